This design comes from an exercise in tuning for small area, a short achievable clock period and few clock cycles on the open sky130 flow, not from production work.
Where RTL was checked, it was by simulation tests only, not by an equivalence proof against the original.
Runs are listed by start time; runs that overlapped did not see each other's results, and the first one shown may already differ from the original design.
Some runs may be left out. An edit can pass the tests and still lose a function that they never use.
For runs 6, 7, 9 to 12, 14, 15, 17, 19, 20, 26, 27, 29, 33 to 35 and 45, only the layout was checked, not whether the RTL still works.

$ cat config.mk
export PLATFORM = sky130hd
export DESIGN_NAME = chip
export DESIGN_NICKNAME = chip
export VERILOG_FILES = /design/flow/design.v
export SDC_FILE = /design/flow/constraint.sdc
export NUM_CORES = 4
export LEC_CHECK = 0
export CAP_MARGIN = 20
export CORE_MARGIN = 2
export CORE_UTILIZATION = 40
export SLEW_MARGIN = 20
$ cat constraint.sdc
create_clock -name core_clock -period 10.0 [get_ports {clk}]
set_input_delay 2.0000 -clock core_clock [delete_from_list [all_inputs] [get_ports {clk}]]
set_output_delay 2.0000 -clock core_clock [all_outputs]
set_load 0.01 [all_outputs]
$ cat design.v
module calculator (
    input wire clk,
    input wire rst,
    input wire signed [7:0] BplusX,
    input wire signed [7:0] BminX,
    input wire signed [7:0] BplusY,
    input wire signed [7:0] BminY,
    input wire signed [7:0] BplusZ,
    input wire signed [7:0] BminZ,
    output reg signed [15:0] omegaPsi,
    output reg signed [15:0] omegaTheta
);
    function automatic [8:0] abs9(input signed [8:0] v);
        abs9 = v[8] ? -v : v;
    endfunction
    function automatic [3:0] msb10(input [9:0] v);
        integer j;
        begin
            msb10 = 0;
            for (j = 0; j < 10; j = j + 1) begin
                if (v[j]) msb10 = j;
            end
        end
    endfunction
    reg signed  [8:0] dx, dy, dz;
    reg signed  [8:0] dx_t, dy_t, dz_t;
    reg         [9:0] sum_mag;
    reg         [9:0] sum_t;
    reg         [3:0] sh;
    reg         [3:0] sh_t;
    always_ff @(posedge clk) begin
        if (rst) begin
            dx <= 0; dy <= 0; dz <= 0;
            sum_mag <= 0; sh <= 0;
            omegaPsi <= 0; omegaTheta <= 0;
        end else begin
            dx_t  = BplusX - BminX;
            dy_t  = BplusY - BminY;
            dz_t  = BplusZ - BminZ;
            sum_t = abs9(dx_t) + abs9(dy_t) + abs9(dz_t);
            sh_t  = (sum_t == 0) ? 0 : msb10(sum_t);
            dx      <= dx_t;
            dy      <= dy_t;
            dz      <= dz_t;
            sum_mag <= sum_t;
            sh      <= sh_t;
            if (sum_t == 0) begin
                omegaPsi   <= 0;
                omegaTheta <= 0;
            end else begin
                omegaPsi   <= ($signed(dy_t)  <<< 8) >>> sh_t;
                omegaTheta <= ($signed(-dz_t) <<< 8) >>> sh_t;
            end
        end
    end
endmodule
module tmr (
    input  wire clk,
    input  wire rst,
    input  wire signed [7:0] BplusX,
    input  wire signed [7:0] BminX,
    input  wire signed [7:0] BplusY,
    input  wire signed [7:0] BminY,
    input  wire signed [7:0] BplusZ,
    input  wire signed [7:0] BminZ,
    output wire signed [15:0] omegaPsi,
    output wire signed [15:0] omegaTheta,
    output wire tmr_mismatch,
    output wire tmr_uncorrectable
);
    wire signed [15:0] psi0, psi1, psi2;
    wire signed [15:0] th0,  th1,  th2;
    calculator u_calc0 (
        .clk(clk), .rst(rst),
        .BplusX(BplusX), .BminX(BminX),
        .BplusY(BplusY), .BminY(BminY),
        .BplusZ(BplusZ), .BminZ(BminZ),
        .omegaPsi(psi0),
        .omegaTheta(th0)
    );
    calculator u_calc1 (
        .clk(clk), .rst(rst),
        .BplusX(BplusX), .BminX(BminX),
        .BplusY(BplusY), .BminY(BminY),
        .BplusZ(BplusZ), .BminZ(BminZ),
        .omegaPsi(psi1),
        .omegaTheta(th1)
    );
    calculator u_calc2 (
        .clk(clk), .rst(rst),
        .BplusX(BplusX), .BminX(BminX),
        .BplusY(BplusY), .BminY(BminY),
        .BplusZ(BplusZ), .BminZ(BminZ),
        .omegaPsi(psi2),
        .omegaTheta(th2)
    );
    assign omegaPsi   = (psi0 & psi1) | (psi0 & psi2) | (psi1 & psi2);
    assign omegaTheta = (th0  & th1 ) | (th0  & th2 ) | (th1  & th2 );
    wire diff_psi01 = (psi0 != psi1);
    wire diff_psi02 = (psi0 != psi2);
    wire diff_psi12 = (psi1 != psi2);
    wire diff_th01  = (th0 != th1);
    wire diff_th02  = (th0 != th2);
    wire diff_th12  = (th1 != th2);
    assign tmr_mismatch =
        (diff_psi01 | diff_psi02 | diff_psi12) |
        (diff_th01  | diff_th02  | diff_th12);
    wire uncor_psi = diff_psi01 & diff_psi02 & diff_psi12;
    wire uncor_th  = diff_th01  & diff_th02  & diff_th12;
    assign tmr_uncorrectable = uncor_psi | uncor_th;
endmodule
module crc8_stream #(
    parameter POLY = 8'h07
)(
    input wire clk,
    input wire rst_n,
    input wire start,
    input wire valid,
    input wire [7:0] byte_in,
    output reg [7:0] crc_out
);
    integer i;
    reg [7:0] temp;
    always @(posedge clk) begin
        if (!rst_n) begin
            crc_out <= 8'h00;
        end
        else if (start) begin
            crc_out <= 8'h00;
        end
        else if (valid) begin
            temp = crc_out ^ byte_in;
            for (i = 0; i < 8; i = i + 1) begin
                if (temp[7])
                    temp = (temp << 1) ^ POLY;
                else
                    temp = (temp << 1);
            end
            crc_out <= temp;
        end
    end
endmodule
module crc_controller #(
    parameter int N = 6
)(
    input wire clk,
    input wire rst_n,
    input wire start,
    input wire [8*N-1:0] bytes_flat,
    output reg done,
    output wire [7:0] crc_out
);
    logic crc_start, crc_valid;
    logic [7:0] crc_byte;
    logic [$clog2(N):0] idx;
    logic busy;
    crc8_stream u_crc (
        .clk (clk),
        .rst_n (rst_n),
        .start (crc_start),
        .valid (crc_valid),
        .byte_in (crc_byte),
        .crc_out (crc_out)
    );
    function automatic [7:0] get_byte(input int k);
        get_byte = bytes_flat[8*k +: 8];
    endfunction
    always_ff @(posedge clk) begin
        if (!rst_n) begin
            crc_start <= 1'b0;
            crc_valid <= 1'b0;
            crc_byte <= 8'd0;
            idx <= '0;
            busy <= 1'b0;
            done <= 1'b0;
        end else begin
            crc_start <= 1'b0;
            crc_valid <= 1'b0;
            done <= 1'b0;
            if (start && !busy) begin
                busy <= 1'b1;
                idx <= '0;
                crc_start <= 1'b1;
            end
            else if (busy) begin
                crc_valid <= 1'b1;
                crc_byte <= get_byte(idx);
                if (idx == N-1) begin
                    busy <= 1'b0;
                    done <= 1'b1;
                end
                idx <= idx + 1'b1;
            end
        end
    end
endmodule
module chip #(
    parameter int IN_BYTES  = 7,
    parameter int OUT_BYTES = 6
)(
    input wire clk,
    input wire rst_n,
    input wire in_valid,
    output wire in_ready,
    input  wire [7:0] in_data,
    output reg out_valid,
    input wire out_ready,
    output reg [7:0] out_data
);
    reg [7:0] in_buf [0:IN_BYTES-1];
    reg [$clog2(IN_BYTES):0] in_idx;
    wire signed [7:0] BplusX = $signed(in_buf[0]);
    wire signed [7:0] BminX  = $signed(in_buf[1]);
    wire signed [7:0] BplusY = $signed(in_buf[2]);
    wire signed [7:0] BminY  = $signed(in_buf[3]);
    wire signed [7:0] BplusZ = $signed(in_buf[4]);
    wire signed [7:0] BminZ  = $signed(in_buf[5]);
    wire [7:0] crc_in = in_buf[6];
    wire [8*6-1:0] sensor_flat =
        { in_buf[5], in_buf[4], in_buf[3], in_buf[2], in_buf[1], in_buf[0] };
    wire signed [15:0] omegaPsi;
    wire signed [15:0] omegaTheta;
    wire tmr_mismatch;
    wire tmr_uncorrectable;
    wire rst = ~rst_n;
    wire fire = out_valid && out_ready;
    tmr u_tmr (
        .clk(clk),
        .rst(rst),
        .BplusX(BplusX),
        .BminX(BminX),
        .BplusY(BplusY),
        .BminY(BminY),
        .BplusZ(BplusZ),
        .BminZ(BminZ),
        .omegaPsi(omegaPsi),
        .omegaTheta(omegaTheta),
        .tmr_mismatch(tmr_mismatch),
        .tmr_uncorrectable(tmr_uncorrectable)
    );
    reg crc1_start;
    wire crc1_done;
    wire [7:0] crc1_out;
    crc_controller #(.N(6)) u_crc1 (
        .clk(clk),
        .rst_n(rst_n),
        .start(crc1_start),
        .bytes_flat(sensor_flat),
        .done(crc1_done),
        .crc_out(crc1_out)
    );
    reg crc2_start;
    wire crc2_done;
    wire [7:0] crc2_out;
    wire [7:0] psi_hi = omegaPsi[15:8];
    wire [7:0] psi_lo = omegaPsi[7:0];
    wire [7:0] th_hi  = omegaTheta[15:8];
    wire [7:0] th_lo  = omegaTheta[7:0];
    wire [8*4-1:0] out_flat = { th_lo, th_hi, psi_lo, psi_hi };
    crc_controller #(.N(4)) u_crc2 (
        .clk(clk),
        .rst_n(rst_n),
        .start(crc2_start),
        .bytes_flat(out_flat),
        .done(crc2_done),
        .crc_out(crc2_out)
    );
    reg [7:0] out_buf [0:OUT_BYTES-1];
    reg [$clog2(OUT_BYTES):0] out_idx;
    reg crc_ok;
    reg error_crc;
    wire error_voter = tmr_mismatch;
    wire error_uncorrectable = tmr_uncorrectable;
    wire [7:0] flags_byte = {
        4'b0000,
        error_uncorrectable,
        error_voter,
        error_crc,
        crc_ok
    };
    typedef enum logic [3:0] {
        S_RECV       = 4'd0,
        S_CRC1       = 4'd1,
        S_CRC1_WAIT  = 4'd2,
        S_CHECK      = 4'd3,
        S_TMR_WAIT   = 4'd4,
        S_CRC2_PREP  = 4'd5,
        S_CRC2_START = 4'd6,
        S_CRC2_WAIT  = 4'd9,
        S_CRC2       = 4'd7,
        S_CRC2_LATCH = 4'd10,
        S_SEND       = 4'd8
    } state_t;
    state_t state;
    assign in_ready = (state == S_RECV);
    reg [3:0] wait_cnt;
    integer k;
    always_ff @(posedge clk) begin
    if (!rst_n) begin
        state <= S_RECV;
        in_idx <= 0;
        crc1_start <= 0;
        crc2_start <= 0;
        crc_ok <= 0;
        error_crc <= 0;
        out_valid <= 0;
        out_data <= 8'h00;
        out_idx <= 0;
        wait_cnt <= 0;
        for (k = 0; k < IN_BYTES; k = k + 1)  in_buf[k]  <= 8'h00;
        for (k = 0; k < OUT_BYTES; k = k + 1) out_buf[k] <= 8'h00;
    end else begin
        crc1_start <= 0;
        crc2_start <= 0;
        if (state != S_SEND) begin
            out_valid <= 0;
            out_idx <= 0;
        end
        case (state)
                S_RECV: begin  
                    crc_ok    <= 0;
                    error_crc <= 0;
                    if (in_valid && in_ready) begin
                        in_buf[in_idx] <= in_data;
                        if (in_idx == IN_BYTES-1) begin
                            in_idx <= 0;
                            crc1_start <= 1;
                            state <= S_CRC1;
                        end else begin
                            in_idx <= in_idx + 1;
                        end
                    end
                end
                S_CRC1: begin
                    if (crc1_done) begin
                        state <= S_CRC1_WAIT;
                    end
                end
                S_CRC1_WAIT: begin
                    state <= S_CHECK;
                end
                S_CHECK: begin
                    if (crc1_out == crc_in) begin
                        crc_ok <= 1;
                        error_crc <= 0;
                        wait_cnt <= 0;
                        state <= S_TMR_WAIT;
                    end else begin
                        crc_ok    <= 0;
                        error_crc <= 1;
                        out_buf[0] <= 8'h00;
                        out_buf[1] <= 8'h00;
                        out_buf[2] <= 8'h00;
                        out_buf[3] <= 8'h00;
                        out_buf[4] <= 8'h00;
                        out_buf[5] <= {
                            4'b0000,
                            error_uncorrectable,
                            error_voter,
                            1'b1,   
                            1'b0    
                        };
                        state      <= S_SEND;
                    end
                end
                S_TMR_WAIT: begin
                    if (wait_cnt == 4) begin
                        state <= S_CRC2_PREP;
                    end else begin
                        wait_cnt <= wait_cnt + 1;
                    end
                end
                S_CRC2_PREP: begin
                    state <= S_CRC2_START;
                end
                S_CRC2_START: begin
                    crc2_start <= 1;
                    state <= S_CRC2_WAIT;
                end
                S_CRC2_WAIT: begin
                    state <= S_CRC2;
                end
                S_CRC2: begin
                    if (crc2_done) begin
                        state <= S_CRC2_LATCH;
                    end
                end
                S_CRC2_LATCH: begin
                    out_buf[0] <= psi_hi;
                    out_buf[1] <= psi_lo;
                    out_buf[2] <= th_hi;
                    out_buf[3] <= th_lo;
                    out_buf[4] <= crc2_out;
                    out_buf[5] <= flags_byte;
                    state <= S_SEND;
                end
                S_SEND: begin
                    out_valid <= 1;
                    if (fire) begin
                        if (out_idx == OUT_BYTES-1) begin
                            out_valid <= 0;
                            out_idx <= 0;
                            state <= S_RECV;
                        end else begin
                            out_idx <= out_idx + 1;
                            out_data <= out_buf[out_idx + 1];
                        end
                    end else begin
                        out_data <= out_buf[out_idx];
                    end
                end
                default: begin
                    state <= S_RECV;
                end
            endcase
        end
    end
endmodule
$ cat run.sh
#!/bin/bash
# synth_recipe.tcl (not shown) runs the flow's synth.tcl, then flattens the netlist and writes it again
# the make line also repeats each setting of config.mk as NAME=value (left out here)
make -C /OpenROAD-flow-scripts/flow DESIGN_CONFIG=/design/flow/config.mk WORK_HOME=/design/flow/orfs CLKGATE_MAP_FILE= SYNTH_SCRIPT=/design/flow/synth_recipe.tcl finish
==> results of run 1 <==
## registers in the layout, summed over array words and instances (netlist names), 3 cells and up
name                      cells
in_buf                       56
out_buf                      42
u_tmr.u_calc2.omegaPsi       16
u_tmr.u_calc2.omegaTheta     16
out_data                      8
u_crc1.crc_byte               8
u_crc1.u_crc.crc_out          8
u_crc2.crc_byte               8
u_crc2.u_crc.crc_out          8
in_idx                        4
out_idx                       4
state                         4
u_crc1.idx                    4
wait_cnt                      4
u_crc2.idx                    3
## area by class of cell
type	instances	area, um2
inverters	77	289
well taps	396	495
fillers	2932	16900
clock inverters	12	135
flip-flops and latches	206	4600
multi-input cells	997	7190
repair buffers	28	280
clock buffers	28	594
## worst paths after layout
| path | from | end | slack [ps] |
|---|---|---|---|
| worst min register to register | out_data[0] | out_data[0] | 470 |
| worst max register to register | in_buf[3][0] | u_tmr.u_calc2.omegaPsi[1] | 3210 |
| worst min-delay path | out_data[0] | out_data[0] | 470 |
| worst max-delay path | in_buf[3][0] | u_tmr.u_calc2.omegaPsi[1] | 3210 |
## tightest hold or removal path: cells and delay by family (launching register included)
family	cells	cell delay, ps
DFF	1	310
AOI/OAI and AO/OA	1	60
and+or+nand+nor	1	50
## stage by stage
stage	instances	area, um2	setup slack, ps	hold WS, ps	util [%]
2_1_floorplan	1351	12400	4440	437	-
3_3_place_gp	1703	12800	3280	454	42.1
3_5_place_dp	1703	12800	3270	459	42.1
4_1_cts	1743	13600	3290	469	44.4
5_1_grt	1744	13600	2690	490	44.6
6_report	1744	13600	3210	467	44.6
## synthesized netlist by cell type, types with 8 or more instances
cell	n	area (um2)
dfxtp_1	158	3160
nor2_1	120	450
nor2b_1	99	619
nand2_1	93	349
inv_1	75	282
a22oi_1	66	495
xor2_1	56	490
a21oi_1	53	265
clkbuf_1	50	188
xnor2_1	49	429
edfxtp_1	48	1440
o21ai_0	47	235
and2_1	43	269
ha_1	42	526
mux2i_1	36	360
nand2b_1	18	113
nor3_1	18	90.1
mux4_2	16	360
nand3_1	16	80.1
mux2_2	15	169
o21a_1	15	113
o22ai_1	15	93.8
fa_1	13	260
a211oi_1	12	90.1
a21boi_0	12	90.1
buf_1	12	45.0
nor3b_1	12	90.1
a221oi_1	11	96.3
o211ai_1	11	82.6
a21o_1	9	67.6
nand4_1	8	50.1
## kinds of logic after synthesis
logic type,Yosys count,synth area share [%]
AOI/OAI and AO/OA,302,17.2
and+or+nand+nor,464,19.2
muxes,69,7.49
adders and majority gates,55,6.36
xor gates and xnor gates,107,7.70
buffers and inverters,148,4.74
DFF,206,37.3
## routing by layer
| metal | share of wire (%) | up-vias |
|---|---|---|
| li1 | - | 4715 |
| met4 | 2.3 | 0 |
| met1 | 45 | 4587 |
| met2 | 49 | 234 |
| met3 | 3.9 | 47 |
| met5 | 0 | - |
==> flow_summary.toml, run 1 <==
[run]
drv_cap = 0

[cts]
clock_path_buffers = 3
clk_latency_ps = 500
cts-resized-gates = 0
cts_sinks = 206
tritoncts = "built"
postCtsHoldBufs = 0
cts.clk_slew.worst_paths_ps = 60
cts_buffers = 23
root_buffer = "clkbuf_16"
htreeDepth = 1
post-cts-setup-buffers = 0

[route]
drt_first_iter_violations = 799
vias_per_cell = 5.49
via_count = 9583
drt_first_pass_iters = 5
drtAntennaViolNets = 0
post-route-drc-count = 0
routed_wl_um = 30600
drt-wirelength-per-cell_um = 17.5

[global_route]
grt_use_met3_pct = 2.05
grt-ovfl-total = 0
antenna_found_initial = 0
grt_usage_pct = 18.6
busiest_layer = "met2"
grt_pass1_wl_um = 49900
met2_usage_pct = 31.5
met1_usage_pct = 25.3
grt_max_degree = 68
grt_pass1_vias = 9218

[synthesis]
yosysSeqAreaShare_pct = 37.3
syn_area_mm2 = 0.0124
synth.net_count = 1418
synth-seq-cells = 206
ys_async_sr_fraction_pct = 0
synth_edf_count = 48
ys.flop_type = "dfxtp_1"
syn_avg_cell_area_um2 = 9.15
synthCells = 1351
synth_warnings = 6
ys_types = 84

[worst_setup_path]
cp_max_fo = 21
cp_num_buf_inv = 2
max_stage_delay_ps = 850
ff2ff_path_depth = 23
worstPathArrival_ps = 7170
crit_type = "reg2reg"
crit_chain = "ha_1 > fa_1 > nor2b_1 > o21ai_0 > a21boi_0 > o21a_1 > o21ai_0 > a31oi_1 > mux2i_1 > fa_1 > inv_1 > ha_1 > inv_1 > fa_1 > nand2b_1 > a21oi_1 > xor2_1 > o21ba_2 > o311ai_4 > mux2i_1 > mux2i_1 > nor2b_1 > o21a_1"
worst_setup_path_end_kind = "flip-flop"
crit_slowest_cell = "o311ai_4"
crit_path_start_kind = "flip-flop"
crit_cells = 23
cp_top_family = "compound AO/OA/AOI/OAI gates"
crit_required_ps = 10390

[floorplan]
dieArea_mm2 = 0.0323
core_mm2 = 0.0305
rows = 64
start_util_pct = 40.5
die_w_um = 180
die_h_um = 180
boundaryPins = 22

[sta]
final-setup-viol-count = 0
max_freq_ghz = 0.147
finalCritPeriodShare_pct = 67.9
drv_slew = 0
final_hold_viol_count = 0
rsz0062_at_grt = "no"
worst_pin_slew_ps = 1060
fin_tns_setup_ps = 0
fin_crit_ps = 6790
fin_skew_ps = 7.28
maxSlewHeadroom_pct = 29.4

[outcome]
status = "complete, no violations"

[place]
routabilityCongestion = 0.901
hpwl_um = 22700
portBuffers = 21

[final_layout]
nNetsFinal = 1400
mostFrequentLayoutCell = "dfxtp_1"
n_antenna_cell = 0
layout_common_cells = "dfxtp_1 (158), nor2_1 (120), nor2b_1 (99)"
syn_to_final_growth_pct = 9.98
drive_gt1_share_pct = 7.12

[min_path]
hold_depth = 2
hold_class = "reg2reg"
Testbench counts, summed over its fixed seeds: cycles 14,592.
Power of run 1 is not shown: the default activity estimate is doubtful for this run.
==> run 2: changes to the inputs <==
==> design.v (replaced) <==
module chip #(
    parameter int IN_BYTES  = 7,
    parameter int OUT_BYTES = 6
)(
    input wire clk,
    input wire rst_n,
    input wire in_valid,
    output reg in_ready,
    input  wire [7:0] in_data,
    output reg out_valid,
    input wire out_ready,
    output reg [7:0] out_data
);
    function automatic [7:0] crc8_upd(input [7:0] c, input [7:0] b);
        reg [7:0] t;
        integer i;
        begin
            t = c ^ b;
            for (i = 0; i < 8; i = i + 1)
                t = t[7] ? ((t << 1) ^ 8'h07) : (t << 1);
            crc8_upd = t;
        end
    endfunction
    function automatic [3:0] msb10(input [9:0] v);
        integer j;
        begin
            msb10 = 0;
            for (j = 0; j < 10; j = j + 1)
                if (v[j]) msb10 = j[3:0];
        end
    endfunction
    reg [2:0] icnt;      
    reg [7:0] P;         
    reg       sg;        
    reg       dv;        
    reg [9:0] S;         
    reg [7:0] Y;         
    reg [7:0] Z;         
    reg [7:0] crc_i;     
    reg       pok;       
    reg       full;      
    localparam [2:0] O_IDLE = 3'd0, O_LOAD = 3'd1, O_B0 = 3'd2, O_B1 = 3'd3,
                     O_B2 = 3'd4, O_B3 = 3'd5, O_B4 = 3'd6, O_B5 = 3'd7;
    reg [2:0] ost;       
    reg [3:0] sh;
    reg       ok;
    reg [7:0] crc_o;     
    wire accept = in_valid & in_ready;
    wire fire   = out_valid & out_ready;
    wire       zpair = (icnt == 3'd5);
    wire [8:0] tsum  = {P[7], P} + {~in_data[7], ~in_data} + {8'd0, ~zpair};
    wire [8:0] dnew  = tsum ^ {9{zpair}};
    wire [9:0] s_base = (icnt == 3'd2) ? 10'd0 : S;
    wire [9:0] s_new  = s_base + {2'b00, P ^ {8{sg}}} + {9'd0, sg};
    wire commit = full && (ost == O_IDLE || (ost == O_B5 && out_ready));
    wire       use_z = (ost == O_B1) || (ost == O_B2);           
    wire       hi    = (ost == O_LOAD) || (ost == O_B1);         
    wire [7:0] v     = use_z ? Z : Y;
    wire [24:0] wsrc = {{9{v[7]}}, v, 8'h00};
    wire [4:0]  wsh  = {1'b0, sh} + (hi ? 5'd8 : 5'd0);
    wire [24:0] wres = wsrc >> wsh;
    wire [7:0]  vbyte = ok ? wres[7:0] : 8'h00;
    reg [2:0] icnt_n;
    reg       full_n;
    reg [2:0] ost_n;
    always @* begin
        icnt_n = icnt;
        if (accept) icnt_n = (icnt == 3'd6) ? 3'd0 : icnt + 3'd1;
        full_n = (full & ~commit) | (accept & (icnt == 3'd6));
        ost_n = ost;
        if (commit) ost_n = O_LOAD;
        else if (ost == O_LOAD) ost_n = O_B0;
        else if (fire) ost_n = (ost == O_B5) ? O_IDLE : ost + 3'd1;
    end
    reg ready_n;
    always @* begin
        case (icnt_n)
            3'd1:    ready_n = ~full_n;
            3'd3:    ready_n = ~(ost_n == O_LOAD || ost_n == O_B0);
            3'd5:    ready_n = ~(ost_n == O_LOAD || ost_n == O_B0 || ost_n == O_B1 || ost_n == O_B2);
            default: ready_n = 1'b1;
        endcase
    end
    always @(posedge clk) begin
        if (!rst_n) begin
            icnt      <= 3'd0;
            dv        <= 1'b0;
            full      <= 1'b0;
            ost       <= O_IDLE;
            out_valid <= 1'b0;
            in_ready  <= 1'b1;
        end else begin
            icnt     <= icnt_n;
            full     <= full_n;
            ost      <= ost_n;
            in_ready <= ready_n;
            dv       <= accept & icnt[0];
            if (ost == O_LOAD) out_valid <= 1'b1;
            else if (fire && ost == O_B5) out_valid <= 1'b0;
        end
        if (accept) begin
            if (icnt != 3'd6) crc_i <= crc8_upd((icnt == 3'd0) ? 8'h00 : crc_i, in_data);
            else              pok   <= (crc_i == in_data);
            if (icnt[0]) begin
                P  <= dnew[7:0];
                sg <= dnew[8];
            end else begin
                P  <= in_data;
            end
            if (icnt == 3'd3) Y <= dnew[7:0];
            if (icnt == 3'd5) Z <= dnew[7:0];
        end
        if (dv) S <= s_new;
        if (commit) begin
            sh <= msb10(S);
            ok <= pok;
        end
        if (ost == O_LOAD) out_data <= vbyte;
        else if (fire) begin
            case (ost)
                O_B0, O_B1, O_B2: out_data <= vbyte;
                O_B3:             out_data <= crc8_upd(crc_o, out_data);
                O_B4:             out_data <= ok ? 8'h01 : 8'h02;
                default:          ;
            endcase
            if (ost == O_B0)                    crc_o <= crc8_upd(8'h00, out_data);
            else if (ost == O_B1 || ost == O_B2) crc_o <= crc8_upd(crc_o, out_data);
        end
    end
endmodule
==> run 2 against run 1 <==
Worst setup slack improved by 2000 ps. Worst hold slack got worse by 30 ps. Cell count fell by 58%. Synthesized area fell by 57%. Wire length fell by 63%. Design area fell by 56%. Via count fell by 60%. Critical endpoint is now sg. Largest cell class unchanged. Highest routed layer unchanged.
==> flow_summary.toml, run 2 <==
[cts]
clock_path_buffers = 2
root_buffer = "clkbuf_16"
post-cts-setup-buffers = 0
cts.clk_slew.worst_paths_ps = 60
cts_sinks = 75
htreeDepth = 3
postCtsHoldBufs = 0
cts-resized-gates = 0
cts_buffers = 9
clk_latency_ps = 340
tritoncts = "built"

[sta]
fin_skew_ps = 8.30
fin_tns_setup_ps = 0
final_hold_viol_count = 0
final-setup-viol-count = 0
rsz0062_at_grt = "no"
max_freq_ghz = 0.211
drv_slew = 0
finalCritPeriodShare_pct = 47.4
maxSlewHeadroom_pct = 38.9
fin_crit_ps = 4740
finalWorstSetupSlack_ps = 5260
worst_pin_slew_ps = 915

[worst_setup_path]
crit_required_ps = 10060
worstPathArrival_ps = 4800
crit_path_start_kind = "primary input"
crit_chain = "clkdlybuf4s50_1 > inv_1 > ha_1 > a21o_1 > fa_1 > a21o_1 > a21oi_1 > o21ai_0 > a2111oi_0 > a21oi_1 > xor2_1"
max_stage_delay_ps = 560
cp_max_fo = 4
startpoint = "in_data[0]"
crit_type = "in2reg"
worst_setup_path_end_kind = "flip-flop"
crit_slowest_cell = "clkdlybuf4s50_1"
r2r_start = "icnt[0]"

[route]
post-route-drc-count = 0
drt_first_pass_iters = 5
vias_per_cell = 5.28
routed_wl_um = 11300
via_count = 3857
drt-wirelength-per-cell_um = 15.4
drt_first_iter_violations = 278
drtAntennaViolNets = 0

[place]
routabilityCongestion = 0.888
dpl.cell_count = 715
hpwl_um = 8490
portBuffers = 21
pre_cts_slack_ps = 4960
placed_area_mm2 = 0.00566

[floorplan]
die_w_um = 119
rows = 42
dieArea_mm2 = 0.0142
die_h_um = 119
boundaryPins = 22
core_mm2 = 0.0131
start_util_pct = 40.4

[synthesis]
synth_common_cells = "xnor2_1 (68), edfxtp_1 (65), nand2_1 (47), xor2_1 (35), nor2_1 (34)"
syn_avg_cell_area_um2 = 9.92
yosys.area.top_type = "edfxtp_1"
yosysSeqAreaShare_pct = 40.7
netlist.area_leader.share_pct = 36.9
synth.net_count = 571
ys.flop_type = "edfxtp_1"
ys_async_sr_fraction_pct = 0
synth_area_leaders = "edfxtp_1 (37%), xnor2_1 (11%), xor2_1 (5.8%)"
synthCells = 533
synth_edf_count = 65
synth_warnings = 1
ys_types = 61
synth_most_common_cell = "xnor2_1"
syn_area_mm2 = 0.00529
synth-seq-cells = 75

[global_route]
grt_pass1_wl_um = 18500
met1_usage_pct = 20.4
grt-ovfl-total = 0
met2_usage_pct = 27.9
busiest_layer = "met2"
antenna_found_initial = 0
grt_use_met3_pct = 2.59
grt_usage_pct = 16.4
grt_max_degree = 28
grt_pass1_vias = 3796

[final_layout]
design_area_mm2 = 0.00597
syn_to_final_growth_pct = 13.0
mostFrequentLayoutCell = "xnor2_1"
largest_register_ffs = 10
nNetsFinal = 588
drive_gt1_share_pct = 6.49
layout_common_cells = "xnor2_1 (68), edfxtp_1 (65), nand2_1 (47)"
stdcell_count = 731
n_antenna_cell = 0
largest-register = "S"
nFillCells = 1203

[min_path]
hold_class = "reg2reg"
hold_start = "pok"

[outcome]
status = "complete, no violations"

[run]
drv_cap = 0
[run 2: cell count changes after synthesis, sizes merged, moves of 28 or more]
| cell | before | now |
|---|---|---|
| nor2b | 99 | 12 |
| nand2 | 95 | 47 |
| inv | 75 | 31 |
| a22oi | 66 | 2 |
| and2 | 43 | 9 |
| nor2 | 121 | 34 |
| clkbuf | 50 | 11 |
| a21oi | 53 | 25 |
| dfxtp | 158 | 10 |
[run 2: layout make-up]
class	count	area [um2]	area share, %
timing repair buffer	23	225	3.77
inverter	32	120	2.01
clock inverter	5	51.3	0.859
multi-input combinational	409	2950	49.4
tap	176	220	3.69
sequential	75	2150	36.0
clock buffer	11	253	4.23
[run 2: final timing paths]
check | depth (start not counted) | to | slack, ps
worst max-delay path | 11 | sg | 5260
worst min-delay path | 0 | ok | 440
worst max register to register | 10 | sg | 6680
worst min register to register | 0 | ok | 440
[run 2: worst max-delay path: cells and delay by family]
kind                       cells  cell delay [ps]
xor gates and xnor gates       1              160
buffers and inverters          2              620
AOI/OAI and AO/OA              6             1300
adders and majority gates      2              730
[run 2: routing by layer]
metal / part of all wire [%] / wire length, um
met2: 49 / 5500
met1: 46 / 5160
met3: 2.9 / 326
met5: 0 / 0
met4: 2.5 / 281
[run 2: cells by family (layout without fill, tap and decap cells)]
group | Yosys count | count (layout) | synth area share, %
flip-flops | 75 | 75 | 40.7
adder cells (fa/ha/maj) | 26 | 26 | 6.44
AO/OA/AOI/OAI | 100 | 100 | 12.1
multiplexers | 29 | 29 | 6.18
AND/OR/NAND/NOR | 151 | 151 | 13.8
buffers and inverters | 49 | 71 | 3.76
XOR/XNOR | 103 | 103 | 17.1
[run 2: stage by stage]
| step | util [%] | hold slack, ps |
|---|---|---|
| after CTS | 45.6 | 445 |
| final | 45.6 | 436 |
| after global placement | 43.2 | 413 |
| after floorplan | - | 400 |
| after detailed placement | 43.2 | 430 |
| after global routing | 45.6 | 451 |
Testbench counts for the RTL of run 2, summed over its fixed seeds: cycles 2,752.
Power of run 2 is not shown: the default activity estimate is doubtful for this run.
==> run 3: changes to the inputs <==
--- a/design.v
+++ b/design.v
@@ -32,2 +32,4 @@
     reg [2:0] icnt;      
+    reg [7:0] din;       
+    reg       acc_r;     
     reg [7:0] P;         
@@ -35,2 +37,3 @@
     reg       dv;        
+    reg       dfirst;    
     reg [9:0] S;         
@@ -44,2 +47,3 @@
     reg [2:0] ost;       
+    reg       lat;       
     reg [3:0] sh;
@@ -49,8 +53,12 @@
     wire fire   = out_valid & out_ready;
-    wire       zpair = (icnt == 3'd5);
-    wire [8:0] tsum  = {P[7], P} + {~in_data[7], ~in_data} + {8'd0, ~zpair};
+    wire [2:0] k = (icnt == 3'd0) ? 3'd6 : icnt - 3'd1;
+    wire       zpair = (k == 3'd5);
+    wire [8:0] tsum  = {P[7], P} + {~din[7], ~din} + {8'd0, ~zpair};
     wire [8:0] dnew  = tsum ^ {9{zpair}};
-    wire [9:0] s_base = (icnt == 3'd2) ? 10'd0 : S;
+    wire [9:0] s_base = dfirst ? 10'd0 : S;
     wire [9:0] s_new  = s_base + {2'b00, P ^ {8{sg}}} + {9'd0, sg};
-    wire commit = full && (ost == O_IDLE || (ost == O_B5 && out_ready));
+    wire [7:0] crc_i_new = crc8_upd((k == 3'd0) ? 8'h00 : crc_i, din);
+    wire       proc6     = acc_r && (k == 3'd6);
+    wire latch_ok = full && !lat && (ost == O_IDLE || ost == O_B5);
+    wire go       = (lat || latch_ok) && (ost == O_IDLE || (ost == O_B5 && out_ready));
     wire       use_z = (ost == O_B1) || (ost == O_B2);           
@@ -62,4 +70,6 @@
     wire [7:0]  vbyte = ok ? wres[7:0] : 8'h00;
+    wire [7:0]  crc_o_new = crc8_upd((ost == O_B0) ? 8'h00 : crc_o, out_data);
     reg [2:0] icnt_n;
     reg       full_n;
+    reg       lat_n;
     reg [2:0] ost_n;
@@ -68,5 +78,6 @@
         if (accept) icnt_n = (icnt == 3'd6) ? 3'd0 : icnt + 3'd1;
-        full_n = (full & ~commit) | (accept & (icnt == 3'd6));
-        ost_n = ost;
-        if (commit) ost_n = O_LOAD;
+        full_n = (full & ~latch_ok) | proc6;
+        lat_n  = (lat | latch_ok) & ~go;
+        ost_n  = ost;
+        if (go) ost_n = O_LOAD;
         else if (ost == O_LOAD) ost_n = O_B0;
@@ -77,5 +88,6 @@
         case (icnt_n)
-            3'd1:    ready_n = ~full_n;
-            3'd3:    ready_n = ~(ost_n == O_LOAD || ost_n == O_B0);
-            3'd5:    ready_n = ~(ost_n == O_LOAD || ost_n == O_B0 || ost_n == O_B1 || ost_n == O_B2);
+            3'd1:    ready_n = ~full_n | (~lat_n & (ost_n == O_IDLE || ost_n == O_B5));
+            3'd4:    ready_n = ~full_n & ~lat_n & ~(ost_n == O_LOAD || ost_n == O_B0);
+            3'd6:    ready_n = ~full_n & ~lat_n & ~(ost_n == O_LOAD || ost_n == O_B0 ||
+                                                    ost_n == O_B1 || ost_n == O_B2);
             default: ready_n = 1'b1;
@@ -84,6 +96,9 @@
     always @(posedge clk) begin
+        din <= in_data;
         if (!rst_n) begin
             icnt      <= 3'd0;
+            acc_r     <= 1'b0;
             dv        <= 1'b0;
             full      <= 1'b0;
+            lat       <= 1'b0;
             ost       <= O_IDLE;
@@ -93,6 +108,8 @@
             icnt     <= icnt_n;
+            acc_r    <= accept;
             full     <= full_n;
+            lat      <= lat_n;
             ost      <= ost_n;
             in_ready <= ready_n;
-            dv       <= accept & icnt[0];
+            dv       <= acc_r & k[0];
             if (ost == O_LOAD) out_valid <= 1'b1;
@@ -100,16 +117,17 @@
         end
-        if (accept) begin
-            if (icnt != 3'd6) crc_i <= crc8_upd((icnt == 3'd0) ? 8'h00 : crc_i, in_data);
-            else              pok   <= (crc_i == in_data);
-            if (icnt[0]) begin
-                P  <= dnew[7:0];
-                sg <= dnew[8];
+        if (acc_r) begin
+            crc_i <= crc_i_new;
+            if (k == 3'd6) pok <= (crc_i_new == 8'h00);
+            if (k[0]) begin
+                P      <= dnew[7:0];
+                sg     <= dnew[8];
+                dfirst <= (k == 3'd1);
             end else begin
-                P  <= in_data;
+                P      <= din;
             end
-            if (icnt == 3'd3) Y <= dnew[7:0];
-            if (icnt == 3'd5) Z <= dnew[7:0];
+            if (k == 3'd4) Y <= P;
+            if (k == 3'd6) Z <= P;
         end
         if (dv) S <= s_new;
-        if (commit) begin
+        if (latch_ok) begin
             sh <= msb10(S);
@@ -121,3 +139,3 @@
                 O_B0, O_B1, O_B2: out_data <= vbyte;
-                O_B3:             out_data <= crc8_upd(crc_o, out_data);
+                O_B3:             out_data <= crc_o_new;
                 O_B4:             out_data <= ok ? 8'h01 : 8'h02;
@@ -125,4 +143,3 @@
             endcase
-            if (ost == O_B0)                    crc_o <= crc8_upd(8'h00, out_data);
-            else if (ost == O_B1 || ost == O_B2) crc_o <= crc8_upd(crc_o, out_data);
+            if (ost == O_B0 || ost == O_B1 || ost == O_B2) crc_o <= crc_o_new;
         end
==> run 3 against run 2 <==
Highest routed layer unchanged. Design area rose by 8.0%. Clock skew about the same. Register-to-register slack lost 390 ps. Still clean. Clock-buffer cell count grew 1. Critical endpoint is now in_ready. Critical path type unchanged. First-iteration DRC count is 13% higher. Critical path depth decreased by 4. Via count up 9.1%. Synthesized area rose by 9.2%. Flip-flop and latch count rose by 11.
==> flow_summary.toml, run 3 <==
[route]
vias_per_cell = 5.46
drt_first_iter_violations = 313
drt-wirelength-per-cell_um = 16.1
via_count = 4208
drtAntennaViolNets = 0
post-route-drc-count = 0
drt_first_pass_iters = 6
routed_wl_um = 12400

[synthesis]
syn_avg_cell_area_um2 = 10.1
synth-seq-cells = 86
synth_warnings = 1
synth_area_leaders = "edfxtp_1 (34%), xnor2_1 (8.3%), dfxtp_1 (6.9%)"
synthCells = 569
yosys.area.top_type = "edfxtp_1"
ys_types = 72
synth.net_count = 612
synth_edf_count = 66
yosysSeqAreaShare_pct = 41.3
ys_async_sr_fraction_pct = 0
synth_most_common_cell = "edfxtp_1"
ys.flop_type = "edfxtp_1"
syn_area_mm2 = 0.00577
netlist.area_leader.share_pct = 34.3
synth_common_cells = "edfxtp_1 (66), xnor2_1 (55), nand2_1 (49), nor2_1 (45), a21oi_1 (32)"

[global_route]
grt_pass1_wl_um = 20400
grt_usage_pct = 17.4
grt-ovfl-total = 0
grt_max_degree = 20
grt_pass1_vias = 4208
antenna_found_initial = 0

[final_layout]
n_antenna_cell = 0
nFillCells = 1334
layout_common_cells = "edfxtp_1 (66), xnor2_1 (55), nand2_1 (49)"
multi_input_area_mm2 = 0.00320
drive_gt1_share_pct = 6.27
largest_register_ffs = 10
mostFrequentLayoutCell = "edfxtp_1"
design_area_mm2 = 0.00645
largest-register = "S"
regArea_mm2 = 0.00238
stdcell_count = 770
syn_to_final_growth_pct = 11.8
fin_util_pct = 46.1
nNetsFinal = 628

[cts]
htreeDepth = 3
clk_latency_ps = 340
postCtsHoldBufs = 0
post-cts-setup-buffers = 0
cts-resized-gates = 0
tritoncts = "built"
cts_sinks = 86
clock_path_buffers = 2
root_buffer = "clkbuf_16"
cts.clk_slew.worst_paths_ps = 60
cts_buffers = 9

[worst_setup_path]
crit_path_start_kind = "primary input"
worst_setup_path_end_kind = "flip-flop"
r2r-end = "sg"
crit_type = "in2reg"
cp-endpoint = "in_ready"
ff2ff_path_depth = 12
r2r_start = "icnt[0]"
cp_max_fo = 8
startpoint = "out_ready"
regToRegSetupSlack_ps = 6290
worstPathArrival_ps = 4050
crit_required_ps = 10220

[sta]
fin_skew_ps = 8.20
fin_crit_ps = 3830
final-setup-viol-count = 0
max_freq_ghz = 0.261
drv_slew = 0
final_hold_viol_count = 0
worst_pin_slew_ps = 942
rsz0062_at_grt = "no"
maxSlewHeadroom_pct = 37.1
finalCritPeriodShare_pct = 38.3
fin_tns_setup_ps = 0

[run]
drv_cap = 0

[place]
hpwl_um = 9290
placed_area_mm2 = 0.00614
dpl.cell_count = 753
portBuffers = 21
routabilityCongestion = 0.880

[floorplan]
start_util_pct = 41.3
rows = 43
boundaryPins = 22
die_w_um = 124
die_h_um = 124
core_mm2 = 0.0140
dieArea_mm2 = 0.0154

[min_path]
hold_class = "reg2reg"

[outcome]
status = "complete, no violations"
-- run 3: layout make-up --
type                    count  area share, %
well taps                 180           3.49
inverters                  29           1.69
clock inverters             4           1.12
multi-input cells         436           49.7
clock buffers              12           3.66
repair buffers             23           3.45
flip-flops and latches     86           36.9
-- run 3: worst max-delay path: stages --
cell and delay, ps:
clkdlybuf4s50_1 620, nand2_1 160, a211oi_1 610, nor3b_1 250
o21ai_0 110, a41oi_1 220, a31oi_1 60
-- run 3: logic make-up (layout without fill, tap and decap cells) --
kind of cell / after synthesis / after routing / share of synthesized area (%)
muxes: 21 / 21 / 5.53
DFF: 86 / 86 / 41.3
AOI/OAI and AO/OA: 132 / 132 / 15.6
adders and majority gates: 31 / 31 / 6.98
and+or+nand+nor: 167 / 167 / 14.1
xor gates and xnor gates: 85 / 85 / 13.4
buffers and inverters: 47 / 68 / 3.23
-- run 3: how the worst min path moves through the flow --
stage | start | end | cells past startpoint
2_1_floorplan | pok | ok | 0
3_3_place_gp | pok | ok | 0
3_5_place_dp | pok | ok | 0
4_1_cts | pok | ok | 0
5_1_grt | pok | ok | 0
6_report | pok | ok | 0
-- run 3: stage by stage --
step / setup WS, ps / hold WS, ps
2_1_floorplan: 6520 / 400
3_3_place_gp: 5920 / 413
3_5_place_dp: 5850 / 435
4_1_cts: 6200 / 446
5_1_grt: 6020 / 452
6_report: 6170 / 433
-- run 3: metal layers --
layer / part of all wire (%) / wire, um / up-vias / track usage [%]
li1: - / - / 2088 / -
met1: 45 / 5580 / 2020 / 21.4
met2: 49 / 6120 / 80 / 29.8
met3: 3.3 / 416 / 20 / 3.34
met4: 2.4 / 294 / 0 / 7.02
met5: 0 / 0 / - / 0
Testbench counts for the RTL of run 3, summed over its fixed seeds: cycles 2,760.
Power of run 3 is not shown: the default activity estimate is doubtful for this run.
==> run 4: changes to the inputs <==
==> flow/run.sh (new file) <==
#!/bin/bash
# Standard ORFS layout (standard.sh, unchanged synthesis, floorplan,
# power grid, placement, CTS and routing) with a tighter setup target for
# the timing repair steps, so that the resizer also shortens paths that
# already meet the 10 ns clock. Constraints (constraint.sdc) are unchanged.
set -euo pipefail
bash standard.sh SETUP_SLACK_MARGIN=7.0 finish > standard_make.log 2>&1
==> standard.sh (new file) <==
#!/bin/bash
# synth_recipe.tcl (not shown) runs the flow's synth.tcl, then flattens the netlist and writes it again
# the make line also repeats each setting of config.mk as NAME=value (left out here)
make -C /OpenROAD-flow-scripts/flow DESIGN_CONFIG=/design/flow/config.mk WORK_HOME=/design/flow/orfs CLKGATE_MAP_FILE= SYNTH_SCRIPT=/design/flow/synth_recipe.tcl "${@:-finish}"
removed: run.sh
==> run 4 against run 3 <==
Still clean. Global-route usage is 0.19 points lower. Cell count is 2.7% higher. Synthesized cell count stayed put. Clock skew is 2.6 ps lower. Critical path depth is 1 lower. Die area stayed put. Critical path type unchanged.
==> flow_summary.toml, run 4 <==
[route]
drt-wirelength-per-cell_um = 16.0
drt_first_iter_violations = 271
vias_per_cell = 5.40
drtAntennaViolNets = 0
drt_first_pass_iters = 5
post-route-drc-count = 0
via_count = 4275
routed_wl_um = 12600

[run]
drv_cap = 0

[worst_setup_path]
worst_setup_path_end_kind = "flip-flop"
worstPathArrival_ps = 3180
cp_max_fo = 7
crit_chain = "dlygate4sd2_1 > nand2_2 > o21ai_0 > o21ai_1 > a41oi_2 > a31oi_1"
max_stage_delay_ps = 350
crit_type = "in2reg"
regToRegSetupSlack_ps = 7050
crit_required_ps = 10220
crit_slowest_cell = "o21ai_0"
crit_path_start_kind = "primary input"

[cts]
cts_sinks = 86
clock_path_buffers = 2
tritoncts = "built"
htreeDepth = 3
cts.clk_slew.worst_paths_ps = 60
postCtsHoldBufs = 0
root_buffer = "clkbuf_16"
cts_buffers = 9
clk_latency_ps = 350

[synthesis]
yosys.area.top_type = "edfxtp_1"
synth_common_cells = "edfxtp_1 (66), xnor2_1 (55), nand2_1 (49), nor2_1 (45), a21oi_1 (32)"
syn_area_mm2 = 0.00577
synth-seq-cells = 86
ys_async_sr_fraction_pct = 0
synth_edf_count = 66
syn_avg_cell_area_um2 = 10.1
synth.net_count = 612
ys_types = 72
ys.flop_type = "edfxtp_1"
yosysSeqAreaShare_pct = 41.3
synth_most_common_cell = "edfxtp_1"
synthCells = 569
synth_warnings = 1
synth_area_leaders = "edfxtp_1 (34%), xnor2_1 (8.3%), dfxtp_1 (6.9%)"
netlist.area_leader.share_pct = 34.3

[floorplan]
die_w_um = 124
rows = 43
core_mm2 = 0.0140
start_util_pct = 41.3
die_h_um = 124
boundaryPins = 22
dieArea_mm2 = 0.0154

[global_route]
grt_pass1_vias = 4064
grt_usage_pct = 17.2
grt_pass1_wl_um = 20200
grt_max_degree = 20
antenna_found_initial = 0
grt-ovfl-total = 0

[final_layout]
mostFrequentLayoutCell = "edfxtp_1"
nNetsFinal = 650
largest-register = "S"
layout_common_cells = "edfxtp_1 (66), xnor2_1 (53), nand2_1 (47)"
n_antenna_cell = 0
largest_register_ffs = 10
drive_gt1_share_pct = 15.4
syn_to_final_growth_pct = 16.3

[sta]
final_hold_viol_count = 0
maxSlewHeadroom_pct = 41.1
fin_crit_ps = 2960
worst_pin_slew_ps = 882
final-setup-viol-count = 0
rsz0062_at_grt = "yes"
max_freq_ghz = 0.338
fin_tns_setup_ps = 0
fin_skew_ps = 5.61
finalCritPeriodShare_pct = 29.6
drv_slew = 0

[outcome]
status = "complete, no violations"

[place]
portBuffers = 21
routabilityCongestion = 0.918
hpwl_um = 9130

[min_path]
hold_class = "reg2reg"
-- run 4: layer usage --
layer / vias up / wire, um / track usage (%)
met5: - / 0 / 0
met4: 0 / 315 / 7.51
met2: 85 / 6270 / 28.9
li1: 2137 / - / -
met1: 2034 / 5630 / 21.4
met3: 19 / 415 / 3.34
-- run 4: worst max-delay path: cells and delay by family --
kind                   cells  cell delay, ps
and+or+nand+nor            1             120
buffers and inverters      1             260
AOI/OAI and AO/OA          4             800
-- run 4: worst paths after layout --
check,startpoint,endpoint,depth (start not counted)
setup / recovery,in_valid,in_ready,6
hold reg to reg,pok,ok,0
hold / removal,pok,ok,0
setup reg to reg,icnt[1],sg,12
-- run 4: logic make-up (layout without fill, tap and decap cells) --
kind of cell | count (synthesis) | in the layout | share of synthesized area, %
compound gates | 132 | 132 | 15.6
mux | 21 | 21 | 5.53
flops | 86 | 86 | 41.3
simple gates | 167 | 167 | 14.1
xor+xnor | 85 | 85 | 13.4
buf+inv | 47 | 89 | 3.23
fa+ha+maj | 31 | 31 | 6.98
-- run 4: what timing repair did --
action / 4_1_cts / 5_1_grt
resized for setup: 43 / 28
endpoints found under the hold margin: 0 / 0
buffers inserted: 13 / 10
pin swaps: 3 / 12
setup endpoints to repair: 38 / 19
-- run 4: metrics by stage --
| step | area (um2) | instances | hold slack, ps | utilization, % | setup WS [ps] |
|---|---|---|---|---|---|
| floorplan | 5820 | 569 | 400 | - | 6950 |
| global placement | 6180 | 753 | 409 | 44.2 | 6250 |
| detailed placement | 6180 | 753 | 414 | 44.2 | 6170 |
| finish | 6710 | 791 | 430 | 48.0 | 7040 |
| global route | 6710 | 791 | 432 | 48.0 | 6920 |
| CTS | 6610 | 781 | 430 | 47.3 | 6960 |
-- run 4: final cells by class --
class	count	area (um2)
inverters	29	119
well taps	180	225
clock buffers	13	240
clock inverters	2	33.8
repair buffers	45	350
fillers	1285	7280
flip-flops and latches	86	2400
multi-input cells	436	3350
Power of run 4 is not shown: the default activity estimate is doubtful for this run.
==> run 5: changes to the inputs <==
--- a/flow/run.sh
+++ b/flow/run.sh
@@ -6,2 +6,2 @@
 set -euo pipefail
-bash standard.sh SETUP_SLACK_MARGIN=7.0 finish > standard_make.log 2>&1
+bash standard.sh SETUP_SLACK_MARGIN=6.5 finish > standard_make.log 2>&1
==> run 5 against run 4 <==
Synthesized area unchanged. Die area unchanged. Non-clock buffer count down 16. Wire length down 0.17%. Clock skew up 2.5 ps. Cell count down 1.8%. Worst setup slack worse by 400 ps. Register-to-register slack worse by 410 ps. Synthesized cell count unchanged. Flip-flop and latch count unchanged. Clock-buffer cell count down 1. Sequential share of layout area up 0.74 points. Critical endpoint is now sg.
==> flow_summary.toml, run 5 <==
[worst_setup_path]
startpoint = "icnt[0]"
cp_max_fo = 6
crit_slowest_cell = "or3b_2"
crit_path_start_kind = "flip-flop"
r2r_start = "icnt[0]"
max_stage_delay_ps = 530
worst_setup_path_end_kind = "flip-flop"
crit_required_ps = 10080
ff2ff_path_depth = 12
r2r-end = "sg"
regToRegSetupSlack_ps = 6640
cp-endpoint = "sg"
crit_type = "reg2reg"
worstPathArrival_ps = 3440
crit_chain = "clkinvlp_4 > ha_1 > or3b_2 > a21o_4 > a21o_1 > fa_1 > a21o_1 > a21oi_2 > o21bai_1 > a21oi_2 > o221ai_1 > xnor2_1"

[sta]
rsz0062_at_grt = "no"
final-setup-viol-count = 0
maxSlewHeadroom_pct = 36.5
finalWorstSetupSlack_ps = 6640
fin_crit_ps = 3360
max_freq_ghz = 0.298
fin_skew_ps = 8.15
finalCritPeriodShare_pct = 33.6
worst_pin_slew_ps = 952
fin_tns_setup_ps = 0
drv_slew = 0
final_hold_viol_count = 0
worst_hold_slack_ps = 435

[synthesis]
synth_compound_area_share_pct = 15.6
syn_avg_cell_area_um2 = 10.1
ys_async_sr_fraction_pct = 0
synthCells = 569
synth_most_common_cell = "edfxtp_1"
synthSimpleGateAreaFrac_pct = 14.1
synthMuxAreaShare_pct = 5.53
yosys.area.top_type = "edfxtp_1"
synth_xor_xnor_area_share_pct = 13.4
syn_area_mm2 = 0.00577
synth.net_count = 612
synth_top_family_by_area = "compound AO/OA/AOI/OAI gates"
synth_edf_count = 66
synth-seq-cells = 86
synth_common_cells = "edfxtp_1 (66), xnor2_1 (55), nand2_1 (49), nor2_1 (45), a21oi_1 (32)"
netlist.area_leader.share_pct = 34.3
ys_types = 72
synth_adder_area_share_pct = 6.98
yosysSeqAreaShare_pct = 41.3
ys.flop_type = "edfxtp_1"
synth_area_leaders = "edfxtp_1 (34%), xnor2_1 (8.3%), dfxtp_1 (6.9%)"
synth_warnings = 1

[floorplan]
die_h_um = 124
rows = 43
die_w_um = 124
dieArea_mm2 = 0.0154
core_mm2 = 0.0140
start_util_pct = 41.3
boundaryPins = 22

[cts]
htreeDepth = 3
cts_sinks = 86
clk_latency_ps = 340
root_buffer = "clkbuf_16"
tritoncts = "built"
cts.clk_slew.worst_paths_ps = 60
clock_path_buffers = 2
cts_buffers = 9

[global_route]
grt_usage_pct = 17.4
grt-ovfl-total = 0
antenna_found_initial = 0
grt_pass1_wl_um = 20500
grt_max_degree = 20
grt_pass1_vias = 4206

[route]
via_count = 4254
drt-wirelength-per-cell_um = 16.2
drt_first_pass_iters = 5
post-route-drc-count = 0
drt_first_iter_violations = 268
vias_per_cell = 5.47
routed_wl_um = 12600
drtAntennaViolNets = 0

[final_layout]
drive_gt1_share_pct = 8.56
nFillCells = 1329
largest-register = "S"
mostFrequentLayoutCell = "edfxtp_1"
layout_common_cells = "edfxtp_1 (66), xnor2_1 (55), nand2_1 (49)"
nNetsFinal = 634
design_area_mm2 = 0.00655
syn_to_final_growth_pct = 13.5
largest_register_ffs = 10

[place]
hpwl_um = 9290
placed_area_mm2 = 0.00614
pre_cts_slack_ps = 5850
routabilityCongestion = 0.880
portBuffers = 21

[min_path]
hold_class = "reg2reg"

[outcome]
status = "complete, no violations"

[run]
drv_cap = 0
-- run 5: cell counts after synthesis --
No cell type changed its count.
-- run 5: what timing repair did --
action                                  CTS  global route
endpoints found under the setup margin   13            22
hold buffers                              0             0
pin swaps                                 0             2
buffers inserted                          1             6
gates resized for setup                   5             8
-- run 5: cell type report --
class                      instances  area (um2)  share of cell area (%)
clock buffer                      12         236                    3.61
inverter                          29         113                    1.72
tap                              180         225                    3.44
clock inverter                     4        72.6                    1.11
sequential                        86        2390                    36.4
multi-input combinational        436        3240                    49.5
timing repair buffer              29         273                    4.16
antenna                            1        2.50                  0.0382
-- run 5: layer usage --
layer	up-vias	GRT usage (%)	part of all wire, %
li1	2099	-	-
met1	2041	21.5	45
met2	94	29.8	50
met3	20	3.34	3.2
met4	0	7.02	2.3
met5	-	0	0
-- run 5: kinds of logic after synthesis --
family | after synthesis
DFF | 86
muxes | 21
xor gates and xnor gates | 85
adders and majority gates | 31
AOI/OAI and AO/OA | 132
and+or+nand+nor | 167
buffers and inverters | 47
-- run 5: worst min path at each step --
stage | cells after the start | from | end | slack, ps
CTS | 0 | pok | ok | 450
finish | 0 | pok | ok | 430
detailed placement | 0 | pok | ok | 440
floorplan | 0 | pok | ok | 400
global route | 0 | pok | ok | 450
global placement | 0 | pok | ok | 410
-- run 5: critical path, delay by kind of cell (launching register included) --
family                     cells  cell delay [ps]
and+or+nand+nor                1              530
AOI/OAI and AO/OA              7             1240
adders and majority gates      2              660
xor gates and xnor gates       1              140
DFF                            1              380
buffers and inverters          1              140
-- run 5: stage by stage --
stage | cells | util (%)
floorplan | 569 | -
global placement | 753 | 43.9
detailed placement | 753 | 43.9
CTS | 770 | 46.2
global route | 776 | 46.8
finish | 777 | 46.8
Power of run 5 is not shown: the default activity estimate is doubtful for this run.
==> run 6: changes to the inputs <==
--- a/design.v
+++ b/design.v
@@ -53,4 +53,9 @@
     wire fire   = out_valid & out_ready;
-    wire [2:0] k = (icnt == 3'd0) ? 3'd6 : icnt - 3'd1;
-    wire       zpair = (k == 3'd5);
+    wire k0   = (icnt == 3'd1);
+    wire k1   = (icnt == 3'd2);
+    wire k4   = (icnt == 3'd5);
+    wire k5   = (icnt == 3'd6);
+    wire k6   = (icnt == 3'd0);
+    wire kodd = (icnt == 3'd2) || (icnt == 3'd4) || (icnt == 3'd6);
+    wire       zpair = k5;
     wire [8:0] tsum  = {P[7], P} + {~din[7], ~din} + {8'd0, ~zpair};
@@ -59,4 +64,4 @@
     wire [9:0] s_new  = s_base + {2'b00, P ^ {8{sg}}} + {9'd0, sg};
-    wire [7:0] crc_i_new = crc8_upd((k == 3'd0) ? 8'h00 : crc_i, din);
-    wire       proc6     = acc_r && (k == 3'd6);
+    wire [7:0] crc_i_new = crc8_upd(k0 ? 8'h00 : crc_i, din);
+    wire       proc6     = acc_r && k6;
     wire latch_ok = full && !lat && (ost == O_IDLE || ost == O_B5);
@@ -66,6 +71,6 @@
     wire [7:0] v     = use_z ? Z : Y;
-    wire [24:0] wsrc = {{9{v[7]}}, v, 8'h00};
-    wire [4:0]  wsh  = {1'b0, sh} + (hi ? 5'd8 : 5'd0);
-    wire [24:0] wres = wsrc >> wsh;
-    wire [7:0]  vbyte = ok ? wres[7:0] : 8'h00;
+    wire [16:0] lsrc = {v[7], v, 8'h00};
+    wire [16:0] lres = lsrc >> sh;
+    wire        hbit = (sh[3] | (sh[2:0] == 3'd7)) ? v[7] : v[sh[2:0]];
+    wire [7:0]  vbyte = ~ok ? 8'h00 : hi ? {{7{v[7]}}, hbit} : lres[7:0];
     wire [7:0]  crc_o_new = crc8_upd((ost == O_B0) ? 8'h00 : crc_o, out_data);
@@ -113,3 +118,3 @@
             in_ready <= ready_n;
-            dv       <= acc_r & k[0];
+            dv       <= acc_r & kodd;
             if (ost == O_LOAD) out_valid <= 1'b1;
@@ -119,7 +124,7 @@
             crc_i <= crc_i_new;
-            if (k == 3'd6) pok <= (crc_i_new == 8'h00);
-            if (k[0]) begin
+            if (k6) pok <= (crc_i_new == 8'h00);
+            if (kodd) begin
                 P      <= dnew[7:0];
                 sg     <= dnew[8];
-                dfirst <= (k == 3'd1);
+                dfirst <= k1;
             end else begin
@@ -127,4 +132,4 @@
             end
-            if (k == 3'd4) Y <= P;
-            if (k == 3'd6) Z <= P;
+            if (k4) Y <= P;
+            if (k6) Z <= P;
         end
==> flow/run.sh (replaced) <==
#!/bin/bash
# Standard ORFS layout (standard.sh: unchanged synthesis, floorplan,
# power grid, placement, CTS and routing) with a tighter setup target for the
# timing repair steps, so that the resizer also shortens paths that already
# meet the 10 ns clock. The constraints (constraint.sdc) are not changed.
# make's full output goes to standard_make.log; each ORFS step keeps its own
# log under orfs/logs/.
set -euo pipefail
bash standard.sh SETUP_SLACK_MARGIN=7.0 finish > standard_make.log 2>&1
--- a/config.mk
+++ b/config.mk
@@ -9,3 +9,4 @@
 export CORE_MARGIN = 2
-export CORE_UTILIZATION = 40
+export CORE_UTILIZATION = 65
+export CTS_BUF_LIST = sky130_fd_sc_hd__clkbuf_4 sky130_fd_sc_hd__clkbuf_8
 export SLEW_MARGIN = 20
==> run 6 against run 5 <==
Clock skew increased by 1.4 ps. Clock-buffer cell count decreased by 3. Synthesized cell count decreased by 9.1%. Register-to-register slack improved by 430 ps. Via count decreased by 9.4%. Die area decreased by 41%. Still clean on timing, DRC and antenna. Wire length decreased by 14%. Synthesized area decreased by 5.6%. Critical endpoint is now in_ready. Critical path depth decreased by 5. Non-clock buffer count increased by 4. Highest routed layer unchanged. Worst setup slack improved by 370 ps.
==> flow_summary.toml, run 6 <==
[worst_setup_path]
max_stage_delay_ps = 310
crit_path_start_kind = "primary input"
worst_setup_path_end_kind = "flip-flop"
worstPathArrival_ps = 3310
crit_type = "in2reg"
crit_slowest_cell = "a2111oi_2"
crit_required_ps = 10320
cp_max_fo = 8
crit_chain = "buf_8 > and4b_1 > a211oi_4 > and3_4 > o21ai_2 > a2111oi_2 > a211o_1"

[synthesis]
ys.flop_type = "edfxtp_1"
ys_async_sr_fraction_pct = 0
synth_warnings = 1
synth-seq-cells = 86
synth_edf_count = 66
syn_area_mm2 = 0.00545
synth.net_count = 554
synth_area_leaders = "edfxtp_1 (36%), xnor2_1 (9.0%), dfxtp_1 (7.3%)"
ys_types = 64
synth_common_cells = "edfxtp_1 (66), xnor2_1 (56), nor2_1 (38), nand2_1 (37), o21ai_0 (27)"
yosysSeqAreaShare_pct = 43.7
syn_avg_cell_area_um2 = 10.5
synth_most_common_cell = "edfxtp_1"
netlist.area_leader.share_pct = 36.4
synthCells = 517
yosys.area.top_type = "edfxtp_1"

[cts]
cts_buffers = 9
root_buffer = "clkbuf_8"
htreeDepth = 3
tritoncts = "built"
cts.clk_slew.worst_paths_ps = 100
cts_sinks = 86
postCtsHoldBufs = 0
clk_latency_ps = 370
clock_path_buffers = 2

[outcome]
status = "complete, no violations"

[floorplan]
die_h_um = 95.6
boundaryPins = 22
core_mm2 = 0.00818
rows = 33
die_w_um = 95.6
dieArea_mm2 = 0.00913
start_util_pct = 66.7

[place]
pre_cts_slack_ps = 5980
routabilityCongestion = 0.844
portBuffers = 21
hpwl_um = 8030

[final_layout]
regArea_mm2 = 0.00239
drive_gt1_share_pct = 14.1
nNetsFinal = 580
n_antenna_cell = 0
largest_register_ffs = 10
syn_to_final_growth_pct = 10.8
nFillCells = 590
multi_input_area_mm2 = 0.00299
largest-register = "S"
mostFrequentLayoutCell = "edfxtp_1"
layout_common_cells = "edfxtp_1 (66), xnor2_1 (56), nor2_1 (38)"

[sta]
max_freq_ghz = 0.334
final-setup-viol-count = 0
maxSlewHeadroom_pct = 30.1
fin_crit_ps = 2990
drv_slew = 0
worst_pin_slew_ps = 1050
finalWorstSetupSlack_ps = 7010
fin_tns_setup_ps = 0
rsz0062_at_grt = "yes"
fin_skew_ps = 9.56
final_hold_viol_count = 0
finalCritPeriodShare_pct = 29.9

[global_route]
grt_pass1_vias = 3774
antenna_found_initial = 0
grt-ovfl-total = 0
grt_max_degree = 21
grt_pass1_wl_um = 17900
grt_usage_pct = 25.8

[route]
via_count = 3854
drt-wirelength-per-cell_um = 16.7
drt_first_iter_violations = 139
drt_first_pass_iters = 4
drtAntennaViolNets = 0
post-route-drc-count = 0
routed_wl_um = 10900
vias_per_cell = 5.90

[run]
drv_cap = 0

[min_path]
hold_class = "reg2reg"
-- run 6: final timing paths --
path | from | end | slack (ps) | cells past startpoint
setup / recovery | out_ready | in_ready | 7010 | 7
hold / removal | pok | ok | 430 | 0
setup reg to reg | icnt[0] | sg | 7070 | 9
hold reg to reg | pok | ok | 430 | 0
-- run 6: kinds of logic (layout without fill, tap and decap cells) --
| group | Yosys count | after routing | share of synthesized area, % |
|---|---|---|---|
| and+or+nand+nor | 157 | 157 | 14.9 |
| adders and majority gates | 25 | 25 | 6.02 |
| muxes | 23 | 23 | 6.25 |
| buffers and inverters | 40 | 71 | 2.82 |
| DFF | 86 | 86 | 43.7 |
| xor gates and xnor gates | 80 | 80 | 13.1 |
| AOI/OAI and AO/OA | 106 | 106 | 13.2 |
-- run 6: per-stage QoR --
| step | std cells | instance area (um2) | hold slack [ps] | utilization [%] |
|---|---|---|---|---|
| 2_1_floorplan | 517 | 5450 | 400 | - |
| 3_3_place_gp | 625 | 5730 | 404 | 70.1 |
| 3_5_place_dp | 625 | 5730 | 415 | 70.1 |
| 4_1_cts | 652 | 5980 | 439 | 73.2 |
| 5_1_grt | 653 | 6040 | 444 | 73.9 |
| 6_report | 653 | 6040 | 435 | 73.9 |
-- run 6: cell type report --
class	count	share of cell area, %
Sequential cell	86	39.6
Tap cell	105	2.18
Timing Repair Buffer	33	4.31
Clock inverter	7	1.06
Inverter	22	1.37
Clock buffer	9	2.05
Multi-Input combinational cell	391	49.4
-- run 6: metal layers --
metal  vias up  wire (um)  share of wire, %  track usage [%]
met5         -          0                 0                0
met2        79       5690                52             45.9
li1       1917          -                 -                -
met4         0        206               1.9             8.21
met3        17        367               3.4             4.51
met1      1841       4630                42             31.9
-- run 6: what timing repair did --
action | 4_1_cts | 5_1_grt
buffers inserted | 11 | 1
endpoints found under the setup margin | 28 | 15
resized for setup | 50 | 21
gates cloned | 0 | 0
pin swaps | 5 | 10
-- run 6: critical path, delay by kind of cell --
kind            cells  cell delay [ps]
compound gates      4              750
buf+inv             1              110
simple gates        2              450
Power of run 6 is not shown: the default activity estimate is doubtful for this run.
==> run 7: changes to the inputs <==
--- a/config.mk
+++ b/config.mk
@@ -9,4 +9,3 @@
 export CORE_MARGIN = 2
-export CORE_UTILIZATION = 65
-export CTS_BUF_LIST = sky130_fd_sc_hd__clkbuf_4 sky130_fd_sc_hd__clkbuf_8
+export CORE_UTILIZATION = 40
 export SLEW_MARGIN = 20
==> run 7 against run 6 <==
Critical path type unchanged. Global-route usage is 9.8 points lower. Maximum frequency is 2.8% lower. Die area is 60% higher. Still clean. Utilization down 27 points.
==> flow_summary.toml, run 7 <==
[outcome]
status = "complete, no violations"

[worst_setup_path]
crit_path_start_kind = "primary input"
cp_num_buf_inv = 1
crit_required_ps = 10290
worstPathArrival_ps = 3360
cp_max_fo = 7
crit_type = "in2reg"
worst_setup_path_end_kind = "flip-flop"
cp_top_family = "compound AO/OA/AOI/OAI gates"
crit_chain = "buf_8 > and4b_2 > a211oi_4 > and3_1 > o21ai_1 > a2111oi_2 > a211o_1"
max_stage_delay_ps = 360
crit_slowest_cell = "a2111oi_2"

[place]
dpl.cell_count = 696
routabilityCongestion = 0.843
hpwl_um = 8050
portBuffers = 21

[sta]
fin_skew_ps = 7.29
fin_crit_ps = 3080
max_freq_ghz = 0.325
finalCritPeriodShare_pct = 30.8
maxSlewHeadroom_pct = 36.9
worst_pin_slew_ps = 945
rsz0062_at_grt = "yes"
final-setup-viol-count = 0
final_hold_viol_count = 0
fin_tns_setup_ps = 0
drv_slew = 0

[global_route]
grt-ovfl-total = 0
grt_max_degree = 21
grt_pass1_wl_um = 18500
grt_usage_pct = 16.1
antenna_found_initial = 0
grt_pass1_vias = 3836

[cts]
htreeDepth = 3
tritoncts = "built"
clock_path_buffers = 2
clk_latency_ps = 350
cts_buffers = 9
cts_sinks = 86
root_buffer = "clkbuf_16"
cts.clk_slew.worst_paths_ps = 60
postCtsHoldBufs = 0

[run]
drv_cap = 0

[final_layout]
stdcell_count = 724
nNetsFinal = 580
mostFrequentLayoutCell = "edfxtp_1"
layout_common_cells = "edfxtp_1 (66), xnor2_1 (56), nor2_1 (38)"
largest-register = "S"
syn_to_final_growth_pct = 14.4
nFillCells = 1229
fin_util_pct = 46.9
largest_register_ffs = 10
drive_gt1_share_pct = 12.8
n_antenna_cell = 0

[synthesis]
synth_warnings = 1
syn_area_mm2 = 0.00545
ys.flop_type = "edfxtp_1"
syn_avg_cell_area_um2 = 10.5
yosys.area.top_type = "edfxtp_1"
yosysSeqAreaShare_pct = 43.7
synth-seq-cells = 86
synth_area_leaders = "edfxtp_1 (36%), xnor2_1 (9.0%), dfxtp_1 (7.3%)"
synthCells = 517
synth_most_common_cell = "edfxtp_1"
synth_edf_count = 66
ys_async_sr_fraction_pct = 0
synth_common_cells = "edfxtp_1 (66), xnor2_1 (56), nor2_1 (38), nand2_1 (37), o21ai_0 (27)"
synth.net_count = 554
netlist.area_leader.share_pct = 36.4
ys_types = 64

[floorplan]
start_util_pct = 41.0
rows = 42
boundaryPins = 22
die_w_um = 121
die_h_um = 121
dieArea_mm2 = 0.0146
core_mm2 = 0.0133

[route]
drt_first_pass_iters = 5
drtAntennaViolNets = 0
drt_first_iter_violations = 198
vias_per_cell = 5.29
drt-wirelength-per-cell_um = 15.1
routed_wl_um = 11000
post-route-drc-count = 0
via_count = 3828

[min_path]
hold_class = "reg2reg"
run 7: cell type report:
cell class	count	area [um2]	area share (%)
multi-input cells	391	2990	47.9
flip-flops and latches	86	2390	38.3
repair buffers	33	264	4.24
clock buffers	9	225	3.61
well taps	176	220	3.53
inverters	22	82.6	1.32
clock inverters	7	65.1	1.04
run 7: timing repair:
item	4_1_cts	5_1_grt
buffers inserted	9	3
setup endpoints to repair	28	27
endpoints found under the hold margin	0	0
gates resized for setup	35	22
pin swaps	1	6
run 7: worst paths after layout:
| path | startpoint | endpoint | slack (ps) | depth (start not counted) |
|---|---|---|---|---|
| worst max register to register | P[0] | sg | 7130 | 9 |
| worst min register to register | pok | ok | 420 | 0 |
| worst max-delay path | out_ready | in_ready | 6920 | 7 |
| worst min-delay path | pok | ok | 420 | 0 |
run 7: cell families (layout without fill, tap and decap cells):
logic type	after synthesis	count (layout)	share of synthesized area (%)
buffers and inverters	40	71	2.82
AOI/OAI and AO/OA	106	106	13.2
DFF	86	86	43.7
xor gates and xnor gates	80	80	13.1
muxes	23	23	6.25
and+or+nand+nor	157	157	14.9
adders and majority gates	25	25	6.02
run 7: layer usage:
| layer | GRT usage, % | wire length, um | up-vias |
|---|---|---|---|
| met2 | 28.4 | 5570 | 48 |
| met1 | 19.8 | 5050 | 1842 |
| li1 | - | - | 1928 |
| met4 | 5.89 | 144 | 0 |
| met3 | 2.41 | 207 | 10 |
| met5 | 0 | 0 | - |
run 7: per-stage QoR:
stage / hold slack [ps] / cell area (um2) / setup slack (ps)
detailed placement: 412 / 5820 / 5990
global placement: 407 / 5820 / 6070
global route: 442 / 6230 / 6800
finish: 424 / 6230 / 6920
CTS: 429 / 6200 / 6740
floorplan: 400 / 5450 / 6790
Power of run 7 is not shown: the default activity estimate is doubtful for this run.
==> run 8: changes to the inputs <==
--- a/design.v
+++ b/design.v
@@ -82,3 +82,3 @@
         icnt_n = icnt;
-        if (accept) icnt_n = (icnt == 3'd6) ? 3'd0 : icnt + 3'd1;
+        if (accept) icnt_n = icnt_inc;
         full_n = (full & ~latch_ok) | proc6;
@@ -90,12 +90,22 @@
     end
-    reg ready_n;
-    always @* begin
-        case (icnt_n)
-            3'd1:    ready_n = ~full_n | (~lat_n & (ost_n == O_IDLE || ost_n == O_B5));
-            3'd4:    ready_n = ~full_n & ~lat_n & ~(ost_n == O_LOAD || ost_n == O_B0);
-            3'd6:    ready_n = ~full_n & ~lat_n & ~(ost_n == O_LOAD || ost_n == O_B0 ||
-                                                    ost_n == O_B1 || ost_n == O_B2);
-            default: ready_n = 1'b1;
-        endcase
-    end
+    wire [2:0] icnt_inc = (icnt == 3'd6) ? 3'd0 : icnt + 3'd1;
+    wire is1 = accept ? (icnt == 3'd0) : (icnt == 3'd1);
+    wire is4 = accept ? (icnt == 3'd3) : (icnt == 3'd4);
+    wire is6 = accept ? (icnt == 3'd5) : (icnt == 3'd6);
+    wire       go0 = (lat || latch_ok) && (ost == O_IDLE);
+    wire       go1 = (lat || latch_ok) && (ost == O_IDLE || ost == O_B5);
+    wire       lat_n0 = (lat | latch_ok) & ~go0;
+    wire       lat_n1 = (lat | latch_ok) & ~go1;
+    wire [2:0] ost_step = (ost == O_B5) ? O_IDLE : ost + 3'd1;
+    wire [2:0] ost_n0 = go0 ? O_LOAD : (ost == O_LOAD) ? O_B0 : ost;
+    wire [2:0] ost_n1 = go1 ? O_LOAD : (ost == O_LOAD) ? O_B0 : out_valid ? ost_step : ost;
+    function automatic [2:0] conds(input fl, input lt, input [2:0] os);
+        conds[0] = ~fl | (~lt & (os == O_IDLE || os == O_B5));
+        conds[1] = ~fl & ~lt & ~(os == O_LOAD || os == O_B0);
+        conds[2] = ~fl & ~lt & ~(os == O_LOAD || os == O_B0 || os == O_B1 || os == O_B2);
+    endfunction
+    wire [2:0] c0 = conds(full_n, lat_n0, ost_n0);
+    wire [2:0] c1 = conds(full_n, lat_n1, ost_n1);
+    wire [2:0] c  = out_ready ? c1 : c0;
+    wire ready_n = ~((is1 & ~c[0]) | (is4 & ~c[1]) | (is6 & ~c[2]));
     always @(posedge clk) begin
--- a/config.mk
+++ b/config.mk
@@ -9,3 +9,4 @@
 export CORE_MARGIN = 2
-export CORE_UTILIZATION = 40
+export CORE_UTILIZATION = 75
+export CTS_BUF_LIST = sky130_fd_sc_hd__clkbuf_4 sky130_fd_sc_hd__clkbuf_8
 export SLEW_MARGIN = 20
==> run 8 against run 7 <==
Still clean. Flip-flop and latch count is the same. Worst setup slack gained 78 ps. Die area shrank 45%. Non-clock buffer count shrank 2. Critical path depth is the same. Maximum frequency grew 2.6%. Clock-buffer cell count grew 1. Critical endpoint unchanged.
==> flow_summary.toml, run 8 <==
[outcome]
status = "complete, no violations"

[route]
via_count = 4160
vias_per_cell = 6.30
drt_first_pass_iters = 5
routed_wl_um = 11600
post-route-drc-count = 0
drt-wirelength-per-cell_um = 17.6
drt_first_iter_violations = 345
drtAntennaViolNets = 0

[synthesis]
ys_types = 63
synth.net_count = 572
syn_avg_cell_area_um2 = 10.2
ys_async_sr_fraction_pct = 0
synth_edf_count = 66
syn_area_mm2 = 0.00548
synth_most_common_cell = "edfxtp_1"
synth_area_leaders = "edfxtp_1 (36%), xnor2_1 (8.0%), dfxtp_1 (7.3%)"
synthCells = 535
yosysSeqAreaShare_pct = 43.5
synth_warnings = 1
ys.flop_type = "edfxtp_1"
netlist.area_leader.share_pct = 36.2
synth_common_cells = "edfxtp_1 (66), xnor2_1 (50), nor2_1 (40), a21oi_1 (39), nand2_1 (31)"
yosys.area.top_type = "edfxtp_1"
synth-seq-cells = 86

[place]
routabilityCongestion = 0.895
dpl.cell_count = 635
pre_cts_slack_ps = 6200
portBuffers = 21
hpwl_um = 8250

[worst_setup_path]
crit_required_ps = 10240
max_stage_delay_ps = 320
cp_max_fo = 4
crit_path_start_kind = "primary input"
cp_num_buf_inv = 1
crit_type = "in2reg"
worst_setup_path_end_kind = "flip-flop"
cp_top_family = "compound AO/OA/AOI/OAI gates"
crit_slowest_cell = "a221oi_1"
crit_chain = "dlygate4sd2_1 > nand4b_1 > o21ai_0 > a22o_1 > nor2_1 > a221oi_1 > a41oi_2"
worstPathArrival_ps = 3240

[final_layout]
drive_gt1_share_pct = 12.1
mostFrequentLayoutCell = "edfxtp_1"
stdcell_count = 660
nNetsFinal = 593
largest-register = "S"
layout_common_cells = "edfxtp_1 (66), xnor2_1 (50), nor2_1 (39), a21oi_1 (39)"
largest_register_ffs = 10
regArea_mm2 = 0.00239
syn_to_final_growth_pct = 9.00
multi_input_area_mm2 = 0.00293
nFillCells = 436
n_antenna_cell = 0

[sta]
worst_pin_slew_ps = 879
fin_skew_ps = 11.8
finalCritPeriodShare_pct = 30.0
finalWorstSetupSlack_ps = 7000
maxSlewHeadroom_pct = 40.9
final_hold_viol_count = 0
rsz0062_at_grt = "yes"
worst_hold_slack_ps = 447
drv_slew = 0
final-setup-viol-count = 0
max_freq_ghz = 0.333
fin_crit_ps = 3000
fin_tns_setup_ps = 0

[cts]
root_buffer = "clkbuf_8"
postCtsHoldBufs = 0
cts.clk_slew.worst_paths_ps = 90
cts_sinks = 86
clock_path_buffers = 2
htreeDepth = 3
cts_buffers = 9
tritoncts = "built"
clk_latency_ps = 370

[floorplan]
rows = 31
die_w_um = 89.5
boundaryPins = 22
core_mm2 = 0.00718
die_h_um = 89.5
start_util_pct = 76.3
dieArea_mm2 = 0.00800

[global_route]
grt-ovfl-total = 0
grt_usage_pct = 30.5
grt_pass1_wl_um = 18300
grt_max_degree = 21
grt_pass1_vias = 3818
antenna_found_initial = 0

[run]
drv_cap = 0

[min_path]
hold_class = "reg2reg"
run 8: area by class of cell:
class                           count  share of cell area [%]
Inverter                           28                    1.76
Tap cell                           99                    2.07
Clock buffer                       10                    2.31
Clock inverter                      6                   0.775
Sequential cell                    86                    40.0
Multi-Input combinational cell    400                    49.1
Timing Repair Buffer               31                    3.90
run 8: worst reg2reg max path: stages, from the launching register on:
cell and delay, ps:
edfxtp_1 490, ha_1 380, a21o_1 180, fa_1 410
a21o_1 180, a21o_1 200, a21o_1 180, a21oi_1 330
xnor2_1 160, o21ai_0 80
run 8: path summary, 6_finish.rpt:
kind / slack [ps] / start / endpoint / depth (start not counted)
setup / recovery: 7000 / in_valid / in_ready / 7
hold / removal: 450 / pok / ok / 0
setup reg to reg: 7160 / P[0] / P[6] / 9
hold reg to reg: 450 / pok / ok / 0
run 8: per-stage QoR:
step | area [um2] | util, %
floorplan | 5480 | -
global placement | 5730 | 79.8
detailed placement | 5730 | 79.8
CTS | 5970 | 83.2
global route | 5970 | 83.2
finish | 5970 | 83.2
run 8: cells by family (layout without fill, tap and decap cells):
| kind of cell | Yosys count | after routing | share of synthesized area (%) |
|---|---|---|---|
| simple gates | 150 | 150 | 14.0 |
| fa+ha+maj | 25 | 25 | 5.98 |
| buf+inv | 49 | 75 | 3.68 |
| mux | 21 | 21 | 5.85 |
| xor+xnor | 79 | 79 | 12.6 |
| flops | 86 | 86 | 43.5 |
| compound gates | 125 | 125 | 14.3 |
run 8: per-layer routing:
layer | global-route usage (%) | share of wire [%] | wire length [um] | vias to the layer above
met5 | 0 | 0 | 0 | -
met3 | 7.02 | 5.9 | 682 | 30
li1 | - | - | - | 1969
met2 | 51.1 | 50 | 5760 | 162
met4 | 10.3 | 2.2 | 261 | 0
met1 | 39.3 | 42 | 4920 | 1999
run 8: what timing repair did:
action                     4_1_cts  5_1_grt
buffers inserted                 9        0
setup endpoints to repair       29        6
cloned                           0        0
pin swaps                        2        2
gates resized for setup         43       11
Testbench counts for the RTL of run 8, summed over its fixed seeds: cycles 2,760.
Power of run 8 is not shown: the default activity estimate is doubtful for this run.
==> run 9: changes to the inputs <==
--- a/design.v
+++ b/design.v
@@ -52,3 +52,4 @@
     wire accept = in_valid & in_ready;
-    wire fire   = out_valid & out_ready;
+    wire ovalid = ost[2] | ost[1];           
+    wire fire   = ovalid & out_ready;
     wire k0   = (icnt == 3'd1);
@@ -75,3 +76,3 @@
     wire [7:0]  vbyte = ~ok ? 8'h00 : hi ? {{7{v[7]}}, hbit} : lres[7:0];
-    wire [7:0]  crc_o_new = crc8_upd((ost == O_B0) ? 8'h00 : crc_o, out_data);
+    wire [7:0]  crc_o_new = crc8_upd((ost == O_LOAD) ? 8'h00 : crc_o, vbyte);
     reg [2:0] icnt_n;
@@ -100,3 +101,3 @@
     wire [2:0] ost_n0 = go0 ? O_LOAD : (ost == O_LOAD) ? O_B0 : ost;
-    wire [2:0] ost_n1 = go1 ? O_LOAD : (ost == O_LOAD) ? O_B0 : out_valid ? ost_step : ost;
+    wire [2:0] ost_n1 = go1 ? O_LOAD : (ost == O_LOAD) ? O_B0 : ovalid ? ost_step : ost;
     function automatic [2:0] conds(input fl, input lt, input [2:0] os);
@@ -150,7 +151,9 @@
         end
-        if (ost == O_LOAD) out_data <= vbyte;
-        else if (fire) begin
+        if (ost == O_LOAD) begin
+            out_data <= vbyte;
+            crc_o    <= crc_o_new;
+        end else if (fire) begin
             case (ost)
                 O_B0, O_B1, O_B2: out_data <= vbyte;
-                O_B3:             out_data <= crc_o_new;
+                O_B3:             out_data <= crc_o;
                 O_B4:             out_data <= ok ? 8'h01 : 8'h02;
--- a/flow/run.sh
+++ b/flow/run.sh
@@ -8,2 +8,2 @@
 set -euo pipefail
-bash standard.sh SETUP_SLACK_MARGIN=7.0 finish > standard_make.log 2>&1
+bash standard.sh SETUP_SLACK_MARGIN=7.2 finish > standard_make.log 2>&1
--- a/config.mk
+++ b/config.mk
@@ -9,3 +9,3 @@
 export CORE_MARGIN = 2
-export CORE_UTILIZATION = 75
+export CORE_UTILIZATION = 65
 export CTS_BUF_LIST = sky130_fd_sc_hd__clkbuf_4 sky130_fd_sc_hd__clkbuf_8
==> run 9 against run 8 <==
Still clean on timing, DRC and antenna. Clock skew fell by 1.7 ps. Global-route usage fell by 4.4 points. Flip-flop and latch count did not move. Critical path type unchanged. Largest cell class unchanged.
==> flow_summary.toml, run 9 <==
[synthesis]
ys_types = 64
synth_area_leaders = "edfxtp_1 (36%), xnor2_1 (7.4%), dfxtp_1 (7.3%)"
synth_edf_count = 66
ys.flop_type = "edfxtp_1"
syn_area_mm2 = 0.00547
syn_avg_cell_area_um2 = 10.1
synth-seq-cells = 86
synth_warnings = 1
synth_common_cells = "edfxtp_1 (66), nand2_1 (53), xnor2_1 (46), nor2_1 (43), o21ai_0 (33)"
netlist.area_leader.share_pct = 36.2
synthCells = 542
yosysSeqAreaShare_pct = 43.6
yosys.area.top_type = "edfxtp_1"
ys_async_sr_fraction_pct = 0
synth_most_common_cell = "edfxtp_1"
synth.net_count = 579

[worst_setup_path]
worstPathArrival_ps = 3220
worst_setup_path_end_kind = "flip-flop"
crit_type = "in2reg"
crit_path_start_kind = "primary input"
max_stage_delay_ps = 150
crit_required_ps = 10230
cp_max_fo = 4
crit_chain = "buf_6 > and2_4 > o21ai_2 > nand2_1 > buf_4 > a21oi_2 > nor2_1 > nor3_1 > o32ai_1 > a21oi_1 > o21ai_1"
crit_slowest_cell = "a21oi_1"

[final_layout]
mostFrequentLayoutCell = "edfxtp_1"
nFillCells = 520
multi_input_area_mm2 = 0.00315
syn_to_final_growth_pct = 18.9
regArea_mm2 = 0.00240
drive_gt1_share_pct = 22.4
n_antenna_cell = 0
nNetsFinal = 625
layout_common_cells = "edfxtp_1 (66), nand2_1 (51), nor2_1 (41), xnor2_1 (41), o21ai_0 (29)"
largest-register = "S"
largest_register_ffs = 10

[place]
hpwl_um = 7990
portBuffers = 21
routabilityCongestion = 0.881

[global_route]
antenna_found_initial = 0
grt-ovfl-total = 0
grt_pass1_vias = 3935
grt_max_degree = 18
grt_usage_pct = 26.1
grt_pass1_wl_um = 18500

[sta]
fin_skew_ps = 10.1
drv_slew = 0
fin_tns_setup_ps = 0
rsz0062_at_grt = "yes"
final_hold_viol_count = 0
max_freq_ghz = 0.335
maxSlewHeadroom_pct = 46.6
fin_crit_ps = 2990
finalCritPeriodShare_pct = 29.9
worst_pin_slew_ps = 799
final-setup-viol-count = 0

[floorplan]
die_w_um = 95.7
dieArea_mm2 = 0.00916
core_mm2 = 0.00818
die_h_um = 95.7
start_util_pct = 66.9
boundaryPins = 22
rows = 33

[route]
via_count = 4193
drt_first_pass_iters = 5
drt-wirelength-per-cell_um = 17.1
post-route-drc-count = 0
drtAntennaViolNets = 0
routed_wl_um = 11900
vias_per_cell = 6.01
drt_first_iter_violations = 237

[cts]
cts_buffers = 9
clock_path_buffers = 2
postCtsHoldBufs = 0
htreeDepth = 3
tritoncts = "built"
cts_sinks = 86
clk_latency_ps = 370
cts.clk_slew.worst_paths_ps = 90
root_buffer = "clkbuf_8"

[run]
drv_cap = 0

[min_path]
hold_class = "reg2reg"

[outcome]
status = "complete, no violations"
run 9: changes by cell type after synthesis, sizes merged, moves of 3 or more:
cell and change:
a31oi +8, nand2 +22, nor3b -4, nand3b -3
o21ai +4, and3 -5, a21boi +3, a21oi -5
nor3 -4
run 9: routing by layer:
layer	track usage [%]	wire [um]	vias up
met5	0	0	-
met4	10.0	237	0
met3	3.52	522	24
met2	44.2	5940	129
met1	34.2	5200	2021
li1	-	-	2019
run 9: worst max-delay path, delay by kind of cell:
kind | cells | cell delay [ps]
AOI/OAI and AO/OA | 5 | 570
and+or+nand+nor | 4 | 400
buffers and inverters | 2 | 240
run 9: area by class of cell:
class	count	share of cell area, %
inverter	28	1.73
tap	105	2.02
timing repair buffer	56	7.29
clock buffer	9	1.90
multi-input combinational	407	48.5
clock inverter	7	1.62
sequential	86	36.9
run 9: logic make-up after synthesis:
group / after synthesis / synth area share, %
AOI/OAI and AO/OA: 126 / 14.8
xor gates and xnor gates: 75 / 12.3
adders and majority gates: 25 / 5.99
buffers and inverters: 49 / 3.64
DFF: 86 / 43.6
muxes: 22 / 6.04
and+or+nand+nor: 159 / 13.7
run 9: metrics by stage:
stage,worst slack (ps),utilization [%],cell area [um2],hold slack [ps],instances
6_report,7010,79.6,6500,420,698
5_1_grt,6950,79.6,6500,432,698
4_1_cts,7040,76.5,6250,427,684
3_5_place_dp,6140,70.9,5790,405,648
3_3_place_gp,6210,70.9,5790,410,648
2_1_floorplan,6780,-,5550,400,542
run 9: repair_timing:
action / 4_1_cts / 5_1_grt
setup endpoints to repair: 50 / 40
gates resized for setup: 79 / 30
buffers inserted: 20 / 14
pin swaps: 23 / 25
run 9: path summary, 6_finish.rpt:
path	endpoint	start	slack, ps	depth (start not counted)
worst min register to register	ok	pok	420	0
worst max register to register	crc_o[4]	ost[1]	7090	11
worst min-delay path	ok	pok	420	0
worst max-delay path	in_ready	in_valid	7010	11
Power of run 9 is not shown: the default activity estimate is doubtful for this run.
==> run 10: changes to the inputs <==
--- a/flow/run.sh
+++ b/flow/run.sh
@@ -8,2 +8,2 @@
 set -euo pipefail
-bash standard.sh SETUP_SLACK_MARGIN=7.2 finish > standard_make.log 2>&1
+bash standard.sh SETUP_SLACK_MARGIN=7.0 finish > standard_make.log 2>&1
==> run 10 against run 9 <==
Still clean on timing, DRC and antenna. First-iteration DRC count up 40%. Utilization down 3.0 points. Die area unchanged. Non-clock buffer count down 12. Synthesized cell count unchanged. Maximum frequency down 3.9%. Register-to-register slack worse by 70 ps. Flip-flop and latch count unchanged. Via count down 1.5%. Largest cell class unchanged.
==> flow_summary.toml, run 10 <==
[outcome]
status = "complete, no violations"

[place]
placed_area_mm2 = 0.00575
dpl.cell_count = 648
hpwl_um = 8160
routabilityCongestion = 0.928
portBuffers = 21

[worst_setup_path]
crit_slowest_cell = "a211oi_1"
worstPathArrival_ps = 3390
crit_required_ps = 10280
r2r_start = "ost[0]"
max_stage_delay_ps = 290
crit_path_start_kind = "primary input"
crit_chain = "buf_8 > nand4b_1 > o21ai_2 > nand2_2 > buf_4 > buf_4 > nand2_1 > a211oi_1 > a21oi_1 > o32ai_1 > a21oi_1 > o21ai_1"
cp_max_fo = 4
crit_type = "in2reg"
startpoint = "in_valid"
worst_setup_path_end_kind = "flip-flop"

[route]
drt_first_pass_iters = 5
vias_per_cell = 6.02
drtAntennaViolNets = 0
post-route-drc-count = 0
via_count = 4129
drt-wirelength-per-cell_um = 16.8
drt_first_iter_violations = 332
routed_wl_um = 11500

[synthesis]
synth_common_cells = "edfxtp_1 (66), nand2_1 (53), xnor2_1 (46), nor2_1 (43), o21ai_0 (33)"
synthCells = 542
synth-seq-cells = 86
synth_warnings = 1
ys.flop_type = "edfxtp_1"
syn_avg_cell_area_um2 = 10.1
synth_area_leaders = "edfxtp_1 (36%), xnor2_1 (7.4%), dfxtp_1 (7.3%)"
syn_area_mm2 = 0.00547
synth.net_count = 579
yosysSeqAreaShare_pct = 43.6
ys_async_sr_fraction_pct = 0
ys_types = 64
synth_most_common_cell = "edfxtp_1"
yosys.area.top_type = "edfxtp_1"
synth_edf_count = 66
netlist.area_leader.share_pct = 36.2

[cts]
cts_sinks = 86
cts_buffers = 9
postCtsHoldBufs = 0
clock_path_buffers = 2
cts.clk_slew.worst_paths_ps = 90
tritoncts = "built"
clk_latency_ps = 360
root_buffer = "clkbuf_8"
htreeDepth = 3

[floorplan]
die_w_um = 95.7
die_h_um = 95.7
start_util_pct = 66.9
rows = 33
dieArea_mm2 = 0.00916
core_mm2 = 0.00818
boundaryPins = 22

[final_layout]
syn_to_final_growth_pct = 14.5
mostFrequentLayoutCell = "edfxtp_1"
largest_register_ffs = 10
nNetsFinal = 613
stdcell_count = 686
drive_gt1_share_pct = 17.6
n_antenna_cell = 0
design_area_mm2 = 0.00626
largest-register = "S"
layout_common_cells = "edfxtp_1 (66), nand2_1 (51), nor2_1 (42)"

[sta]
fin_tns_setup_ps = 0
fin_skew_ps = 11.0
drv_slew = 0
maxSlewHeadroom_pct = 46.7
rsz0062_at_grt = "yes"
fin_crit_ps = 3110
finalCritPeriodShare_pct = 31.1
final-setup-viol-count = 0
worst_pin_slew_ps = 798
max_freq_ghz = 0.322
final_hold_viol_count = 0

[global_route]
grt_pass1_wl_um = 18700
grt_max_degree = 18
antenna_found_initial = 0
grt_pass1_vias = 3915
grt-ovfl-total = 0
grt_usage_pct = 26.3

[run]
drv_cap = 0

[min_path]
hold_start = "pok"
hold_class = "reg2reg"
run 10: changes by cell type in the layout (fill, tap and decap cells not counted), sizes merged:
cell | before | now
clkdlybuf4s15 | 0 | 2
inv | 29 | 28
bufinv | 2 | 0
clkinv | 2 | 3
buf | 47 | 24
clkinvlp | 2 | 4
clkbuf | 9 | 17
dlymetal6s2s | 0 | 1
run 10: cells by family (layout without fill, tap and decap cells):
kind of cell    Yosys count  after routing  share of synthesized area (%)
simple gates            159            159                           13.7
buf+inv                  49             88                           3.64
xor+xnor                 75             75                           12.3
mux                      22             22                           6.04
fa+ha+maj                25             25                           5.99
compound gates          126            126                           14.8
flops                    86             86                           43.6
run 10: path summary, 6_finish.rpt:
| kind | endpoint | slack, ps | cells after the start |
|---|---|---|---|
| worst min register to register | ok | 430 | 0 |
| worst max register to register | crc_o[5] | 7020 | 12 |
| worst max-delay path | in_ready | 6890 | 12 |
| worst min-delay path | ok | 430 | 0 |
run 10: stage by stage:
step	worst slack [ps]	hold WS (ps)	util, %
2_1_floorplan	6780	400	-
3_3_place_gp	6210	407	70.3
3_5_place_dp	6120	420	70.3
4_1_cts	6960	441	74.3
5_1_grt	6850	455	76.6
6_report	6890	433	76.6
run 10: layer usage:
metal	up-vias	track usage (%)	wire, um
met2	153	43.0	5580
met4	0	7.74	231
met1	1961	36.3	5130
met5	-	0	0
li1	1988	-	-
met3	27	4.46	601
run 10: cell type report:
class | count | area, um2
Sequential cell | 86 | 2390
Clock buffer | 9 | 124
Clock inverter | 7 | 48.8
Tap cell | 105 | 131
Inverter | 28 | 110
Timing Repair Buffer | 44 | 390
Multi-Input combinational cell | 407 | 3060
Fill cell | 563 | 1910
run 10: critical path: cells and delay by family:
family	cells	cell delay [ps]
simple gates	3	270
compound gates	6	820
buf+inv	3	300
run 10: repair_timing:
item,CTS,global route
setup endpoints to repair,45,35
buffers inserted,8,14
resized for setup,44,33
pin swaps,12,11
Power of run 10 is not shown: the default activity estimate is doubtful for this run.
==> run 11: changes to the inputs <==
--- a/design.v
+++ b/design.v
@@ -77,2 +77,3 @@
     wire [7:0]  crc_o_new = crc8_upd((ost == O_LOAD) ? 8'h00 : crc_o, vbyte);
+    wire [2:0] icnt_inc = (icnt == 3'd6) ? 3'd0 : icnt + 3'd1;
     reg [2:0] icnt_n;
@@ -91,6 +92,6 @@
     end
-    wire [2:0] icnt_inc = (icnt == 3'd6) ? 3'd0 : icnt + 3'd1;
-    wire is1 = accept ? (icnt == 3'd0) : (icnt == 3'd1);
-    wire is4 = accept ? (icnt == 3'd3) : (icnt == 3'd4);
-    wire is6 = accept ? (icnt == 3'd5) : (icnt == 3'd6);
+    wire on_byte  = (icnt == 3'd1) || (icnt == 3'd4) || (icnt == 3'd6);    
+    wire pre_byte = (icnt == 3'd0) || (icnt == 3'd3) || (icnt == 3'd5);    
+    wire t1 = (icnt == 3'd0) || (icnt == 3'd1);
+    wire t4 = (icnt == 3'd3) || (icnt == 3'd4);
     wire       go0 = (lat || latch_ok) && (ost == O_IDLE);
@@ -102,11 +103,11 @@
     wire [2:0] ost_n1 = go1 ? O_LOAD : (ost == O_LOAD) ? O_B0 : ovalid ? ost_step : ost;
-    function automatic [2:0] conds(input fl, input lt, input [2:0] os);
-        conds[0] = ~fl | (~lt & (os == O_IDLE || os == O_B5));
-        conds[1] = ~fl & ~lt & ~(os == O_LOAD || os == O_B0);
-        conds[2] = ~fl & ~lt & ~(os == O_LOAD || os == O_B0 || os == O_B1 || os == O_B2);
+    function automatic cond(input ty1, input ty4, input fl, input lt, input [2:0] os);
+        if (ty1)      cond = ~fl | (~lt & (os == O_IDLE || os == O_B5));
+        else if (ty4) cond = ~fl & ~lt & ~(os == O_LOAD || os == O_B0);
+        else          cond = ~fl & ~lt & ~(os == O_LOAD || os == O_B0 || os == O_B1 || os == O_B2);
     endfunction
-    wire [2:0] c0 = conds(full_n, lat_n0, ost_n0);
-    wire [2:0] c1 = conds(full_n, lat_n1, ost_n1);
-    wire [2:0] c  = out_ready ? c1 : c0;
-    wire ready_n = ~((is1 & ~c[0]) | (is4 & ~c[1]) | (is6 & ~c[2]));
+    wire c0 = cond(t1, t4, full_n, lat_n0, ost_n0);
+    wire c1 = cond(t1, t4, full_n, lat_n1, ost_n1);
+    wire c  = out_ready ? c1 : c0;
+    wire ready_n = c | ~(on_byte | pre_byte) | (on_byte & accept) | (pre_byte & ~accept);
     always @(posedge clk) begin
==> run 11 against run 10 <==
Largest cell class unchanged. Cell count grew 2.5%. Synthesized area rose by 1.1%. Non-clock buffer count fell by 2. Still clean. Utilization is 1.6 points higher. Via count rose by 4.1%. Maximum frequency increased by 3.0%.
==> flow_summary.toml, run 11 <==
[global_route]
antenna_found_initial = 0
grt_usage_pct = 27.6
grt_pass1_vias = 4014
grt_pass1_wl_um = 19600
grt_max_degree = 26
grt-ovfl-total = 0

[route]
post-route-drc-count = 0
drt_first_pass_iters = 5
drt_first_iter_violations = 263
via_count = 4299
drtAntennaViolNets = 0
vias_per_cell = 6.12
routed_wl_um = 12400
drt-wirelength-per-cell_um = 17.7

[sta]
maxSlewHeadroom_pct = 43.8
worst_pin_slew_ps = 843
drv_slew = 0
max_freq_ghz = 0.331
fin_tns_setup_ps = 0
final-setup-viol-count = 0
worst_hold_slack_ps = 438
fin_crit_ps = 3020
final_hold_viol_count = 0
finalCritPeriodShare_pct = 30.2
rsz0062_at_grt = "yes"
fin_skew_ps = 14.3

[place]
portBuffers = 21
hpwl_um = 8530
routabilityCongestion = 0.930
dpl.cell_count = 666

[synthesis]
netlist.area_leader.share_pct = 35.8
synth_most_common_cell = "edfxtp_1"
synth_common_cells = "edfxtp_1 (66), nand2_1 (55), nor2_1 (42), xnor2_1 (37), o21ai_0 (36)"
synthCells = 565
yosysSeqAreaShare_pct = 43.1
syn_area_mm2 = 0.00553
synth_area_leaders = "edfxtp_1 (36%), dfxtp_1 (7.2%), xnor2_1 (5.9%)"
ys_types = 59
ys_async_sr_fraction_pct = 0
syn_avg_cell_area_um2 = 9.79
yosys.area.top_type = "edfxtp_1"
synth.net_count = 602
synth-seq-cells = 86
synth_edf_count = 66
ys.flop_type = "edfxtp_1"
synth_warnings = 1

[worst_setup_path]
cp_max_fo = 6
crit_path_start_kind = "flip-flop"
worstPathArrival_ps = 3130
crit_type = "reg2reg"
crit_required_ps = 10110
worst_setup_path_end_kind = "flip-flop"

[floorplan]
start_util_pct = 67.3
die_h_um = 96.2
die_w_um = 96.2
core_mm2 = 0.00822
boundaryPins = 22
dieArea_mm2 = 0.00926
rows = 33

[cts]
clock_path_buffers = 2
clk_latency_ps = 360
cts.clk_slew.worst_paths_ps = 90
postCtsHoldBufs = 0
tritoncts = "built"
cts_buffers = 9
htreeDepth = 3
cts_sinks = 86
root_buffer = "clkbuf_8"

[run]
drv_cap = 0

[final_layout]
nNetsFinal = 630
n_antenna_cell = 0
syn_to_final_growth_pct = 16.1
drive_gt1_share_pct = 16.1
largest_register_ffs = 10
mostFrequentLayoutCell = "edfxtp_1"
fin_util_pct = 78.2
largest-register = "S"
stdcell_count = 703
layout_common_cells = "edfxtp_1 (66), nand2_1 (55), nor2_1 (41)"

[outcome]
status = "complete, no violations"

[min_path]
hold_class = "reg2reg"
run 11: cell count changes in the layout (fill, tap and decap cells not counted), moves of 5 or more:
cell     change
o21ai_0      +5
mux2i_1      +5
xnor2_2      -5
a31oi_1      -6
xnor2_1      -5
run 11: path summary, 6_finish.rpt:
kind           from  endpoint  slack [ps]  cells after the start
min reg2reg     pok        ok         440                      0
min             pok        ok         440                      0
max          ost[1]  crc_o[3]        6980                     11
max reg2reg  ost[1]  crc_o[3]        6980                     11
run 11: cell families (layout without fill, tap and decap cells):
| family | Yosys count | count (layout) | synth area share, % |
|---|---|---|---|
| buffers and inverters | 57 | 90 | 4.05 |
| flip-flops | 86 | 86 | 43.1 |
| AND/OR/NAND/NOR | 175 | 175 | 15.2 |
| adder cells (fa/ha/maj) | 25 | 25 | 5.93 |
| AO/OA/AOI/OAI | 132 | 132 | 15.3 |
| XOR/XNOR | 66 | 66 | 10.8 |
| multiplexers | 24 | 24 | 5.59 |
run 11: through the flow:
stage               area, um2  worst slack, ps
floorplan                5560             6950
global placement         5800             6250
detailed placement       5800             6180
CTS                      6190             6860
global route             6420             6870
finish                   6420             6980
run 11: metal layers:
layer  up-vias  GRT usage, %  wire [um]
li1       2067             -          -
met1      2078          36.9       5370
met2       141          47.1       6300
met3        13          3.76        620
met4         0          7.62        147
met5         -             0          0
run 11: layout make-up:
class / count / area, um2
Multi-Input combinational cell: 422 / 3140
Fill cell: 552 / 1790
Sequential cell: 86 / 2400
Timing Repair Buffer: 42 / 388
Tap cell: 105 / 131
Inverter: 32 / 123
Clock inverter: 7 / 120
Clock buffer: 9 / 124
run 11: repair_timing:
item / in CTS / in global routing
resized for setup: 38 / 33
buffers inserted: 8 / 12
setup endpoints to repair: 47 / 23
pin swaps: 5 / 6
gates cloned: 0 / 1
run 11: worst max-delay path, cell delays in order (launching register included):
cell and delay [ps]:
dfxtp_4 410, inv_4 60, ha_4 170, mux2i_4 230
buf_12 160, mux4_2 330, mux4_2 510, a21oi_4 160
nor2_2 60, xor2_2 260, xnor2_2 170, xnor3_1 250
Power of run 11 is not shown: the default activity estimate is doubtful for this run.
==> run 12: changes to the inputs <==
--- a/design.v
+++ b/design.v
@@ -76,3 +76,3 @@
     wire [7:0]  vbyte = ~ok ? 8'h00 : hi ? {{7{v[7]}}, hbit} : lres[7:0];
-    wire [7:0]  crc_o_new = crc8_upd((ost == O_LOAD) ? 8'h00 : crc_o, vbyte);
+    wire [7:0]  crc_o_new = crc8_upd((ost == O_B0) ? 8'h00 : crc_o, out_data);
     wire [2:0] icnt_inc = (icnt == 3'd6) ? 3'd0 : icnt + 3'd1;
@@ -152,9 +152,7 @@
         end
-        if (ost == O_LOAD) begin
-            out_data <= vbyte;
-            crc_o    <= crc_o_new;
-        end else if (fire) begin
+        if (ost == O_LOAD) out_data <= vbyte;
+        else if (fire) begin
             case (ost)
                 O_B0, O_B1, O_B2: out_data <= vbyte;
-                O_B3:             out_data <= crc_o;
+                O_B3:             out_data <= crc_o_new;
                 O_B4:             out_data <= ok ? 8'h01 : 8'h02;
==> run 12 against run 11 <==
Still clean on timing, DRC and antenna. Non-clock buffer count shrank 9. Synthesized area grew 0.41%. Global-route usage shrank 1.0 points. Utilization shrank 3.7 points. Register-to-register slack gained 180 ps. Synthesized cell count shrank 2.3%. Wire length shrank 6.9%. Cell count shrank 2.6%. Die area grew 0.38%. Clock-buffer cell count is the same. Design area shrank 4.3%. Worst setup slack lost 5.9 ps. Critical path type is now in2reg. Critical endpoint is now in_ready.
==> flow_summary.toml, run 12 <==
[place]
hpwl_um = 8310
dpl.cell_count = 657
routabilityCongestion = 0.937
portBuffers = 21

[cts]
cts.clk_slew.worst_paths_ps = 90
clk_latency_ps = 360
cts_buffers = 9
postCtsHoldBufs = 0
cts_sinks = 86
root_buffer = "clkbuf_8"
clock_path_buffers = 2
htreeDepth = 3
tritoncts = "built"

[floorplan]
dieArea_mm2 = 0.00930
start_util_pct = 67.2
core_mm2 = 0.00826
rows = 33
die_w_um = 96.4
boundaryPins = 22
die_h_um = 96.4

[final_layout]
largest_register_ffs = 10
regArea_mm2 = 0.00239
n_antenna_cell = 0
nFillCells = 595
multi_input_area_mm2 = 0.00308
largest-register = "S"
mostFrequentLayoutCell = "edfxtp_1"
stdcell_count = 685
nNetsFinal = 612
drive_gt1_share_pct = 12.2
layout_common_cells = "edfxtp_1 (66), xnor2_1 (57), nor2_1 (38)"
syn_to_final_growth_pct = 10.7

[route]
drt_first_iter_violations = 240
routed_wl_um = 11600
post-route-drc-count = 0
vias_per_cell = 6.15
drt-wirelength-per-cell_um = 16.9
drtAntennaViolNets = 0
via_count = 4211
drt_first_pass_iters = 5

[sta]
max_freq_ghz = 0.331
maxSlewHeadroom_pct = 41.4
drv_slew = 0
worst_hold_slack_ps = 435
fin_tns_setup_ps = 0
final_hold_viol_count = 0
worst_pin_slew_ps = 877
final-setup-viol-count = 0
fin_skew_ps = 9.85
fin_crit_ps = 3030
rsz0062_at_grt = "yes"
finalCritPeriodShare_pct = 30.3

[global_route]
grt_pass1_vias = 3955
antenna_found_initial = 0
grt_pass1_wl_um = 18900
grt_max_degree = 21
grt-ovfl-total = 0
grt_usage_pct = 26.5

[worst_setup_path]
worstPathArrival_ps = 3260
crit_path_start_kind = "primary input"
ff2ff_path_depth = 9
cp_max_fo = 10
crit_type = "in2reg"
crit_required_ps = 10240
worst_setup_path_end_kind = "flip-flop"

[outcome]
status = "complete, no violations"

[synthesis]
synth.net_count = 589
synth_top_family_by_area = "simple AND/OR/NAND/NOR gates"
syn_area_mm2 = 0.00555
ys.flop_type = "edfxtp_1"
synth_compound_area_share_pct = 13.2
yosys.area.top_type = "edfxtp_1"
synthCells = 552
synth_xor_xnor_area_share_pct = 13.9
synthMuxAreaShare_pct = 4.75
ys_types = 62
syn_avg_cell_area_um2 = 10.1
synth_area_leaders = "edfxtp_1 (36%), xnor2_1 (9.0%), dfxtp_1 (7.2%)"
synth-seq-cells = 86
synth_adder_area_share_pct = 5.90
netlist.area_leader.share_pct = 35.7
synth_edf_count = 66
synth_most_common_cell = "edfxtp_1"
ys_async_sr_fraction_pct = 0
synth_common_cells = "edfxtp_1 (66), xnor2_1 (57), o21ai_0 (39), nor2_1 (38), nand2_1 (37)"
synth_warnings = 1
yosysSeqAreaShare_pct = 42.9
synthSimpleGateAreaFrac_pct = 16.3

[run]
drv_cap = 0

[min_path]
hold_class = "reg2reg"
hold_depth = 0
==> run 12: what timing repair did <==
item,in CTS,in global routing
pin swaps,5,0
buffers inserted,9,3
endpoints found under the setup margin,31,10
gates resized for setup,54,9
gates cloned,0,0
==> run 12: metrics by stage <==
stage	setup slack, ps	instance area (um2)	util, %
2_1_floorplan	6850	5600	-
3_3_place_gp	6290	5840	70.7
3_5_place_dp	6230	5840	70.7
4_1_cts	6950	6120	74.1
5_1_grt	6950	6150	74.5
6_report	6970	6150	74.5
==> run 12: cell families after synthesis <==
group | after synthesis
AO/OA/AOI/OAI | 119
XOR/XNOR | 88
adder cells (fa/ha/maj) | 25
buffers and inverters | 43
flip-flops | 86
multiplexers | 17
AND/OR/NAND/NOR | 174
==> run 12: final timing paths <==
kind,startpoint,endpoint,slack (ps)
setup / recovery,out_ready,in_ready,6970
hold reg to reg,pok,ok,430
hold / removal,pok,ok,430
setup reg to reg,P[0],sg,7160
==> run 12: final cells by class <==
cell class                 count  area share, %
clock buffer                   9           2.01
clock inverter                 7           1.32
inverter                      22           1.34
multi-input combinational    423           50.1
sequential                    86           38.9
tap                          105           2.14
timing repair buffer          33           4.17
==> run 12: critical path, cell delays in order <==
cell and delay [ps]:
clkdlybuf4s15_2 280, o311ai_4 270, a211o_1 150, o21ai_1 70, or4b_4 500
==> run 12: routing by layer <==
| layer | global-route usage [%] | share of wire (%) | vias to the layer above |
|---|---|---|---|
| li1 | - | - | 2042 |
| met1 | 35.9 | 43 | 2010 |
| met2 | 45.5 | 50 | 145 |
| met3 | 4.03 | 5.4 | 14 |
| met4 | 5.99 | 1.4 | 0 |
| met5 | 0 | 0 | - |
Power of run 12 is not shown: the default activity estimate is doubtful for this run.
==> run 13: changes to the inputs <==
--- a/design.v
+++ b/design.v
@@ -52,4 +52,3 @@
     wire accept = in_valid & in_ready;
-    wire ovalid = ost[2] | ost[1];           
-    wire fire   = ovalid & out_ready;
+    wire fire   = out_valid & out_ready;
     wire k0   = (icnt == 3'd1);
@@ -77,3 +76,2 @@
     wire [7:0]  crc_o_new = crc8_upd((ost == O_B0) ? 8'h00 : crc_o, out_data);
-    wire [2:0] icnt_inc = (icnt == 3'd6) ? 3'd0 : icnt + 3'd1;
     reg [2:0] icnt_n;
@@ -92,6 +90,6 @@
     end
-    wire on_byte  = (icnt == 3'd1) || (icnt == 3'd4) || (icnt == 3'd6);    
-    wire pre_byte = (icnt == 3'd0) || (icnt == 3'd3) || (icnt == 3'd5);    
-    wire t1 = (icnt == 3'd0) || (icnt == 3'd1);
-    wire t4 = (icnt == 3'd3) || (icnt == 3'd4);
+    wire [2:0] icnt_inc = (icnt == 3'd6) ? 3'd0 : icnt + 3'd1;
+    wire is1 = accept ? (icnt == 3'd0) : (icnt == 3'd1);
+    wire is4 = accept ? (icnt == 3'd3) : (icnt == 3'd4);
+    wire is6 = accept ? (icnt == 3'd5) : (icnt == 3'd6);
     wire       go0 = (lat || latch_ok) && (ost == O_IDLE);
@@ -102,12 +100,12 @@
     wire [2:0] ost_n0 = go0 ? O_LOAD : (ost == O_LOAD) ? O_B0 : ost;
-    wire [2:0] ost_n1 = go1 ? O_LOAD : (ost == O_LOAD) ? O_B0 : ovalid ? ost_step : ost;
-    function automatic cond(input ty1, input ty4, input fl, input lt, input [2:0] os);
-        if (ty1)      cond = ~fl | (~lt & (os == O_IDLE || os == O_B5));
-        else if (ty4) cond = ~fl & ~lt & ~(os == O_LOAD || os == O_B0);
-        else          cond = ~fl & ~lt & ~(os == O_LOAD || os == O_B0 || os == O_B1 || os == O_B2);
+    wire [2:0] ost_n1 = go1 ? O_LOAD : (ost == O_LOAD) ? O_B0 : out_valid ? ost_step : ost;
+    function automatic [2:0] conds(input fl, input lt, input [2:0] os);
+        conds[0] = ~fl | (~lt & (os == O_IDLE || os == O_B5));
+        conds[1] = ~fl & ~lt & ~(os == O_LOAD || os == O_B0);
+        conds[2] = ~fl & ~lt & ~(os == O_LOAD || os == O_B0 || os == O_B1 || os == O_B2);
     endfunction
-    wire c0 = cond(t1, t4, full_n, lat_n0, ost_n0);
-    wire c1 = cond(t1, t4, full_n, lat_n1, ost_n1);
-    wire c  = out_ready ? c1 : c0;
-    wire ready_n = c | ~(on_byte | pre_byte) | (on_byte & accept) | (pre_byte & ~accept);
+    wire [2:0] c0 = conds(full_n, lat_n0, ost_n0);
+    wire [2:0] c1 = conds(full_n, lat_n1, ost_n1);
+    wire [2:0] c  = out_ready ? c1 : c0;
+    wire ready_n = ~((is1 & ~c[0]) | (is4 & ~c[1]) | (is6 & ~c[2]));
     always @(posedge clk) begin
==> run 13 against run 12 <==
Still clean. Worst setup slack better by 45 ps. Die area down 1.3%. Synthesized area down 1.4%. Critical path depth up 2. Worst hold slack worse by 4.7 ps. Critical endpoint unchanged. Highest routed layer unchanged.
==> flow_summary.toml, run 13 <==
[outcome]
status = "complete, no violations"

[synthesis]
synth.net_count = 572
synth_common_cells = "edfxtp_1 (66), xnor2_1 (50), nor2_1 (40), a21oi_1 (39), nand2_1 (31)"
synthSimpleGateAreaFrac_pct = 14.0
netlist.area_leader.share_pct = 36.2
yosysSeqAreaShare_pct = 43.5
ys_types = 63
ys.flop_type = "edfxtp_1"
synth_top_family_by_area = "compound AO/OA/AOI/OAI gates"
syn_avg_cell_area_um2 = 10.2
synth_most_common_cell = "edfxtp_1"
syn_area_mm2 = 0.00548
synth_warnings = 1
synth-seq-cells = 86
yosys.area.top_type = "edfxtp_1"
synthMuxAreaShare_pct = 5.85
synthCells = 535
synth_compound_area_share_pct = 14.3
ys_async_sr_fraction_pct = 0
synth_xor_xnor_area_share_pct = 12.6
synth_adder_area_share_pct = 5.98
synth_edf_count = 66
synth_area_leaders = "edfxtp_1 (36%), xnor2_1 (8.0%), dfxtp_1 (7.3%)"

[floorplan]
die_w_um = 95.8
start_util_pct = 67.0
dieArea_mm2 = 0.00918
die_h_um = 95.8
rows = 33
core_mm2 = 0.00818
boundaryPins = 22

[sta]
fin_skew_ps = 12.0
worst_pin_slew_ps = 882
finalCritPeriodShare_pct = 29.8
fin_crit_ps = 2980
maxSlewHeadroom_pct = 40.8
fin_tns_setup_ps = 0
rsz0062_at_grt = "yes"
worst_hold_slack_ps = 430
drv_slew = 0
final-setup-viol-count = 0
max_freq_ghz = 0.336
final_hold_viol_count = 0

[final_layout]
fin_util_pct = 73.4
nNetsFinal = 594
n_antenna_cell = 0
drive_gt1_share_pct = 12.3
mostFrequentLayoutCell = "edfxtp_1"
largest_register_ffs = 10
largest-register = "S"
layout_common_cells = "edfxtp_1 (66), xnor2_1 (50), nor2_1 (39), a21oi_1 (39)"
syn_to_final_growth_pct = 9.48

[cts]
clk_latency_ps = 360
clock_path_buffers = 2
tritoncts = "built"
cts_buffers = 9
root_buffer = "clkbuf_8"
cts_sinks = 86
cts.clk_slew.worst_paths_ps = 70
htreeDepth = 3

[worst_setup_path]
crit_path_start_kind = "primary input"
worstPathArrival_ps = 3190
crit_type = "in2reg"
cp_max_fo = 4
ff2ff_path_depth = 9
worst_setup_path_end_kind = "flip-flop"
crit_required_ps = 10210

[place]
routabilityCongestion = 0.835
hpwl_um = 8130
portBuffers = 21

[global_route]
grt_usage_pct = 25.8
antenna_found_initial = 0
grt-ovfl-total = 0
grt_max_degree = 21
grt_pass1_vias = 3854
grt_pass1_wl_um = 18200

[route]
dr_wl_met3_um = 683
drt-wirelength-per-cell_um = 16.5
drt_first_iter_violations = 245
met1_length_um = 5090
vias_per_cell = 5.98
wl_met2_um = 5070
routed_wl_um = 11000
highest_layer = "met4"
post-route-drc-count = 0
via_count = 3989
drtAntennaViolNets = 0
drt_first_pass_iters = 4

[run]
drv_cap = 0

[min_path]
hold_depth = 0
hold_class = "reg2reg"
==> run 13: final timing paths <==
path / startpoint / to / slack [ps]
worst min-delay path: pok / ok / 430
worst max register to register: P[0] / P[6] / 7150
worst min register to register: pok / ok / 430
worst max-delay path: in_valid / in_ready / 7020
==> run 13: stage by stage <==
step	worst slack (ps)	instance area (um2)	instances
after floorplan	7030	5480	535
after global placement	6270	5740	641
after detailed placement	6190	5740	641
after CTS	7000	6000	666
after global routing	6960	6000	667
final	7020	6000	667
==> run 13: critical path, stage by stage <==
cell,delay [ps]
clkdlybuf4s15_2,200
and2_4,170
o21ai_2,190
nand2_2,100
o311ai_2,290
a31o_2,140
a41oi_1,100
==> run 13: cell type report <==
cell class | instances | area, um2
multi-input cells | 400 | 2930
fillers | 581 | 2180
flip-flops and latches | 86 | 2390
inverters | 28 | 105
well taps | 105 | 131
clock buffers | 13 | 166
clock inverters | 3 | 18.8
repair buffers | 32 | 251
==> run 13: repair_timing <==
item                                    CTS  global route
gates cloned                              0             0
endpoints found under the setup margin   30             7
pin swaps                                 4             0
setup buffers                             9             1
hold buffers                              0             0
gates resized for setup                  45            10
hold endpoints to repair                  0             0
==> run 13: layer usage <==
metal | global-route usage [%] | vias to the layer above
li1 | - | 1974
met1 | 36.3 | 1863
met2 | 40.6 | 134
met3 | 4.93 | 18
met5 | 0 | -
met4 | 7.98 | 0
==> run 13: kinds of logic (layout without fill, tap and decap cells) <==
family,Yosys count,in the layout
simple gates,150,150
fa+ha+maj,25,25
compound gates,125,125
mux,21,21
xor+xnor,79,79
flops,86,86
buf+inv,49,76
Testbench counts for the RTL of run 13, summed over its fixed seeds: cycles 2,760.
Power of run 13 is not shown: the default activity estimate is doubtful for this run.
==> run 14: changes to the inputs <==
--- a/design.v
+++ b/design.v
@@ -52,3 +52,4 @@
     wire accept = in_valid & in_ready;
-    wire fire   = out_valid & out_ready;
+    wire ovalid = ost[2] | ost[1];           
+    wire fire   = ovalid & out_ready;
     wire k0   = (icnt == 3'd1);
@@ -76,2 +77,3 @@
     wire [7:0]  crc_o_new = crc8_upd((ost == O_B0) ? 8'h00 : crc_o, out_data);
+    wire [2:0] icnt_inc = (icnt == 3'd6) ? 3'd0 : icnt + 3'd1;
     reg [2:0] icnt_n;
@@ -90,6 +92,6 @@
     end
-    wire [2:0] icnt_inc = (icnt == 3'd6) ? 3'd0 : icnt + 3'd1;
-    wire is1 = accept ? (icnt == 3'd0) : (icnt == 3'd1);
-    wire is4 = accept ? (icnt == 3'd3) : (icnt == 3'd4);
-    wire is6 = accept ? (icnt == 3'd5) : (icnt == 3'd6);
+    wire on_byte  = (icnt == 3'd1) || (icnt == 3'd4) || (icnt == 3'd6);    
+    wire pre_byte = (icnt == 3'd0) || (icnt == 3'd3) || (icnt == 3'd5);    
+    wire t1 = (icnt == 3'd0) || (icnt == 3'd1);
+    wire t4 = (icnt == 3'd3) || (icnt == 3'd4);
     wire       go0 = (lat || latch_ok) && (ost == O_IDLE);
@@ -100,12 +102,12 @@
     wire [2:0] ost_n0 = go0 ? O_LOAD : (ost == O_LOAD) ? O_B0 : ost;
-    wire [2:0] ost_n1 = go1 ? O_LOAD : (ost == O_LOAD) ? O_B0 : out_valid ? ost_step : ost;
-    function automatic [2:0] conds(input fl, input lt, input [2:0] os);
-        conds[0] = ~fl | (~lt & (os == O_IDLE || os == O_B5));
-        conds[1] = ~fl & ~lt & ~(os == O_LOAD || os == O_B0);
-        conds[2] = ~fl & ~lt & ~(os == O_LOAD || os == O_B0 || os == O_B1 || os == O_B2);
+    wire [2:0] ost_n1 = go1 ? O_LOAD : (ost == O_LOAD) ? O_B0 : ovalid ? ost_step : ost;
+    function automatic cond(input ty1, input ty4, input fl, input lt, input [2:0] os);
+        if (ty1)      cond = ~fl | (~lt & (os == O_IDLE || os == O_B5));
+        else if (ty4) cond = ~fl & ~lt & ~(os == O_LOAD || os == O_B0);
+        else          cond = ~fl & ~lt & ~(os == O_LOAD || os == O_B0 || os == O_B1 || os == O_B2);
     endfunction
-    wire [2:0] c0 = conds(full_n, lat_n0, ost_n0);
-    wire [2:0] c1 = conds(full_n, lat_n1, ost_n1);
-    wire [2:0] c  = out_ready ? c1 : c0;
-    wire ready_n = ~((is1 & ~c[0]) | (is4 & ~c[1]) | (is6 & ~c[2]));
+    wire c0 = cond(t1, t4, full_n, lat_n0, ost_n0);
+    wire c1 = cond(t1, t4, full_n, lat_n1, ost_n1);
+    wire c  = out_ready ? c1 : c0;
+    wire ready_n = c | ~(on_byte | pre_byte) | (on_byte & accept) | (pre_byte & ~accept);
     always @(posedge clk) begin
--- a/config.mk
+++ b/config.mk
@@ -9,4 +9,6 @@
 export CORE_MARGIN = 2
-export CORE_UTILIZATION = 65
-export CTS_BUF_LIST = sky130_fd_sc_hd__clkbuf_4 sky130_fd_sc_hd__clkbuf_8
+export CORE_UTILIZATION = 75
+export CTS_BUF_LIST = sky130_fd_sc_hd__clkbuf_8
+export CTS_CLUSTER_DIAMETER = 100
+export CTS_CLUSTER_SIZE = 40
 export SLEW_MARGIN = 20
==> run 14 against run 13 <==
Still clean. Die area decreased by 12%. Maximum frequency decreased by 0.21%. Worst setup slack got worse by 6.3 ps. Via count increased by 10%. Sequential share of layout area decreased by 1.2 points. Global-route usage increased by 5.4 points. Synthesized cell count increased by 3.2%. First-iteration DRC count increased by 73%. Clock skew decreased by 4.7 ps. Clock-buffer cell count decreased by 3.
==> flow_summary.toml, run 14 <==
[outcome]
status = "complete, no violations"

[route]
drt-wirelength-per-cell_um = 18.4
vias_per_cell = 6.44
post-route-drc-count = 0
via_count = 4389
drtAntennaViolNets = 0
drt_first_iter_violations = 423
routed_wl_um = 12500
drt_first_pass_iters = 7

[floorplan]
die_w_um = 90.0
core_mm2 = 0.00721
die_h_um = 90.0
dieArea_mm2 = 0.00811
rows = 31
boundaryPins = 22
start_util_pct = 77.0

[worst_setup_path]
cp_max_fo = 4
worstPathArrival_ps = 990
worst_setup_path_end_kind = "output port"
cp_top_family = "flip-flops"
crit_chain = "clkdlybuf4s15_2"
crit_slowest_cell = "dfxtp_2"
crit_required_ps = 8000
max_stage_delay_ps = 380
crit_type = "reg2out"
cp_num_buf_inv = 1
crit_path_start_kind = "flip-flop"

[cts]
cts_sinks = 86
clock_path_buffers = 2
clk_latency_ps = 370
tritoncts = "built"
root_buffer = "clkbuf_8"
cts.clk_slew.worst_paths_ps = 80
cts_buffers = 9
postCtsHoldBufs = 0
htreeDepth = 3

[global_route]
grt-ovfl-total = 0
antenna_found_initial = 0
grt_pass1_wl_um = 20200
grt_usage_pct = 31.2
grt_pass1_vias = 4212
grt_max_degree = 21

[run]
drv_cap = 0

[sta]
fin_tns_setup_ps = 0
max_freq_ghz = 0.335
fin_crit_ps = 2990
final_hold_viol_count = 0
maxSlewHeadroom_pct = 43.8
worst_pin_slew_ps = 842
fin_skew_ps = 7.31
final-setup-viol-count = 0
rsz0062_at_grt = "yes"
finalCritPeriodShare_pct = 29.9
drv_slew = 0

[final_layout]
nNetsFinal = 614
fin_util_pct = 85.6
drive_gt1_share_pct = 12.9
syn_to_final_growth_pct = 11.2
layout_common_cells = "edfxtp_1 (66), xnor2_1 (57), nor2_1 (37)"
largest_register_ffs = 10
largest-register = "S"
mostFrequentLayoutCell = "edfxtp_1"
n_antenna_cell = 0

[synthesis]
synth.net_count = 589
yosysSeqAreaShare_pct = 42.9
synthCells = 552
synth_edf_count = 66
synth_warnings = 1
syn_avg_cell_area_um2 = 10.1
netlist.area_leader.share_pct = 35.7
syn_area_mm2 = 0.00555
synth-seq-cells = 86
synth_area_leaders = "edfxtp_1 (36%), xnor2_1 (9.0%), dfxtp_1 (7.2%)"
ys_types = 62
yosys.area.top_type = "edfxtp_1"
ys_async_sr_fraction_pct = 0
synth_most_common_cell = "edfxtp_1"
synth_common_cells = "edfxtp_1 (66), xnor2_1 (57), o21ai_0 (39), nor2_1 (38), nand2_1 (37)"
ys.flop_type = "edfxtp_1"

[place]
routabilityCongestion = 0.921
portBuffers = 21
hpwl_um = 8620

[min_path]
hold_class = "reg2reg"
-- run 14: changes by cell type after synthesis, sizes merged, moves of 6 or more --
cell | before | now
a21oi | 39 | 28
nor2b | 12 | 19
nor4 | 1 | 8
o21ai | 32 | 39
xnor2 | 50 | 57
inv | 27 | 21
nand2 | 31 | 37
nand3 | 6 | 12
-- run 14: final cells by class --
type                       count  area (um2)
clock buffer                  10         138
multi-input combinational    423        3100
timing repair buffer          35         275
inverter                      22        82.6
fill                         391        1040
sequential                    86        2390
clock inverter                 6        70.1
tap                           99         124
-- run 14: layer usage --
metal	vias to the layer above	part of all wire (%)	track usage [%]
met4	0	3.1	11.3
met1	2090	41	39.9
met2	211	49	54.8
met5	-	0	0
li1	2043	-	-
met3	45	6.7	3.94
-- run 14: cell families (layout without fill, tap and decap cells) --
| kind of cell | after synthesis | after routing | synth area share [%] |
|---|---|---|---|
| simple gates | 174 | 174 | 16.3 |
| fa+ha+maj | 25 | 25 | 5.90 |
| mux | 17 | 17 | 4.75 |
| buf+inv | 43 | 73 | 3.02 |
| compound gates | 119 | 119 | 13.2 |
| flops | 86 | 86 | 42.9 |
| xor+xnor | 88 | 88 | 13.9 |
-- run 14: timing repair --
item | CTS | global route
cloned | 0 | 0
buffers inserted | 10 | 4
resized for setup | 53 | 14
endpoints found under the setup margin | 31 | 7
pin swaps | 5 | 6
-- run 14: path summary, 6_finish.rpt --
kind / end / start / cells after the start / slack (ps)
setup / recovery: in_ready / in_ready / 1 / 7010
hold / removal: ok / pok / 0 / 430
setup reg to reg: out_data[7] / ost[0] / 7 / 7080
hold reg to reg: ok / pok / 0 / 430
-- run 14: through the flow --
step,cells,hold WS (ps),setup slack (ps),cell area (um2)
final,681,429,7010,6180
after global routing,681,439,6980,6180
after CTS,677,426,6960,6120
after detailed placement,651,406,6210,5830
after global placement,651,406,6290,5830
after floorplan,552,400,6850,5600
Power of run 14 is not shown: the default activity estimate is doubtful for this run.
==> run 15: changes to the inputs <==
--- a/design.v
+++ b/design.v
@@ -44,5 +44,5 @@
     reg       full;      
-    localparam [2:0] O_IDLE = 3'd0, O_LOAD = 3'd1, O_B0 = 3'd2, O_B1 = 3'd3,
-                     O_B2 = 3'd4, O_B3 = 3'd5, O_B4 = 3'd6, O_B5 = 3'd7;
-    reg [2:0] ost;       
+    localparam [2:0] O_LOAD = 3'd0, O_B0 = 3'd1, O_B1 = 3'd2, O_B2 = 3'd3,
+                     O_B3 = 3'd4, O_B4 = 3'd5, O_B5 = 3'd6, O_IDLE = 3'd7;
+    reg [2:0] ost;
     reg       lat;       
@@ -52,3 +52,3 @@
     wire accept = in_valid & in_ready;
-    wire ovalid = ost[2] | ost[1];           
+    wire ovalid = (ost != O_LOAD) && (ost != O_IDLE);    
     wire fire   = ovalid & out_ready;
@@ -67,6 +67,7 @@
     wire       proc6     = acc_r && k6;
-    wire latch_ok = full && !lat && (ost == O_IDLE || ost == O_B5);
+    wire ost_end  = ost[2] & ost[1];                        
+    wire latch_ok = full && !lat && ost_end;
     wire go       = (lat || latch_ok) && (ost == O_IDLE || (ost == O_B5 && out_ready));
-    wire       use_z = (ost == O_B1) || (ost == O_B2);           
-    wire       hi    = (ost == O_LOAD) || (ost == O_B1);         
+    wire       use_z = ~ost[2] & ost[1];                    
+    wire       hi    = ~ost[2] & ~ost[0];                   
     wire [7:0] v     = use_z ? Z : Y;
@@ -78,16 +79,6 @@
     wire [2:0] icnt_inc = (icnt == 3'd6) ? 3'd0 : icnt + 3'd1;
-    reg [2:0] icnt_n;
-    reg       full_n;
-    reg       lat_n;
-    reg [2:0] ost_n;
-    always @* begin
-        icnt_n = icnt;
-        if (accept) icnt_n = icnt_inc;
-        full_n = (full & ~latch_ok) | proc6;
-        lat_n  = (lat | latch_ok) & ~go;
-        ost_n  = ost;
-        if (go) ost_n = O_LOAD;
-        else if (ost == O_LOAD) ost_n = O_B0;
-        else if (fire) ost_n = (ost == O_B5) ? O_IDLE : ost + 3'd1;
-    end
+    wire [2:0] icnt_n   = accept ? icnt_inc : icnt;
+    wire       full_n   = (full & ~latch_ok) | proc6;
+    wire       lat_n    = (lat | latch_ok) & ~go;
+    wire [2:0] ost_n    = go ? O_LOAD : (ost == O_LOAD || fire) ? ost + 3'd1 : ost;
     wire on_byte  = (icnt == 3'd1) || (icnt == 3'd4) || (icnt == 3'd6);    
@@ -96,13 +87,12 @@
     wire t4 = (icnt == 3'd3) || (icnt == 3'd4);
-    wire       go0 = (lat || latch_ok) && (ost == O_IDLE);
-    wire       go1 = (lat || latch_ok) && (ost == O_IDLE || ost == O_B5);
+    wire       go0    = (lat || latch_ok) && (ost == O_IDLE);
+    wire       go1    = (lat || latch_ok) && ost_end;
     wire       lat_n0 = (lat | latch_ok) & ~go0;
     wire       lat_n1 = (lat | latch_ok) & ~go1;
-    wire [2:0] ost_step = (ost == O_B5) ? O_IDLE : ost + 3'd1;
     wire [2:0] ost_n0 = go0 ? O_LOAD : (ost == O_LOAD) ? O_B0 : ost;
-    wire [2:0] ost_n1 = go1 ? O_LOAD : (ost == O_LOAD) ? O_B0 : ovalid ? ost_step : ost;
+    wire [2:0] ost_n1 = go1 ? O_LOAD : (ost == O_LOAD || ovalid) ? ost + 3'd1 : ost;
     function automatic cond(input ty1, input ty4, input fl, input lt, input [2:0] os);
-        if (ty1)      cond = ~fl | (~lt & (os == O_IDLE || os == O_B5));
-        else if (ty4) cond = ~fl & ~lt & ~(os == O_LOAD || os == O_B0);
-        else          cond = ~fl & ~lt & ~(os == O_LOAD || os == O_B0 || os == O_B1 || os == O_B2);
+        if (ty1)      cond = ~fl | (~lt & os[2] & os[1]);    
+        else if (ty4) cond = ~lt & (os[2] | os[1]);           
+        else          cond = ~lt & os[2];                     
     endfunction
--- a/config.mk
+++ b/config.mk
@@ -9,6 +9,4 @@
 export CORE_MARGIN = 2
-export CORE_UTILIZATION = 75
-export CTS_BUF_LIST = sky130_fd_sc_hd__clkbuf_8
-export CTS_CLUSTER_DIAMETER = 100
-export CTS_CLUSTER_SIZE = 40
+export CORE_UTILIZATION = 65
+export CTS_BUF_LIST = sky130_fd_sc_hd__clkbuf_4 sky130_fd_sc_hd__clkbuf_8
 export SLEW_MARGIN = 20
==> run 15 against run 14 <==
Synthesized area fell by 0.68%. Design area fell by 2.7%. Die area rose by 14%. Cell count fell by 2.6%. Register-to-register slack got worse by 70 ps. Utilization fell by 12 points. Sequential share of layout area rose by 1.1 points. Worst hold slack got worse by 2.0 ps. Wire length fell by 12%. Global-route usage fell by 5.4 points. Clock skew fell by 0.76 ps. Critical path type is now reg2reg. Largest cell class unchanged.
==> flow_summary.toml, run 15 <==
[global_route]
antenna_found_initial = 0
grt-ovfl-total = 0
grt_pass1_vias = 3854
grt_max_degree = 27
grt_usage_pct = 25.8
grt_pass1_wl_um = 18200

[sta]
fin_tns_setup_ps = 0
worst_pin_slew_ps = 922
fin_crit_ps = 2990
final-setup-viol-count = 0
max_freq_ghz = 0.334
finalCritPeriodShare_pct = 29.9
drv_slew = 0
maxSlewHeadroom_pct = 38.4
rsz0062_at_grt = "yes"
worst_hold_slack_ps = 427
final_hold_viol_count = 0
fin_skew_ps = 6.55

[synthesis]
synth_edf_count = 66
synth_area_leaders = "edfxtp_1 (36%), dfxtp_1 (7.3%), xnor2_1 (6.8%)"
synth_common_cells = "edfxtp_1 (66), xnor2_1 (43), nand2_1 (36), nor2_1 (36), xor2_1 (32)"
ys.flop_type = "edfxtp_1"
netlist.area_leader.share_pct = 35.9
syn_area_mm2 = 0.00552
synth.net_count = 565
synth_most_common_cell = "edfxtp_1"
yosysSeqAreaShare_pct = 43.2
synth_warnings = 1
synthCells = 528
yosys.area.top_type = "edfxtp_1"
ys_types = 73
ys_async_sr_fraction_pct = 0
synth-seq-cells = 86
syn_avg_cell_area_um2 = 10.4

[worst_setup_path]
crit_type = "reg2reg"
crit_path_frequent_cell = "a21o_1"
cp_num_buf_inv = 1
cp_max_fo = 6
cp_top_family = "compound AO/OA/AOI/OAI gates"
regToRegSetupSlack_ps = 7010
r2r_start = "P[0]"
max_stage_delay_ps = 500
ff2ff_path_depth = 10
worst_setup_path_end_kind = "flip-flop"
crit_path_start_kind = "flip-flop"
crit_slowest_cell = "edfxtp_1"
worstPathArrival_ps = 3110
r2r-end = "P[6]"
crit_chain = "ha_1 > a21oi_2 > inv_1 > fa_1 > a21o_1 > a21o_1 > a21o_1 > a21oi_1 > xnor2_1 > mux2_2"
crit_required_ps = 10120

[place]
hpwl_um = 8180
routabilityCongestion = 0.965
dpl.cell_count = 636
portBuffers = 21

[floorplan]
die_h_um = 96.1
boundaryPins = 22
dieArea_mm2 = 0.00924
core_mm2 = 0.00822
die_w_um = 96.1
start_util_pct = 67.1
rows = 33

[final_layout]
largest-register = "S"
n_antenna_cell = 0
nFillCells = 625
mostFrequentLayoutCell = "edfxtp_1"
layout_common_cells = "edfxtp_1 (66), xnor2_1 (43), nor2_1 (36)"
drive_gt1_share_pct = 13.8
syn_to_final_growth_pct = 8.92
nNetsFinal = 590
largest_register_ffs = 10
stdcell_count = 663

[min_path]
hold_start = "pok"
hold_depth = 0
holdPathEnd = "ok"
hold_class = "reg2reg"

[cts]
clk_latency_ps = 360
tritoncts = "built"
cts.clk_slew.worst_paths_ps = 90
cts_sinks = 86
cts_buffers = 9
root_buffer = "clkbuf_8"
htreeDepth = 3
clock_path_buffers = 2

[route]
routed_wl_um = 11100
drt_first_iter_violations = 359
vias_per_cell = 6.03
drt-wirelength-per-cell_um = 16.7
drt_first_pass_iters = 5
via_count = 3997
drtAntennaViolNets = 0
post-route-drc-count = 0

[run]
drv_cap = 0

[outcome]
status = "complete, no violations"
-- run 15: final cells by class --
type / count / area [um2] / area share [%]
multi-input cells: 394 / 2940 / 49.0
well taps: 105 / 131 / 2.19
clock inverters: 7 / 55.1 / 0.916
flip-flops and latches: 86 / 2390 / 39.8
inverters: 29 / 110 / 1.83
repair buffers: 33 / 255 / 4.25
clock buffers: 9 / 124 / 2.06
-- run 15: worst max-delay path by stage --
stage | startpoint | to | slack [ps] | cells past startpoint
global route | P[0] | P[6] | 6830 | 10
global placement | out_ready | out_data[3] | 6370 | 4
CTS | icnt[2] | P[6] | 6920 | 10
detailed placement | out_ready | out_data[3] | 6320 | 4
finish | P[0] | P[6] | 7010 | 10
floorplan | out_ready | out_data[0] | 7060 | 3
-- run 15: cell families after synthesis --
kind of cell             after synthesis  synth area share, %
AND/OR/NAND/NOR                      156                 14.8
AO/OA/AOI/OAI                        112                 13.4
flip-flops                            86                 43.2
XOR/XNOR                              78                 12.9
buffers and inverters                 48                 3.83
adder cells (fa/ha/maj)               25                 5.94
multiplexers                          23                 5.94
-- run 15: timing repair --
action,4_1_cts,5_1_grt
resized for setup,39,8
pin swaps,2,0
hold buffers,0,0
setup endpoints to repair,33,10
buffers inserted,10,1
-- run 15: worst register-to-register path: stages (launching register included) --
cell	delay [ps]
edfxtp_1	500
ha_1	370
a21oi_2	200
inv_1	80
fa_1	400
a21o_1	170
a21o_1	190
a21o_1	170
a21oi_1	300
xnor2_1	110
mux2_2	260
-- run 15: through the flow --
step                      util (%)  cell area (um2)  worst slack, ps
after floorplan                  -             5530             7060
after global placement        70.3             5770             6370
after detailed placement      70.3             5770             6320
after CTS                     73.1             6010             6920
after global routing          73.1             6010             6830
final                         73.1             6010             7010
-- run 15: metal layers --
layer  wire (um)  track usage (%)  vias up
met1        4920             34.1     1919
met2        5510             43.4      102
met4         162             7.86        0
met3         489             4.39       14
li1            -                -     1962
met5           0                0        -
Power of run 15 is not shown: the default activity estimate is doubtful for this run.
==> run 16: changes to the inputs <==
--- a/design.v
+++ b/design.v
@@ -77,3 +77,3 @@
     wire [7:0]  vbyte = ~ok ? 8'h00 : hi ? {{7{v[7]}}, hbit} : lres[7:0];
-    wire [7:0]  crc_o_new = crc8_upd((ost == O_B0) ? 8'h00 : crc_o, out_data);
+    wire [7:0]  crc_o_new = crc8_upd((ost == O_LOAD) ? 8'h00 : crc_o, vbyte);
     wire [2:0] icnt_inc = (icnt == 3'd6) ? 3'd0 : icnt + 3'd1;
@@ -142,7 +142,9 @@
         end
-        if (ost == O_LOAD) out_data <= vbyte;
-        else if (fire) begin
+        if (ost == O_LOAD) begin
+            out_data <= vbyte;
+            crc_o    <= crc_o_new;
+        end else if (fire) begin
             case (ost)
                 O_B0, O_B1, O_B2: out_data <= vbyte;
-                O_B3:             out_data <= crc_o_new;
+                O_B3:             out_data <= crc_o;
                 O_B4:             out_data <= ok ? 8'h01 : 8'h02;
==> run 16 against run 15 <==
Still clean. Global-route usage decreased by 0.079 points. Register-to-register slack improved by 180 ps. Worst hold slack got worse by 2.1 ps. First-iteration DRC count decreased by 40%. Synthesized cell count unchanged. Worst setup slack improved by 31 ps. Clock-buffer cell count unchanged. Flip-flop and latch count unchanged. Maximum frequency increased by 1.0%. Design area decreased by 1.2%. Non-clock buffer count decreased by 6. Critical endpoint is now out_data[3].
==> flow_summary.toml, run 16 <==
[cts]
clk_latency_ps = 360
htreeDepth = 3
tritoncts = "built"
cts_sinks = 86
clock_path_buffers = 2
postCtsHoldBufs = 0
cts.clk_slew.worst_paths_ps = 90
cts_buffers = 9
root_buffer = "clkbuf_8"

[final_layout]
design_area_mm2 = 0.00594
largest_register_ffs = 10
syn_to_final_growth_pct = 10.5
drive_gt1_share_pct = 9.49
largest-register = "S"
mostFrequentLayoutCell = "edfxtp_1"
n_antenna_cell = 0
nNetsFinal = 580
layout_common_cells = "edfxtp_1 (66), nand2_1 (62), xnor2_1 (47)"
stdcell_count = 653

[min_path]
hold_start = "pok"
holdPathEnd = "ok"
hold_class = "reg2reg"
hold_depth = 0

[worst_setup_path]
crit_required_ps = 8000
r2r_start = "P[0]"
r2r-end = "sg"
crit_chain = "clkdlybuf4s15_1"
cp_num_buf_inv = 1
ff2ff_path_depth = 10
crit_slowest_cell = "edfxtp_1"
worstPathArrival_ps = 960
crit_path_start_kind = "flip-flop"
max_stage_delay_ps = 370
cp_max_fo = 1
regToRegSetupSlack_ps = 7190
crit_type = "reg2out"
worst_setup_path_end_kind = "output port"
cp_top_family = "flip-flops"

[synthesis]
yosysSeqAreaShare_pct = 44.3
ys.flop_type = "edfxtp_1"
syn_area_mm2 = 0.00537
yosys.area.top_type = "edfxtp_1"
synth_most_common_cell = "edfxtp_1"
ys_types = 64
synth_area_leaders = "edfxtp_1 (37%), xnor2_1 (7.8%), dfxtp_1 (7.5%)"
synth.net_count = 565
synth_edf_count = 66
synth_warnings = 1
netlist.area_leader.share_pct = 36.9
synth_common_cells = "edfxtp_1 (66), nand2_1 (62), xnor2_1 (48), o21ai_0 (35), nor2_1 (33)"
syn_avg_cell_area_um2 = 10.2
synthCells = 528
synth-seq-cells = 86
ys_async_sr_fraction_pct = 0

[sta]
drv_slew = 0
final-setup-viol-count = 0
fin_skew_ps = 13.5
fin_crit_ps = 2960
final_hold_viol_count = 0
worst_pin_slew_ps = 864
maxSlewHeadroom_pct = 42.2
max_freq_ghz = 0.338
fin_tns_setup_ps = 0
rsz0062_at_grt = "yes"
finalCritPeriodShare_pct = 29.6

[floorplan]
rows = 33
start_util_pct = 66.4
boundaryPins = 22
dieArea_mm2 = 0.00901
die_w_um = 94.9
core_mm2 = 0.00809
die_h_um = 94.9

[route]
drt_first_pass_iters = 5
drtAntennaViolNets = 0
post-route-drc-count = 0
vias_per_cell = 5.85
drt-wirelength-per-cell_um = 16.3
drt_first_iter_violations = 217
via_count = 3820
routed_wl_um = 10700

[global_route]
grt-ovfl-total = 0
grt_max_degree = 20
grt_pass1_vias = 3724
grt_usage_pct = 25.7
antenna_found_initial = 0
grt_pass1_wl_um = 17900

[place]
routabilityCongestion = 0.905
hpwl_um = 7730
portBuffers = 21
dpl.cell_count = 631
placed_area_mm2 = 0.00561

[outcome]
status = "complete, no violations"

[run]
drv_cap = 0
==> run 16: per-stage QoR <==
stage / setup WS, ps / hold slack (ps) / util [%]
after floorplan: 7070 / 400 / -
after global placement: 6450 / 408 / 69.4
after detailed placement: 6420 / 405 / 69.4
after CTS: 6960 / 426 / 73.3
after global routing: 6960 / 451 / 73.3
final: 7040 / 425 / 73.3
==> run 16: how the worst max path moves through the flow <==
| stage | from | slack, ps | cells past startpoint | to |
|---|---|---|---|---|
| after floorplan | out_ready | 7070 | 3 | out_data[0] |
| after global placement | out_ready | 6450 | 4 | out_data[2] |
| after detailed placement | out_ready | 6420 | 4 | out_data[1] |
| after CTS | in_ready | 6960 | 1 | in_ready |
| after global routing | icnt[2] | 6960 | 8 | pok |
| final | out_data[3] | 7040 | 1 | out_data[3] |
==> run 16: cell type report <==
type | instances | area [um2]
fill | 620 | 2160
multi-input combinational | 393 | 2820
sequential | 86 | 2390
clock inverter | 7 | 128
clock buffer | 9 | 124
tap | 105 | 131
timing repair buffer | 27 | 249
inverter | 26 | 97.6
==> run 16: repair_timing <==
action / 4_1_cts / 5_1_grt
cloned: 0 / 0
setup buffers: 6 / 0
gates resized for setup: 29 / 11
setup endpoints to repair: 34 / 12
pin swaps: 3 / 1
==> run 16: routing by layer <==
layer  vias to the layer above  global-route usage, %  routed length, um
li1                       1894                      -                  -
met1                      1817                   33.7               4750
met2                        92                   44.0               5310
met3                        17                   3.43                446
met4                         0                   8.45                163
met5                         -                      0                  0
==> run 16: logic make-up after synthesis <==
family	share of synthesized area (%)
AO/OA/AOI/OAI	12.8
buffers and inverters	4.03
XOR/XNOR	12.5
adder cells (fa/ha/maj)	6.10
multiplexers	6.66
flip-flops	44.3
AND/OR/NAND/NOR	13.5
Testbench counts for the RTL of run 16, summed over its fixed seeds: cycles 2,760.
Power of run 16 is not shown: the default activity estimate is doubtful for this run.
==> run 17: changes to the inputs <==
--- a/design.v
+++ b/design.v
@@ -77,3 +77,3 @@
     wire [7:0]  vbyte = ~ok ? 8'h00 : hi ? {{7{v[7]}}, hbit} : lres[7:0];
-    wire [7:0]  crc_o_new = crc8_upd((ost == O_LOAD) ? 8'h00 : crc_o, vbyte);
+    wire [7:0]  crc_o_new = crc8_upd((ost == O_B0) ? 8'h00 : crc_o, out_data);
     wire [2:0] icnt_inc = (icnt == 3'd6) ? 3'd0 : icnt + 3'd1;
@@ -142,9 +142,7 @@
         end
-        if (ost == O_LOAD) begin
-            out_data <= vbyte;
-            crc_o    <= crc_o_new;
-        end else if (fire) begin
+        if (ost == O_LOAD) out_data <= vbyte;
+        else if (fire) begin
             case (ost)
                 O_B0, O_B1, O_B2: out_data <= vbyte;
-                O_B3:             out_data <= crc_o;
+                O_B3:             out_data <= crc_o_new;
                 O_B4:             out_data <= ok ? 8'h01 : 8'h02;
--- a/flow/run.sh
+++ b/flow/run.sh
@@ -8,2 +8,2 @@
 set -euo pipefail
-bash standard.sh SETUP_SLACK_MARGIN=7.0 finish > standard_make.log 2>&1
+bash standard.sh SETUP_SLACK_MARGIN=6.8 finish > standard_make.log 2>&1
==> run 17 against run 16 <==
Still clean. Via count grew 5.2%. Design area up 1.7%. Wire length is 4.8% higher. Non-clock buffer count increased by 2. Worst hold slack better by 1.8 ps. Clock skew decreased by 2.3 ps. Synthesized cell count is the same. Sequential share of layout area shrank 0.75 points. Critical endpoint unchanged. Largest cell class unchanged. Highest routed layer unchanged.
==> flow_summary.toml, run 17 <==
[outcome]
status = "complete, no violations"

[sta]
drv_slew = 0
maxSlewHeadroom_pct = 36.5
worst_pin_slew_ps = 951
fin_tns_setup_ps = 0
max_freq_ghz = 0.321
finalCritPeriodShare_pct = 31.2
fin_crit_ps = 3120
final_hold_viol_count = 0
fin_skew_ps = 11.2
final-setup-viol-count = 0
rsz0062_at_grt = "no"

[final_layout]
n_antenna_cell = 0
stdcell_count = 659
drive_gt1_share_pct = 11.6
mostFrequentLayoutCell = "edfxtp_1"
syn_to_final_growth_pct = 9.51
nNetsFinal = 586
largest_register_ffs = 10
largest-register = "S"
layout_common_cells = "edfxtp_1 (66), xnor2_1 (43), nor2_1 (36), nand2_1 (36), xor2_1 (32)"
nFillCells = 609

[worst_setup_path]
crit_chain = "dlygate4sd2_1"
crit_slowest_cell = "edfxtp_1"
max_stage_delay_ps = 450
cp_max_fo = 3
r2r_start = "P[0]"
regToRegSetupSlack_ps = 7000
ff2ff_path_depth = 10
r2r-end = "P[6]"
cp_num_buf_inv = 1
crit_path_start_kind = "flip-flop"
crit_required_ps = 8000
worstPathArrival_ps = 1120
cp_top_family = "flip-flops"
worst_setup_path_end_kind = "output port"
crit_type = "reg2out"

[min_path]
hold_class = "reg2reg"
holdPathEnd = "ok"
hold_start = "pok"
hold_depth = 0

[synthesis]
synth_common_cells = "edfxtp_1 (66), xnor2_1 (43), nand2_1 (36), nor2_1 (36), xor2_1 (32)"
syn_area_mm2 = 0.00552
syn_avg_cell_area_um2 = 10.4
synth.net_count = 565
synthCells = 528
synth-seq-cells = 86
synth_edf_count = 66
ys_types = 73
yosysSeqAreaShare_pct = 43.2
synth_area_leaders = "edfxtp_1 (36%), dfxtp_1 (7.3%), xnor2_1 (6.8%)"
ys_async_sr_fraction_pct = 0
netlist.area_leader.share_pct = 35.9
yosys.area.top_type = "edfxtp_1"
ys.flop_type = "edfxtp_1"
synth_warnings = 1
synth_most_common_cell = "edfxtp_1"

[cts]
tritoncts = "built"
cts.clk_slew.worst_paths_ps = 80
cts_buffers = 9
postCtsHoldBufs = 0
clock_path_buffers = 2
root_buffer = "clkbuf_8"
clk_latency_ps = 360
cts_sinks = 86
htreeDepth = 3

[route]
drt_first_pass_iters = 5
post-route-drc-count = 0
drt-wirelength-per-cell_um = 17.0
vias_per_cell = 6.10
drtAntennaViolNets = 0
routed_wl_um = 11200
drt_first_iter_violations = 326
via_count = 4019

[floorplan]
die_h_um = 96.1
boundaryPins = 22
start_util_pct = 67.1
die_w_um = 96.1
dieArea_mm2 = 0.00924
core_mm2 = 0.00822
rows = 33

[global_route]
grt_max_degree = 27
grt_pass1_wl_um = 18500
grt-ovfl-total = 0
grt_usage_pct = 26.3
antenna_found_initial = 0
grt_pass1_vias = 3906

[place]
portBuffers = 21
dpl.cell_count = 635
routabilityCongestion = 0.962
hpwl_um = 8240

[run]
drv_cap = 0
-- run 17: cell count changes in the layout (fill, tap and decap cells not counted), moves of 9 or more --
cell and delta:
nand2_1 -26, o21ai_0 -13, mux2i_1 -12, nor3_1 +12
dlygate4sd2_1 +9, o22ai_1 +9
-- run 17: logic make-up (layout without fill, tap and decap cells) --
logic type	after synthesis	in the layout	share of synthesized area, %
fa+ha+maj	25	25	5.94
simple gates	156	156	14.8
compound gates	112	112	13.4
mux	23	23	5.94
buf+inv	48	74	3.83
flops	86	86	43.2
xor+xnor	78	78	12.9
-- run 17: per-layer routing --
metal  GRT usage (%)  vias to the layer above  wire length, um
met5               0                        -                0
met4            8.33                        0              146
met3            3.37                       15              482
met2            45.4                      126             5640
met1            34.4                     1934             4900
li1                -                     1944                -
-- run 17: layout make-up --
type	count	area [um2]	share of cell area, %
inverter	29	113	1.86
clock buffer	10	138	2.28
tap	105	131	2.18
multi-input combinational	394	2940	48.7
timing repair buffer	29	260	4.31
sequential	86	2390	39.5
clock inverter	6	68.8	1.14
-- run 17: what timing repair did --
| item | in CTS | in global routing |
|---|---|---|
| pin swaps | 1 | 1 |
| setup buffers | 6 | 2 |
| setup endpoints to repair | 20 | 20 |
| cloned | 0 | 0 |
| gates resized for setup | 14 | 5 |
-- run 17: metrics by stage --
step	instance area (um2)	hold WS (ps)	setup WS [ps]	util, %
final	6040	427	6880	73.5
after detailed placement	5760	408	6060	70.1
after global routing	6040	449	6810	73.5
after global placement	5760	410	6140	70.1
after CTS	6010	429	6810	73.1
after floorplan	5520	400	6870	-
-- run 17: how the worst max path moves through the flow --
stage	startpoint	end	slack, ps	depth (start not counted)
floorplan	out_ready	out_data[0]	6870	3
global placement	out_ready	out_data[3]	6140	4
detailed placement	out_ready	out_data[3]	6060	4
finish	out_data[3]	out_data[3]	6880	1
CTS	ost[1]	out_data[2]	6810	8
global route	in_valid	in_ready	6810	6
Power of run 17 is not shown: the default activity estimate is doubtful for this run.
==> run 18: changes to the inputs <==
--- a/design.v
+++ b/design.v
@@ -77,3 +77,3 @@
     wire [7:0]  vbyte = ~ok ? 8'h00 : hi ? {{7{v[7]}}, hbit} : lres[7:0];
-    wire [7:0]  crc_o_new = crc8_upd((ost == O_B0) ? 8'h00 : crc_o, out_data);
+    wire [7:0]  crc_o_new = crc8_upd((ost == O_LOAD) ? 8'h00 : crc_o, vbyte);
     wire [2:0] icnt_inc = (icnt == 3'd6) ? 3'd0 : icnt + 3'd1;
@@ -142,7 +142,9 @@
         end
-        if (ost == O_LOAD) out_data <= vbyte;
-        else if (fire) begin
+        if (ost == O_LOAD) begin
+            out_data <= vbyte;
+            crc_o    <= crc_o_new;
+        end else if (fire) begin
             case (ost)
                 O_B0, O_B1, O_B2: out_data <= vbyte;
-                O_B3:             out_data <= crc_o_new;
+                O_B3:             out_data <= crc_o;
                 O_B4:             out_data <= ok ? 8'h01 : 8'h02;
--- a/flow/run.sh
+++ b/flow/run.sh
@@ -8,2 +8,2 @@
 set -euo pipefail
-bash standard.sh SETUP_SLACK_MARGIN=6.8 finish > standard_make.log 2>&1
+bash standard.sh SETUP_SLACK_MARGIN=7.2  finish > standard_make.log 2>&1
==> run 18 against run 17 <==
Largest cell class unchanged. Critical endpoint unchanged. Design area is 1.0% lower. Critical path depth unchanged. Highest routed layer unchanged. Via count decreased by 4.2%. First-iteration DRC count is 38% lower. Critical path type unchanged. Register-to-register slack better by 320 ps. Cell count fell by 0.15%.
==> flow_summary.toml, run 18 <==
[outcome]
status = "complete, no violations"

[global_route]
grt_pass1_vias = 3666
grt_max_degree = 20
grt-ovfl-total = 0
grt_usage_pct = 25.1
grt_pass1_wl_um = 17500
antenna_found_initial = 0

[run]
drv_cap = 0

[place]
portBuffers = 21
hpwl_um = 7700
routabilityCongestion = 0.916

[worst_setup_path]
regToRegSetupSlack_ps = 7320
crit_slowest_cell = "edfxtp_1"
worstPathArrival_ps = 890
crit_required_ps = 8000
crit_path_start_kind = "flip-flop"
cp_top_family = "flip-flops"
r2r_start = "ost[2]"
cp_num_buf_inv = 1
cp_max_fo = 1
crit_chain = "buf_2"
crit_type = "reg2out"
startpoint = "out_data[3]"
worst_setup_path_end_kind = "output port"
max_stage_delay_ps = 380

[floorplan]
dieArea_mm2 = 0.00901
boundaryPins = 22
die_w_um = 94.9
die_h_um = 94.9
start_util_pct = 66.4
core_mm2 = 0.00809
rows = 33

[sta]
final-setup-viol-count = 0
maxSlewHeadroom_pct = 43.6
fin_crit_ps = 2890
fin_skew_ps = 8.91
finalCritPeriodShare_pct = 28.9
final_hold_viol_count = 0
fin_tns_setup_ps = 0
worst_pin_slew_ps = 845
max_freq_ghz = 0.347
rsz0062_at_grt = "yes"
drv_slew = 0

[cts]
clock_path_buffers = 2
tritoncts = "built"
postCtsHoldBufs = 0
clk_latency_ps = 360
root_buffer = "clkbuf_8"
htreeDepth = 3
cts_buffers = 9
cts.clk_slew.worst_paths_ps = 100
cts_sinks = 86

[route]
via_count = 3849
drtAntennaViolNets = 0
drt_first_iter_violations = 201
drt-wirelength-per-cell_um = 16.0
post-route-drc-count = 0
vias_per_cell = 5.85
routed_wl_um = 10500
drt_first_pass_iters = 5

[final_layout]
syn_to_final_growth_pct = 11.2
layout_common_cells = "edfxtp_1 (66), nand2_1 (62), xnor2_1 (43)"
mostFrequentLayoutCell = "edfxtp_1"
nFillCells = 617
largest-register = "S"
nNetsFinal = 585
n_antenna_cell = 0
largest_register_ffs = 10
drive_gt1_share_pct = 13.2

[synthesis]
ys_types = 64
syn_avg_cell_area_um2 = 10.2
syn_area_mm2 = 0.00537
synthCells = 528
synthSimpleGateAreaFrac_pct = 13.5
ys.flop_type = "edfxtp_1"
yosysSeqAreaShare_pct = 44.3
netlist.area_leader.share_pct = 36.9
synth_area_leaders = "edfxtp_1 (37%), xnor2_1 (7.8%), dfxtp_1 (7.5%)"
synth-seq-cells = 86
synth_xor_xnor_area_share_pct = 12.5
yosys.area.top_type = "edfxtp_1"
synth_most_common_cell = "edfxtp_1"
ys_async_sr_fraction_pct = 0
synth_adder_area_share_pct = 6.10
synth_edf_count = 66
synth_common_cells = "edfxtp_1 (66), nand2_1 (62), xnor2_1 (48), o21ai_0 (35), nor2_1 (33)"
synth_compound_area_share_pct = 12.8
synth.net_count = 565
synth_warnings = 1
synthMuxAreaShare_pct = 6.66
synth_top_family_by_area = "simple AND/OR/NAND/NOR gates"

[min_path]
hold_start = "pok"
hold_class = "reg2reg"
run 18: cell types whose count changed after synthesis, sizes merged, moves of 4 or more:
cell and delta:
nand2 +26, a21oi -5, o21ai +14, nor3 -12
and2 +4, nand2b -5, mux2i +12, clkbuf +5
xor2 -5, nor2 -4, a31oi -4, xnor2 +4
o22ai -8
run 18: metal layers:
layer	vias up	share of wire, %	track usage [%]
met5	-	0	0
met3	17	4.8	4.95
li1	1911	-	-
met1	1818	44	33.6
met4	0	1.6	7.73
met2	103	50	41.3
run 18: cell type report:
type	count	area (um2)	area share, %
multi-input combinational	393	2870	48.1
sequential	86	2390	40.1
timing repair buffer	32	264	4.42
tap	105	131	2.20
clock buffer	9	124	2.07
inverter	26	110	1.84
clock inverter	7	78.8	1.32
run 18: repair_timing:
item | CTS | global route
pin swaps | 2 | 1
setup buffers | 5 | 6
gates resized for setup | 60 | 10
endpoints found under the hold margin | 0 | 0
gates cloned | 0 | 0
endpoints found under the setup margin | 46 | 32
run 18: cells by family (layout without fill, tap and decap cells):
group                    after synthesis  in the layout
AND/OR/NAND/NOR                      154            154
AO/OA/AOI/OAI                        109            109
flip-flops                            86             86
XOR/XNOR                              76             76
buffers and inverters                 49             74
multiplexers                          29             29
adder cells (fa/ha/maj)               25             25
run 18: worst paths after layout:
check,end,cells after the start
setup / recovery,out_data[3],1
hold / removal,ok,0
setup reg to reg,crc_o[3],8
hold reg to reg,ok,0
run 18: per-stage QoR:
| step | cell area, um2 | setup WS [ps] | utilization (%) | hold WS [ps] | instances |
|---|---|---|---|---|---|
| floorplan | 5420 | 7110 | - | 400 | 528 |
| finish | 5980 | 7110 | 73.9 | 432 | 658 |
| global placement | 5640 | 6340 | 69.7 | 409 | 631 |
| global route | 5980 | 7070 | 73.9 | 461 | 658 |
| detailed placement | 5640 | 6280 | 69.7 | 413 | 631 |
| CTS | 5890 | 7090 | 72.8 | 434 | 652 |
Testbench counts for the RTL of run 18, summed over its fixed seeds: cycles 2,760.
Power of run 18 is not shown: the default activity estimate is doubtful for this run.
==> run 19: changes to the inputs <==
--- a/design.v
+++ b/design.v
@@ -61,6 +61,9 @@
     wire       zpair = k5;
-    wire [8:0] tsum  = {P[7], P} + {~din[7], ~din} + {8'd0, ~zpair};
-    wire [8:0] dnew  = tsum ^ {9{zpair}};
     wire [9:0] s_base = dfirst ? 10'd0 : S;
-    wire [9:0] s_new  = s_base + {2'b00, P ^ {8{sg}}} + {9'd0, sg};
+    wire [9:0] add_a  = dv ? s_base : {{2{P[7]}}, P};
+    wire [9:0] add_b  = dv ? {2'b00, P ^ {8{sg}}} : {{2{~din[7]}}, ~din};
+    wire       add_c  = dv ? sg : ~zpair;
+    wire [9:0] asum   = add_a + add_b + {9'd0, add_c};
+    wire [8:0] dnew   = asum[8:0] ^ {9{zpair}};
+    wire [9:0] s_new  = asum;
     wire [7:0] crc_i_new = crc8_upd(k0 ? 8'h00 : crc_i, din);
--- a/flow/run.sh
+++ b/flow/run.sh
@@ -8,2 +8,2 @@
 set -euo pipefail
-bash standard.sh SETUP_SLACK_MARGIN=7.2  finish > standard_make.log 2>&1
+bash standard.sh SETUP_SLACK_MARGIN=7.0 "BUFFER_PORTS_ARGS=-buffer_cell sky130_fd_sc_hd__buf_1" finish > standard_make.log 2>&1
==> run 19 against run 18 <==
Still clean. Design area rose by 2.4%. Global-route usage rose by 3.8 points. Flip-flop and latch count did not move. Clock-buffer cell count did not move. Critical path type is now reg2reg. Highest routed layer unchanged.
==> flow_summary.toml, run 19 <==
[synthesis]
synthSimpleGateAreaFrac_pct = 13.9
ys_types = 62
synth_common_cells = "edfxtp_1 (66), nand2_1 (50), nor2_1 (37), xnor2_1 (33), xor2_1 (33)"
ys.flop_type = "edfxtp_1"
syn_area_mm2 = 0.00541
synth_adder_area_share_pct = 4.44
synth_top_family_by_area = "compound AO/OA/AOI/OAI gates"
yosys.area.top_type = "edfxtp_1"
syn_avg_cell_area_um2 = 10.2
synth_compound_area_share_pct = 14.0
synthCells = 532
yosysSeqAreaShare_pct = 44.1
synthMuxAreaShare_pct = 7.54
synth_xor_xnor_area_share_pct = 11.9
synth.net_count = 562
synth-seq-cells = 86
synth_area_leaders = "edfxtp_1 (37%), dfxtp_1 (7.4%), xnor2_1 (5.3%)"
synth_most_common_cell = "edfxtp_1"
synth_warnings = 1
netlist.area_leader.share_pct = 36.7
synth_edf_count = 66
ys_async_sr_fraction_pct = 0

[cts]
htreeDepth = 3
postCtsHoldBufs = 0
cts.clk_slew.worst_paths_ps = 80
clk_latency_ps = 350
cts_sinks = 86
clock_path_buffers = 2
tritoncts = "built"
root_buffer = "clkbuf_8"
cts_buffers = 9

[floorplan]
die_w_um = 95.2
core_mm2 = 0.00813
dieArea_mm2 = 0.00906
rows = 33
boundaryPins = 22
start_util_pct = 66.5
die_h_um = 95.2

[global_route]
grt_pass1_wl_um = 19700
grt_pass1_vias = 3962
antenna_found_initial = 0
grt-ovfl-total = 0
grt_usage_pct = 28.8
grt_max_degree = 30

[final_layout]
syn_to_final_growth_pct = 13.2
layout_common_cells = "edfxtp_1 (66), nand2_1 (50), nor2_1 (37)"
nNetsFinal = 599
largest_register_ffs = 10
largest-register = "S"
drive_gt1_share_pct = 19.0
stdcell_count = 679
n_antenna_cell = 0
nFillCells = 559
mostFrequentLayoutCell = "edfxtp_1"

[sta]
finalCritPeriodShare_pct = 29.6
max_freq_ghz = 0.338
worst_hold_slack_ps = 438
rsz0062_at_grt = "yes"
fin_crit_ps = 2960
final_hold_viol_count = 0
drv_slew = 0
maxSlewHeadroom_pct = 47.8
fin_skew_ps = 5.86
worst_pin_slew_ps = 783
fin_tns_setup_ps = 0
final-setup-viol-count = 0

[route]
drtAntennaViolNets = 0
vias_per_cell = 6.08
drt_first_iter_violations = 320
via_count = 4130
routed_wl_um = 12600
drt_first_pass_iters = 5
post-route-drc-count = 0
drt-wirelength-per-cell_um = 18.5

[min_path]
hold_depth = 0
hold_class = "reg2reg"

[place]
routabilityCongestion = 0.838
hpwl_um = 8590
portBuffers = 21
dpl.cell_count = 632

[worst_setup_path]
ff2ff_path_depth = 14
crit_type = "reg2reg"
crit_required_ps = 10110
worst_setup_path_end_kind = "flip-flop"
worstPathArrival_ps = 3070
cp_max_fo = 3
crit_path_start_kind = "flip-flop"

[outcome]
status = "complete, no violations"

[run]
drv_cap = 0
run 19: cell count changes after synthesis, moves of 6 or more:
cell,previous run,this run
nand2_1,62,50
o22a_1,0,7
xor2_1,27,33
xnor2_1,48,33
nor3_1,4,14
ha_1,23,16
nor2b_1,15,9
run 19: timing repair:
item	4_1_cts	5_1_grt
buffers inserted	21	10
setup endpoints to repair	30	23
resized for setup	18	25
pin swaps	10	17
run 19: worst max-delay path, stage by stage, from the launching register on:
cell and delay, ps:
edfxtp_1 500, xnor2_2 190, mux2i_2 190, fa_2 260
inv_2 40, fa_2 360, inv_2 60, a21oi_2 50
o21bai_2 190, a21oi_2 90, o21bai_2 200, xor2_2 200
xnor2_1 150, a21oi_1 90, o22a_1 160
run 19: area by class of cell:
class	count	area (um2)	share of cell area, %
multi-input combinational	391	2970	48.5
tap	105	131	2.15
clock inverter	7	41.3	0.675
clock buffer	9	124	2.02
sequential	86	2400	39.2
timing repair buffer	54	349	5.71
inverter	27	101	1.66
run 19: kinds of logic (layout without fill, tap and decap cells):
family,after synthesis,count (layout)
simple gates,156,156
compound gates,117,117
flops,86,86
xor+xnor,70,70
buf+inv,55,97
mux,30,30
fa+ha+maj,18,18
run 19: final timing paths:
check        start    to  slack, ps
max             sg  P[6]       7040
min reg2reg    pok    ok        440
max reg2reg     sg  P[6]       7040
min            pok    ok        440
run 19: routing by layer:
layer | track usage (%) | vias up | wire, um
met4 | 10.1 | 0 | 338
li1 | - | 1967 | -
met5 | 0 | - | 0
met3 | 5.61 | 30 | 561
met2 | 48.3 | 127 | 6340
met1 | 37.4 | 2006 | 5360
run 19: through the flow:
| step | cell area [um2] | utilization, % | worst slack [ps] |
|---|---|---|---|
| 2_1_floorplan | 5440 | - | 7010 |
| 3_3_place_gp | 5530 | 67.9 | 6470 |
| 3_5_place_dp | 5530 | 67.9 | 6280 |
| 4_1_cts | 5920 | 72.8 | 6920 |
| 5_1_grt | 6120 | 75.2 | 6840 |
| 6_report | 6120 | 75.2 | 7040 |
Power of run 19 is not shown: the default activity estimate is doubtful for this run.
==> run 20: changes to the inputs <==
--- a/flow/run.sh
+++ b/flow/run.sh
@@ -8,2 +8,2 @@
 set -euo pipefail
-bash standard.sh SETUP_SLACK_MARGIN=7.0 "BUFFER_PORTS_ARGS=-buffer_cell sky130_fd_sc_hd__buf_1" finish > standard_make.log 2>&1
+bash standard.sh SETUP_SLACK_MARGIN=7.2 "BUFFER_PORTS_ARGS=-buffer_cell sky130_fd_sc_hd__buf_1" finish > standard_make.log 2>&1
==> run 20 against run 19 <==
Critical path type unchanged. Largest cell class unchanged. Cell count is 2.2% higher. Highest routed layer unchanged. Critical endpoint unchanged. Flip-flop and latch count unchanged. Clock skew is 8.4 ps higher.
==> flow_summary.toml, run 20 <==
[cts]
cts_buffers = 9
cts.clk_slew.worst_paths_ps = 80
tritoncts = "built"
cts_sinks = 86
clock_path_buffers = 2
htreeDepth = 3
root_buffer = "clkbuf_8"
clk_latency_ps = 360

[route]
routed_wl_um = 13300
via_count = 4292
post-route-drc-count = 0
drtAntennaViolNets = 0
drt-wirelength-per-cell_um = 19.2
drt_first_iter_violations = 311
vias_per_cell = 6.18
drt_first_pass_iters = 7

[global_route]
antenna_found_initial = 0
grt-ovfl-total = 0
grt_max_degree = 29
grt_usage_pct = 30.0
grt_pass1_wl_um = 20600
grt_pass1_vias = 4167

[floorplan]
rows = 33
die_h_um = 95.2
start_util_pct = 66.5
core_mm2 = 0.00813
dieArea_mm2 = 0.00906
die_w_um = 95.2
boundaryPins = 22

[final_layout]
largest-register = "S"
syn_to_final_growth_pct = 19.8
mostFrequentLayoutCell = "edfxtp_1"
layout_common_cells = "edfxtp_1 (66), nand2_1 (49), buf_4 (42)"
largest_register_ffs = 10
nNetsFinal = 614
drive_gt1_share_pct = 27.5
n_antenna_cell = 0

[synthesis]
synth_warnings = 1
ys.flop_type = "edfxtp_1"
synthCells = 532
synth_most_common_cell = "edfxtp_1"
yosysSeqAreaShare_pct = 44.1
synth_common_cells = "edfxtp_1 (66), nand2_1 (50), nor2_1 (37), xnor2_1 (33), xor2_1 (33)"
ys_types = 62
synth-seq-cells = 86
synth_edf_count = 66
syn_area_mm2 = 0.00541
ys_async_sr_fraction_pct = 0
synth.net_count = 562
synth_area_leaders = "edfxtp_1 (37%), dfxtp_1 (7.4%), xnor2_1 (5.3%)"
syn_avg_cell_area_um2 = 10.2
netlist.area_leader.share_pct = 36.7
yosys.area.top_type = "edfxtp_1"

[worst_setup_path]
startpoint = "sg"
crit_required_ps = 10110
worst_setup_path_end_kind = "flip-flop"
crit_path_start_kind = "flip-flop"
cp_max_fo = 4
crit_type = "reg2reg"
r2r_start = "sg"
worstPathArrival_ps = 3110

[min_path]
hold_class = "reg2reg"
hold_start = "pok"

[outcome]
status = "complete, no violations"

[place]
pre_cts_slack_ps = 6390
hpwl_um = 8480
routabilityCongestion = 0.842
portBuffers = 21

[sta]
fin_skew_ps = 14.2
drv_slew = 0
final-setup-viol-count = 0
rsz0062_at_grt = "yes"
finalWorstSetupSlack_ps = 7000
final_hold_viol_count = 0
worst_pin_slew_ps = 838
max_freq_ghz = 0.334
fin_tns_setup_ps = 0
finalCritPeriodShare_pct = 30.0
fin_crit_ps = 3000
maxSlewHeadroom_pct = 44.1

[run]
drv_cap = 0
run 20: cells by family after synthesis:
kind of cell / Yosys count / synth area share, %
mux: 30 / 7.54
simple gates: 156 / 13.9
compound gates: 117 / 14.0
xor+xnor: 70 / 11.9
flops: 86 / 44.1
fa+ha+maj: 18 / 4.44
buf+inv: 55 / 4.17
run 20: critical path, stage by stage (launching register included):
cell	delay, ps
edfxtp_1	500
xnor2_1	180
mux2i_2	210
fa_2	260
inv_2	40
fa_2	340
inv_2	60
a21oi_2	50
o21bai_2	160
a21oi_1	90
o21bai_1	200
xor2_1	280
xnor2_1	150
a21oi_1	80
o22a_1	160
run 20: cell type report:
cell class	count	area, um2
Clock buffer	10	131
Clock inverter	6	92.6
Fill cell	495	1660
Inverter	27	101
Multi-Input combinational cell	392	3150
Sequential cell	86	2400
Tap cell	105	131
Timing Repair Buffer	68	467
run 20: layer usage:
metal  track usage [%]  share of wire (%)  vias to the layer above
met5                 0                  0                        -
met4              11.2                2.8                        0
met3              4.98                6.0                       44
met2              51.4                 52                      202
met1              38.2                 40                     2051
li1                  -                  -                     1995
run 20: final timing paths:
kind / slack (ps) / to / cells after the start
worst max-delay path: 7000 / P[6] / 14
worst min-delay path: 440 / ok / 0
worst max register to register: 7000 / P[6] / 14
worst min register to register: 440 / ok / 0
run 20: per-stage QoR:
stage,area (um2),util [%],hold WS [ps],instances
6_report,6480,79.6,441,694
5_1_grt,6480,79.6,443,694
4_1_cts,6110,75.1,440,675
3_5_place_dp,5580,68.6,420,631
3_3_place_gp,5580,68.6,403,631
2_1_floorplan,5530,-,400,532
run 20: timing repair:
| action | CTS | global route |
|---|---|---|
| setup endpoints to repair | 46 | 29 |
| resized for setup | 28 | 48 |
| pin swaps | 27 | 24 |
| cloned | 1 | 0 |
| hold buffers | 0 | 0 |
| setup buffers | 27 | 19 |
Power of run 20 is not shown: the default activity estimate is doubtful for this run.
==> run 21: changes to the inputs <==
--- a/design.v
+++ b/design.v
@@ -61,9 +61,6 @@
     wire       zpair = k5;
+    wire [8:0] tsum  = {P[7], P} + {~din[7], ~din} + {8'd0, ~zpair};
+    wire [8:0] dnew  = tsum ^ {9{zpair}};
     wire [9:0] s_base = dfirst ? 10'd0 : S;
-    wire [9:0] add_a  = dv ? s_base : {{2{P[7]}}, P};
-    wire [9:0] add_b  = dv ? {2'b00, P ^ {8{sg}}} : {{2{~din[7]}}, ~din};
-    wire       add_c  = dv ? sg : ~zpair;
-    wire [9:0] asum   = add_a + add_b + {9'd0, add_c};
-    wire [8:0] dnew   = asum[8:0] ^ {9{zpair}};
-    wire [9:0] s_new  = asum;
+    wire [9:0] s_new  = s_base + {2'b00, P ^ {8{sg}}} + {9'd0, sg};
     wire [7:0] crc_i_new = crc8_upd(k0 ? 8'h00 : crc_i, din);
--- a/flow/run.sh
+++ b/flow/run.sh
@@ -8,2 +8,2 @@
 set -euo pipefail
-bash standard.sh SETUP_SLACK_MARGIN=7.2 "BUFFER_PORTS_ARGS=-buffer_cell sky130_fd_sc_hd__buf_1" finish > standard_make.log 2>&1
+bash standard.sh SETUP_SLACK_MARGIN=7.0 "BUFFER_PORTS_ARGS=-buffer_cell sky130_fd_sc_hd__buf_1" finish > standard_make.log 2>&1
==> run 21 against run 20 <==
Sequential share of layout area up 4.3 points. First-iteration DRC count down 31%. Worst setup slack better by 76 ps. Critical path type is now reg2out. Worst hold slack better by 8.4 ps. Still clean.
==> flow_summary.toml, run 21 <==
[synthesis]
ys.flop_type = "edfxtp_1"
yosysSeqAreaShare_pct = 44.3
synth.net_count = 565
ys_types = 64
synthCells = 528
yosys.area.top_type = "edfxtp_1"
synth_area_leaders = "edfxtp_1 (37%), xnor2_1 (7.8%), dfxtp_1 (7.5%)"
syn_area_mm2 = 0.00537
synth-seq-cells = 86
netlist.area_leader.share_pct = 36.9
synth_common_cells = "edfxtp_1 (66), nand2_1 (62), xnor2_1 (48), o21ai_0 (35), nor2_1 (33)"
synth_warnings = 1
syn_avg_cell_area_um2 = 10.2
ys_async_sr_fraction_pct = 0
synth_edf_count = 66
synth_most_common_cell = "edfxtp_1"

[place]
routabilityCongestion = 0.850
placed_area_mm2 = 0.00548
hpwl_um = 7710
portBuffers = 21

[worst_setup_path]
cp_max_fo = 4
worst_setup_path_end_kind = "output port"
crit_type = "reg2out"
max_stage_delay_ps = 390
crit_required_ps = 8000
crit_chain = "buf_1"
cp_top_family = "flip-flops"
ff2ff_path_depth = 8
crit_path_start_kind = "flip-flop"
r2r_start = "ost[2]"
r2r-end = "crc_o[1]"
crit_slowest_cell = "dfxtp_1"
regToRegSetupSlack_ps = 7170
cp_num_buf_inv = 1
worstPathArrival_ps = 920

[floorplan]
start_util_pct = 66.4
core_mm2 = 0.00809
die_h_um = 94.9
rows = 33
boundaryPins = 22
die_w_um = 94.9
dieArea_mm2 = 0.00901

[sta]
fin_crit_ps = 2920
final_hold_viol_count = 0
rsz0062_at_grt = "yes"
fin_tns_setup_ps = 0
finalCritPeriodShare_pct = 29.2
drv_slew = 0
final-setup-viol-count = 0
fin_skew_ps = 9.33
worst_pin_slew_ps = 884
maxSlewHeadroom_pct = 41.0
max_freq_ghz = 0.342

[final_layout]
mostFrequentLayoutCell = "edfxtp_1"
largest-register = "S"
layout_common_cells = "edfxtp_1 (66), nand2_1 (62), xnor2_1 (46)"
n_antenna_cell = 0
syn_to_final_growth_pct = 7.22
nFillCells = 625
design_area_mm2 = 0.00576
nNetsFinal = 577
fin_util_pct = 71.2
largest_register_ffs = 10
drive_gt1_share_pct = 7.71

[cts]
clock_path_buffers = 2
cts.clk_slew.worst_paths_ps = 90
cts_sinks = 86
htreeDepth = 3
clk_latency_ps = 370
cts_buffers = 9
tritoncts = "built"
root_buffer = "clkbuf_8"

[route]
drtAntennaViolNets = 0
via_count = 3766
vias_per_cell = 5.79
drt-wirelength-per-cell_um = 16.6
post-route-drc-count = 0
drt_first_pass_iters = 5
drt_first_iter_violations = 214
routed_wl_um = 10800

[global_route]
grt_usage_pct = 26.1
grt_pass1_wl_um = 18000
grt_max_degree = 20
grt-ovfl-total = 0
antenna_found_initial = 0
grt_pass1_vias = 3730

[min_path]
hold_start = "pok"
hold_depth = 0
hold_class = "reg2reg"
holdPathEnd = "ok"

[outcome]
status = "complete, no violations"

[run]
drv_cap = 0
-- run 21: cell count changes after synthesis, sizes merged, moves of 4 or more --
cell and delta:
a21o +4, a21oi -4, clkbuf -5, ha +7
nand2 +12, nor2 -4, nor2b +5, nor3 -10
o22a -7, xnor2 +13, xor2 -7
-- run 21: kinds of logic after synthesis --
| group | Yosys count | share of synthesized area, % |
|---|---|---|
| multiplexers | 29 | 6.66 |
| flip-flops | 86 | 44.3 |
| AND/OR/NAND/NOR | 154 | 13.5 |
| AO/OA/AOI/OAI | 109 | 12.8 |
| buffers and inverters | 49 | 4.03 |
| adder cells (fa/ha/maj) | 25 | 6.10 |
| XOR/XNOR | 76 | 12.5 |
-- run 21: metrics by stage --
stage,hold WS (ps),worst slack [ps],cells
finish,449,7080,650
global route,480,6980,650
CTS,445,7010,650
detailed placement,423,6760,631
global placement,407,6840,631
floorplan,400,7070,528
-- run 21: routing by layer --
layer | track usage [%] | routed length (um)
met5 | 0 | 0
met4 | 8.94 | 147
met3 | 4.31 | 433
met2 | 44.9 | 5430
met1 | 33.5 | 4770
-- run 21: worst max-delay path by stage --
stage / start / to / slack, ps / depth (start not counted)
global placement: out_ready / out_data[1] / 6840 / 4
global route: icnt[1] / pok / 6980 / 8
detailed placement: icnt[1] / sg / 6760 / 10
floorplan: out_ready / out_data[0] / 7070 / 3
finish: in_ready / in_ready / 7080 / 1
CTS: icnt[1] / pok / 7010 / 8
-- run 21: what timing repair did --
item / CTS / global route
endpoints found under the setup margin: 7 / 8
endpoints found under the hold margin: 0 / 0
resized for setup: 1 / 4
setup buffers: 3 / 0
pin swaps: 1 / 0
hold buffers: 0 / 0
-- run 21: layout make-up --
class,instances,area [um2],area share [%]
clock buffers,9,124,2.15
clock inverters,7,97.6,1.69
inverters,26,97.6,1.69
multi-input cells,393,2810,48.8
flip-flops and latches,86,2380,41.4
well taps,105,131,2.28
repair buffers,24,114,1.98
Testbench counts for the RTL of run 21, summed over its fixed seeds: cycles 2,760.
Power of run 21 is not shown: the default activity estimate is doubtful for this run.
==> run 22: changes to the inputs <==
--- a/flow/run.sh
+++ b/flow/run.sh
@@ -8,2 +8,2 @@
 set -euo pipefail
-bash standard.sh SETUP_SLACK_MARGIN=7.0 "BUFFER_PORTS_ARGS=-buffer_cell sky130_fd_sc_hd__buf_1" finish > standard_make.log 2>&1
+bash standard.sh SETUP_SLACK_MARGIN=7.0 "BUFFER_PORTS_ARGS=-buffer_cell sky130_fd_sc_hd__buf_1" "CTS_ARGS=-sink_clustering_enable -repair_clock_nets -dont_use_dummy_load -buf_list {sky130_fd_sc_hd__clkbuf_16}" finish > standard_make.log 2>&1
--- a/config.mk
+++ b/config.mk
@@ -10,3 +10,3 @@
 export CORE_UTILIZATION = 65
-export CTS_BUF_LIST = sky130_fd_sc_hd__clkbuf_4 sky130_fd_sc_hd__clkbuf_8
+export CTS_BUF_LIST = sky130_fd_sc_hd__clkbuf_16
 export SLEW_MARGIN = 20
==> run 22 against run 21 <==
Synthesized area stayed put. Register-to-register slack better by 30 ps. Critical path depth stayed put. Critical path type unchanged. Synthesized cell count stayed put. Worst hold slack worse by 8.4 ps. First-iteration DRC count is 8.4% higher. Worst setup slack better by 43 ps.
==> flow_summary.toml, run 22 <==
[outcome]
status = "complete, no violations"

[final_layout]
stdcell_count = 642
syn_to_final_growth_pct = 7.15
n_antenna_cell = 0
largest_register_ffs = 10
nFillCells = 626
multi_input_area_mm2 = 0.00281
nNetsFinal = 576
layout_common_cells = "edfxtp_1 (66), nand2_1 (62), xnor2_1 (46)"
regArea_mm2 = 0.00238
drive_gt1_share_pct = 6.33
largest-register = "S"
fin_util_pct = 71.1
mostFrequentLayoutCell = "edfxtp_1"

[sta]
worst_pin_slew_ps = 867
final-setup-viol-count = 0
fin_crit_ps = 2880
drv_slew = 0
max_freq_ghz = 0.348
maxSlewHeadroom_pct = 42.1
final_hold_viol_count = 0
rsz0062_at_grt = "yes"
fin_tns_setup_ps = 0
fin_skew_ps = 15.8
finalCritPeriodShare_pct = 28.8

[synthesis]
synth_warnings = 1
synthCells = 528
syn_avg_cell_area_um2 = 10.2
ys_async_sr_fraction_pct = 0
synth_common_cells = "edfxtp_1 (66), nand2_1 (62), xnor2_1 (48), o21ai_0 (35), nor2_1 (33)"
synth_area_leaders = "edfxtp_1 (37%), xnor2_1 (7.8%), dfxtp_1 (7.5%)"
synth_edf_count = 66
synth.net_count = 565
ys.flop_type = "edfxtp_1"
ys_types = 64
synth_most_common_cell = "edfxtp_1"
yosys.area.top_type = "edfxtp_1"
synth-seq-cells = 86
syn_area_mm2 = 0.00537
netlist.area_leader.share_pct = 36.9
yosysSeqAreaShare_pct = 44.3

[worst_setup_path]
crit_type = "reg2out"
crit_chain = "buf_1"
cp_num_buf_inv = 1
crit_path_start_kind = "flip-flop"
cp_max_fo = 4
max_stage_delay_ps = 370
r2r_start = "P[0]"
r2r-end = "sg"
crit_slowest_cell = "dfxtp_1"
crit_required_ps = 8000
worst_setup_path_end_kind = "output port"
worstPathArrival_ps = 880
regToRegSetupSlack_ps = 7200
cp_top_family = "flip-flops"
ff2ff_path_depth = 10

[route]
vias_per_cell = 5.87
drt_first_pass_iters = 5
drtAntennaViolNets = 0
post-route-drc-count = 0
drt-wirelength-per-cell_um = 16.5
via_count = 3768
drt_first_iter_violations = 232
routed_wl_um = 10600

[global_route]
grt_usage_pct = 25.6
grt-ovfl-total = 0
grt_max_degree = 20
grt_pass1_vias = 3664
grt_pass1_wl_um = 17500
antenna_found_initial = 0

[cts]
cts.clk_slew.worst_paths_ps = 60
htreeDepth = 3
tritoncts = "built"
clock_path_buffers = 2
cts_buffers = 9
clk_latency_ps = 340
postCtsHoldBufs = 0
root_buffer = "clkbuf_16"
cts_sinks = 86

[floorplan]
rows = 33
start_util_pct = 66.4
dieArea_mm2 = 0.00901
core_mm2 = 0.00809
boundaryPins = 22
die_w_um = 94.9
die_h_um = 94.9

[min_path]
hold_start = "pok"
holdPathEnd = "ok"
hold_class = "reg2reg"
hold_depth = 0

[place]
routabilityCongestion = 0.850
portBuffers = 21
hpwl_um = 7710
dpl.cell_count = 631

[run]
drv_cap = 0
## run 22: changes by cell type in the layout (fill, tap and decap cells not counted), sizes merged
| cell | change |
|---|---|
| bufinv | -2 |
| buf | -1 |
| inv | -1 |
| clkinvlp | -2 |
| clkinv | -2 |
## run 22: final cells by class
| class | instances | share of cell area (%) |
|---|---|---|
| clock buffers | 9 | 3.91 |
| inverters | 26 | 1.70 |
| multi-input cells | 393 | 48.8 |
| flip-flops and latches | 86 | 41.4 |
| well taps | 105 | 2.28 |
| repair buffers | 23 | 1.85 |
## run 22: cells by family (layout without fill, tap and decap cells)
kind of cell	count (synthesis)	in the layout	synth area share [%]
compound gates	109	109	12.8
xor+xnor	76	76	12.5
fa+ha+maj	25	25	6.10
buf+inv	49	58	4.03
flops	86	86	44.3
mux	29	29	6.66
simple gates	154	154	13.5
## run 22: timing repair
item / 4_1_cts / 5_1_grt
endpoints found under the hold margin: 0 / 0
setup endpoints to repair: 6 / 8
pin swaps: 1 / 0
gates cloned: 0 / 0
resized for setup: 1 / 4
buffers inserted: 2 / 0
## run 22: worst max path at each step
stage / to / slack (ps) / cells after the start / start
final: in_ready / 7120 / 1 / in_ready
after global routing: pok / 6980 / 8 / icnt[1]
after CTS: pok / 7010 / 8 / icnt[1]
after detailed placement: sg / 6760 / 10 / icnt[1]
after global placement: out_data[1] / 6840 / 4 / out_ready
after floorplan: out_data[0] / 7070 / 3 / out_ready
## run 22: per-layer routing
metal  track usage (%)  routed length, um  up-vias
met4              9.06                166        0
met3              4.79                493       20
met1              33.0               4740     1772
met5                 0                  0        -
met2              43.1               5200      101
li1                  -                  -     1875
## run 22: through the flow
stage | cell area [um2] | setup WS (ps) | hold slack, ps
3_5_place_dp | 5480 | 6760 | 423
3_3_place_gp | 5480 | 6840 | 407
5_1_grt | 5760 | 6980 | 466
4_1_cts | 5740 | 7010 | 435
2_1_floorplan | 5390 | 7070 | 400
6_report | 5760 | 7120 | 441
Power of run 22 is not shown: the default activity estimate is doubtful for this run.
==> run 23: changes to the inputs <==
--- a/flow/run.sh
+++ b/flow/run.sh
@@ -8,2 +8,2 @@
 set -euo pipefail
-bash standard.sh SETUP_SLACK_MARGIN=7.0 "BUFFER_PORTS_ARGS=-buffer_cell sky130_fd_sc_hd__buf_1" "CTS_ARGS=-sink_clustering_enable -repair_clock_nets -dont_use_dummy_load -buf_list {sky130_fd_sc_hd__clkbuf_16}" finish > standard_make.log 2>&1
+bash standard.sh SETUP_SLACK_MARGIN=7.0 "BUFFER_PORTS_ARGS=-buffer_cell sky130_fd_sc_hd__buf_1" "CTS_ARGS=-sink_clustering_enable -repair_clock_nets -dont_use_dummy_load -buf_list {sky130_fd_sc_hd__clkbuf_4 sky130_fd_sc_hd__clkbuf_8}" finish > standard_make.log 2>&1
--- a/config.mk
+++ b/config.mk
@@ -10,3 +10,3 @@
 export CORE_UTILIZATION = 65
-export CTS_BUF_LIST = sky130_fd_sc_hd__clkbuf_16
+export CTS_BUF_LIST = sky130_fd_sc_hd__clkbuf_4 sky130_fd_sc_hd__clkbuf_8
 export SLEW_MARGIN = 20
==> run 23 against run 22 <==
Still clean on timing, DRC and antenna. Flip-flop and latch count stayed put. Synthesized cell count stayed put. First-iteration DRC count is 14% lower. Global-route usage is 0.12 points lower. Clock-buffer cell count stayed put. Non-clock buffer count is 2 higher. Clock skew is 5.7 ps higher. Wire length is 1.2% lower. Cell count is 0.31% higher. Highest routed layer unchanged.
==> flow_summary.toml, run 23 <==
[synthesis]
synth_common_cells = "edfxtp_1 (66), nand2_1 (62), xnor2_1 (48), o21ai_0 (35), nor2_1 (33)"
syn_avg_cell_area_um2 = 10.2
synth_edf_count = 66
netlist.area_leader.share_pct = 36.9
synthCells = 528
synth-seq-cells = 86
ys.flop_type = "edfxtp_1"
ys_async_sr_fraction_pct = 0
synth_warnings = 1
yosys.area.top_type = "edfxtp_1"
synth_area_leaders = "edfxtp_1 (37%), xnor2_1 (7.8%), dfxtp_1 (7.5%)"
synth.net_count = 565
synth_most_common_cell = "edfxtp_1"
ys_types = 64
yosysSeqAreaShare_pct = 44.3
syn_area_mm2 = 0.00537

[worst_setup_path]
cp_max_fo = 4
cp_num_buf_inv = 1
worst_setup_path_end_kind = "output port"
crit_path_start_kind = "flip-flop"
crit_slowest_cell = "dfxtp_1"
cp_top_family = "flip-flops"
crit_required_ps = 8000
crit_chain = "buf_1"
crit_type = "reg2out"
worstPathArrival_ps = 910
max_stage_delay_ps = 390

[cts]
cts_sinks = 86
clk_latency_ps = 360
clock_path_buffers = 2
tritoncts = "built"
postCtsHoldBufs = 0
cts_buffers = 9
htreeDepth = 3
root_buffer = "clkbuf_8"
cts.clk_slew.worst_paths_ps = 80

[sta]
fin_skew_ps = 21.4
worst_pin_slew_ps = 864
final-setup-viol-count = 0
rsz0062_at_grt = "no"
fin_tns_setup_ps = 0
final_hold_viol_count = 0
max_freq_ghz = 0.344
drv_slew = 0
fin_crit_ps = 2910
maxSlewHeadroom_pct = 42.2
finalCritPeriodShare_pct = 29.1

[route]
via_count = 3761
routed_wl_um = 10500
drt_first_iter_violations = 200
drtAntennaViolNets = 0
vias_per_cell = 5.84
drt_first_pass_iters = 5
drt-wirelength-per-cell_um = 16.3
post-route-drc-count = 0

[final_layout]
largest-register = "S"
n_antenna_cell = 0
layout_common_cells = "edfxtp_1 (66), nand2_1 (62), xnor2_1 (45)"
mostFrequentLayoutCell = "edfxtp_1"
drive_gt1_share_pct = 6.86
syn_to_final_growth_pct = 5.68
nNetsFinal = 578
largest_register_ffs = 10

[global_route]
grt-ovfl-total = 0
grt_usage_pct = 25.5
met2_usage_pct = 43.1
grt_pass1_vias = 3671
grt_use_met3_pct = 4.07
grt_pass1_wl_um = 17500
antenna_found_initial = 0
busiest_layer = "met2"
grt_max_degree = 20
met1_usage_pct = 33.0

[floorplan]
core_mm2 = 0.00809
start_util_pct = 66.4
die_h_um = 94.9
boundaryPins = 22
dieArea_mm2 = 0.00901
rows = 33
die_w_um = 94.9

[min_path]
hold_class = "reg2reg"

[place]
routabilityCongestion = 0.850
hpwl_um = 7710
portBuffers = 21

[outcome]
status = "complete, no violations"

[run]
drv_cap = 0
run 23: stage by stage:
step                hold WS [ps]  util [%]  std cells  setup slack, ps  cell area (um2)
detailed placement           423      67.7        631             6760             5480
floorplan                    400         -        528             7070             5390
CTS                          440      69.8        644             7010             5650
finish                       448      70.2        644             7090             5680
global route                 474      70.2        644             7020             5680
global placement             407      67.7        631             6840             5480
run 23: cell type report:
type,instances,area (um2)
Clock buffer,9,124
Tap cell,105,131
Sequential cell,86,2380
Fill cell,636,2410
Timing Repair Buffer,25,121
Multi-Input combinational cell,393,2820
Inverter,26,97.6
run 23: layer usage:
| layer | share of wire (%) | vias up | wire length (um) |
|---|---|---|---|
| li1 | - | 1878 | - |
| met1 | 44 | 1755 | 4610 |
| met2 | 50 | 117 | 5270 |
| met3 | 4.3 | 11 | 447 |
| met4 | 1.4 | 0 | 146 |
| met5 | 0 | - | 0 |
run 23: worst paths after layout:
path / start / to / slack [ps] / cells after the start
max: in_ready / in_ready / 7090 / 1
min: pok / ok / 450 / 0
max reg2reg: ost[2] / crc_o[1] / 7210 / 8
min reg2reg: pok / ok / 450 / 0
run 23: kinds of logic after synthesis:
logic type / count (synthesis) / share of synthesized area, %
DFF: 86 / 44.3
muxes: 29 / 6.66
and+or+nand+nor: 154 / 13.5
adders and majority gates: 25 / 6.10
AOI/OAI and AO/OA: 109 / 12.8
buffers and inverters: 49 / 4.03
xor gates and xnor gates: 76 / 12.5
run 23: repair_timing:
action / 4_1_cts / 5_1_grt
pin swaps: 1 / 0
resized for setup: 1 / 5
endpoints found under the setup margin: 6 / 8
buffers inserted: 4 / 0
Power of run 23 is not shown: the default activity estimate is doubtful for this run.
==> run 24: changes to the inputs <==
--- a/flow/run.sh
+++ b/flow/run.sh
@@ -8,2 +8,2 @@
 set -euo pipefail
-bash standard.sh SETUP_SLACK_MARGIN=7.0 "BUFFER_PORTS_ARGS=-buffer_cell sky130_fd_sc_hd__buf_1" "CTS_ARGS=-sink_clustering_enable -repair_clock_nets -dont_use_dummy_load -buf_list {sky130_fd_sc_hd__clkbuf_4 sky130_fd_sc_hd__clkbuf_8}" finish > standard_make.log 2>&1
+bash standard.sh SETUP_SLACK_MARGIN=7.2 "BUFFER_PORTS_ARGS=-buffer_cell sky130_fd_sc_hd__buf_1" "CTS_ARGS=-sink_clustering_enable -repair_clock_nets -dont_use_dummy_load -buf_list {sky130_fd_sc_hd__clkbuf_4 sky130_fd_sc_hd__clkbuf_8}" finish > standard_make.log 2>&1
==> run 24 against run 23 <==
Largest cell class unchanged. Worst setup slack better by 54 ps. First-iteration DRC count increased by 24%. Highest routed layer unchanged. Worst hold slack worse by 19 ps. Still clean on timing, DRC and antenna.
==> flow_summary.toml, run 24 <==
[synthesis]
synth_common_cells = "edfxtp_1 (66), nand2_1 (62), xnor2_1 (48), o21ai_0 (35), nor2_1 (33)"
netlist.area_leader.share_pct = 36.9
synth_warnings = 1
syn_area_mm2 = 0.00537
synth_edf_count = 66
yosys.area.top_type = "edfxtp_1"
syn_avg_cell_area_um2 = 10.2
synthCells = 528
synth_area_leaders = "edfxtp_1 (37%), xnor2_1 (7.8%), dfxtp_1 (7.5%)"
synth.net_count = 565
synth_most_common_cell = "edfxtp_1"
synth-seq-cells = 86
yosysSeqAreaShare_pct = 44.3
ys.flop_type = "edfxtp_1"
ys_async_sr_fraction_pct = 0
ys_types = 64

[sta]
rsz0062_at_grt = "yes"
drv_slew = 0
fin_crit_ps = 2850
final_hold_viol_count = 0
final-setup-viol-count = 0
finalWorstSetupSlack_ps = 7150
finalCritPeriodShare_pct = 28.5
max_freq_ghz = 0.350
fin_tns_setup_ps = 0
fin_skew_ps = 17.0
worst_pin_slew_ps = 830
maxSlewHeadroom_pct = 44.6

[final_layout]
n_antenna_cell = 0
layout_common_cells = "edfxtp_1 (66), nand2_1 (62), xnor2_1 (43)"
mostFrequentLayoutCell = "edfxtp_1"
syn_to_final_growth_pct = 8.50
nFillCells = 622
nNetsFinal = 586
drive_gt1_share_pct = 11.9
largest-register = "S"
largest_register_ffs = 10
fin_util_pct = 72.0

[route]
drt_first_iter_violations = 248
vias_per_cell = 5.87
via_count = 3826
post-route-drc-count = 0
drtAntennaViolNets = 0
drt-wirelength-per-cell_um = 15.8
drt_first_pass_iters = 5
routed_wl_um = 10300

[cts]
clk_latency_ps = 360
cts.clk_slew.worst_paths_ps = 70
htreeDepth = 3
cts_buffers = 9
clock_path_buffers = 2
root_buffer = "clkbuf_8"
tritoncts = "built"
cts_sinks = 86
postCtsHoldBufs = 0

[global_route]
grt-ovfl-total = 0
grt_use_met3_pct = 3.75
grt_usage_pct = 25.0
grt_pass1_wl_um = 17400
grt_pass1_vias = 3646
met2_usage_pct = 41.4
met1_usage_pct = 33.2
grt_max_degree = 20
antenna_found_initial = 0
busiest_layer = "met2"

[worst_setup_path]
cp_max_fo = 1
crit_required_ps = 8000
cp_top_family = "flip-flops"
crit_chain = "clkbuf_2"
regToRegSetupSlack_ps = 7330
crit_type = "reg2out"
crit_slowest_cell = "edfxtp_1"
max_stage_delay_ps = 370
cp_num_buf_inv = 1
worstPathArrival_ps = 850
crit_path_start_kind = "flip-flop"
worst_setup_path_end_kind = "output port"

[floorplan]
rows = 33
dieArea_mm2 = 0.00901
start_util_pct = 66.4
core_mm2 = 0.00809
boundaryPins = 22
die_h_um = 94.9
die_w_um = 94.9

[outcome]
status = "complete, no violations"

[place]
pre_cts_slack_ps = 6640
routabilityCongestion = 0.882
hpwl_um = 7530
portBuffers = 21

[run]
drv_cap = 0

[min_path]
hold_class = "reg2reg"
[run 24: cell types whose count changed in the layout (fill, tap and decap cells not counted), moves of 2 or more]
cell / previous run / this run
xnor2_1: 45 / 43
buf_1: 21 / 10
dfxtp_1: 18 / 14
buf_4: 3 / 12
buf_6: 0 / 2
clkbuf_2: 0 / 8
xnor2_2: 3 / 5
dfxtp_2: 2 / 5
[run 24: worst paths after layout]
path / end / depth (start not counted) / startpoint
worst min-delay path: ok / 0 / pok
worst max-delay path: out_data[2] / 1 / out_data[2]
worst max register to register: crc_o[4] / 7 / ost[2]
worst min register to register: ok / 0 / pok
[run 24: worst register-to-register path, stage by stage, from the launching register on]
cell      delay [ps]
dfxtp_4          460
nand2b_4         280
mux4_1           640
o32a_1           200
a21oi_1          130
o21ai_0          210
xnor2_1          370
xor2_1           120
[run 24: logic make-up after synthesis]
family	count (synthesis)	share of synthesized area, %
compound gates	109	12.8
xor+xnor	76	12.5
fa+ha+maj	25	6.10
buf+inv	49	4.03
flops	86	44.3
mux	29	6.66
simple gates	154	13.5
[run 24: layout make-up]
cell class                      count  area [um2]  area share (%)
Sequential cell                    86        2390            41.0
Clock buffer                        9         124            2.12
Timing Repair Buffer               33         210            3.61
Inverter                           26         110            1.89
Multi-Input combinational cell    393        2860            49.1
Tap cell                          105         131            2.25
[run 24: per-stage QoR]
stage               hold slack (ps)  instance area [um2]  cells
global placement                409                 5510    631
global route                    454                 5830    652
floorplan                       400                 5420    528
finish                          428                 5830    652
CTS                             430                 5730    645
detailed placement              406                 5510    631
[run 24: timing repair]
| action | in CTS | in global routing |
|---|---|---|
| pin swaps | 1 | 2 |
| buffers inserted | 5 | 7 |
| hold endpoints to repair | 0 | 0 |
| resized for setup | 13 | 17 |
| setup endpoints to repair | 38 | 32 |
[run 24: routing by layer]
metal / vias to the layer above / part of all wire (%)
met1: 1799 / 45
met3: 21 / 4.5
met2: 108 / 48
met5: - / 0
met4: 0 / 2.3
li1: 1898 / -
Power of run 24 is not shown: the default activity estimate is doubtful for this run.
==> run 25: changes to the inputs <==
--- a/flow/run.sh
+++ b/flow/run.sh
@@ -8,2 +8,2 @@
 set -euo pipefail
-bash standard.sh SETUP_SLACK_MARGIN=7.2 "BUFFER_PORTS_ARGS=-buffer_cell sky130_fd_sc_hd__buf_1" "CTS_ARGS=-sink_clustering_enable -repair_clock_nets -dont_use_dummy_load -buf_list {sky130_fd_sc_hd__clkbuf_4 sky130_fd_sc_hd__clkbuf_8}" finish > standard_make.log 2>&1
+bash standard.sh SETUP_SLACK_MARGIN=7.0 "BUFFER_PORTS_ARGS=-buffer_cell sky130_fd_sc_hd__buf_1" "CTS_ARGS=-sink_clustering_enable -repair_clock_nets -dont_use_dummy_load -buf_list {sky130_fd_sc_hd__clkbuf_4 sky130_fd_sc_hd__clkbuf_8}" finish > standard_make.log 2>&1
--- a/config.mk
+++ b/config.mk
@@ -9,3 +9,3 @@
 export CORE_MARGIN = 2
-export CORE_UTILIZATION = 65
+export CORE_UTILIZATION = 80
 export CTS_BUF_LIST = sky130_fd_sc_hd__clkbuf_4 sky130_fd_sc_hd__clkbuf_8
==> run 25 against run 24 <==
Still clean on timing, DRC and antenna. Die area decreased by 18%. Utilization rose by 16 points. Synthesized cell count did not move. Largest cell class unchanged.
==> flow_summary.toml, run 25 <==
[outcome]
status = "complete, no violations"

[sta]
final-setup-viol-count = 0
fin_crit_ps = 2910
fin_skew_ps = 15.4
final_hold_viol_count = 0
finalCritPeriodShare_pct = 29.1
maxSlewHeadroom_pct = 41.0
fin_tns_setup_ps = 0
worst_pin_slew_ps = 882
drv_slew = 0
rsz0062_at_grt = "no"
max_freq_ghz = 0.344

[route]
drt-wirelength-per-cell_um = 18.3
drt_first_iter_violations = 369
via_count = 3974
drtAntennaViolNets = 0
post-route-drc-count = 0
vias_per_cell = 6.45
routed_wl_um = 11300
drt_first_pass_iters = 7

[final_layout]
syn_to_final_growth_pct = 4.68
n_antenna_cell = 0
mostFrequentLayoutCell = "edfxtp_1"
largest-register = "S"
largest_register_ffs = 10
drive_gt1_share_pct = 6.31
layout_common_cells = "edfxtp_1 (66), nand2_1 (62), xnor2_1 (47)"
nNetsFinal = 578

[cts]
cts_buffers = 9
clock_path_buffers = 2
tritoncts = "built"
cts_sinks = 86
cts.clk_slew.worst_paths_ps = 70
htreeDepth = 3
clk_latency_ps = 350
root_buffer = "clkbuf_8"

[synthesis]
synth_edf_count = 66
syn_avg_cell_area_um2 = 10.2
syn_area_mm2 = 0.00537
synth_warnings = 1
synth.net_count = 565
netlist.area_leader.share_pct = 36.9
yosys.area.top_type = "edfxtp_1"
synth-seq-cells = 86
synthCells = 528
ys.flop_type = "edfxtp_1"
synth_most_common_cell = "edfxtp_1"
yosysSeqAreaShare_pct = 44.3
synth_area_leaders = "edfxtp_1 (37%), xnor2_1 (7.8%), dfxtp_1 (7.5%)"
ys_types = 64
synth_common_cells = "edfxtp_1 (66), nand2_1 (62), xnor2_1 (48), o21ai_0 (35), nor2_1 (33)"
ys_async_sr_fraction_pct = 0

[worst_setup_path]
crit_type = "reg2out"
worst_setup_path_end_kind = "output port"
cp_top_family = "flip-flops"
crit_path_start_kind = "flip-flop"
crit_chain = "buf_1"
crit_required_ps = 8000
max_stage_delay_ps = 390
cp_num_buf_inv = 1
ff2ff_path_depth = 8
crit_cells = 1
worstPathArrival_ps = 910
crit_slowest_cell = "dfxtp_1"
cp_max_fo = 4

[global_route]
grt_max_degree = 20
grt-ovfl-total = 0
grt_pass1_wl_um = 18500
antenna_found_initial = 0
grt_usage_pct = 32.1
grt_pass1_vias = 3870

[floorplan]
core_mm2 = 0.00642
die_h_um = 86.0
die_w_um = 86.0
dieArea_mm2 = 0.00739
boundaryPins = 22
rows = 29
start_util_pct = 83.7

[min_path]
hold_depth = 0
hold_class = "reg2reg"

[place]
hpwl_um = 8080
portBuffers = 21
routabilityCongestion = 0.848

[run]
drv_cap = 0
run 25: layout make-up:
class	count	area, um2
timing repair buffer	25	121
inverter	26	97.6
clock buffer	9	124
tap	77	96.3
multi-input combinational	393	2800
fill	332	798
sequential	86	2380
run 25: path summary, 6_finish.rpt:
kind	from	end	slack, ps
max	in_ready	in_ready	7090
min	pok	ok	440
max reg2reg	ost[2]	crc_o[0]	7120
min reg2reg	pok	ok	440
run 25: metal layers:
metal	vias up	track usage, %	wire, um
li1	1884	-	-
met1	1854	41.5	4620
met2	202	55.3	5770
met3	34	5.58	666
met4	0	10.1	206
met5	-	0	0
run 25: timing repair:
| action | in CTS | in global routing |
|---|---|---|
| pin swaps | 1 | 0 |
| cloned | 0 | 0 |
| hold buffers | 0 | 0 |
| hold endpoints to repair | 0 | 0 |
| endpoints found under the setup margin | 9 | 5 |
| gates resized for setup | 1 | 3 |
| buffers inserted | 4 | 0 |
run 25: cell families after synthesis:
group	count (synthesis)	share of synthesized area, %
mux	29	6.66
flops	86	44.3
compound gates	109	12.8
fa+ha+maj	25	6.10
xor+xnor	76	12.5
simple gates	154	13.5
buf+inv	49	4.03
run 25: per-stage QoR:
stage	utilization (%)	instances	setup slack, ps	instance area (um2)	hold WS [ps]
after floorplan	-	528	7070	5390	400
final	87.6	616	7090	5620	442
after CTS	87.4	616	7080	5620	443
after global placement	84.8	603	6850	5450	405
after global routing	87.6	616	7020	5620	445
after detailed placement	84.8	603	6780	5450	425
Power of run 25 is not shown: the default activity estimate is doubtful for this run.
==> run 26: changes to the inputs <==
--- a/design.v
+++ b/design.v
@@ -23,8 +23,8 @@
     endfunction
-    function automatic [3:0] msb10(input [9:0] v);
+    function automatic [3:0] lshift10(input [9:0] v);
         integer j;
         begin
-            msb10 = 0;
+            lshift10 = 4'd9;
             for (j = 0; j < 10; j = j + 1)
-                if (v[j]) msb10 = j[3:0];
+                if (v[j]) lshift10 = 4'd9 - j[3:0];
         end
@@ -48,3 +48,3 @@
     reg       lat;       
-    reg [3:0] sh;
+    reg [3:0] m;         
     reg       ok;
@@ -73,6 +73,4 @@
     wire [7:0] v     = use_z ? Z : Y;
-    wire [16:0] lsrc = {v[7], v, 8'h00};
-    wire [16:0] lres = lsrc >> sh;
-    wire        hbit = (sh[3] | (sh[2:0] == 3'd7)) ? v[7] : v[sh[2:0]];
-    wire [7:0]  vbyte = ~ok ? 8'h00 : hi ? {{7{v[7]}}, hbit} : lres[7:0];
+    wire [17:0] lres = {8'd0, v[7], v[7], v} << m;
+    wire [7:0]  vbyte = ~ok ? 8'h00 : hi ? {{7{v[7]}}, lres[9]} : lres[8:1];
     wire [7:0]  crc_o_new = crc8_upd((ost == O_LOAD) ? 8'h00 : crc_o, vbyte);
@@ -139,3 +137,3 @@
         if (latch_ok) begin
-            sh <= msb10(S);
+            m  <= lshift10(S);
             ok <= pok;
--- a/config.mk
+++ b/config.mk
@@ -9,3 +9,3 @@
 export CORE_MARGIN = 2
-export CORE_UTILIZATION = 80
+export CORE_UTILIZATION = 65
 export CTS_BUF_LIST = sky130_fd_sc_hd__clkbuf_4 sky130_fd_sc_hd__clkbuf_8
==> run 26 against run 25 <==
Maximum frequency shrank 0.37%. Wire length is 6.7% lower. Worst hold slack got worse by 27 ps. Still clean. Critical endpoint is now out_data[0]. Critical path depth up 3. Utilization shrank 18 points. Non-clock buffer count increased by 1. Critical path type is now in2reg. Largest cell class unchanged. Highest routed layer unchanged. Clock skew increased by 12 ps. Clock-buffer cell count unchanged. Register-to-register slack better by 30 ps. Via count decreased by 6.3%.
==> flow_summary.toml, run 26 <==
[place]
hpwl_um = 7850
routabilityCongestion = 0.853
portBuffers = 21
pre_cts_slack_ps = 6640

[synthesis]
synthMuxAreaShare_pct = 6.20
synth_edf_count = 66
synth-seq-cells = 86
ys_types = 61
synth_xor_xnor_area_share_pct = 14.3
synth_warnings = 1
synth_top_family_by_area = "XOR/XNOR gates"
yosysSeqAreaShare_pct = 44.2
synth_adder_area_share_pct = 6.09
synth.net_count = 550
synth_common_cells = "edfxtp_1 (66), xnor2_1 (57), nand2_1 (43), nor2_1 (40), o21ai_0 (28)"
synth_area_leaders = "edfxtp_1 (37%), xnor2_1 (9.3%), dfxtp_1 (7.4%)"
syn_avg_cell_area_um2 = 10.5
ys.flop_type = "edfxtp_1"
netlist.area_leader.share_pct = 36.8
synthCells = 513
synthSimpleGateAreaFrac_pct = 13.9
syn_area_mm2 = 0.00538
ys_async_sr_fraction_pct = 0
synth_compound_area_share_pct = 11.5
synth_most_common_cell = "edfxtp_1"
yosys.area.top_type = "edfxtp_1"

[sta]
worst_pin_slew_ps = 868
final_hold_viol_count = 0
fin_crit_ps = 2920
fin_tns_setup_ps = 0
rsz0062_at_grt = "no"
finalCritPeriodShare_pct = 29.2
finalWorstSetupSlack_ps = 7080
fin_skew_ps = 27.6
final-setup-viol-count = 0
maxSlewHeadroom_pct = 42.0
drv_slew = 0
max_freq_ghz = 0.343

[final_layout]
largest_register_ffs = 10
layout_common_cells = "edfxtp_1 (66), xnor2_1 (56), nand2_1 (43)"
drive_gt1_share_pct = 8.17
n_antenna_cell = 0
largest-register = "S"
nFillCells = 638
syn_to_final_growth_pct = 5.60
mostFrequentLayoutCell = "edfxtp_1"
nNetsFinal = 565
fin_util_pct = 69.9

[floorplan]
core_mm2 = 0.00813
start_util_pct = 66.2
die_h_um = 95.0
rows = 33
die_w_um = 95.0
dieArea_mm2 = 0.00903
boundaryPins = 22

[route]
drt-wirelength-per-cell_um = 16.6
post-route-drc-count = 0
drt_first_pass_iters = 6
drt_first_iter_violations = 208
routed_wl_um = 10500
drtAntennaViolNets = 0
vias_per_cell = 5.90
via_count = 3725

[cts]
cts.clk_slew.worst_paths_ps = 60
cts_sinks = 86
cts_buffers = 9
htreeDepth = 3
postCtsHoldBufs = 0
root_buffer = "clkbuf_8"
clk_latency_ps = 350
clock_path_buffers = 2
tritoncts = "built"

[worst_setup_path]
crit_path_start_kind = "primary input"
crit_required_ps = 10010
max_stage_delay_ps = 390
cp_max_fo = 8
cp_top_family = "compound AO/OA/AOI/OAI gates"
cp_num_buf_inv = 1
worst_setup_path_end_kind = "flip-flop"
crit_slowest_cell = "a21boi_4"
crit_type = "in2reg"
crit_chain = "buf_1 > nor2_1 > o21ai_2 > a21boi_4"
worstPathArrival_ps = 2930
regToRegSetupSlack_ps = 7150

[run]
drv_cap = 0

[outcome]
status = "complete, no violations"

[global_route]
grt_usage_pct = 25.4
grt-ovfl-total = 0
grt_max_degree = 20
grt_pass1_wl_um = 17800
antenna_found_initial = 0
grt_pass1_vias = 3762

[min_path]
hold_class = "reg2reg"
[run 26: cell types whose count changed in the layout (fill, tap and decap cells not counted), sizes merged, moves of 3 or more]
cell	before	now
nor2	33	40
nor2b	15	18
nor3	4	11
inv	26	23
o21ai	37	30
nand2	62	43
o22ai	2	5
mux2i	20	13
a211oi	4	1
xnor2	48	59
mux4	4	8
mux2	5	1
[run 26: through the flow]
stage / instances / hold WS, ps / instance area, um2
global route: 631 / 414 / 5690
detailed placement: 617 / 407 / 5490
CTS: 630 / 415 / 5660
global placement: 617 / 412 / 5490
finish: 631 / 415 / 5690
floorplan: 513 / 400 / 5400
[run 26: routing by layer]
metal	vias to the layer above	part of all wire [%]	global-route usage, %	routed length, um
met5	-	0	0	0
met4	0	1.6	7.37	168
met3	18	3.8	3.48	395
met2	82	51	45.0	5350
met1	1794	44	32.6	4590
li1	1831	-	-	-
[run 26: cells by family after synthesis]
logic type                 count (synthesis)
muxes                                     22
and+or+nand+nor                          152
DFF                                       86
xor gates and xnor gates                  86
buffers and inverters                     45
AOI/OAI and AO/OA                         97
adders and majority gates                 25
[run 26: path summary, 6_finish.rpt]
kind,startpoint,endpoint,cells after the start
worst max-delay path,out_ready,out_data[0],4
worst min-delay path,pok,ok,0
worst max register to register,icnt[0],pok,8
worst min register to register,pok,ok,0
[run 26: final cells by class]
type | count | area (um2) | area share (%)
clock buffers | 9 | 124 | 2.18
multi-input cells | 382 | 2830 | 49.7
inverters | 23 | 86.3 | 1.52
repair buffers | 26 | 129 | 2.27
flip-flops and latches | 86 | 2390 | 42.0
well taps | 105 | 131 | 2.31
[run 26: repair_timing]
action	4_1_cts	5_1_grt
cloned	0	0
endpoints found under the setup margin	11	18
buffers inserted	4	1
gates resized for setup	2	5
pin swaps	1	1
Power of run 26 is not shown: the default activity estimate is doubtful for this run.
==> run 27: changes to the inputs <==
--- a/design.v
+++ b/design.v
@@ -49,3 +49,2 @@
     reg [3:0] m;         
-    reg       ok;
     reg [7:0] crc_o;     
@@ -73,4 +72,5 @@
     wire [7:0] v     = use_z ? Z : Y;
-    wire [17:0] lres = {8'd0, v[7], v[7], v} << m;
-    wire [7:0]  vbyte = ~ok ? 8'h00 : hi ? {{7{v[7]}}, lres[9]} : lres[8:1];
+    wire        ok    = ~(m[3] & (m[2] | m[1]));
+    wire [17:0] lres  = {8'd0, v[7], v[7], v} << m;
+    wire [7:0]  vbyte = hi ? {{7{v[7] & ok}}, lres[9]} : lres[8:1];
     wire [7:0]  crc_o_new = crc8_upd((ost == O_LOAD) ? 8'h00 : crc_o, vbyte);
@@ -137,4 +137,3 @@
         if (latch_ok) begin
-            m  <= lshift10(S);
-            ok <= pok;
+            m  <= pok ? lshift10(S) : 4'd15;
         end
==> run 27 against run 26 <==
Highest routed layer unchanged. Still clean on timing, DRC and antenna. Synthesized area hardly changed. Worst setup slack worse by 11 ps. Non-clock buffer count is 7 higher.
==> flow_summary.toml, run 27 <==
[outcome]
status = "complete, no violations"

[worst_setup_path]
regToRegSetupSlack_ps = 7120
crit_slowest_cell = "a21boi_4"
worst_setup_path_end_kind = "flip-flop"
crit_required_ps = 10030
r2r-end = "crc_o[0]"
crit_path_start_kind = "primary input"
r2r_start = "ost[2]"
cp_max_fo = 8
crit_chain = "buf_1 > inv_1 > o22ai_2 > a21boi_4"
crit_type = "in2reg"
worstPathArrival_ps = 2950
max_stage_delay_ps = 380
ff2ff_path_depth = 7

[synthesis]
syn_area_mm2 = 0.00539
synth_common_cells = "edfxtp_1 (65), xnor2_1 (54), nand2_1 (52), nor2_1 (39), a21oi_1 (34)"
synth.net_count = 549
synth_warnings = 1
yosysSeqAreaShare_pct = 43.7
synth_edf_count = 65
synth_area_leaders = "edfxtp_1 (36%), xnor2_1 (8.8%), dfxtp_1 (7.4%)"
synth-seq-cells = 85
ys_types = 65
synth_most_common_cell = "edfxtp_1"
ys.flop_type = "edfxtp_1"
syn_avg_cell_area_um2 = 10.5
ys_async_sr_fraction_pct = 0
synthCells = 512
netlist.area_leader.share_pct = 36.2
yosys.area.top_type = "edfxtp_1"

[route]
via_count = 3774
vias_per_cell = 5.92
drt_first_iter_violations = 239
routed_wl_um = 10700
drt_first_pass_iters = 4
post-route-drc-count = 0
drtAntennaViolNets = 0
drt-wirelength-per-cell_um = 16.7

[sta]
maxSlewHeadroom_pct = 41.9
fin_skew_ps = 27.1
finalCritPeriodShare_pct = 29.3
drv_slew = 0
finalWorstSetupSlack_ps = 7070
final_hold_viol_count = 0
fin_crit_ps = 2930
fin_tns_setup_ps = 0
rsz0062_at_grt = "yes"
worst_pin_slew_ps = 871
max_freq_ghz = 0.341
final-setup-viol-count = 0

[floorplan]
die_h_um = 95.0
die_w_um = 95.0
core_mm2 = 0.00813
boundaryPins = 22
dieArea_mm2 = 0.00903
rows = 33
start_util_pct = 66.2

[cts]
clock_path_buffers = 2
postCtsHoldBufs = 0
clk_latency_ps = 370
cts_sinks = 85
htreeDepth = 3
cts.clk_slew.worst_paths_ps = 70
cts_buffers = 9
tritoncts = "built"
root_buffer = "clkbuf_8"

[final_layout]
largest-register = "S"
mostFrequentLayoutCell = "edfxtp_1"
stdcell_count = 638
nFillCells = 622
design_area_mm2 = 0.00573
n_antenna_cell = 0
syn_to_final_growth_pct = 6.29
drive_gt1_share_pct = 9.38
nNetsFinal = 572
layout_common_cells = "edfxtp_1 (65), xnor2_1 (54), nand2_1 (52)"
largest_register_ffs = 10

[global_route]
grt_use_met3_pct = 4.27
grt_pass1_wl_um = 17200
antenna_found_initial = 0
busiest_layer = "met2"
met1_usage_pct = 33.7
met2_usage_pct = 41.1
grt_max_degree = 21
grt_usage_pct = 25.0
grt_pass1_vias = 3528
grt-ovfl-total = 0

[min_path]
holdPathEnd = "acc_r"
hold_class = "reg2reg"
hold_start = "in_ready"
hold_depth = 1

[run]
drv_cap = 0

[place]
portBuffers = 21
dpl.cell_count = 617
placed_area_mm2 = 0.00548
routabilityCongestion = 0.932
pre_cts_slack_ps = 6580
hpwl_um = 7780
run 27: worst max-delay path by stage:
stage,from,to,slack [ps],cells after the start
3_3_place_gp,out_ready,crc_o[4],6630,4
2_1_floorplan,out_ready,crc_o[0],7000,3
5_1_grt,m[0],crc_o[6],6990,8
6_report,out_ready,out_data[5],7070,4
3_5_place_dp,out_ready,crc_o[5],6580,4
4_1_cts,m[1],crc_o[0],7020,7
run 27: what timing repair did:
item,in CTS,in global routing
setup endpoints to repair,26,7
pin swaps,1,0
setup buffers,2,10
gates resized for setup,4,6
run 27: area by class of cell:
cell class / instances / area [um2] / share of cell area (%)
multi-input cells: 383 / 2840 / 49.7
flip-flops and latches: 85 / 2360 / 41.2
repair buffers: 33 / 181 / 3.17
well taps: 105 / 131 / 2.29
clock buffers: 9 / 124 / 2.16
inverters: 23 / 86.3 / 1.51
run 27: stage by stage:
step | util [%] | hold WS [ps]
6_report | 70.4 | 521
3_5_place_dp | 67.3 | 499
2_1_floorplan | - | 495
4_1_cts | 69.3 | 522
5_1_grt | 70.4 | 545
3_3_place_gp | 67.3 | 490
run 27: cell families (layout without fill, tap and decap cells):
| kind of cell | after synthesis | in the layout | synth area share (%) |
|---|---|---|---|
| XOR/XNOR | 80 | 80 | 13.3 |
| buffers and inverters | 44 | 65 | 4.06 |
| adder cells (fa/ha/maj) | 25 | 25 | 6.09 |
| flip-flops | 85 | 85 | 43.7 |
| AND/OR/NAND/NOR | 151 | 151 | 13.7 |
| multiplexers | 22 | 22 | 6.76 |
| AO/OA/AOI/OAI | 105 | 105 | 12.5 |
run 27: worst max-delay path: cells and delay by family:
kind | cells | cell delay (ps)
compound gates | 2 | 660
buf+inv | 2 | 290
run 27: per-layer routing:
layer	wire length, um	up-vias	part of all wire [%]
li1	-	1865	-
met1	4890	1813	46
met2	5210	82	49
met3	376	14	3.5
met4	185	0	1.7
met5	0	-	0
Power of run 27 is not shown: the default activity estimate is doubtful for this run.
==> run 28: changes to the inputs <==
--- a/design.v
+++ b/design.v
@@ -23,8 +23,8 @@
     endfunction
-    function automatic [3:0] lshift10(input [9:0] v);
+    function automatic [3:0] msb10(input [9:0] v);
         integer j;
         begin
-            lshift10 = 4'd9;
+            msb10 = 0;
             for (j = 0; j < 10; j = j + 1)
-                if (v[j]) lshift10 = 4'd9 - j[3:0];
+                if (v[j]) msb10 = j[3:0];
         end
@@ -48,3 +48,4 @@
     reg       lat;       
-    reg [3:0] m;         
+    reg [3:0] sh;
+    reg       ok;
     reg [7:0] crc_o;     
@@ -72,5 +73,6 @@
     wire [7:0] v     = use_z ? Z : Y;
-    wire        ok    = ~(m[3] & (m[2] | m[1]));
-    wire [17:0] lres  = {8'd0, v[7], v[7], v} << m;
-    wire [7:0]  vbyte = hi ? {{7{v[7] & ok}}, lres[9]} : lres[8:1];
+    wire [16:0] lsrc = {v[7], v, 8'h00};
+    wire [16:0] lres = lsrc >> sh;
+    wire        hbit = (sh[3] | (sh[2:0] == 3'd7)) ? v[7] : v[sh[2:0]];
+    wire [7:0]  vbyte = ~ok ? 8'h00 : hi ? {{7{v[7]}}, hbit} : lres[7:0];
     wire [7:0]  crc_o_new = crc8_upd((ost == O_LOAD) ? 8'h00 : crc_o, vbyte);
@@ -137,3 +139,4 @@
         if (latch_ok) begin
-            m  <= pok ? lshift10(S) : 4'd15;
+            sh <= msb10(S);
+            ok <= pok;
         end
--- a/flow/run.sh
+++ b/flow/run.sh
@@ -8,2 +8,2 @@
 set -euo pipefail
-bash standard.sh SETUP_SLACK_MARGIN=7.0 "BUFFER_PORTS_ARGS=-buffer_cell sky130_fd_sc_hd__buf_1" "CTS_ARGS=-sink_clustering_enable -repair_clock_nets -dont_use_dummy_load -buf_list {sky130_fd_sc_hd__clkbuf_4 sky130_fd_sc_hd__clkbuf_8}" finish > standard_make.log 2>&1
+bash standard.sh SETUP_SLACK_MARGIN=7.1 "BUFFER_PORTS_ARGS=-buffer_cell sky130_fd_sc_hd__buf_1" "CTS_ARGS=-sink_clustering_enable -repair_clock_nets -dont_use_dummy_load -buf_list {sky130_fd_sc_hd__clkbuf_4 sky130_fd_sc_hd__clkbuf_8}" finish > standard_make.log 2>&1
--- a/config.mk
+++ b/config.mk
@@ -11,2 +11,3 @@
 export CTS_BUF_LIST = sky130_fd_sc_hd__clkbuf_4 sky130_fd_sc_hd__clkbuf_8
+export PLACE_DENSITY = 0.75
 export SLEW_MARGIN = 20
==> run 28 against run 27 <==
Die area decreased by 0.24%. Clock skew shrank 4.6 ps. Register-to-register slack gained 100 ps. First-iteration DRC count down 0.42%. Synthesized cell count increased by 3.1%. Global-route usage is 0.36 points higher. Wire length up 0.97%. Via count grew 2.2%. Design area is 0.24% higher.
==> flow_summary.toml, run 28 <==
[global_route]
grt_max_degree = 20
antenna_found_initial = 0
grt_usage_pct = 25.4
met2_usage_pct = 43.6
grt_pass1_wl_um = 17500
busiest_layer = "met2"
grt_pass1_vias = 3706
grt_use_met3_pct = 3.43
grt-ovfl-total = 0
met1_usage_pct = 32.8

[final_layout]
syn_to_final_growth_pct = 6.82
mostFrequentLayoutCell = "edfxtp_1"
n_antenna_cell = 0
nFillCells = 661
regArea_mm2 = 0.00239
layout_common_cells = "edfxtp_1 (66), nand2_1 (62), xnor2_1 (44)"
drive_gt1_share_pct = 9.54
nNetsFinal = 584
multi_input_area_mm2 = 0.00283
largest-register = "S"
fin_util_pct = 70.9
largest_register_ffs = 10

[sta]
finalCritPeriodShare_pct = 28.7
rsz0062_at_grt = "yes"
drv_slew = 0
final-setup-viol-count = 0
maxSlewHeadroom_pct = 42.7
final_hold_viol_count = 0
fin_tns_setup_ps = 0
worst_pin_slew_ps = 856
max_freq_ghz = 0.349
fin_skew_ps = 22.5
fin_crit_ps = 2870

[synthesis]
yosys.area.top_type = "edfxtp_1"
synth-seq-cells = 86
synth.net_count = 565
yosysSeqAreaShare_pct = 44.3
synth_most_common_cell = "edfxtp_1"
netlist.area_leader.share_pct = 36.9
synthCells = 528
synth_edf_count = 66
synth_area_leaders = "edfxtp_1 (37%), xnor2_1 (7.8%), dfxtp_1 (7.5%)"
ys_async_sr_fraction_pct = 0
synth_common_cells = "edfxtp_1 (66), nand2_1 (62), xnor2_1 (48), o21ai_0 (35), nor2_1 (33)"
ys.flop_type = "edfxtp_1"
ys_types = 64
syn_area_mm2 = 0.00537
synth_warnings = 1
syn_avg_cell_area_um2 = 10.2

[worst_setup_path]
cp_num_buf_inv = 1
r2r-end = "crc_o[4]"
worst_setup_path_end_kind = "output port"
crit_type = "reg2out"
r2r_start = "ost[2]"
crit_chain = "clkbuf_2"
cp-endpoint = "out_data[7]"
crit_path_start_kind = "flip-flop"
worstPathArrival_ps = 870
crit_slowest_cell = "edfxtp_1"
cp_max_fo = 1
ff2ff_path_depth = 8
cp_top_family = "flip-flops"
max_stage_delay_ps = 370
startpoint = "out_data[7]"
regToRegSetupSlack_ps = 7220
crit_required_ps = 8000
crit_cells = 1

[cts]
cts.clk_slew.worst_paths_ps = 90
cts_sinks = 86
clock_path_buffers = 2
clk_latency_ps = 370
htreeDepth = 3
cts_buffers = 9
tritoncts = "built"
postCtsHoldBufs = 0
root_buffer = "clkbuf_8"

[outcome]
status = "complete, no violations"

[route]
routed_wl_um = 10800
vias_per_cell = 5.93
via_count = 3857
drtAntennaViolNets = 0
drt_first_pass_iters = 5
post-route-drc-count = 0
drt_first_iter_violations = 238
drt-wirelength-per-cell_um = 16.6

[place]
routabilityCongestion = 0.962
hpwl_um = 7860
portBuffers = 21

[floorplan]
die_h_um = 94.9
start_util_pct = 66.4
rows = 33
boundaryPins = 22
core_mm2 = 0.00809
dieArea_mm2 = 0.00901
die_w_um = 94.9

[min_path]
hold_class = "reg2reg"

[run]
drv_cap = 0
## run 28: cell count changes in the layout (fill, tap and decap cells not counted), moves of 6 or more
cell / before / now
nand2_1: 52 / 62
o21ai_0: 26 / 35
xnor2_1: 54 / 44
mux2i_1: 11 / 19
a21oi_1: 33 / 23
nor2_1: 39 / 33
## run 28: worst min path at each step
stage                     to  slack, ps  startpoint  depth (start not counted)
after floorplan           ok        400         pok                          0
after global placement    ok        410         pok                          0
after detailed placement  ok        410         pok                          0
after CTS                 ok        410         pok                          0
after global routing      ok        440         pok                          0
final                     ok        420         pok                          0
## run 28: cell families after synthesis
group / Yosys count / share of synthesized area, %
flops: 86 / 44.3
fa+ha+maj: 25 / 6.10
mux: 29 / 6.66
compound gates: 109 / 12.8
xor+xnor: 76 / 12.5
buf+inv: 49 / 4.03
simple gates: 154 / 13.5
## run 28: final cells by class
class                           count  share of cell area (%)
Multi-Input combinational cell    393                    49.3
Sequential cell                    86                    41.6
Timing Repair Buffer               31                    2.99
Tap cell                          105                    2.29
Clock buffer                        9                    2.16
Inverter                           26                    1.70
## run 28: worst register-to-register path: cells and delay by family, from the launching register on
kind                      cells  cell delay (ps)
DFF                           1              530
and+or+nand+nor               1              310
buffers and inverters         1              170
xor gates and xnor gates      2              350
AOI/OAI and AO/OA             3              540
muxes                         1              630
## run 28: routing by layer
metal	share of wire, %	vias up
li1	-	1893
met1	45	1856
met2	51	94
met3	3.2	14
met4	1.7	0
met5	0	-
## run 28: timing repair
action,in CTS,in global routing
gates resized for setup,2,13
buffers inserted,3,7
gates cloned,0,0
endpoints found under the setup margin,11,16
pin swaps,1,2
## run 28: per-stage QoR
stage	std cells	hold slack (ps)	setup WS [ps]	area, um2
5_1_grt	650	437	7070	5740
3_3_place_gp	631	411	6860	5480
6_report	650	417	7130	5740
3_5_place_dp	631	408	6780	5480
4_1_cts	643	413	7100	5650
2_1_floorplan	528	400	7100	5390
Testbench counts for the RTL of run 28, summed over its fixed seeds: cycles 2,760.
Power of run 28 is not shown: the default activity estimate is doubtful for this run.
==> run 29: changes to the inputs <==
--- a/design.v
+++ b/design.v
@@ -23,8 +23,8 @@
     endfunction
-    function automatic [3:0] msb10(input [9:0] v);
+    function automatic [3:0] lshift10(input [9:0] v);
         integer j;
         begin
-            msb10 = 0;
+            lshift10 = 4'd9;
             for (j = 0; j < 10; j = j + 1)
-                if (v[j]) msb10 = j[3:0];
+                if (v[j]) lshift10 = 4'd9 - j[3:0];
         end
@@ -48,3 +48,3 @@
     reg       lat;       
-    reg [3:0] sh;
+    reg [3:0] m;         
     reg       ok;
@@ -73,6 +73,4 @@
     wire [7:0] v     = use_z ? Z : Y;
-    wire [16:0] lsrc = {v[7], v, 8'h00};
-    wire [16:0] lres = lsrc >> sh;
-    wire        hbit = (sh[3] | (sh[2:0] == 3'd7)) ? v[7] : v[sh[2:0]];
-    wire [7:0]  vbyte = ~ok ? 8'h00 : hi ? {{7{v[7]}}, hbit} : lres[7:0];
+    wire [17:0] lres = {8'd0, v[7], v[7], v} << m;
+    wire [7:0]  vbyte = ~ok ? 8'h00 : hi ? {{7{v[7]}}, lres[9]} : lres[8:1];
     wire [7:0]  crc_o_new = crc8_upd((ost == O_LOAD) ? 8'h00 : crc_o, vbyte);
@@ -139,3 +137,3 @@
         if (latch_ok) begin
-            sh <= msb10(S);
+            m  <= lshift10(S);
             ok <= pok;
--- a/flow/run.sh
+++ b/flow/run.sh
@@ -8,2 +8,2 @@
 set -euo pipefail
-bash standard.sh SETUP_SLACK_MARGIN=7.1 "BUFFER_PORTS_ARGS=-buffer_cell sky130_fd_sc_hd__buf_1" "CTS_ARGS=-sink_clustering_enable -repair_clock_nets -dont_use_dummy_load -buf_list {sky130_fd_sc_hd__clkbuf_4 sky130_fd_sc_hd__clkbuf_8}" finish > standard_make.log 2>&1
+bash standard.sh SETUP_SLACK_MARGIN=7.0 "BUFFER_PORTS_ARGS=-buffer_cell sky130_fd_sc_hd__buf_1" "CTS_ARGS=-sink_clustering_enable -repair_clock_nets -dont_use_dummy_load -buf_list {sky130_fd_sc_hd__clkbuf_4 sky130_fd_sc_hd__clkbuf_8}" finish > standard_make.log 2>&1
==> run 29 against run 28 <==
Synthesized cell count down 2.8%. Clock skew down 0.63 ps. Non-clock buffer count down 6. First-iteration DRC count down 2.1%. Largest cell class unchanged. Critical path depth up 3. Utilization down 1.1 points. Sequential share of layout area up 0.47 points. Die area up 0.20%. Critical path type is now in2reg. Highest routed layer unchanged. Design area down 1.1%. Worst setup slack worse by 33 ps. Worst hold slack better by 13 ps. Cell count down 2.9%.
==> flow_summary.toml, run 29 <==
[outcome]
status = "complete, no violations"

[place]
hpwl_um = 7560
routabilityCongestion = 0.914
portBuffers = 21

[global_route]
met1_usage_pct = 31.8
busiest_layer = "met2"
antenna_found_initial = 0
grt_pass1_vias = 3465
grt_max_degree = 21
grt-ovfl-total = 0
grt_usage_pct = 24.3
grt_pass1_wl_um = 16700
met2_usage_pct = 41.4
grt_use_met3_pct = 3.72

[route]
drt_first_iter_violations = 233
vias_per_cell = 5.88
drtAntennaViolNets = 0
via_count = 3712
drt_first_pass_iters = 5
drt-wirelength-per-cell_um = 16.3
post-route-drc-count = 0
routed_wl_um = 10300

[worst_setup_path]
regToRegSetupSlack_ps = 7120
crit_type = "in2reg"
cp_max_fo = 8
r2r-end = "crc_o[0]"
crit_path_start_kind = "primary input"
cp_num_buf_inv = 1
crit_slowest_cell = "a21boi_4"
worstPathArrival_ps = 2910
max_stage_delay_ps = 380
cp_top_family = "compound AO/OA/AOI/OAI gates"
crit_chain = "buf_1 > nor2_1 > o21ai_2 > a21boi_4"
ff2ff_path_depth = 8
crit_required_ps = 10010
worst_setup_path_end_kind = "flip-flop"
r2r_start = "ost[1]"

[floorplan]
core_mm2 = 0.00813
die_w_um = 95.0
dieArea_mm2 = 0.00903
boundaryPins = 22
start_util_pct = 66.2
die_h_um = 95.0
rows = 33

[cts]
clock_path_buffers = 2
cts_sinks = 86
cts_buffers = 9
root_buffer = "clkbuf_8"
cts.clk_slew.worst_paths_ps = 70
postCtsHoldBufs = 0
tritoncts = "built"
clk_latency_ps = 360
htreeDepth = 3

[final_layout]
syn_to_final_growth_pct = 5.41
layout_common_cells = "edfxtp_1 (66), xnor2_1 (55), nand2_1 (43)"
n_antenna_cell = 0
multi_input_area_mm2 = 0.00284
largest_register_ffs = 10
largest-register = "S"
mostFrequentLayoutCell = "edfxtp_1"
drive_gt1_share_pct = 8.37
nNetsFinal = 565
regArea_mm2 = 0.00239
nFillCells = 625

[sta]
finalCritPeriodShare_pct = 29.0
rsz0062_at_grt = "yes"
fin_skew_ps = 21.9
final-setup-viol-count = 0
fin_tns_setup_ps = 0
maxSlewHeadroom_pct = 41.6
final_hold_viol_count = 0
max_freq_ghz = 0.345
worst_pin_slew_ps = 875
drv_slew = 0
fin_crit_ps = 2900

[min_path]
hold_class = "reg2reg"
hold_depth = 0
hold_start = "pok"
holdPathEnd = "ok"

[synthesis]
ys_async_sr_fraction_pct = 0
synth.net_count = 550
synthSimpleGateAreaFrac_pct = 13.9
yosys.area.top_type = "edfxtp_1"
netlist.area_leader.share_pct = 36.8
synth_xor_xnor_area_share_pct = 14.3
ys_types = 61
synth_top_family_by_area = "XOR/XNOR gates"
synth_common_cells = "edfxtp_1 (66), xnor2_1 (57), nand2_1 (43), nor2_1 (40), o21ai_0 (28)"
synth_most_common_cell = "edfxtp_1"
synth_adder_area_share_pct = 6.09
yosysSeqAreaShare_pct = 44.2
synthCells = 513
synth_edf_count = 66
synthMuxAreaShare_pct = 6.20
synth_compound_area_share_pct = 11.5
synth_area_leaders = "edfxtp_1 (37%), xnor2_1 (9.3%), dfxtp_1 (7.4%)"
syn_area_mm2 = 0.00538
ys.flop_type = "edfxtp_1"
synth_warnings = 1
syn_avg_cell_area_um2 = 10.5
synth-seq-cells = 86

[run]
drv_cap = 0
run 29: cell types whose count changed after synthesis, sizes merged, moves of 3 or more:
cell	previous run	this run
nand2	62	43
xnor2	48	59
mux2i	20	13
nor2	33	40
nor3	4	11
o21ai	37	30
mux2	5	1
mux4	4	8
a211oi	4	1
inv	26	23
nor2b	15	18
o22ai	2	5
run 29: logic make-up (layout without fill, tap and decap cells):
group                    Yosys count  after routing
flip-flops                        86             86
AO/OA/AOI/OAI                     97             97
adder cells (fa/ha/maj)           25             25
buffers and inverters             45             57
AND/OR/NAND/NOR                  152            153
multiplexers                      22             22
XOR/XNOR                          86             86
run 29: worst max-delay path by stage:
stage               startpoint     endpoint  slack, ps  cells after the start
floorplan            out_ready     crc_o[0]       7050                      3
global placement     out_ready  out_data[2]       6710                      4
detailed placement   out_ready     crc_o[4]       6610                      4
CTS                       P[0]           sg       7090                     11
global route            ost[1]     crc_o[0]       6970                      8
finish               out_ready  out_data[2]       7100                      4
run 29: worst register-to-register path, delay by kind of cell, from the launching register on:
kind	cells	cell delay, ps
and+or+nand+nor	1	420
AOI/OAI and AO/OA	2	400
muxes	2	780
xor gates and xnor gates	3	480
DFF	1	510
run 29: repair_timing:
| item | CTS | global route |
|---|---|---|
| endpoints found under the setup margin | 24 | 5 |
| gates cloned | 1 | 0 |
| pin swaps | 1 | 0 |
| resized for setup | 4 | 5 |
| setup buffers | 3 | 1 |
run 29: layout make-up:
cell class	instances	area share, %
inverter	23	1.52
timing repair buffer	25	1.92
tap	105	2.31
sequential	86	42.1
multi-input combinational	383	50.0
clock buffer	9	2.18
run 29: per-layer routing:
metal	vias to the layer above	wire length (um)
met5	-	0
met3	13	449
met1	1758	4560
li1	1849	-
met4	0	166
met2	92	5120
run 29: stage by stage:
stage	cells	setup slack, ps	hold WS [ps]	util (%)	cell area (um2)
global route	631	6970	443	69.8	5680
global placement	617	6710	416	67.5	5490
floorplan	513	7050	400	-	5400
CTS	630	7090	431	69.5	5650
finish	631	7100	430	69.8	5680
detailed placement	617	6610	405	67.5	5490
Power of run 29 is not shown: the default activity estimate is doubtful for this run.
==> run 30: changes to the inputs <==
--- a/design.v
+++ b/design.v
@@ -23,8 +23,8 @@
     endfunction
-    function automatic [3:0] lshift10(input [9:0] v);
+    function automatic [3:0] msb10(input [9:0] v);
         integer j;
         begin
-            lshift10 = 4'd9;
+            msb10 = 0;
             for (j = 0; j < 10; j = j + 1)
-                if (v[j]) lshift10 = 4'd9 - j[3:0];
+                if (v[j]) msb10 = j[3:0];
         end
@@ -48,3 +48,3 @@
     reg       lat;       
-    reg [3:0] m;         
+    reg [3:0] sh;
     reg       ok;
@@ -73,4 +73,6 @@
     wire [7:0] v     = use_z ? Z : Y;
-    wire [17:0] lres = {8'd0, v[7], v[7], v} << m;
-    wire [7:0]  vbyte = ~ok ? 8'h00 : hi ? {{7{v[7]}}, lres[9]} : lres[8:1];
+    wire [16:0] lsrc = {v[7], v, 8'h00};
+    wire [16:0] lres = lsrc >> sh;
+    wire        hbit = (sh[3] | (sh[2:0] == 3'd7)) ? v[7] : v[sh[2:0]];
+    wire [7:0]  vbyte = ~ok ? 8'h00 : hi ? {{7{v[7]}}, hbit} : lres[7:0];
     wire [7:0]  crc_o_new = crc8_upd((ost == O_LOAD) ? 8'h00 : crc_o, vbyte);
@@ -137,3 +139,3 @@
         if (latch_ok) begin
-            m  <= lshift10(S);
+            sh <= msb10(S);
             ok <= pok;
==> run 30 against run 29 <==
Die area decreased by 0.20%. Still clean. Clock-buffer cell count unchanged. Synthesized area decreased by 0.21%. Cell count increased by 2.2%.
==> flow_summary.toml, run 30 <==
[outcome]
status = "complete, no violations"

[sta]
maxSlewHeadroom_pct = 40.5
drv_slew = 0
final_hold_viol_count = 0
fin_skew_ps = 19.9
worst_hold_slack_ps = 410
fin_tns_setup_ps = 0
final-setup-viol-count = 0
max_freq_ghz = 0.348
finalCritPeriodShare_pct = 28.7
worst_pin_slew_ps = 891
rsz0062_at_grt = "no"
fin_crit_ps = 2870

[run]
drv_cap = 0

[synthesis]
synth-seq-cells = 86
ys_types = 64
syn_avg_cell_area_um2 = 10.2
synth_most_common_cell = "edfxtp_1"
synth.net_count = 565
ys_async_sr_fraction_pct = 0
synth_common_cells = "edfxtp_1 (66), nand2_1 (62), xnor2_1 (48), o21ai_0 (35), nor2_1 (33)"
synthCells = 528
synth_warnings = 1
ys.flop_type = "edfxtp_1"
synth_area_leaders = "edfxtp_1 (37%), xnor2_1 (7.8%), dfxtp_1 (7.5%)"
netlist.area_leader.share_pct = 36.9
synth_edf_count = 66
syn_area_mm2 = 0.00537
yosysSeqAreaShare_pct = 44.3
yosys.area.top_type = "edfxtp_1"

[floorplan]
die_w_um = 94.9
core_mm2 = 0.00809
dieArea_mm2 = 0.00901
boundaryPins = 22
die_h_um = 94.9
rows = 33
start_util_pct = 66.4

[min_path]
hold_start = "pok"
hold_class = "reg2reg"

[place]
portBuffers = 21
hpwl_um = 7620
dpl.cell_count = 631
routabilityCongestion = 0.908

[final_layout]
layout_common_cells = "edfxtp_1 (66), nand2_1 (62), xnor2_1 (46)"
fin_util_pct = 70.1
largest_register_ffs = 10
stdcell_count = 645
drive_gt1_share_pct = 6.67
mostFrequentLayoutCell = "edfxtp_1"
largest-register = "S"
n_antenna_cell = 0
nNetsFinal = 579
nFillCells = 662
syn_to_final_growth_pct = 5.61

[worst_setup_path]
worst_setup_path_end_kind = "output port"
cp_max_fo = 4
crit_path_start_kind = "flip-flop"
startpoint = "in_ready"
crit_required_ps = 8000
worstPathArrival_ps = 870
crit_type = "reg2out"
cp_top_family = "flip-flops"
cp_num_buf_inv = 1
crit_slowest_cell = "dfxtp_1"
r2r_start = "ost[2]"
max_stage_delay_ps = 360
crit_chain = "buf_1"

[cts]
cts_sinks = 86
root_buffer = "clkbuf_8"
tritoncts = "built"
cts.clk_slew.worst_paths_ps = 80
postCtsHoldBufs = 0
clk_latency_ps = 350
htreeDepth = 3
cts_buffers = 9
clock_path_buffers = 2

[route]
vias_per_cell = 5.91
wl_met2_um = 5040
dr_wl_met3_um = 369
post-route-drc-count = 0
drt-wirelength-per-cell_um = 16.0
via_count = 3812
highest_layer = "met4"
routed_wl_um = 10300
drt_first_pass_iters = 5
met1_length_um = 4690
drt_first_iter_violations = 237
drtAntennaViolNets = 0

[global_route]
grt_pass1_wl_um = 17000
antenna_found_initial = 0
grt_pass1_vias = 3600
grt_max_degree = 20
grt_usage_pct = 24.4
grt-ovfl-total = 0
[run 30: changes by cell type after synthesis, moves of 3 or more]
cell	change
nand2_1	+19
mux2i_1	+8
nor3_1	-6
mux4_2	-5
o21ai_0	+7
xnor2_1	-9
inv_1	+3
nor2_1	-7
a211oi_1	+3
[run 30: area by class of cell]
type / count / area [um2] / area share [%]
multi-input combinational: 393 / 2810 / 49.5
sequential: 86 / 2380 / 42.0
tap: 105 / 131 / 2.32
timing repair buffer: 26 / 129 / 2.27
clock buffer: 9 / 124 / 2.18
inverter: 26 / 97.6 / 1.72
[run 30: repair_timing]
item,CTS,global route
buffers inserted,5,0
pin swaps,1,0
cloned,0,0
setup endpoints to repair,9,5
resized for setup,1,4
[run 30: final timing paths]
| path | endpoint | slack, ps | cells past startpoint |
|---|---|---|---|
| max | in_ready | 7130 | 1 |
| min | ok | 410 | 0 |
| max reg2reg | crc_o[2] | 7180 | 8 |
| min reg2reg | ok | 410 | 0 |
[run 30: metrics by stage]
step           setup WS, ps  instance area (um2)
2_1_floorplan          7070                 5390
3_3_place_gp           6840                 5480
3_5_place_dp           6800                 5480
4_1_cts                7080                 5660
5_1_grt                7020                 5670
6_report               7130                 5670
[run 30: layer usage]
layer / vias up / track usage, %
met4: 0 / 7.85
met3: 14 / 4.15
met5: - / 0
met2: 103 / 40.4
met1: 1802 / 32.8
li1: 1893 / -
[run 30: kinds of logic after synthesis]
logic type	Yosys count	synth area share, %
buf+inv	49	4.03
simple gates	154	13.5
fa+ha+maj	25	6.10
mux	29	6.66
flops	86	44.3
xor+xnor	76	12.5
compound gates	109	12.8
Testbench counts for the RTL of run 30, summed over its fixed seeds: cycles 2,760.
Power of run 30 is not shown: the default activity estimate is doubtful for this run.
==> run 31: changes to the inputs <==
--- a/config.mk
+++ b/config.mk
@@ -8,2 +8,4 @@
 export CAP_MARGIN = 20
+export CELL_PAD_IN_SITES_DETAIL_PLACEMENT = 0
+export CELL_PAD_IN_SITES_GLOBAL_PLACEMENT = 0
 export CORE_MARGIN = 2
==> run 31 against run 30 <==
Still clean. First-iteration DRC count did not move. Global-route usage did not move. Die area did not move. Utilization did not move. Sequential share of layout area did not move. Register-to-register slack barely moved. Synthesized area did not move. Design area did not move. Clock-buffer cell count did not move. Critical path depth did not move. Maximum frequency did not move. Flip-flop and latch count did not move. Highest routed layer unchanged.
==> flow_summary.toml, run 31 <==
[min_path]
hold_class = "reg2reg"

[outcome]
status = "complete, no violations"

[synthesis]
ys_async_sr_fraction_pct = 0
synth-seq-cells = 86
ys.flop_type = "edfxtp_1"
yosys.area.top_type = "edfxtp_1"
synth_most_common_cell = "edfxtp_1"
syn_avg_cell_area_um2 = 10.2
netlist.area_leader.share_pct = 36.9
syn_area_mm2 = 0.00537
synth_edf_count = 66
yosysSeqAreaShare_pct = 44.3
synth_area_leaders = "edfxtp_1 (37%), xnor2_1 (7.8%), dfxtp_1 (7.5%)"
synthCells = 528
ys_types = 64
synth_warnings = 1
synth.net_count = 565
synth_common_cells = "edfxtp_1 (66), nand2_1 (62), xnor2_1 (48), o21ai_0 (35), nor2_1 (33)"

[floorplan]
die_h_um = 94.9
dieArea_mm2 = 0.00901
die_w_um = 94.9
start_util_pct = 66.4
core_mm2 = 0.00809
rows = 33
boundaryPins = 22

[global_route]
grt_pass1_vias = 3600
grt_usage_pct = 24.4
grt-ovfl-total = 0
grt_pass1_wl_um = 17000
grt_max_degree = 20
antenna_found_initial = 0

[worst_setup_path]
crit_required_ps = 8000
cp_max_fo = 4
max_stage_delay_ps = 360
worstPathArrival_ps = 870
worst_setup_path_end_kind = "output port"
crit_type = "reg2out"
crit_chain = "buf_1"
crit_path_start_kind = "flip-flop"
cp_num_buf_inv = 1
crit_slowest_cell = "dfxtp_1"
cp_top_family = "flip-flops"

[cts]
postCtsHoldBufs = 0
clk_latency_ps = 350
cts.clk_slew.worst_paths_ps = 80
root_buffer = "clkbuf_8"
clock_path_buffers = 2
cts_buffers = 9
htreeDepth = 3
cts_sinks = 86
tritoncts = "built"

[final_layout]
nNetsFinal = 579
mostFrequentLayoutCell = "edfxtp_1"
drive_gt1_share_pct = 6.67
largest_register_ffs = 10
n_antenna_cell = 0
largest-register = "S"
layout_common_cells = "edfxtp_1 (66), nand2_1 (62), xnor2_1 (46)"
syn_to_final_growth_pct = 5.61

[sta]
rsz0062_at_grt = "no"
drv_slew = 0
final-setup-viol-count = 0
fin_skew_ps = 19.9
fin_crit_ps = 2870
max_freq_ghz = 0.348
finalCritPeriodShare_pct = 28.7
worst_pin_slew_ps = 891
fin_tns_setup_ps = 0
final_hold_viol_count = 0
maxSlewHeadroom_pct = 40.5

[place]
portBuffers = 21
routabilityCongestion = 0.908
hpwl_um = 7620

[run]
drv_cap = 0

[route]
drt_first_pass_iters = 5
drt-wirelength-per-cell_um = 16.0
vias_per_cell = 5.91
via_count = 3812
post-route-drc-count = 0
drtAntennaViolNets = 0
routed_wl_um = 10300
drt_first_iter_violations = 237
run 31: cell counts in the layout (fill, tap and decap cells not counted):
No cell type changed its count.
run 31: worst paths after layout:
kind                                from  endpoint  slack (ps)  cells past startpoint
worst max register to register    ost[2]  crc_o[2]        7180                      8
worst max-delay path            in_ready  in_ready        7130                      1
worst min register to register       pok        ok         410                      0
worst min-delay path                 pok        ok         410                      0
run 31: area by class of cell:
cell class / instances / area (um2)
tap: 105 / 131
timing repair buffer: 26 / 129
inverter: 26 / 97.6
sequential: 86 / 2380
clock buffer: 9 / 124
fill: 662 / 2420
multi-input combinational: 393 / 2810
run 31: cell families after synthesis:
| logic type | Yosys count | synth area share (%) |
|---|---|---|
| compound gates | 109 | 12.8 |
| xor+xnor | 76 | 12.5 |
| fa+ha+maj | 25 | 6.10 |
| flops | 86 | 44.3 |
| mux | 29 | 6.66 |
| simple gates | 154 | 13.5 |
| buf+inv | 49 | 4.03 |
run 31: per-stage QoR:
stage                     worst slack, ps  hold WS [ps]  std cells  utilization [%]  area, um2
final                                7130           410        645             70.1       5670
after global routing                 7020           443        645             70.1       5670
after CTS                            7080           415        645             69.9       5660
after detailed placement             6800           405        631             67.7       5480
after global placement               6840           407        631             67.7       5480
after floorplan                      7070           400        528                -       5390
run 31: repair_timing:
| action | CTS | global route |
|---|---|---|
| resized for setup | 1 | 4 |
| endpoints found under the setup margin | 9 | 5 |
| endpoints found under the hold margin | 0 | 0 |
| buffers inserted | 5 | 0 |
| gates cloned | 0 | 0 |
| pin swaps | 1 | 0 |
run 31: routing by layer:
metal / wire (um) / track usage, % / vias up
met1: 4690 / 32.8 / 1802
li1: - / - / 1893
met5: 0 / 0 / -
met2: 5040 / 40.4 / 103
met3: 369 / 4.15 / 14
met4: 198 / 7.85 / 0
Power of run 31 is not shown: the default activity estimate is doubtful for this run.
==> run 32: changes to the inputs <==
--- a/config.mk
+++ b/config.mk
@@ -8,4 +8,2 @@
 export CAP_MARGIN = 20
-export CELL_PAD_IN_SITES_DETAIL_PLACEMENT = 0
-export CELL_PAD_IN_SITES_GLOBAL_PLACEMENT = 0
 export CORE_MARGIN = 2
@@ -15 +13,2 @@
 export SLEW_MARGIN = 20
+export TNS_END_PERCENT = 100
==> run 32 against run 31 <==
Worst hold slack unchanged. Clock skew did not move. Design area is the same. Wire length is the same. Maximum frequency is the same. Largest cell class unchanged. Worst setup slack did not move. Critical path type unchanged. Synthesized area unchanged. Cell count unchanged. Sequential share of layout area did not move. Highest routed layer unchanged. Global-route usage unchanged. Flip-flop and latch count unchanged. Die area did not move.
==> flow_summary.toml, run 32 <==
[global_route]
grt_pass1_wl_um = 17000
grt_pass1_vias = 3600
antenna_found_initial = 0
grt_max_degree = 20
grt_usage_pct = 24.4
grt-ovfl-total = 0

[final_layout]
n_antenna_cell = 0
design_area_mm2 = 0.00567
largest-register = "S"
nNetsFinal = 579
mostFrequentLayoutCell = "edfxtp_1"
largest_register_ffs = 10
layout_common_cells = "edfxtp_1 (66), nand2_1 (62), xnor2_1 (46)"
syn_to_final_growth_pct = 5.61
drive_gt1_share_pct = 6.67

[sta]
finalCritPeriodShare_pct = 28.7
fin_skew_ps = 19.9
fin_crit_ps = 2870
fin_tns_setup_ps = 0
final_hold_viol_count = 0
rsz0062_at_grt = "no"
worst_pin_slew_ps = 891
drv_slew = 0
maxSlewHeadroom_pct = 40.5
final-setup-viol-count = 0
max_freq_ghz = 0.348

[worst_setup_path]
cp_max_fo = 4
crit_type = "reg2out"
max_stage_delay_ps = 360
crit_required_ps = 8000
crit_slowest_cell = "dfxtp_1"
crit_path_start_kind = "flip-flop"
worstPathArrival_ps = 870
cp_num_buf_inv = 1
worst_setup_path_end_kind = "output port"
cp_top_family = "flip-flops"
crit_chain = "buf_1"

[synthesis]
ys_types = 64
ys_async_sr_fraction_pct = 0
netlist.area_leader.share_pct = 36.9
synth_warnings = 1
yosys.area.top_type = "edfxtp_1"
synthCells = 528
synth_edf_count = 66
synth-seq-cells = 86
yosysSeqAreaShare_pct = 44.3
synth_common_cells = "edfxtp_1 (66), nand2_1 (62), xnor2_1 (48), o21ai_0 (35), nor2_1 (33)"
ys.flop_type = "edfxtp_1"
synth_most_common_cell = "edfxtp_1"
syn_area_mm2 = 0.00537
syn_avg_cell_area_um2 = 10.2
synth.net_count = 565
synth_area_leaders = "edfxtp_1 (37%), xnor2_1 (7.8%), dfxtp_1 (7.5%)"

[cts]
postCtsHoldBufs = 0
clk_latency_ps = 350
cts_sinks = 86
cts_buffers = 9
tritoncts = "built"
htreeDepth = 3
root_buffer = "clkbuf_8"
clock_path_buffers = 2
cts.clk_slew.worst_paths_ps = 80

[floorplan]
core_mm2 = 0.00809
rows = 33
die_h_um = 94.9
start_util_pct = 66.4
die_w_um = 94.9
dieArea_mm2 = 0.00901
boundaryPins = 22

[place]
routabilityCongestion = 0.908
hpwl_um = 7620
portBuffers = 21
placed_area_mm2 = 0.00548

[route]
vias_per_cell = 5.91
drtAntennaViolNets = 0
drt_first_iter_violations = 237
drt-wirelength-per-cell_um = 16.0
post-route-drc-count = 0
routed_wl_um = 10300
via_count = 3812
drt_first_pass_iters = 5

[run]
drv_cap = 0

[min_path]
hold_class = "reg2reg"

[outcome]
status = "complete, no violations"
run 32: layer usage:
layer  wire length (um)  share of wire [%]  track usage (%)
met1               4690                 46             32.8
met2               5040                 49             40.4
met3                369                3.6             4.15
met4                198                1.9             7.85
met5                  0                  0                0
run 32: what timing repair did:
item	CTS	global route
resized for setup	1	4
setup endpoints to repair	9	5
setup buffers	5	0
pin swaps	1	0
run 32: stage by stage:
step	hold slack [ps]	std cells	worst slack (ps)	util, %
2_1_floorplan	400	528	7070	-
3_3_place_gp	407	631	6840	67.7
3_5_place_dp	405	631	6800	67.7
4_1_cts	415	645	7080	69.9
5_1_grt	443	645	7020	70.1
6_report	410	645	7130	70.1
run 32: path summary, 6_finish.rpt:
path / from / end / slack (ps) / cells past startpoint
setup / recovery: in_ready / in_ready / 7130 / 1
hold reg to reg: pok / ok / 410 / 0
hold / removal: pok / ok / 410 / 0
setup reg to reg: ost[2] / crc_o[2] / 7180 / 8
run 32: area by class of cell:
type                    count  area (um2)
clock buffers               9         124
well taps                 105         131
multi-input cells         393        2810
repair buffers             26         129
flip-flops and latches     86        2380
fillers                   662        2420
inverters                  26        97.6
run 32: cells by family after synthesis:
| family | share of synthesized area (%) |
|---|---|
| AO/OA/AOI/OAI | 12.8 |
| XOR/XNOR | 12.5 |
| adder cells (fa/ha/maj) | 6.10 |
| buffers and inverters | 4.03 |
| flip-flops | 44.3 |
| multiplexers | 6.66 |
| AND/OR/NAND/NOR | 13.5 |
Power of run 32 is not shown: the default activity estimate is doubtful for this run.
==> run 33: changes to the inputs <==
--- a/design.v
+++ b/design.v
@@ -44,3 +44,3 @@
     reg       full;      
-    localparam [2:0] O_LOAD = 3'd0, O_B0 = 3'd1, O_B1 = 3'd2, O_B2 = 3'd3,
+    localparam [2:0] O_B0 = 3'd1, O_B1 = 3'd2, O_B2 = 3'd3,
                      O_B3 = 3'd4, O_B4 = 3'd5, O_B5 = 3'd6, O_IDLE = 3'd7;
@@ -52,3 +52,3 @@
     wire accept = in_valid & in_ready;
-    wire ovalid = (ost != O_LOAD) && (ost != O_IDLE);    
+    wire ovalid = (ost != O_IDLE);                       
     wire fire   = ovalid & out_ready;
@@ -70,10 +70,13 @@
     wire go       = (lat || latch_ok) && (ost == O_IDLE || (ost == O_B5 && out_ready));
-    wire       use_z = ~ost[2] & ost[1];                    
-    wire       hi    = ~ost[2] & ~ost[0];                   
+    wire sel0     = ost_end & ~lat;                         
+    wire       use_z = (ost == O_B1) || (ost == O_B2);      
+    wire       hi    = ost_end || (ost == O_B1);            
     wire [7:0] v     = use_z ? Z : Y;
+    wire [3:0] sh_h  = sel0 ? msb10(S) : sh;
+    wire       ok_h  = sel0 ? pok : ok;
     wire [16:0] lsrc = {v[7], v, 8'h00};
     wire [16:0] lres = lsrc >> sh;
-    wire        hbit = (sh[3] | (sh[2:0] == 3'd7)) ? v[7] : v[sh[2:0]];
-    wire [7:0]  vbyte = ~ok ? 8'h00 : hi ? {{7{v[7]}}, hbit} : lres[7:0];
-    wire [7:0]  crc_o_new = crc8_upd((ost == O_LOAD) ? 8'h00 : crc_o, vbyte);
+    wire        hbit = (sh_h[3] | (sh_h[2:0] == 3'd7)) ? v[7] : v[sh_h[2:0]];
+    wire [7:0]  vbyte = hi ? (ok_h ? {{7{v[7]}}, hbit} : 8'h00) : (ok ? lres[7:0] : 8'h00);
+    wire [7:0]  crc_o_new = crc8_upd(ost_end ? 8'h00 : crc_o, vbyte);
     wire [2:0] icnt_inc = (icnt == 3'd6) ? 3'd0 : icnt + 3'd1;
@@ -82,3 +85,3 @@
     wire       lat_n    = (lat | latch_ok) & ~go;
-    wire [2:0] ost_n    = go ? O_LOAD : (ost == O_LOAD || fire) ? ost + 3'd1 : ost;
+    wire [2:0] ost_n    = go ? O_B0 : fire ? ost + 3'd1 : ost;
     wire on_byte  = (icnt == 3'd1) || (icnt == 3'd4) || (icnt == 3'd6);    
@@ -87,16 +90,6 @@
     wire t4 = (icnt == 3'd3) || (icnt == 3'd4);
-    wire       go0    = (lat || latch_ok) && (ost == O_IDLE);
-    wire       go1    = (lat || latch_ok) && ost_end;
-    wire       lat_n0 = (lat | latch_ok) & ~go0;
-    wire       lat_n1 = (lat | latch_ok) & ~go1;
-    wire [2:0] ost_n0 = go0 ? O_LOAD : (ost == O_LOAD) ? O_B0 : ost;
-    wire [2:0] ost_n1 = go1 ? O_LOAD : (ost == O_LOAD || ovalid) ? ost + 3'd1 : ost;
-    function automatic cond(input ty1, input ty4, input fl, input lt, input [2:0] os);
-        if (ty1)      cond = ~fl | (~lt & os[2] & os[1]);    
-        else if (ty4) cond = ~lt & (os[2] | os[1]);           
-        else          cond = ~lt & os[2];                     
-    endfunction
-    wire c0 = cond(t1, t4, full_n, lat_n0, ost_n0);
-    wire c1 = cond(t1, t4, full_n, lat_n1, ost_n1);
-    wire c  = out_ready ? c1 : c0;
+    wire done_in = ~full & ~proc6;
+    wire c = t1 ? (done_in | (~lat & ost_end)) :
+             t4 ? (done_in & ~lat & (ost != O_B0)) :     
+                  (done_in & ~lat & ost[2]);              
     wire ready_n = c | ~(on_byte | pre_byte) | (on_byte & accept) | (pre_byte & ~accept);
@@ -121,3 +114,3 @@
             dv       <= acc_r & kodd;
-            if (ost == O_LOAD) out_valid <= 1'b1;
+            if (go) out_valid <= 1'b1;
             else if (fire && ost == O_B5) out_valid <= 1'b0;
@@ -142,3 +135,3 @@
         end
-        if (ost == O_LOAD) begin
+        if (go) begin
             out_data <= vbyte;
--- a/config.mk
+++ b/config.mk
@@ -13,2 +13 @@
 export SLEW_MARGIN = 20
-export TNS_END_PERCENT = 100
==> run 33 against run 32 <==
Flip-flop and latch count did not move. Non-clock buffer count rose by 15. Worst setup slack lost 74 ps. Critical path depth increased by 3. Die area is 2.7% higher. Register-to-register slack got worse by 130 ps. Via count rose by 6.7%. Critical endpoint is now out_data[2].
==> flow_summary.toml, run 33 <==
[floorplan]
boundaryPins = 22
die_h_um = 96.2
core_mm2 = 0.00822
dieArea_mm2 = 0.00925
rows = 33
start_util_pct = 67.2
die_w_um = 96.2

[sta]
drv_slew = 0
final_hold_viol_count = 0
rsz0062_at_grt = "yes"
maxSlewHeadroom_pct = 46.7
finalCritPeriodShare_pct = 29.5
finalWorstSetupSlack_ps = 7050
max_freq_ghz = 0.339
final-setup-viol-count = 0
worst_pin_slew_ps = 799
fin_tns_setup_ps = 0
fin_skew_ps = 18.6
fin_crit_ps = 2950

[worst_setup_path]
crit_required_ps = 10000
cp_max_fo = 8
cp_num_buf_inv = 1
cp_top_family = "compound AO/OA/AOI/OAI gates"
max_stage_delay_ps = 410
worstPathArrival_ps = 2940
crit_slowest_cell = "a41oi_4"
crit_path_start_kind = "primary input"
crit_chain = "buf_1 > nor2b_2 > a21oi_1 > a41oi_4"
worst_setup_path_end_kind = "flip-flop"
crit_type = "in2reg"

[synthesis]
synth_warnings = 1
synthCells = 543
ys.flop_type = "edfxtp_1"
yosysSeqAreaShare_pct = 43.1
synth-seq-cells = 86
synth_common_cells = "edfxtp_1 (66), nand2_1 (49), xnor2_1 (43), nor2_1 (41), xor2_1 (36)"
synth_xor_xnor_area_share_pct = 13.9
syn_avg_cell_area_um2 = 10.2
synthMuxAreaShare_pct = 5.30
synth_adder_area_share_pct = 5.93
synth_edf_count = 66
synth_compound_area_share_pct = 13.2
ys_types = 64
synth_top_family_by_area = "simple AND/OR/NAND/NOR gates"
synthSimpleGateAreaFrac_pct = 14.5
ys_async_sr_fraction_pct = 0
synth.net_count = 580
synth_most_common_cell = "edfxtp_1"
netlist.area_leader.share_pct = 35.9
syn_area_mm2 = 0.00552
synth_area_leaders = "edfxtp_1 (36%), dfxtp_1 (7.2%), xnor2_1 (6.8%)"
yosys.area.top_type = "edfxtp_1"

[place]
portBuffers = 21
hpwl_um = 8580
routabilityCongestion = 0.963
pre_cts_slack_ps = 6540

[cts]
htreeDepth = 3
clk_latency_ps = 350
clock_path_buffers = 2
cts.clk_slew.worst_paths_ps = 80
root_buffer = "clkbuf_8"
cts_sinks = 86
tritoncts = "built"
postCtsHoldBufs = 0
cts_buffers = 9

[global_route]
grt_usage_pct = 26.8
grt_pass1_wl_um = 18800
grt-ovfl-total = 0
grt_pass1_vias = 3899
antenna_found_initial = 0
grt_max_degree = 19

[route]
drtAntennaViolNets = 0
drt_first_pass_iters = 5
vias_per_cell = 6.03
routed_wl_um = 11800
drt_first_iter_violations = 299
post-route-drc-count = 0
via_count = 4066
drt-wirelength-per-cell_um = 17.6

[final_layout]
n_antenna_cell = 0
drive_gt1_share_pct = 12.5
largest-register = "S"
syn_to_final_growth_pct = 9.45
mostFrequentLayoutCell = "edfxtp_1"
largest_register_ffs = 10
fin_util_pct = 73.6
layout_common_cells = "edfxtp_1 (66), nand2_1 (48), xnor2_1 (43)"
nNetsFinal = 608

[min_path]
hold_class = "reg2reg"

[outcome]
status = "complete, no violations"

[run]
drv_cap = 0
## run 33: final cells by class
cell class / instances / area (um2)
fill: 598 / 2170
timing repair buffer: 41 / 254
multi-input combinational: 405 / 3040
sequential: 86 / 2390
inverter: 28 / 105
clock buffer: 9 / 124
tap: 105 / 131
## run 33: cell families (layout without fill, tap and decap cells)
| family | Yosys count | count (layout) |
|---|---|---|
| flip-flops | 86 | 86 |
| adder cells (fa/ha/maj) | 25 | 25 |
| multiplexers | 21 | 21 |
| AO/OA/AOI/OAI | 112 | 112 |
| buffers and inverters | 52 | 78 |
| AND/OR/NAND/NOR | 164 | 164 |
| XOR/XNOR | 83 | 83 |
## run 33: metal layers
metal | up-vias | global-route usage (%) | wire length, um
li1 | 1985 | - | -
met1 | 1930 | 35.9 | 5110
met4 | 0 | 9.64 | 253
met3 | 24 | 3.21 | 507
met5 | - | 0 | 0
met2 | 127 | 45.0 | 5970
## run 33: final timing paths
check / startpoint / endpoint / slack, ps / cells past startpoint
setup / recovery: out_ready / out_data[2] / 7050 / 4
hold / removal: pok / ok / 460 / 0
setup reg to reg: ost[1] / crc_o[3] / 7050 / 9
hold reg to reg: pok / ok / 460 / 0
## run 33: stage by stage
step | hold WS [ps] | cells | area [um2]
2_1_floorplan | 426 | 543 | 5570
3_3_place_gp | 439 | 645 | 5660
3_5_place_dp | 459 | 645 | 5670
4_1_cts | 468 | 661 | 5880
5_1_grt | 473 | 674 | 6050
6_report | 462 | 674 | 6050
## run 33: what timing repair did
| item | in CTS | in global routing |
|---|---|---|
| setup buffers | 7 | 13 |
| pin swaps | 4 | 5 |
| endpoints found under the hold margin | 0 | 0 |
| endpoints found under the setup margin | 19 | 21 |
| gates resized for setup | 5 | 14 |
## run 33: worst reg2reg max path, delay by kind of cell, from the launching register on
family          cells  cell delay [ps]
mux                 2              830
simple gates        2              250
buf+inv             1              140
compound gates      2              390
xor+xnor            2              700
flops               1              370
Power of run 33 is not shown: the default activity estimate is doubtful for this run.
==> run 34: changes to the inputs <==
--- a/design.v
+++ b/design.v
@@ -44,3 +44,3 @@
     reg       full;      
-    localparam [2:0] O_B0 = 3'd1, O_B1 = 3'd2, O_B2 = 3'd3,
+    localparam [2:0] O_LOAD = 3'd0, O_B0 = 3'd1, O_B1 = 3'd2, O_B2 = 3'd3,
                      O_B3 = 3'd4, O_B4 = 3'd5, O_B5 = 3'd6, O_IDLE = 3'd7;
@@ -52,3 +52,3 @@
     wire accept = in_valid & in_ready;
-    wire ovalid = (ost != O_IDLE);                       
+    wire ovalid = (ost != O_LOAD) && (ost != O_IDLE);    
     wire fire   = ovalid & out_ready;
@@ -70,13 +70,10 @@
     wire go       = (lat || latch_ok) && (ost == O_IDLE || (ost == O_B5 && out_ready));
-    wire sel0     = ost_end & ~lat;                         
-    wire       use_z = (ost == O_B1) || (ost == O_B2);      
-    wire       hi    = ost_end || (ost == O_B1);            
+    wire       use_z = ~ost[2] & ost[1];                    
+    wire       hi    = ~ost[2] & ~ost[0];                   
     wire [7:0] v     = use_z ? Z : Y;
-    wire [3:0] sh_h  = sel0 ? msb10(S) : sh;
-    wire       ok_h  = sel0 ? pok : ok;
     wire [16:0] lsrc = {v[7], v, 8'h00};
     wire [16:0] lres = lsrc >> sh;
-    wire        hbit = (sh_h[3] | (sh_h[2:0] == 3'd7)) ? v[7] : v[sh_h[2:0]];
-    wire [7:0]  vbyte = hi ? (ok_h ? {{7{v[7]}}, hbit} : 8'h00) : (ok ? lres[7:0] : 8'h00);
-    wire [7:0]  crc_o_new = crc8_upd(ost_end ? 8'h00 : crc_o, vbyte);
+    wire        hbit = (sh[3] | (sh[2:0] == 3'd7)) ? v[7] : v[sh[2:0]];
+    wire [7:0]  vbyte = ~ok ? 8'h00 : hi ? {{7{v[7]}}, hbit} : lres[7:0];
+    wire [7:0]  crc_o_new = crc8_upd((ost == O_LOAD) ? 8'h00 : crc_o, vbyte);
     wire [2:0] icnt_inc = (icnt == 3'd6) ? 3'd0 : icnt + 3'd1;
@@ -85,3 +82,3 @@
     wire       lat_n    = (lat | latch_ok) & ~go;
-    wire [2:0] ost_n    = go ? O_B0 : fire ? ost + 3'd1 : ost;
+    wire [2:0] ost_n    = go ? O_LOAD : (ost == O_LOAD || fire) ? ost + 3'd1 : ost;
     wire on_byte  = (icnt == 3'd1) || (icnt == 3'd4) || (icnt == 3'd6);    
@@ -90,6 +87,16 @@
     wire t4 = (icnt == 3'd3) || (icnt == 3'd4);
-    wire done_in = ~full & ~proc6;
-    wire c = t1 ? (done_in | (~lat & ost_end)) :
-             t4 ? (done_in & ~lat & (ost != O_B0)) :     
-                  (done_in & ~lat & ost[2]);              
+    wire       go0    = (lat || latch_ok) && (ost == O_IDLE);
+    wire       go1    = (lat || latch_ok) && ost_end;
+    wire       lat_n0 = (lat | latch_ok) & ~go0;
+    wire       lat_n1 = (lat | latch_ok) & ~go1;
+    wire [2:0] ost_n0 = go0 ? O_LOAD : (ost == O_LOAD) ? O_B0 : ost;
+    wire [2:0] ost_n1 = go1 ? O_LOAD : (ost == O_LOAD || ovalid) ? ost + 3'd1 : ost;
+    function automatic cond(input ty1, input ty4, input fl, input lt, input [2:0] os);
+        if (ty1)      cond = ~fl | (~lt & os[2] & os[1]);    
+        else if (ty4) cond = ~lt & (os[2] | os[1]);           
+        else          cond = ~lt & os[2];                     
+    endfunction
+    wire c0 = cond(t1, t4, full_n, lat_n0, ost_n0);
+    wire c1 = cond(t1, t4, full_n, lat_n1, ost_n1);
+    wire c  = out_ready ? c1 : c0;
     wire ready_n = c | ~(on_byte | pre_byte) | (on_byte & accept) | (pre_byte & ~accept);
@@ -114,3 +121,3 @@
             dv       <= acc_r & kodd;
-            if (go) out_valid <= 1'b1;
+            if (ost == O_LOAD) out_valid <= 1'b1;
             else if (fire && ost == O_B5) out_valid <= 1'b0;
@@ -122,4 +129,2 @@
                 P      <= dnew[7:0];
-                sg     <= dnew[8];
-                dfirst <= k1;
             end else begin
@@ -130,2 +135,4 @@
         end
+        sg     <= dnew[8];
+        dfirst <= k1;
         if (dv) S <= s_new;
@@ -135,3 +142,3 @@
         end
-        if (go) begin
+        if (ost == O_LOAD) begin
             out_data <= vbyte;
==> run 34 against run 33 <==
Clock skew is 8.2 ps higher. Clock-buffer cell count unchanged. Largest cell class unchanged. Cell count decreased by 3.1%. Maximum frequency up 2.3%. Critical path depth down 3. Die area is 1.8% lower. Wire length is 8.7% lower.
==> flow_summary.toml, run 34 <==
[worst_setup_path]
crit_type = "reg2out"
max_stage_delay_ps = 350
cp-endpoint = "out_valid"
cp_max_fo = 3
cp_top_family = "flip-flops"
startpoint = "out_valid"
r2r_start = "ost[1]"
worstPathArrival_ps = 880
worst_setup_path_end_kind = "output port"
regToRegSetupSlack_ps = 7170
crit_chain = "buf_1"
crit_path_start_kind = "flip-flop"
crit_slowest_cell = "dfxtp_1"
ff2ff_path_depth = 8
cp_num_buf_inv = 1
crit_cells = 1
r2r-end = "crc_o[2]"
crit_required_ps = 8000

[global_route]
grt_usage_pct = 25.7
grt_pass1_wl_um = 17800
grt_pass1_vias = 3675
antenna_found_initial = 0
grt-ovfl-total = 0
grt_max_degree = 21

[synthesis]
netlist.area_leader.share_pct = 35.4
yosysSeqAreaShare_pct = 43.6
ys_async_sr_fraction_pct = 0
synth_edf_count = 64
synthSimpleGateAreaFrac_pct = 14.4
synth_common_cells = "edfxtp_1 (64), nand2_1 (58), xnor2_1 (52), nor2_1 (37), xor2_1 (26)"
synth_xor_xnor_area_share_pct = 12.9
synth_adder_area_share_pct = 6.05
synth_area_leaders = "edfxtp_1 (35%), xnor2_1 (8.4%), dfxtp_1 (8.1%)"
synthCells = 536
yosys.area.top_type = "edfxtp_1"
synth_warnings = 1
syn_area_mm2 = 0.00542
synth_top_family_by_area = "simple AND/OR/NAND/NOR gates"
ys.flop_type = "edfxtp_1"
syn_avg_cell_area_um2 = 10.1
ys_types = 59
synth-seq-cells = 86
synthMuxAreaShare_pct = 7.11
synth.net_count = 573
synth_compound_area_share_pct = 12.2
synth_most_common_cell = "edfxtp_1"

[sta]
drv_slew = 0
finalCritPeriodShare_pct = 28.8
worst_hold_slack_ps = 432
max_freq_ghz = 0.347
final_hold_viol_count = 0
fin_skew_ps = 26.9
fin_crit_ps = 2880
maxSlewHeadroom_pct = 42.1
fin_tns_setup_ps = 0
worst_pin_slew_ps = 867
rsz0062_at_grt = "no"
final-setup-viol-count = 0

[route]
vias_per_cell = 5.94
post-route-drc-count = 0
via_count = 3880
drtAntennaViolNets = 0
drt_first_iter_violations = 264
drt_first_pass_iters = 5
routed_wl_um = 10800
drt-wirelength-per-cell_um = 16.6

[run]
drv_cap = 0

[floorplan]
start_util_pct = 66.7
rows = 33
core_mm2 = 0.00813
die_w_um = 95.3
boundaryPins = 22
dieArea_mm2 = 0.00909
die_h_um = 95.3

[final_layout]
largest_register_ffs = 10
mostFrequentLayoutCell = "edfxtp_1"
nNetsFinal = 587
syn_to_final_growth_pct = 6.71
n_antenna_cell = 0
largest-register = "S"
drive_gt1_share_pct = 8.76
layout_common_cells = "edfxtp_1 (64), nand2_1 (58), xnor2_1 (50)"

[place]
hpwl_um = 7630
portBuffers = 21
routabilityCongestion = 0.868

[cts]
root_buffer = "clkbuf_8"
cts_buffers = 9
htreeDepth = 3
cts.clk_slew.worst_paths_ps = 80
cts_sinks = 86
clk_latency_ps = 370
clock_path_buffers = 2
tritoncts = "built"
postCtsHoldBufs = 0

[min_path]
hold_class = "reg2reg"

[outcome]
status = "complete, no violations"
[run 34: cell count changes after synthesis, moves of 5 or more]
cell      delta
a21oi_1      -7
o21ai_1     +10
nand2_1      +9
a31oi_1      +5
mux2i_1      +7
xor2_1      -10
clkbuf_1     +5
xnor2_1      +9
buf_2        -5
[run 34: through the flow]
stage                     worst slack (ps)  instance area (um2)  utilization (%)  instances
after floorplan                       7080                 5440                -        536
after global placement                6560                 5540             68.1        637
after detailed placement              6470                 5540             68.1        637
after CTS                             6910                 5690             69.9        648
after global routing                  7020                 5790             71.1        653
final                                 7120                 5790             71.1        653
[run 34: worst min path at each step]
| stage | startpoint | endpoint | slack (ps) | depth (start not counted) |
|---|---|---|---|---|
| floorplan | pok | ok | 400 | 0 |
| global placement | pok | ok | 410 | 0 |
| detailed placement | pok | ok | 410 | 0 |
| CTS | pok | ok | 430 | 0 |
| global route | pok | ok | 460 | 0 |
| finish | pok | ok | 430 | 0 |
[run 34: layer usage]
layer,wire (um),track usage (%),up-vias
met5,0,0,-
met4,225,10.5,0
met3,543,3.40,16
met2,5220,40.7,120
met1,4830,35.7,1828
li1,-,-,1916
[run 34: final cells by class]
| class | instances | area, um2 |
|---|---|---|
| multi-input cells | 403 | 2930 |
| flip-flops and latches | 86 | 2370 |
| fillers | 589 | 2350 |
| repair buffers | 27 | 149 |
| well taps | 105 | 131 |
| clock buffers | 9 | 124 |
| inverters | 23 | 86.3 |
[run 34: kinds of logic after synthesis]
logic type,after synthesis
AND/OR/NAND/NOR,164
AO/OA/AOI/OAI,104
XOR/XNOR,79
flip-flops,86
multiplexers,30
buffers and inverters,48
adder cells (fa/ha/maj),25
[run 34: what timing repair did]
item | CTS | global route
gates cloned | 0 | 1
setup buffers | 2 | 4
endpoints found under the setup margin | 15 | 18
resized for setup | 2 | 6
pin swaps | 1 | 0
Power of run 34 is not shown: the default activity estimate is doubtful for this run.
==> run 35: changes to the inputs <==
--- a/design.v
+++ b/design.v
@@ -87,16 +87,9 @@
     wire t4 = (icnt == 3'd3) || (icnt == 3'd4);
-    wire       go0    = (lat || latch_ok) && (ost == O_IDLE);
-    wire       go1    = (lat || latch_ok) && ost_end;
-    wire       lat_n0 = (lat | latch_ok) & ~go0;
-    wire       lat_n1 = (lat | latch_ok) & ~go1;
-    wire [2:0] ost_n0 = go0 ? O_LOAD : (ost == O_LOAD) ? O_B0 : ost;
-    wire [2:0] ost_n1 = go1 ? O_LOAD : (ost == O_LOAD || ovalid) ? ost + 3'd1 : ost;
-    function automatic cond(input ty1, input ty4, input fl, input lt, input [2:0] os);
-        if (ty1)      cond = ~fl | (~lt & os[2] & os[1]);    
-        else if (ty4) cond = ~lt & (os[2] | os[1]);           
-        else          cond = ~lt & os[2];                     
-    endfunction
-    wire c0 = cond(t1, t4, full_n, lat_n0, ost_n0);
-    wire c1 = cond(t1, t4, full_n, lat_n1, ost_n1);
-    wire c  = out_ready ? c1 : c0;
+    wire       lt  = lat | latch_ok;
+    wire [2:0] os0 = (ost == O_LOAD) ? O_B0 : ost;
+    wire [2:0] os1 = (ost == O_LOAD || ovalid) ? ost + 3'd1 : ost;
+    wire [2:0] os  = out_ready ? os1 : os0;
+    wire c = t1 ? (~full_n | (~lt & os[2] & os[1])) :    
+             t4 ? (~lt & (os[2] | os[1])) :              
+                  (~lt & os[2]);                         
     wire ready_n = c | ~(on_byte | pre_byte) | (on_byte & accept) | (pre_byte & ~accept);
@@ -129,2 +122,4 @@
                 P      <= dnew[7:0];
+                sg     <= dnew[8];
+                dfirst <= k1;
             end else begin
@@ -135,4 +130,2 @@
         end
-        sg     <= dnew[8];
-        dfirst <= k1;
         if (dv) S <= s_new;
==> run 35 against run 34 <==
Design area grew 0.37%. Highest routed layer unchanged. Cell count shrank 2.3%. Clock-buffer cell count is the same. Utilization shrank 0.099 points. Worst hold slack gained 1.8 ps. Synthesized cell count shrank 4.1%. First-iteration DRC count shrank 48%. Critical path depth is the same. Clock skew shrank 1.2 ps. Critical endpoint is now in_ready. Largest cell class unchanged. Non-clock buffer count grew 5. Global-route usage shrank 0.76 points.
==> flow_summary.toml, run 35 <==
[outcome]
status = "complete, no violations"

[floorplan]
die_w_um = 95.7
start_util_pct = 66.8
dieArea_mm2 = 0.00915
boundaryPins = 22
die_h_um = 95.7
rows = 33
core_mm2 = 0.00818

[final_layout]
largest_register_ffs = 10
drive_gt1_share_pct = 12.0
n_antenna_cell = 0
mostFrequentLayoutCell = "edfxtp_1"
largest-register = "S"
regArea_mm2 = 0.00238
multi_input_area_mm2 = 0.00292
layout_common_cells = "edfxtp_1 (66), xnor2_1 (51), nand2_1 (43)"
syn_to_final_growth_pct = 6.32
nNetsFinal = 572
nFillCells = 633

[sta]
final_hold_viol_count = 0
worst_pin_slew_ps = 873
max_freq_ghz = 0.346
maxSlewHeadroom_pct = 41.7
fin_tns_setup_ps = 0
final-setup-viol-count = 0
drv_slew = 0
fin_skew_ps = 25.7
rsz0062_at_grt = "no"
fin_crit_ps = 2890
finalCritPeriodShare_pct = 28.9

[worst_setup_path]
worstPathArrival_ps = 890
worst_setup_path_end_kind = "output port"
cp_max_fo = 4
crit_type = "reg2out"
max_stage_delay_ps = 360
crit_required_ps = 8000
cp_num_buf_inv = 1
r2r-end = "sg"
regToRegSetupSlack_ps = 7190
crit_chain = "buf_1"
ff2ff_path_depth = 10
r2r_start = "icnt[1]"
crit_slowest_cell = "dfxtp_1"
crit_path_start_kind = "flip-flop"
cp_top_family = "flip-flops"

[synthesis]
syn_avg_cell_area_um2 = 10.6
synth-seq-cells = 86
netlist.area_leader.share_pct = 36.3
syn_area_mm2 = 0.00546
synthSimpleGateAreaFrac_pct = 12.7
synth_most_common_cell = "edfxtp_1"
synth_compound_area_share_pct = 11.6
synth_xor_xnor_area_share_pct = 14.3
ys_async_sr_fraction_pct = 0
synthMuxAreaShare_pct = 8.04
yosys.area.top_type = "edfxtp_1"
ys.flop_type = "edfxtp_1"
synth_warnings = 1
synth_common_cells = "edfxtp_1 (66), xnor2_1 (51), nand2_1 (43), xor2_1 (31), nor2_1 (30)"
synth_adder_area_share_pct = 6.00
synthCells = 514
synth.net_count = 551
ys_types = 60
synth_edf_count = 66
synth_top_family_by_area = "XOR/XNOR gates"
yosysSeqAreaShare_pct = 43.6
synth_area_leaders = "edfxtp_1 (36%), xnor2_1 (8.2%), dfxtp_1 (7.3%)"

[route]
drtAntennaViolNets = 0
drt-wirelength-per-cell_um = 16.3
post-route-drc-count = 0
via_count = 3697
drt_first_pass_iters = 4
routed_wl_um = 10400
drt_first_iter_violations = 138
vias_per_cell = 5.79

[min_path]
hold_class = "reg2reg"
hold_depth = 0
holdPathEnd = "ok"
hold_start = "pok"

[place]
hpwl_um = 7680
routabilityCongestion = 0.820
portBuffers = 21

[cts]
cts.clk_slew.worst_paths_ps = 90
clk_latency_ps = 360
htreeDepth = 3
tritoncts = "built"
cts_buffers = 9
root_buffer = "clkbuf_8"
cts_sinks = 86
clock_path_buffers = 2

[global_route]
grt_usage_pct = 24.9
grt_pass1_vias = 3692
grt-ovfl-total = 0
antenna_found_initial = 0
grt_pass1_wl_um = 17200
grt_max_degree = 18

[run]
drv_cap = 0
==> run 35: cell count changes in the layout (fill, tap and decap cells not counted), moves of 5 or more <==
cell / previous run / this run
a21oi_1: 17 / 22
a31oi_1: 9 / 4
buf_4: 4 / 11
mux2_2: 7 / 14
nand2_1: 58 / 43
nor2_1: 37 / 30
o21ai_1: 12 / 4
xor2_1: 26 / 31
==> run 35: final cells by class <==
type | count | area share [%]
timing repair buffer | 32 | 2.78
tap | 105 | 2.26
clock buffer | 9 | 2.13
multi-input combinational | 382 | 50.2
sequential | 86 | 41.1
inverter | 24 | 1.55
==> run 35: worst register-to-register path, stage by stage (launching register included) <==
cell      delay, ps
dfxtp_1         590
nand3b_1        230
a21o_1          250
fa_1            400
a21o_1          170
a21o_1          200
a21o_1          180
a21oi_1         230
o211ai_1        110
o21ai_0         100
xnor2_1          80
==> run 35: per-layer routing <==
| metal | track usage [%] | up-vias | part of all wire (%) |
|---|---|---|---|
| met5 | 0 | - | 0 |
| li1 | - | 1842 | - |
| met3 | 4.35 | 12 | 3.1 |
| met1 | 30.6 | 1780 | 44 |
| met2 | 43.2 | 63 | 51 |
| met4 | 10.2 | 0 | 1.4 |
==> run 35: worst max-delay path by stage <==
stage / start / end / slack [ps] / cells past startpoint
finish: in_ready / in_ready / 7110 / 1
global route: icnt[1] / sg / 7020 / 10
CTS: sh[0] / crc_o[0] / 7030 / 9
detailed placement: out_ready / crc_o[3] / 6600 / 4
global placement: out_ready / crc_o[3] / 6650 / 4
floorplan: out_ready / crc_o[0] / 7010 / 3
==> run 35: cell families after synthesis <==
family,after synthesis
AND/OR/NAND/NOR,139
AO/OA/AOI/OAI,97
XOR/XNOR,86
flip-flops,86
buffers and inverters,46
multiplexers,35
adder cells (fa/ha/maj),25
==> run 35: timing repair <==
| item | 4_1_cts | 5_1_grt |
|---|---|---|
| endpoints found under the setup margin | 17 | 18 |
| hold buffers | 0 | 0 |
| buffers inserted | 5 | 5 |
| gates resized for setup | 1 | 3 |
| pin swaps | 1 | 1 |
==> run 35: per-stage QoR <==
step	area (um2)	hold slack [ps]	utilization [%]	setup slack [ps]	std cells
after global placement	5590	406	68.4	6650	619
after floorplan	5470	400	-	7010	514
final	5810	434	71.0	7110	638
after global routing	5810	455	71.0	7020	638
after CTS	5760	435	70.4	7030	633
after detailed placement	5590	416	68.4	6600	619
Power of run 35 is not shown: the default activity estimate is doubtful for this run.
==> run 36: changes to the inputs <==
--- a/design.v
+++ b/design.v
@@ -87,9 +87,16 @@
     wire t4 = (icnt == 3'd3) || (icnt == 3'd4);
-    wire       lt  = lat | latch_ok;
-    wire [2:0] os0 = (ost == O_LOAD) ? O_B0 : ost;
-    wire [2:0] os1 = (ost == O_LOAD || ovalid) ? ost + 3'd1 : ost;
-    wire [2:0] os  = out_ready ? os1 : os0;
-    wire c = t1 ? (~full_n | (~lt & os[2] & os[1])) :    
-             t4 ? (~lt & (os[2] | os[1])) :              
-                  (~lt & os[2]);                         
+    wire       go0    = (lat || latch_ok) && (ost == O_IDLE);
+    wire       go1    = (lat || latch_ok) && ost_end;
+    wire       lat_n0 = (lat | latch_ok) & ~go0;
+    wire       lat_n1 = (lat | latch_ok) & ~go1;
+    wire [2:0] ost_n0 = go0 ? O_LOAD : (ost == O_LOAD) ? O_B0 : ost;
+    wire [2:0] ost_n1 = go1 ? O_LOAD : (ost == O_LOAD || ovalid) ? ost + 3'd1 : ost;
+    function automatic cond(input ty1, input ty4, input fl, input lt, input [2:0] os);
+        if (ty1)      cond = ~fl | (~lt & os[2] & os[1]);    
+        else if (ty4) cond = ~lt & (os[2] | os[1]);           
+        else          cond = ~lt & os[2];                     
+    endfunction
+    wire c0 = cond(t1, t4, full_n, lat_n0, ost_n0);
+    wire c1 = cond(t1, t4, full_n, lat_n1, ost_n1);
+    wire c  = out_ready ? c1 : c0;
     wire ready_n = c | ~(on_byte | pre_byte) | (on_byte & accept) | (pre_byte & ~accept);
==> flow/run.sh (replaced) <==
#!/bin/bash
# Layout flow: the standard layout (standard.sh, which runs ORFS with the
# unchanged standard synthesis, floorplan, power grid and tap cells, placement,
# CTS and routing at the design's clock and constraints) with three changes to
# how the layout is made:
#   - the timing-repair steps aim at 7.0 ns of setup slack instead of 0, so the
#     resizer also shortens paths that already meet the 10 ns clock (the
#     constraints in constraint.sdc are not changed);
#   - the buffer that ORFS puts on every input and output port starts as
#     buf_1, which the resizer sizes up where timing needs it;
#   - clock tree synthesis uses clkbuf_4/clkbuf_8 and adds no dummy loads.
# make's full output goes to standard_make.log; each ORFS step keeps its own
# log under orfs/logs/.
set -euo pipefail
bash standard.sh \
    SETUP_SLACK_MARGIN=7.0 \
    "BUFFER_PORTS_ARGS=-buffer_cell sky130_fd_sc_hd__buf_1" \
    "CTS_ARGS=-sink_clustering_enable -repair_clock_nets -dont_use_dummy_load -buf_list {sky130_fd_sc_hd__clkbuf_4 sky130_fd_sc_hd__clkbuf_8}" \
    finish > standard_make.log 2>&1
==> run 36 against run 35 <==
Worst hold slack lost 24 ps. Maximum frequency grew 0.67%. Die area shrank 1.6%. Clock skew shrank 5.8 ps. Register-to-register slack is essentially flat. Non-clock buffer count shrank 6. Still clean. Clock-buffer cell count is the same.
==> flow_summary.toml, run 36 <==
[run]
drv_cap = 0

[global_route]
grt_usage_pct = 24.4
antenna_found_initial = 0
grt_pass1_wl_um = 17000
grt_pass1_vias = 3600
grt-ovfl-total = 0
grt_max_degree = 20

[place]
placed_area_mm2 = 0.00548
routabilityCongestion = 0.908
dpl.cell_count = 631
hpwl_um = 7620
portBuffers = 21

[min_path]
hold_class = "reg2reg"
hold_start = "pok"

[final_layout]
layout_common_cells = "edfxtp_1 (66), nand2_1 (62), xnor2_1 (46)"
nFillCells = 662
mostFrequentLayoutCell = "edfxtp_1"
stdcell_count = 645
syn_to_final_growth_pct = 5.61
design_area_mm2 = 0.00567
largest_register_ffs = 10
regArea_mm2 = 0.00238
n_antenna_cell = 0
drive_gt1_share_pct = 6.67
nNetsFinal = 579
multi_input_area_mm2 = 0.00281
largest-register = "S"

[floorplan]
boundaryPins = 22
die_w_um = 94.9
dieArea_mm2 = 0.00901
start_util_pct = 66.4
rows = 33
die_h_um = 94.9
core_mm2 = 0.00809

[sta]
fin_skew_ps = 19.9
finalCritPeriodShare_pct = 28.7
maxSlewHeadroom_pct = 40.5
final-setup-viol-count = 0
fin_tns_setup_ps = 0
rsz0062_at_grt = "no"
final_hold_viol_count = 0
worst_pin_slew_ps = 891
drv_slew = 0
max_freq_ghz = 0.348
fin_crit_ps = 2870

[synthesis]
syn_avg_cell_area_um2 = 10.2
synth_area_leaders = "edfxtp_1 (37%), xnor2_1 (7.8%), dfxtp_1 (7.5%)"
ys_async_sr_fraction_pct = 0
synth_edf_count = 66
netlist.area_leader.share_pct = 36.9
yosysSeqAreaShare_pct = 44.3
synth-seq-cells = 86
synth_common_cells = "edfxtp_1 (66), nand2_1 (62), xnor2_1 (48), o21ai_0 (35), nor2_1 (33)"
yosys.area.top_type = "edfxtp_1"
synth_most_common_cell = "edfxtp_1"
ys_types = 64
syn_area_mm2 = 0.00537
synthCells = 528
ys.flop_type = "edfxtp_1"
synth.net_count = 565
synth_warnings = 1

[route]
vias_per_cell = 5.91
routed_wl_um = 10300
via_count = 3812
drt_first_pass_iters = 5
post-route-drc-count = 0
drt-wirelength-per-cell_um = 16.0
drt_first_iter_violations = 237
drtAntennaViolNets = 0

[cts]
tritoncts = "built"
cts.clk_slew.worst_paths_ps = 80
clock_path_buffers = 2
cts_sinks = 86
clk_latency_ps = 350
htreeDepth = 3
root_buffer = "clkbuf_8"
postCtsHoldBufs = 0
cts_buffers = 9

[worst_setup_path]
r2r_start = "ost[2]"
worstPathArrival_ps = 870
max_stage_delay_ps = 360
worst_setup_path_end_kind = "output port"
crit_chain = "buf_1"
cp_max_fo = 4
crit_slowest_cell = "dfxtp_1"
crit_type = "reg2out"
cp_num_buf_inv = 1
startpoint = "in_ready"
cp_top_family = "flip-flops"
crit_path_start_kind = "flip-flop"
crit_required_ps = 8000

[outcome]
status = "complete, no violations"
run 36: cell count changes after synthesis, sizes merged, moves of 4 or more:
cell,before,now
nand2,43,62
and3,2,6
and2,10,6
mux2,18,5
xor2,33,28
xnor2,53,48
o31ai,5,1
o21ai,30,37
mux2i,12,20
run 36: cells by family (layout without fill, tap and decap cells):
| family | Yosys count | count (layout) | synth area share [%] |
|---|---|---|---|
| muxes | 29 | 29 | 6.66 |
| buffers and inverters | 49 | 61 | 4.03 |
| DFF | 86 | 86 | 44.3 |
| adders and majority gates | 25 | 25 | 6.10 |
| xor gates and xnor gates | 76 | 76 | 12.5 |
| and+or+nand+nor | 154 | 154 | 13.5 |
| AOI/OAI and AO/OA | 109 | 109 | 12.8 |
run 36: repair_timing:
item,in CTS,in global routing
pin swaps,1,0
setup buffers,5,0
cloned,0,0
endpoints found under the setup margin,9,5
endpoints found under the hold margin,0,0
gates resized for setup,1,4
run 36: metrics by stage:
| stage | hold WS, ps | utilization (%) | setup WS [ps] |
|---|---|---|---|
| 3_5_place_dp | 405 | 67.7 | 6800 |
| 3_3_place_gp | 407 | 67.7 | 6840 |
| 5_1_grt | 443 | 70.1 | 7020 |
| 4_1_cts | 415 | 69.9 | 7080 |
| 6_report | 410 | 70.1 | 7130 |
| 2_1_floorplan | 400 | - | 7070 |
run 36: per-layer routing:
| layer | part of all wire, % | GRT usage [%] |
|---|---|---|
| met3 | 3.6 | 4.15 |
| met2 | 49 | 40.4 |
| met4 | 1.9 | 7.85 |
| met1 | 46 | 32.8 |
| met5 | 0 | 0 |
run 36: cell type report:
type                    count  area share, %
multi-input cells         393           49.5
repair buffers             26           2.27
inverters                  26           1.72
clock buffers               9           2.18
flip-flops and latches     86           42.0
well taps                 105           2.32
run 36: worst paths after layout:
path | depth (start not counted) | slack [ps] | to
worst max-delay path | 1 | 7130 | in_ready
worst min-delay path | 0 | 410 | ok
worst min register to register | 0 | 410 | ok
worst max register to register | 8 | 7180 | crc_o[2]
Testbench counts for the RTL of run 36, summed over its fixed seeds: cycles 2,760.
Power of run 36 is not shown: the default activity estimate is doubtful for this run.
==> run 37: changes to the inputs <==
==> flow/run.sh (replaced) <==
#!/bin/bash
# Standard ORFS layout (standard.sh: unchanged synthesis, floorplan,
# power grid, placement, CTS and routing) with a tighter setup target for the
# timing repair steps, so that the resizer also shortens paths that already
# meet the 10 ns clock. The constraints (constraint.sdc) are not changed.
# make's full output goes to standard_make.log; each ORFS step keeps its own
# log under orfs/logs/.
set -euo pipefail
bash standard.sh SETUP_SLACK_MARGIN=6.9 "BUFFER_PORTS_ARGS=-buffer_cell sky130_fd_sc_hd__buf_1" "CTS_ARGS=-sink_clustering_enable -repair_clock_nets -dont_use_dummy_load -buf_list {sky130_fd_sc_hd__clkbuf_4 sky130_fd_sc_hd__clkbuf_8}" finish > standard_make.log 2>&1
==> run 37 against run 36 <==
Global-route usage rose by 0.42 points. Register-to-register slack lost 20 ps. Largest cell class unchanged. Clock skew increased by 8.2 ps. Critical endpoint is now out_data[6]. Utilization fell by 0.48 points. Sequential share of layout area rose by 0.27 points. Non-clock buffer count fell by 3. Still clean on timing, DRC and antenna. Synthesized cell count unchanged. Clock-buffer cell count unchanged. Maximum frequency fell by 4.2%. Design area shrank 0.68%. First-iteration DRC count fell by 21%.
==> flow_summary.toml, run 37 <==
[synthesis]
ys_types = 64
synth_warnings = 1
synth-seq-cells = 86
synth_most_common_cell = "edfxtp_1"
syn_avg_cell_area_um2 = 10.2
synth.net_count = 565
synthCells = 528
yosysSeqAreaShare_pct = 44.3
ys_async_sr_fraction_pct = 0
syn_area_mm2 = 0.00537
synth_common_cells = "edfxtp_1 (66), nand2_1 (62), xnor2_1 (48), o21ai_0 (35), nor2_1 (33)"
ys.flop_type = "edfxtp_1"
netlist.area_leader.share_pct = 36.9
synth_edf_count = 66
yosys.area.top_type = "edfxtp_1"
synth_area_leaders = "edfxtp_1 (37%), xnor2_1 (7.8%), dfxtp_1 (7.5%)"

[sta]
drv_slew = 0
rsz0062_at_grt = "yes"
finalCritPeriodShare_pct = 30.0
fin_tns_setup_ps = 0
fin_skew_ps = 28.1
final-setup-viol-count = 0
finalWorstSetupSlack_ps = 7000
final_hold_viol_count = 0
maxSlewHeadroom_pct = 41.9
fin_crit_ps = 3000
max_freq_ghz = 0.334
worst_pin_slew_ps = 870

[final_layout]
layout_common_cells = "edfxtp_1 (66), nand2_1 (62), xnor2_1 (47)"
largest_register_ffs = 10
syn_to_final_growth_pct = 4.89
nNetsFinal = 576
fin_util_pct = 69.6
nFillCells = 646
drive_gt1_share_pct = 5.40
largest-register = "S"
n_antenna_cell = 0
mostFrequentLayoutCell = "edfxtp_1"

[cts]
postCtsHoldBufs = 0
root_buffer = "clkbuf_8"
tritoncts = "built"
cts_sinks = 86
htreeDepth = 3
cts_buffers = 9
clock_path_buffers = 2
cts.clk_slew.worst_paths_ps = 70
clk_latency_ps = 350

[global_route]
grt_max_degree = 20
grt_usage_pct = 24.8
antenna_found_initial = 0
grt-ovfl-total = 0
grt_pass1_vias = 3633
grt_pass1_wl_um = 17400

[floorplan]
rows = 33
die_w_um = 94.9
dieArea_mm2 = 0.00901
start_util_pct = 66.4
die_h_um = 94.9
core_mm2 = 0.00809
boundaryPins = 22

[worst_setup_path]
r2r_start = "ost[1]"
r2r-end = "crc_o[2]"
crit_type = "in2reg"
ff2ff_path_depth = 8
worst_setup_path_end_kind = "flip-flop"
crit_path_start_kind = "primary input"
regToRegSetupSlack_ps = 7160
crit_required_ps = 10000
worstPathArrival_ps = 3000
cp_max_fo = 8

[route]
drt_first_pass_iters = 4
post-route-drc-count = 0
routed_wl_um = 10400
drt_first_iter_violations = 187
via_count = 3770
vias_per_cell = 5.87
drtAntennaViolNets = 0
drt-wirelength-per-cell_um = 16.2

[min_path]
hold_start = "pok"
holdPathEnd = "ok"
hold_class = "reg2reg"
hold_depth = 0

[place]
hpwl_um = 7720
portBuffers = 21
pre_cts_slack_ps = 6570
routabilityCongestion = 0.944

[outcome]
status = "complete, no violations"

[run]
drv_cap = 0
==> run 37: cell counts after synthesis <==
Identical to the previous run, type by type.
==> run 37: routing by layer <==
layer  wire (um)  GRT usage [%]  vias to the layer above
met5           0              0                        -
met4         175           9.18                        0
met3         471           3.35                       15
met2        5130           41.4                      103
met1        4620           33.1                     1769
li1            -              -                     1883
==> run 37: how the worst max path moves through the flow <==
stage / depth (start not counted) / to / slack (ps) / from
finish: 4 / out_data[6] / 7000 / out_ready
detailed placement: 4 / out_data[6] / 6570 / out_ready
global placement: 4 / out_data[0] / 6640 / out_ready
floorplan: 3 / out_data[0] / 6920 / out_ready
CTS: 4 / out_data[6] / 6910 / out_ready
global route: 4 / crc_o[6] / 6890 / out_ready
==> run 37: cell type report <==
| cell class | instances | area [um2] | share of cell area, % |
|---|---|---|---|
| clock buffer | 9 | 124 | 2.20 |
| inverter | 26 | 97.6 | 1.73 |
| multi-input combinational | 393 | 2790 | 49.6 |
| sequential | 86 | 2380 | 42.3 |
| tap | 105 | 131 | 2.33 |
| timing repair buffer | 23 | 106 | 1.89 |
==> run 37: cell families (layout without fill, tap and decap cells) <==
family,count (synthesis),after routing,synth area share (%)
XOR/XNOR,76,76,12.5
AND/OR/NAND/NOR,154,154,13.5
AO/OA/AOI/OAI,109,109,12.8
flip-flops,86,86,44.3
multiplexers,29,29,6.66
buffers and inverters,49,58,4.03
adder cells (fa/ha/maj),25,25,6.10
==> run 37: metrics by stage <==
| step | instances | hold slack (ps) | instance area [um2] |
|---|---|---|---|
| floorplan | 528 | 400 | 5380 |
| global placement | 631 | 407 | 5470 |
| detailed placement | 631 | 432 | 5470 |
| CTS | 641 | 456 | 5600 |
| global route | 642 | 464 | 5640 |
| finish | 642 | 450 | 5640 |
==> run 37: critical path, stage by stage <==
cell	delay, ps
buf_1	130
inv_1	90
o22ai_1	370
a21boi_4	410
==> run 37: what timing repair did <==
| item | in CTS | in global routing |
|---|---|---|
| setup endpoints to repair | 2 | 18 |
| setup buffers | 1 | 1 |
| gates resized for setup | 0 | 3 |
| pin swaps | 1 | 0 |
Power of run 37 is not shown: the default activity estimate is doubtful for this run.
==> run 38: changes to the inputs <==
--- a/flow/run.sh
+++ b/flow/run.sh
@@ -8,2 +8,2 @@
 set -euo pipefail
-bash standard.sh SETUP_SLACK_MARGIN=6.9 "BUFFER_PORTS_ARGS=-buffer_cell sky130_fd_sc_hd__buf_1" "CTS_ARGS=-sink_clustering_enable -repair_clock_nets -dont_use_dummy_load -buf_list {sky130_fd_sc_hd__clkbuf_4 sky130_fd_sc_hd__clkbuf_8}" finish > standard_make.log 2>&1
+bash standard.sh SETUP_SLACK_MARGIN=7.3 "BUFFER_PORTS_ARGS=-buffer_cell sky130_fd_sc_hd__buf_1" "CTS_ARGS=-sink_clustering_enable -repair_clock_nets -dont_use_dummy_load -buf_list {sky130_fd_sc_hd__clkbuf_4 sky130_fd_sc_hd__clkbuf_8}" finish > standard_make.log 2>&1
==> run 38 against run 37 <==
Non-clock buffer count rose by 20. Synthesized cell count stayed put. Wire length up 5.3%. Register-to-register slack gained 200 ps. Utilization rose by 3.9 points. Worst setup slack better by 160 ps. Flip-flop and latch count unchanged. Critical path type is now reg2out. First-iteration DRC count rose by 15%. Largest cell class unchanged. Critical path depth decreased by 3. Cell count increased by 3.1%.
==> flow_summary.toml, run 38 <==
[route]
routed_wl_um = 10900
vias_per_cell = 5.92
drt-wirelength-per-cell_um = 16.5
drt_first_iter_violations = 215
drtAntennaViolNets = 0
drt_first_pass_iters = 7
post-route-drc-count = 0
via_count = 3920

[cts]
cts_sinks = 86
cts.clk_slew.worst_paths_ps = 70
htreeDepth = 3
clock_path_buffers = 2
root_buffer = "clkbuf_8"
cts_buffers = 9
clk_latency_ps = 360
tritoncts = "built"

[synthesis]
syn_area_mm2 = 0.00537
netlist.area_leader.share_pct = 36.9
syn_avg_cell_area_um2 = 10.2
synth_common_cells = "edfxtp_1 (66), nand2_1 (62), xnor2_1 (48), o21ai_0 (35), nor2_1 (33)"
synth_most_common_cell = "edfxtp_1"
synth-seq-cells = 86
synth_area_leaders = "edfxtp_1 (37%), xnor2_1 (7.8%), dfxtp_1 (7.5%)"
synth.net_count = 565
synth_edf_count = 66
ys_async_sr_fraction_pct = 0
synthCells = 528
synth_warnings = 1
yosysSeqAreaShare_pct = 44.3
ys.flop_type = "edfxtp_1"
ys_types = 64
yosys.area.top_type = "edfxtp_1"

[sta]
final-setup-viol-count = 0
fin_skew_ps = 29.7
worst_pin_slew_ps = 857
final_hold_viol_count = 0
finalCritPeriodShare_pct = 28.4
fin_tns_setup_ps = 0
fin_crit_ps = 2840
rsz0062_at_grt = "yes"
maxSlewHeadroom_pct = 42.8
max_freq_ghz = 0.352
drv_slew = 0

[worst_setup_path]
cp_num_buf_inv = 1
cp_top_family = "flip-flops"
crit_slowest_cell = "edfxtp_1"
ff2ff_path_depth = 10
crit_path_start_kind = "flip-flop"
worstPathArrival_ps = 840
worst_setup_path_end_kind = "output port"
crit_required_ps = 8000
crit_type = "reg2out"
crit_cells = 1
cp_max_fo = 1
max_stage_delay_ps = 370
crit_chain = "clkbuf_2"

[floorplan]
die_w_um = 94.9
start_util_pct = 66.4
core_mm2 = 0.00809
boundaryPins = 22
die_h_um = 94.9
dieArea_mm2 = 0.00901
rows = 33

[final_layout]
nNetsFinal = 596
drive_gt1_share_pct = 15.3
largest_register_ffs = 10
largest-register = "S"
nFillCells = 605
fin_util_pct = 73.5
layout_common_cells = "edfxtp_1 (66), nand2_1 (62), xnor2_1 (41)"
mostFrequentLayoutCell = "edfxtp_1"
syn_to_final_growth_pct = 10.7
design_area_mm2 = 0.00595
n_antenna_cell = 0

[place]
routabilityCongestion = 0.937
placed_area_mm2 = 0.00552
hpwl_um = 7830
portBuffers = 21

[run]
drv_cap = 0

[global_route]
met1_usage_pct = 33.8
grt_max_degree = 20
grt_usage_pct = 25.5
grt-ovfl-total = 0
busiest_layer = "met2"
grt_pass1_wl_um = 17600
grt_pass1_vias = 3633
grt_use_met3_pct = 3.11
antenna_found_initial = 0
met2_usage_pct = 43.7

[outcome]
status = "complete, no violations"

[min_path]
hold_depth = 0
hold_class = "reg2reg"
==> run 38: kinds of logic (layout without fill, tap and decap cells) <==
kind of cell,after synthesis,count (layout),share of synthesized area (%)
multiplexers,29,29,6.66
AND/OR/NAND/NOR,154,154,13.5
AO/OA/AOI/OAI,109,109,12.8
flip-flops,86,86,44.3
XOR/XNOR,76,76,12.5
adder cells (fa/ha/maj),25,25,6.10
buffers and inverters,49,78,4.03
==> run 38: area by class of cell <==
class                           instances  area, um2  area share, %
Inverter                               26        114           1.91
Multi-Input combinational cell        393       2890           48.6
Sequential cell                        86       2400           40.3
Timing Repair Buffer                   43        290           4.88
Tap cell                              105        131           2.21
Clock buffer                            9        124           2.08
==> run 38: layer usage <==
| layer | routed length [um] | up-vias |
|---|---|---|
| met5 | 0 | - |
| met4 | 187 | 0 |
| met3 | 428 | 21 |
| met2 | 5570 | 104 |
| met1 | 4760 | 1883 |
| li1 | - | 1912 |
==> run 38: per-stage QoR <==
step | hold WS [ps] | std cells | setup WS [ps]
after floorplan | 400 | 528 | 7110
after global placement | 411 | 631 | 6680
after detailed placement | 415 | 631 | 6630
after CTS | 437 | 647 | 7140
after global routing | 456 | 662 | 7110
final | 432 | 662 | 7160
==> run 38: repair_timing <==
| item | in CTS | in global routing |
|---|---|---|
| gates cloned | 0 | 0 |
| hold buffers | 0 | 0 |
| hold endpoints to repair | 0 | 0 |
| setup buffers | 7 | 15 |
| pin swaps | 2 | 3 |
| resized for setup | 18 | 26 |
| endpoints found under the setup margin | 45 | 31 |
==> run 38: worst paths after layout <==
path | end | slack [ps] | from
max reg2reg | sg | 7360 | P[0]
min | ok | 430 | pok
max | out_data[0] | 7160 | out_data[0]
min reg2reg | ok | 430 | pok
Power of run 38 is not shown: the default activity estimate is doubtful for this run.
==> run 39: changes to the inputs <==
--- a/flow/run.sh
+++ b/flow/run.sh
@@ -8,2 +8,2 @@
 set -euo pipefail
-bash standard.sh SETUP_SLACK_MARGIN=7.3 "BUFFER_PORTS_ARGS=-buffer_cell sky130_fd_sc_hd__buf_1" "CTS_ARGS=-sink_clustering_enable -repair_clock_nets -dont_use_dummy_load -buf_list {sky130_fd_sc_hd__clkbuf_4 sky130_fd_sc_hd__clkbuf_8}" finish > standard_make.log 2>&1
+bash standard.sh SETUP_SLACK_MARGIN=7.0 "BUFFER_PORTS_ARGS=-buffer_cell sky130_fd_sc_hd__buf_1" "CTS_ARGS=-sink_clustering_enable -repair_clock_nets -dont_use_dummy_load -buf_list {sky130_fd_sc_hd__clkbuf_4 sky130_fd_sc_hd__clkbuf_8}" finish > standard_make.log 2>&1
--- a/config.mk
+++ b/config.mk
@@ -9,5 +9,5 @@
 export CORE_MARGIN = 2
-export CORE_UTILIZATION = 65
+export CORE_UTILIZATION = 55
 export CTS_BUF_LIST = sky130_fd_sc_hd__clkbuf_4 sky130_fd_sc_hd__clkbuf_8
-export PLACE_DENSITY = 0.75
+export PLACE_DENSITY = 0.65
 export SLEW_MARGIN = 20
==> run 39 against run 38 <==
Non-clock buffer count shrank 17. Critical path type unchanged. Sequential share of layout area increased by 1.5 points. Utilization shrank 14 points. Wire length decreased by 5.0%. Worst setup slack got worse by 32 ps. Clock skew down 13 ps. Highest routed layer unchanged. Die area rose by 17%. Clock-buffer cell count unchanged. Design area down 4.0%.
==> flow_summary.toml, run 39 <==
[final_layout]
largest-register = "S"
mostFrequentLayoutCell = "edfxtp_1"
n_antenna_cell = 0
layout_common_cells = "edfxtp_1 (66), nand2_1 (62), xnor2_1 (46)"
drive_gt1_share_pct = 6.67
syn_to_final_growth_pct = 6.26
nFillCells = 860
largest_register_ffs = 10
nNetsFinal = 579

[route]
via_count = 3732
drtAntennaViolNets = 0
drt-wirelength-per-cell_um = 15.5
drt_first_iter_violations = 203
drt_first_pass_iters = 5
vias_per_cell = 5.55
post-route-drc-count = 0
routed_wl_um = 10400

[synthesis]
yosysSeqAreaShare_pct = 44.3
syn_area_mm2 = 0.00537
synth_most_common_cell = "edfxtp_1"
synth.net_count = 565
synth_area_leaders = "edfxtp_1 (37%), xnor2_1 (7.8%), dfxtp_1 (7.5%)"
syn_avg_cell_area_um2 = 10.2
netlist.area_leader.share_pct = 36.9
synth-seq-cells = 86
ys_types = 64
synthCells = 528
ys_async_sr_fraction_pct = 0
synth_warnings = 1
ys.flop_type = "edfxtp_1"
synth_common_cells = "edfxtp_1 (66), nand2_1 (62), xnor2_1 (48), o21ai_0 (35), nor2_1 (33)"
yosys.area.top_type = "edfxtp_1"
synth_edf_count = 66

[worst_setup_path]
crit_type = "reg2out"
crit_slowest_cell = "dfxtp_1"
regToRegSetupSlack_ps = 7200
crit_cells = 1
cp_num_buf_inv = 1
ff2ff_path_depth = 10
crit_chain = "buf_1"
max_stage_delay_ps = 350
cp_top_family = "flip-flops"
crit_path_start_kind = "flip-flop"
r2r-end = "sg"
worstPathArrival_ps = 870
cp_max_fo = 4
worst_setup_path_end_kind = "output port"
crit_required_ps = 8000
r2r_start = "P[0]"

[global_route]
grt_usage_pct = 21.4
grt_max_degree = 20
antenna_found_initial = 0
grt-ovfl-total = 0
grt_pass1_wl_um = 17200
grt_pass1_vias = 3497

[floorplan]
dieArea_mm2 = 0.0106
core_mm2 = 0.00964
rows = 36
die_w_um = 103
start_util_pct = 55.7
die_h_um = 103
boundaryPins = 22

[sta]
maxSlewHeadroom_pct = 44.3
rsz0062_at_grt = "no"
fin_tns_setup_ps = 0
fin_skew_ps = 16.2
drv_slew = 0
final_hold_viol_count = 0
max_freq_ghz = 0.348
fin_crit_ps = 2870
worst_pin_slew_ps = 835
final-setup-viol-count = 0
finalCritPeriodShare_pct = 28.7

[cts]
tritoncts = "built"
cts.clk_slew.worst_paths_ps = 80
root_buffer = "clkbuf_8"
cts_buffers = 9
postCtsHoldBufs = 0
htreeDepth = 3
clk_latency_ps = 370
clock_path_buffers = 2
cts_sinks = 86

[place]
portBuffers = 21
routabilityCongestion = 0.801
hpwl_um = 7760

[min_path]
hold_class = "reg2reg"
holdPathEnd = "ok"
hold_depth = 0
hold_start = "pok"

[run]
drv_cap = 0

[outcome]
status = "complete, no violations"
run 39: changes by cell type in the layout (fill, tap and decap cells not counted), moves of 3 or more:
cell	previous run	this run
buf_6	3	0
clkbuf_2	9	0
o21ai_1	5	2
xnor2_2	7	2
dfxtp_2	6	2
buf_1	9	21
dfxtp_1	12	18
xnor2_1	41	46
buf_4	21	4
o21ai_0	32	35
run 39: final cells by class:
type | instances | area (um2) | share of cell area, %
well taps | 133 | 166 | 2.91
flip-flops and latches | 86 | 2380 | 41.8
repair buffers | 26 | 129 | 2.26
inverters | 26 | 97.6 | 1.71
clock buffers | 9 | 124 | 2.17
multi-input cells | 393 | 2810 | 49.2
run 39: logic make-up (layout without fill, tap and decap cells):
| kind of cell | count (synthesis) | after routing | synth area share, % |
|---|---|---|---|
| and+or+nand+nor | 154 | 154 | 13.5 |
| AOI/OAI and AO/OA | 109 | 109 | 12.8 |
| DFF | 86 | 86 | 44.3 |
| xor gates and xnor gates | 76 | 76 | 12.5 |
| buffers and inverters | 49 | 61 | 4.03 |
| muxes | 29 | 29 | 6.66 |
| adders and majority gates | 25 | 25 | 6.10 |
run 39: worst max-delay path by stage:
stage / startpoint / endpoint / slack, ps
floorplan: out_ready / out_data[0] / 7070
global placement: out_ready / out_data[0] / 6840
detailed placement: icnt[1] / sg / 6770
CTS: ost[2] / crc_o[0] / 7000
global route: ost[2] / crc_o[1] / 7030
finish: in_ready / in_ready / 7130
run 39: layer usage:
layer | GRT usage, % | wire, um | vias to the layer above
met4 | 8.70 | 226 | 0
met1 | 29.3 | 4920 | 1766
met2 | 34.7 | 4980 | 64
li1 | - | - | 1888
met3 | 2.92 | 277 | 14
met5 | 0 | 0 | -
run 39: repair_timing:
item | CTS | global route
pin swaps | 1 | 0
hold endpoints to repair | 0 | 0
buffers inserted | 5 | 0
cloned | 0 | 0
resized for setup | 0 | 4
endpoints found under the setup margin | 5 | 10
run 39: through the flow:
stage          utilization [%]  cells  instance area, um2  setup slack [ps]  hold slack [ps]
5_1_grt                   59.2    673                5710              7030              435
3_5_place_dp              57.2    659                5520              6770              405
2_1_floorplan                -    528                5390              7070              400
4_1_cts                   59.0    673                5690              7000              425
3_3_place_gp              57.2    659                5520              6840              406
6_report                  59.2    673                5710              7130              423
Power of run 39 is not shown: the default activity estimate is doubtful for this run.
==> run 40: changes to the inputs <==
--- a/config.mk
+++ b/config.mk
@@ -9,5 +9,6 @@
 export CORE_MARGIN = 2
-export CORE_UTILIZATION = 55
+export CORE_UTILIZATION = 65
 export CTS_BUF_LIST = sky130_fd_sc_hd__clkbuf_4 sky130_fd_sc_hd__clkbuf_8
-export PLACE_DENSITY = 0.65
+export GPL_TIMING_DRIVEN = 0
+export PLACE_DENSITY = 0.75
 export SLEW_MARGIN = 20
==> run 40 against run 39 <==
Cell count is 1.5% lower. Utilization is 12 points higher. Flip-flop and latch count stayed put. Worst setup slack worse by 73 ps. Via count is 4.7% higher. Still clean on timing, DRC and antenna. Clock skew is 3.2 ps higher. Synthesized area stayed put. Wire length is 3.5% higher.
==> flow_summary.toml, run 40 <==
[outcome]
status = "complete, no violations"

[synthesis]
ys_async_sr_fraction_pct = 0
synth_edf_count = 66
yosys.area.top_type = "edfxtp_1"
synth_most_common_cell = "edfxtp_1"
ys_types = 64
synth-seq-cells = 86
ys.flop_type = "edfxtp_1"
syn_avg_cell_area_um2 = 10.2
synth_area_leaders = "edfxtp_1 (37%), xnor2_1 (7.8%), dfxtp_1 (7.5%)"
netlist.area_leader.share_pct = 36.9
yosysSeqAreaShare_pct = 44.3
synthCells = 528
synth.net_count = 565
synth_warnings = 1
syn_area_mm2 = 0.00537
synth_common_cells = "edfxtp_1 (66), nand2_1 (62), xnor2_1 (48), o21ai_0 (35), nor2_1 (33)"

[sta]
max_freq_ghz = 0.339
final-setup-viol-count = 0
fin_tns_setup_ps = 0
drv_slew = 0
finalWorstSetupSlack_ps = 7050
worst_pin_slew_ps = 851
rsz0062_at_grt = "no"
finalCritPeriodShare_pct = 29.5
maxSlewHeadroom_pct = 43.2
fin_skew_ps = 19.4
fin_crit_ps = 2950
final_hold_viol_count = 0

[floorplan]
die_w_um = 94.9
start_util_pct = 66.4
dieArea_mm2 = 0.00901
boundaryPins = 22
core_mm2 = 0.00809
die_h_um = 94.9
rows = 33

[route]
drt-wirelength-per-cell_um = 16.2
drt_first_pass_iters = 4
routed_wl_um = 10800
drt_first_iter_violations = 204
drtAntennaViolNets = 0
via_count = 3908
post-route-drc-count = 0
vias_per_cell = 5.89

[place]
placed_area_mm2 = 0.00560
dpl.cell_count = 654
portBuffers = 21
pre_cts_slack_ps = 6710
hpwl_um = 8170
routabilityCongestion = 0.879

[cts]
post-cts-setup-buffers = 0
root_buffer = "clkbuf_8"
htreeDepth = 3
clk_latency_ps = 360
tritoncts = "built"
cts.clk_slew.worst_paths_ps = 80
postCtsHoldBufs = 0
cts_sinks = 86
cts_buffers = 9
clock_path_buffers = 2

[global_route]
grt_max_degree = 20
grt_pass1_wl_um = 17800
grt_pass1_vias = 3696
grt-ovfl-total = 0
antenna_found_initial = 0
grt_usage_pct = 25.6

[run]
drv_cap = 0

[final_layout]
nNetsFinal = 597
n_antenna_cell = 0
nFillCells = 631
syn_to_final_growth_pct = 6.59
largest-register = "S"
regArea_mm2 = 0.00238
stdcell_count = 663
design_area_mm2 = 0.00573
mostFrequentLayoutCell = "edfxtp_1"
layout_common_cells = "edfxtp_1 (66), nand2_1 (62), xnor2_1 (48)"
drive_gt1_share_pct = 6.09
multi_input_area_mm2 = 0.00279
largest_register_ffs = 10

[worst_setup_path]
crit_path_start_kind = "primary input"
worst_setup_path_end_kind = "flip-flop"
crit_type = "in2reg"
crit_required_ps = 10010
cp_max_fo = 8
worstPathArrival_ps = 2960

[min_path]
hold_class = "reg2reg"
## run 40: cell counts after synthesis
No cell type changed its count.
## run 40: routing by layer
layer	global-route usage, %	vias up	part of all wire [%]
met4	8.94	0	1.9
met1	33.9	1853	44
met2	43.0	110	50
li1	-	1924	-
met3	3.75	21	4.2
met5	0	-	0
## run 40: area by class of cell
type,count,share of cell area (%)
repair buffers,21,1.38
multi-input cells,393,48.8
clock buffers,9,2.16
plain buffers,23,2.10
flip-flops and latches,86,41.6
well taps,105,2.29
inverters,26,1.70
## run 40: timing repair
action / in CTS / in global routing
endpoints found under the setup margin: 0 / 1
gates resized for setup: 0 / 2
hold endpoints to repair: 0 / 0
## run 40: worst max-delay path, cell delays in order
cell,delay (ps)
buf_1,140
inv_1,110
o22ai_2,310
a21boi_4,390
## run 40: through the flow
| step | util [%] | hold WS, ps |
|---|---|---|
| 3_5_place_dp | 69.2 | 421 |
| 3_3_place_gp | 69.2 | 413 |
| 2_1_floorplan | - | 400 |
| 6_report | 70.8 | 452 |
| 5_1_grt | 70.8 | 482 |
| 4_1_cts | 70.7 | 457 |
## run 40: path summary, 6_finish.rpt
path                                 from     endpoint  slack, ps  cells past startpoint
worst min-delay path                  pok           ok        450                      0
worst min register to register        pok           ok        450                      0
worst max-delay path            out_ready  out_data[5]       7050                      4
worst max register to register       P[0]           sg       7170                     10
## run 40: kinds of logic after synthesis
logic type / after synthesis / synth area share (%)
mux: 29 / 6.66
xor+xnor: 76 / 12.5
fa+ha+maj: 25 / 6.10
buf+inv: 49 / 4.03
simple gates: 154 / 13.5
compound gates: 109 / 12.8
flops: 86 / 44.3
Power of run 40 is not shown: the default activity estimate is doubtful for this run.
==> run 41: changes to the inputs <==
--- a/config.mk
+++ b/config.mk
@@ -9,6 +9,5 @@
 export CORE_MARGIN = 2
-export CORE_UTILIZATION = 65
+export CORE_UTILIZATION = 50
 export CTS_BUF_LIST = sky130_fd_sc_hd__clkbuf_4 sky130_fd_sc_hd__clkbuf_8
-export GPL_TIMING_DRIVEN = 0
-export PLACE_DENSITY = 0.75
+export PLACE_DENSITY = 0.6
 export SLEW_MARGIN = 20
==> run 41 against run 40 <==
Critical path type is now reg2out. Flip-flop and latch count stayed put. Highest routed layer unchanged. Still clean on timing, DRC and antenna. Synthesized area stayed put. Global-route usage is 5.1 points lower.
==> flow_summary.toml, run 41 <==
[worst_setup_path]
crit_required_ps = 8000
crit_chain = "buf_1"
crit_path_start_kind = "flip-flop"
crit_type = "reg2out"
worst_setup_path_end_kind = "output port"
worstPathArrival_ps = 900
cp_num_buf_inv = 1
cp_top_family = "flip-flops"
crit_slowest_cell = "dfxtp_1"
max_stage_delay_ps = 370
cp_max_fo = 4

[global_route]
grt_pass1_vias = 3717
grt_max_degree = 20
antenna_found_initial = 0
grt_usage_pct = 20.5
grt_pass1_wl_um = 18600
grt-ovfl-total = 0

[sta]
final-setup-viol-count = 0
finalCritPeriodShare_pct = 29.0
worst_hold_slack_ps = 419
final_hold_viol_count = 0
maxSlewHeadroom_pct = 39.4
worst_pin_slew_ps = 906
fin_crit_ps = 2900
drv_slew = 0
fin_skew_ps = 35.0
rsz0062_at_grt = "yes"
fin_tns_setup_ps = 0
max_freq_ghz = 0.345

[final_layout]
drive_gt1_share_pct = 6.86
largest-register = "S"
layout_common_cells = "edfxtp_1 (66), nand2_1 (62), xnor2_1 (45)"
largest_register_ffs = 10
syn_to_final_growth_pct = 6.59
nNetsFinal = 578
n_antenna_cell = 0
mostFrequentLayoutCell = "edfxtp_1"
fin_util_pct = 55.2

[floorplan]
start_util_pct = 51.8
dieArea_mm2 = 0.0116
boundaryPins = 22
die_h_um = 108
core_mm2 = 0.0104
die_w_um = 108
rows = 37

[route]
drt-wirelength-per-cell_um = 16.0
routed_wl_um = 10800
drt_first_pass_iters = 5
vias_per_cell = 5.55
drt_first_iter_violations = 194
via_count = 3745
drtAntennaViolNets = 0
post-route-drc-count = 0

[synthesis]
synthCells = 528
ys_async_sr_fraction_pct = 0
synth_common_cells = "edfxtp_1 (66), nand2_1 (62), xnor2_1 (48), o21ai_0 (35), nor2_1 (33)"
yosysSeqAreaShare_pct = 44.3
syn_avg_cell_area_um2 = 10.2
synth_area_leaders = "edfxtp_1 (37%), xnor2_1 (7.8%), dfxtp_1 (7.5%)"
synth-seq-cells = 86
synth_adder_area_share_pct = 6.10
synth_warnings = 1
netlist.area_leader.share_pct = 36.9
synth_edf_count = 66
syn_area_mm2 = 0.00537
yosys.area.top_type = "edfxtp_1"
synthMuxAreaShare_pct = 6.66
synthSimpleGateAreaFrac_pct = 13.5
ys.flop_type = "edfxtp_1"
synth_compound_area_share_pct = 12.8
synth.net_count = 565
synth_most_common_cell = "edfxtp_1"
ys_types = 64
synth_top_family_by_area = "simple AND/OR/NAND/NOR gates"
synth_xor_xnor_area_share_pct = 12.5

[outcome]
status = "complete, no violations"

[cts]
clock_path_buffers = 2
cts_sinks = 86
tritoncts = "built"
clk_latency_ps = 360
cts.clk_slew.worst_paths_ps = 90
htreeDepth = 3
root_buffer = "clkbuf_8"
postCtsHoldBufs = 0
cts_buffers = 9

[min_path]
hold_class = "reg2reg"

[place]
portBuffers = 21
routabilityCongestion = 0.889
hpwl_um = 7830

[run]
drv_cap = 0
## run 41: path summary, 6_finish.rpt
check	start	end	slack, ps	depth (start not counted)
setup / recovery	in_ready	in_ready	7100	1
hold / removal	pok	ok	420	0
setup reg to reg	ost[2]	crc_o[3]	7200	8
hold reg to reg	pok	ok	420	0
## run 41: kinds of logic after synthesis
| group | after synthesis |
|---|---|
| and+or+nand+nor | 154 |
| AOI/OAI and AO/OA | 109 |
| DFF | 86 |
| xor gates and xnor gates | 76 |
| buffers and inverters | 49 |
| muxes | 29 |
| adders and majority gates | 25 |
## run 41: routing by layer
metal | part of all wire (%) | GRT usage, % | vias to the layer above
met5 | 0 | 0 | -
li1 | - | - | 1886
met4 | 1.4 | 6.23 | 0
met2 | 48 | 33.1 | 76
met1 | 47 | 27.7 | 1769
met3 | 3.6 | 4.48 | 14
## run 41: through the flow
| stage | std cells | area, um2 | worst slack, ps |
|---|---|---|---|
| after floorplan | 528 | 5390 | 7070 |
| after global placement | 662 | 5520 | 6830 |
| after detailed placement | 662 | 5520 | 6780 |
| after CTS | 675 | 5700 | 7030 |
| after global routing | 675 | 5730 | 6960 |
| final | 675 | 5730 | 7100 |
## run 41: what timing repair did
action                                  CTS  global route
endpoints found under the setup margin    7             8
setup buffers                             4             0
pin swaps                                 1             0
hold endpoints to repair                  0             0
resized for setup                         1             5
## run 41: cell type report
cell class | count | area, um2
Sequential cell | 86 | 2390
Tap cell | 136 | 170
Clock buffer | 9 | 124
Inverter | 26 | 97.6
Timing Repair Buffer | 25 | 134
Multi-Input combinational cell | 393 | 2820
Fill cell | 943 | 4640
Power of run 41 is not shown: the default activity estimate is doubtful for this run.
==> run 42: changes to the inputs <==
--- a/config.mk
+++ b/config.mk
@@ -9,5 +9,5 @@
 export CORE_MARGIN = 2
-export CORE_UTILIZATION = 50
+export CORE_UTILIZATION = 55
 export CTS_BUF_LIST = sky130_fd_sc_hd__clkbuf_4 sky130_fd_sc_hd__clkbuf_8
-export PLACE_DENSITY = 0.6
+export PLACE_DENSITY = 0.75
 export SLEW_MARGIN = 20
==> run 42 against run 41 <==
Flip-flop and latch count did not move. Sequential share of layout area rose by 0.22 points. Global-route usage fell by 0.29 points. Die area fell by 8.8%. Synthesized cell count did not move. Non-clock buffer count fell by 1. Synthesized area did not move.
==> flow_summary.toml, run 42 <==
[min_path]
hold_class = "reg2reg"
hold_depth = 0

[sta]
final_hold_viol_count = 0
finalCritPeriodShare_pct = 29.1
rsz0062_at_grt = "no"
maxSlewHeadroom_pct = 43.9
fin_tns_setup_ps = 0
fin_skew_ps = 20.4
worst_pin_slew_ps = 841
final-setup-viol-count = 0
fin_crit_ps = 2910
worst_hold_slack_ps = 414
max_freq_ghz = 0.343
drv_slew = 0

[floorplan]
core_mm2 = 0.00964
start_util_pct = 55.7
rows = 36
dieArea_mm2 = 0.0106
boundaryPins = 22
die_h_um = 103
die_w_um = 103

[synthesis]
synthCells = 528
synth.net_count = 565
synth_area_leaders = "edfxtp_1 (37%), xnor2_1 (7.8%), dfxtp_1 (7.5%)"
syn_avg_cell_area_um2 = 10.2
synth_edf_count = 66
ys_types = 64
synth_common_cells = "edfxtp_1 (66), nand2_1 (62), xnor2_1 (48), o21ai_0 (35), nor2_1 (33)"
syn_area_mm2 = 0.00537
ys_async_sr_fraction_pct = 0
yosys.area.top_type = "edfxtp_1"
ys.flop_type = "edfxtp_1"
netlist.area_leader.share_pct = 36.9
synth_warnings = 1
yosysSeqAreaShare_pct = 44.3
synth-seq-cells = 86
synth_most_common_cell = "edfxtp_1"

[worst_setup_path]
worst_setup_path_end_kind = "output port"
cp_num_buf_inv = 1
crit_cells = 1
cp_top_family = "flip-flops"
ff2ff_path_depth = 8
worstPathArrival_ps = 910
max_stage_delay_ps = 410
crit_required_ps = 8000
cp-endpoint = "in_ready"
crit_chain = "buf_1"
r2r_start = "ost[2]"
crit_slowest_cell = "dfxtp_1"
crit_path_start_kind = "flip-flop"
regToRegSetupSlack_ps = 7180
crit_type = "reg2out"
r2r-end = "crc_o[3]"
startpoint = "in_ready"
cp_max_fo = 4

[final_layout]
regArea_mm2 = 0.00238
multi_input_area_mm2 = 0.00281
syn_to_final_growth_pct = 5.99
largest_register_ffs = 10
layout_common_cells = "edfxtp_1 (66), nand2_1 (62), xnor2_1 (46)"
nFillCells = 833
n_antenna_cell = 0
drive_gt1_share_pct = 6.32
nNetsFinal = 577
mostFrequentLayoutCell = "edfxtp_1"
largest-register = "S"

[route]
vias_per_cell = 5.59
post-route-drc-count = 0
drt-wirelength-per-cell_um = 15.2
routed_wl_um = 10200
drt_first_iter_violations = 174
via_count = 3752
drtAntennaViolNets = 0
drt_first_pass_iters = 5

[cts]
htreeDepth = 3
clock_path_buffers = 2
cts_buffers = 9
cts_sinks = 86
clk_latency_ps = 340
tritoncts = "built"
cts.clk_slew.worst_paths_ps = 80
root_buffer = "clkbuf_8"

[global_route]
grt_usage_pct = 20.2
grt_max_degree = 20
grt_pass1_vias = 3636
antenna_found_initial = 0
grt_pass1_wl_um = 16700
grt-ovfl-total = 0

[place]
portBuffers = 21
routabilityCongestion = 0.868
hpwl_um = 7600

[run]
drv_cap = 0

[outcome]
status = "complete, no violations"
-- run 42: cell counts after synthesis --
Identical to the previous run, type by type.
-- run 42: how the worst min path moves through the flow --
stage	from	to	slack [ps]
2_1_floorplan	pok	ok	400
4_1_cts	pok	ok	420
3_5_place_dp	pok	ok	410
5_1_grt	pok	ok	420
3_3_place_gp	pok	ok	410
6_report	pok	ok	410
-- run 42: cell type report --
| type | instances | area share [%] |
|---|---|---|
| Clock buffer | 9 | 2.18 |
| Inverter | 26 | 1.71 |
| Multi-Input combinational cell | 393 | 49.3 |
| Sequential cell | 86 | 41.9 |
| Tap cell | 133 | 2.92 |
| Timing Repair Buffer | 24 | 2.00 |
-- run 42: logic make-up (layout without fill, tap and decap cells) --
group / Yosys count / count (layout) / share of synthesized area [%]
and+or+nand+nor: 154 / 154 / 13.5
AOI/OAI and AO/OA: 109 / 109 / 12.8
DFF: 86 / 86 / 44.3
xor gates and xnor gates: 76 / 76 / 12.5
buffers and inverters: 49 / 59 / 4.03
muxes: 29 / 29 / 6.66
adders and majority gates: 25 / 25 / 6.10
-- run 42: what timing repair did --
item	in CTS	in global routing
setup endpoints to repair	6	5
hold buffers	0	0
gates resized for setup	1	3
setup buffers	3	0
pin swaps	1	0
-- run 42: routing by layer --
layer  track usage, %  share of wire [%]  up-vias
met2             35.1                 50       68
li1                 -                  -     1883
met3             3.46                3.4        8
met5                0                  0        -
met1             25.7                 45     1793
met4             6.88                1.1        0
-- run 42: through the flow --
stage                     utilization (%)  instances  cell area [um2]  setup WS (ps)
after floorplan                         -        528             5390           7070
after global placement               57.2        659             5520           6840
after detailed placement             57.2        659             5520           6800
after CTS                            58.9        671             5680           7070
after global routing                 59.1        671             5690           7010
final                                59.1        671             5690           7090
Power of run 42 is not shown: the default activity estimate is doubtful for this run.
==> run 43: changes to the inputs <==
==> flow/run.sh (replaced) <==
#!/bin/bash
# Layout flow: the standard layout (standard.sh, which runs ORFS with the
# unchanged standard synthesis, floorplan, power grid and tap cells, placement,
# CTS and routing at the design's clock and constraints) with three changes to
# how the layout is made:
#   - the timing-repair steps aim at 7.0 ns of setup slack instead of 0, so the
#     resizer also shortens paths that already meet the 10 ns clock (the
#     constraints in constraint.sdc are not changed);
#   - the buffer that ORFS puts on every input and output port starts as
#     buf_1, which the resizer sizes up where timing needs it;
#   - clock tree synthesis uses clkbuf_4/clkbuf_8 and adds no dummy loads.
# make's full output goes to standard_make.log; each ORFS step keeps its own
# log under orfs/logs/.
set -euo pipefail
bash standard.sh \
    SETUP_SLACK_MARGIN=7.0 \
    "BUFFER_PORTS_ARGS=-buffer_cell sky130_fd_sc_hd__buf_1" \
    "CTS_ARGS=-sink_clustering_enable -repair_clock_nets -dont_use_dummy_load -buf_list {sky130_fd_sc_hd__clkbuf_4 sky130_fd_sc_hd__clkbuf_8}" \
    finish > standard_make.log 2>&1
--- a/config.mk
+++ b/config.mk
@@ -11,3 +11,3 @@
 export CTS_BUF_LIST = sky130_fd_sc_hd__clkbuf_4 sky130_fd_sc_hd__clkbuf_8
-export PLACE_DENSITY = 0.75
+export PLACE_DENSITY = 0.65
 export SLEW_MARGIN = 20
==> run 43 against run 42 <==
Sequential share of layout area decreased by 0.11 points. Global-route usage up 1.2 points. Design area rose by 0.26%. Cell count grew 0.30%. Synthesized area unchanged. Wire length increased by 2.0%. Flip-flop and latch count unchanged.
==> flow_summary.toml, run 43 <==
[outcome]
status = "complete, no violations"

[sta]
fin_tns_setup_ps = 0
max_freq_ghz = 0.348
drv_slew = 0
maxSlewHeadroom_pct = 44.3
final_hold_viol_count = 0
fin_crit_ps = 2870
final-setup-viol-count = 0
rsz0062_at_grt = "no"
finalCritPeriodShare_pct = 28.7
worst_hold_slack_ps = 423
worst_pin_slew_ps = 835
fin_skew_ps = 16.2

[route]
drt_first_pass_iters = 5
drt-wirelength-per-cell_um = 15.5
drtAntennaViolNets = 0
via_count = 3732
routed_wl_um = 10400
vias_per_cell = 5.55
drt_first_iter_violations = 203
post-route-drc-count = 0

[cts]
cts.clk_slew.worst_paths_ps = 80
clock_path_buffers = 2
tritoncts = "built"
htreeDepth = 3
clk_latency_ps = 370
cts_sinks = 86
root_buffer = "clkbuf_8"
cts_buffers = 9

[final_layout]
largest_register_ffs = 10
syn_to_final_growth_pct = 6.26
design_area_mm2 = 0.00571
n_antenna_cell = 0
nNetsFinal = 579
layout_common_cells = "edfxtp_1 (66), nand2_1 (62), xnor2_1 (46)"
largest-register = "S"
nFillCells = 860
mostFrequentLayoutCell = "edfxtp_1"
drive_gt1_share_pct = 6.67

[synthesis]
yosys.area.top_type = "edfxtp_1"
synthCells = 528
synth_area_leaders = "edfxtp_1 (37%), xnor2_1 (7.8%), dfxtp_1 (7.5%)"
ys_types = 64
ys_async_sr_fraction_pct = 0
syn_area_mm2 = 0.00537
netlist.area_leader.share_pct = 36.9
synth-seq-cells = 86
yosysSeqAreaShare_pct = 44.3
synth.net_count = 565
syn_avg_cell_area_um2 = 10.2
ys.flop_type = "edfxtp_1"
synth_warnings = 1
synth_edf_count = 66
synth_common_cells = "edfxtp_1 (66), nand2_1 (62), xnor2_1 (48), o21ai_0 (35), nor2_1 (33)"
synth_most_common_cell = "edfxtp_1"

[global_route]
grt_pass1_vias = 3497
antenna_found_initial = 0
grt-ovfl-total = 0
grt_max_degree = 20
grt_usage_pct = 21.4
grt_pass1_wl_um = 17200

[worst_setup_path]
worst_setup_path_end_kind = "output port"
cp_max_fo = 4
crit_slowest_cell = "dfxtp_1"
crit_required_ps = 8000
max_stage_delay_ps = 350
cp_num_buf_inv = 1
crit_path_start_kind = "flip-flop"
cp_top_family = "flip-flops"
crit_type = "reg2out"
worstPathArrival_ps = 870
crit_chain = "buf_1"

[place]
placed_area_mm2 = 0.00552
hpwl_um = 7760
portBuffers = 21
routabilityCongestion = 0.801

[floorplan]
die_h_um = 103
die_w_um = 103
start_util_pct = 55.7
boundaryPins = 22
core_mm2 = 0.00964
rows = 36
dieArea_mm2 = 0.0106

[run]
drv_cap = 0

[min_path]
hold_class = "reg2reg"
[run 43: cell counts after synthesis]
No cell type changed its count.
[run 43: per-layer routing]
metal  track usage, %  wire (um)  up-vias
met5                0          0        -
met4             8.70        226        0
met3             2.92        277       14
met2             34.7       4980       64
met1             29.3       4920     1766
li1                 -          -     1888
[run 43: cell families (layout without fill, tap and decap cells)]
family | Yosys count | after routing | synth area share [%]
AOI/OAI and AO/OA | 109 | 109 | 12.8
adders and majority gates | 25 | 25 | 6.10
buffers and inverters | 49 | 61 | 4.03
xor gates and xnor gates | 76 | 76 | 12.5
and+or+nand+nor | 154 | 154 | 13.5
DFF | 86 | 86 | 44.3
muxes | 29 | 29 | 6.66
[run 43: per-stage QoR]
step	worst slack (ps)	utilization, %	instances
finish	7130	59.2	673
global route	7030	59.2	673
CTS	7000	59.0	673
detailed placement	6770	57.2	659
global placement	6840	57.2	659
floorplan	7070	-	528
[run 43: path summary, 6_finish.rpt]
check / startpoint / endpoint / slack (ps) / depth (start not counted)
worst max-delay path: in_ready / in_ready / 7130 / 1
worst max register to register: P[0] / sg / 7200 / 10
worst min register to register: pok / ok / 420 / 0
worst min-delay path: pok / ok / 420 / 0
[run 43: cell type report]
cell class              instances  area (um2)  area share (%)
well taps                     133         166            2.91
inverters                      26        97.6            1.71
clock buffers                   9         124            2.17
flip-flops and latches         86        2380            41.8
multi-input cells             393        2810            49.2
repair buffers                 26         129            2.26
[run 43: what timing repair did]
item,4_1_cts,5_1_grt
pin swaps,1,0
setup endpoints to repair,5,10
hold buffers,0,0
gates resized for setup,0,4
setup buffers,5,0
Power of run 43 is not shown: the default activity estimate is doubtful for this run.
==> run 44: changes to the inputs <==
==> flow/run.sh (replaced) <==
#!/bin/bash
# Standard ORFS layout (standard.sh: unchanged synthesis, floorplan,
# power grid, placement, CTS and routing) with a tighter setup target for the
# timing repair steps, so that the resizer also shortens paths that already
# meet the 10 ns clock. The constraints (constraint.sdc) are not changed.
# make's full output goes to standard_make.log; each ORFS step keeps its own
# log under orfs/logs/.
set -euo pipefail
bash standard.sh SETUP_SLACK_MARGIN=7.1 "BUFFER_PORTS_ARGS=-buffer_cell sky130_fd_sc_hd__buf_1" "CTS_ARGS=-sink_clustering_enable -repair_clock_nets -dont_use_dummy_load -buf_list {sky130_fd_sc_hd__clkbuf_4 sky130_fd_sc_hd__clkbuf_8}" finish > standard_make.log 2>&1
==> run 44 against run 43 <==
Utilization increased by 0.35 points. Clock-buffer cell count unchanged. Maximum frequency increased by 1.7%. Design area increased by 0.59%. Critical path depth unchanged. Non-clock buffer count unchanged. Wire length increased by 1.5%. Register-to-register slack improved by 60 ps. First-iteration DRC count decreased by 24%. Flip-flop and latch count unchanged. Critical path type unchanged.
==> flow_summary.toml, run 44 <==
[worst_setup_path]
max_stage_delay_ps = 360
cp_top_family = "flip-flops"
regToRegSetupSlack_ps = 7260
cp_max_fo = 1
ff2ff_path_depth = 8
cp_num_buf_inv = 1
r2r-end = "pok"
worstPathArrival_ps = 830
crit_slowest_cell = "edfxtp_1"
crit_required_ps = 8000
crit_chain = "buf_1"
r2r_start = "icnt[0]"
crit_type = "reg2out"
worst_setup_path_end_kind = "output port"
crit_path_start_kind = "flip-flop"

[floorplan]
start_util_pct = 55.7
die_w_um = 103
dieArea_mm2 = 0.0106
core_mm2 = 0.00964
boundaryPins = 22
die_h_um = 103
rows = 36

[final_layout]
layout_common_cells = "edfxtp_1 (66), nand2_1 (62), xnor2_1 (45)"
drive_gt1_share_pct = 7.59
syn_to_final_growth_pct = 6.89
largest-register = "S"
largest_register_ffs = 10
mostFrequentLayoutCell = "edfxtp_1"
n_antenna_cell = 0
nNetsFinal = 579

[sta]
final_hold_viol_count = 0
fin_crit_ps = 2830
final-setup-viol-count = 0
max_freq_ghz = 0.354
maxSlewHeadroom_pct = 42.6
rsz0062_at_grt = "no"
drv_slew = 0
fin_tns_setup_ps = 0
finalCritPeriodShare_pct = 28.3
fin_skew_ps = 17.4
worst_pin_slew_ps = 857

[min_path]
hold_depth = 0
holdPathEnd = "ok"
hold_start = "pok"
hold_class = "reg2reg"

[global_route]
grt_pass1_vias = 3558
grt_max_degree = 20
grt-ovfl-total = 0
grt_usage_pct = 21.4
grt_pass1_wl_um = 17400
antenna_found_initial = 0

[run]
drv_cap = 0

[synthesis]
synthCells = 528
synth_edf_count = 66
synth_most_common_cell = "edfxtp_1"
ys_types = 64
syn_avg_cell_area_um2 = 10.2
yosys.area.top_type = "edfxtp_1"
yosysSeqAreaShare_pct = 44.3
synth_warnings = 1
netlist.area_leader.share_pct = 36.9
synth-seq-cells = 86
syn_area_mm2 = 0.00537
ys_async_sr_fraction_pct = 0
ys.flop_type = "edfxtp_1"
synth.net_count = 565
synth_common_cells = "edfxtp_1 (66), nand2_1 (62), xnor2_1 (48), o21ai_0 (35), nor2_1 (33)"
synth_area_leaders = "edfxtp_1 (37%), xnor2_1 (7.8%), dfxtp_1 (7.5%)"

[cts]
clock_path_buffers = 2
clk_latency_ps = 350
cts_buffers = 9
cts.clk_slew.worst_paths_ps = 80
tritoncts = "built"
cts_sinks = 86
root_buffer = "clkbuf_8"
htreeDepth = 3

[route]
post-route-drc-count = 0
routed_wl_um = 10600
drt_first_pass_iters = 5
drt_first_iter_violations = 155
via_count = 3784
vias_per_cell = 5.62
drtAntennaViolNets = 0
drt-wirelength-per-cell_um = 15.7

[outcome]
status = "complete, no violations"

[place]
portBuffers = 21
routabilityCongestion = 0.830
hpwl_um = 7770
-- run 44: cell counts after synthesis --
Identical to the previous run, type by type.
-- run 44: worst max path at each step --
stage,startpoint,to,cells past startpoint
3_5_place_dp,out_ready,out_data[5],4
4_1_cts,in_ready,in_ready,1
3_3_place_gp,out_ready,out_data[0],4
5_1_grt,icnt[0],pok,8
6_report,out_data[5],out_data[5],1
2_1_floorplan,in_valid,in_ready,7
-- run 44: layer usage --
metal / share of wire, % / global-route usage [%] / up-vias
met5: 0 / 0 / -
met4: 2.0 / 8.70 / 0
met3: 2.7 / 2.78 / 15
met2: 49 / 35.6 / 71
met1: 46 / 28.6 / 1808
li1: - / - / 1890
-- run 44: per-stage QoR --
| stage | hold WS, ps | setup slack, ps | cell area [um2] | instances | util (%) |
|---|---|---|---|---|---|
| 6_report | 422 | 7170 | 5740 | 673 | 59.6 |
| 5_1_grt | 431 | 7090 | 5740 | 673 | 59.6 |
| 4_1_cts | 424 | 7100 | 5710 | 672 | 59.2 |
| 3_5_place_dp | 405 | 6820 | 5520 | 659 | 57.2 |
| 3_3_place_gp | 407 | 6860 | 5520 | 659 | 57.2 |
| 2_1_floorplan | 400 | 7100 | 5390 | 528 | - |
-- run 44: logic make-up (layout without fill, tap and decap cells) --
logic type | count (synthesis) | in the layout | synth area share, %
adders and majority gates | 25 | 25 | 6.10
muxes | 29 | 29 | 6.66
buffers and inverters | 49 | 61 | 4.03
and+or+nand+nor | 154 | 154 | 13.5
AOI/OAI and AO/OA | 109 | 109 | 12.8
xor gates and xnor gates | 76 | 76 | 12.5
DFF | 86 | 86 | 44.3
-- run 44: area by class of cell --
cell class                      count  area, um2
Inverter                           26       97.6
Multi-Input combinational cell    393       2820
Sequential cell                    86       2390
Clock buffer                        9        124
Fill cell                         840       3900
Tap cell                          133        166
Timing Repair Buffer               26        144
-- run 44: what timing repair did --
item | 4_1_cts | 5_1_grt
setup endpoints to repair | 11 | 20
endpoints found under the hold margin | 0 | 0
resized for setup | 2 | 8
pin swaps | 1 | 2
hold buffers | 0 | 0
buffers inserted | 4 | 1
Power of run 44 is not shown: the default activity estimate is doubtful for this run.
==> run 45: changes to the inputs <==
--- a/design.v
+++ b/design.v
@@ -23,8 +23,8 @@
     endfunction
-    function automatic [3:0] msb10(input [9:0] v);
+    function automatic [3:0] lshift10(input [9:0] v);
         integer j;
         begin
-            msb10 = 0;
+            lshift10 = 4'd9;
             for (j = 0; j < 10; j = j + 1)
-                if (v[j]) msb10 = j[3:0];
+                if (v[j]) lshift10 = 4'd9 - j[3:0];
         end
@@ -48,3 +48,3 @@
     reg       lat;       
-    reg [3:0] sh;
+    reg [3:0] m;         
     reg       ok;
@@ -73,6 +73,4 @@
     wire [7:0] v     = use_z ? Z : Y;
-    wire [16:0] lsrc = {v[7], v, 8'h00};
-    wire [16:0] lres = lsrc >> sh;
-    wire        hbit = (sh[3] | (sh[2:0] == 3'd7)) ? v[7] : v[sh[2:0]];
-    wire [7:0]  vbyte = ~ok ? 8'h00 : hi ? {{7{v[7]}}, hbit} : lres[7:0];
+    wire [17:0] lres = {8'd0, v[7], v[7], v} << m;
+    wire [7:0]  vbyte = ~ok ? 8'h00 : hi ? {{7{v[7]}}, lres[9]} : lres[8:1];
     wire [7:0]  crc_o_new = crc8_upd((ost == O_LOAD) ? 8'h00 : crc_o, vbyte);
@@ -139,3 +137,3 @@
         if (latch_ok) begin
-            sh <= msb10(S);
+            m  <= lshift10(S);
             ok <= pok;
--- a/flow/run.sh
+++ b/flow/run.sh
@@ -8,2 +8,2 @@
 set -euo pipefail
-bash standard.sh SETUP_SLACK_MARGIN=7.1 "BUFFER_PORTS_ARGS=-buffer_cell sky130_fd_sc_hd__buf_1" "CTS_ARGS=-sink_clustering_enable -repair_clock_nets -dont_use_dummy_load -buf_list {sky130_fd_sc_hd__clkbuf_4 sky130_fd_sc_hd__clkbuf_8}" finish > standard_make.log 2>&1
+bash standard.sh SETUP_SLACK_MARGIN=7.0 "BUFFER_PORTS_ARGS=-buffer_cell sky130_fd_sc_hd__buf_1" "CTS_ARGS=-sink_clustering_enable -repair_clock_nets -dont_use_dummy_load -buf_list {sky130_fd_sc_hd__clkbuf_4 sky130_fd_sc_hd__clkbuf_8}" finish > standard_make.log 2>&1
==> run 45 against run 44 <==
Utilization shrank 0.43 points. Still clean on timing, DRC and antenna. First-iteration DRC count grew 13%. Worst hold slack lost 5.8 ps. Global-route usage shrank 0.40 points. Critical endpoint is now in_ready. Wire length shrank 2.9%. Non-clock buffer count shrank 1. Flip-flop and latch count is the same.
==> flow_summary.toml, run 45 <==
[sta]
rsz0062_at_grt = "no"
fin_crit_ps = 2870
worst_pin_slew_ps = 867
maxSlewHeadroom_pct = 42.1
finalCritPeriodShare_pct = 28.7
final-setup-viol-count = 0
fin_tns_setup_ps = 0
worst_hold_slack_ps = 417
final_hold_viol_count = 0
fin_skew_ps = 19.4
drv_slew = 0
max_freq_ghz = 0.348

[place]
routabilityCongestion = 0.838
placed_area_mm2 = 0.00552
portBuffers = 21
hpwl_um = 7630

[synthesis]
ys_types = 61
syn_avg_cell_area_um2 = 10.5
synthCells = 513
synth_warnings = 1
synth.net_count = 550
synth_area_leaders = "edfxtp_1 (37%), xnor2_1 (9.3%), dfxtp_1 (7.4%)"
ys_async_sr_fraction_pct = 0
synth_most_common_cell = "edfxtp_1"
synth_common_cells = "edfxtp_1 (66), xnor2_1 (57), nand2_1 (43), nor2_1 (40), o21ai_0 (28)"
ys.flop_type = "edfxtp_1"
syn_area_mm2 = 0.00538
synth-seq-cells = 86
yosys.area.top_type = "edfxtp_1"
yosysSeqAreaShare_pct = 44.2
netlist.area_leader.share_pct = 36.8
synth_edf_count = 66

[final_layout]
nNetsFinal = 564
largest_register_ffs = 10
drive_gt1_share_pct = 7.81
n_antenna_cell = 0
mostFrequentLayoutCell = "edfxtp_1"
layout_common_cells = "edfxtp_1 (66), xnor2_1 (57), nand2_1 (43)"
largest-register = "S"
nFillCells = 851
syn_to_final_growth_pct = 5.90
fin_util_pct = 59.2
design_area_mm2 = 0.00570

[floorplan]
dieArea_mm2 = 0.0106
start_util_pct = 55.9
core_mm2 = 0.00964
die_h_um = 103
die_w_um = 103
rows = 36
boundaryPins = 22

[cts]
clk_latency_ps = 360
root_buffer = "clkbuf_8"
clock_path_buffers = 2
cts.clk_slew.worst_paths_ps = 80
cts_sinks = 86
htreeDepth = 3
tritoncts = "built"
cts_buffers = 9

[worst_setup_path]
cp_max_fo = 4
crit_chain = "buf_1"
crit_slowest_cell = "dfxtp_1"
regToRegSetupSlack_ps = 7160
crit_type = "reg2out"
max_stage_delay_ps = 360
worst_setup_path_end_kind = "output port"
worstPathArrival_ps = 870
crit_path_start_kind = "flip-flop"
cp_num_buf_inv = 1
cp_top_family = "flip-flops"
crit_required_ps = 8000

[global_route]
grt_pass1_vias = 3569
grt_max_degree = 20
met1_usage_pct = 27.9
grt_usage_pct = 21.0
grt-ovfl-total = 0
busiest_layer = "met2"
grt_pass1_wl_um = 17100
grt_use_met3_pct = 3.93
antenna_found_initial = 0
met2_usage_pct = 34.3

[route]
drt_first_pass_iters = 5
drtAntennaViolNets = 0
drt_first_iter_violations = 175
post-route-drc-count = 0
drt-wirelength-per-cell_um = 15.6
vias_per_cell = 5.59
routed_wl_um = 10200
via_count = 3678

[outcome]
status = "complete, no violations"

[min_path]
hold_class = "reg2reg"

[run]
drv_cap = 0
==> run 45: kinds of logic after synthesis <==
group / synth area share (%)
and+or+nand+nor: 13.9
AOI/OAI and AO/OA: 11.5
xor gates and xnor gates: 14.3
DFF: 44.2
buffers and inverters: 3.79
adders and majority gates: 6.09
muxes: 6.20
==> run 45: cell type report <==
type | instances | area (um2) | area share [%]
Tap cell | 133 | 166 | 2.92
Timing Repair Buffer | 25 | 121 | 2.13
Sequential cell | 86 | 2390 | 41.9
Multi-Input combinational cell | 382 | 2810 | 49.4
Clock buffer | 9 | 124 | 2.17
Inverter | 23 | 86.3 | 1.51
==> run 45: metal layers <==
metal	wire (um)	vias to the layer above	part of all wire [%]
met5	0	-	0
met4	172	0	1.7
met3	372	13	3.6
met2	5030	66	49
met1	4670	1765	46
li1	-	1834	-
==> run 45: stage by stage <==
step           setup slack (ps)  cells
3_3_place_gp               6690    645
2_1_floorplan              7050    513
6_report                   7130    658
3_5_place_dp               6610    645
4_1_cts                    7020    657
5_1_grt                    7010    658
==> run 45: repair_timing <==
action	in CTS	in global routing
endpoints found under the setup margin	10	25
resized for setup	1	6
pin swaps	1	0
hold buffers	0	0
setup buffers	3	1
==> run 45: final timing paths <==
path / from / end / cells after the start
max reg2reg: P[0] / sg / 11
min reg2reg: pok / ok / 0
min: pok / ok / 0
max: in_ready / in_ready / 1
Power of run 45 is not shown: the default activity estimate is doubtful for this run.
==> run 46: changes to the inputs <==
--- a/design.v
+++ b/design.v
@@ -23,8 +23,8 @@
     endfunction
-    function automatic [3:0] lshift10(input [9:0] v);
+    function automatic [3:0] msb10(input [9:0] v);
         integer j;
         begin
-            lshift10 = 4'd9;
+            msb10 = 0;
             for (j = 0; j < 10; j = j + 1)
-                if (v[j]) lshift10 = 4'd9 - j[3:0];
+                if (v[j]) msb10 = j[3:0];
         end
@@ -48,3 +48,3 @@
     reg       lat;       
-    reg [3:0] m;         
+    reg [3:0] sh;
     reg       ok;
@@ -73,4 +73,6 @@
     wire [7:0] v     = use_z ? Z : Y;
-    wire [17:0] lres = {8'd0, v[7], v[7], v} << m;
-    wire [7:0]  vbyte = ~ok ? 8'h00 : hi ? {{7{v[7]}}, lres[9]} : lres[8:1];
+    wire [16:0] lsrc = {v[7], v, 8'h00};
+    wire [16:0] lres = lsrc >> sh;
+    wire        hbit = (sh[3] | (sh[2:0] == 3'd7)) ? v[7] : v[sh[2:0]];
+    wire [7:0]  vbyte = ~ok ? 8'h00 : hi ? {{7{v[7]}}, hbit} : lres[7:0];
     wire [7:0]  crc_o_new = crc8_upd((ost == O_LOAD) ? 8'h00 : crc_o, vbyte);
@@ -137,3 +139,3 @@
         if (latch_ok) begin
-            m  <= lshift10(S);
+            sh <= msb10(S);
             ok <= pok;
==> flow/run.sh (replaced) <==
#!/bin/bash
# Layout flow: the standard layout (standard.sh, which runs ORFS with the
# unchanged standard synthesis, floorplan, power grid and tap cells, placement,
# CTS and routing at the design's clock and constraints) with three changes to
# how the layout is made:
#   - the timing-repair steps aim at 7.1 ns of setup slack instead of 0, so the
#     resizer also shortens paths that already meet the 10 ns clock (the
#     constraints in constraint.sdc are not changed);
#   - the buffer that ORFS puts on every input and output port starts as
#     buf_1, which the resizer sizes up where timing needs it;
#   - clock tree synthesis uses clkbuf_4/clkbuf_8 and adds no dummy loads.
# make's full output goes to standard_make.log; each ORFS step keeps its own
# log under orfs/logs/.
set -euo pipefail
bash standard.sh \
    SETUP_SLACK_MARGIN=7.1 \
    "BUFFER_PORTS_ARGS=-buffer_cell sky130_fd_sc_hd__buf_1" \
    "CTS_ARGS=-sink_clustering_enable -repair_clock_nets -dont_use_dummy_load -buf_list {sky130_fd_sc_hd__clkbuf_4 sky130_fd_sc_hd__clkbuf_8}" \
    finish > standard_make.log 2>&1
==> run 46 against run 45 <==
Cell count increased by 2.3%. Highest routed layer unchanged. Via count up 2.9%. Synthesized cell count up 2.9%. First-iteration DRC count is 11% lower. Die area down 0.20%. Clock skew is 2.0 ps lower. Clock-buffer cell count is the same. Sequential share of layout area fell by 0.32 points. Largest cell class unchanged. Global-route usage up 0.40 points.
==> flow_summary.toml, run 46 <==
[worst_setup_path]
cp_max_fo = 1
max_stage_delay_ps = 360
crit_chain = "buf_1"
crit_type = "reg2out"
crit_slowest_cell = "edfxtp_1"
cp_num_buf_inv = 1
worst_setup_path_end_kind = "output port"
regToRegSetupSlack_ps = 7260
crit_required_ps = 8000
crit_path_start_kind = "flip-flop"
worstPathArrival_ps = 830
cp_top_family = "flip-flops"

[global_route]
met2_usage_pct = 35.6
busiest_layer = "met2"
antenna_found_initial = 0
grt_max_degree = 20
met1_usage_pct = 28.6
grt_pass1_wl_um = 17400
grt-ovfl-total = 0
grt_use_met3_pct = 2.78
grt_usage_pct = 21.4
grt_pass1_vias = 3558

[sta]
final_hold_viol_count = 0
fin_crit_ps = 2830
worst_pin_slew_ps = 857
final-setup-viol-count = 0
max_freq_ghz = 0.354
fin_tns_setup_ps = 0
fin_skew_ps = 17.4
drv_slew = 0
finalCritPeriodShare_pct = 28.3
rsz0062_at_grt = "no"
maxSlewHeadroom_pct = 42.6

[synthesis]
syn_avg_cell_area_um2 = 10.2
synthCells = 528
synth_edf_count = 66
synth_common_cells = "edfxtp_1 (66), nand2_1 (62), xnor2_1 (48), o21ai_0 (35), nor2_1 (33)"
ys_types = 64
syn_area_mm2 = 0.00537
netlist.area_leader.share_pct = 36.9
ys.flop_type = "edfxtp_1"
synth_area_leaders = "edfxtp_1 (37%), xnor2_1 (7.8%), dfxtp_1 (7.5%)"
yosysSeqAreaShare_pct = 44.3
yosys.area.top_type = "edfxtp_1"
synth_most_common_cell = "edfxtp_1"
synth.net_count = 565
synth-seq-cells = 86
synth_warnings = 1
ys_async_sr_fraction_pct = 0

[floorplan]
boundaryPins = 22
die_w_um = 103
rows = 36
die_h_um = 103
dieArea_mm2 = 0.0106
core_mm2 = 0.00964
start_util_pct = 55.7

[place]
routabilityCongestion = 0.830
portBuffers = 21
hpwl_um = 7770

[route]
drt_first_pass_iters = 5
drt-wirelength-per-cell_um = 15.7
vias_per_cell = 5.62
post-route-drc-count = 0
routed_wl_um = 10600
drtAntennaViolNets = 0
via_count = 3784
drt_first_iter_violations = 155

[min_path]
hold_class = "reg2reg"

[final_layout]
largest-register = "S"
layout_common_cells = "edfxtp_1 (66), nand2_1 (62), xnor2_1 (45)"
n_antenna_cell = 0
drive_gt1_share_pct = 7.59
nNetsFinal = 579
largest_register_ffs = 10
mostFrequentLayoutCell = "edfxtp_1"
syn_to_final_growth_pct = 6.89
nFillCells = 840

[cts]
cts_buffers = 9
htreeDepth = 3
postCtsHoldBufs = 0
cts_sinks = 86
cts.clk_slew.worst_paths_ps = 80
clock_path_buffers = 2
root_buffer = "clkbuf_8"
tritoncts = "built"
clk_latency_ps = 350

[run]
drv_cap = 0

[outcome]
status = "complete, no violations"
[run 46: cell types whose count changed after synthesis, moves of 3 or more]
cell | before | now
xnor2_1 | 57 | 48
o21ai_0 | 28 | 35
nand2_1 | 43 | 62
a211oi_1 | 1 | 4
inv_1 | 23 | 26
nor3_1 | 10 | 4
nor2_1 | 40 | 33
mux4_2 | 8 | 3
mux2i_1 | 12 | 20
[run 46: cell families (layout without fill, tap and decap cells)]
group	after synthesis	count (layout)	synth area share, %
flops	86	86	44.3
buf+inv	49	61	4.03
simple gates	154	154	13.5
fa+ha+maj	25	25	6.10
mux	29	29	6.66
xor+xnor	76	76	12.5
compound gates	109	109	12.8
[run 46: metal layers]
metal	routed length (um)	vias up
met3	284	15
met5	0	-
met1	4840	1808
met4	208	0
met2	5220	71
li1	-	1890
[run 46: final timing paths]
check | start | cells past startpoint | endpoint
max | out_data[5] | 1 | out_data[5]
min reg2reg | pok | 0 | ok
min | pok | 0 | ok
max reg2reg | icnt[0] | 8 | pok
[run 46: metrics by stage]
stage               instances  hold slack [ps]  setup slack, ps  area [um2]  util (%)
floorplan                 528              400             7100        5390         -
detailed placement        659              405             6820        5520      57.2
CTS                       672              424             7100        5710      59.2
global placement          659              407             6860        5520      57.2
global route              673              431             7090        5740      59.6
finish                    673              422             7170        5740      59.6
[run 46: area by class of cell]
type | count | area [um2] | share of cell area [%]
clock buffers | 9 | 124 | 2.16
flip-flops and latches | 86 | 2390 | 41.6
inverters | 26 | 97.6 | 1.70
repair buffers | 26 | 144 | 2.51
multi-input cells | 393 | 2820 | 49.2
well taps | 133 | 166 | 2.90
[run 46: what timing repair did]
action,4_1_cts,5_1_grt
endpoints found under the setup margin,11,20
gates resized for setup,2,8
pin swaps,1,2
buffers inserted,4,1
Testbench counts for the RTL of run 46, summed over its fixed seeds: cycles 2,760.
Power of run 46 is not shown: the default activity estimate is doubtful for this run.
==> run 47: changes to the inputs <==
==> flow/run.sh (replaced) <==
#!/bin/bash
# Standard ORFS layout (standard.sh: unchanged synthesis, floorplan,
# power grid, placement, CTS and routing) with a tighter setup target for the
# timing repair steps, so that the resizer also shortens paths that already
# meet the 10 ns clock. The constraints (constraint.sdc) are not changed.
# make's full output goes to standard_make.log; each ORFS step keeps its own
# log under orfs/logs/.
set -euo pipefail
bash standard.sh SETUP_SLACK_MARGIN=7.1 "BUFFER_PORTS_ARGS=-buffer_cell sky130_fd_sc_hd__buf_1" "CTS_ARGS=-sink_clustering_enable -sink_clustering_size 30 -sink_clustering_max_diameter 150 -repair_clock_nets -dont_use_dummy_load -buf_list {sky130_fd_sc_hd__clkbuf_4 sky130_fd_sc_hd__clkbuf_8}" finish > standard_make.log 2>&1
==> run 47 against run 46 <==
Still clean on timing, DRC and antenna. Via count did not move. Critical endpoint unchanged. Flip-flop and latch count did not move. Global-route usage did not move. Cell count did not move. Synthesized area did not move. Sequential share of layout area did not move.
==> flow_summary.toml, run 47 <==
[outcome]
status = "complete, no violations"

[global_route]
antenna_found_initial = 0
grt_pass1_wl_um = 17400
grt_pass1_vias = 3558
met2_usage_pct = 35.6
grt_use_met3_pct = 2.78
grt_usage_pct = 21.4
busiest_layer = "met2"
met1_usage_pct = 28.6
grt_max_degree = 20
grt-ovfl-total = 0

[route]
vias_per_cell = 5.62
routed_wl_um = 10600
drt-wirelength-per-cell_um = 15.7
drt_first_iter_violations = 155
drt_first_pass_iters = 5
via_count = 3784
post-route-drc-count = 0
drtAntennaViolNets = 0

[cts]
tritoncts = "built"
cts_sinks = 86
root_buffer = "clkbuf_8"
htreeDepth = 3
clock_path_buffers = 2
clk_latency_ps = 350
cts.clk_slew.worst_paths_ps = 80
cts_buffers = 9

[synthesis]
synth_compound_area_share_pct = 12.8
synthSimpleGateAreaFrac_pct = 13.5
synth_area_leaders = "edfxtp_1 (37%), xnor2_1 (7.8%), dfxtp_1 (7.5%)"
syn_area_mm2 = 0.00537
synth_most_common_cell = "edfxtp_1"
ys_async_sr_fraction_pct = 0
yosysSeqAreaShare_pct = 44.3
synth_edf_count = 66
netlist.area_leader.share_pct = 36.9
ys.flop_type = "edfxtp_1"
synth-seq-cells = 86
synth_common_cells = "edfxtp_1 (66), nand2_1 (62), xnor2_1 (48), o21ai_0 (35), nor2_1 (33)"
yosys.area.top_type = "edfxtp_1"
synth_top_family_by_area = "simple AND/OR/NAND/NOR gates"
ys_types = 64
synth_adder_area_share_pct = 6.10
synth.net_count = 565
synthMuxAreaShare_pct = 6.66
synth_xor_xnor_area_share_pct = 12.5
synth_warnings = 1
syn_avg_cell_area_um2 = 10.2
synthCells = 528

[worst_setup_path]
ff2ff_path_depth = 8
cp_top_family = "flip-flops"
crit_type = "reg2out"
regToRegSetupSlack_ps = 7260
crit_cells = 1
startpoint = "out_data[5]"
worstPathArrival_ps = 830
r2r_start = "icnt[0]"
crit_slowest_cell = "edfxtp_1"
worst_setup_path_end_kind = "output port"
cp-endpoint = "out_data[5]"
cp_num_buf_inv = 1
cp_max_fo = 1
crit_chain = "buf_1"
r2r-end = "pok"
crit_required_ps = 8000
max_stage_delay_ps = 360
crit_path_start_kind = "flip-flop"

[sta]
fin_skew_ps = 17.4
finalWorstSetupSlack_ps = 7170
final_hold_viol_count = 0
finalCritPeriodShare_pct = 28.3
max_freq_ghz = 0.354
worst_pin_slew_ps = 857
final-setup-viol-count = 0
fin_crit_ps = 2830
rsz0062_at_grt = "no"
fin_tns_setup_ps = 0
worst_hold_slack_ps = 422
maxSlewHeadroom_pct = 42.6
drv_slew = 0

[place]
pre_cts_slack_ps = 6820
portBuffers = 21
dpl.cell_count = 659
hpwl_um = 7770
routabilityCongestion = 0.830

[final_layout]
drive_gt1_share_pct = 7.59
stdcell_count = 673
mostFrequentLayoutCell = "edfxtp_1"
n_antenna_cell = 0
largest-register = "S"
syn_to_final_growth_pct = 6.89
layout_common_cells = "edfxtp_1 (66), nand2_1 (62), xnor2_1 (45)"
nNetsFinal = 579
largest_register_ffs = 10

[floorplan]
rows = 36
die_h_um = 103
core_mm2 = 0.00964
die_w_um = 103
dieArea_mm2 = 0.0106
boundaryPins = 22
start_util_pct = 55.7

[run]
drv_cap = 0

[min_path]
hold_class = "reg2reg"
## run 47: cell counts after synthesis
Identical to the previous run, type by type.
## run 47: layer usage
layer  vias to the layer above  wire, um
met4                         0       208
met3                        15       284
met1                      1808      4840
met2                        71      5220
met5                         -         0
li1                       1890         -
## run 47: stage by stage
| stage | area (um2) | util, % |
|---|---|---|
| 3_3_place_gp | 5520 | 57.2 |
| 2_1_floorplan | 5390 | - |
| 5_1_grt | 5740 | 59.6 |
| 3_5_place_dp | 5520 | 57.2 |
| 6_report | 5740 | 59.6 |
| 4_1_cts | 5710 | 59.2 |
## run 47: worst min-delay path by stage
| stage | start | end | slack (ps) | depth (start not counted) |
|---|---|---|---|---|
| global placement | pok | ok | 410 | 0 |
| CTS | pok | ok | 420 | 0 |
| floorplan | pok | ok | 400 | 0 |
| finish | pok | ok | 420 | 0 |
| global route | pok | ok | 430 | 0 |
| detailed placement | pok | ok | 400 | 0 |
## run 47: what timing repair did
item | in CTS | in global routing
hold buffers | 0 | 0
pin swaps | 1 | 2
buffers inserted | 4 | 1
gates resized for setup | 2 | 8
endpoints found under the setup margin | 11 | 20
## run 47: logic make-up (layout without fill, tap and decap cells)
kind of cell,count (synthesis),after routing
AND/OR/NAND/NOR,154,154
buffers and inverters,49,61
multiplexers,29,29
XOR/XNOR,76,76
AO/OA/AOI/OAI,109,109
adder cells (fa/ha/maj),25,25
flip-flops,86,86
## run 47: final cells by class
class,instances,area [um2]
fillers,840,3900
multi-input cells,393,2820
flip-flops and latches,86,2390
well taps,133,166
repair buffers,26,144
clock buffers,9,124
inverters,26,97.6
Power of run 47 is not shown: the default activity estimate is doubtful for this run.
==> run 48: changes to the inputs <==
--- a/flow/run.sh
+++ b/flow/run.sh
@@ -8,2 +8,2 @@
 set -euo pipefail
-bash standard.sh SETUP_SLACK_MARGIN=7.1 "BUFFER_PORTS_ARGS=-buffer_cell sky130_fd_sc_hd__buf_1" "CTS_ARGS=-sink_clustering_enable -sink_clustering_size 30 -sink_clustering_max_diameter 150 -repair_clock_nets -dont_use_dummy_load -buf_list {sky130_fd_sc_hd__clkbuf_4 sky130_fd_sc_hd__clkbuf_8}" finish > standard_make.log 2>&1
+bash standard.sh SETUP_SLACK_MARGIN=7.1 "BUFFER_PORTS_ARGS=-buffer_cell sky130_fd_sc_hd__buf_1" "CTS_ARGS=-sink_clustering_enable -sink_clustering_levels 1 -repair_clock_nets -dont_use_dummy_load -buf_list {sky130_fd_sc_hd__clkbuf_4 sky130_fd_sc_hd__clkbuf_8}" finish > standard_make.log 2>&1
==> run 48 against run 47 <==
Still clean on timing, DRC and antenna. Flip-flop and latch count unchanged. Utilization unchanged. Register-to-register slack about the same. Synthesized cell count did not move. Clock-buffer cell count stayed put. Synthesized area stayed put. Critical path type unchanged. Highest routed layer unchanged.
==> flow_summary.toml, run 48 <==
[final_layout]
layout_common_cells = "edfxtp_1 (66), nand2_1 (62), xnor2_1 (45)"
largest_register_ffs = 10
drive_gt1_share_pct = 7.59
syn_to_final_growth_pct = 6.89
mostFrequentLayoutCell = "edfxtp_1"
nNetsFinal = 579
fin_util_pct = 59.6
largest-register = "S"
n_antenna_cell = 0

[min_path]
holdPathEnd = "ok"
hold_depth = 0
hold_start = "pok"
hold_class = "reg2reg"

[synthesis]
yosysSeqAreaShare_pct = 44.3
netlist.area_leader.share_pct = 36.9
yosys.area.top_type = "edfxtp_1"
synth.net_count = 565
syn_area_mm2 = 0.00537
synth-seq-cells = 86
syn_avg_cell_area_um2 = 10.2
ys.flop_type = "edfxtp_1"
synth_edf_count = 66
synth_warnings = 1
synth_most_common_cell = "edfxtp_1"
ys_types = 64
synth_common_cells = "edfxtp_1 (66), nand2_1 (62), xnor2_1 (48), o21ai_0 (35), nor2_1 (33)"
synth_area_leaders = "edfxtp_1 (37%), xnor2_1 (7.8%), dfxtp_1 (7.5%)"
ys_async_sr_fraction_pct = 0
synthCells = 528

[place]
pre_cts_slack_ps = 6820
routabilityCongestion = 0.830
portBuffers = 21
hpwl_um = 7770

[global_route]
grt_pass1_wl_um = 17400
grt_max_degree = 20
grt-ovfl-total = 0
antenna_found_initial = 0
grt_usage_pct = 21.4
grt_pass1_vias = 3558

[worst_setup_path]
r2r_start = "icnt[0]"
crit_type = "reg2out"
crit_path_start_kind = "flip-flop"
cp_max_fo = 1
r2r-end = "pok"
crit_required_ps = 8000
cp_top_family = "flip-flops"
worst_setup_path_end_kind = "output port"
crit_slowest_cell = "edfxtp_1"
regToRegSetupSlack_ps = 7260
crit_chain = "buf_1"
worstPathArrival_ps = 830
cp_num_buf_inv = 1
max_stage_delay_ps = 360
ff2ff_path_depth = 8

[route]
post-route-drc-count = 0
drt_first_pass_iters = 5
via_count = 3784
routed_wl_um = 10600
vias_per_cell = 5.62
drt_first_iter_violations = 155
drt-wirelength-per-cell_um = 15.7
drtAntennaViolNets = 0

[sta]
maxSlewHeadroom_pct = 42.6
finalWorstSetupSlack_ps = 7170
fin_crit_ps = 2830
finalCritPeriodShare_pct = 28.3
final-setup-viol-count = 0
worst_pin_slew_ps = 857
final_hold_viol_count = 0
max_freq_ghz = 0.354
worst_hold_slack_ps = 422
drv_slew = 0
rsz0062_at_grt = "no"
fin_tns_setup_ps = 0
fin_skew_ps = 17.4

[run]
drv_cap = 0

[cts]
cts_sinks = 86
clk_latency_ps = 350
htreeDepth = 3
cts.clk_slew.worst_paths_ps = 80
cts_buffers = 9
clock_path_buffers = 2
root_buffer = "clkbuf_8"
tritoncts = "built"

[floorplan]
rows = 36
dieArea_mm2 = 0.0106
start_util_pct = 55.7
boundaryPins = 22
die_w_um = 103
die_h_um = 103
core_mm2 = 0.00964

[outcome]
status = "complete, no violations"
-- run 48: cell counts after synthesis --
Identical to the previous run, type by type.
-- run 48: cell type report --
cell class,count,area [um2]
Timing Repair Buffer,26,144
Clock buffer,9,124
Tap cell,133,166
Multi-Input combinational cell,393,2820
Inverter,26,97.6
Fill cell,840,3900
Sequential cell,86,2390
-- run 48: routing by layer --
metal	wire (um)	global-route usage (%)
met4	208	8.70
met3	284	2.78
met5	0	0
met1	4840	28.6
met2	5220	35.6
-- run 48: through the flow --
| stage | cells | instance area, um2 |
|---|---|---|
| 2_1_floorplan | 528 | 5390 |
| 3_3_place_gp | 659 | 5520 |
| 3_5_place_dp | 659 | 5520 |
| 4_1_cts | 672 | 5710 |
| 5_1_grt | 673 | 5740 |
| 6_report | 673 | 5740 |
-- run 48: repair_timing --
action | 4_1_cts | 5_1_grt
hold buffers | 0 | 0
gates resized for setup | 2 | 8
buffers inserted | 4 | 1
pin swaps | 1 | 2
setup endpoints to repair | 11 | 20
-- run 48: how the worst max path moves through the flow --
stage | from | endpoint | slack (ps) | depth (start not counted)
2_1_floorplan | in_valid | in_ready | 7100 | 7
3_3_place_gp | out_ready | out_data[0] | 6860 | 4
5_1_grt | icnt[0] | pok | 7090 | 8
4_1_cts | in_ready | in_ready | 7100 | 1
6_report | out_data[5] | out_data[5] | 7170 | 1
3_5_place_dp | out_ready | out_data[5] | 6820 | 4
-- run 48: cell families after synthesis --
kind of cell,share of synthesized area (%)
buffers and inverters,4.03
and+or+nand+nor,13.5
xor gates and xnor gates,12.5
DFF,44.3
AOI/OAI and AO/OA,12.8
muxes,6.66
adders and majority gates,6.10
Power of run 48 is not shown: the default activity estimate is doubtful for this run.

[static timing again, ports no longer ideal]
The results above use ideal ports. As a check the final layouts listed here were re-extracted and re-timed, cells and wires unchanged.
Step 1: set_driving_cell puts a clkbuf_16 on clk and a buf_2 on each other input, an assumption about the parent block.
Step 2 also shifts input and output timing later by t, the mid clock arrival at the registers, as if the neighbouring blocks saw the same clock.
a / b / c = ideal ports / drivers / drivers and shift; a / b = the first two.
run | shift t [ns] | setup WS [ns] | latest minus earliest clock arrival (ns) | worst register clock-pin slew, ns | pins driven straight from the clock port
run 1 | 0.542 | 3.215 / 3.215 / 3.215 | 0.008 / 0.009 | 0.06 / 0.06 | 1
run 2 | 0.371 | 5.260 / 5.275 / 4.903 | 0.009 / 0.009 | 0.06 / 0.06 | 1
run 3 | 0.385 | 6.167 / 6.144 / 5.759 | 0.010 / 0.009 | 0.06 / 0.06 | 1
run 4 | 0.384 | 7.041 / 7.041 / 6.677 | 0.006 / 0.005 | 0.06 / 0.06 | 1
run 5 | 0.384 | 6.640 / 6.612 / 6.403 | 0.009 / 0.010 | 0.06 / 0.06 | 1
run 6 | 0.400 | 7.009 / 6.992 / 6.601 | 0.011 / 0.011 | 0.10 / 0.10 | 1
run 7 | 0.381 | 6.923 / 6.922 / 6.541 | 0.007 / 0.007 | 0.07 / 0.07 | 1
run 8 | 0.394 | 7.000 / 7.008 / 6.615 | 0.012 / 0.012 | 0.09 / 0.09 | 1
run 9 | 0.396 | 7.011 / 7.012 / 6.616 | 0.011 / 0.010 | 0.10 / 0.10 | 1
run 10 | 0.384 | 6.890 / 6.885 / 6.502 | 0.011 / 0.011 | 0.09 / 0.09 | 1
run 11 | 0.389 | 6.980 / 6.980 / 6.691 | 0.014 / 0.014 | 0.10 / 0.10 | 1
run 12 | 0.385 | 6.974 / 6.977 / 6.601 | 0.010 / 0.010 | 0.10 / 0.10 | 1
run 13 | 0.385 | 7.020 / 7.033 / 6.648 | 0.013 / 0.013 | 0.09 / 0.09 | 1
run 14 | 0.395 | 7.014 / 6.983 / 6.666 | 0.008 / 0.008 | 0.09 / 0.09 | 1
run 15 | 0.388 | 7.010 / 7.010 / 6.700 | 0.007 / 0.006 | 0.09 / 0.09 | 1
run 16 | 0.385 | 7.041 / 7.010 / 6.770 | 0.013 / 0.013 | 0.10 / 0.10 | 1
run 17 | 0.384 | 6.884 / 6.851 / 6.580 | 0.011 / 0.012 | 0.09 / 0.09 | 1
run 18 | 0.387 | 7.114 / 7.083 / 6.875 | 0.009 / 0.008 | 0.10 / 0.10 | 1
run 19 | 0.383 | 7.042 / 7.042 / 6.733 | 0.006 / 0.007 | 0.09 / 0.09 | 1
run 20 | 0.385 | 7.004 / 7.004 / 6.893 | 0.014 / 0.014 | 0.10 / 0.10 | 1
run 21 | 0.394 | 7.079 / 7.046 / 6.786 | 0.009 / 0.010 | 0.09 / 0.09 | 1
run 22 | 0.377 | 7.122 / 7.082 / 6.776 | 0.016 / 0.016 | 0.07 / 0.07 | 1
run 23 | 0.386 | 7.093 / 7.061 / 6.781 | 0.022 / 0.022 | 0.09 / 0.09 | 1
run 24 | 0.387 | 7.146 / 7.113 / 6.898 | 0.019 / 0.019 | 0.09 / 0.09 | 1
run 25 | 0.375 | 7.093 / 7.064 / 6.754 | 0.016 / 0.016 | 0.08 / 0.08 | 1
run 26 | 0.370 | 7.082 / 7.092 / 6.722 | 0.027 / 0.028 | 0.09 / 0.09 | 1
run 27 | 0.386 | 7.071 / 7.073 / 6.687 | 0.027 / 0.027 | 0.09 / 0.09 | 1
run 28 | 0.390 | 7.131 / 7.098 / 6.815 | 0.023 / 0.023 | 0.09 / 0.09 | 1
run 29 | 0.379 | 7.098 / 7.095 / 6.731 | 0.024 / 0.024 | 0.09 / 0.09 | 1
run 30 | 0.371 | 7.128 / 7.096 / 6.774 | 0.021 / 0.021 | 0.09 / 0.09 | 1
run 31 | 0.371 | 7.128 / 7.096 / 6.774 | 0.021 / 0.021 | 0.09 / 0.09 | 1
run 32 | 0.371 | 7.128 / 7.096 / 6.774 | 0.021 / 0.021 | 0.09 / 0.09 | 1
run 33 | 0.374 | 7.054 / 7.055 / 6.691 | 0.019 / 0.018 | 0.09 / 0.09 | 1
run 34 | 0.396 | 7.121 / 7.086 / 6.750 | 0.028 / 0.029 | 0.09 / 0.09 | 1
run 35 | 0.379 | 7.109 / 7.075 / 6.814 | 0.026 / 0.026 | 0.09 / 0.09 | 1
run 36 | 0.371 | 7.128 / 7.096 / 6.774 | 0.021 / 0.021 | 0.09 / 0.09 | 1
run 37 | 0.373 | 7.002 / 7.015 / 6.642 | 0.029 / 0.028 | 0.09 / 0.09 | 1
run 38 | 0.378 | 7.159 / 7.125 / 6.984 | 0.030 / 0.031 | 0.10 / 0.10 | 1
run 39 | 0.395 | 7.127 / 7.093 / 6.787 | 0.016 / 0.016 | 0.08 / 0.08 | 1
run 40 | 0.378 | 7.054 / 7.063 / 6.685 | 0.020 / 0.020 | 0.09 / 0.09 | 1
run 41 | 0.380 | 7.099 / 7.067 / 6.782 | 0.035 / 0.036 | 0.09 / 0.09 | 1
run 42 | 0.366 | 7.089 / 7.055 / 6.812 | 0.020 / 0.021 | 0.09 / 0.09 | 1
run 43 | 0.395 | 7.127 / 7.093 / 6.787 | 0.016 / 0.016 | 0.08 / 0.08 | 1
run 44 | 0.377 | 7.174 / 7.141 / 6.849 | 0.017 / 0.018 | 0.08 / 0.08 | 1
run 45 | 0.381 | 7.128 / 7.096 / 6.795 | 0.020 / 0.021 | 0.08 / 0.08 | 1
run 46 | 0.377 | 7.174 / 7.141 / 6.849 | 0.017 / 0.018 | 0.08 / 0.08 | 1
run 47 | 0.377 | 7.174 / 7.141 / 6.849 | 0.017 / 0.018 | 0.08 / 0.08 | 1
run 48 | 0.377 | 7.174 / 7.141 / 6.849 | 0.017 / 0.018 | 0.08 / 0.08 | 1
After both steps every run listed still meets setup and hold.
